What follows belongs to an exercise in optimizing a design on an open flow for small area, a short achievable clock period and few clock cycles; a production flow would make more cautious choices.
At most, simulation tests tie the RTL to the original design; equivalence was not proved.
The runs stand in the order in which they began. Some may have run side by side, so a run need not build on the results above it, and the first need not be the original design.
The series may have gaps, and a smaller design here may also do less where the tests do not look.
Function not checked in runs 2 to 7, 9, 12, 16, 17, 19, 25, 26, 37, 39, 42, 49, 53, 58 and 68 to 70: the RTL went through the layout flow alone.
No driver is modelled on the clock port, so clocking that relies on it looks cheaper here than on a real chip.
Power and IR drop assume default switching activity.

--- flow/run.sh ---
#!/bin/bash
# synth_recipe.tcl (not shown) runs the flow's synth.tcl, then flattens the netlist and writes it again
# the make line also repeats each setting of config.mk as NAME=value (left out here)
make -C /OpenROAD-flow-scripts/flow DESIGN_CONFIG=/design/flow/config.mk WORK_HOME=/design/flow/orfs CLKGATE_MAP_FILE= SYNTH_SCRIPT=/design/flow/synth_recipe.tcl finish
--- flow/config.mk ---
export PLATFORM = sky130hd
export DESIGN_NAME = RISC_V
export DESIGN_NICKNAME = RISC_V
export VERILOG_FILES = /design/flow/design.v
export SDC_FILE = /design/flow/constraint.sdc
export NUM_CORES = 4
export LEC_CHECK = 0
export CAP_MARGIN = 20
export CORE_MARGIN = 2
export CORE_UTILIZATION = 40
export SLEW_MARGIN = 20
--- flow/constraint.sdc ---
create_clock -name core_clock -period 8.0 [get_ports {clk}]
set_input_delay 1.6000 -clock core_clock [delete_from_list [all_inputs] [get_ports {clk}]]
set_output_delay 1.6000 -clock core_clock [all_outputs]
set_load 0.01 [all_outputs]
--- flow/design.v ---
`timescale 1ns/1ps
module ALU(ALUControl, a, b, zero, less_greater, w);
    parameter N = 16;
    input [2:0] ALUControl;
    input signed [N-1:0] a, b;
    output zero, less_greater;
    output reg signed [N-1:0] w;
    always @(a or b or ALUControl) begin
        case (ALUControl)
            3'b000   :  w = a + b;
            3'b001   :  w = a - b;
            3'b010   :  w = a & b;
            3'b011    :  w = a | b;
            3'b101   :  w = $signed(a) < $signed(b) ? 16'd1 : 16'd0;
            3'b100   :  w = a ^ b;
            default:  w = {N{1'bx}};
        endcase
    end
    assign zero = (~|w);
    assign less_greater = |w;
endmodule
`timescale 1ns/1ps
module ALU_Controller(func3, Branch_funct, ALUOp, ALUControl);
    input [2:0] func3;
    input [1:0] Branch_funct;
    input [1:0] ALUOp;  
    output reg [2:0] ALUControl;
    always @(ALUOp or func3 or Branch_funct)begin
        case (ALUOp)
            2'b00   : ALUControl <= 3'b000;
            2'b01   : ALUControl <= 
                        (Branch_funct == 2'b00) ? 3'b001:
                        (Branch_funct == 2'b01) ? 3'b001:
                        (Branch_funct == 2'b10) ? 3'b101: 3'bxxx;
            2'b10   : ALUControl <= 
                        (func3 == 3'b000) ? 3'b000:
                        (func3 == 3'b001)  ? 3'b001:
                        (func3 == 3'b111) ? 3'b010:
                        (func3 == 3'b110) ? 3'b011:
                        (func3 == 3'b010) ? 3'b101 : 3'bxxx;
            2'b11   : ALUControl <= 3'b000;
            default: ALUControl <= 3'b000;
        endcase
    end
endmodule
module BranchController(Branch_funct, branch, less_greater, zero, w);
    input branch, zero, less_greater;
    input [1:0] Branch_funct;
    output reg w;
    always @(Branch_funct, zero, less_greater, branch) begin
        case (Branch_funct)
            2'b00   : w <= branch && zero;
            2'b01   : w <= branch && ~zero;
            2'b10   : w <= branch && less_greater;
            default: w <= 1'b0;
        endcase
    end
endmodule
`timescale 1ns/1ps
module CRegister(in, en, rst, clk, out);
    parameter N = 16;
    input [N-1:0] in;
    input en, clk, rst;
    output reg [N-1:0] out;
    always @(posedge clk or posedge rst) begin
        if (rst)
            out <= {N{1'b0}};
        else if (en)
            out <= in;
    end
endmodule
`timescale 1ns/1ps
module ImmExtension(immSrc, data, w);
    input [2:0] immSrc;
    input [12:0] data;
    parameter [2:0] L_T = 3'b000, S_T = 3'b001,
                    B_T = 3'b010, J_T = 3'b011,
                    I_T = 3'b100;
    output reg [15:0] w;
    always @(immSrc, data) begin
        case (immSrc)
            L_T   : w <= {{9{data[12]}},data[12], data[8:6] , data[2:0]};
            S_T   : w <= {{19{data[12]}},data[12], data[5:0]};
            J_T   : w <= {{3{data[12]}},data[12], data[11:0]};
            B_T   : w <= {{11{data[12]}}, data[12], data[9], data[2:0]};
            I_T   : w <= {{9{data[12]}},data[12], data[8:6], data[2:0]};
            default: w <= 16'dx;
        endcase
    end
endmodule
`timescale 1ns/1ps
module Mux2to1(slc, a, b, w);
    parameter N = 16;
    input slc;
    input [N-1:0] a, b;
    output [N-1:0] w;
    assign w = ~slc ? a : b;
endmodule
`timescale 1ns/1ps
module Mux4to1(slc, a, b, c, d, w);
    parameter N = 16;
    input [1:0] slc;
    input [N-1:0] a, b, c, d;
    output reg [N-1:0] w;
    always @(a or b or c or d or slc) begin
        case (slc)
            2'b00  : w <= a;
            2'b01  : w <= b;
            2'b10  : w <= c;
            2'b11  : w <= d;
            default: w <= {N{1'bx}};
        endcase
    end
endmodule
`timescale 1ns/1ps
module RegisterFile(clk, regWrite,
                    readRegister1, readRegister2,
                    writeRegister, writeData,
                    readData1, readData2);
    parameter WordLen = 16;
    parameter WordCount = 16;
    input regWrite, clk;
    input [2:0] readRegister1, readRegister2, writeRegister;
    input [WordLen-1:0] writeData;
    output [WordLen-1:0] readData1, readData2;
    reg [WordLen-1:0] registerFile [0:(WordCount /2)-1];
    always @(posedge clk) begin
        if (regWrite)
            registerFile[writeRegister] <= writeData;
    end
    assign readData1 = registerFile[readRegister1];
    assign readData2 = registerFile[readRegister2];
endmodule
`timescale 1ns/1ps
module MainController(clk, rst, op,
                      PCUpdate, adrSrc, memWrite, branch,
                      IRWrite, resultSrc, ALUOp, 
                      ALUSrcA, ALUSrcB, immSrc, regWrite, jump);
    input [2:0] op;
    input clk, rst;
    output reg [1:0]  resultSrc, ALUSrcA, ALUSrcB, ALUOp;
    output reg [2:0] immSrc;
    output reg adrSrc, regWrite, memWrite, PCUpdate, branch, IRWrite, jump;
    parameter [2:0] R_T = 3'b000, L_T = 3'b001,
                    S_T = 3'b010, B_T = 3'b011,
                    J_T = 3'b100, I_T = 3'b101;
    reg [11:0] pstate;
    reg [11:0] nstate;
    always @(*) begin
        case (pstate)
            12'b000000000001   : nstate = 12'b000000000010;
            12'b000000000010  : nstate =  (op == L_T)    ? 12'b000000000100     :
                                 (op == R_T)    ? 12'b000000010000     :
                                 (op == B_T)    ? 12'b000001000000     :                                   
                                 (op == J_T)    ? 12'b000000001000     :
                                 (op == S_T)    ? 12'b000010000000     : 
                                 (op == I_T)    ? 12'b100000000001     :12'b000000000001;   
            12'b100000000001 : nstate = 12'b000000100000;
            12'b000000000100 : nstate = 12'b001000000001;
            12'b000000010000 : nstate = 12'b000000100000;
            12'b000000100000: nstate = 12'b000000000001;
            12'b000001000000 : nstate = 12'b000000000001;
            12'b000000001000 : nstate = 12'b000000000001;
            12'b000010000000 : nstate = 12'b000100000000;
            12'b000100000000: nstate = 12'b000000000001;
            12'b001000000001: nstate = 12'b010000000001;
            12'b010000000001 : nstate = 12'b000000000001;
            default: nstate = 12'b000000000001;
        endcase
    end
    always @(pstate) begin
        {resultSrc, memWrite, ALUOp, ALUSrcA, ALUSrcB, immSrc, 
                regWrite, PCUpdate, branch, IRWrite, jump, adrSrc} = 18'b0;
        case (pstate)
            12'b000000000001 : begin
                IRWrite   = 1'b1;
                adrSrc    = 1'b0;
                ALUSrcA   = 2'b00;
                ALUSrcB   = 2'b10;
                ALUOp     = 2'b00;
                resultSrc = 2'b10;
                PCUpdate  = 1'b1;
            end
            12'b000000000010: begin
                ALUSrcA   = 2'b01;
                ALUSrcB   = 2'b01;
                ALUOp     = 2'b00;
                immSrc    = 3'b010;
            end
            12'b100000000001: begin 
                ALUSrcA   = 2'b10;
                ALUSrcB   = 2'b01;
                immSrc    = 3'b100;
                ALUOp     = 2'b11;
            end
            12'b000000000100: begin 
                ALUSrcA   = 2'b10;
                ALUSrcB   = 2'b01;
                immSrc    = 3'b000;
                ALUOp     = 2'b11;
            end
            12'b001000000001: begin
                resultSrc = 2'b00;
                adrSrc    = 1'b1;
            end
            12'b010000000001: begin
                resultSrc = 2'b01;
                regWrite  = 1'b1;
            end
            12'b000000010000: begin
                ALUSrcA   = 2'b10;
                ALUSrcB   = 2'b00;
                ALUOp     = 2'b10;
            end
            12'b000001000000: begin
                ALUSrcA   = 2'b10;
                ALUSrcB   = 2'b00;
                ALUOp     = 2'b01;
                resultSrc = 2'b00;
                branch    = 1'b1;
            end
            12'b000000001000: begin
                ALUSrcA   = 2'b01;
                ALUSrcB   = 2'b01;
                ALUOp     = 2'b00;
                resultSrc = 2'b10;
                immSrc    = 3'b011;
                jump      = 1'b1;
            end
            12'b000010000000: begin
                ALUSrcA   = 2'b10;
                ALUSrcB   = 2'b01;
                ALUOp     = 2'b00;
                immSrc    = 3'b001;
            end
            12'b000100000000: begin
                resultSrc = 2'b00;
                adrSrc    = 1'b1;
                memWrite  = 1'b1;
            end
            12'b000000100000: begin
                resultSrc = 2'b00;
                regWrite  = 1'b1;
            end
        endcase
    end
    always @(posedge clk or posedge rst) begin
        if (rst)
            pstate <= 12'b000000000001;
        else
            pstate <= nstate;
    end
endmodule
`timescale 1ns/1ps
module RISC_V_Controller(clk, rst, op, func3, Branch_funct, zero,less_greater,
                    PCWrite, adrSrc, memWrite,
                    IRWrite, resultSrc, ALUControl,
                    ALUSrcA, ALUSrcB, immSrc, regWrite);
    input [2:0] op;
    input [2:0] func3;
    input [1:0] Branch_funct;
    input clk, rst, zero, less_greater;
    output PCWrite, adrSrc, memWrite, IRWrite, regWrite;
    output [1:0] resultSrc, ALUSrcA, ALUSrcB;
    output [2:0] ALUControl;
    output [2:0] immSrc;
    wire PCUpdate, branch, Branch_out, jump;
    wire[1:0] ALUOp;
    MainController mainController(
        .clk(clk), .rst(rst), .op(op),
        .PCUpdate(PCUpdate),
        .adrSrc(adrSrc), .memWrite(memWrite),
        .branch(branch), .resultSrc(resultSrc),
        .ALUSrcA(ALUSrcA), .ALUSrcB(ALUSrcB),
        .immSrc(immSrc), .regWrite(regWrite),
        .IRWrite(IRWrite), .ALUOp(ALUOp), .jump(jump)
    );
    ALU_Controller ALUController(
        .func3(func3),  .ALUOp(ALUOp), .ALUControl(ALUControl), .Branch_funct(Branch_funct)
    );    
    BranchController Branch_Control(
                                    .Branch_funct(Branch_funct), .branch(branch), .less_greater(less_greater), .zero(zero), .w(Branch_out)
                                    );
    assign PCWrite = (PCUpdate | Branch_out | jump); 
endmodule
`timescale 1ns/1ps
module RISC_V_Datapath(clk, rst, PCWrite, adrSrc, memWrite,
                    IRWrite, resultSrc, ALUControl,
                    ALUSrcA, ALUSrcB, immSrc, regWrite,
                    op, func3, Branch_funct, zero, less_greater, funct7,
                    mem_addr, mem_wdata, mem_we, mem_rdata);
    input clk, rst, PCWrite, adrSrc, memWrite, IRWrite, regWrite;
    input [1:0] resultSrc, ALUSrcA, ALUSrcB;
    input [2:0] ALUControl;
    input [2:0] immSrc;
    input  [15:0] mem_rdata;
    output [15:0] mem_addr, mem_wdata;
    output        mem_we;
    output [2:0] op;
    output [2:0] func3;
    output [1:0] Branch_funct;
    output  zero, less_greater, funct7;
    wire [15:0] Adr, PC, ReadData, OldPC;
    wire [15:0] ImmExt, instr, Data;
    wire [15:0] RD1, RD2, A, B, SrcA, SrcB;
    wire [15:0] ALUResult, ALUOut, Result;
    CRegister  PCR  (.in(Result),    .en(PCWrite), .rst(rst), .clk(clk), .out(PC));
    CRegister OldPCR(.in(PC),        .en(IRWrite), .rst(rst), .clk(clk), .out(OldPC));
    CRegister  IR   (.in(ReadData),  .en(IRWrite), .rst(rst), .clk(clk), .out(instr));
    CRegister MDR   (.in(ReadData),  .en(1'b1),    .rst(rst), .clk(clk), .out(Data));
    CRegister AR    (.in(RD1),       .en(1'b1),    .rst(rst), .clk(clk), .out(A));
    CRegister BR    (.in(RD2),       .en(1'b1),    .rst(rst), .clk(clk), .out(B));
    CRegister ALUR  (.in(ALUResult), .en(1'b1),    .rst(rst), .clk(clk), .out(ALUOut));
    Mux2to1 AdrMux(.slc(adrSrc),    .a(PC),     .b(Result), .w(Adr));
    Mux4to1 AMux     (.slc(ALUSrcA),   .a(PC),     .b(OldPC),  .c(A),         .d(16'd0),  .w(SrcA));
    Mux4to1 BMux     (.slc(ALUSrcB),   .a(B),      .b(ImmExt), .c(16'd2),     .d(16'd0),  .w(SrcB));
    Mux4to1 ResultMux(.slc(resultSrc), .a(ALUOut), .b(Data),   .c(ALUResult), .d(ImmExt), .w(Result));
    ImmExtension Extend(
        .immSrc(immSrc), .data({instr[15], instr[11:0]}), .w(ImmExt)
    );
    ALU ALU_Instance(
        .ALUControl(ALUControl), .a(SrcA), .b(SrcB), 
        .zero(zero), .less_greater(less_greater), .w(ALUResult)
    );
    assign mem_addr  = Adr;
    assign mem_wdata = B;
    assign mem_we    = memWrite;
    assign ReadData  = mem_rdata;
    RegisterFile RF(
        .clk(clk), 
        .regWrite(regWrite),
        .writeData(Result), 
        .readData1(RD1), .readData2(RD2),
        .readRegister1(instr[5:3]), 
        .readRegister2(instr[8:6]),
        .writeRegister(instr[11:9])
    );
    assign funct7 = instr[15]; 
    assign op = instr[14:12];
    assign func3 = instr[2:0];
    assign Branch_funct = instr[11:10];
endmodule
`timescale 1ns/1ps
module RISC_V(clk, rst, mem_addr, mem_wdata, mem_we, mem_rdata);
    input clk, rst;
    input  [15:0] mem_rdata;  
    output [15:0] mem_addr;   
    output [15:0] mem_wdata;  
    output        mem_we;     
    wire [2:0] func3, ALUControl;
    wire[2:0] immSrc;
    wire zero, less_greater, PCSrc, memWrite, 
         regWrite, ALUSrc, PCWrite, adrSrc, IRWrite, funct7;
    wire [1:0] resultSrc, ALUSrcA, ALUSrcB, Branch_funct;
    wire [2:0] op; 
    RISC_V_Controller CU(
        .clk(clk), .rst(rst), .op(op), 
        .func3(func3), .immSrc(immSrc), .zero(zero), 
        .less_greater(less_greater), .PCWrite(PCWrite),
        .adrSrc(adrSrc), .memWrite(memWrite), 
        .IRWrite(IRWrite), .resultSrc(resultSrc), 
        .ALUControl(ALUControl), .ALUSrcA(ALUSrcA),
        .ALUSrcB(ALUSrcB), .regWrite(regWrite),
        .Branch_funct(Branch_funct)
    );
    RISC_V_Datapath DP(
        .clk(clk), .rst(rst), .less_greater(less_greater),
        .PCWrite(PCWrite), .adrSrc(adrSrc),
        .memWrite(memWrite), .IRWrite(IRWrite), 
        .resultSrc(resultSrc), .immSrc(immSrc), 
        .ALUControl(ALUControl), .op(op),
        .ALUSrcA(ALUSrcA), .func3(func3),
        .ALUSrcB(ALUSrcB), .zero(zero),
        .regWrite(regWrite), .Branch_funct(Branch_funct), .funct7(funct7),
        .mem_addr(mem_addr), .mem_wdata(mem_wdata), .mem_we(mem_we), .mem_rdata(mem_rdata)
    );
endmodule
==> results.sh, run 1 <==
export IMPL_die_x_um=191.8
export IMPL_setup_viol=0
export IMPL_antenna_found_initial=1
export IMPL_worst_path_max_fanout=6
export IMPL_htree_levels=1
export IMPL_hold_viol=0
export IMPL_die_h_um=191.8
export IMPL_totalWireLength_um=40670
export IMPL_path_class="reg -> out"
export IMPL_whs_path_depth=2
export IMPL_first_global_vias=10031
export IMPL_gp_congestion=0.9466
export IMPL_dp_slack_ps=-112.5
export IMPL_crit_top_cell="buf_4"
export IMPL_finClkSkew_ps=20.05
export IMPL_grt_max_degree=68
export IMPL_tightest_slew_ps=1216
export IMPL_num_antenna_cells=0
export IMPL_end_kind="primary output"
export IMPL_syn_avg_cell_area_um2=11.86
export IMPL_crit_buf_inv=6
export IMPL_vias_per_cell=5.801
export IMPL_area_growth_pct=16.98
export IMPL_cts_tree="done"
export IMPL_grt_first_pass_wirelength_um=61530
export IMPL_final_nets=1337
export IMPL_grt_overflow=0
export IMPL_ys_ff_latch=252
export IMPL_grt_usage_pct=22.29
export IMPL_start_util_pct=40.73
export IMPL_period_share_pct=97.97
export IMPL_slew_headroom_pct=18.17
export IMPL_min_delay_path_class="reg -> reg"
export IMPL_setup_ws_ps=162.5
export IMPL_hold_path_endpoint="DP.OldPCR.out[11]"
export IMPL_yosys_most_used_dff="edfxtp_1"
export IMPL_num_rows=68
export IMPL_regToRegSetupSlack_ps=880
export IMPL_io_buffers=50
export IMPL_fin_hold_ws_ps=468.1
export IMPL_slew_violations=0
export IMPL_vias=10077
export IMPL_layout_drive_gt1_share_pct=23.63
export IMPL_worst_ep_arrival_time_ps=6240
export IMPL_outcome="timing/DRC/antenna clean"
export IMPL_cts_root_buf="clkbuf_16"
export IMPL_worstSetupStartpointType="register"
export IMPL_holdCritStartpoint="DP.OldPCR.out[11]"
export IMPL_cts_inserted_buffers=25
export IMPL_hpwlAfterDp_um=28430
export IMPL_antenna_left=0
export IMPL_netlist_area_um2=14100
export IMPL_dr_pass1_iters=8
export IMPL_drt_iter0_drc=878
export IMPL_cts_sinks=252
export IMPL_fp_coreArea_um2=34630
export IMPL_crit_required_ps=6400
export IMPL_ios=51
export IMPL_cts_max_path_buffers=3
export IMPL_fmax_mhz=127.6
export IMPL_rr_startpoint="CU.mainController.pstate[7]"
export IMPL_clk_pin_slew_worst_paths_ps=70
export IMPL_rsz0062_at_grt="yes"
export IMPL_worstSkewPairLatency_ps=530
export IMPL_max_cap_violations=0
export IMPL_min_period_ps=7838
export IMPL_r2r_cells=27
export IMPL_cpPeakStageDelay_ps=560
export IMPL_cts_hold_buf=0
export IMPL_synth_seq_area_share_pct=49.26
export IMPL_yosysTopAreaCell="edfxtp_1"
export IMPL_r2r_end="DP.PCR.out[10]"
export IMPL_async_reset_ff_share_pct=49.21
export IMPL_syn_inst=1189
export IMPL_final_util_pct=47.65
export IMPL_synth_edff_count=128
export IMPL_cpLargestDelayFamily="simple AND/OR/NAND/NOR gates"
export IMPL_yosys_top_cells_area="edfxtp_1 27%, dfrtp_1 22%, mux4_2 10%"
export IMPL_synth_fp_nets=1262
export IMPL_crit_slowest_cell="or4_4"
export IMPL_drc=0
export IMPL_die_area_um2=36780
export IMPL_ys_warnings_count=8
export IMPL_synth_top_area_share_pct=27.25
export IMPL_routedWlPerCell_um=23.41
export IMPL_synth_distinct_cells=78
-- placed cells by master (no fill, tap or decap), drive strengths merged, types with 9 or more instances in the layout --
master         count
mux4              64
mux2              67
clkbuf            36
nand2            166
a211oi            14
nor3              29
buf               66
nor2              65
and2              11
clkdlybuf4s50     46
inv               55
a21oi             49
nand3             24
ha                53
o21a              19
mux2i             32
o21ai             39
nor2b              9
edfxtp           128
o22ai              9
dfrtp            123
a21o              12
or4                9
-- Yosys cell counts (10+ instances only) --
library cell / n
mux2_2: 51
a21o_1: 12
a211oi_1: 14
dfrtp_1: 123
nand2_1: 166
nor2_1: 61
a21oi_1: 48
ha_1: 53
mux4_2: 64
mux2_4: 10
o21a_1: 19
buf_1: 13
nand3_1: 24
o21ai_0: 37
clkbuf_1: 45
and2_1: 11
nor3_1: 29
mux2i_1: 32
edfxtp_1: 128
inv_1: 55
-- area by class of cell --
class / count / area, um^2
sequential: 252 / 6950
inverter: 55 / 211.5
clock inverter: 9 / 41.29
multi-input combinational: 814 / 7009
clock buffer: 36 / 696.9
timing repair buffer: 116 / 1021
fill: 3089 / 18130
tap: 455 / 569.3
-- tightest hold or removal path, delay by kind of cell, from the launching register on --
family | cells | cell delay (ps)
DFF | 1 | 340
and+or+nand+nor | 2 | 100
-- worst max path at each step --
stage | startpoint | endpoint | slack (ps) | depth (start not counted)
final | CU.mainController.pstate[7] | mem_addr[14] | 160 | 27
after global routing | CU.mainController.pstate[7] | mem_addr[14] | -110 | 27
after CTS | CU.mainController.pstate[7] | mem_addr[13] | 20 | 23
after detailed placement | CU.mainController.pstate[7] | mem_addr[14] | -110 | 25
after global placement | CU.mainController.pstate[7] | mem_addr[14] | -130 | 25
after floorplan | CU.mainController.pstate[7] | mem_addr[13] | 250 | 23
-- per-stage QoR --
step / instance area (um^2) / setup TNS [ps] / instances
after detailed placement: 15320 / -118.4 / 1680
after floorplan: 14100 / 0 / 1189
after global placement: 15320 / -133.1 / 1680
final: 16500 / 0 / 1737
after global routing: 16500 / -139.9 / 1737
after CTS: 16230 / 0 / 1730
-- kinds of logic (layout without fill, tap and decap cells) --
group / after synthesis / count (layout) / synth area share, %
mux: 163 / 163 / 18.11
xor+xnor: 7 / 7 / 0.4347
flops: 252 / 252 / 49.26
fa+ha+maj: 55 / 55 / 4.985
simple gates: 362 / 362 / 12.61
buf+inv: 123 / 216 / 3.566
compound gates: 227 / 227 / 11.04
-- metal layers --
metal | GRT usage (%) | vias up | part of all wire (%)
met2 | 36.93 | 284 | 48
met1 | 31.10 | 5122 | 44
li1 | - | 4602 | -
met3 | 2.485 | 69 | 5.1
met5 | 0 | - | 0
met4 | 6.213 | 0 | 2.9
-- state kept, by name (all words and copies together) (netlist names) --
register                  flops
DP.BR.out                    16
DP.MDR.out                   16
DP.OldPCR.out                16
DP.PCR.out                   16
DP.RF.registerFile          128
CU.mainController.pstate     12
DP.IR.out                    16
DP.AR.out                    16
DP.ALUR.out                  16
-- repair_timing --
action                                  4_1_cts  5_1_grt
pin swaps                                     6       10
resized for setup                            39       44
buffers inserted                              5        7
endpoints found under the setup margin       14       15
Testbench counts, summed over its fixed seeds: cycles 115,935.
Power of run 1 is not shown: default switching activity piles up to over one toggle a cycle in this logic, so the estimate is an artifact.
==> run 2: changes to the inputs <==
==> flow/design.v (replaced) <==
`timescale 1ns/1ps
module RISC_V(clk, rst, mem_addr, mem_wdata, mem_we, mem_rdata);
    input clk, rst;
    input  [15:0] mem_rdata;
    output [15:0] mem_addr;
    output [15:0] mem_wdata;
    output        mem_we;
    reg  [15:0] fa;         
    reg  [15:0] ir;         
    reg         iv;         
    reg  [15:0] alt;        
    reg         mem;        
    reg  [15:0] ea;         
    reg  [2:0]  midx;       
    reg         mst;        
    reg  [15:0] rf [0:7];
    wire [15:0] w      = mem_rdata;
    wire        w_jump = (w[14:12] == 3'b100);
    wire        w_br   = (w[14:12] == 3'b011);
    wire        w_pt   = w_br & w[15];                  
    wire [15:0] w_imm  = w_jump ? {{4{w[15]}}, w[11:0]}
                                : {{12{w[15]}}, w[9], w[2:0]};
    wire [15:0] tcomb  = fa + w_imm;
    wire [15:0] fa2    = fa + 16'd2;
    wire [2:0] op  = ir[14:12];
    wire [2:0] f3  = ir[2:0];
    wire       exv = iv & ~mem;
    wire is_r  = (op == 3'b000);
    wire is_l  = (op == 3'b001);
    wire is_s  = (op == 3'b010);
    wire is_b  = (op == 3'b011);
    wire is_i  = (op == 3'b101);
    wire [2:0]  ra2 = mem ? midx : ir[8:6];
    wire [15:0] a   = rf[ir[5:3]];
    wire [15:0] b   = rf[ra2];
    wire [15:0] immI = {{10{ir[15]}}, ir[8:6], ir[2:0]};
    wire [15:0] immS = {{10{ir[15]}}, ir[5:0]};
    wire        sub  = is_b | (is_r & ~f3[2] & (f3[1] | f3[0]));
    wire [15:0] op2  = (is_r | is_b) ? (sub ? ~b : b) : (is_s ? immS : immI);
    wire [15:0] sum  = a + op2 + {15'd0, sub};
    wire        lt   = (a[15] ^ b[15]) ? a[15] : sum[15];
    wire        eq   = (a == b);
    reg [15:0] res;
    always @(*) begin
        if (is_r & (f3 == 3'b111))      res = a & b;
        else if (is_r & (f3 == 3'b110)) res = a | b;
        else if (is_r & (f3 == 3'b010)) res = {15'd0, lt};
        else                            res = sum;
    end
    wire taken    = ir[11] ? lt : (eq ^ ir[10]);
    wire redirect = exv & is_b & (taken ^ ir[15]);
    wire        ex_we = exv & (is_r | is_i);
    wire        wen   = mem ? ~mst : ex_we;
    wire [2:0]  wa    = mem ? midx : ir[11:9];
    wire [15:0] wd    = mem ? mem_rdata : res;
    always @(posedge clk)
        if (wen) rf[wa] <= wd;
    always @(posedge clk or posedge rst) begin
        if (rst) begin
            fa  <= 16'd0;
            iv  <= 1'b0;
            mem <= 1'b0;
        end else begin
            mem <= exv & (is_l | is_s);
            if (~mem) begin
                if (redirect) begin
                    fa <= alt;
                    iv <= 1'b0;
                end else begin
                    fa <= (w_jump | w_pt) ? tcomb : fa2;
                    iv <= 1'b1;
                end
            end
        end
    end
    always @(posedge clk) begin
        if (~mem) begin
            ir  <= w;
            alt <= w_pt ? fa2 : tcomb;
        end
        ea   <= sum;
        midx <= is_s ? ir[8:6] : ir[11:9];
        mst  <= is_s;
    end
    assign mem_addr  = mem ? ea : fa;
    assign mem_wdata = b;
    assign mem_we    = mem & mst;
endmodule
==> run 2 against run 1 <==
Compared with the run above: critical path depth is 7 lower; cell count is 16% lower; maximum frequency grew 25%; still clean.
==> results.sh, run 2 <==
export IMPL_final_util_pct=46.65
export IMPL_synth_seq_area_share_pct=47.14
export IMPL_whs_path_depth=2
export IMPL_slew_violations=0
export IMPL_worst_path_max_fanout=61
export IMPL_min_period_ps=6279
export IMPL_start_util_pct=40.80
export IMPL_crit_slowest_cell="buf_4"
export IMPL_cts_sinks=201
export IMPL_final_common_cell="edfxtp_1"
export IMPL_totalWireLength_um=32330
export IMPL_ys_warnings_count=1
export IMPL_async_reset_ff_share_pct=8.955
export IMPL_worstSetupStartpointType="register"
export IMPL_syn_avg_cell_area_um2=12.08
export IMPL_num_rows=63
export IMPL_cts_root_buf="clkbuf_16"
export IMPL_slew_headroom_pct=37.36
export IMPL_fp_coreArea_um2=29720
export IMPL_synth_edff_count=160
export IMPL_top_usage_layer="met2"
export IMPL_routedWlPerCell_um=22.16
export IMPL_hold_viol=0
export IMPL_setup_viol=0
export IMPL_period_share_pct=78.49
export IMPL_first_global_vias=8253
export IMPL_htree_levels=1
export IMPL_outcome="timing/DRC/antenna clean"
export IMPL_yosys_most_used_dff="edfxtp_1"
export IMPL_fmax_mhz=159.3
export IMPL_grt_max_degree=62
export IMPL_gp_congestion=0.8710
export IMPL_vias_per_cell=5.683
export IMPL_grt_first_pass_wirelength_um=49780
export IMPL_worst_ep_arrival_time_ps=6520
export IMPL_tightest_slew_ps=938.3
export IMPL_cts_max_path_buffers=3
export IMPL_crit_required_ps=8240
export IMPL_antenna_left=0
export IMPL_worstSkewPairLatency_ps=530
export IMPL_die_area_um2=31720
export IMPL_antenna_found_initial=0
export IMPL_largest_reg_flops=128
export IMPL_dp_slack_ps=1825
export IMPL_dp_cells=1415
export IMPL_vias=8292
export IMPL_crit_top_cell="a21oi_1"
export IMPL_highest_layer="met4"
export IMPL_setup_ws_ps=1721
-- run 2: changes by cell type after synthesis, sizes merged, moves of 20 or more --
cell	change
edfxtp	+32
xnor2	+24
nor3	-20
dfxtp	+23
o21ai	+35
xor2	+24
dfrtp	-105
mux2	-35
nand2	-93
-- run 2: layout make-up --
cell class              instances  area, um^2
multi-input cells             686        5948
repair buffers                 74       680.7
clock buffers                  30       623.1
clock inverters                14       163.9
fillers                      2705       15850
well taps                     390       488.0
flip-flops and latches        201        5720
inverters                      64       240.2
-- run 2: logic make-up after synthesis --
kind of cell	synth area share, %
AND/OR/NAND/NOR	8.823
XOR/XNOR	3.973
flip-flops	47.14
buffers and inverters	4.045
adder cells (fa/ha/maj)	6.831
multiplexers	17.41
AO/OA/AOI/OAI	11.78
-- run 2: path summary, 6_finish.rpt --
path                        start        end
max                           mem  rf[6][10]
min                        alt[3]      fa[3]
max in group asynchronous     rst        mem
min reg2reg                alt[3]      fa[3]
max reg2reg                   mem  rf[6][10]
min in group asynchronous     rst      fa[0]
-- run 2: critical path, delay by kind of cell (launching register included) --
kind,cells,cell delay [ps]
mux,2,740
flops,1,620
buf+inv,2,1030
simple gates,1,230
compound gates,11,2150
xor+xnor,2,330
fa+ha+maj,2,820
Power of run 2 is not shown: the default activity estimate is doubtful for this run.
==> run 3: changes to the inputs <==
--- a/flow/design.v
+++ b/flow/design.v
@@ -7,13 +7,16 @@
     output        mem_we;
     reg  [15:0] fa;         
     reg  [15:0] ir;         
+    reg  [7:0]  sa, sb;     
     reg         iv;         
     reg  [15:0] alt;        
     reg         mem;        
     reg  [15:0] ea;         
-    reg  [2:0]  midx;       
+    reg  [15:0] wdata;      
+    reg  [2:0]  mrd;        
     reg         mst;        
     reg  [15:0] rf [0:7];
+    integer k;
     wire [15:0] w      = mem_rdata;
     wire        w_jump = (w[14:12] == 3'b100);
     wire        w_br   = (w[14:12] == 3'b011);
@@ -30,9 +33,15 @@
     wire is_s  = (op == 3'b010);
     wire is_b  = (op == 3'b011);
     wire is_i  = (op == 3'b101);
-    wire [2:0]  ra2 = mem ? midx : ir[8:6];
-    wire [15:0] a   = rf[ir[5:3]];
-    wire [15:0] b   = rf[ra2];
+    reg [15:0] a, b;
+    always @(*) begin
+        a = 16'd0;
+        b = 16'd0;
+        for (k = 0; k < 8; k = k + 1) begin
+            a = a | ({16{sa[k]}} & rf[k]);
+            b = b | ({16{sb[k]}} & rf[k]);
+        end
+    end
     wire [15:0] immI = {{10{ir[15]}}, ir[8:6], ir[2:0]};
     wire [15:0] immS = {{10{ir[15]}}, ir[5:0]};
     wire        sub  = is_b | (is_r & ~f3[2] & (f3[1] | f3[0]));
@@ -51,7 +60,7 @@
     wire redirect = exv & is_b & (taken ^ ir[15]);
     wire        ex_we = exv & (is_r | is_i);
     wire        wen   = mem ? ~mst : ex_we;
-    wire [2:0]  wa    = mem ? midx : ir[11:9];
+    wire [2:0]  wa    = mem ? mrd : ir[11:9];
     wire [15:0] wd    = mem ? mem_rdata : res;
     always @(posedge clk)
         if (wen) rf[wa] <= wd;
@@ -77,12 +86,17 @@
         if (~mem) begin
             ir  <= w;
             alt <= w_pt ? fa2 : tcomb;
+            for (k = 0; k < 8; k = k + 1) begin
+                sa[k] <= (w[5:3] == k);
+                sb[k] <= (w[8:6] == k);
+            end
         end
-        ea   <= sum;
-        midx <= is_s ? ir[8:6] : ir[11:9];
-        mst  <= is_s;
+        ea    <= sum;
+        wdata <= b;
+        mrd   <= ir[11:9];
+        mst   <= is_s;
     end
     assign mem_addr  = mem ? ea : fa;
-    assign mem_wdata = b;
+    assign mem_wdata = wdata;
     assign mem_we    = mem & mst;
 endmodule
==> run 3 against run 2 <==
Compared with the run above: area after synthesis down 0.36%; die area is 0.35% lower; non-clock buffer count down 1; critical path type is now in -> reg; largest cell class is now registers.
==> results.sh, run 3 <==
export IMPL_outcome="timing/DRC/antenna clean"
export IMPL_yosysTopAreaCell="edfxtp_1"
export IMPL_dp_slack_ps=2020
export IMPL_min_period_ps=5577
export IMPL_wl_met1_um=15290
export IMPL_largestClassByArea="registers"
export IMPL_wl_met2_um=16750
export IMPL_num_antenna_cells=0
export IMPL_final_common_cell="edfxtp_1"
export IMPL_ys_ff_latch=230
export IMPL_end_kind="register"
export IMPL_synthSimpleGateAreaFrac_pct=9.600
export IMPL_finalSetupTns_ps=0
export IMPL_dp_cells=1467
export IMPL_synth_edff_count=176
export IMPL_gp_congestion=0.8560
export IMPL_worst_ep_arrival_time_ps=6000
export IMPL_first_global_vias=8856
export IMPL_area_growth_pct=15.84
export IMPL_routedWlPerCell_um=23.82
export IMPL_syn_inst=1071
export IMPL_synth_top_family_by_area="compound AO/OA/AOI/OAI gates"
export IMPL_top_usage_layer="met2"
export IMPL_yosys_most_used_dff="edfxtp_1"
export IMPL_setup_viol=0
export IMPL_yosys_top_cells_area="edfxtp_1 44%, a22oi_1 8.2%, ha_1 6.4%"
export IMPL_wl_met3_um=3005
export IMPL_largest_reg_flops=128
export IMPL_setup_ws_ps=2423
export IMPL_sh_seq_area_pct=46.14
export IMPL_synthAdderAreaFrac_pct=6.918
export IMPL_ys_warnings_count=1
export IMPL_multi_input_area_share_pct=36.64
export IMPL_top_register="rf"
export IMPL_start_util_pct=40.66
export IMPL_yosys_area_share_xor_xnor_pct=4.277
export IMPL_vias_per_cell=6.012
export IMPL_clk_pin_slew_worst_paths_ps=60
export IMPL_num_rows=63
export IMPL_hold_viol=0
export IMPL_final_util_pct=47.10
export IMPL_path_class="in -> reg"
export IMPL_finClkSkew_ps=11.97
export IMPL_final_clk_cell_share_pct=7.232
export IMPL_final_nets=1190
export IMPL_cts_setup_buffers=0
export IMPL_synthMostInstantiatedCell="edfxtp_1"
export IMPL_synth_seq_area_share_pct=53.44
export IMPL_grt_max_degree=77
-- run 3: cell count changes after synthesis, moves of 17 or more --
cell	before	now
mux2_2	31	14
nor3_1	5	22
clkbuf_1	31	58
mux2i_1	34	8
a22oi_1	1	132
mux4_2	62	0
nand4_1	5	30
-- run 3: critical path: stages --
cell	delay (ps)
clkdlybuf4s50_1	540
and3_1	530
nor2b_1	280
a21o_1	220
ha_1	340
a21o_1	180
a21oi_1	190
nor2b_1	80
a2111oi_0	870
o21ai_0	300
a31oi_1	260
xnor2_1	170
mux2i_1	110
a221o_1	310
-- run 3: final timing paths --
check	start	end	slack, ps	depth (start not counted)
setup / recovery	mem_rdata[14]	fa[15]	2420	14
setup reg to reg	sb[7]	rf[0][12]	2550	15
hold / removal	ir[9]	mrd[0]	380	0
min in group asynchronous	rst	fa[11]	1520	2
hold reg to reg	ir[9]	mrd[0]	380	0
max in group asynchronous	rst	mem	5920	2
-- run 3: logic make-up after synthesis --
logic type,after synthesis
DFF,230
muxes,23
xor gates and xnor gates,59
AOI/OAI and AO/OA,339
buffers and inverters,130
and+or+nand+nor,225
adders and majority gates,65
Power of run 3 is not shown: the default activity estimate is doubtful for this run.
==> run 4: changes to the inputs <==
--- a/flow/config.mk
+++ b/flow/config.mk
@@ -8,4 +8,5 @@
 export CAP_MARGIN = 20
 export CORE_MARGIN = 2
 export CORE_UTILIZATION = 40
+export SETUP_SLACK_MARGIN = 4
 export SLEW_MARGIN = 20
==> run 4 against run 3 <==
Compared with the run above: worst setup slack better by 1500 ps; die area unchanged; flip-flop and latch count unchanged; critical path type is now reg -> reg; highest routed layer is now met5.
==> results.sh, run 4 <==
export IMPL_outcome="timing/DRC/antenna clean"
export IMPL_largest_reg_flops=128
export IMPL_multi_input_cells=714
export IMPL_antenna_left=0
export IMPL_cts_hold_buf=0
export IMPL_synthMostInstantiatedCell="edfxtp_1"
export IMPL_top_register="rf"
export IMPL_grt_first_pass_wirelength_um=57730
export IMPL_inv_count=63
export IMPL_slew_headroom_pct=19.08
export IMPL_grt_usage_pct=24.72
export IMPL_slew_violations=0
export IMPL_final_cell_mix="176 x edfxtp_1, 131 x a22oi_1, 88 x buf_4, 59 x inv_1, 56 x nand2_1"
export IMPL_grt_max_degree=77
export IMPL_final_nets=1283
export IMPL_placed_area_um2=13080
export IMPL_synth_distinct_cells=68
export IMPL_largestClassByArea="registers"
export IMPL_fin_hold_ws_ps=368.7
export IMPL_first_global_vias=9397
export IMPL_max_cap_violations=0
export IMPL_die_x_um=177.8
export IMPL_finClkSkew_ps=27.65
export IMPL_signal_buffers=165
export IMPL_ys_warnings_count=1
export IMPL_routedWlPerCell_um=25.12
export IMPL_dr_pass1_iters=6
export IMPL_io_buffers=50
export IMPL_cts_max_path_buffers=3
export IMPL_worstSetupStartpointType="register"
export IMPL_final_util_pct=52.22
export IMPL_nFillCells=2523
export IMPL_totalWireLength_um=40440
export IMPL_cts_tree="done"
export IMPL_yosysTopAreaCell="edfxtp_1"
export IMPL_worstSkewPairLatency_ps=550
export IMPL_path_class="reg -> reg"
export IMPL_setup_viol=0
export IMPL_instances_no_fill=1610
export IMPL_cts_sinks=230
export IMPL_multi_input_area_share_pct=37.99
export IMPL_worst_path_max_fanout=8
export IMPL_tap_cells=390
export IMPL_final_area_um2=15520
export IMPL_regArea_um2=6457
export IMPL_synthTopCellsByCount="176 x edfxtp_1, 132 x a22oi_1, 64 x o21ai_0, 62 x ha_1, 62 x inv_1"
export IMPL_crit_required_ps=8270
export IMPL_end_kind="register"
export IMPL_hold_viol=0
==> run 4: cell counts after synthesis <==
No cell type changed its count.
==> run 4: critical path: cells and delay by family (launching register included) <==
kind            cells  cell delay, ps
simple gates        1             410
xor+xnor            2             290
flops               1             400
compound gates     10            1830
buf+inv             1             160
fa+ha+maj           2             730
==> run 4: worst paths after layout <==
path,startpoint,endpoint,slack [ps],depth (start not counted)
max,ir[13],rf[1][12],3880,16
min reg2reg,ir[9],mrd[0],370,0
max in group asynchronous,rst,mem,5910,2
min in group asynchronous,rst,fa[2],1530,2
min,ir[9],mrd[0],370,0
max reg2reg,ir[13],rf[1][12],3880,16
==> run 4: logic make-up after synthesis <==
| group | share of synthesized area (%) |
|---|---|
| compound gates | 19.48 |
| flops | 53.44 |
| simple gates | 9.600 |
| buf+inv | 4.194 |
| fa+ha+maj | 6.918 |
| xor+xnor | 4.277 |
| mux | 2.092 |
==> run 4: routing by layer <==
metal / part of all wire, % / global-route usage (%) / vias to the layer above / routed length (um)
li1: - / - / 4366 / -
met1: 41 / 32.89 / 4937 / 16530
met2: 46 / 40.20 / 486 / 18650
met3: 8.6 / 4.006 / 112 / 3474
met4: 4.4 / 10.04 / 2 / 1778
met5: 0.032 / 0 / - / 13
Power of run 4 is not shown: the default activity estimate is doubtful for this run.
==> run 5: changes to the inputs <==
--- a/flow/config.mk
+++ b/flow/config.mk
@@ -8,5 +8,5 @@
 export CAP_MARGIN = 20
 export CORE_MARGIN = 2
 export CORE_UTILIZATION = 40
-export SETUP_SLACK_MARGIN = 4
+export SETUP_SLACK_MARGIN = 3
 export SLEW_MARGIN = 20
==> run 5 against run 4 <==
Compared with the run above: synthesized cell count stayed put; critical path depth stayed put; clock skew is 11 ps lower; via count is 6.1% lower; worst setup slack worse by 650 ps; flip-flop and latch count stayed put; worst hold slack better by 18 ps.
==> results.sh, run 5 <==
export IMPL_cts_sinks=230
export IMPL_grt_first_pass_wirelength_um=55170
export IMPL_use_met2_pct=37.76
export IMPL_largest_reg_flops=128
export IMPL_yosysTopAreaCell="edfxtp_1"
export IMPL_vias=9303
export IMPL_synthTopCellsByCount="176 x edfxtp_1, 132 x a22oi_1, 64 x o21ai_0, 62 x ha_1, 62 x inv_1"
export IMPL_holdCritStartpoint="ir[9]"
export IMPL_gp_congestion=0.8560
export IMPL_setup_ws_ps=3226
export IMPL_cts_inserted_buffers=28
export IMPL_period_share_pct=59.67
export IMPL_grt_overflow=0
export IMPL_ys_warnings_count=1
export IMPL_synth_mux_area_share_pct=2.092
export IMPL_io_buffers=50
export IMPL_outcome="timing/DRC/antenna clean"
export IMPL_final_nets=1208
export IMPL_highest_layer="met4"
export IMPL_worst_ep_arrival_time_ps=5000
export IMPL_final_util_pct=47.77
export IMPL_rsz0062_at_grt="no"
export IMPL_async_reset_ff_share_pct=7.826
export IMPL_min_delay_path_class="reg -> reg"
export IMPL_yosys_top_cells_area="edfxtp_1 44%, a22oi_1 8.2%, ha_1 6.4%"
export IMPL_cpLargestDelayFamily="compound AO/OA/AOI/OAI gates"
export IMPL_antenna_left=0
export IMPL_layout_drive_gt1_share_pct=12.12
export IMPL_cts_tree="done"
export IMPL_use_met1_pct=32.16
export IMPL_grt_usage_pct=23.33
export IMPL_antenna_found_initial=0
export IMPL_netlist_area_um2=12080
export IMPL_synth_distinct_cells=68
export IMPL_first_global_vias=8961
export IMPL_critPathLaunch="ir[12]"
export IMPL_vias_per_cell=6.053
export IMPL_grt_max_degree=77
export IMPL_final_cell_mix="176 x edfxtp_1, 132 x a22oi_1, 64 x o21ai_0, 62 x inv_1, 62 x ha_1"
export IMPL_worst_path_max_fanout=17
export IMPL_crit_buf_inv=1
export IMPL_nFillCells=2600
export IMPL_min_period_ps=4774
export IMPL_synth_compound_area_share_pct=19.48
export IMPL_fin_hold_ws_ps=386.9
export IMPL_cpPeakStageDelay_ps=470
export IMPL_clk_pin_slew_worst_paths_ps=60
export IMPL_crit_slowest_cell="fa_2"
export IMPL_cts_max_path_buffers=3
run 5: cell counts after synthesis:
No cell type changed its count.
run 5: what timing repair did:
item | in CTS | in global routing
cloned | 0 | 0
endpoints found under the hold margin | 0 | 0
endpoints found under the setup margin | 60 | 52
resized for setup | 9 | 10
setup buffers | 14 | 4
run 5: final cells by class:
cell class                 count  area, um^2  area share (%)
sequential                   230        6457           45.49
clock inverter                15       196.4           1.384
inverter                      63       236.5           1.666
multi-input combinational    711        5180           36.49
tap                          390       488.0           3.438
clock buffer                  37       815.8           5.747
timing repair buffer          91       820.8           5.782
run 5: worst paths after layout:
| kind | endpoint | slack [ps] | depth (start not counted) |
|---|---|---|---|
| worst min-delay path | mrd[0] | 390 | 0 |
| worst max register to register | rf[0][12] | 3230 | 16 |
| worst max-delay path | rf[0][12] | 3230 | 16 |
| min in group asynchronous | fa[8] | 1520 | 2 |
| worst min register to register | mrd[0] | 390 | 0 |
| max in group asynchronous | mem | 5910 | 2 |
Power of run 5 is not shown: the default activity estimate is doubtful for this run.
==> run 6: changes to the inputs <==
--- a/flow/design.v
+++ b/flow/design.v
@@ -5,26 +5,22 @@
     output [15:0] mem_addr;
     output [15:0] mem_wdata;
     output        mem_we;
-    reg  [15:0] fa;         
+    reg  [15:1] fa;         
     reg  [15:0] ir;         
     reg  [7:0]  sa, sb;     
     reg         iv;         
-    reg  [15:0] alt;        
     reg         mem;        
     reg  [15:0] ea;         
-    reg  [15:0] wdata;      
     reg  [2:0]  mrd;        
     reg         mst;        
     reg  [15:0] rf [0:7];
     integer k;
     wire [15:0] w      = mem_rdata;
     wire        w_jump = (w[14:12] == 3'b100);
-    wire        w_br   = (w[14:12] == 3'b011);
-    wire        w_pt   = w_br & w[15];                  
-    wire [15:0] w_imm  = w_jump ? {{4{w[15]}}, w[11:0]}
-                                : {{12{w[15]}}, w[9], w[2:0]};
-    wire [15:0] tcomb  = fa + w_imm;
-    wire [15:0] fa2    = fa + 16'd2;
+    wire        w_pt   = (w[14:12] == 3'b011) & w[15];   
+    wire [15:1] inc    = w_jump ? {{4{w[15]}}, w[11:1]} :
+                         w_pt   ? {{12{w[15]}}, w[9], w[2:1]} : 15'd1;
+    wire [15:1] fnext  = fa + inc;
     wire [2:0] op  = ir[14:12];
     wire [2:0] f3  = ir[2:0];
     wire       exv = iv & ~mem;
@@ -56,6 +52,9 @@
         else if (is_r & (f3 == 3'b010)) res = {15'd0, lt};
         else                            res = sum;
     end
+    wire [4:0]  bimm  = {ir[15], ir[15], ir[9], ir[2:1]};         
+    wire [4:0]  boff  = ir[15] ? (5'd1 - bimm) : (bimm - 5'd1);
+    wire [15:1] alt   = fa + {{10{boff[4]}}, boff};
     wire taken    = ir[11] ? lt : (eq ^ ir[10]);
     wire redirect = exv & is_b & (taken ^ ir[15]);
     wire        ex_we = exv & (is_r | is_i);
@@ -66,37 +65,30 @@
         if (wen) rf[wa] <= wd;
     always @(posedge clk or posedge rst) begin
         if (rst) begin
-            fa  <= 16'd0;
+            fa  <= 15'd0;
             iv  <= 1'b0;
             mem <= 1'b0;
         end else begin
             mem <= exv & (is_l | is_s);
             if (~mem) begin
-                if (redirect) begin
-                    fa <= alt;
-                    iv <= 1'b0;
-                end else begin
-                    fa <= (w_jump | w_pt) ? tcomb : fa2;
-                    iv <= 1'b1;
-                end
+                fa <= redirect ? alt : fnext;
+                iv <= ~redirect;
             end
         end
     end
+    wire keep_b = mem | (exv & is_s);
     always @(posedge clk) begin
-        if (~mem) begin
-            ir  <= w;
-            alt <= w_pt ? fa2 : tcomb;
-            for (k = 0; k < 8; k = k + 1) begin
-                sa[k] <= (w[5:3] == k);
-                sb[k] <= (w[8:6] == k);
-            end
+        if (~mem)
+            ir <= w;
+        for (k = 0; k < 8; k = k + 1) begin
+            sa[k] <= mem ? (ir[5:3] == k) : (w[5:3] == k);
+            sb[k] <= keep_b ? (ir[8:6] == k) : (w[8:6] == k);
         end
-        ea    <= sum;
-        wdata <= b;
-        mrd   <= ir[11:9];
-        mst   <= is_s;
+        ea  <= sum;
+        mrd <= ir[11:9];
+        mst <= is_s;
     end
-    assign mem_addr  = mem ? ea : fa;
-    assign mem_wdata = wdata;
+    assign mem_addr  = mem ? ea : {fa, 1'b0};
+    assign mem_wdata = b;
     assign mem_we    = mem & mst;
 endmodule
--- a/flow/config.mk
+++ b/flow/config.mk
@@ -8,5 +8,5 @@
 export CAP_MARGIN = 20
 export CORE_MARGIN = 2
 export CORE_UTILIZATION = 40
-export SETUP_SLACK_MARGIN = 3
+export SETUP_SLACK_MARGIN = 5
 export SLEW_MARGIN = 20
==> run 6 against run 5 <==
Compared with the run above: still clean; register-to-register slack worse by 1300 ps; worst hold slack gained 110 ps; non-clock buffer count up 136; routed wire length up 0.35%; critical path depth rose by 18; die area fell by 12%; utilization up 7.9 points.
==> results.sh, run 6 <==
export IMPL_min_period_ps=6068
export IMPL_finalSetupTns_ps=0
export IMPL_outcome="timing/DRC/antenna clean"
export IMPL_area_growth_pct=36.72
export IMPL_min_delay_path_class="reg -> reg"
export IMPL_final_util_pct=55.67
export IMPL_die_area_um2=27840
export IMPL_gp_congestion=0.8497
export IMPL_use_met1_pct=32.14
export IMPL_synth_seq_area_share_pct=51.56
export IMPL_cts_max_path_buffers=2
export IMPL_yosys_top_cells_area="edfxtp_1 41%, a22oi_1 9.1%, ha_1 7.3%"
export IMPL_die_h_um=166.9
export IMPL_htree_levels=4
export IMPL_worstSetupStartpointType="register"
export IMPL_largest_reg_flops=128
export IMPL_synth_compound_area_share_pct=19.30
export IMPL_synthAdderAreaFrac_pct=7.877
export IMPL_cts_hold_buf=0
export IMPL_syn_inst=981
export IMPL_clk_pin_slew_worst_paths_ps=80
export IMPL_wl_met1_um=14280
export IMPL_synth_top_area_share_pct=40.75
export IMPL_period_share_pct=75.86
export IMPL_drt_iter0_drc=1297
export IMPL_highest_layer="met4"
export IMPL_final_nets=1250
export IMPL_use_met2_pct=42.08
export IMPL_synthMostInstantiatedCell="edfxtp_1"
export IMPL_hpwlAfterDp_um=21960
export IMPL_cts_sinks=197
export IMPL_ys_warnings_count=1
export IMPL_end_kind="register"
export IMPL_synth_mux_area_share_pct=2.889
export IMPL_fp_coreArea_um2=26060
export IMPL_dp_slack_ps=1483
export IMPL_cpPeakStageDelay_ps=440
export IMPL_grt_overflow=0
export IMPL_crit_top_cell="o21ai_2"
export IMPL_placed_area_um2=11560
export IMPL_drc=0
export IMPL_instances_no_fill=1515
export IMPL_worst_ep_arrival_time_ps=6390
export IMPL_final_common_cell="edfxtp_1"
export IMPL_antenna_found_initial=0
export IMPL_worst_path_max_fanout=7
export IMPL_top_regs="rf: 128 flops, ea: 16 flops, ir: 16 flops"
export IMPL_ios=51
export IMPL_netlist_area_um2=10610
-- run 6: layout make-up --
type                            count  area (um^2)
Fill cell                        2085        11550
Sequential cell                   197         5502
Multi-Input combinational cell    652         5386
Timing Repair Buffer              227         2322
Clock buffer                       17        425.4
Tap cell                          335        419.2
Inverter                           72        272.8
Clock inverter                     15        178.9
-- run 6: critical path, delay by kind of cell (launching register included) --
kind | cells | cell delay, ps
AOI/OAI and AO/OA | 16 | 2530
and+or+nand+nor | 7 | 950
adders and majority gates | 3 | 850
xor gates and xnor gates | 4 | 710
buffers and inverters | 4 | 460
DFF | 1 | 440
-- run 6: final timing paths --
check	slack [ps]	from	end	cells after the start
worst max-delay path	1930	ir[2]	fa[15]	34
worst min-delay path	490	ir[9]	mrd[0]	0
worst max register to register	1930	ir[2]	fa[15]	34
worst min register to register	490	ir[9]	mrd[0]	0
max in group asynchronous	5880	rst	mem	2
min in group asynchronous	1570	rst	fa[6]	2
-- run 6: repair_timing --
item	in CTS	in global routing
pin swaps	76	46
endpoints found under the setup margin	190	191
cloned	3	0
hold endpoints to repair	0	0
buffers inserted	128	32
gates resized for setup	281	117
Power of run 6 is not shown: default switching activity piles up to over one toggle a cycle in this logic, so the estimate is an artifact.
==> run 7: changes to the inputs <==
--- a/flow/config.mk
+++ b/flow/config.mk
@@ -8,5 +8,5 @@
 export CAP_MARGIN = 20
 export CORE_MARGIN = 2
 export CORE_UTILIZATION = 40
-export SETUP_SLACK_MARGIN = 5
+export SETUP_SLACK_MARGIN = 4
 export SLEW_MARGIN = 20
==> run 7 against run 6 <==
Compared with the run above: design area decreased by 12%; synthesized cell count unchanged; utilization decreased by 6.8 points; critical path depth decreased by 3; global-route usage decreased by 2.3 points; register-to-register slack improved by 130 ps; flip-flop and latch count unchanged; routed wire length decreased by 11%; worst setup slack improved by 130 ps; cell count decreased by 8.1%.
==> results.sh, run 7 <==
export IMPL_end_kind="register"
export IMPL_crit_required_ps=8320
export IMPL_rsz0062_at_grt="yes"
export IMPL_slew_headroom_pct=31.23
export IMPL_ios=51
export IMPL_grt_first_pass_wirelength_um=49040
export IMPL_synth_top_area_share_pct=40.75
export IMPL_die_x_um=166.9
export IMPL_finalSetupTns_ps=0
export IMPL_cpPeakStageDelay_ps=450
export IMPL_dp_slack_ps=1498
export IMPL_synthTopCellsByCount="144 x edfxtp_1, 128 x a22oi_1, 73 x o21ai_0, 72 x inv_1, 62 x ha_1"
export IMPL_io_buffers=50
export IMPL_die_h_um=166.9
export IMPL_hold_viol=0
export IMPL_first_global_vias=8069
export IMPL_max_cap_violations=0
export IMPL_synth_edff_count=144
export IMPL_dr_pass1_iters=5
export IMPL_critPathLaunch="ir[13]"
export IMPL_area_growth_pct=20.08
export IMPL_routedWlPerCell_um=23.51
export IMPL_final_area_um2=12740
export IMPL_slew_violations=0
export IMPL_synthSimpleGateAreaFrac_pct=9.634
export IMPL_final_util_pct=48.89
export IMPL_outcome="timing/DRC/antenna clean"
export IMPL_fin_hold_ws_ps=462.5
export IMPL_yosys_top_cells_area="edfxtp_1 41%, a22oi_1 9.1%, ha_1 7.3%"
export IMPL_crit_top_cell="o21ai_2"
export IMPL_vias_per_cell=6.012
export IMPL_netlist_area_um2=10610
export IMPL_finClkSkew_ps=18.85
export IMPL_largest_reg_flops=128
export IMPL_whs_path_depth=0
export IMPL_antenna_left=0
export IMPL_synth_distinct_cells=62
export IMPL_tightest_slew_ps=1021
export IMPL_fp_coreArea_um2=26060
export IMPL_synth_compound_area_share_pct=19.30
export IMPL_cpLargestDelayFamily="compound AO/OA/AOI/OAI gates"
export IMPL_top_register="rf"
export IMPL_synth_mux_area_share_pct=2.889
export IMPL_rr_startpoint="ir[13]"
export IMPL_final_common_cell="edfxtp_1"
export IMPL_grt_usage_pct=23.29
export IMPL_die_area_um2=27840
export IMPL_synthAdderAreaFrac_pct=7.877
export IMPL_dp_cells=1319
run 7: cell counts after synthesis:
No cell type changed its count.
run 7: worst register-to-register path: cells and delay by family, from the launching register on:
| family | cells | cell delay [ps] |
|---|---|---|
| adders and majority gates | 3 | 770 |
| buffers and inverters | 2 | 200 |
| DFF | 1 | 450 |
| AOI/OAI and AO/OA | 14 | 2440 |
| and+or+nand+nor | 7 | 1020 |
| muxes | 1 | 300 |
| xor gates and xnor gates | 4 | 640 |
run 7: final cells by class:
class                   count  area, um^2
clock inverters            14       191.4
well taps                 335       419.2
repair buffers            105       972.2
multi-input cells         652        4977
clock buffers              18       429.2
fillers                  2332       13320
inverters                  72       270.3
flip-flops and latches    197        5482
run 7: per-layer routing:
| layer | GRT usage, % | up-vias | share of wire (%) |
|---|---|---|---|
| met5 | 0 | - | 0 |
| met4 | 9.408 | 0 | 3.7 |
| met3 | 4.563 | 85 | 7.8 |
| met2 | 37.20 | 438 | 46 |
| met1 | 31.18 | 4039 | 42 |
| li1 | - | 3813 | - |
run 7: timing repair:
item / CTS / global route
buffers inserted: 33 / 8
endpoints found under the hold margin: 0 / 0
setup endpoints to repair: 150 / 136
gates resized for setup: 45 / 28
pin swaps: 31 / 30
cloned: 1 / 0
Power of run 7 is not shown: the default activity estimate is doubtful for this run.
==> run 8: changes to the inputs <==
--- a/flow/design.v
+++ b/flow/design.v
@@ -71,7 +71,7 @@
         end else begin
             mem <= exv & (is_l | is_s);
             if (~mem) begin
-                fa <= redirect ? alt : fnext;
+                fa <= ({15{redirect}} & alt) | ({15{~redirect}} & fnext);
                 iv <= ~redirect;
             end
         end
==> run 8 against run 7 <==
Compared with the run above: worst setup slack gained 1600 ps; routed wire length grew 8.8%; flip-flop and latch count is the same; clock skew is essentially flat.
==> results.sh, run 8 <==
export IMPL_num_rows=61
export IMPL_whs_path_depth=0
export IMPL_netlist_area_um2=11410
export IMPL_vias_per_cell=6.078
export IMPL_hold_path_endpoint="mrd[1]"
export IMPL_worstSetupStartpointType="register"
export IMPL_signal_buffers=107
export IMPL_area_growth_pct=19.75
export IMPL_largestClassByArea="multi-input combinational cells"
export IMPL_min_period_ps=4296
export IMPL_critPathLaunch="ir[12]"
export IMPL_dp_slack_ps=2850
export IMPL_period_share_pct=53.70
export IMPL_worst_ep_arrival_time_ps=4470
export IMPL_io_buffers=50
export IMPL_dp_cells=1448
export IMPL_antenna_found_initial=0
export IMPL_multiInputGateArea_um2=5849
export IMPL_final_area_um2=13670
export IMPL_synth_seq_area_share_pct=47.92
export IMPL_die_x_um=172.9
export IMPL_final_clk_cell_share_pct=4.522
export IMPL_placed_area_um2=12320
export IMPL_final_common_cell="edfxtp_1"
export IMPL_largest_reg_flops=128
export IMPL_rsz0062_at_grt="yes"
export IMPL_endpoint="rf[6][14]"
export IMPL_antenna_left=0
export IMPL_num_antenna_cells=0
export IMPL_ios=51
export IMPL_instances_no_fill=1530
export IMPL_r2r_cells=17
export IMPL_setup_viol=0
export IMPL_gp_congestion=0.8528
export IMPL_crit_buf_inv=2
export IMPL_fmax_mhz=232.8
export IMPL_clk_pin_slew_worst_paths_ps=80
export IMPL_slew_headroom_pct=50.19
export IMPL_drt_iter0_drc=1044
export IMPL_outcome="timing/DRC/antenna clean"
export IMPL_synth_edff_count=144
export IMPL_top_register="rf"
export IMPL_cpLargestDelayFamily="compound AO/OA/AOI/OAI gates"
export IMPL_ys_ff_latch=197
export IMPL_first_global_vias=9034
export IMPL_cp_num_cells=17
export IMPL_vias=9300
export IMPL_worstSkewPairLatency_ps=450
export IMPL_worst_path_max_fanout=12
## run 8: cell count changes after synthesis, sizes merged, moves of 7 or more
cell,previous run,this run
a21oi,33,46
a31oi,10,17
ha,62,76
nand2,53,42
nor3,9,22
o21a,2,14
o21ai,75,53
xor2,16,26
## run 8: cells by family (layout without fill, tap and decap cells)
| logic type | Yosys count | in the layout | synth area share, % |
|---|---|---|---|
| flip-flops | 197 | 197 | 47.92 |
| adder cells (fa/ha/maj) | 80 | 80 | 9.032 |
| AO/OA/AOI/OAI | 342 | 343 | 21.05 |
| buffers and inverters | 136 | 209 | 4.516 |
| AND/OR/NAND/NOR | 235 | 240 | 10.62 |
| XOR/XNOR | 59 | 59 | 4.593 |
| multiplexers | 24 | 24 | 2.269 |
## run 8: repair_timing
| action | CTS | global route |
|---|---|---|
| hold buffers | 0 | 0 |
| gates resized for setup | 74 | 42 |
| pin swaps | 10 | 19 |
| setup endpoints to repair | 167 | 131 |
| buffers inserted | 26 | 18 |
| gates cloned | 4 | 2 |
## run 8: metal layers
layer | vias up | global-route usage (%) | wire length (um)
li1 | 4245 | - | -
met1 | 4519 | 29.84 | 14880
met2 | 432 | 37.95 | 17180
met3 | 104 | 4.046 | 2308
met4 | 0 | 11.05 | 1257
met5 | - | 0 | 0
Testbench counts for the RTL of run 8, summed over its fixed seeds: cycles 40,390.
Power of run 8 is not shown: the default activity estimate is doubtful for this run.
==> run 9: changes to the inputs <==
==> flow/design.v (replaced) <==
`timescale 1ns/1ps
module RISC_V(clk, rst, mem_addr, mem_wdata, mem_we, mem_rdata);
    input clk, rst;
    input  [15:0] mem_rdata;
    output [15:0] mem_addr;
    output [15:0] mem_wdata;
    output        mem_we;
    reg  [15:1] fa;         
    reg  [15:0] ir;         
    reg         iv;         
    reg         mem;        
    reg  [15:0] ea;         
    reg  [2:0]  mrd;        
    reg         mst;        
    reg  [15:0] rf [0:7];
    reg  [7:0]  sa;         
    reg  [8:0]  sb;         
    reg         c_sub;      
    reg         c_sum, c_and, c_or, c_slt;    
    reg         c_we;       
    reg         c_mem;      
    reg         c_st;       
    reg         c_br;       
    integer k;
    wire [15:0] d    = mem ? ir : mem_rdata;
    wire [2:0]  dop  = d[14:12];
    wire        d_r  = (dop == 3'b000);
    wire        d_l  = (dop == 3'b001);
    wire        d_s  = (dop == 3'b010);
    wire        d_b  = (dop == 3'b011);
    wire        d_i  = (dop == 3'b101);
    wire        d_imm = d_l | d_s | d_i;
    wire [15:0] w      = mem_rdata;
    wire        w_jump = (w[14:12] == 3'b100);
    wire        w_pt   = (w[14:12] == 3'b011) & w[15];   
    wire [15:1] fp1    = fa + 15'd1;
    wire [15:1] tj     = fa + {{4{w[15]}}, w[11:1]};
    wire [4:0]  blo    = {1'b0, fa[4:1]} + {1'b0, 1'b1, w[9], w[2:1]};
    wire [15:5] fm1    = fa[15:5] - 11'd1;
    wire [15:1] tb     = {blo[4] ? fa[15:5] : fm1, blo[3:0]};
    wire [15:1] fnext  = ({15{w_jump}} & tj) | ({15{w_pt}} & tb) |
                         ({15{~w_jump & ~w_pt}} & fp1);
    wire       exv = iv & ~mem;
    reg [15:0] a, b;
    wire [15:0] imm = c_st ? {{10{ir[15]}}, ir[5:0]}
                           : {{10{ir[15]}}, ir[8:6], ir[2:0]};
    always @(*) begin
        a = 16'd0;
        b = {16{sb[8]}} & imm;
        for (k = 0; k < 8; k = k + 1) begin
            a = a | ({16{sa[k]}} & rf[k]);
            b = b | ({16{sb[k]}} & rf[k]);
        end
    end
    wire [15:0] sum  = a + (b ^ {16{c_sub}}) + {15'd0, c_sub};
    wire        lt   = (a[15] ^ b[15]) ? a[15] : sum[15];
    wire        eq   = (a == b);
    wire [15:0] wd = ({16{c_sum & ~mem}} & sum) |
                     ({16{c_and & ~mem}} & (a & b)) |
                     ({16{c_or  & ~mem}} & (a | b)) |
                     {15'd0, c_slt & ~mem & lt} |
                     ({16{mem}} & mem_rdata);
    wire [4:0]  bimm  = {ir[15], ir[15], ir[9], ir[2:1]};   
    wire [4:0]  boff  = ir[15] ? (5'd1 - bimm) : (bimm - 5'd1);
    wire [15:1] alt   = fa + {{10{boff[4]}}, boff};
    wire taken    = ir[11] ? lt : (eq ^ ir[10]);
    wire redirect = exv & c_br & (taken ^ ir[15]);
    wire        wen   = mem ? ~mst : (exv & c_we);
    wire [2:0]  wa    = mem ? mrd : ir[11:9];
    always @(posedge clk)
        if (wen) rf[wa] <= wd;
    always @(posedge clk or posedge rst) begin
        if (rst) begin
            fa  <= 15'd0;
            iv  <= 1'b0;
            mem <= 1'b0;
        end else begin
            mem <= exv & c_mem;
            if (~mem) begin
                fa <= ({15{redirect}} & alt) | ({15{~redirect}} & fnext);
                iv <= ~redirect;
            end
        end
    end
    wire keep_b = ~mem & exv & c_st;
    always @(posedge clk) begin
        if (~mem)
            ir <= mem_rdata;
        for (k = 0; k < 8; k = k + 1) begin
            sa[k] <= (d[5:3] == k);
            sb[k] <= keep_b ? (ir[8:6] == k) : (~d_imm & (d[8:6] == k));
        end
        sb[8] <= ~keep_b & d_imm;
        c_sub <= d_b | (d_r & ~d[2] & (d[1] | d[0]));
        c_sum <= ~(d_r & (d[2:0] == 3'b111 || d[2:0] == 3'b110 || d[2:0] == 3'b010));
        c_and <= d_r & (d[2:0] == 3'b111);
        c_or  <= d_r & (d[2:0] == 3'b110);
        c_slt <= d_r & (d[2:0] == 3'b010);
        c_we  <= d_r | d_i;
        c_mem <= d_l | d_s;
        c_st  <= d_s;
        c_br  <= d_b;
        ea  <= sum;
        mrd <= ir[11:9];
        mst <= c_st;
    end
    assign mem_addr  = mem ? ea : {fa, 1'b0};
    assign mem_wdata = b;
    assign mem_we    = mem & mst;
endmodule
==> run 9 against run 8 <==
Compared with the run above: area after synthesis is 2.9% higher; worst setup slack better by 100 ps; critical path depth up 7; worst hold slack lost 19 ps; count of clock-buffer cells in the layout up 13.
==> results.sh, run 9 <==
export IMPL_rsz0062_at_grt="yes"
export IMPL_setup_ws_ps=3804
export IMPL_drt_iter0_drc=1178
export IMPL_final_nets=1327
export IMPL_final_common_cell="edfxtp_1"
export IMPL_crit_path_cell_trace="buf_8, ha_4, fa_2, a211oi_4, nand2_1, buf_4, buf_6, buf_6, buf_6, buf_6, buf_6, buf_6, buf_6, buf_6, buf_6, buf_6, buf_6, buf_6, buf_6, buf_6, buf_6, a21oi_4, a221oi_2, o21ai_1"
export IMPL_cts_setup_buffers=50
export IMPL_die_area_um2=30760
export IMPL_outcome="timing/DRC/antenna clean"
export IMPL_worstSkewPairLatency_ps=540
export IMPL_ys_warnings_count=1
export IMPL_syn_inst=1130
export IMPL_netlist_area_um2=11750
export IMPL_yosysTopAreaCell="edfxtp_1"
export IMPL_synth_mux_area_share_pct=2.183
export IMPL_cts_tree="done"
export IMPL_grt_first_pass_wirelength_um=57910
export IMPL_synthSimpleGateAreaFrac_pct=10.72
export IMPL_worstSetupStartpointType="input port"
export IMPL_finClkSkew_ps=19.73
export IMPL_nFillCells=2539
export IMPL_die_h_um=175.4
export IMPL_cts_inserted_buffers=24
export IMPL_yosys_top_cells_area="edfxtp_1 34%, dfxtp_1 9.9%, ha_1 8.5%"
export IMPL_cts_hold_buf=0
export IMPL_drc=0
export IMPL_clk_pin_slew_worst_paths_ps=60
export IMPL_yosys_most_used_dff="edfxtp_1"
export IMPL_min_period_ps=4196
export IMPL_crit_required_ps=8450
export IMPL_cts_root_buf="clkbuf_16"
export IMPL_vias=10125
export IMPL_final_area_um2=14650
export IMPL_slew_headroom_pct=32.45
export IMPL_synthTopCellsByCount="132 x edfxtp_1, 106 x a22oi_1, 80 x ha_1, 78 x inv_1, 71 x nor2_1"
export IMPL_synth_fp_nets=1231
export IMPL_vias_per_cell=6.219
export IMPL_instances_no_fill=1628
export IMPL_grt_max_degree=58
export IMPL_syn_avg_cell_area_um2=10.40
export IMPL_dp_slack_ps=2657
export IMPL_synth_seq_area_share_pct=47.24
export IMPL_cpPeakStageDelay_ps=420
export IMPL_min_delay_path_class="reg -> reg"
export IMPL_hpwlAfterDp_um=25550
export IMPL_start_util_pct=40.83
export IMPL_crit_top_cell="buf_6"
export IMPL_period_share_pct=52.45
export IMPL_antenna_found_initial=1
==> run 9: cell types whose count changed after synthesis, moves of 15 or more <==
| cell | change |
|---|---|
| xnor2_1 | +18 |
| o21ai_0 | -16 |
| and3_1 | +15 |
| dfxtp_1 | +22 |
| a22oi_1 | -22 |
| a221oi_1 | +24 |
| a21oi_1 | +21 |
| nand2_1 | +19 |
| xor2_1 | -16 |
==> run 9: area by class of cell <==
cell class                 count  area, um^2  area share (%)
clock inverter                14       145.1          0.9909
inverter                      79       296.5           2.025
timing repair buffer         131        1255           8.568
multi-input combinational    783        6166           42.10
clock buffer                  30       686.9           4.690
tap                          384       480.5           3.280
sequential                   207        5617           38.35
==> run 9: metal layers <==
metal / track usage [%] / up-vias / wire length, um
met3: 4.589 / 106 / 3849
met5: 0 / - / 0
met1: 32.98 / 4935 / 16050
li1: - / 4520 / -
met4: 8.750 / 0 / 1465
met2: 40.73 / 564 / 18240
==> run 9: final timing paths <==
path,slack [ps],start,to,cells after the start
setup / recovery,3800,mem_rdata[1],fa[5],24
hold / removal,430,c_st,mst,0
setup reg to reg,3980,rf[0][2],fa[5],16
hold reg to reg,430,c_st,mst,0
max in group asynchronous,5920,rst,mem,2
min in group asynchronous,1520,rst,mem,2
Power of run 9 is not shown: default switching activity piles up to over one toggle a cycle in this logic, so the estimate is an artifact.
==> run 10: changes to the inputs <==
==> flow/design.v: back to that of run 8 <==
==> flow/flow/run.sh (new file) <==
#!/bin/bash
# Standard layout, unchanged.
bash standard.sh > standard.log 2>&1
==> flow/standard.sh (new file) <==
#!/bin/bash
# synth_recipe.tcl (not shown) runs the flow's synth.tcl, then flattens the netlist and writes it again
# the make line also repeats each setting of config.mk as NAME=value (left out here)
make -C /OpenROAD-flow-scripts/flow DESIGN_CONFIG=/design/flow/config.mk WORK_HOME=/design/flow/orfs CLKGATE_MAP_FILE= SYNTH_SCRIPT=/design/flow/synth_recipe.tcl "${@:-finish}"
removed: flow/run.sh
==> run 10 against run 9 <==
Compared with the run above: design area down 6.7%; count of clock-buffer cells in the layout down 13; still clean on timing, DRC and antenna; die area down 2.8%; maximum frequency down 2.3%; critical path type is now reg -> reg.
==> results.sh, run 10 <==
export IMPL_tightest_slew_ps=747.1
export IMPL_start_util_pct=40.86
export IMPL_use_met1_pct=29.84
export IMPL_num_rows=61
export IMPL_setup_ws_ps=3704
export IMPL_vias=9300
export IMPL_multiInputGateArea_um2=5849
export IMPL_fmax_mhz=232.8
export IMPL_cts_sinks=197
export IMPL_end_kind="register"
export IMPL_synthSimpleGateAreaFrac_pct=10.62
export IMPL_largestClassByArea="multi-input combinational cells"
export IMPL_cts_root_buf="clkbuf_16"
export IMPL_die_x_um=172.9
export IMPL_min_period_ps=4296
export IMPL_area_growth_pct=19.75
export IMPL_synth_fp_nets=1171
export IMPL_setup_viol=0
export IMPL_first_global_vias=9034
export IMPL_sh_seq_area_pct=40.34
export IMPL_cts_inserted_buffers=17
export IMPL_vias_per_cell=6.078
export IMPL_nFillCells=2495
export IMPL_final_nets=1237
export IMPL_worst_ep_arrival_time_ps=4470
export IMPL_top_register="rf"
export IMPL_synth_distinct_cells=72
export IMPL_finalSetupTns_ps=0
export IMPL_nClkBuffers=17
export IMPL_multi_input_area_share_pct=42.79
export IMPL_synth_mux_area_share_pct=2.269
export IMPL_yosys_top_cells_area="edfxtp_1 38%, a22oi_1 8.4%, ha_1 8.3%"
export IMPL_io_buffers=50
export IMPL_wl_met2_um=17180
export IMPL_dp_slack_ps=2850
export IMPL_cts_setup_buffers=26
export IMPL_yosysTopAreaCell="edfxtp_1"
export IMPL_gp_congestion=0.8528
export IMPL_drc=0
export IMPL_final_common_cell="edfxtp_1"
export IMPL_worstSkewPairLatency_ps=450
export IMPL_cpPeakStageDelay_ps=520
export IMPL_outcome="timing/DRC/antenna clean"
export IMPL_wl_met3_um=2308
export IMPL_top_usage_layer="met2"
export IMPL_synth_top_family_by_area="compound AO/OA/AOI/OAI gates"
export IMPL_hold_viol=0
export IMPL_yosys_area_share_xor_xnor_pct=4.593
export IMPL_instances_no_fill=1530
==> run 10: changes by cell type in the layout (fill, tap and decap cells not counted), sizes merged, moves of 16 or more <==
cell    change
a21oi      -19
a221oi     -26
a22oi      +22
buf        -24
dfxtp      -22
nand2      -19
xnor2      -17
xor2       +16
==> run 10: cells by family (layout without fill, tap and decap cells) <==
group,after synthesis,count (layout)
AO/OA/AOI/OAI,342,343
flip-flops,197,197
multiplexers,24,24
adder cells (fa/ha/maj),80,80
XOR/XNOR,59,59
buffers and inverters,136,209
AND/OR/NAND/NOR,235,240
==> run 10: path summary, 6_finish.rpt <==
path                            startpoint   endpoint  slack [ps]  depth (start not counted)
worst max register to register      ir[12]  rf[6][14]        3700                         17
worst min-delay path                ir[10]     mrd[1]         450                          0
max in group asynchronous              rst        mem        5910                          2
worst max-delay path                ir[12]  rf[6][14]        3700                         17
min in group asynchronous              rst      fa[2]        1570                          2
worst min register to register      ir[10]     mrd[1]         450                          0
==> run 10: worst max-delay path, delay by kind of cell (launching register included) <==
kind / cells / cell delay, ps
AOI/OAI and AO/OA: 9 / 2090
DFF: 1 / 520
and+or+nand+nor: 2 / 270
muxes: 1 / 100
adders and majority gates: 2 / 550
buffers and inverters: 2 / 250
xor gates and xnor gates: 1 / 250
Testbench counts for the RTL of run 10, summed over its fixed seeds: cycles 40,390.
Power of run 10 is not shown: the default activity estimate is doubtful for this run.
==> run 11: changes to the inputs <==
==> flow/run.sh (new file) <==
#!/bin/bash
# synth_recipe.tcl (not shown) runs the flow's synth.tcl, then flattens the netlist and writes it again
# the make line also repeats each setting of config.mk as NAME=value (left out here)
make -C /OpenROAD-flow-scripts/flow DESIGN_CONFIG=/design/flow/config.mk WORK_HOME=/design/flow/orfs CLKGATE_MAP_FILE= SYNTH_SCRIPT=/design/flow/synth_recipe.tcl finish
--- a/flow/config.mk
+++ b/flow/config.mk
@@ -7,6 +7,6 @@
 export LEC_CHECK = 0
 export CAP_MARGIN = 20
 export CORE_MARGIN = 2
-export CORE_UTILIZATION = 40
+export CORE_UTILIZATION = 60
 export SETUP_SLACK_MARGIN = 4
 export SLEW_MARGIN = 20
removed: flow/flow/run.sh
removed: flow/standard.sh
==> run 11 against run 10 <==
Compared with the run above: first-iteration DRC count is 0.48% higher; via count is 2.6% higher; clock skew is 6.9 ps lower.
==> results.sh, run 11 <==
export IMPL_period_share_pct=54.82
export IMPL_routedWlPerCell_um=25.36
export IMPL_cp_num_cells=19
export IMPL_vias=9540
export IMPL_final_nets=1251
export IMPL_slew_headroom_pct=31.31
export IMPL_cts_root_buf="clkbuf_16"
export IMPL_crit_path_cell_trace="buf_4, nor2_4, a31oi_4, buf_6, buf_12, xnor2_2, nor2_1, a21oi_1, ha_2, or3_1, o211ai_1, a21oi_2, o211ai_1, a21oi_2, buf_4, o311ai_1, o21ai_0, a21oi_1, o21ai_1"
export IMPL_top_usage_layer="met2"
export IMPL_cts_inserted_buffers=17
export IMPL_clk_pin_slew_worst_paths_ps=80
export IMPL_fin_hold_ws_ps=451.4
export IMPL_cts_sinks=197
export IMPL_totalWireLength_um=35510
export IMPL_die_x_um=141.9
export IMPL_die_h_um=141.9
export IMPL_top_regs="rf: 128 flops, ea: 16 flops, ir: 16 flops"
export IMPL_ys_warnings_count=1
export IMPL_syn_inst=1073
export IMPL_use_met2_pct=56.52
export IMPL_worst_path_max_fanout=8
export IMPL_setup_viol=0
export IMPL_cts_tree="done"
export IMPL_end_kind="register"
export IMPL_antenna_left=0
export IMPL_grt_usage_pct=34.90
export IMPL_fp_coreArea_um2=18710
export IMPL_slew_violations=0
export IMPL_wl_met1_um=13800
export IMPL_dp_cells=1304
export IMPL_crit_slowest_cell="edfxtp_1"
export IMPL_ios=51
export IMPL_first_global_vias=9041
export IMPL_finClkSkew_ps=11.57
export IMPL_regToRegSetupSlack_ps=3610
export IMPL_netlist_area_um2=11410
export IMPL_wl_met3_um=3180
export IMPL_hpwlAfterDp_um=22040
export IMPL_crit_buf_inv=4
export IMPL_worst_ep_arrival_time_ps=4480
export IMPL_vias_per_cell=6.814
export IMPL_final_common_cell="edfxtp_1"
export IMPL_yosys_most_used_dff="edfxtp_1"
export IMPL_crit_required_ps=8100
export IMPL_max_cap_violations=0
export IMPL_outcome="timing/DRC/antenna clean"
export IMPL_min_period_ps=4386
export IMPL_cts_hold_buf=0
export IMPL_gp_congestion=0.9221
run 11: area by class of cell:
cell class	count	area, um^2	area share [%]
clock buffer	18	429.2	3.129
sequential	197	5508	40.15
inverter	70	264.0	1.925
multi-input combinational	746	6008	43.80
clock inverter	14	150.1	1.095
timing repair buffer	121	1065	7.762
tap	234	292.8	2.134
run 11: logic make-up (layout without fill, tap and decap cells):
group                    count (synthesis)  after routing  synth area share (%)
AND/OR/NAND/NOR                        235            240                 10.62
adder cells (fa/ha/maj)                 80             80                 9.032
AO/OA/AOI/OAI                          342            343                 21.05
buffers and inverters                  136            223                 4.516
flip-flops                             197            197                 47.92
XOR/XNOR                                59             59                 4.593
multiplexers                            24             24                 2.269
run 11: final timing paths:
path                        start       end
max                        ir[14]  rf[1][0]
min                        ir[10]    mrd[1]
max reg2reg                ir[14]  rf[1][0]
min reg2reg                ir[10]    mrd[1]
max in group asynchronous     rst       mem
min in group asynchronous     rst     fa[4]
run 11: repair_timing:
item / CTS / global route
gates cloned: 5 / 1
endpoints found under the setup margin: 169 / 121
setup buffers: 37 / 21
pin swaps: 28 / 23
resized for setup: 85 / 59
Power of run 11 is not shown: the default activity estimate is doubtful for this run.
==> run 12: changes to the inputs <==
==> flow/design.v: back to that of run 9 <==
--- a/flow/config.mk
+++ b/flow/config.mk
@@ -5,8 +5,9 @@
 export SDC_FILE = /design/flow/constraint.sdc
 export NUM_CORES = 4
 export LEC_CHECK = 0
+export ABC_AREA = 1
 export CAP_MARGIN = 20
 export CORE_MARGIN = 2
-export CORE_UTILIZATION = 60
+export CORE_UTILIZATION = 40
 export SETUP_SLACK_MARGIN = 4
 export SLEW_MARGIN = 20
==> run 12 against run 11 <==
Compared with the run above: critical path depth shrank 12; cell count grew 41%; still clean; via count grew 13%; worst hold slack lost 56 ps; clock skew grew 0.74 ps.
==> results.sh, run 12 <==
export IMPL_final_util_pct=48.15
export IMPL_grt_first_pass_wirelength_um=58590
export IMPL_grt_overflow=0
export IMPL_worst_path_max_fanout=5
export IMPL_crit_buf_inv=2
export IMPL_setup_ws_ps=4025
export IMPL_rr_startpoint="sa[6]"
export IMPL_slew_violations=0
export IMPL_outcome="timing/DRC/antenna clean"
export IMPL_clk_pin_slew_worst_paths_ps=60
export IMPL_cpPeakStageDelay_ps=530
export IMPL_synth_top_area_share_pct=31.47
export IMPL_die_area_um2=32920
export IMPL_drc=0
export IMPL_grt_max_degree=46
export IMPL_top_regs="rf: 128 flops, ea: 16 flops, ir: 16 flops"
export IMPL_cts_root_buf="clkbuf_16"
export IMPL_worst_ep_arrival_time_ps=2370
export IMPL_ios=51
export IMPL_wl_met1_um=16290
export IMPL_placed_area_um2=13480
export IMPL_yosysTopAreaCell="edfxtp_1"
export IMPL_top_usage_layer="met2"
export IMPL_cts_setup_buffers=15
export IMPL_setup_viol=0
export IMPL_totalWireLength_um=38620
export IMPL_use_met2_pct=38.24
export IMPL_cts_sinks=207
export IMPL_io_buffers=50
export IMPL_use_met1_pct=30.74
export IMPL_routedWlPerCell_um=19.63
export IMPL_min_period_ps=3975
export IMPL_synth_edff_count=132
export IMPL_netlist_area_um2=12590
export IMPL_wl_met3_um=2534
export IMPL_crit_required_ps=6400
export IMPL_async_reset_ff_share_pct=8.213
export IMPL_antenna_found_initial=0
export IMPL_area_growth_pct=17.85
export IMPL_ys_warnings_count=1
export IMPL_highest_layer="met4"
export IMPL_drt_iter0_drc=865
export IMPL_min_delay_path_class="reg -> reg"
export IMPL_gp_congestion=0.9229
export IMPL_num_antenna_cells=0
export IMPL_die_h_um=181.4
export IMPL_num_rows=64
export IMPL_crit_path_cell_trace="nand2_4, o21ai_0, a21oi_1, nand4_1, nor4_4, inv_2, buf_6"
export IMPL_die_x_um=181.4
[run 12: changes by cell type after synthesis, moves of 29 or more]
cell,delta
nand2_1,+318
nand3_1,+38
inv_1,+135
a22oi_1,-128
clkbuf_1,-29
o21ai_0,+51
[run 12: worst max-delay path by stage]
stage,endpoint,depth (start not counted),from
detailed placement,fa[15],17,mem_rdata[1]
CTS,mem_wdata[6],7,ir[15]
finish,mem_wdata[6],7,ir[15]
global route,fa[4],22,ir[15]
floorplan,fa[15],16,mem_rdata[1]
global placement,fa[15],17,mem_rdata[1]
[run 12: final cells by class]
cell class	instances	area, um^2	area share (%)
flip-flops and latches	207	5568	37.51
clock inverters	11	102.6	0.6912
multi-input cells	1014	6337	42.70
repair buffers	95	882.1	5.943
well taps	396	495.5	3.338
inverters	211	799.5	5.386
clock buffers	33	658.1	4.434
[run 12: kinds of logic after synthesis]
kind of cell             count (synthesis)  share of synthesized area, %
AND/OR/NAND/NOR                        614                         22.68
AO/OA/AOI/OAI                          267                         12.91
buffers and inverters                  259                         8.494
flip-flops                             207                         44.07
adder cells (fa/ha/maj)                 83                         8.424
XOR/XNOR                                48                         3.338
multiplexers                             1                       0.07948
Power of run 12 is not shown: default switching activity piles up to over one toggle a cycle in this logic, so the estimate is an artifact.
==> run 13: changes to the inputs <==
==> flow/design.v: back to that of run 8 <==
--- a/flow/config.mk
+++ b/flow/config.mk
@@ -9,5 +9,6 @@
 export CAP_MARGIN = 20
 export CORE_MARGIN = 2
 export CORE_UTILIZATION = 40
+export CTS_BUF_LIST = sky130_fd_sc_hd__clkbuf_8
 export SETUP_SLACK_MARGIN = 4
 export SLEW_MARGIN = 20
==> run 13 against run 12 <==
Compared with the run above: still clean on timing, DRC and antenna; area after synthesis down 5.5%; global-route usage is 1.1 points higher; via count fell by 4.1%; routed wire length decreased by 1.4%; utilization down 0.96 points; flip-flop and latch count is 10 lower; die area fell by 5.4%; highest routed layer unchanged.
==> results.sh, run 13 <==
export IMPL_worstSkewPairLatency_ps=490
export IMPL_drt_iter0_drc=1156
export IMPL_grt_first_pass_wirelength_um=56610
export IMPL_fp_coreArea_um2=29480
export IMPL_cts_sinks=197
export IMPL_max_cap_violations=0
export IMPL_synth_seq_area_share_pct=45.95
export IMPL_multi_input_area_share_pct=41.94
export IMPL_end_kind="primary output"
export IMPL_first_global_vias=9890
export IMPL_min_delay_path_class="reg -> reg"
export IMPL_multiInputGateArea_um2=5834
export IMPL_cts_root_buf="clkbuf_8"
export IMPL_worst_path_max_fanout=6
export IMPL_synthAdderAreaFrac_pct=8.661
export IMPL_largest_reg_flops=128
export IMPL_synth_top_area_share_pct=36.33
export IMPL_final_clk_cell_share_pct=2.573
export IMPL_hold_path_endpoint="mrd[1]"
export IMPL_cts_setup_buffers=19
export IMPL_outcome="timing/DRC/antenna clean"
export IMPL_buf_share_pct=6.135
export IMPL_synthMostInstantiatedCell="nand2_1"
export IMPL_worst_ep_arrival_time_ps=2320
export IMPL_top_regs="rf: 128 flops, ea: 16 flops, ir: 16 flops"
export IMPL_signal_buffers=96
export IMPL_regArea_um2=5493
export IMPL_crit_buf_inv=4
export IMPL_num_antenna_cells=0
export IMPL_final_cell_mix="401 x nand2_1, 217 x inv_1, 144 x edfxtp_1, 74 x ha_1, 65 x o21ai_0"
export IMPL_wl_met2_um=18120
export IMPL_final_nets=1589
export IMPL_num_rows=63
export IMPL_r2r_cells=14
export IMPL_nFillCells=2862
export IMPL_holdCritStartpoint="ir[10]"
export IMPL_whs_path_depth=0
export IMPL_synthTopCellsByCount="403 x nand2_1, 228 x inv_1, 144 x edfxtp_1, 83 x o21ai_0, 76 x ha_1"
export IMPL_grt_overflow=0
export IMPL_path_class="reg -> out"
export IMPL_top_register="rf"
export IMPL_grtUsageMet3_pct=3.015
export IMPL_ys_warnings_count=1
export IMPL_wl_met3_um=2391
export IMPL_crit_slowest_cell="clkdlybuf4s50_1"
export IMPL_antenna_found_initial=0
export IMPL_use_met2_pct=41.18
export IMPL_n_sequential_cell=197
export IMPL_die_x_um=176.5
==> run 13: kinds of logic (layout without fill, tap and decap cells) <==
group / after synthesis / in the layout
AOI/OAI and AO/OA: 219 / 219
xor gates and xnor gates: 45 / 45
adders and majority gates: 80 / 80
buffers and inverters: 280 / 359
DFF: 197 / 197
and+or+nand+nor: 602 / 604
==> run 13: how the worst max path moves through the flow <==
stage,endpoint,from
after detailed placement,rf[5][10],sb[6]
after global routing,fa[11],ir[0]
final,mem_wdata[12],sb[1]
after global placement,rf[2][10],sb[6]
after floorplan,fa[15],mem_rdata[15]
after CTS,mem_wdata[12],sb[1]
==> run 13: metrics by stage <==
| stage | instance area, um^2 | cells | setup slack [ps] | hold slack, ps | utilization, % |
|---|---|---|---|---|---|
| 2_1_floorplan | 11900 | 1423 | 4006 | 364.6 | - |
| 3_3_place_gp | 12780 | 1828 | 3035 | 425.5 | 43.35 |
| 3_5_place_dp | 12780 | 1828 | 2745 | 423.8 | 43.35 |
| 4_1_cts | 13570 | 1879 | 4001 | 449.2 | 46.03 |
| 5_1_grt | 13910 | 1894 | 3934 | 463.5 | 47.18 |
| 6_report | 13910 | 1894 | 4077 | 456.9 | 47.18 |
Testbench counts for the RTL of run 13, summed over its fixed seeds: cycles 40,390.
Power of run 13 is not shown: the default activity estimate is doubtful for this run.
==> run 14: changes to the inputs <==
--- a/flow/config.mk
+++ b/flow/config.mk
@@ -9,6 +9,5 @@
 export CAP_MARGIN = 20
 export CORE_MARGIN = 2
 export CORE_UTILIZATION = 40
-export CTS_BUF_LIST = sky130_fd_sc_hd__clkbuf_8
-export SETUP_SLACK_MARGIN = 4
+export SETUP_SLACK_MARGIN = 4.5
 export SLEW_MARGIN = 20
==> run 14 against run 13 <==
Compared with the run above: via count up 6.2%; sequential share of layout area down 4.4 points; first-iteration DRC count up 1.8%; worst hold slack worse by 25 ps; flip-flop and latch count unchanged; routed wire length up 9.6%; cell count up 4.7%; register-to-register slack better by 270 ps; still clean; count of clock-buffer cells in the layout up 1; synthesized cell count unchanged.
==> results.sh, run 14 <==
export IMPL_whs_path_depth=0
export IMPL_gp_congestion=0.8823
export IMPL_regToRegSetupSlack_ps=4370
export IMPL_cts_sinks=197
export IMPL_tightest_slew_ps=1046
export IMPL_cpLargestDelayFamily="compound AO/OA/AOI/OAI gates"
export IMPL_slew_violations=0
export IMPL_antenna_found_initial=0
export IMPL_synthMostInstantiatedCell="nand2_1"
export IMPL_final_common_cell="nand2_1"
export IMPL_crit_required_ps=8320
export IMPL_fp_coreArea_um2=29480
export IMPL_synth_top_family_by_area="simple AND/OR/NAND/NOR gates"
export IMPL_synth_seq_area_share_pct=45.95
export IMPL_use_met1_pct=32.89
export IMPL_yosys_most_used_dff="edfxtp_1"
export IMPL_grt_max_degree=31
export IMPL_ys_ff_latch=197
export IMPL_hold_viol=0
export IMPL_netlist_area_um2=11900
export IMPL_rsz0062_at_grt="yes"
export IMPL_first_global_vias=10712
export IMPL_worstSetupStartpointType="register"
export IMPL_num_rows=63
export IMPL_cts_inserted_buffers=17
export IMPL_r2r_cells=18
export IMPL_period_share_pct=45.41
export IMPL_cpPeakStageDelay_ps=460
export IMPL_top_regs="rf: 128 flops, ea: 16 flops, ir: 16 flops"
export IMPL_finalSetupTns_ps=0
export IMPL_die_area_um2=31160
export IMPL_synthSimpleGateAreaFrac_pct=21.48
export IMPL_final_nets=1678
export IMPL_critPathLaunch="sa[0]"
export IMPL_synth_fp_nets=1521
export IMPL_num_antenna_cells=0
export IMPL_outcome="timing/DRC/antenna clean"
export IMPL_synth_top_area_share_pct=36.33
export IMPL_synth_compound_area_share_pct=11.48
export IMPL_nFillCells=2600
export IMPL_drt_iter0_drc=1177
export IMPL_final_area_um2=15700
export IMPL_die_x_um=176.5
export IMPL_syn_inst=1423
export IMPL_routedWlPerCell_um=21.03
export IMPL_r2r_end="rf[6][13]"
export IMPL_wl_met1_um=16080
export IMPL_synth_distinct_cells=46
export IMPL_area_growth_pct=31.92
[run 14: cell counts after synthesis]
No cell type changed its count.
[run 14: what timing repair did]
action                                  4_1_cts  5_1_grt
pin swaps                                    49       43
endpoints found under the setup margin      185      159
hold buffers                                  0        0
setup buffers                                86       33
cloned                                        6        0
gates resized for setup                     276      118
[run 14: stage by stage]
step                util (%)  hold WS [ps]  worst slack (ps)
detailed placement     43.61         403.9              3259
global route           53.27         443.7              4194
global placement       43.61         403.8              3331
floorplan                  -         364.6              4184
finish                 53.27         432.1              4367
CTS                    50.92         430.9              4387
[run 14: layout make-up]
type	count	area (um^2)	area share (%)
sequential	197	5505	35.06
tap	390	488.0	3.107
timing repair buffer	184	1702	10.84
multi-input combinational	948	6482	41.28
timing repair inverter	1	6.256	0.03984
clock inverter	14	156.4	0.9959
clock buffer	18	429.2	2.733
inverter	231	934.6	5.952
[run 14: logic make-up (layout without fill, tap and decap cells)]
kind of cell,count (synthesis),after routing
XOR/XNOR,45,45
buffers and inverters,280,448
adder cells (fa/ha/maj),80,80
AND/OR/NAND/NOR,602,604
flip-flops,197,197
AO/OA/AOI/OAI,219,219
Power of run 14 is not shown: the default activity estimate is doubtful for this run.
==> run 15: changes to the inputs <==
--- a/flow/config.mk
+++ b/flow/config.mk
@@ -9,5 +9,5 @@
 export CAP_MARGIN = 20
 export CORE_MARGIN = 2
 export CORE_UTILIZATION = 40
-export SETUP_SLACK_MARGIN = 4.5
+export SETUP_SLACK_MARGIN = 4
 export SLEW_MARGIN = 20
==> run 15 against run 14 <==
Compared with the run above: sequential share of layout area up 3.9 points; area after synthesis did not move; count of clock-buffer cells in the layout is the same; register-to-register slack worse by 200 ps.
==> results.sh, run 15 <==
export IMPL_outcome="timing/DRC/antenna clean"
export IMPL_io_buffers=50
export IMPL_slew_headroom_pct=26.39
export IMPL_tightest_slew_ps=1093
export IMPL_regArea_um2=5494
export IMPL_crit_path_cell_trace="clkinvlp_4, buf_4, o21ai_0, nor4_4, inv_1, clkdlybuf4s50_1"
export IMPL_worst_path_max_fanout=5
export IMPL_first_global_vias=9890
export IMPL_cp_num_cells=6
export IMPL_nFillCells=2824
export IMPL_grt_usage_pct=24.38
export IMPL_num_rows=63
export IMPL_end_kind="primary output"
export IMPL_yosysTopAreaCell="edfxtp_1"
export IMPL_cts_resized_gates=73
export IMPL_instances_no_fill=1885
export IMPL_ios=51
export IMPL_fmax_mhz=255.1
export IMPL_hpwlAfterDp_um=26100
export IMPL_slew_violations=0
export IMPL_min_period_ps=3920
export IMPL_ys_warnings_count=1
export IMPL_cpLargestDelayFamily="buffers and inverters"
export IMPL_cts_hold_buf=0
export IMPL_final_common_cell="nand2_1"
export IMPL_synth_edff_count=144
export IMPL_drt_iter0_drc=1165
export IMPL_synth_seq_area_share_pct=45.95
export IMPL_htree_levels=4
export IMPL_final_nets=1579
export IMPL_max_cap_violations=0
export IMPL_ys_ff_latch=197
export IMPL_dp_cells=1828
export IMPL_crit_buf_inv=4
export IMPL_fp_coreArea_um2=29480
export IMPL_hold_viol=0
export IMPL_setup_ws_ps=4080
export IMPL_holdCritStartpoint="ir[10]"
export IMPL_vias=10308
export IMPL_min_delay_path_class="reg -> reg"
export IMPL_period_share_pct=49.00
export IMPL_cts_inserted_buffers=17
export IMPL_worstSetupStartpointType="register"
export IMPL_synth_top_area_share_pct=36.33
export IMPL_r2r_end="fa[11]"
export IMPL_cts_max_path_buffers=2
export IMPL_start_util_pct=40.38
export IMPL_synthMostInstantiatedCell="nand2_1"
export IMPL_dr_pass1_iters=6
[run 15: cell counts after synthesis]
Identical to the previous run, type by type.
[run 15: final cells by class]
| type | count | area share, % |
|---|---|---|
| flip-flops and latches | 197 | 38.98 |
| multi-input cells | 948 | 41.69 |
| clock inverters | 14 | 0.8521 |
| repair buffers | 86 | 5.690 |
| clock buffers | 18 | 3.045 |
| well taps | 390 | 3.462 |
| diodes | 1 | 0.01775 |
| inverters | 231 | 6.267 |
[run 15: per-layer routing]
metal | GRT usage [%] | routed length, um
met3 | 3.252 | 2412
met4 | 9.952 | 1487
met2 | 41.60 | 18280
met1 | 31.17 | 15790
met5 | 0 | 0
[run 15: cells by family (layout without fill, tap and decap cells)]
family,count (synthesis),in the layout,share of synthesized area (%)
simple gates,602,604,21.48
buf+inv,280,349,9.113
compound gates,219,219,11.48
flops,197,197,45.95
fa+ha+maj,80,80,8.661
xor+xnor,45,45,3.311
other cells,0,1,0
[run 15: through the flow]
step / utilization [%] / hold WS (ps) / instance area (um^2)
floorplan: - / 364.6 / 11900
global placement: 43.35 / 425.5 / 12780
detailed placement: 43.35 / 423.8 / 12780
CTS: 46.34 / 441.4 / 13660
global route: 47.81 / 454.6 / 14090
finish: 47.81 / 442.9 / 14100
Power of run 15 is not shown: the default activity estimate is doubtful for this run.
==> run 16: changes to the inputs <==
--- a/flow/design.v
+++ b/flow/design.v
@@ -18,9 +18,14 @@
     wire [15:0] w      = mem_rdata;
     wire        w_jump = (w[14:12] == 3'b100);
     wire        w_pt   = (w[14:12] == 3'b011) & w[15];   
-    wire [15:1] inc    = w_jump ? {{4{w[15]}}, w[11:1]} :
-                         w_pt   ? {{12{w[15]}}, w[9], w[2:1]} : 15'd1;
-    wire [15:1] fnext  = fa + inc;
+    wire [15:5] hp1    = fa[15:5] + 11'd1;
+    wire [15:5] hm1    = fa[15:5] - 11'd1;
+    wire [4:0]  lp1    = {1'b0, fa[4:1]} + 5'd1;
+    wire [15:1] fp1    = {lp1[4] ? hp1 : fa[15:5], lp1[3:0]};
+    wire [15:1] tj     = fa + {{4{w[15]}}, w[11:1]};
+    wire [4:0]  blo    = {1'b0, fa[4:1]} + {2'b01, w[9], w[2:1]};
+    wire [15:1] tb     = {blo[4] ? fa[15:5] : hm1, blo[3:0]};
+    wire [15:1] fnext  = w_jump ? tj : w_pt ? tb : fp1;
     wire [2:0] op  = ir[14:12];
     wire [2:0] f3  = ir[2:0];
     wire       exv = iv & ~mem;
@@ -41,8 +46,9 @@
     wire [15:0] immI = {{10{ir[15]}}, ir[8:6], ir[2:0]};
     wire [15:0] immS = {{10{ir[15]}}, ir[5:0]};
     wire        sub  = is_b | (is_r & ~f3[2] & (f3[1] | f3[0]));
-    wire [15:0] op2  = (is_r | is_b) ? (sub ? ~b : b) : (is_s ? immS : immI);
-    wire [15:0] sum  = a + op2 + {15'd0, sub};
+    wire [15:0] op2  = (is_r | is_b) ? b : (is_s ? immS : immI);
+    wire [15:0] sx   = {16{sub}};
+    wire [15:0] sum  = sx ^ ((a ^ sx) + op2);
     wire        lt   = (a[15] ^ b[15]) ? a[15] : sum[15];
     wire        eq   = (a == b);
     reg [15:0] res;
@@ -54,7 +60,8 @@
     end
     wire [4:0]  bimm  = {ir[15], ir[15], ir[9], ir[2:1]};         
     wire [4:0]  boff  = ir[15] ? (5'd1 - bimm) : (bimm - 5'd1);
-    wire [15:1] alt   = fa + {{10{boff[4]}}, boff};
+    wire [5:0]  alo   = {2'b00, fa[4:1]} + {boff[4], boff};
+    wire [15:1] alt   = {alo[5] ? hm1 : alo[4] ? hp1 : fa[15:5], alo[3:0]};
     wire taken    = ir[11] ? lt : (eq ^ ir[10]);
     wire redirect = exv & is_b & (taken ^ ir[15]);
     wire        ex_we = exv & (is_r | is_i);
==> run 16 against run 15 <==
Compared with the run above: via count increased by 7.7%; non-clock buffer count increased by 2; area after synthesis increased by 4.0%; die area increased by 3.9%; clock skew about the same; critical path type unchanged; critical endpoint is now mem_wdata[7]; highest routed layer unchanged.
==> results.sh, run 16 <==
export IMPL_yosys_most_used_dff="edfxtp_1"
export IMPL_area_growth_pct=16.72
export IMPL_worstSetupStartpointType="register"
export IMPL_slew_headroom_pct=28.42
export IMPL_min_period_ps=3945
export IMPL_synth_top_area_share_pct=34.93
export IMPL_die_x_um=179.9
export IMPL_crit_path_cell_trace="inv_6, o22ai_1, a21oi_1, o21ai_0, nor4_2, buf_4, inv_1, clkdlybuf4s50_1"
export IMPL_worst_path_max_fanout=10
export IMPL_holdCritStartpoint="ir[9]"
export IMPL_syn_inst=1503
export IMPL_period_share_pct=49.32
export IMPL_hpwlAfterDp_um=29390
export IMPL_final_nets=1656
export IMPL_outcome="timing/DRC/antenna clean"
export IMPL_largestClassByArea="multi-input combinational cells"
export IMPL_final_common_cell="nand2_1"
export IMPL_antenna_found_initial=0
export IMPL_final_cell_mix="417 x nand2_1, 215 x inv_1, 144 x edfxtp_1, 87 x o21ai_0, 70 x ha_1"
export IMPL_ys_ff_latch=197
export IMPL_final_util_pct=47.36
export IMPL_signal_buffers=88
export IMPL_grt_first_pass_wirelength_um=62680
export IMPL_cts_hold_buf=0
export IMPL_io_buffers=50
export IMPL_layout_drive_gt1_share_pct=11.29
export IMPL_path_class="reg -> out"
export IMPL_cts_setup_buffers=9
export IMPL_finalSetupTns_ps=0
export IMPL_regArea_um2=5498
export IMPL_synth_edff_count=144
export IMPL_whs_path_depth=0
export IMPL_cts_tree="done"
export IMPL_dr_pass1_iters=5
export IMPL_fin_hold_ws_ps=431.2
export IMPL_rr_startpoint="ir[12]"
export IMPL_regToRegSetupSlack_ps=4160
export IMPL_sh_seq_area_pct=38.05
export IMPL_placed_area_um2=13260
export IMPL_top_register="rf"
export IMPL_hold_viol=0
export IMPL_netlist_area_um2=12380
export IMPL_grt_max_degree=68
export IMPL_cts_sinks=197
export IMPL_multiInputGateArea_um2=6223
export IMPL_yosys_top_cells_area="edfxtp_1 35%, nand2_1 13%, ha_1 7.2%"
export IMPL_crit_buf_inv=4
export IMPL_start_util_pct=40.58
export IMPL_htree_levels=4
[run 16: changes by cell type in the layout (fill, tap and decap cells not counted), moves of 10 or more]
cell and delta:
xor2_1 +23, nand3_1 -18, o21ai_0 +18, nand2_1 +17
o211ai_1 -17, o21ai_1 +17, o22ai_1 +17, nand4_1 +12
o311ai_0 +10
[run 16: how the worst max path moves through the flow]
stage	startpoint	end	slack (ps)
CTS	sb[0]	mem_wdata[12]	4000
floorplan	ir[12]	rf[0][12]	4450
global route	ir[12]	rf[3][10]	3960
detailed placement	ir[2]	rf[1][6]	2880
finish	sb[0]	mem_wdata[7]	4050
global placement	ir[2]	rf[1][6]	2910
[run 16: per-layer routing]
metal | up-vias | GRT usage [%] | routed length [um]
met3 | 108 | 4.558 | 3831
met1 | 5200 | 33.39 | 16870
met2 | 634 | 40.48 | 18690
li1 | 5163 | - | -
met4 | 0 | 10.05 | 1636
met5 | - | 0 | 0
[run 16: cells by family (layout without fill, tap and decap cells)]
family | count (synthesis) | count (layout) | synth area share, %
compound gates | 260 | 261 | 12.61
fa+ha+maj | 74 | 74 | 7.661
simple gates | 627 | 628 | 21.97
buf+inv | 276 | 347 | 8.682
flops | 197 | 197 | 44.19
xor+xnor | 69 | 69 | 4.882
Power of run 16 is not shown: the default activity estimate is doubtful for this run.
==> run 17: changes to the inputs <==
--- a/flow/config.mk
+++ b/flow/config.mk
@@ -9,5 +9,5 @@
 export CAP_MARGIN = 20
 export CORE_MARGIN = 2
 export CORE_UTILIZATION = 40
-export SETUP_SLACK_MARGIN = 4
+export SETUP_SLACK_MARGIN = 4.5
 export SLEW_MARGIN = 20
==> run 17 against run 16 <==
Compared with the run above: clock skew about the same; non-clock buffer count increased by 117; synthesized cell count unchanged; cell count increased by 6.1%; routed wire length increased by 12%; die area unchanged; highest routed layer unchanged.
==> results.sh, run 17 <==
export IMPL_outcome="timing/DRC/antenna clean"
export IMPL_clk_pin_slew_worst_paths_ps=80
export IMPL_worstSetupStartpointType="register"
export IMPL_yosysTopAreaCell="edfxtp_1"
export IMPL_cpPeakStageDelay_ps=510
export IMPL_final_util_pct=53.71
export IMPL_cts_hold_buf=0
export IMPL_dr_pass1_iters=6
export IMPL_num_antenna_cells=0
export IMPL_antenna_found_initial=0
export IMPL_layout_drive_gt1_share_pct=25.22
export IMPL_dp_slack_ps=2994
export IMPL_vias_per_cell=5.734
export IMPL_hpwlAfterDp_um=29030
export IMPL_cts_root_buf="clkbuf_16"
export IMPL_cts_tree="done"
export IMPL_top_regs="rf: 128 flops, ea: 16 flops, ir: 16 flops"
export IMPL_min_delay_path_class="reg -> reg"
export IMPL_hold_path_endpoint="mrd[0]"
export IMPL_worst_path_max_fanout=13
export IMPL_synth_distinct_cells=51
export IMPL_setup_ws_ps=4326
export IMPL_htree_levels=4
export IMPL_yosys_most_used_dff="edfxtp_1"
export IMPL_grt_first_pass_wirelength_um=65690
export IMPL_top_register="rf"
export IMPL_synth_top_area_share_pct=34.93
export IMPL_async_reset_ff_share_pct=8.629
export IMPL_drt_iter0_drc=1251
export IMPL_finalSetupTns_ps=0
export IMPL_syn_inst=1503
export IMPL_cpLargestDelayFamily="simple AND/OR/NAND/NOR gates"
export IMPL_fmax_mhz=272.2
export IMPL_cts_setup_buffers=68
export IMPL_ios=51
export IMPL_cts_max_path_buffers=2
export IMPL_r2r_cells=23
export IMPL_ys_ff_latch=197
export IMPL_die_x_um=179.9
export IMPL_placed_area_um2=13290
export IMPL_grt_usage_pct=26.49
export IMPL_period_share_pct=45.93
export IMPL_routedWlPerCell_um=21.89
export IMPL_netlist_area_um2=12380
export IMPL_synthTopCellsByCount="418 x nand2_1, 221 x inv_1, 144 x edfxtp_1, 108 x o21ai_0, 71 x ha_1"
export IMPL_synth_seq_area_share_pct=44.19
export IMPL_antenna_left=0
export IMPL_num_rows=64
export IMPL_crit_buf_inv=5
-- run 17: changes by cell type in the layout (fill, tap and decap cells not counted), moves of 13 or more --
cell	change
buf_6	+21
o21ai_0	-20
nand2_2	+26
clkdlybuf4s50_1	-32
buf_12	+13
buf_4	+89
inv_1	-15
nand2_1	-34
-- run 17: cell type report --
cell class	instances	area, um^2	share of cell area [%]
clock buffers	17	425.4	2.596
clock inverters	15	193.9	1.183
inverters	228	925.9	5.650
multi-input cells	1033	6842	41.75
flip-flops and latches	197	5527	33.73
well taps	396	495.5	3.024
repair buffers	205	1961	11.96
repair inverters	2	17.52	0.1069
-- run 17: routing by layer --
| metal | share of wire [%] | global-route usage, % | up-vias |
|---|---|---|---|
| li1 | - | - | 5411 |
| met1 | 39 | 33.98 | 5705 |
| met2 | 46 | 42.07 | 709 |
| met3 | 8.9 | 4.923 | 176 |
| met4 | 5.8 | 15.06 | 0 |
| met5 | 0 | 0 | - |
-- run 17: cell families after synthesis --
kind of cell | synth area share (%)
fa+ha+maj | 7.661
buf+inv | 8.682
xor+xnor | 4.882
compound gates | 12.61
flops | 44.19
simple gates | 21.97
Power of run 17 is not shown: the default activity estimate is doubtful for this run.
==> run 18: changes to the inputs <==
--- a/flow/design.v
+++ b/flow/design.v
@@ -18,14 +18,9 @@
     wire [15:0] w      = mem_rdata;
     wire        w_jump = (w[14:12] == 3'b100);
     wire        w_pt   = (w[14:12] == 3'b011) & w[15];   
-    wire [15:5] hp1    = fa[15:5] + 11'd1;
-    wire [15:5] hm1    = fa[15:5] - 11'd1;
-    wire [4:0]  lp1    = {1'b0, fa[4:1]} + 5'd1;
-    wire [15:1] fp1    = {lp1[4] ? hp1 : fa[15:5], lp1[3:0]};
-    wire [15:1] tj     = fa + {{4{w[15]}}, w[11:1]};
-    wire [4:0]  blo    = {1'b0, fa[4:1]} + {2'b01, w[9], w[2:1]};
-    wire [15:1] tb     = {blo[4] ? fa[15:5] : hm1, blo[3:0]};
-    wire [15:1] fnext  = w_jump ? tj : w_pt ? tb : fp1;
+    wire [15:1] inc    = w_jump ? {{4{w[15]}}, w[11:1]} :
+                         w_pt   ? {{12{w[15]}}, w[9], w[2:1]} : 15'd1;
+    wire [15:1] fnext  = fa + inc;
     wire [2:0] op  = ir[14:12];
     wire [2:0] f3  = ir[2:0];
     wire       exv = iv & ~mem;
@@ -46,9 +41,8 @@
     wire [15:0] immI = {{10{ir[15]}}, ir[8:6], ir[2:0]};
     wire [15:0] immS = {{10{ir[15]}}, ir[5:0]};
     wire        sub  = is_b | (is_r & ~f3[2] & (f3[1] | f3[0]));
-    wire [15:0] op2  = (is_r | is_b) ? b : (is_s ? immS : immI);
-    wire [15:0] sx   = {16{sub}};
-    wire [15:0] sum  = sx ^ ((a ^ sx) + op2);
+    wire [15:0] op2  = (is_r | is_b) ? (sub ? ~b : b) : (is_s ? immS : immI);
+    wire [15:0] sum  = a + op2 + {15'd0, sub};
     wire        lt   = (a[15] ^ b[15]) ? a[15] : sum[15];
     wire        eq   = (a == b);
     reg [15:0] res;
@@ -60,8 +54,7 @@
     end
     wire [4:0]  bimm  = {ir[15], ir[15], ir[9], ir[2:1]};         
     wire [4:0]  boff  = ir[15] ? (5'd1 - bimm) : (bimm - 5'd1);
-    wire [5:0]  alo   = {2'b00, fa[4:1]} + {boff[4], boff};
-    wire [15:1] alt   = {alo[5] ? hm1 : alo[4] ? hp1 : fa[15:5], alo[3:0]};
+    wire [15:1] alt   = fa + {{10{boff[4]}}, boff};
     wire taken    = ir[11] ? lt : (eq ^ ir[10]);
     wire redirect = exv & is_b & (taken ^ ir[15]);
     wire        ex_we = exv & (is_r | is_i);
--- a/flow/config.mk
+++ b/flow/config.mk
@@ -9,5 +9,5 @@
 export CAP_MARGIN = 20
 export CORE_MARGIN = 2
 export CORE_UTILIZATION = 40
-export SETUP_SLACK_MARGIN = 4.5
+export SETUP_SLACK_MARGIN = 3.5
 export SLEW_MARGIN = 20
==> run 18 against run 17 <==
Compared with the run above: global-route usage shrank 2.6 points; utilization shrank 7.5 points; worst hold slack gained 31 ps; count of clock-buffer cells in the layout grew 1; synthesized cell count shrank 5.3%; largest cell class unchanged; highest routed layer unchanged.
==> results.sh, run 18 <==
export IMPL_outcome="timing/DRC/antenna clean"
export IMPL_die_h_um=176.5
export IMPL_cts_max_path_buffers=2
export IMPL_cts_sinks=197
export IMPL_synth_fp_nets=1521
export IMPL_rr_startpoint="sa[6]"
export IMPL_multi_input_cells=946
export IMPL_final_util_pct=46.23
export IMPL_critPathLaunch="sa[6]"
export IMPL_top_regs="rf: 128 flops, ea: 16 flops, ir: 16 flops"
export IMPL_yosys_top_cells_area="edfxtp_1 36%, nand2_1 13%, ha_1 8.0%"
export IMPL_drc=0
export IMPL_crit_required_ps=8200
export IMPL_crit_path_cell_trace="inv_1, o21ai_0, nor4_1, inv_1, ha_1, nand2_1, inv_1, nand3_1, o21ai_1, inv_1, nor3_1, nor2_1, o21ai_0, xor2_1, a21o_1, nand2_1, o21ai_2"
export IMPL_area_growth_pct=14.48
export IMPL_cts_root_buf="clkbuf_16"
export IMPL_fp_coreArea_um2=29480
export IMPL_holdCritStartpoint="ir[10]"
export IMPL_path_class="reg -> reg"
export IMPL_min_period_ps=4260
export IMPL_dp_cells=1827
export IMPL_syn_avg_cell_area_um2=8.365
export IMPL_io_buffers=50
export IMPL_die_area_um2=31160
export IMPL_grt_usage_pct=23.88
export IMPL_max_cap_violations=0
export IMPL_hpwlAfterDp_um=25950
export IMPL_yosys_most_used_dff="edfxtp_1"
export IMPL_synth_seq_area_share_pct=45.95
export IMPL_min_delay_path_class="reg -> reg"
export IMPL_routedWlPerCell_um=19.63
export IMPL_top_register="rf"
export IMPL_synth_mux_area_share_pct=0
export IMPL_first_global_vias=9509
export IMPL_nFillCells=2860
export IMPL_htree_levels=4
export IMPL_totalWireLength_um=36670
export IMPL_multiInputGateArea_um2=5519
export IMPL_vias_per_cell=5.353
export IMPL_netlist_area_um2=11900
export IMPL_antenna_left=0
export IMPL_final_common_cell="nand2_1"
export IMPL_tightest_slew_ps=1087
export IMPL_antenna_found_initial=0
export IMPL_regArea_um2=5478
export IMPL_ys_warnings_count=1
export IMPL_rsz0062_at_grt="no"
export IMPL_async_reset_ff_share_pct=8.629
export IMPL_layout_drive_gt1_share_pct=7.645
[run 18: stage by stage]
step                hold WS (ps)  cell area, um^2  setup slack (ps)
floorplan                  364.6            11900              3881
global placement           422.3            12770              2869
detailed placement         429.8            12770              2832
CTS                        451.7            13430              3480
global route               468.8            13630              3502
finish                     451.6            13630              3740
[run 18: path summary, 6_finish.rpt]
path / slack, ps / end / cells after the start
max reg2reg: 3740 / rf[6][13] / 17
min in group asynchronous: 1580 / fa[10] / 2
max: 3740 / rf[6][13] / 17
min: 450 / mrd[1] / 0
min reg2reg: 450 / mrd[1] / 0
max in group asynchronous: 5920 / fa[12] / 2
[run 18: layer usage]
| metal | up-vias | wire [um] | GRT usage (%) | share of wire, % |
|---|---|---|---|---|
| met5 | - | 0 | 0 | 0 |
| met4 | 0 | 1557 | 11.43 | 4.2 |
| met3 | 84 | 2371 | 4.242 | 6.5 |
| met2 | 384 | 17470 | 39.79 | 48 |
| met1 | 4707 | 15270 | 30.00 | 42 |
| li1 | 4825 | - | - | - |
[run 18: timing repair]
action	4_1_cts	5_1_grt
endpoints found under the setup margin	98	117
resized for setup	18	37
setup buffers	0	7
pin swaps	0	5
Testbench counts for the RTL of run 18, summed over its fixed seeds: cycles 40,390.
Power of run 18 is not shown: the default activity estimate is doubtful for this run.
==> run 19: changes to the inputs <==
--- a/flow/design.v
+++ b/flow/design.v
@@ -18,9 +18,14 @@
     wire [15:0] w      = mem_rdata;
     wire        w_jump = (w[14:12] == 3'b100);
     wire        w_pt   = (w[14:12] == 3'b011) & w[15];   
-    wire [15:1] inc    = w_jump ? {{4{w[15]}}, w[11:1]} :
-                         w_pt   ? {{12{w[15]}}, w[9], w[2:1]} : 15'd1;
-    wire [15:1] fnext  = fa + inc;
+    wire [15:5] hp1    = fa[15:5] + 11'd1;
+    wire [15:5] hm1    = fa[15:5] - 11'd1;
+    wire [4:0]  lp1    = {1'b0, fa[4:1]} + 5'd1;
+    wire [15:1] fp1    = {lp1[4] ? hp1 : fa[15:5], lp1[3:0]};
+    wire [15:1] tj     = fa + {{4{w[15]}}, w[11:1]};
+    wire [4:0]  blo    = {1'b0, fa[4:1]} + {2'b01, w[9], w[2:1]};
+    wire [15:1] tb     = {blo[4] ? fa[15:5] : hm1, blo[3:0]};
+    wire [15:1] fnext  = w_jump ? tj : w_pt ? tb : fp1;
     wire [2:0] op  = ir[14:12];
     wire [2:0] f3  = ir[2:0];
     wire       exv = iv & ~mem;
@@ -41,8 +46,9 @@
     wire [15:0] immI = {{10{ir[15]}}, ir[8:6], ir[2:0]};
     wire [15:0] immS = {{10{ir[15]}}, ir[5:0]};
     wire        sub  = is_b | (is_r & ~f3[2] & (f3[1] | f3[0]));
-    wire [15:0] op2  = (is_r | is_b) ? (sub ? ~b : b) : (is_s ? immS : immI);
-    wire [15:0] sum  = a + op2 + {15'd0, sub};
+    wire [15:0] op2  = (is_r | is_b) ? b : (is_s ? immS : immI);
+    wire [15:0] sx   = {16{sub}};
+    wire [15:0] sum  = sx ^ ((a ^ sx) + op2);
     wire        lt   = (a[15] ^ b[15]) ? a[15] : sum[15];
     wire        eq   = (a == b);
     reg [15:0] res;
@@ -54,7 +60,8 @@
     end
     wire [4:0]  bimm  = {ir[15], ir[15], ir[9], ir[2:1]};         
     wire [4:0]  boff  = ir[15] ? (5'd1 - bimm) : (bimm - 5'd1);
-    wire [15:1] alt   = fa + {{10{boff[4]}}, boff};
+    wire [5:0]  alo   = {2'b00, fa[4:1]} + {boff[4], boff};
+    wire [15:1] alt   = {alo[5] ? hm1 : alo[4] ? hp1 : fa[15:5], alo[3:0]};
     wire taken    = ir[11] ? lt : (eq ^ ir[10]);
     wire redirect = exv & is_b & (taken ^ ir[15]);
     wire        ex_we = exv & (is_r | is_i);
==> run 19 against run 18 <==
Compared with the run above: area after synthesis increased by 4.0%; utilization decreased by 0.32 points; cell count increased by 4.4%; critical endpoint is now mem_wdata[7]; flip-flop and latch count unchanged; via count increased by 8.9%; global-route usage increased by 0.86 points; routed wire length increased by 11%; critical path type is now reg -> out; synthesized cell count increased by 5.6%.
==> results.sh, run 19 <==
export IMPL_antenna_found_initial=0
export IMPL_syn_inst=1503
export IMPL_synth_seq_area_share_pct=44.19
export IMPL_synth_fp_nets=1595
export IMPL_holdCritStartpoint="ir[9]"
export IMPL_vias_per_cell=5.579
export IMPL_yosys_area_share_xor_xnor_pct=4.882
export IMPL_setup_ws_ps=3637
export IMPL_grt_max_degree=68
export IMPL_cpPeakStageDelay_ps=550
export IMPL_drc=0
export IMPL_ios=51
export IMPL_gp_congestion=0.9864
export IMPL_setup_viol=0
export IMPL_final_nets=1635
export IMPL_final_common_cell="nand2_1"
export IMPL_finClkSkew_ps=15.64
export IMPL_dp_slack_ps=2881
export IMPL_synth_distinct_cells=51
export IMPL_dr_pass1_iters=5
export IMPL_crit_path_cell_trace="inv_1, o22ai_1, a21oi_1, o21ai_0, nor4_2, inv_1, clkdlybuf4s50_1"
export IMPL_vias=10885
export IMPL_start_util_pct=40.58
export IMPL_end_kind="primary output"
export IMPL_hpwlAfterDp_um=29390
export IMPL_syn_avg_cell_area_um2=8.236
export IMPL_synthAdderAreaFrac_pct=7.661
export IMPL_min_period_ps=4363
export IMPL_die_area_um2=32370
export IMPL_num_rows=64
export IMPL_hold_viol=0
export IMPL_placed_area_um2=13260
export IMPL_yosys_most_used_dff="edfxtp_1"
export IMPL_crit_top_cell="inv_1"
export IMPL_yosys_top_cells_area="edfxtp_1 35%, nand2_1 13%, ha_1 7.2%"
export IMPL_synthTopCellsByCount="418 x nand2_1, 221 x inv_1, 144 x edfxtp_1, 108 x o21ai_0, 71 x ha_1"
export IMPL_use_met1_pct=33.39
export IMPL_cts_inserted_buffers=17
export IMPL_critPathLaunch="sb[1]"
export IMPL_cts_root_buf="clkbuf_16"
export IMPL_wl_met2_um=18660
export IMPL_crit_slowest_cell="dfxtp_1"
export IMPL_die_x_um=179.9
export IMPL_htree_levels=4
export IMPL_antenna_left=0
export IMPL_outcome="timing/DRC/antenna clean"
export IMPL_wl_met3_um=3448
export IMPL_final_cell_mix="418 x nand2_1, 220 x inv_1, 144 x edfxtp_1, 95 x o21ai_0, 71 x ha_1"
export IMPL_clk_pin_slew_worst_paths_ps=80
[run 19: layout make-up]
cell class              instances  area (um^2)
clock inverters                13        115.1
clock buffers                  18        429.2
well taps                     396        495.5
fillers                      2939        16500
multi-input cells            1031         5991
inverters                     228        865.8
repair buffers                 68        635.6
flip-flops and latches        197         5474
[run 19: kinds of logic after synthesis]
kind of cell	count (synthesis)
adder cells (fa/ha/maj)	74
AO/OA/AOI/OAI	260
flip-flops	197
buffers and inverters	276
AND/OR/NAND/NOR	627
XOR/XNOR	69
[run 19: what timing repair did]
action | in CTS | in global routing
setup buffers | 1 | 4
gates cloned | 0 | 1
gates resized for setup | 19 | 21
endpoints found under the setup margin | 108 | 132
pin swaps | 1 | 2
[run 19: worst paths after layout]
check | to | slack (ps) | cells past startpoint
setup / recovery | mem_wdata[7] | 3640 | 7
hold / removal | mrd[0] | 430 | 0
setup reg to reg | rf[4][6] | 3680 | 15
hold reg to reg | mrd[0] | 430 | 0
max in group asynchronous | mem | 5910 | 2
min in group asynchronous | asynchronous set/reset pin | 1580 | 2
Power of run 19 is not shown: the default activity estimate is doubtful for this run.
==> run 20: changes to the inputs <==
--- a/flow/design.v
+++ b/flow/design.v
@@ -18,14 +18,9 @@
     wire [15:0] w      = mem_rdata;
     wire        w_jump = (w[14:12] == 3'b100);
     wire        w_pt   = (w[14:12] == 3'b011) & w[15];   
-    wire [15:5] hp1    = fa[15:5] + 11'd1;
-    wire [15:5] hm1    = fa[15:5] - 11'd1;
-    wire [4:0]  lp1    = {1'b0, fa[4:1]} + 5'd1;
-    wire [15:1] fp1    = {lp1[4] ? hp1 : fa[15:5], lp1[3:0]};
-    wire [15:1] tj     = fa + {{4{w[15]}}, w[11:1]};
-    wire [4:0]  blo    = {1'b0, fa[4:1]} + {2'b01, w[9], w[2:1]};
-    wire [15:1] tb     = {blo[4] ? fa[15:5] : hm1, blo[3:0]};
-    wire [15:1] fnext  = w_jump ? tj : w_pt ? tb : fp1;
+    wire [15:1] inc    = w_jump ? {{4{w[15]}}, w[11:1]} :
+                         w_pt   ? {{12{w[15]}}, w[9], w[2:1]} : 15'd1;
+    wire [15:1] fnext  = fa + inc;
     wire [2:0] op  = ir[14:12];
     wire [2:0] f3  = ir[2:0];
     wire       exv = iv & ~mem;
@@ -46,9 +41,8 @@
     wire [15:0] immI = {{10{ir[15]}}, ir[8:6], ir[2:0]};
     wire [15:0] immS = {{10{ir[15]}}, ir[5:0]};
     wire        sub  = is_b | (is_r & ~f3[2] & (f3[1] | f3[0]));
-    wire [15:0] op2  = (is_r | is_b) ? b : (is_s ? immS : immI);
-    wire [15:0] sx   = {16{sub}};
-    wire [15:0] sum  = sx ^ ((a ^ sx) + op2);
+    wire [15:0] op2  = (is_r | is_b) ? (sub ? ~b : b) : (is_s ? immS : immI);
+    wire [15:0] sum  = a + op2 + {15'd0, sub};
     wire        lt   = (a[15] ^ b[15]) ? a[15] : sum[15];
     wire        eq   = (a == b);
     reg [15:0] res;
@@ -60,8 +54,7 @@
     end
     wire [4:0]  bimm  = {ir[15], ir[15], ir[9], ir[2:1]};         
     wire [4:0]  boff  = ir[15] ? (5'd1 - bimm) : (bimm - 5'd1);
-    wire [5:0]  alo   = {2'b00, fa[4:1]} + {boff[4], boff};
-    wire [15:1] alt   = {alo[5] ? hm1 : alo[4] ? hp1 : fa[15:5], alo[3:0]};
+    wire [15:1] alt   = fa + {{10{boff[4]}}, boff};
     wire taken    = ir[11] ? lt : (eq ^ ir[10]);
     wire redirect = exv & is_b & (taken ^ ir[15]);
     wire        ex_we = exv & (is_r | is_i);
--- a/flow/config.mk
+++ b/flow/config.mk
@@ -9,5 +9,7 @@
 export CAP_MARGIN = 20
 export CORE_MARGIN = 2
 export CORE_UTILIZATION = 40
-export SETUP_SLACK_MARGIN = 3.5
+export CTS_CLUSTER_DIAMETER = 150
+export CTS_CLUSTER_SIZE = 30
+export SETUP_SLACK_MARGIN = 4
 export SLEW_MARGIN = 20
==> run 20 against run 19 <==
Compared with the run above: clock skew is 2.1 ps higher; highest routed layer unchanged; routed wire length is 6.3% lower; worst setup slack gained 440 ps; utilization increased by 1.9 points; die area shrank 3.8%; non-clock buffer count is 18 higher; area after synthesis decreased by 3.8%; synthesized cell count decreased by 5.3%; sequential share of layout area down 0.11 points.
==> results.sh, run 20 <==
export IMPL_top_register="rf"
export IMPL_yosysTopAreaCell="edfxtp_1"
export IMPL_vias=10308
export IMPL_crit_buf_inv=4
export IMPL_synth_top_area_share_pct=36.33
export IMPL_slew_violations=0
export IMPL_cpLargestDelayFamily="buffers and inverters"
export IMPL_final_nets=1579
export IMPL_syn_avg_cell_area_um2=8.365
export IMPL_drt_iter0_drc=1165
export IMPL_ios=51
export IMPL_synth_distinct_cells=46
export IMPL_cts_hold_buf=0
export IMPL_die_area_um2=31160
export IMPL_outcome="timing/DRC/antenna clean"
export IMPL_die_h_um=176.5
export IMPL_setup_viol=0
export IMPL_first_global_vias=9890
export IMPL_crit_path_cell_trace="clkinvlp_4, buf_4, o21ai_0, nor4_4, inv_1, clkdlybuf4s50_1"
export IMPL_path_class="reg -> out"
export IMPL_max_cap_violations=0
export IMPL_antenna_found_initial=0
export IMPL_cts_inserted_buffers=17
export IMPL_min_period_ps=3920
export IMPL_synthMostInstantiatedCell="nand2_1"
export IMPL_layout_drive_gt1_share_pct=12.45
export IMPL_dp_slack_ps=2745
export IMPL_largest_reg_flops=128
export IMPL_async_reset_ff_share_pct=8.629
export IMPL_worst_ep_arrival_time_ps=2320
export IMPL_finalSetupTns_ps=0
export IMPL_cpPeakStageDelay_ps=610
export IMPL_instances_no_fill=1885
export IMPL_grt_max_degree=56
export IMPL_io_buffers=50
export IMPL_dr_pass1_iters=6
export IMPL_min_delay_path_class="reg -> reg"
export IMPL_clk_pin_slew_worst_paths_ps=80
export IMPL_synth_edff_count=144
export IMPL_cts_sinks=197
export IMPL_ys_ff_latch=197
export IMPL_drc=0
export IMPL_final_cell_mix="400 x nand2_1, 215 x inv_1, 144 x edfxtp_1, 74 x ha_1, 69 x o21ai_0"
export IMPL_vias_per_cell=5.468
export IMPL_rsz0062_at_grt="yes"
export IMPL_cts_max_path_buffers=2
export IMPL_grt_usage_pct=24.38
export IMPL_tightest_slew_ps=1093
export IMPL_netlist_area_um2=11900
-- run 20: repair_timing --
action / in CTS / in global routing
gates resized for setup: 73 / 79
cloned: 0 / 2
buffers inserted: 10 / 12
setup endpoints to repair: 161 / 117
pin swaps: 9 / 22
-- run 20: logic make-up after synthesis --
family | count (synthesis) | share of synthesized area, %
adder cells (fa/ha/maj) | 80 | 8.661
XOR/XNOR | 45 | 3.311
buffers and inverters | 280 | 9.113
AND/OR/NAND/NOR | 602 | 21.48
AO/OA/AOI/OAI | 219 | 11.48
flip-flops | 197 | 45.95
-- run 20: path summary, 6_finish.rpt --
path,startpoint,endpoint,slack [ps],cells past startpoint
max reg2reg,sa[6],fa[11],4170,14
min reg2reg,ir[10],mrd[1],440,0
max,sb[1],mem_wdata[3],4080,6
min,ir[10],mrd[1],440,0
min in group asynchronous,rst,fa[10],1600,2
max in group asynchronous,rst,fa[6],5890,2
-- run 20: cell type report --
type	instances	area, um^2
clock inverters	14	120.1
multi-input cells	948	5877
fillers	2824	15380
repair buffers	86	802.0
clock buffers	18	429.2
diodes	1	2.502
inverters	231	883.3
flip-flops and latches	197	5494
well taps	390	488.0
Testbench counts for the RTL of run 20, summed over its fixed seeds: cycles 40,390.
Power of run 20 is not shown: the default activity estimate is doubtful for this run.
==> run 21: changes to the inputs <==
==> flow/flow/run.sh (new file) <==
#!/bin/bash
# The standard layout, with plain buffers (sky130_fd_sc_hd__buf_2) on the
# ports instead of the delay-cell buffers buffer_ports picks by default, so
# that timing repair can size them. Full tool output goes to standard.log.
set -e
export BUFFER_PORTS_ARGS="-buffer_cell sky130_fd_sc_hd__buf_2"
bash standard.sh > standard.log 2>&1
==> flow/standard.sh (new file) <==
#!/bin/bash
# synth_recipe.tcl (not shown) runs the flow's synth.tcl, then flattens the netlist and writes it again
# the make line also repeats each setting of config.mk as NAME=value (left out here)
make -C /OpenROAD-flow-scripts/flow DESIGN_CONFIG=/design/flow/config.mk WORK_HOME=/design/flow/orfs CLKGATE_MAP_FILE= SYNTH_SCRIPT=/design/flow/synth_recipe.tcl "${@:-finish}"
--- a/flow/config.mk
+++ b/flow/config.mk
@@ -9,7 +9,5 @@
 export CAP_MARGIN = 20
 export CORE_MARGIN = 2
 export CORE_UTILIZATION = 40
-export CTS_CLUSTER_DIAMETER = 150
-export CTS_CLUSTER_SIZE = 30
 export SETUP_SLACK_MARGIN = 4
 export SLEW_MARGIN = 20
removed: flow/run.sh
==> run 21 against run 20 <==
Compared with the run above: utilization decreased by 0.77 points; synthesized cell count unchanged; register-to-register slack worse by 90 ps; count of clock-buffer cells in the layout is the same; sequential share of layout area rose by 0.67 points; flip-flop and latch count did not move; via count increased by 0.54%; routed wire length is essentially flat; cell count did not move.
==> results.sh, run 21 <==
export IMPL_synthMostInstantiatedCell="nand2_1"
export IMPL_netlist_area_um2=11900
export IMPL_antenna_left=0
export IMPL_fp_coreArea_um2=29480
export IMPL_top_regs="rf: 128 flops, ea: 16 flops, ir: 16 flops"
export IMPL_crit_top_cell="nand2_1"
export IMPL_crit_buf_inv=6
export IMPL_synth_compound_area_share_pct=11.48
export IMPL_synth_fp_nets=1521
export IMPL_outcome="timing/DRC/antenna clean"
export IMPL_ys_warnings_count=1
export IMPL_first_global_vias=9837
export IMPL_crit_slowest_cell="nor4_2"
export IMPL_cts_tree="done"
export IMPL_final_nets=1580
export IMPL_placed_area_um2=12490
export IMPL_synth_seq_area_share_pct=45.95
export IMPL_synth_top_family_by_area="simple AND/OR/NAND/NOR gates"
export IMPL_dp_cells=1823
export IMPL_layout_drive_gt1_share_pct=15.52
export IMPL_worst_ep_arrival_time_ps=4030
export IMPL_totalWireLength_um=37930
export IMPL_die_x_um=176.5
export IMPL_grt_max_degree=84
export IMPL_async_reset_ff_share_pct=8.629
export IMPL_rsz0062_at_grt="yes"
export IMPL_period_share_pct=48.94
export IMPL_hpwlAfterDp_um=26320
export IMPL_syn_avg_cell_area_um2=8.365
export IMPL_routedWlPerCell_um=20.12
export IMPL_crit_path_cell_trace="buf_4, inv_2, o21ai_0, nor4_2, inv_1, nand2_1, nand3_1, nand2_1, inv_1, ha_1, nand2_1, nor2_1, inv_1, o21bai_1, inv_1, nand2_1, nand3_1, nand3_1, nand4_1, o211ai_1, a21o_1, nand2_1"
export IMPL_dr_pass1_iters=5
export IMPL_grt_first_pass_wirelength_um=56990
export IMPL_final_area_um2=13870
run 21: path summary, 6_finish.rpt:
kind / start / endpoint / depth (start not counted)
min: ir[10] / mrd[1] / 0
min reg2reg: ir[10] / mrd[1] / 0
max in group asynchronous: rst / fa[1] / 2
min in group asynchronous: rst / fa[15] / 2
max reg2reg: sb[0] / rf[7][0] / 22
max: sb[0] / rf[7][0] / 22
run 21: cell type report:
cell class                      instances  area, um^2
Inverter                              231       875.8
Tap cell                              390       488.0
Timing Repair Buffer                   88       560.5
Clock buffer                           18       429.2
Sequential cell                       197        5499
Fill cell                            2853       15610
Clock inverter                         14       156.4
Multi-Input combinational cell        947        5861
run 21: what timing repair did:
item,4_1_cts,5_1_grt
cloned,0,1
endpoints found under the setup margin,147,104
setup buffers,8,21
resized for setup,56,83
pin swaps,9,24
run 21: logic make-up after synthesis:
kind of cell	Yosys count
compound gates	219
xor+xnor	45
fa+ha+maj	80
buf+inv	280
flops	197
simple gates	602
run 21: layer usage:
metal | up-vias | track usage [%] | wire [um]
met1 | 4939 | 31.52 | 15880
li1 | 4857 | - | -
met3 | 104 | 4.005 | 2676
met5 | - | 0 | 0
met4 | 0 | 10.78 | 1655
met2 | 464 | 39.91 | 17720
Power of run 21 is not shown: the default activity estimate is doubtful for this run.
==> run 22: changes to the inputs <==
==> flow/run.sh (new file) <==
#!/bin/bash
# synth_recipe.tcl (not shown) runs the flow's synth.tcl, then flattens the netlist and writes it again
# the make line also repeats each setting of config.mk as NAME=value (left out here)
make -C /OpenROAD-flow-scripts/flow DESIGN_CONFIG=/design/flow/config.mk WORK_HOME=/design/flow/orfs CLKGATE_MAP_FILE= SYNTH_SCRIPT=/design/flow/synth_recipe.tcl finish
--- a/flow/config.mk
+++ b/flow/config.mk
@@ -11,3 +11,4 @@
 export CORE_UTILIZATION = 40
 export SETUP_SLACK_MARGIN = 4
 export SLEW_MARGIN = 20
+export TNS_END_PERCENT = 50
removed: flow/flow/run.sh
removed: flow/standard.sh
==> run 22 against run 21 <==
Compared with the run above: global-route usage about the same; non-clock buffer count shrank 4; critical path type is now reg -> out; routed wire length increased by 0.54%; design area is 1.5% higher; flip-flop and latch count stayed put; first-iteration DRC count increased by 22%; cell count is 0.16% lower; worst hold slack got worse by 4.4 ps; area after synthesis stayed put.
==> results.sh, run 22 <==
export IMPL_outcome="timing/DRC/antenna clean"
export IMPL_final_area_um2=14080
export IMPL_fin_hold_ws_ps=454.0
export IMPL_grt_max_degree=56
export IMPL_cts_resized_gates=71
export IMPL_hold_viol=0
export IMPL_worstSkewPairLatency_ps=440
export IMPL_final_util_pct=47.76
export IMPL_ys_warnings_count=1
export IMPL_yosys_most_used_dff="edfxtp_1"
export IMPL_antenna_left=0
export IMPL_cts_root_buf="clkbuf_16"
export IMPL_top_regs="rf: 128 flops, ea: 16 flops, ir: 16 flops"
export IMPL_routedWlPerCell_um=20.26
export IMPL_cts_sinks=197
export IMPL_start_util_pct=40.38
export IMPL_worst_ep_arrival_time_ps=2410
export IMPL_synth_top_area_share_pct=36.33
export IMPL_grt_overflow=0
export IMPL_dp_slack_ps=2745
export IMPL_io_buffers=50
export IMPL_netlist_area_um2=11900
export IMPL_vias=10391
export IMPL_synthTopCellsByCount="403 x nand2_1, 228 x inv_1, 144 x edfxtp_1, 83 x o21ai_0, 76 x ha_1"
export IMPL_hold_path_endpoint="mrd[1]"
export IMPL_regToRegSetupSlack_ps=4150
export IMPL_layout_drive_gt1_share_pct=11.93
export IMPL_fmax_mhz=249.5
export IMPL_yosysTopAreaCell="edfxtp_1"
export IMPL_whs_path_depth=0
export IMPL_num_rows=63
export IMPL_critPathLaunch="sb[1]"
export IMPL_yosys_top_cells_area="edfxtp_1 36%, nand2_1 13%, ha_1 8.0%"
export IMPL_worst_path_max_fanout=5
export IMPL_ys_ff_latch=197
export IMPL_totalWireLength_um=38140
export IMPL_top_usage_layer="met2"
export IMPL_grt_first_pass_wirelength_um=57080
export IMPL_wl_met3_um=2391
export IMPL_ios=51
export IMPL_gp_congestion=0.9037
export IMPL_final_common_cell="nand2_1"
export IMPL_crit_required_ps=6400
export IMPL_setup_ws_ps=3993
export IMPL_setup_viol=0
export IMPL_syn_inst=1423
export IMPL_min_period_ps=4007
export IMPL_hpwlAfterDp_um=26100
export IMPL_die_h_um=176.5
==> run 22: cell counts after synthesis <==
No cell type changed its count.
==> run 22: worst max-delay path, cell delays in order, from the launching register on <==
cell,delay [ps]
dfxtp_4,380
clkinvlp_4,140
buf_4,140
o21ai_0,100
nor4_2,480
inv_1,160
clkdlybuf4s50_1,580
==> run 22: cell families (layout without fill, tap and decap cells) <==
| group | Yosys count | count (layout) | share of synthesized area [%] |
|---|---|---|---|
| and+or+nand+nor | 602 | 604 | 21.48 |
| buffers and inverters | 280 | 347 | 9.113 |
| AOI/OAI and AO/OA | 219 | 219 | 11.48 |
| DFF | 197 | 197 | 45.95 |
| adders and majority gates | 80 | 80 | 8.661 |
| xor gates and xnor gates | 45 | 45 | 3.311 |
==> run 22: final cells by class <==
cell class | count | area (um^2) | share of cell area (%)
clock inverters | 14 | 120.1 | 0.8531
repair buffers | 84 | 784.5 | 5.572
well taps | 390 | 488.0 | 3.466
inverters | 231 | 883.3 | 6.274
multi-input cells | 948 | 5881 | 41.77
flip-flops and latches | 197 | 5494 | 39.02
clock buffers | 18 | 429.2 | 3.048
Power of run 22 is not shown: the default activity estimate is doubtful for this run.
==> run 23: changes to the inputs <==
--- a/flow/config.mk
+++ b/flow/config.mk
@@ -8,7 +8,6 @@
 export ABC_AREA = 1
 export CAP_MARGIN = 20
 export CORE_MARGIN = 2
-export CORE_UTILIZATION = 40
+export CORE_UTILIZATION = 55
 export SETUP_SLACK_MARGIN = 4
 export SLEW_MARGIN = 20
-export TNS_END_PERCENT = 50
==> run 23 against run 22 <==
Compared with the run above: first-iteration DRC count decreased by 16%; utilization increased by 18 points; routed wire length decreased by 1.4%.
==> results.sh, run 23 <==
export IMPL_outcome="timing/DRC/antenna clean"
export IMPL_final_util_pct=66.10
export IMPL_antenna_left=0
export IMPL_num_rows=53
export IMPL_fmax_mhz=254.4
export IMPL_io_buffers=50
export IMPL_synthAdderAreaFrac_pct=8.661
export IMPL_die_x_um=151.1
export IMPL_ys_warnings_count=1
export IMPL_tightest_slew_ps=1173
export IMPL_clk_pin_slew_worst_paths_ps=90
export IMPL_largest_reg_flops=128
export IMPL_worst_ep_arrival_time_ps=2330
export IMPL_synth_fp_nets=1521
export IMPL_fp_coreArea_um2=21150
export IMPL_syn_inst=1423
export IMPL_synthSimpleGateAreaFrac_pct=21.48
export IMPL_synth_top_area_share_pct=36.33
export IMPL_slew_headroom_pct=20.98
export IMPL_finalSetupTns_ps=0
export IMPL_yosysTopAreaCell="edfxtp_1"
export IMPL_vias=10298
export IMPL_setup_ws_ps=4069
export IMPL_dr_pass1_iters=5
export IMPL_wl_met1_um=14510
export IMPL_instances_no_fill=1769
export IMPL_routedWlPerCell_um=21.26
export IMPL_htree_levels=4
export IMPL_crit_required_ps=6400
export IMPL_grt_usage_pct=33.52
export IMPL_drt_iter0_drc=1016
export IMPL_totalWireLength_um=37610
export IMPL_slew_violations=0
export IMPL_top_register="rf"
export IMPL_r2r_cells=21
export IMPL_async_reset_ff_share_pct=8.629
export IMPL_synthTopCellsByCount="403 x nand2_1, 228 x inv_1, 144 x edfxtp_1, 83 x o21ai_0, 76 x ha_1"
export IMPL_grt_first_pass_wirelength_um=56010
export IMPL_grt_overflow=0
export IMPL_yosys_most_used_dff="edfxtp_1"
export IMPL_drc=0
export IMPL_final_cell_mix="401 x nand2_1, 218 x inv_1, 144 x edfxtp_1, 71 x ha_1, 70 x o21ai_0"
export IMPL_final_common_cell="nand2_1"
export IMPL_r2r_end="rf[7][14]"
export IMPL_synth_edff_count=144
export IMPL_worstSetupStartpointType="register"
export IMPL_cts_hold_buf=0
export IMPL_yosys_area_share_xor_xnor_pct=3.311
export IMPL_placed_area_um2=12600
run 23: worst max path at each step:
stage / cells past startpoint / end
floorplan: 19 / fa[15]
global placement: 20 / fa[15]
detailed placement: 19 / rf[6][10]
CTS: 15 / rf[1][9]
global route: 20 / rf[0][11]
finish: 5 / mem_wdata[13]
run 23: kinds of logic after synthesis:
kind of cell / after synthesis
buffers and inverters: 280
DFF: 197
adders and majority gates: 80
and+or+nand+nor: 602
AOI/OAI and AO/OA: 219
xor gates and xnor gates: 45
run 23: layout make-up:
cell class / instances / area share [%]
multi-input cells: 946 / 41.64
clock buffers: 17 / 3.042
inverters: 231 / 6.281
well taps: 275 / 2.461
clock inverters: 15 / 1.360
flip-flops and latches: 197 / 39.39
repair buffers: 88 / 5.825
run 23: timing repair:
action / in CTS / in global routing
pin swaps: 12 / 17
setup buffers: 10 / 19
setup endpoints to repair: 156 / 120
gates resized for setup: 78 / 65
run 23: critical path: stages, from the launching register on:
cell and delay (ps):
dfxtp_4 430, inv_1 150, o21ai_0 180, nor4_4 440
inv_1 170, clkdlybuf4s50_1 510
run 23: layer usage:
layer  vias up  global-route usage (%)
met1      4859                   40.89
met2       481                   56.34
met3       112                   6.627
li1       4846                       -
met5         -                       0
met4         0                   17.66
Power of run 23 is not shown: the default activity estimate is doubtful for this run.
==> run 24: changes to the inputs <==
--- a/flow/config.mk
+++ b/flow/config.mk
@@ -8,6 +8,7 @@
 export ABC_AREA = 1
 export CAP_MARGIN = 20
 export CORE_MARGIN = 2
-export CORE_UTILIZATION = 55
+export CORE_UTILIZATION = 40
+export PLACE_DENSITY = 0.5
 export SETUP_SLACK_MARGIN = 4
 export SLEW_MARGIN = 20
==> run 24 against run 23 <==
Compared with the run above: still clean on timing, DRC and antenna; global-route usage fell by 7.6 points; cell count up 7.0%; count of clock-buffer cells in the layout unchanged; register-to-register slack gained 40 ps; critical path depth up 2; critical path type unchanged; largest cell class unchanged.
==> results.sh, run 24 <==
export IMPL_finClkSkew_ps=11.76
export IMPL_placed_area_um2=12790
export IMPL_area_growth_pct=19.13
export IMPL_worst_path_max_fanout=6
export IMPL_cts_sinks=197
export IMPL_slew_violations=0
export IMPL_clk_pin_slew_worst_paths_ps=80
export IMPL_hold_path_endpoint="mrd[1]"
export IMPL_synthAdderAreaFrac_pct=8.661
export IMPL_rr_startpoint="sb[3]"
export IMPL_slew_headroom_pct=19.76
export IMPL_synth_top_family_by_area="simple AND/OR/NAND/NOR gates"
export IMPL_worstSetupStartpointType="register"
export IMPL_synth_distinct_cells=46
export IMPL_synthSimpleGateAreaFrac_pct=21.48
export IMPL_cts_hold_buf=0
export IMPL_synth_fp_nets=1521
export IMPL_antenna_found_initial=0
export IMPL_start_util_pct=40.38
export IMPL_use_met1_pct=33.55
export IMPL_die_h_um=176.5
export IMPL_fin_hold_ws_ps=422.9
export IMPL_period_share_pct=49.04
export IMPL_gp_congestion=0.8830
export IMPL_netlist_area_um2=11900
export IMPL_outcome="timing/DRC/antenna clean"
export IMPL_cts_tree="done"
export IMPL_whs_path_depth=0
export IMPL_totalWireLength_um=40310
export IMPL_grt_overflow=0
export IMPL_max_cap_violations=0
export IMPL_cts_root_buf="clkbuf_16"
export IMPL_vias_per_cell=5.442
export IMPL_use_met2_pct=44.30
export IMPL_drc=0
export IMPL_final_area_um2=14180
export IMPL_r2r_cells=20
export IMPL_grt_first_pass_wirelength_um=59950
export IMPL_die_x_um=176.5
export IMPL_top_register="rf"
export IMPL_syn_inst=1423
export IMPL_io_buffers=50
export IMPL_wl_met1_um=17430
export IMPL_tightest_slew_ps=1191
export IMPL_hold_viol=0
export IMPL_largest_reg_flops=128
export IMPL_grt_usage_pct=25.96
export IMPL_wl_met3_um=1919
export IMPL_highest_layer="met4"
## run 24: cell counts after synthesis
Identical to the previous run, type by type.
## run 24: critical path, delay by kind of cell (launching register included)
| kind | cells | cell delay (ps) |
|---|---|---|
| buffers and inverters | 5 | 1110 |
| DFF | 1 | 390 |
| and+or+nand+nor | 1 | 90 |
| AOI/OAI and AO/OA | 1 | 310 |
## run 24: kinds of logic after synthesis
logic type | after synthesis
compound gates | 219
simple gates | 602
xor+xnor | 45
buf+inv | 280
flops | 197
fa+ha+maj | 80
## run 24: worst max-delay path by stage
stage	start	end	slack [ps]
finish	sb[6]	mem_wdata[9]	4080
global route	sb[3]	rf[0][14]	3990
CTS	sa[0]	rf[2][14]	3970
detailed placement	sb[6]	rf[5][10]	2900
global placement	sb[6]	rf[7][10]	3080
floorplan	mem_rdata[15]	fa[15]	4010
## run 24: final cells by class
cell class,instances,area [um^2]
Clock buffer,17,425.4
Clock inverter,15,166.4
Fill cell,2895,15300
Inverter,231,882.1
Multi-Input combinational cell,947,5852
Sequential cell,197,5500
Tap cell,390,488.0
Timing Repair Buffer,95,867.1
## run 24: repair_timing
action,in CTS,in global routing
setup endpoints to repair,173,124
pin swaps,12,20
gates resized for setup,85,67
cloned,0,1
buffers inserted,13,17
Power of run 24 is not shown: the default activity estimate is doubtful for this run.
==> run 25: changes to the inputs <==
--- a/flow/design.v
+++ b/flow/design.v
@@ -41,8 +41,9 @@
     wire [15:0] immI = {{10{ir[15]}}, ir[8:6], ir[2:0]};
     wire [15:0] immS = {{10{ir[15]}}, ir[5:0]};
     wire        sub  = is_b | (is_r & ~f3[2] & (f3[1] | f3[0]));
-    wire [15:0] op2  = (is_r | is_b) ? (sub ? ~b : b) : (is_s ? immS : immI);
-    wire [15:0] sum  = a + op2 + {15'd0, sub};
+    wire [15:0] op2  = (is_r | is_b) ? b : (is_s ? immS : immI);
+    wire [15:0] sx   = {16{sub}};
+    wire [15:0] sum  = sx ^ ((a ^ sx) + op2);
     wire        lt   = (a[15] ^ b[15]) ? a[15] : sum[15];
     wire        eq   = (a == b);
     reg [15:0] res;
--- a/flow/config.mk
+++ b/flow/config.mk
@@ -9,6 +9,5 @@
 export CAP_MARGIN = 20
 export CORE_MARGIN = 2
 export CORE_UTILIZATION = 40
-export PLACE_DENSITY = 0.5
 export SETUP_SLACK_MARGIN = 4
 export SLEW_MARGIN = 20
==> run 25 against run 24 <==
Compared with the run above: still clean on timing, DRC and antenna; global-route usage down 1.7 points; worst setup slack worse by 55 ps; die area grew 0.47%; design area down 0.58%; sequential share of layout area up 0.21 points.
==> results.sh, run 25 <==
export IMPL_outcome="timing/DRC/antenna clean"
export IMPL_instances_no_fill=1863
export IMPL_crit_slowest_cell="clkdlybuf4s50_1"
export IMPL_fin_hold_ws_ps=420.1
export IMPL_whs_path_depth=0
export IMPL_multi_input_cells=949
export IMPL_antenna_found_initial=0
export IMPL_rr_startpoint="sa[0]"
export IMPL_use_met1_pct=30.64
export IMPL_layout_drive_gt1_share_pct=11.27
export IMPL_hpwlAfterDp_um=26350
export IMPL_buf_share_pct=5.201
export IMPL_yosys_most_used_dff="edfxtp_1"
export IMPL_cts_hold_buf=0
export IMPL_syn_avg_cell_area_um2=8.520
export IMPL_largest_reg_flops=128
export IMPL_fp_coreArea_um2=29560
export IMPL_synthMostInstantiatedCell="nand2_1"
export IMPL_slew_headroom_pct=29.62
export IMPL_cpLargestDelayFamily="buffers and inverters"
export IMPL_totalWireLength_um=37360
export IMPL_setup_viol=0
export IMPL_synth_top_area_share_pct=36.15
export IMPL_hold_path_endpoint="mrd[0]"
export IMPL_cts_sinks=197
export IMPL_cts_max_path_buffers=2
export IMPL_highest_layer="met4"
export IMPL_tightest_slew_ps=1045
export IMPL_ys_ff_latch=197
export IMPL_use_met2_pct=39.91
export IMPL_routedWlPerCell_um=20.05
export IMPL_final_common_cell="nand2_1"
export IMPL_synth_seq_area_share_pct=45.73
export IMPL_dr_pass1_iters=5
export IMPL_wl_met1_um=15610
export IMPL_syn_inst=1404
export IMPL_synth_fp_nets=1502
export IMPL_signal_buffers=75
export IMPL_num_rows=63
export IMPL_cp_num_cells=6
export IMPL_cts_tree="done"
export IMPL_worst_ep_arrival_time_ps=2380
export IMPL_dp_cells=1811
export IMPL_r2r_end="iv"
export IMPL_final_util_pct=47.70
export IMPL_slew_violations=0
export IMPL_placed_area_um2=12830
export IMPL_grt_overflow=0
export IMPL_cts_root_buf="clkbuf_16"
-- run 25: changes by cell type after synthesis, moves of 8 or more --
cell       before  now
nand2_1       403  381
o22ai_1        10   26
inv_1         228  213
nand4_1        19   30
o211ai_1       23   14
o2111ai_1      12    4
nand3_1        65   38
o21ai_0        83   94
xnor2_1        16   40
-- run 25: cell families after synthesis --
family | Yosys count | synth area share [%]
AND/OR/NAND/NOR | 560 | 20.21
buffers and inverters | 260 | 8.462
AO/OA/AOI/OAI | 237 | 11.91
flip-flops | 197 | 45.73
adder cells (fa/ha/maj) | 80 | 8.556
XOR/XNOR | 70 | 5.126
-- run 25: worst max-delay path by stage --
stage / start / end / slack (ps)
after global routing: sb[0] / mem_wdata[1] / 3950
after detailed placement: mem_rdata[14] / fa[15] / 3350
after CTS: sb[6] / fa[12] / 4010
after global placement: mem_rdata[14] / fa[15] / 3390
after floorplan: mem_rdata[12] / fa[15] / 4180
final: sb[0] / mem_wdata[1] / 4020
-- run 25: timing repair --
item / CTS / global route
pin swaps: 6 / 9
setup endpoints to repair: 141 / 128
buffers inserted: 6 / 11
cloned: 1 / 2
gates resized for setup: 64 / 59
Power of run 25 is not shown: the default activity estimate is doubtful for this run.
==> run 26: changes to the inputs <==
--- a/flow/design.v
+++ b/flow/design.v
@@ -13,6 +13,7 @@
     reg  [15:0] ea;         
     reg  [2:0]  mrd;        
     reg         mst;        
+    reg  [15:0] wdata;      
     reg  [15:0] rf [0:7];
     integer k;
     wire [15:0] w      = mem_rdata;
@@ -41,9 +42,8 @@
     wire [15:0] immI = {{10{ir[15]}}, ir[8:6], ir[2:0]};
     wire [15:0] immS = {{10{ir[15]}}, ir[5:0]};
     wire        sub  = is_b | (is_r & ~f3[2] & (f3[1] | f3[0]));
-    wire [15:0] op2  = (is_r | is_b) ? b : (is_s ? immS : immI);
-    wire [15:0] sx   = {16{sub}};
-    wire [15:0] sum  = sx ^ ((a ^ sx) + op2);
+    wire [15:0] op2  = (is_r | is_b) ? (sub ? ~b : b) : (is_s ? immS : immI);
+    wire [15:0] sum  = a + op2 + {15'd0, sub};
     wire        lt   = (a[15] ^ b[15]) ? a[15] : sum[15];
     wire        eq   = (a == b);
     reg [15:0] res;
@@ -77,7 +77,7 @@
             end
         end
     end
-    wire keep_b = mem | (exv & is_s);
+    wire keep_b = mem;
     always @(posedge clk) begin
         if (~mem)
             ir <= w;
@@ -86,10 +86,11 @@
             sb[k] <= keep_b ? (ir[8:6] == k) : (w[8:6] == k);
         end
         ea  <= sum;
+        wdata <= b;
         mrd <= ir[11:9];
         mst <= is_s;
     end
     assign mem_addr  = mem ? ea : {fa, 1'b0};
-    assign mem_wdata = b;
+    assign mem_wdata = wdata;
     assign mem_we    = mem & mst;
 endmodule
==> run 26 against run 25 <==
Compared with the run above: worst hold slack improved by 25 ps; global-route usage fell by 0.079 points; utilization rose by 1.7 points; flip-flop and latch count rose by 16; clock skew fell by 2.5 ps; non-clock buffer count rose by 19; first-iteration DRC count rose by 13%; sequential share of layout area rose by 0.57 points; routed wire length rose by 3.9%; via count rose by 2.5%; critical path depth rose by 9; area after synthesis rose by 1.6%.
==> results.sh, run 26 <==
export IMPL_outcome="timing/DRC/antenna clean"
export IMPL_die_area_um2=31790
export IMPL_max_cap_violations=0
export IMPL_slew_headroom_pct=24.65
export IMPL_vias=10292
export IMPL_num_rows=63
export IMPL_buf_share_pct=5.905
export IMPL_slew_violations=0
export IMPL_cts_max_path_buffers=3
export IMPL_worst_path_max_fanout=10
export IMPL_worstSetupStartpointType="register"
export IMPL_nFillCells=2742
export IMPL_ys_ff_latch=213
export IMPL_end_kind="register"
export IMPL_die_x_um=178.3
export IMPL_yosys_area_share_xor_xnor_pct=3.244
export IMPL_synthTopCellsByCount="370 x nand2_1, 226 x inv_1, 144 x edfxtp_1, 83 x o21ai_0, 76 x ha_1"
export IMPL_fp_coreArea_um2=29800
export IMPL_final_common_cell="nand2_1"
export IMPL_synthMostInstantiatedCell="nand2_1"
export IMPL_gp_congestion=0.9613
export IMPL_synthSimpleGateAreaFrac_pct=20.31
export IMPL_synthAdderAreaFrac_pct=8.485
export IMPL_io_buffers=50
export IMPL_top_register="rf"
export IMPL_grt_max_degree=68
export IMPL_num_antenna_cells=0
export IMPL_totalWireLength_um=38800
export IMPL_dr_pass1_iters=6
export IMPL_wl_met2_um=17730
export IMPL_area_growth_pct=21.02
export IMPL_fmax_mhz=257.1
export IMPL_clk_pin_slew_worst_paths_ps=60
export IMPL_worst_ep_arrival_time_ps=4080
export IMPL_cts_hold_buf=0
export IMPL_synth_top_family_by_area="simple AND/OR/NAND/NOR gates"
export IMPL_crit_required_ps=8190
export IMPL_cts_root_buf="clkbuf_16"
export IMPL_finClkSkew_ps=14.75
export IMPL_nClkBuffers=26
export IMPL_multi_input_area_share_pct=39.60
export IMPL_synth_compound_area_share_pct=11.67
export IMPL_n_sequential_cell=213
export IMPL_cts_inserted_buffers=24
export IMPL_cpLargestDelayFamily="compound AO/OA/AOI/OAI gates"
export IMPL_synth_seq_area_share_pct=47.66
export IMPL_yosysTopAreaCell="edfxtp_1"
export IMPL_path_class="reg -> reg"
export IMPL_hold_viol=0
run 26: cell count changes after synthesis, moves of 5 or more:
cell | previous run | this run
a21oi_1 | 48 | 43
a221oi_1 | 6 | 0
a22o_1 | 22 | 17
dfxtp_1 | 36 | 52
inv_1 | 213 | 226
nand2_1 | 381 | 370
nor4_1 | 29 | 37
o211ai_1 | 14 | 24
o21ai_0 | 94 | 83
xnor2_1 | 40 | 14
run 26: stage by stage:
step                      util, %  setup WS, ps  area [um^2]  hold slack (ps)  instances
after floorplan                 -          4104        12150            385.5       1407
after detailed placement    43.70          3056        13020            429.4       1812
after global routing        49.35          3889        14700            469.0       1892
after CTS                   47.58          4009        14180            443.0       1861
final                       49.35          4111        14700            445.5       1892
after global placement      43.70          3182        13020            421.8       1812
run 26: kinds of logic after synthesis:
kind of cell	Yosys count
AO/OA/AOI/OAI	230
XOR/XNOR	45
adder cells (fa/ha/maj)	80
buffers and inverters	275
flip-flops	213
AND/OR/NAND/NOR	564
run 26: metal layers:
metal,GRT usage (%),vias up
met5,0,-
met4,10.74,0
met3,3.176,132
met2,40.26,463
met1,31.49,4798
li1,-,4899
Power of run 26 is not shown: the default activity estimate is doubtful for this run.
==> run 27: changes to the inputs <==
--- a/flow/design.v
+++ b/flow/design.v
@@ -13,7 +13,6 @@
     reg  [15:0] ea;         
     reg  [2:0]  mrd;        
     reg         mst;        
-    reg  [15:0] wdata;      
     reg  [15:0] rf [0:7];
     integer k;
     wire [15:0] w      = mem_rdata;
@@ -77,7 +76,7 @@
             end
         end
     end
-    wire keep_b = mem;
+    wire keep_b = mem | (exv & is_s);
     always @(posedge clk) begin
         if (~mem)
             ir <= w;
@@ -86,11 +85,10 @@
             sb[k] <= keep_b ? (ir[8:6] == k) : (w[8:6] == k);
         end
         ea  <= sum;
-        wdata <= b;
         mrd <= ir[11:9];
         mst <= is_s;
     end
     assign mem_addr  = mem ? ea : {fa, 1'b0};
-    assign mem_wdata = wdata;
+    assign mem_wdata = b;
     assign mem_we    = mem & mst;
 endmodule
--- a/flow/config.mk
+++ b/flow/config.mk
@@ -9,5 +9,5 @@
 export CAP_MARGIN = 20
 export CORE_MARGIN = 2
 export CORE_UTILIZATION = 40
-export SETUP_SLACK_MARGIN = 4
+export SETUP_SLACK_MARGIN = 4.2
 export SLEW_MARGIN = 20
==> run 27 against run 26 <==
Compared with the run above: largest cell class unchanged; clock skew shrank 3.8 ps; area after synthesis shrank 2.0%; design area is 1.1% lower; utilization barely moved; still clean; critical path type is now reg -> out; synthesized cell count rose by 1.1%; maximum frequency is 3.4% higher; die area shrank 2.0%; sequential share of layout area shrank 1.8 points; routed wire length fell by 0.18%.
==> results.sh, run 27 <==
export IMPL_n_sequential_cell=197
export IMPL_tightest_slew_ps=1110
export IMPL_ys_ff_latch=197
export IMPL_syn_inst=1423
export IMPL_multi_input_cells=948
export IMPL_grtUsageMet3_pct=4.027
export IMPL_dr_pass1_iters=7
export IMPL_cts_max_path_buffers=2
export IMPL_final_common_cell="nand2_1"
export IMPL_worstSetupStartpointType="register"
export IMPL_rr_startpoint="sa[1]"
export IMPL_holdCritStartpoint="ir[10]"
export IMPL_multiInputGateArea_um2=6025
export IMPL_grt_first_pass_wirelength_um=57030
export IMPL_vias_per_cell=5.480
export IMPL_top_usage_layer="met2"
export IMPL_inv_count=231
export IMPL_top_regs="rf: 128 flops, ea: 16 flops, ir: 16 flops"
export IMPL_hpwlAfterDp_um=26370
export IMPL_synth_edff_count=144
export IMPL_multi_input_area_share_pct=41.41
export IMPL_cts_inserted_buffers=17
export IMPL_sh_seq_area_pct=37.78
export IMPL_endpoint="mem_wdata[9]"
export IMPL_synthTopCellsByCount="403 x nand2_1, 228 x inv_1, 144 x edfxtp_1, 83 x o21ai_0, 76 x ha_1"
export IMPL_wl_met1_um=15500
export IMPL_rsz0062_at_grt="yes"
export IMPL_async_reset_ff_share_pct=8.629
export IMPL_slew_violations=0
export IMPL_critPathLaunch="sb[1]"
export IMPL_final_clk_cell_share_pct=3.904
export IMPL_final_nets=1608
export IMPL_start_util_pct=40.38
export IMPL_worst_ep_arrival_time_ps=2160
export IMPL_routedWlPerCell_um=20.26
export IMPL_buf_share_pct=7.413
export IMPL_yosys_most_used_dff="edfxtp_1"
export IMPL_grt_overflow=0
export IMPL_cts_sinks=197
export IMPL_final_cell_mix="396 x nand2_1, 209 x inv_1, 144 x edfxtp_1, 67 x ha_1, 59 x o21ai_0"
export IMPL_netlist_area_um2=11900
export IMPL_antenna_found_initial=0
export IMPL_highest_layer="met4"
export IMPL_syn_avg_cell_area_um2=8.365
export IMPL_synthMostInstantiatedCell="nand2_1"
export IMPL_synth_compound_area_share_pct=11.48
export IMPL_outcome="timing/DRC/antenna clean"
export IMPL_whs_path_depth=0
export IMPL_end_kind="primary output"
run 27: cell count changes after synthesis, moves of 15 or more:
cell / delta
nand2_1: +33
nand3_1: +25
dfxtp_1: -16
o22ai_1: -16
nand4_1: -15
run 27: worst min-delay path by stage:
stage / end / slack [ps]
after global placement: mrd[1] / 400
after detailed placement: mrd[1] / 410
after CTS: mrd[1] / 420
after global routing: mrd[1] / 440
after floorplan: mrd[0] / 360
final: mrd[1] / 420
run 27: what timing repair did:
item / 4_1_cts / 5_1_grt
hold buffers: 0 / 0
gates resized for setup: 112 / 95
endpoints found under the setup margin: 177 / 122
setup buffers: 26 / 21
cloned: 2 / 2
pin swaps: 20 / 34
run 27: per-stage QoR:
stage	std cells	cell area, um^2	util, %	setup slack, ps
after floorplan	1423	11950	-	4180
after global placement	1829	12830	43.52	3207
after detailed placement	1829	12830	43.52	3112
after CTS	1888	14030	47.60	4201
after global routing	1912	14550	49.35	4148
final	1912	14550	49.35	4240
run 27: worst max-delay path: stages, from the launching register on:
cell and delay (ps):
dfxtp_1 310, buf_6 150, clkinvlp_4 100, buf_4 120, o21ai_0 130, nor4_2 440, inv_1 140, dlygate4sd2_1 320
Testbench counts for the RTL of run 27, summed over its fixed seeds: cycles 40,390.
Power of run 27 is not shown: the default activity estimate is doubtful for this run.
==> run 28: changes to the inputs <==
--- a/flow/config.mk
+++ b/flow/config.mk
@@ -9,5 +9,5 @@
 export CAP_MARGIN = 20
 export CORE_MARGIN = 2
 export CORE_UTILIZATION = 40
-export SETUP_SLACK_MARGIN = 4.2
+export SETUP_SLACK_MARGIN = 3.8
 export SLEW_MARGIN = 20
==> run 28 against run 27 <==
Compared with the run above: design area fell by 4.4%; routed wire length fell by 3.7%; die area did not move; worst setup slack got worse by 450 ps; largest cell class unchanged; still clean on timing, DRC and antenna; global-route usage fell by 0.49 points; critical endpoint unchanged; register-to-register slack got worse by 410 ps; critical path depth did not move; clock skew rose by 2.7 ps.
==> results.sh, run 28 <==
export IMPL_routedWlPerCell_um=19.83
export IMPL_cts_tree="done"
export IMPL_die_area_um2=31160
export IMPL_wl_met1_um=15400
export IMPL_ios=51
export IMPL_totalWireLength_um=37300
export IMPL_grt_first_pass_wirelength_um=55530
export IMPL_ys_ff_latch=197
export IMPL_yosys_top_cells_area="edfxtp_1 36%, nand2_1 13%, ha_1 8.0%"
export IMPL_cts_sinks=197
export IMPL_yosys_most_used_dff="edfxtp_1"
export IMPL_cts_hold_buf=0
export IMPL_top_usage_layer="met2"
export IMPL_finalSetupTns_ps=0
export IMPL_signal_buffers=85
export IMPL_synth_edff_count=144
export IMPL_final_common_cell="nand2_1"
export IMPL_final_util_pct=47.16
export IMPL_num_rows=63
export IMPL_min_period_ps=4214
export IMPL_regArea_um2=5482
export IMPL_cts_inserted_buffers=17
export IMPL_critPathLaunch="sb[1]"
export IMPL_hold_path_endpoint="mrd[1]"
export IMPL_final_cell_mix="402 x nand2_1, 221 x inv_1, 144 x edfxtp_1, 74 x ha_1, 70 x o21ai_0"
export IMPL_wl_met2_um=17820
export IMPL_nFillCells=2832
export IMPL_r2r_cells=18
export IMPL_buf_share_pct=5.661
export IMPL_hpwlAfterDp_um=25950
export IMPL_path_class="reg -> out"
export IMPL_yosysTopAreaCell="edfxtp_1"
export IMPL_outcome="timing/DRC/antenna clean"
export IMPL_use_met2_pct=40.22
export IMPL_drt_iter0_drc=1074
export IMPL_grtUsageMet3_pct=4.220
export IMPL_cts_max_path_buffers=2
export IMPL_multi_input_cells=946
export IMPL_worst_path_max_fanout=11
export IMPL_inv_count=231
export IMPL_first_global_vias=9599
export IMPL_final_clk_cell_share_pct=4.320
export IMPL_worst_ep_arrival_time_ps=2610
export IMPL_regToRegSetupSlack_ps=3900
export IMPL_syn_inst=1423
export IMPL_nClkBuffers=18
export IMPL_largest_reg_flops=128
export IMPL_cts_root_buf="clkbuf_16"
export IMPL_layout_drive_gt1_share_pct=9.926
## run 28: worst max-delay path, cell delays in order (launching register included)
cell and delay (ps):
dfxtp_4 490, clkinvlp_4 200, buf_4 180, o21ai_0 350, nor4_2 100, buf_4 160
inv_1 110, clkdlybuf4s50_1 560
## run 28: logic make-up (layout without fill, tap and decap cells)
family,after synthesis,count (layout),synth area share [%]
simple gates,602,602,21.48
buf+inv,280,348,9.113
compound gates,219,219,11.48
flops,197,197,45.95
fa+ha+maj,80,80,8.661
xor+xnor,45,45,3.311
## run 28: how the worst max path moves through the flow
stage / end / depth (start not counted)
global placement: fa[15] / 20
floorplan: fa[15] / 19
CTS: fa[12] / 19
finish: mem_wdata[9] / 7
detailed placement: fa[15] / 20
global route: rf[2][14] / 22
## run 28: stage by stage
stage / hold slack, ps / instance area, um^2 / setup slack [ps]
after detailed placement: 429.8 / 12770 / 2832
final: 452.1 / 13900 / 3786
after global placement: 422.3 / 12770 / 2869
after global routing: 468.8 / 13900 / 3703
after floorplan: 364.6 / 11900 / 3881
after CTS: 451.7 / 13590 / 3806
## run 28: what timing repair did
action                     in CTS  in global routing
buffers inserted                6                 14
setup endpoints to repair     128                116
gates resized for setup        50                 44
hold endpoints to repair        0                  0
pin swaps                       6                 11
Power of run 28 is not shown: the default activity estimate is doubtful for this run.
==> run 29: changes to the inputs <==
==> flow/flow/run.sh (new file) <==
#!/bin/bash
# The standard layout with two changes: plain buffers on the ports
# (buffer_ports otherwise picks delay cells), and an area recovery pass after
# the post-CTS timing repair. Full tool output goes to standard.log.
set -e
export BUFFER_PORTS_ARGS="-buffer_cell sky130_fd_sc_hd__buf_1"
export POST_CTS_TCL=$PWD/flow/post_cts.tcl
bash standard.sh > standard.log 2>&1
==> flow/flow/post_cts.tcl (new file) <==
# Downsize cells on paths that keep their setup slack above the margin.
puts "post-CTS area recovery"
report_design_area
report_worst_slack -max
repair_timing -recover_power 100 -setup_margin $::env(SETUP_SLACK_MARGIN) -match_cell_footprint -verbose
report_design_area
report_worst_slack -max
detailed_placement
check_placement -verbose
==> flow/standard.sh (new file) <==
#!/bin/bash
# synth_recipe.tcl (not shown) runs the flow's synth.tcl, then flattens the netlist and writes it again
# the make line also repeats each setting of config.mk as NAME=value (left out here)
make -C /OpenROAD-flow-scripts/flow DESIGN_CONFIG=/design/flow/config.mk WORK_HOME=/design/flow/orfs CLKGATE_MAP_FILE= SYNTH_SCRIPT=/design/flow/synth_recipe.tcl "${@:-finish}"
--- a/flow/config.mk
+++ b/flow/config.mk
@@ -9,5 +9,5 @@
 export CAP_MARGIN = 20
 export CORE_MARGIN = 2
 export CORE_UTILIZATION = 40
-export SETUP_SLACK_MARGIN = 3.8
+export SETUP_SLACK_MARGIN = 4
 export SLEW_MARGIN = 20
removed: flow/run.sh
==> run 29 against run 28 <==
Compared with the run above: worst setup slack better by 360 ps; first-iteration DRC count is 8.4% higher; count of clock-buffer cells in the layout is 1 lower; worst hold slack better by 35 ps.
==> results.sh, run 29 <==
export IMPL_outcome="timing/DRC/antenna clean"
export IMPL_synth_fp_nets=1521
export IMPL_synth_compound_area_share_pct=11.48
export IMPL_grt_overflow=0
export IMPL_clk_pin_slew_worst_paths_ps=90
export IMPL_ys_ff_latch=197
export IMPL_regArea_um2=5494
export IMPL_ios=51
export IMPL_crit_buf_inv=4
export IMPL_routedWlPerCell_um=20.20
export IMPL_max_cap_violations=0
export IMPL_setup_ws_ps=4142
export IMPL_final_cell_mix="401 x nand2_1, 217 x inv_1, 144 x edfxtp_1, 74 x ha_1, 67 x o21ai_0"
export IMPL_cts_sinks=197
export IMPL_die_x_um=176.5
export IMPL_worst_ep_arrival_time_ps=4060
export IMPL_grt_usage_pct=24.35
export IMPL_vias_per_cell=5.468
export IMPL_start_util_pct=40.38
export IMPL_final_area_um2=13810
export IMPL_crit_path_cell_trace="clkinvlp_2, buf_4, o22ai_1, nor4_1, inv_1, ha_1, a21oi_1, o21ai_0, nand2_1, o2111ai_2, xor2_1, nand2_1, o211ai_1, o211ai_1, o21ai_1, buf_6"
export IMPL_worstSkewPairLatency_ps=450
export IMPL_syn_inst=1423
export IMPL_antenna_left=0
export IMPL_netlist_area_um2=11900
export IMPL_die_area_um2=31160
export IMPL_yosys_top_cells_area="edfxtp_1 36%, nand2_1 13%, ha_1 8.0%"
export IMPL_final_nets=1585
export IMPL_num_rows=63
export IMPL_antenna_found_initial=0
export IMPL_dp_slack_ps=2994
export IMPL_slew_violations=0
export IMPL_hold_viol=0
export IMPL_setup_viol=0
export IMPL_synthTopCellsByCount="403 x nand2_1, 228 x inv_1, 144 x edfxtp_1, 83 x o21ai_0, 76 x ha_1"
export IMPL_cpPeakStageDelay_ps=590
export IMPL_crit_slowest_cell="nor4_1"
export IMPL_period_share_pct=48.23
export IMPL_dr_pass1_iters=6
export IMPL_io_buffers=50
export IMPL_cts_tree="done"
export IMPL_wl_met3_um=2762
export IMPL_highest_layer="met4"
export IMPL_instances_no_fill=1890
export IMPL_yosys_area_share_xor_xnor_pct=3.311
export IMPL_synth_seq_area_share_pct=45.95
export IMPL_use_met1_pct=31.43
export IMPL_top_regs="rf: 128 flops, ea: 16 flops, ir: 16 flops"
export IMPL_drt_iter0_drc=1164
run 29: final timing paths:
check | from | to | slack [ps] | cells after the start
min in group asynchronous | rst | fa[14] | 1270 | 2
max | sa[6] | rf[6][14] | 4140 | 16
min reg2reg | ir[9] | mrd[0] | 490 | 0
min | ir[9] | mrd[0] | 490 | 0
max in group asynchronous | rst | fa[10] | 6240 | 2
max reg2reg | sa[6] | rf[6][14] | 4140 | 16
run 29: layout make-up:
cell class,count,share of cell area (%)
Multi-Input combinational cell,947,42.07
Clock buffer,17,3.080
Sequential cell,197,39.77
Timing Repair Buffer,92,3.850
Timing Repair inverter,1,0.03623
Inverter,231,6.377
Tap cell,390,3.533
Clock inverter,15,1.286
run 29: stage by stage:
step	hold WS (ps)	util, %
floorplan	364.6	-
global placement	461.3	42.21
detailed placement	451.9	42.21
global route	488.0	46.86
finish	487.4	46.86
run 29: cell families (layout without fill, tap and decap cells):
| kind of cell | after synthesis | in the layout |
|---|---|---|
| and+or+nand+nor | 602 | 603 |
| buffers and inverters | 280 | 356 |
| AOI/OAI and AO/OA | 219 | 219 |
| DFF | 197 | 197 |
| adders and majority gates | 80 | 80 |
| xor gates and xnor gates | 45 | 45 |
Power of run 29 is not shown: the default activity estimate is doubtful for this run.
==> run 30: changes to the inputs <==
==> flow/run.sh (new file) <==
#!/bin/bash
# synth_recipe.tcl (not shown) runs the flow's synth.tcl, then flattens the netlist and writes it again
# the make line also repeats each setting of config.mk as NAME=value (left out here)
make -C /OpenROAD-flow-scripts/flow DESIGN_CONFIG=/design/flow/config.mk WORK_HOME=/design/flow/orfs CLKGATE_MAP_FILE= SYNTH_SCRIPT=/design/flow/synth_recipe.tcl finish
--- a/flow/config.mk
+++ b/flow/config.mk
@@ -9,5 +9,6 @@
 export CAP_MARGIN = 20
 export CORE_MARGIN = 2
 export CORE_UTILIZATION = 40
+export CTS_BUF_LIST = sky130_fd_sc_hd__clkbuf_8 sky130_fd_sc_hd__clkbuf_16
 export SETUP_SLACK_MARGIN = 4
 export SLEW_MARGIN = 20
removed: flow/flow/run.sh
removed: flow/flow/post_cts.tcl
removed: flow/standard.sh
==> run 30 against run 29 <==
Compared with the run above: still clean on timing, DRC and antenna; die area did not move; sequential share of layout area fell by 0.79 points; register-to-register slack improved by 20 ps; design area rose by 2.0%; via count fell by 0.20%; count of clock-buffer cells in the layout did not move; non-clock buffer count fell by 6; routed wire length fell by 0.23%; critical path depth fell by 10; critical path type is now reg -> out; critical endpoint is now mem_wdata[14].
==> results.sh, run 30 <==
export IMPL_hpwlAfterDp_um=26100
export IMPL_ys_warnings_count=1
export IMPL_yosys_area_share_xor_xnor_pct=3.311
export IMPL_end_kind="primary output"
export IMPL_clk_pin_slew_worst_paths_ps=80
export IMPL_finalSetupTns_ps=0
export IMPL_cts_sinks=197
export IMPL_synth_top_area_share_pct=36.33
export IMPL_num_antenna_cells=0
export IMPL_die_area_um2=31160
export IMPL_cpLargestDelayFamily="buffers and inverters"
export IMPL_hold_viol=0
export IMPL_grt_first_pass_wirelength_um=57120
export IMPL_max_cap_violations=0
export IMPL_cts_hold_buf=0
export IMPL_wl_met3_um=2308
export IMPL_synth_compound_area_share_pct=11.48
export IMPL_final_nets=1579
export IMPL_final_area_um2=14090
export IMPL_worstSetupStartpointType="register"
export IMPL_wl_met1_um=15960
export IMPL_htree_levels=4
export IMPL_tightest_slew_ps=1124
export IMPL_use_met1_pct=31.17
export IMPL_crit_buf_inv=4
export IMPL_highest_layer="met4"
export IMPL_dp_cells=1828
export IMPL_worstSkewPairLatency_ps=440
export IMPL_synth_top_family_by_area="simple AND/OR/NAND/NOR gates"
export IMPL_first_global_vias=9890
export IMPL_yosysTopAreaCell="edfxtp_1"
export IMPL_min_delay_path_class="reg -> reg"
export IMPL_instances_no_fill=1884
export IMPL_fmax_mhz=255.3
export IMPL_setup_viol=0
export IMPL_grtUsageMet3_pct=3.252
export IMPL_grt_overflow=0
export IMPL_gp_congestion=0.9037
export IMPL_cts_inserted_buffers=17
export IMPL_outcome="timing/DRC/antenna clean"
export IMPL_rsz0062_at_grt="yes"
export IMPL_synth_fp_nets=1521
export IMPL_start_util_pct=40.38
export IMPL_num_rows=63
export IMPL_nFillCells=2825
export IMPL_syn_inst=1423
export IMPL_routedWlPerCell_um=20.22
export IMPL_use_met2_pct=41.60
export IMPL_slew_violations=0
## run 30: cell counts after synthesis
Identical to the previous run, type by type.
## run 30: path summary, 6_finish.rpt
| check | from | to | cells past startpoint |
|---|---|---|---|
| max | sb[0] | mem_wdata[14] | 6 |
| min | ir[10] | mrd[1] | 0 |
| max reg2reg | sa[6] | fa[11] | 14 |
| min reg2reg | ir[10] | mrd[1] | 0 |
| max in group asynchronous | rst | fa[6] | 2 |
| min in group asynchronous | rst | fa[10] | 2 |
## run 30: logic make-up after synthesis
family                   Yosys count
buffers and inverters            280
AND/OR/NAND/NOR                  602
flip-flops                       197
XOR/XNOR                          45
AO/OA/AOI/OAI                    219
adder cells (fa/ha/maj)           80
## run 30: stage by stage
stage	setup slack, ps	util [%]
3_5_place_dp	2745	43.35
5_1_grt	3947	47.81
3_3_place_gp	3035	43.35
6_report	4083	47.81
2_1_floorplan	4006	-
4_1_cts	3976	46.34
## run 30: cell type report
type / instances / share of cell area [%]
sequential: 197 / 38.98
clock inverter: 15 / 0.8789
multi-input combinational: 948 / 41.70
inverter: 231 / 6.268
tap: 390 / 3.462
clock buffer: 17 / 3.018
timing repair buffer: 86 / 5.691
Power of run 30 is not shown: the default activity estimate is doubtful for this run.
==> run 31: changes to the inputs <==
==> flow/flow/run.sh (new file) <==
#!/bin/bash
# The standard layout, with plain buffers (sky130_fd_sc_hd__buf_1) on the
# ports instead of the delay-cell buffers buffer_ports picks by default, so
# that timing repair can size them. Full tool output goes to standard.log.
set -e
export BUFFER_PORTS_ARGS="-buffer_cell sky130_fd_sc_hd__buf_1"
bash standard.sh > standard.log 2>&1
==> flow/standard.sh (new file) <==
#!/bin/bash
# synth_recipe.tcl (not shown) runs the flow's synth.tcl, then flattens the netlist and writes it again
# the make line also repeats each setting of config.mk as NAME=value (left out here)
make -C /OpenROAD-flow-scripts/flow DESIGN_CONFIG=/design/flow/config.mk WORK_HOME=/design/flow/orfs CLKGATE_MAP_FILE= SYNTH_SCRIPT=/design/flow/synth_recipe.tcl "${@:-finish}"
--- a/flow/config.mk
+++ b/flow/config.mk
@@ -9,6 +9,5 @@
 export CAP_MARGIN = 20
 export CORE_MARGIN = 2
 export CORE_UTILIZATION = 40
-export CTS_BUF_LIST = sky130_fd_sc_hd__clkbuf_8 sky130_fd_sc_hd__clkbuf_16
 export SETUP_SLACK_MARGIN = 4
 export SLEW_MARGIN = 20
removed: flow/run.sh
==> run 31 against run 30 <==
Compared with the run above: still clean; worst hold slack gained 27 ps; register-to-register slack lost 40 ps; design area shrank 2.0%; worst setup slack gained 40 ps; first-iteration DRC count shrank 10%; flip-flop and latch count is the same; global-route usage is essentially flat; clock skew grew 0.91 ps; maximum frequency grew 1.0%; critical path type is now reg -> reg.
==> results.sh, run 31 <==
export IMPL_outcome="timing/DRC/antenna clean"
export IMPL_first_global_vias=9784
export IMPL_syn_avg_cell_area_um2=8.365
export IMPL_wl_met3_um=2642
export IMPL_slew_violations=0
export IMPL_fmax_mhz=258.0
export IMPL_gp_congestion=0.9324
export IMPL_multi_input_cells=946
export IMPL_grt_usage_pct=24.33
export IMPL_min_period_ps=3877
export IMPL_yosysTopAreaCell="edfxtp_1"
export IMPL_r2r_end="rf[4][12]"
export IMPL_highest_layer="met4"
export IMPL_n_sequential_cell=197
export IMPL_wl_met1_um=15610
export IMPL_synth_seq_area_share_pct=45.95
export IMPL_final_util_pct=46.87
export IMPL_nClkBuffers=17
export IMPL_placed_area_um2=12440
export IMPL_rsz0062_at_grt="yes"
export IMPL_worstSkewPairLatency_ps=450
export IMPL_signal_buffers=91
export IMPL_multi_input_area_share_pct=42.14
export IMPL_final_clk_cell_share_pct=4.364
export IMPL_worst_ep_arrival_time_ps=4090
export IMPL_finClkSkew_ps=16.53
export IMPL_whs_path_depth=0
export IMPL_top_usage_layer="met2"
export IMPL_grt_max_degree=53
export IMPL_wl_met2_um=17890
export IMPL_largest_reg_flops=128
export IMPL_synthTopCellsByCount="403 x nand2_1, 228 x inv_1, 144 x edfxtp_1, 83 x o21ai_0, 76 x ha_1"
export IMPL_clk_pin_slew_worst_paths_ps=80
export IMPL_setup_ws_ps=4123
export IMPL_worst_path_max_fanout=13
export IMPL_period_share_pct=48.46
export IMPL_inv_count=231
export IMPL_fp_coreArea_um2=29480
export IMPL_endpoint="rf[4][12]"
export IMPL_io_buffers=50
export IMPL_cpPeakStageDelay_ps=860
export IMPL_cts_tree="done"
export IMPL_num_rows=63
export IMPL_die_x_um=176.5
export IMPL_die_area_um2=31160
export IMPL_hpwlAfterDp_um=26620
export IMPL_setup_viol=0
export IMPL_use_met1_pct=31.25
export IMPL_final_nets=1582
==> run 31: cell types whose count changed in the layout (fill, tap and decap cells not counted), sizes merged <==
cell	before	now
buf	36	88
clkdlybuf4s50	45	0
clkinvlp	5	2
clkdlybuf4s15	2	0
clkinv	6	8
clkbuf	19	20
dlymetal6s2s	1	0
inv	235	236
nand2	407	406
nand3	70	69
==> run 31: worst max-delay path, delay by kind of cell (launching register included) <==
family,cells,cell delay [ps]
fa+ha+maj,2,560
compound gates,7,1230
flops,1,860
simple gates,6,520
buf+inv,2,250
xor+xnor,1,220
==> run 31: repair_timing <==
action	CTS	global route
buffers inserted	8	22
resized for setup	53	71
pin swaps	5	17
setup endpoints to repair	145	124
==> run 31: cell families (layout without fill, tap and decap cells) <==
| logic type | count (synthesis) | count (layout) | share of synthesized area, % |
|---|---|---|---|
| xor+xnor | 45 | 45 | 3.311 |
| buf+inv | 280 | 354 | 9.113 |
| compound gates | 219 | 219 | 11.48 |
| fa+ha+maj | 80 | 80 | 8.661 |
| simple gates | 602 | 602 | 21.48 |
| flops | 197 | 197 | 45.95 |
Power of run 31 is not shown: the default activity estimate is doubtful for this run.
==> run 32: changes to the inputs <==
==> flow/run.sh (new file) <==
#!/bin/bash
# synth_recipe.tcl (not shown) runs the flow's synth.tcl, then flattens the netlist and writes it again
# the make line also repeats each setting of config.mk as NAME=value (left out here)
make -C /OpenROAD-flow-scripts/flow DESIGN_CONFIG=/design/flow/config.mk WORK_HOME=/design/flow/orfs CLKGATE_MAP_FILE= SYNTH_SCRIPT=/design/flow/synth_recipe.tcl finish
--- a/flow/config.mk
+++ b/flow/config.mk
@@ -9,5 +9,8 @@
 export CAP_MARGIN = 20
 export CORE_MARGIN = 2
 export CORE_UTILIZATION = 40
+export CTS_BUF_LIST = sky130_fd_sc_hd__clkbuf_8
+export CTS_CLUSTER_DIAMETER = 60
+export CTS_CLUSTER_SIZE = 10
 export SETUP_SLACK_MARGIN = 4
 export SLEW_MARGIN = 20
removed: flow/flow/run.sh
removed: flow/standard.sh
==> run 32 against run 31 <==
Compared with the run above: critical endpoint is now mem_wdata[12]; largest cell class unchanged; routed wire length increased by 0.46%; worst hold slack got worse by 25 ps; clock skew increased by 8.9 ps; still clean on timing, DRC and antenna.
==> results.sh, run 32 <==
export IMPL_num_rows=63
export IMPL_num_antenna_cells=0
export IMPL_hold_viol=0
export IMPL_synth_top_family_by_area="simple AND/OR/NAND/NOR gates"
export IMPL_fin_hold_ws_ps=456.9
export IMPL_slew_headroom_pct=26.71
export IMPL_multi_input_cells=948
export IMPL_highest_layer="met4"
export IMPL_ys_warnings_count=1
export IMPL_end_kind="primary output"
export IMPL_grt_overflow=0
export IMPL_largest_reg_flops=128
export IMPL_htree_levels=4
export IMPL_finClkSkew_ps=25.39
export IMPL_largestClassByArea="multi-input combinational cells"
export IMPL_syn_inst=1423
export IMPL_final_cell_mix="401 x nand2_1, 217 x inv_1, 144 x edfxtp_1, 74 x ha_1, 65 x o21ai_0"
export IMPL_synthTopCellsByCount="403 x nand2_1, 228 x inv_1, 144 x edfxtp_1, 83 x o21ai_0, 76 x ha_1"
export IMPL_critPathLaunch="sb[1]"
export IMPL_netlist_area_um2=11900
export IMPL_dr_pass1_iters=5
export IMPL_multiInputGateArea_um2=5834
export IMPL_yosys_area_share_xor_xnor_pct=3.311
export IMPL_start_util_pct=40.38
export IMPL_area_growth_pct=16.85
export IMPL_gp_congestion=0.9037
export IMPL_top_register="rf"
export IMPL_outcome="timing/DRC/antenna clean"
export IMPL_nFillCells=2862
export IMPL_multi_input_area_share_pct=41.94
export IMPL_async_reset_ff_share_pct=8.629
export IMPL_use_met1_pct=31.05
export IMPL_layout_drive_gt1_share_pct=12.63
export IMPL_yosysTopAreaCell="edfxtp_1"
export IMPL_io_buffers=50
export IMPL_routedWlPerCell_um=20.09
export IMPL_nClkBuffers=17
export IMPL_finalSetupTns_ps=0
export IMPL_cts_hold_buf=0
export IMPL_vias_per_cell=5.456
export IMPL_tightest_slew_ps=1088
export IMPL_regArea_um2=5493
export IMPL_yosys_most_used_dff="edfxtp_1"
export IMPL_cpPeakStageDelay_ps=570
export IMPL_cts_max_path_buffers=2
export IMPL_syn_avg_cell_area_um2=8.365
export IMPL_r2r_cells=14
export IMPL_max_cap_violations=0
export IMPL_period_share_pct=49.04
==> run 32: cell types whose count changed in the layout (fill, tap and decap cells not counted), sizes merged <==
| cell | delta |
|---|---|
| dlygate4sd2 | +2 |
| dlymetal6s2s | +3 |
| nand3 | +1 |
| clkbuf | -1 |
| nor2 | +1 |
| buf | -42 |
| clkinv | -3 |
| clkinvlp | +3 |
| clkdlybuf4s50 | +43 |
==> run 32: worst max path at each step <==
stage                     to  slack (ps)  cells after the start
2_1_floorplan         fa[15]        4010                     19
3_3_place_gp       rf[2][10]        3040                     19
3_5_place_dp       rf[5][10]        2740                     19
4_1_cts        mem_wdata[12]        4000                      6
5_1_grt               fa[11]        3930                     23
6_report       mem_wdata[12]        4080                      6
==> run 32: metrics by stage <==
step	setup slack [ps]	utilization [%]	cells	instance area, um^2
final	4077	47.18	1894	13910
after global routing	3934	47.18	1894	13910
after CTS	4001	46.03	1879	13570
after detailed placement	2745	43.35	1828	12780
after global placement	3035	43.35	1828	12780
after floorplan	4006	-	1423	11900
==> run 32: kinds of logic (layout without fill, tap and decap cells) <==
logic type      count (synthesis)  in the layout
simple gates                  602            604
xor+xnor                       45             45
buf+inv                       280            359
fa+ha+maj                      80             80
compound gates                219            219
flops                         197            197
Power of run 32 is not shown: the default activity estimate is doubtful for this run.
==> run 33: changes to the inputs <==
==> flow/flow/run.sh (new file) <==
#!/bin/bash
# The standard layout (standard.sh, unchanged synthesis) with two
# changes: plain buffers on the ports (buffer_ports otherwise picks delay
# cells), and an area recovery pass after each timing repair (after CTS and
# after global route) that downsizes cells while the setup slack stays at
# or above SETUP_SLACK_MARGIN. Full tool output goes to standard.log.
set -e
export FLOW_FLOW_DIR=$PWD/flow
export BUFFER_PORTS_ARGS="-buffer_cell sky130_fd_sc_hd__buf_1"
export POST_CTS_TCL=$FLOW_FLOW_DIR/post_cts.tcl
export PRE_GLOBAL_ROUTE_TCL=$FLOW_FLOW_DIR/pre_grt.tcl
bash standard.sh > standard.log 2>&1
==> flow/flow/area_recover.tcl (new file) <==
# Greedy area recovery: try each sized-up cell at smaller drive strengths of
# the same cell (same footprint) and keep the smallest one that leaves the
# worst setup slack at or above the margin. Clock cells are left alone.
proc area_recover { margin } {
  set dont_use {}
  if { [info exists ::env(DONT_USE_CELLS)] } { set dont_use $::env(DONT_USE_CELLS) }
  set wns0 [sta::worst_slack_cmd max]
  set slew0 [sta::max_slew_violation_count]
  set cap0 [sta::max_capacitance_violation_count]
  set limit [expr { min($margin * 1e-9, $wns0) }]
  puts "area_recover: worst slack $wns0, keeping it at or above $limit"
  set n 0
  set insts {}
  foreach inst [get_cells *] {
    set cell [get_property $inst ref_name]
    if { ![regexp {^(sky130_fd_sc_hd__[a-z0-9]+)_([0-9]+)$} $cell -> base drive] } { continue }
    if { [regexp {clk|dly|tap|fill|decap|diode} $base] } { continue }
    if { $drive == 0 } { continue }
    lappend insts [list $inst $base $drive $cell]
  }
  foreach rec $insts {
    lassign $rec inst base drive cell
    set cands {}
    foreach lc [get_lib_cells ${base}_*] {
      set name [get_name $lc]
      if { ![regexp "^${base}_(\[0-9\]+)\$" $name -> d] } { continue }
      if { $d >= $drive } { continue }
      set skip 0
      foreach p $dont_use { if { [string match $p $name] } { set skip 1 } }
      if { $skip } { continue }
      lappend cands [list $d $name]
    }
    set cands [lsort -integer -index 0 $cands]
    foreach c $cands {
      set name [lindex $c 1]
      replace_cell $inst $name
      if { [sta::worst_slack_cmd max] >= $limit
           && [sta::max_slew_violation_count] <= $slew0
           && [sta::max_capacitance_violation_count] <= $cap0 } {
        incr n
        break
      }
      replace_cell $inst $cell
    }
  }
  puts "area_recover: resized $n cells, worst slack [sta::worst_slack_cmd max]"
}
==> flow/flow/post_cts.tcl (new file) <==
# After CTS and its timing repair: give back the drive strength that repair
# added where the setup slack stays at or above the repair margin, then
# legalize the placement again.
source $::env(FLOW_FLOW_DIR)/area_recover.tcl
area_recover $::env(SETUP_SLACK_MARGIN)
detailed_placement
check_placement -verbose
==> flow/flow/pre_grt.tcl (new file) <==
# The global route step calls recover_power_helper between an incremental
# global route's start and end, after its own timing repair; do the same
# area recovery there, on global-route parasitics.
proc recover_power_helper { } {
  source $::env(FLOW_FLOW_DIR)/area_recover.tcl
  estimate_parasitics -global_routing
  area_recover $::env(SETUP_SLACK_MARGIN)
  detailed_placement
}
==> flow/standard.sh (new file) <==
#!/bin/bash
# synth_recipe.tcl (not shown) runs the flow's synth.tcl, then flattens the netlist and writes it again
# the make line also repeats each setting of config.mk as NAME=value (left out here)
make -C /OpenROAD-flow-scripts/flow DESIGN_CONFIG=/design/flow/config.mk WORK_HOME=/design/flow/orfs CLKGATE_MAP_FILE= SYNTH_SCRIPT=/design/flow/synth_recipe.tcl "${@:-finish}"
--- a/flow/config.mk
+++ b/flow/config.mk
@@ -9,8 +9,5 @@
 export CAP_MARGIN = 20
 export CORE_MARGIN = 2
 export CORE_UTILIZATION = 40
-export CTS_BUF_LIST = sky130_fd_sc_hd__clkbuf_8
-export CTS_CLUSTER_DIAMETER = 60
-export CTS_CLUSTER_SIZE = 10
 export SETUP_SLACK_MARGIN = 4
 export SLEW_MARGIN = 20
removed: flow/run.sh
==> run 33 against run 32 <==
Compared with the run above: the layout now fails its checks (max-capacitance violations, max-slew violations); routed wire length rose by 0.82%; flip-flop and latch count is the same; worst hold slack better by 13 ps; clock skew up 1.1 ps; non-clock buffer count shrank 10; maximum frequency decreased by 13%; critical endpoint is now mem_addr[10]; largest cell class unchanged.
==> results.sh, run 33 <==
export IMPL_final_nets=1579
export IMPL_drt_iter0_drc=1085
export IMPL_outcome="failed layout checks"
export IMPL_fin_hold_ws_ps=470.1
export IMPL_rsz0062_at_grt="yes"
export IMPL_die_area_um2=31160
export IMPL_worst_ep_arrival_time_ps=2900
export IMPL_yosys_top_cells_area="edfxtp_1 36%, nand2_1 13%, ha_1 8.0%"
export IMPL_syn_avg_cell_area_um2=8.365
export IMPL_worst_path_max_fanout=35
export IMPL_drc=0
export IMPL_num_rows=63
export IMPL_synth_top_area_share_pct=36.33
export IMPL_max_cap_violations=1
export IMPL_synthMostInstantiatedCell="nand2_1"
export IMPL_multiInputGateArea_um2=5582
export IMPL_slew_violations=36
export IMPL_layout_drive_gt1_share_pct=6.693
export IMPL_final_common_cell="nand2_1"
export IMPL_grt_first_pass_wirelength_um=57110
export IMPL_yosys_most_used_dff="edfxtp_1"
export IMPL_num_antenna_cells=0
export IMPL_min_delay_path_class="reg -> reg"
export IMPL_min_period_ps=4496
export IMPL_syn_inst=1423
export IMPL_failed_checks="max-capacitance violations, max-slew violations"
export IMPL_routedWlPerCell_um=20.37
export IMPL_grt_max_degree=53
export IMPL_io_buffers=50
export IMPL_final_util_pct=45.23
export IMPL_nFillCells=2961
export IMPL_period_share_pct=56.21
export IMPL_finalSetupTns_ps=0
export IMPL_die_x_um=176.5
export IMPL_netlist_area_um2=11900
export IMPL_hpwlAfterDp_um=26620
export IMPL_cts_sinks=197
export IMPL_vias=10434
export IMPL_ys_warnings_count=1
export IMPL_antenna_left=0
export IMPL_worstSetupStartpointType="register"
export IMPL_dr_pass1_iters=9
export IMPL_top_register="rf"
export IMPL_regArea_um2=5483
export IMPL_dp_slack_ps=2994
export IMPL_worstSkewPairLatency_ps=450
export IMPL_vias_per_cell=5.538
export IMPL_wl_met3_um=2959
export IMPL_grt_usage_pct=24.34
run 33: cell counts after synthesis:
Identical to the previous run, type by type.
run 33: cells by family after synthesis:
kind of cell    synth area share, %
buf+inv                       9.113
simple gates                  21.48
fa+ha+maj                     8.661
xor+xnor                      3.311
compound gates                11.48
flops                         45.95
run 33: final cells by class:
type	instances	share of cell area, %
multi-input combinational	948	41.86
sequential	197	41.12
inverter	231	6.559
tap	390	3.660
clock buffer	17	3.190
timing repair buffer	86	2.618
clock inverter	15	0.9947
run 33: path summary, 6_finish.rpt:
check                           startpoint            to  slack [ps]  depth (start not counted)
worst max-delay path                   mem  mem_addr[10]        3500                          5
worst min-delay path                ir[10]        mrd[1]         470                          0
worst max register to register       sa[0]     rf[4][15]        3710                         14
worst min register to register      ir[10]        mrd[1]         470                          0
max in group asynchronous              rst        fa[10]        6250                          2
min in group asynchronous              rst        fa[14]        1260                          2
run 33: critical path: stages (launching register included):
cell and delay [ps]:
dfrtp_1 360, clkbuf_2 260, buf_1 1260, nand2_1 190
nand2_1 190, buf_1 170
run 33: per-layer routing:
layer / GRT usage, % / up-vias
met5: 0 / -
met4: 10.98 / 0
met3: 3.854 / 112
met2: 40.38 / 515
met1: 31.29 / 4959
li1: - / 4848
Power of run 33 is not shown: the default activity estimate is doubtful for this run.
==> run 34: changes to the inputs <==
==> flow/flow/run.sh (replaced) <==
#!/bin/bash
# The standard layout (standard.sh, unchanged synthesis) with two
# changes: plain buffers on the ports (buffer_ports otherwise picks delay
# cells), and an area recovery pass after the post-CTS timing repair that
# downsizes cells while the setup slack stays at or above
# SETUP_SLACK_MARGIN; the global-route repair then runs as usual. Full tool
# output goes to standard.log.
set -e
export FLOW_FLOW_DIR=$PWD/flow
export BUFFER_PORTS_ARGS="-buffer_cell sky130_fd_sc_hd__buf_1"
export POST_CTS_TCL=$FLOW_FLOW_DIR/post_cts.tcl
bash standard.sh > standard.log 2>&1
removed: flow/flow/pre_grt.tcl
==> run 34 against run 33 <==
Compared with the run above: now clean on timing, DRC and antenna; die area is the same; synthesized cell count is the same; utilization grew 1.3 points; maximum frequency grew 15%; area after synthesis is the same; first-iteration DRC count grew 8.3%; critical endpoint is now fa[11]; highest routed layer unchanged.
==> results.sh, run 34 <==
export IMPL_outcome="timing/DRC/antenna clean"
export IMPL_dp_slack_ps=2994
export IMPL_yosys_most_used_dff="edfxtp_1"
export IMPL_first_global_vias=9779
export IMPL_num_rows=63
export IMPL_grtUsageMet3_pct=3.854
export IMPL_end_kind="register"
export IMPL_grt_usage_pct=24.34
export IMPL_totalWireLength_um=38330
export IMPL_worst_path_max_fanout=9
export IMPL_synthMostInstantiatedCell="nand2_1"
export IMPL_fp_coreArea_um2=29480
export IMPL_final_nets=1579
export IMPL_die_x_um=176.5
export IMPL_regArea_um2=5502
export IMPL_ios=51
export IMPL_crit_slowest_cell="nor4_2"
export IMPL_synth_distinct_cells=46
export IMPL_rsz0062_at_grt="yes"
export IMPL_cpPeakStageDelay_ps=490
export IMPL_io_buffers=50
export IMPL_synthAdderAreaFrac_pct=8.661
export IMPL_synth_fp_nets=1521
export IMPL_wl_met1_um=15900
export IMPL_dp_cells=1825
export IMPL_finalSetupTns_ps=0
export IMPL_area_growth_pct=15.26
export IMPL_synthSimpleGateAreaFrac_pct=21.48
export IMPL_netlist_area_um2=11900
export IMPL_dr_pass1_iters=6
export IMPL_crit_path_cell_trace="clkinvlp_4, buf_2, o21ai_0, nor4_2, inv_1, ha_1, nor4_1, nand4_1, xnor2_1, or2_0, nand3_1, nand2_2, nand3_1, nand3_1, nand2_1"
export IMPL_synthTopCellsByCount="403 x nand2_1, 228 x inv_1, 144 x edfxtp_1, 83 x o21ai_0, 76 x ha_1"
export IMPL_tightest_slew_ps=1028
export IMPL_cts_sinks=197
export IMPL_antenna_found_initial=0
export IMPL_async_reset_ff_share_pct=8.629
export IMPL_worstSkewPairLatency_ps=450
export IMPL_synth_edff_count=144
export IMPL_crit_buf_inv=3
export IMPL_grt_overflow=0
export IMPL_synth_mux_area_share_pct=0
export IMPL_fmax_mhz=255.4
export IMPL_crit_required_ps=8330
export IMPL_top_regs="rf: 128 flops, ea: 16 flops, ir: 16 flops"
export IMPL_grt_max_degree=53
export IMPL_wl_met2_um=18050
export IMPL_ys_ff_latch=197
export IMPL_grt_first_pass_wirelength_um=57110
export IMPL_layout_drive_gt1_share_pct=10.58
==> run 34: stage by stage <==
stage	utilization, %	area, um^2
floorplan	-	11900
global placement	42.21	12440
detailed placement	42.21	12440
global route	46.54	13720
finish	46.54	13720
==> run 34: layout make-up <==
cell class              count  share of cell area, %
clock buffers              17                  3.100
clock inverters            15                 0.9666
inverters                 231                  6.392
multi-input cells         948                  42.68
flip-flops and latches    197                  40.10
well taps                 390                  3.556
repair buffers             86                  3.210
==> run 34: logic make-up after synthesis <==
family / Yosys count
xor+xnor: 45
compound gates: 219
fa+ha+maj: 80
simple gates: 602
buf+inv: 280
flops: 197
==> run 34: final timing paths <==
| path | endpoint | slack [ps] | startpoint |
|---|---|---|---|
| setup reg to reg | fa[11] | 4080 | sa[6] |
| max in group asynchronous | fa[10] | 6240 | rst |
| hold / removal | mrd[1] | 470 | ir[10] |
| setup / recovery | fa[11] | 4080 | sa[6] |
| min in group asynchronous | fa[14] | 1270 | rst |
| hold reg to reg | mrd[1] | 470 | ir[10] |
Power of run 34 is not shown: the default activity estimate is doubtful for this run.
==> run 35: changes to the inputs <==
--- a/flow/config.mk
+++ b/flow/config.mk
@@ -9,5 +9,5 @@
 export CAP_MARGIN = 20
 export CORE_MARGIN = 2
 export CORE_UTILIZATION = 40
-export SETUP_SLACK_MARGIN = 4
+export SETUP_SLACK_MARGIN = 4.2
 export SLEW_MARGIN = 20
==> run 35 against run 34 <==
Compared with the run above: clock skew shrank 11 ps; cell count increased by 1.1%; synthesized cell count is the same; routed wire length shrank 1.5%; design area increased by 2.6%; worst setup slack improved by 200 ps; maximum frequency up 5.3%; largest cell class unchanged; non-clock buffer count grew 19; critical endpoint is now rf[5][14]; sequential share of layout area is 0.95 points lower; still clean; critical path type unchanged.
==> results.sh, run 35 <==
export IMPL_cts_tree="done"
export IMPL_use_met2_pct=39.08
export IMPL_hpwlAfterDp_um=25850
export IMPL_fin_hold_ws_ps=427.4
export IMPL_synth_seq_area_share_pct=45.95
export IMPL_clk_pin_slew_worst_paths_ps=70
export IMPL_tap_cells=390
export IMPL_largest_reg_flops=128
export IMPL_wl_met1_um=15280
export IMPL_area_growth_pct=18.21
export IMPL_r2r_end="rf[5][14]"
export IMPL_finClkSkew_ps=17.42
export IMPL_die_x_um=176.5
export IMPL_synthTopCellsByCount="403 x nand2_1, 228 x inv_1, 144 x edfxtp_1, 83 x o21ai_0, 76 x ha_1"
export IMPL_synth_mux_area_share_pct=0
export IMPL_outcome="timing/DRC/antenna clean"
export IMPL_final_nets=1601
export IMPL_antenna_found_initial=0
export IMPL_regArea_um2=5509
export IMPL_inv_count=233
export IMPL_rr_startpoint="ir[14]"
export IMPL_buf_share_pct=4.730
export IMPL_dp_slack_ps=3235
export IMPL_highest_layer="met4"
export IMPL_synth_fp_nets=1521
export IMPL_min_period_ps=3717
export IMPL_ios=51
export IMPL_die_h_um=176.5
export IMPL_yosys_most_used_dff="edfxtp_1"
export IMPL_yosys_top_cells_area="edfxtp_1 36%, nand2_1 13%, ha_1 8.0%"
export IMPL_drc=0
export IMPL_dp_cells=1821
export IMPL_worstSkewPairLatency_ps=450
export IMPL_grt_usage_pct=23.45
export IMPL_rsz0062_at_grt="yes"
export IMPL_period_share_pct=46.46
export IMPL_final_util_pct=47.73
export IMPL_n_sequential_cell=197
export IMPL_syn_inst=1423
export IMPL_nFillCells=2801
export IMPL_whs_path_depth=0
export IMPL_top_register="rf"
export IMPL_finalSetupTns_ps=0
export IMPL_top_usage_layer="met2"
export IMPL_final_common_cell="nand2_1"
export IMPL_first_global_vias=9563
export IMPL_synth_top_family_by_area="simple AND/OR/NAND/NOR gates"
export IMPL_setup_viol=0
export IMPL_cts_sinks=197
-- run 35: cell types whose count changed in the layout (fill, tap and decap cells not counted), moves of 5 or more --
cell     previous run  this run
buf_2               7         2
buf_4              16        45
inv_1             224       216
nand2_2             3         8
o21ai_0            68        63
-- run 35: worst max-delay path by stage --
| stage | startpoint | endpoint | slack [ps] | depth (start not counted) |
|---|---|---|---|---|
| floorplan | mem_rdata[15] | fa[15] | 4180 | 19 |
| global placement | sa[1] | rf[2][12] | 3290 | 17 |
| detailed placement | sb[6] | rf[7][12] | 3240 | 20 |
| global route | rf[0][6] | rf[2][13] | 4070 | 21 |
| finish | ir[14] | rf[5][14] | 4280 | 20 |
-- run 35: critical path, cell delays in order (launching register included) --
cell       delay (ps)
edfxtp_1          440
nor2_2            200
nand2_2           160
o21ai_4           230
xor2_1            160
nand2_1            80
o21ai_2            80
fa_2              220
inv_1              70
fa_2              400
nand3_1            90
nand2_2            90
a21oi_4           200
inv_1              60
nand3_1            70
o2111ai_1         120
xor2_1            240
nand2_1            80
o211ai_1          100
o211ai_1          120
o21ai_2           260
Power of run 35 is not shown: the default activity estimate is doubtful for this run.
==> run 36: changes to the inputs <==
--- a/flow/config.mk
+++ b/flow/config.mk
@@ -9,5 +9,5 @@
 export CAP_MARGIN = 20
 export CORE_MARGIN = 2
 export CORE_UTILIZATION = 40
-export SETUP_SLACK_MARGIN = 4.2
+export SETUP_SLACK_MARGIN = 4.4
 export SLEW_MARGIN = 20
==> run 36 against run 35 <==
Compared with the run above: global-route usage is 0.63 points higher; largest cell class unchanged; count of clock-buffer cells in the layout is 1 lower; register-to-register slack better by 70 ps; critical path type unchanged.
==> results.sh, run 36 <==
export IMPL_outcome="timing/DRC/antenna clean"
export IMPL_io_buffers=50
export IMPL_instances_no_fill=1931
export IMPL_syn_avg_cell_area_um2=8.365
export IMPL_finClkSkew_ps=30.04
export IMPL_hpwlAfterDp_um=26140
export IMPL_tightest_slew_ps=1097
export IMPL_die_h_um=176.5
export IMPL_signal_buffers=132
export IMPL_finalSetupTns_ps=0
export IMPL_end_kind="register"
export IMPL_vias_per_cell=5.477
export IMPL_syn_inst=1423
export IMPL_first_global_vias=9967
export IMPL_drc=0
export IMPL_drt_iter0_drc=1177
export IMPL_critPathLaunch="sa[0]"
export IMPL_cts_sinks=197
export IMPL_crit_slowest_cell="dfxtp_2"
export IMPL_final_util_pct=49.78
export IMPL_area_growth_pct=23.27
export IMPL_min_period_ps=3645
export IMPL_regArea_um2=5507
export IMPL_max_cap_violations=0
export IMPL_worst_path_max_fanout=12
export IMPL_synth_seq_area_share_pct=45.95
export IMPL_slew_headroom_pct=26.86
export IMPL_rr_startpoint="sa[0]"
export IMPL_top_regs="rf: 128 flops, ea: 16 flops, ir: 16 flops"
export IMPL_ios=51
export IMPL_crit_path_cell_trace="inv_1, o22ai_1, a221o_1, nor4_4, inv_1, ha_2, a21oi_1, nand2_2, a21oi_4, buf_6, inv_2, nand3_2, o2111ai_2, xor2_1, nand2_1, o211ai_1, o211ai_1, o21ai_4"
export IMPL_synthTopCellsByCount="403 x nand2_1, 228 x inv_1, 144 x edfxtp_1, 83 x o21ai_0, 76 x ha_1"
export IMPL_n_sequential_cell=197
export IMPL_buf_share_pct=5.491
export IMPL_final_area_um2=14670
export IMPL_ys_warnings_count=1
export IMPL_num_antenna_cells=0
export IMPL_netlist_area_um2=11900
export IMPL_die_x_um=176.5
export IMPL_rsz0062_at_grt="yes"
export IMPL_worstSetupStartpointType="register"
export IMPL_fmax_mhz=274.3
export IMPL_nFillCells=2765
export IMPL_layout_drive_gt1_share_pct=19.01
export IMPL_synth_edff_count=144
export IMPL_grt_max_degree=58
export IMPL_antenna_left=0
export IMPL_path_class="reg -> reg"
export IMPL_synthMostInstantiatedCell="nand2_1"
## run 36: cell counts after synthesis
Identical to the previous run, type by type.
## run 36: logic make-up after synthesis
logic type / count (synthesis) / share of synthesized area (%)
AND/OR/NAND/NOR: 602 / 21.48
buffers and inverters: 280 / 9.113
AO/OA/AOI/OAI: 219 / 11.48
flip-flops: 197 / 45.95
adder cells (fa/ha/maj): 80 / 8.661
XOR/XNOR: 45 / 3.311
## run 36: worst reg2reg max path: cells and delay by family, from the launching register on
family / cells / cell delay [ps]
compound gates: 8 / 1410
fa+ha+maj: 1 / 360
xor+xnor: 1 / 190
simple gates: 4 / 450
buf+inv: 4 / 530
flops: 1 / 450
## run 36: path summary, 6_finish.rpt
path,cells past startpoint,endpoint,slack [ps]
max in group asynchronous,2,fa[7],6200
worst min register to register,0,mrd[1],440
worst max register to register,18,rf[6][14],4350
min in group asynchronous,2,fa[14],1270
worst min-delay path,0,mrd[1],440
worst max-delay path,18,rf[6][14],4350
## run 36: metal layers
layer	share of wire (%)	GRT usage, %	up-vias
met5	0	0	-
met4	4.7	12.98	0
met3	6.3	3.058	120
met2	48	39.73	493
met1	41	30.79	5011
li1	-	-	4952
Power of run 36 is not shown: the default activity estimate is doubtful for this run.
==> run 37: changes to the inputs <==
--- a/flow/design.v
+++ b/flow/design.v
@@ -44,7 +44,7 @@
     wire [15:0] op2  = (is_r | is_b) ? (sub ? ~b : b) : (is_s ? immS : immI);
     wire [15:0] sum  = a + op2 + {15'd0, sub};
     wire        lt   = (a[15] ^ b[15]) ? a[15] : sum[15];
-    wire        eq   = (a == b);
+    wire        eq   = (sum == 16'd0);                    
     reg [15:0] res;
     always @(*) begin
         if (is_r & (f3 == 3'b111))      res = a & b;
--- a/flow/config.mk
+++ b/flow/config.mk
@@ -9,5 +9,5 @@
 export CAP_MARGIN = 20
 export CORE_MARGIN = 2
 export CORE_UTILIZATION = 40
-export SETUP_SLACK_MARGIN = 4.4
+export SETUP_SLACK_MARGIN = 4.2
 export SLEW_MARGIN = 20
==> run 37 against run 36 <==
Compared with the run above: still clean; utilization is 2.0 points lower; area after synthesis fell by 2.9%; clock skew down 3.5 ps; global-route usage increased by 0.99 points; non-clock buffer count decreased by 25; maximum frequency shrank 9.7%; worst hold slack got worse by 11 ps; die area shrank 2.8%; flip-flop and latch count unchanged.
==> results.sh, run 37 <==
export IMPL_outcome="timing/DRC/antenna clean"
export IMPL_synth_compound_area_share_pct=12.76
export IMPL_synth_fp_nets=1457
export IMPL_routedWlPerCell_um=20.64
export IMPL_wl_met1_um=15950
export IMPL_synthSimpleGateAreaFrac_pct=23.82
export IMPL_totalWireLength_um=38580
export IMPL_crit_required_ps=8340
export IMPL_highest_layer="met4"
export IMPL_grt_max_degree=52
export IMPL_crit_buf_inv=2
export IMPL_fmax_mhz=247.7
export IMPL_yosys_most_used_dff="edfxtp_1"
export IMPL_io_buffers=50
export IMPL_clk_pin_slew_worst_paths_ps=80
export IMPL_syn_avg_cell_area_um2=8.325
export IMPL_drc=0
export IMPL_ys_ff_latch=197
export IMPL_synth_edff_count=144
export IMPL_grt_first_pass_wirelength_um=57670
export IMPL_wl_met3_um=2471
export IMPL_yosys_top_cells_area="edfxtp_1 37%, nand2_1 13%, dfxtp_1 6.2%"
export IMPL_synth_seq_area_share_pct=47.31
export IMPL_fp_coreArea_um2=28550
export IMPL_rsz0062_at_grt="yes"
export IMPL_num_rows=62
export IMPL_use_met1_pct=32.24
export IMPL_worstSkewPairLatency_ps=450
export IMPL_largest_reg_flops=128
export IMPL_first_global_vias=9822
export IMPL_min_period_ps=4038
export IMPL_grtUsageMet3_pct=3.193
export IMPL_drt_iter0_drc=1038
export IMPL_yosysTopAreaCell="edfxtp_1"
==> run 37: cell count changes in the layout (fill, tap and decap cells not counted), moves of 14 or more <==
cell	delta
ha_1	-19
a21oi_1	+18
a221oi_1	+20
nand3_1	+16
o21ai_0	+21
nor2_1	+14
buf_4	-24
inv_1	-30
nand4_1	+17
o211ai_1	-20
==> run 37: layout make-up <==
class                      instances  area, um^2  area share, %
multi-input combinational        964        5817          42.65
tap                              384       480.5          3.523
clock inverter                    15       100.1         0.7339
sequential                       197        5502          40.34
timing repair buffer             107       599.3          4.394
clock buffer                      17       425.4          3.119
inverter                         185       715.7          5.247
==> run 37: worst paths after layout <==
check                      start      to  slack (ps)  cells past startpoint
max                        sa[6]  fa[15]        3960                     23
max in group asynchronous    rst   fa[3]        6250                      2
min                        ir[9]  mrd[0]         430                      0
min reg2reg                ir[9]  mrd[0]         430                      0
max reg2reg                sa[6]  fa[15]        3960                     23
min in group asynchronous    rst  fa[11]        1260                      2
==> run 37: per-stage QoR <==
step | utilization [%] | area, um^2
floorplan | - | 11730
global placement | 42.80 | 12220
detailed placement | 42.80 | 12220
global route | 47.78 | 13640
finish | 47.78 | 13640
Power of run 37 is not shown: the default activity estimate is doubtful for this run.
==> run 38: changes to the inputs <==
--- a/flow/design.v
+++ b/flow/design.v
@@ -44,7 +44,7 @@
     wire [15:0] op2  = (is_r | is_b) ? (sub ? ~b : b) : (is_s ? immS : immI);
     wire [15:0] sum  = a + op2 + {15'd0, sub};
     wire        lt   = (a[15] ^ b[15]) ? a[15] : sum[15];
-    wire        eq   = (sum == 16'd0);                    
+    wire        eq   = (a == b);
     reg [15:0] res;
     always @(*) begin
         if (is_r & (f3 == 3'b111))      res = a & b;
--- a/flow/config.mk
+++ b/flow/config.mk
@@ -5,7 +5,6 @@
 export SDC_FILE = /design/flow/constraint.sdc
 export NUM_CORES = 4
 export LEC_CHECK = 0
-export ABC_AREA = 1
 export CAP_MARGIN = 20
 export CORE_MARGIN = 2
 export CORE_UTILIZATION = 40
==> run 38 against run 37 <==
Compared with the run above: first-iteration DRC count up 18%; utilization up 2.5 points; maximum frequency shrank 5.0%; routed wire length decreased by 1.9%; largest cell class unchanged.
==> results.sh, run 38 <==
export IMPL_outcome="timing/DRC/antenna clean"
export IMPL_die_h_um=172.9
export IMPL_top_usage_layer="met2"
export IMPL_setup_viol=0
export IMPL_wl_met1_um=15640
export IMPL_first_global_vias=9344
export IMPL_final_cell_mix="144 x edfxtp_1, 123 x a22oi_1, 72 x buf_1, 68 x ha_1, 68 x buf_4"
export IMPL_synthMostInstantiatedCell="edfxtp_1"
export IMPL_grt_overflow=0
export IMPL_rsz0062_at_grt="yes"
export IMPL_fp_coreArea_um2=27930
export IMPL_slew_headroom_pct=49.59
export IMPL_netlist_area_um2=11410
export IMPL_antenna_left=0
export IMPL_crit_slowest_cell="a2111oi_0"
export IMPL_num_antenna_cells=0
export IMPL_yosys_top_cells_area="edfxtp_1 38%, a22oi_1 8.4%, ha_1 8.3%"
export IMPL_num_rows=61
export IMPL_crit_path_cell_trace="buf_12, buf_4, a22oi_1, nand4_1, xnor2_1, nor2_1, a21oi_2, ha_4, or3_1, o211ai_1, a21oi_2, buf_4, buf_1, a21oi_1, xnor2_1, nand2_1, o21ai_0, a2111oi_0, a21oi_2"
export IMPL_ios=51
export IMPL_start_util_pct=40.86
export IMPL_ys_warnings_count=1
export IMPL_die_area_um2=29900
export IMPL_final_area_um2=14040
export IMPL_end_kind="register"
export IMPL_largest_reg_flops=128
export IMPL_worstSetupStartpointType="register"
export IMPL_area_growth_pct=23.02
export IMPL_grtUsageMet3_pct=4.837
export IMPL_r2r_end="rf[4][9]"
export IMPL_async_reset_ff_share_pct=8.629
export IMPL_cts_tree="done"
export IMPL_holdCritStartpoint="ir[10]"
export IMPL_synth_mux_area_share_pct=2.269
export IMPL_totalWireLength_um=37850
export IMPL_ys_ff_latch=197
export IMPL_top_regs="rf: 128 flops, ea: 16 flops, ir: 16 flops"
export IMPL_use_met2_pct=39.60
export IMPL_worst_path_max_fanout=8
export IMPL_fmax_mhz=235.3
export IMPL_wl_met3_um=3318
export IMPL_clk_pin_slew_worst_paths_ps=80
export IMPL_layout_drive_gt1_share_pct=20.68
export IMPL_synthAdderAreaFrac_pct=9.032
export IMPL_drc=0
export IMPL_crit_top_cell="a21oi_2"
export IMPL_cpLargestDelayFamily="compound AO/OA/AOI/OAI gates"
export IMPL_yosysTopAreaCell="edfxtp_1"
export IMPL_grt_usage_pct=24.11
-- run 38: cell count changes in the layout (fill, tap and decap cells not counted), moves of 27 or more --
cell	before	now
a21oi_1	54	27
a22oi_1	0	123
buf_4	28	68
ha_1	41	68
inv_1	181	67
nand2_1	392	38
nand3_1	62	17
o21ai_0	76	40
-- run 38: how the worst max path moves through the flow --
stage                        startpoint   endpoint  slack, ps  cells past startpoint
after floorplan           mem_rdata[14]     fa[15]       3800                     16
after global placement            ir[2]  rf[1][14]       3040                     19
after detailed placement          ir[2]      fa[2]       2930                     17
after global routing              sb[4]   rf[4][9]       3590                     19
final                             sb[4]   rf[4][9]       3750                     19
-- run 38: area by class of cell --
class / count / area [um^2] / area share (%)
clock buffers: 17 / 425.4 / 3.029
clock inverters: 14 / 177.7 / 1.265
inverters: 70 / 267.8 / 1.907
multi-input cells: 744 / 5936 / 42.27
flip-flops and latches: 197 / 5509 / 39.23
well taps: 378 / 473.0 / 3.368
repair buffers: 191 / 1254 / 8.928
-- run 38: stage by stage --
stage,instances,utilization [%],setup slack (ps)
after floorplan,1073,-,3800
after global placement,1451,43.09,3043
after detailed placement,1451,43.09,2932
after global routing,1611,50.27,3591
final,1611,50.27,3750
Testbench counts for the RTL of run 38, summed over its fixed seeds: cycles 40,390.
Power of run 38 is not shown: the default activity estimate is doubtful for this run.
==> run 39: changes to the inputs <==
--- a/flow/design.v
+++ b/flow/design.v
@@ -18,9 +18,14 @@
     wire [15:0] w      = mem_rdata;
     wire        w_jump = (w[14:12] == 3'b100);
     wire        w_pt   = (w[14:12] == 3'b011) & w[15];   
-    wire [15:1] inc    = w_jump ? {{4{w[15]}}, w[11:1]} :
-                         w_pt   ? {{12{w[15]}}, w[9], w[2:1]} : 15'd1;
-    wire [15:1] fnext  = fa + inc;
+    wire [15:5] hp1    = fa[15:5] + 11'd1;
+    wire [15:5] hm1    = fa[15:5] - 11'd1;
+    wire [4:0]  lp1    = {1'b0, fa[4:1]} + 5'd1;
+    wire [15:1] fp1    = {lp1[4] ? hp1 : fa[15:5], lp1[3:0]};
+    wire [15:1] tj     = fa + {{4{w[15]}}, w[11:1]};
+    wire [4:0]  blo    = {1'b0, fa[4:1]} + {2'b01, w[9], w[2:1]};
+    wire [15:1] tb     = {blo[4] ? fa[15:5] : hm1, blo[3:0]};
+    wire [15:1] fnext  = w_jump ? tj : w_pt ? tb : fp1;
     wire [2:0] op  = ir[14:12];
     wire [2:0] f3  = ir[2:0];
     wire       exv = iv & ~mem;
@@ -41,8 +46,9 @@
     wire [15:0] immI = {{10{ir[15]}}, ir[8:6], ir[2:0]};
     wire [15:0] immS = {{10{ir[15]}}, ir[5:0]};
     wire        sub  = is_b | (is_r & ~f3[2] & (f3[1] | f3[0]));
-    wire [15:0] op2  = (is_r | is_b) ? (sub ? ~b : b) : (is_s ? immS : immI);
-    wire [15:0] sum  = a + op2 + {15'd0, sub};
+    wire [15:0] op2  = (is_r | is_b) ? b : (is_s ? immS : immI);
+    wire [15:0] sx   = {16{sub}};
+    wire [15:0] sum  = sx ^ ((a ^ sx) + op2);
     wire        lt   = (a[15] ^ b[15]) ? a[15] : sum[15];
     wire        eq   = (a == b);
     reg [15:0] res;
@@ -54,7 +60,8 @@
     end
     wire [4:0]  bimm  = {ir[15], ir[15], ir[9], ir[2:1]};         
     wire [4:0]  boff  = ir[15] ? (5'd1 - bimm) : (bimm - 5'd1);
-    wire [15:1] alt   = fa + {{10{boff[4]}}, boff};
+    wire [5:0]  alo   = {2'b00, fa[4:1]} + {boff[4], boff};
+    wire [15:1] alt   = {alo[5] ? hm1 : alo[4] ? hp1 : fa[15:5], alo[3:0]};
     wire taken    = ir[11] ? lt : (eq ^ ir[10]);
     wire redirect = exv & is_b & (taken ^ ir[15]);
     wire        ex_we = exv & (is_r | is_i);
--- a/flow/config.mk
+++ b/flow/config.mk
@@ -5,6 +5,7 @@
 export SDC_FILE = /design/flow/constraint.sdc
 export NUM_CORES = 4
 export LEC_CHECK = 0
+export ABC_AREA = 1
 export CAP_MARGIN = 20
 export CORE_MARGIN = 2
 export CORE_UTILIZATION = 40
==> run 39 against run 38 <==
Compared with the run above: cell count increased by 24%; utilization decreased by 2.5 points; global-route usage increased by 0.72 points; sequential share of layout area decreased by 1.4 points; still clean; worst setup slack improved by 420 ps; maximum frequency increased by 11%; non-clock buffer count decreased by 73; clock skew increased by 2.3 ps; flip-flop and latch count unchanged; via count increased by 13%; routed wire length increased by 9.4%; synthesized cell count increased by 40%.
==> results.sh, run 39 <==
export IMPL_synth_top_family_by_area="simple AND/OR/NAND/NOR gates"
export IMPL_yosys_top_cells_area="edfxtp_1 35%, nand2_1 13%, ha_1 7.2%"
export IMPL_num_antenna_cells=0
export IMPL_signal_buffers=118
export IMPL_die_h_um=179.9
export IMPL_ios=51
export IMPL_inv_count=228
export IMPL_io_buffers=50
export IMPL_hold_viol=0
export IMPL_period_share_pct=47.92
export IMPL_instances_no_fill=2003
export IMPL_syn_avg_cell_area_um2=8.236
export IMPL_top_usage_layer="met2"
export IMPL_synth_mux_area_share_pct=0
export IMPL_final_common_cell="nand2_1"
export IMPL_worstSetupStartpointType="register"
export IMPL_nClkBuffers=17
export IMPL_outcome="timing/DRC/antenna clean"
export IMPL_layout_drive_gt1_share_pct=13.25
export IMPL_cts_tree="done"
export IMPL_antenna_left=0
export IMPL_ys_warnings_count=1
export IMPL_min_period_ps=3834
export IMPL_path_class="reg -> reg"
export IMPL_top_regs="rf: 128 flops, ea: 16 flops, ir: 16 flops"
export IMPL_synthAdderAreaFrac_pct=7.661
export IMPL_largestClassByArea="multi-input combinational cells"
export IMPL_grt_usage_pct=24.83
export IMPL_fp_coreArea_um2=30510
export IMPL_min_delay_path_class="reg -> reg"
export IMPL_regArea_um2=5515
export IMPL_drc=0
export IMPL_final_cell_mix="410 x nand2_1, 212 x inv_1, 144 x edfxtp_1, 98 x o21ai_0, 68 x ha_1"
export IMPL_synth_distinct_cells=51
export IMPL_cts_sinks=197
export IMPL_dp_slack_ps=3003
export IMPL_grt_overflow=0
export IMPL_final_area_um2=14570
export IMPL_use_met1_pct=32.59
export IMPL_yosys_area_share_xor_xnor_pct=4.882
export IMPL_wl_met2_um=19070
export IMPL_yosys_most_used_dff="edfxtp_1"
export IMPL_multi_input_cells=1032
export IMPL_grtUsageMet3_pct=5.429
export IMPL_worstSkewPairLatency_ps=450
export IMPL_sh_seq_area_pct=37.87
export IMPL_setup_viol=0
export IMPL_antenna_found_initial=0
export IMPL_fmax_mhz=260.8
## run 39: cell count changes in the layout (fill, tap and decap cells not counted), moves of 24 or more
cell,delta
xor2_1,+29
nand2_1,+372
a22oi_1,-123
inv_1,+145
o21ai_0,+58
nand3_1,+24
## run 39: final timing paths
kind                       startpoint  depth (start not counted)  slack (ps)  endpoint
min in group asynchronous         rst                          2        1230     fa[4]
min                             ir[9]                          0         450    mrd[0]
min reg2reg                     ir[9]                          0         450    mrd[0]
max in group asynchronous         rst                          2        6290     fa[5]
max reg2reg                    ir[12]                         25        4170  register
max                            ir[12]                         25        4170  register
## run 39: critical path, cell delays in order (launching register included)
cell and delay [ps]:
edfxtp_1 450, nor2_2 170, nand2_2 100, inv_2 90, o211ai_1 100, nand2_2 160
clkinv_8 90, buf_12 150, xor2_1 160, ha_1 400, nand2_1 110, nand2_1 70
nand2_1 60, nand2_1 80, a21oi_2 150, nand2_2 80, nand3_1 100, nand2_2 90
nand2_2 70, nand3_2 80, nand3_4 150, nand3_4 200, buf_6 210, a21oi_4 220
nand3_1 140, nand2_1 90
Power of run 39 is not shown: the default activity estimate is doubtful for this run.
==> run 40: changes to the inputs <==
--- a/flow/design.v
+++ b/flow/design.v
@@ -18,14 +18,9 @@
     wire [15:0] w      = mem_rdata;
     wire        w_jump = (w[14:12] == 3'b100);
     wire        w_pt   = (w[14:12] == 3'b011) & w[15];   
-    wire [15:5] hp1    = fa[15:5] + 11'd1;
-    wire [15:5] hm1    = fa[15:5] - 11'd1;
-    wire [4:0]  lp1    = {1'b0, fa[4:1]} + 5'd1;
-    wire [15:1] fp1    = {lp1[4] ? hp1 : fa[15:5], lp1[3:0]};
-    wire [15:1] tj     = fa + {{4{w[15]}}, w[11:1]};
-    wire [4:0]  blo    = {1'b0, fa[4:1]} + {2'b01, w[9], w[2:1]};
-    wire [15:1] tb     = {blo[4] ? fa[15:5] : hm1, blo[3:0]};
-    wire [15:1] fnext  = w_jump ? tj : w_pt ? tb : fp1;
+    wire [15:1] inc    = w_jump ? {{4{w[15]}}, w[11:1]} :
+                         w_pt   ? {{12{w[15]}}, w[9], w[2:1]} : 15'd1;
+    wire [15:1] fnext  = fa + inc;
     wire [2:0] op  = ir[14:12];
     wire [2:0] f3  = ir[2:0];
     wire       exv = iv & ~mem;
@@ -46,9 +41,8 @@
     wire [15:0] immI = {{10{ir[15]}}, ir[8:6], ir[2:0]};
     wire [15:0] immS = {{10{ir[15]}}, ir[5:0]};
     wire        sub  = is_b | (is_r & ~f3[2] & (f3[1] | f3[0]));
-    wire [15:0] op2  = (is_r | is_b) ? b : (is_s ? immS : immI);
-    wire [15:0] sx   = {16{sub}};
-    wire [15:0] sum  = sx ^ ((a ^ sx) + op2);
+    wire [15:0] op2  = (is_r | is_b) ? (sub ? ~b : b) : (is_s ? immS : immI);
+    wire [15:0] sum  = a + op2 + {15'd0, sub};
     wire        lt   = (a[15] ^ b[15]) ? a[15] : sum[15];
     wire        eq   = (a == b);
     reg [15:0] res;
@@ -60,8 +54,7 @@
     end
     wire [4:0]  bimm  = {ir[15], ir[15], ir[9], ir[2:1]};         
     wire [4:0]  boff  = ir[15] ? (5'd1 - bimm) : (bimm - 5'd1);
-    wire [5:0]  alo   = {2'b00, fa[4:1]} + {boff[4], boff};
-    wire [15:1] alt   = {alo[5] ? hm1 : alo[4] ? hp1 : fa[15:5], alo[3:0]};
+    wire [15:1] alt   = fa + {{10{boff[4]}}, boff};
     wire taken    = ir[11] ? lt : (eq ^ ir[10]);
     wire redirect = exv & is_b & (taken ^ ir[15]);
     wire        ex_we = exv & (is_r | is_i);
==> flow/flow/run.sh (replaced) <==
#!/bin/bash
# The standard layout (standard.sh, unchanged synthesis) with two
# changes: plain buffers on the ports (buffer_ports otherwise picks delay
# cells), and an area recovery pass after each timing repair (after CTS,
# and after global route's repair) that downsizes cells while the setup
# slack stays at or above SETUP_SLACK_MARGIN and slews and loads stay well
# inside their limits. Full tool output goes to standard.log.
set -e
export FLOW_FLOW_DIR=$PWD/flow
export BUFFER_PORTS_ARGS="-buffer_cell sky130_fd_sc_hd__buf_1"
export POST_CTS_TCL=$FLOW_FLOW_DIR/post_cts.tcl
export PRE_GLOBAL_ROUTE_TCL=$FLOW_FLOW_DIR/pre_grt.tcl
bash standard.sh > standard.log 2>&1
--- a/flow/flow/area_recover.tcl
+++ b/flow/flow/area_recover.tcl
@@ -1,13 +1,15 @@
 # Greedy area recovery: try each sized-up cell at smaller drive strengths of
 # the same cell (same footprint) and keep the smallest one that leaves the
-# worst setup slack at or above the margin. Clock cells are left alone.
+# worst setup slack at or above the margin (or where it was, if lower), and
+# keeps every pin at least 20% inside its max-slew and max-capacitance
+# limits (or no worse than before). Clock-tree cells are left alone.
 proc area_recover { margin } {
   set dont_use {}
   if { [info exists ::env(DONT_USE_CELLS)] } { set dont_use $::env(DONT_USE_CELLS) }
   set wns0 [sta::worst_slack_cmd max]
-  set slew0 [sta::max_slew_violation_count]
-  set cap0 [sta::max_capacitance_violation_count]
   set limit [expr { min($margin * 1e-9, $wns0) }]
+  set slew_lim [expr { min(0.2 * [sta::max_slew_check_limit], [sta::max_slew_check_slack]) }]
+  set cap_lim [expr { min(0.2 * [sta::max_capacitance_check_limit], [sta::max_capacitance_check_slack]) }]
   puts "area_recover: worst slack $wns0, keeping it at or above $limit"
   set n 0
   set insts {}
@@ -35,8 +37,8 @@
       set name [lindex $c 1]
       replace_cell $inst $name
       if { [sta::worst_slack_cmd max] >= $limit
-           && [sta::max_slew_violation_count] <= $slew0
-           && [sta::max_capacitance_violation_count] <= $cap0 } {
+           && [sta::max_slew_check_slack] >= $slew_lim
+           && [sta::max_capacitance_check_slack] >= $cap_lim } {
         incr n
         break
       }
==> flow/flow/pre_grt.tcl (new file) <==
# The global route step calls recover_power_helper between an incremental
# global route's start and end, after its own timing repair; do the same
# area recovery there, on global-route parasitics.
proc recover_power_helper { } {
  source $::env(FLOW_FLOW_DIR)/area_recover.tcl
  estimate_parasitics -global_routing
  area_recover $::env(SETUP_SLACK_MARGIN)
}
==> run 40 against run 39 <==
Compared with the run above: now fails the layout checks on max-capacitance violations, max-slew violations; highest routed layer unchanged; area after synthesis decreased by 3.8%; flip-flop and latch count unchanged; via count fell by 7.4%; design area fell by 6.7%; routed wire length is 9.1% lower; maximum frequency decreased by 17%; worst hold slack lost 18 ps; die area decreased by 3.8%; clock skew up 3.1 ps; largest cell class unchanged; non-clock buffer count is 17 lower; synthesized cell count shrank 5.3%.
==> results.sh, run 40 <==
export IMPL_highest_layer="met4"
export IMPL_top_usage_layer="met2"
export IMPL_drt_iter0_drc=1203
export IMPL_hold_path_endpoint="mrd[0]"
export IMPL_placed_area_um2=12460
export IMPL_cts_sinks=197
export IMPL_grt_max_degree=53
export IMPL_wl_met3_um=2480
export IMPL_failed_checks="max-capacitance violations, max-slew violations"
export IMPL_signal_buffers=101
export IMPL_setup_ws_ps=3382
export IMPL_die_x_um=176.5
export IMPL_final_area_um2=13600
export IMPL_instances_no_fill=1900
export IMPL_grtUsageMet3_pct=3.252
export IMPL_crit_slowest_cell="buf_1"
export IMPL_slew_violations=46
export IMPL_die_area_um2=31160
export IMPL_max_cap_violations=1
export IMPL_min_period_ps=4619
export IMPL_area_growth_pct=14.21
export IMPL_r2r_end="rf[3][3]"
export IMPL_synth_fp_nets=1521
export IMPL_cts_tree="done"
export IMPL_min_delay_path_class="reg -> reg"
export IMPL_grt_usage_pct=23.45
export IMPL_fin_hold_ws_ps=428.1
export IMPL_worst_ep_arrival_time_ps=3020
export IMPL_rsz0062_at_grt="yes"
export IMPL_yosys_most_used_dff="edfxtp_1"
export IMPL_inv_count=232
export IMPL_async_reset_ff_share_pct=8.629
export IMPL_setup_viol=0
export IMPL_tap_cells=390
export IMPL_worstSetupStartpointType="register"
export IMPL_fp_coreArea_um2=29480
export IMPL_first_global_vias=9563
export IMPL_outcome="failed layout checks"
export IMPL_layout_drive_gt1_share_pct=9.404
export IMPL_final_nets=1596
export IMPL_slew_headroom_pct=-53.92
export IMPL_finClkSkew_ps=18.77
export IMPL_rr_startpoint="mem"
export IMPL_crit_path_cell_trace="buf_1, nand2_1, o21ai_0, buf_1"
export IMPL_n_sequential_cell=197
export IMPL_clk_pin_slew_worst_paths_ps=60
export IMPL_multi_input_cells=949
export IMPL_yosysTopAreaCell="edfxtp_1"
export IMPL_cpPeakStageDelay_ps=1650
==> run 40: changes by cell type in the layout (fill, tap and decap cells not counted), moves of 12 or more <==
| cell | change |
|---|---|
| nand4_1 | -12 |
| nand2_2 | -13 |
| o211ai_1 | +17 |
| xor2_1 | -23 |
| o22ai_1 | -19 |
| nand3_1 | +23 |
| o21ai_0 | -22 |
| inv_1 | +15 |
| o311ai_0 | -12 |
==> run 40: cells by family after synthesis <==
| family | count (synthesis) | share of synthesized area (%) |
|---|---|---|
| buf+inv | 280 | 9.113 |
| fa+ha+maj | 80 | 8.661 |
| compound gates | 219 | 11.48 |
| xor+xnor | 45 | 3.311 |
| flops | 197 | 45.95 |
| simple gates | 602 | 21.48 |
==> run 40: worst max-delay path by stage <==
stage	depth (start not counted)	slack [ps]	from	to
2_1_floorplan	19	4180	mem_rdata[15]	fa[15]
3_3_place_gp	17	3290	sa[1]	rf[2][12]
3_5_place_dp	20	3240	sb[6]	rf[7][12]
5_1_grt	4	3200	mem	mem_addr[15]
6_report	4	3380	mem	mem_addr[15]
Testbench counts for the RTL of run 40, summed over its fixed seeds: cycles 40,390.
Power of run 40 is not shown: the default activity estimate is doubtful for this run.
==> run 41: changes to the inputs <==
==> flow/flow/run.sh (replaced) <==
#!/bin/bash
# The standard layout with two changes: plain buffers on the ports
# (buffer_ports otherwise picks delay cells), and an area recovery pass after
# the post-CTS timing repair. Full tool output goes to standard.log.
set -e
export BUFFER_PORTS_ARGS="-buffer_cell sky130_fd_sc_hd__buf_1"
export POST_CTS_TCL=$PWD/flow/post_cts.tcl
bash standard.sh > standard.log 2>&1
==> flow/flow/post_cts.tcl (replaced) <==
# Downsize cells on paths that keep their setup slack above the margin.
puts "post-CTS area recovery"
report_design_area
report_worst_slack -max
repair_timing -recover_power 100 -setup_margin $::env(SETUP_SLACK_MARGIN) -match_cell_footprint -verbose
report_design_area
report_worst_slack -max
detailed_placement
check_placement -verbose
removed: flow/flow/area_recover.tcl
removed: flow/flow/pre_grt.tcl
==> run 41 against run 40 <==
Compared with the run above: now clean on timing, DRC and antenna; maximum frequency is 23% higher; utilization is 1.4 points higher; first-iteration DRC count is 2.1% higher; flip-flop and latch count stayed put; area after synthesis stayed put; non-clock buffer count is 7 lower; clock skew is 11 ps lower; sequential share of layout area is 1.0 points lower; design area is 3.0% higher; worst setup slack better by 880 ps; largest cell class unchanged; die area stayed put; cell count is 0.42% lower.
==> results.sh, run 41 <==
export IMPL_grt_usage_pct=23.46
export IMPL_num_rows=63
export IMPL_finClkSkew_ps=8.048
export IMPL_antenna_found_initial=0
export IMPL_multi_input_cells=947
export IMPL_final_clk_cell_share_pct=3.886
export IMPL_die_x_um=176.5
export IMPL_slew_headroom_pct=30.25
export IMPL_vias=10249
export IMPL_tightest_slew_ps=1035
export IMPL_multi_input_area_share_pct=42.51
export IMPL_crit_buf_inv=5
export IMPL_drc=0
export IMPL_buf_share_pct=4.315
export IMPL_outcome="timing/DRC/antenna clean"
export IMPL_async_reset_ff_share_pct=8.629
export IMPL_instances_no_fill=1892
export IMPL_period_share_pct=46.79
export IMPL_yosysTopAreaCell="edfxtp_1"
export IMPL_yosys_top_cells_area="edfxtp_1 36%, nand2_1 13%, ha_1 8.0%"
export IMPL_syn_inst=1423
export IMPL_first_global_vias=9552
export IMPL_fin_hold_ws_ps=427.9
export IMPL_grt_max_degree=53
export IMPL_regArea_um2=5507
export IMPL_min_delay_path_class="reg -> reg"
export IMPL_n_sequential_cell=197
export IMPL_end_kind="register"
export IMPL_grt_first_pass_wirelength_um=54810
export IMPL_synth_top_area_share_pct=36.33
export IMPL_io_buffers=50
export IMPL_totalWireLength_um=37100
export IMPL_gp_congestion=0.8917
export IMPL_ios=51
export IMPL_yosys_most_used_dff="edfxtp_1"
export IMPL_largest_reg_flops=128
export IMPL_start_util_pct=40.38
export IMPL_ys_ff_latch=197
export IMPL_syn_avg_cell_area_um2=8.365
export IMPL_synthMostInstantiatedCell="nand2_1"
export IMPL_rsz0062_at_grt="yes"
export IMPL_netlist_area_um2=11900
export IMPL_antenna_left=0
export IMPL_final_nets=1588
export IMPL_vias_per_cell=5.417
export IMPL_drt_iter0_drc=1228
export IMPL_grt_overflow=0
export IMPL_clk_pin_slew_worst_paths_ps=70
export IMPL_hpwlAfterDp_um=25850
## run 41: cell counts after synthesis
No cell type changed its count.
## run 41: worst paths after layout
path                            cells past startpoint   endpoint           from  slack [ps]
max in group asynchronous                           2      fa[6]            rst        6210
worst min-delay path                                0     mrd[0]          ir[9]         430
worst max-delay path                               21     fa[15]  mem_rdata[14]        4260
min in group asynchronous                           2     fa[13]            rst        1280
worst max register to register                     20  rf[5][14]         ir[14]        4310
worst min register to register                      0     mrd[0]          ir[9]         430
## run 41: per-stage QoR
step | worst slack [ps] | util, % | cell area (um^2)
global route | 4081 | 47.51 | 14010
detailed placement | 3235 | 42.25 | 12460
global placement | 3287 | 42.25 | 12460
floorplan | 4180 | - | 11950
finish | 4257 | 47.51 | 14010
## run 41: logic make-up after synthesis
kind of cell / share of synthesized area [%]
AND/OR/NAND/NOR: 21.48
buffers and inverters: 9.113
AO/OA/AOI/OAI: 11.48
flip-flops: 45.95
adder cells (fa/ha/maj): 8.661
XOR/XNOR: 3.311
## run 41: layer usage
metal	track usage [%]	up-vias	share of wire, %
met4	12.16	0	4.8
met2	39.10	464	48
met1	29.71	4810	40
li1	-	4867	-
met3	3.208	108	7.2
met5	0	-	0
Power of run 41 is not shown: the default activity estimate is doubtful for this run.
==> run 42: changes to the inputs <==
--- a/flow/design.v
+++ b/flow/design.v
@@ -13,6 +13,7 @@
     reg  [15:0] ea;         
     reg  [2:0]  mrd;        
     reg         mst;        
+    reg  [15:0] wdata;      
     reg  [15:0] rf [0:7];
     integer k;
     wire [15:0] w      = mem_rdata;
@@ -76,7 +77,7 @@
             end
         end
     end
-    wire keep_b = mem | (exv & is_s);
+    wire keep_b = mem;
     always @(posedge clk) begin
         if (~mem)
             ir <= w;
@@ -85,10 +86,11 @@
             sb[k] <= keep_b ? (ir[8:6] == k) : (w[8:6] == k);
         end
         ea  <= sum;
+        wdata <= b;
         mrd <= ir[11:9];
         mst <= is_s;
     end
     assign mem_addr  = mem ? ea : {fa, 1'b0};
-    assign mem_wdata = b;
+    assign mem_wdata = wdata;
     assign mem_we    = mem & mst;
 endmodule
==> flow/flow/run.sh (replaced) <==
#!/bin/bash
# The standard layout (standard.sh, unchanged synthesis) with two
# changes: plain buffers on the ports (buffer_ports otherwise picks delay
# cells), and an area recovery pass after the post-CTS timing repair that
# downsizes cells while the setup slack stays at or above
# SETUP_SLACK_MARGIN; the global-route repair then runs as usual. Full tool
# output goes to standard.log.
set -e
export FLOW_FLOW_DIR=$PWD/flow
export BUFFER_PORTS_ARGS="-buffer_cell sky130_fd_sc_hd__buf_1"
export POST_CTS_TCL=$FLOW_FLOW_DIR/post_cts.tcl
bash standard.sh > standard.log 2>&1
==> flow/flow/area_recover.tcl (new file) <==
# Greedy area recovery: try each sized-up cell at smaller drive strengths of
# the same cell (same footprint) and keep the smallest one that leaves the
# worst setup slack at or above the margin (or where it was, if lower), and
# keeps every pin at least 20% inside its max-slew and max-capacitance
# limits (or no worse than before). Clock-tree cells are left alone.
proc area_recover { margin } {
  set dont_use {}
  if { [info exists ::env(DONT_USE_CELLS)] } { set dont_use $::env(DONT_USE_CELLS) }
  set wns0 [sta::worst_slack_cmd max]
  set limit [expr { min($margin * 1e-9, $wns0) }]
  set slew_lim [expr { min(0.2 * [sta::max_slew_check_limit], [sta::max_slew_check_slack]) }]
  set cap_lim [expr { min(0.2 * [sta::max_capacitance_check_limit], [sta::max_capacitance_check_slack]) }]
  puts "area_recover: worst slack $wns0, keeping it at or above $limit"
  set n 0
  set insts {}
  foreach inst [get_cells *] {
    set cell [get_property $inst ref_name]
    if { ![regexp {^(sky130_fd_sc_hd__[a-z0-9]+)_([0-9]+)$} $cell -> base drive] } { continue }
    if { [regexp {clk|dly|tap|fill|decap|diode} $base] } { continue }
    if { $drive == 0 } { continue }
    lappend insts [list $inst $base $drive $cell]
  }
  foreach rec $insts {
    lassign $rec inst base drive cell
    set cands {}
    foreach lc [get_lib_cells ${base}_*] {
      set name [get_name $lc]
      if { ![regexp "^${base}_(\[0-9\]+)\$" $name -> d] } { continue }
      if { $d >= $drive } { continue }
      set skip 0
      foreach p $dont_use { if { [string match $p $name] } { set skip 1 } }
      if { $skip } { continue }
      lappend cands [list $d $name]
    }
    set cands [lsort -integer -index 0 $cands]
    foreach c $cands {
      set name [lindex $c 1]
      replace_cell $inst $name
      if { [sta::worst_slack_cmd max] >= $limit
           && [sta::max_slew_check_slack] >= $slew_lim
           && [sta::max_capacitance_check_slack] >= $cap_lim } {
        incr n
        break
      }
      replace_cell $inst $cell
    }
  }
  puts "area_recover: resized $n cells, worst slack [sta::worst_slack_cmd max]"
}
==> flow/flow/post_cts.tcl (replaced) <==
# After CTS and its timing repair: give back the drive strength that repair
# added where the setup slack stays at or above the repair margin, then
# legalize the placement again.
source $::env(FLOW_FLOW_DIR)/area_recover.tcl
area_recover $::env(SETUP_SLACK_MARGIN)
detailed_placement
check_placement -verbose
==> run 42 against run 41 <==
Compared with the run above: worst setup slack better by 74 ps; via count is 3.6% higher; global-route usage rose by 1.0 points; register-to-register slack improved by 40 ps; worst hold slack gained 11 ps; routed wire length rose by 7.5%; synthesized cell count shrank 1.1%; sequential share of layout area is 0.54 points higher; critical path type is now reg -> out; critical endpoint is now mem_addr[3]; largest cell class unchanged; highest routed layer unchanged.
==> results.sh, run 42 <==
export IMPL_outcome="timing/DRC/antenna clean"
export IMPL_nClkBuffers=32
export IMPL_nFillCells=2783
export IMPL_inv_count=232
export IMPL_r2r_cells=15
export IMPL_end_kind="primary output"
export IMPL_tap_cells=390
export IMPL_clk_pin_slew_worst_paths_ps=60
export IMPL_min_period_ps=3669
export IMPL_final_common_cell="nand2_1"
export IMPL_buf_share_pct=4.612
export IMPL_setup_ws_ps=4331
export IMPL_synth_top_area_share_pct=35.59
export IMPL_synthTopCellsByCount="370 x nand2_1, 226 x inv_1, 144 x edfxtp_1, 83 x o21ai_0, 76 x ha_1"
export IMPL_antenna_left=0
export IMPL_dp_slack_ps=3277
export IMPL_multi_input_cells=922
export IMPL_final_cell_mix="361 x nand2_1, 211 x inv_1, 144 x edfxtp_1, 70 x ha_1, 65 x o21ai_0"
export IMPL_min_delay_path_class="reg -> reg"
export IMPL_worst_path_max_fanout=48
export IMPL_r2r_end="rf[6][7]"
export IMPL_num_rows=63
export IMPL_cts_sinks=213
export IMPL_area_growth_pct=20.12
export IMPL_final_util_pct=48.98
export IMPL_antenna_found_initial=0
export IMPL_final_area_um2=14600
export IMPL_die_area_um2=31790
export IMPL_setup_viol=0
export IMPL_vias_per_cell=5.554
export IMPL_yosysTopAreaCell="edfxtp_1"
export IMPL_fin_hold_ws_ps=439.4
export IMPL_n_sequential_cell=213
export IMPL_multiInputGateArea_um2=5989
export IMPL_yosys_top_cells_area="edfxtp_1 36%, nand2_1 11%, dfxtp_1 8.6%"
export IMPL_crit_required_ps=6400
export IMPL_finalSetupTns_ps=0
export IMPL_ys_warnings_count=1
export IMPL_first_global_vias=9925
export IMPL_slew_headroom_pct=27.50
export IMPL_hold_path_endpoint="mrd[1]"
export IMPL_synth_edff_count=144
export IMPL_final_nets=1602
export IMPL_holdCritStartpoint="ir[10]"
export IMPL_rsz0062_at_grt="no"
export IMPL_period_share_pct=45.86
export IMPL_dp_cells=1814
export IMPL_async_reset_ff_share_pct=7.981
export IMPL_drt_iter0_drc=1233
[run 42: logic make-up (layout without fill, tap and decap cells)]
logic type / after synthesis / count (layout) / synth area share, %
and+or+nand+nor: 564 / 567 / 20.31
AOI/OAI and AO/OA: 230 / 230 / 11.67
buffers and inverters: 275 / 387 / 8.640
DFF: 213 / 213 / 47.66
adders and majority gates: 80 / 80 / 8.485
xor gates and xnor gates: 45 / 45 / 3.244
[run 42: how the worst max path moves through the flow]
stage	startpoint	end	cells past startpoint
after floorplan	mem_rdata[15]	fa[13]	17
after global placement	ir[2]	rf[2][12]	20
after detailed placement	sb[0]	rf[6][10]	19
after global routing	sb[0]	fa[3]	25
final	mem	mem_addr[3]	6
[run 42: metal layers]
| metal | up-vias | wire length (um) | GRT usage [%] |
|---|---|---|---|
| met5 | - | 0 | 0 |
| met4 | 0 | 1608 | 9.654 |
| met3 | 128 | 3930 | 5.882 |
| met2 | 604 | 17970 | 38.79 |
| met1 | 4941 | 16380 | 32.35 |
| li1 | 4947 | - | - |
[run 42: worst max-delay path, stage by stage (launching register included)]
cell and delay (ps):
dfrtp_1 330, clkbuf_8 340, clkinv_8 270, buf_12 270
nand2_1 80, nand2_1 60, buf_1 130
Power of run 42 is not shown: the default activity estimate is doubtful for this run.
==> run 43: changes to the inputs <==
--- a/flow/design.v
+++ b/flow/design.v
@@ -13,7 +13,6 @@
     reg  [15:0] ea;         
     reg  [2:0]  mrd;        
     reg         mst;        
-    reg  [15:0] wdata;      
     reg  [15:0] rf [0:7];
     integer k;
     wire [15:0] w      = mem_rdata;
@@ -77,7 +76,7 @@
             end
         end
     end
-    wire keep_b = mem;
+    wire keep_b = mem | (exv & is_s);
     always @(posedge clk) begin
         if (~mem)
             ir <= w;
@@ -86,11 +85,10 @@
             sb[k] <= keep_b ? (ir[8:6] == k) : (w[8:6] == k);
         end
         ea  <= sum;
-        wdata <= b;
         mrd <= ir[11:9];
         mst <= is_s;
     end
     assign mem_addr  = mem ? ea : {fa, 1'b0};
-    assign mem_wdata = wdata;
+    assign mem_wdata = b;
     assign mem_we    = mem & mst;
 endmodule
--- a/flow/config.mk
+++ b/flow/config.mk
@@ -9,5 +9,6 @@
 export CAP_MARGIN = 20
 export CORE_MARGIN = 2
 export CORE_UTILIZATION = 40
+export GPL_TIMING_DRIVEN = 0
 export SETUP_SLACK_MARGIN = 4.2
 export SLEW_MARGIN = 20
==> run 43 against run 42 <==
Compared with the run above: critical path type is now in -> reg; critical endpoint is now fa[13]; sequential share of layout area down 3.8 points; still clean on timing, DRC and antenna; cell count up 4.0%; routed wire length about the same; area after synthesis down 2.0%; highest routed layer unchanged; maximum frequency down 1.8%.
==> results.sh, run 43 <==
export IMPL_clk_pin_slew_worst_paths_ps=70
export IMPL_die_area_um2=31160
export IMPL_hold_viol=0
export IMPL_outcome="timing/DRC/antenna clean"
export IMPL_synthAdderAreaFrac_pct=8.661
export IMPL_finalSetupTns_ps=0
export IMPL_final_cell_mix="389 x nand2_1, 206 x inv_1, 144 x edfxtp_1, 65 x ha_1, 62 x buf_4"
export IMPL_worstSetupStartpointType="input port"
export IMPL_die_h_um=176.5
export IMPL_largest_reg_flops=128
export IMPL_syn_avg_cell_area_um2=8.365
export IMPL_end_kind="register"
export IMPL_final_area_um2=15210
export IMPL_synth_fp_nets=1521
export IMPL_use_met2_pct=41.16
export IMPL_vias=10813
export IMPL_path_class="in -> reg"
export IMPL_worstSkewPairLatency_ps=440
export IMPL_synth_distinct_cells=46
export IMPL_dp_slack_ps=2651
export IMPL_slew_headroom_pct=25.46
export IMPL_synthSimpleGateAreaFrac_pct=21.48
export IMPL_start_util_pct=40.38
export IMPL_cpPeakStageDelay_ps=370
export IMPL_regArea_um2=5480
export IMPL_hpwlAfterDp_um=28210
export IMPL_highest_layer="met4"
export IMPL_wl_met3_um=2838
export IMPL_tightest_slew_ps=1106
export IMPL_gp_congestion=0.9528
export IMPL_wl_met2_um=18700
export IMPL_syn_inst=1423
export IMPL_cts_tree="done"
export IMPL_period_share_pct=46.70
export IMPL_crit_slowest_cell="fa_2"
export IMPL_top_register="rf"
export IMPL_nFillCells=2669
export IMPL_synth_mux_area_share_pct=0
export IMPL_dr_pass1_iters=6
export IMPL_final_nets=1683
export IMPL_num_antenna_cells=0
export IMPL_grt_max_degree=26
export IMPL_ys_ff_latch=197
export IMPL_drt_iter0_drc=1021
export IMPL_antenna_found_initial=0
export IMPL_synth_compound_area_share_pct=11.48
export IMPL_yosys_top_cells_area="edfxtp_1 36%, nand2_1 13%, ha_1 8.0%"
export IMPL_setup_ws_ps=4264
export IMPL_grt_overflow=0
run 43: metrics by stage:
stage | instances | hold slack [ps]
after floorplan | 1423 | 364.6
after global placement | 1863 | 434.8
after detailed placement | 1863 | 437.5
after global routing | 1988 | 471.1
final | 1988 | 452.2
run 43: logic make-up (layout without fill, tap and decap cells):
family	count (synthesis)	after routing
AND/OR/NAND/NOR	602	602
XOR/XNOR	45	45
flip-flops	197	197
adder cells (fa/ha/maj)	80	80
buffers and inverters	280	455
AO/OA/AOI/OAI	219	219
run 43: layout make-up:
| class | instances | share of cell area [%] |
|---|---|---|
| clock buffer | 19 | 2.846 |
| timing repair buffer | 143 | 6.226 |
| multi-input combinational | 946 | 41.80 |
| clock inverter | 13 | 0.9129 |
| sequential | 197 | 36.02 |
| buffer | 49 | 3.010 |
| tap | 390 | 3.208 |
| inverter | 231 | 5.971 |
run 43: worst paths after layout:
kind	cells after the start	slack, ps	from	end
setup / recovery	20	4260	mem_rdata[13]	fa[13]
hold / removal	0	450	ir[9]	mrd[0]
setup reg to reg	21	4290	sb[1]	rf[0][15]
hold reg to reg	0	450	ir[9]	mrd[0]
max in group asynchronous	2	6270	rst	fa[4]
min in group asynchronous	2	1260	rst	fa[1]
Testbench counts for the RTL of run 43, summed over its fixed seeds: cycles 40,390.
Power of run 43 is not shown: the default activity estimate is doubtful for this run.
==> run 44: changes to the inputs <==
==> flow/flow/run.sh (replaced) <==
#!/bin/bash
# The standard layout (standard.sh, unchanged synthesis) with plain
# buffers on the ports (buffer_ports otherwise picks delay cells) and area
# recovery passes between the timing repairs. Full tool output goes to
# standard.log.
set -e
export FLOW_FLOW_DIR=$PWD/flow
export BUFFER_PORTS_ARGS="-buffer_cell sky130_fd_sc_hd__buf_1"
export POST_CTS_TCL=$FLOW_FLOW_DIR/post_cts.tcl
export SKIP_CTS_REPAIR_TIMING=1
bash standard.sh > standard.log 2>&1
==> flow/flow/post_cts.tcl (replaced) <==
# After CTS and its timing repair: downsize cells for area (OpenROAD's
# power recovery), then legalize the placement again. The global-route
# timing repair that follows restores the setup margin.
puts "post-CTS area recovery"
report_design_area
report_worst_slack -max
repair_timing -recover_power 100 -match_cell_footprint -verbose
report_design_area
report_worst_slack -max
detailed_placement
check_placement -verbose
==> flow/flow/post_fp.tcl (new file) <==
# After the floorplan-stage timing repair: downsize cells for area again
# (OpenROAD's power recovery); placement and the later repairs follow.
puts "post-floorplan area recovery"
report_design_area
repair_timing -recover_power 100 -match_cell_footprint -verbose
report_design_area
--- a/flow/config.mk
+++ b/flow/config.mk
@@ -9,6 +9,5 @@
 export CAP_MARGIN = 20
 export CORE_MARGIN = 2
 export CORE_UTILIZATION = 40
-export GPL_TIMING_DRIVEN = 0
 export SETUP_SLACK_MARGIN = 4.2
 export SLEW_MARGIN = 20
removed: flow/flow/area_recover.tcl
==> run 44 against run 43 <==
Compared with the run above: still clean on timing, DRC and antenna; non-clock buffer count decreased by 99; register-to-register slack got worse by 40 ps; first-iteration DRC count increased by 22%; count of clock-buffer cells in the layout decreased by 1; maximum frequency decreased by 1.7%; cell count decreased by 4.9%; global-route usage decreased by 2.0 points; area after synthesis unchanged.
==> results.sh, run 44 <==
export IMPL_crit_buf_inv=4
export IMPL_end_kind="register"
export IMPL_critPathLaunch="mem_rdata[15]"
export IMPL_dr_pass1_iters=6
export IMPL_netlist_area_um2=11900
export IMPL_layout_drive_gt1_share_pct=13.59
export IMPL_path_class="in -> reg"
export IMPL_antenna_found_initial=0
export IMPL_hold_viol=0
export IMPL_finalSetupTns_ps=0
export IMPL_ios=51
export IMPL_vias_per_cell=5.415
export IMPL_grt_max_degree=53
export IMPL_min_period_ps=3802
export IMPL_use_met2_pct=38.09
export IMPL_placed_area_um2=12460
export IMPL_die_x_um=176.5
export IMPL_outcome="timing/DRC/antenna clean"
export IMPL_setup_viol=0
export IMPL_hpwlAfterDp_um=25850
export IMPL_rr_startpoint="sa[0]"
export IMPL_synth_fp_nets=1521
export IMPL_final_cell_mix="399 x nand2_1, 214 x inv_1, 144 x edfxtp_1, 69 x ha_1"
export IMPL_area_growth_pct=17.31
export IMPL_slew_violations=0
export IMPL_largest_reg_flops=128
export IMPL_grt_first_pass_wirelength_um=54050
export IMPL_num_rows=63
export IMPL_slew_headroom_pct=27.56
export IMPL_synthMostInstantiatedCell="nand2_1"
export IMPL_ys_ff_latch=197
export IMPL_worst_path_max_fanout=5
export IMPL_min_delay_path_class="reg -> reg"
export IMPL_cpLargestDelayFamily="simple AND/OR/NAND/NOR gates"
==> run 44: worst max-delay path by stage <==
stage,to,slack (ps)
floorplan,fa[15],4180
global placement,rf[2][12],3290
detailed placement,rf[7][12],3240
global route,rf[2][13],4020
finish,fa[15],4200
==> run 44: routing by layer <==
metal  wire, um  share of wire [%]
met5          0                  0
met4       2022                5.4
met3       2651                7.1
met2      17450                 47
met1      14980                 40
==> run 44: cell families after synthesis <==
kind of cell / share of synthesized area [%]
flops: 45.95
buf+inv: 9.113
xor+xnor: 3.311
compound gates: 11.48
fa+ha+maj: 8.661
simple gates: 21.48
==> run 44: final cells by class <==
cell class | count | area share, %
Sequential cell | 197 | 39.45
Multi-Input combinational cell | 948 | 42.52
Clock inverter | 13 | 0.8243
Inverter | 231 | 6.442
Timing Repair inverter | 1 | 0.05376
Tap cell | 390 | 3.494
Clock buffer | 18 | 3.073
Timing Repair Buffer | 93 | 4.139
==> run 44: stage by stage <==
step	utilization (%)	setup WS (ps)	hold slack, ps	instances
finish	47.37	4198	424.4	1891
global placement	42.25	3287	404.7	1821
global route	47.37	4017	448.4	1891
detailed placement	42.25	3235	410.0	1821
floorplan	-	4180	364.6	1423
Power of run 44 is not shown: the default activity estimate is doubtful for this run.
==> run 45: changes to the inputs <==
--- a/flow/flow/run.sh
+++ b/flow/flow/run.sh
@@ -7,5 +7,5 @@
 export FLOW_FLOW_DIR=$PWD/flow
 export BUFFER_PORTS_ARGS="-buffer_cell sky130_fd_sc_hd__buf_1"
 export POST_CTS_TCL=$FLOW_FLOW_DIR/post_cts.tcl
-export SKIP_CTS_REPAIR_TIMING=1
+export POST_FLOORPLAN_TCL=$FLOW_FLOW_DIR/post_fp.tcl
 bash standard.sh > standard.log 2>&1
==> run 45 against run 44 <==
Compared with the run above: still clean; clock skew rose by 9.2 ps; maximum frequency increased by 1.8%; area after synthesis unchanged; worst hold slack improved by 26 ps; utilization grew 1.0 points; worst setup slack improved by 68 ps; non-clock buffer count grew 16; flip-flop and latch count unchanged; sequential share of layout area decreased by 0.85 points; via count is 2.2% higher; design area increased by 2.2%; cell count is 0.95% higher.
==> results.sh, run 45 <==
export IMPL_synthSimpleGateAreaFrac_pct=21.48
export IMPL_yosys_top_cells_area="edfxtp_1 36%, nand2_1 13%, ha_1 8.0%"
export IMPL_final_cell_mix="395 x nand2_1, 214 x inv_1, 144 x edfxtp_1, 69 x ha_1, 60 x o21ai_0"
export IMPL_worstSetupStartpointType="input port"
export IMPL_yosysTopAreaCell="edfxtp_1"
export IMPL_synth_compound_area_share_pct=11.48
export IMPL_regToRegSetupSlack_ps=4290
export IMPL_outcome="timing/DRC/antenna clean"
export IMPL_cts_tree="done"
export IMPL_grt_overflow=0
export IMPL_nFillCells=2812
export IMPL_vias_per_cell=5.482
export IMPL_tightest_slew_ps=1146
export IMPL_io_buffers=50
export IMPL_routedWlPerCell_um=20.31
export IMPL_placed_area_um2=12450
export IMPL_largest_reg_flops=128
export IMPL_setup_ws_ps=4267
export IMPL_async_reset_ff_share_pct=8.629
export IMPL_rsz0062_at_grt="yes"
export IMPL_worst_ep_arrival_time_ps=4140
export IMPL_drc=0
export IMPL_final_nets=1604
export IMPL_end_kind="register"
export IMPL_slew_headroom_pct=23.15
export IMPL_final_area_um2=14270
export IMPL_crit_required_ps=8400
export IMPL_hold_path_endpoint="mrd[0]"
export IMPL_num_antenna_cells=0
export IMPL_fp_coreArea_um2=29480
export IMPL_antenna_found_initial=0
export IMPL_antenna_left=0
export IMPL_start_util_pct=40.38
export IMPL_cpLargestDelayFamily="simple AND/OR/NAND/NOR gates"
==> run 45: cell count changes in the layout (fill, tap and decap cells not counted), moves of 3 or more <==
cell        change
o21ai_1         -3
nand3_1         -6
buf_4          +15
nand2_1         -4
clkinv_8        +3
clkinvlp_4      -3
nand2_2         +3
nand3_4         +5
==> run 45: per-stage QoR <==
stage / utilization (%) / hold WS, ps
2_1_floorplan: - / 364.6
3_3_place_gp: 42.23 / 414.5
3_5_place_dp: 42.23 / 428.5
5_1_grt: 48.40 / 476.5
6_report: 48.40 / 450.1
==> run 45: layout make-up <==
class | count | share of cell area [%]
clock buffer | 17 | 2.982
clock inverter | 15 | 1.315
inverter | 231 | 6.253
multi-input combinational | 948 | 42.77
sequential | 197 | 38.60
tap | 390 | 3.420
timing repair buffer | 109 | 4.569
timing repair inverter | 2 | 0.08770
==> run 45: routing by layer <==
metal / up-vias / part of all wire (%) / GRT usage (%)
met5: - / 0 / 0
met4: 0 / 4.1 / 10.50
met3: 117 / 6.8 / 3.467
met2: 486 / 48 / 41.24
met1: 4949 / 41 / 31.37
li1: 4913 / - / -
Power of run 45 is not shown: the default activity estimate is doubtful for this run.
==> run 46: changes to the inputs <==
--- a/flow/flow/run.sh
+++ b/flow/flow/run.sh
@@ -7,5 +7,5 @@
 export FLOW_FLOW_DIR=$PWD/flow
 export BUFFER_PORTS_ARGS="-buffer_cell sky130_fd_sc_hd__buf_1"
 export POST_CTS_TCL=$FLOW_FLOW_DIR/post_cts.tcl
-export POST_FLOORPLAN_TCL=$FLOW_FLOW_DIR/post_fp.tcl
+
 bash standard.sh > standard.log 2>&1
--- a/flow/config.mk
+++ b/flow/config.mk
@@ -9,5 +9,5 @@
 export CAP_MARGIN = 20
 export CORE_MARGIN = 2
 export CORE_UTILIZATION = 40
-export SETUP_SLACK_MARGIN = 4.2
+export SETUP_SLACK_MARGIN = 4.4
 export SLEW_MARGIN = 20
==> run 46 against run 45 <==
Compared with the run above: still clean; worst setup slack gained 79 ps; register-to-register slack gained 60 ps; global-route usage shrank 0.34 points; utilization grew 1.5 points.
==> results.sh, run 46 <==
export IMPL_dr_pass1_iters=6
export IMPL_setup_viol=0
export IMPL_die_x_um=176.5
export IMPL_finClkSkew_ps=15.70
export IMPL_num_rows=63
export IMPL_end_kind="register"
export IMPL_sh_seq_area_pct=37.43
export IMPL_holdCritStartpoint="ir[10]"
export IMPL_wl_met2_um=18610
export IMPL_top_regs="rf: 128 flops, ea: 16 flops, ir: 16 flops"
export IMPL_crit_slowest_cell="dfxtp_4"
export IMPL_first_global_vias=9945
export IMPL_async_reset_ff_share_pct=8.629
export IMPL_cpLargestDelayFamily="compound AO/OA/AOI/OAI gates"
export IMPL_netlist_area_um2=11900
export IMPL_multi_input_area_share_pct=42.56
export IMPL_fmax_mhz=273.6
export IMPL_worst_path_max_fanout=8
export IMPL_wl_met1_um=15610
export IMPL_cts_tree="done"
export IMPL_grt_overflow=0
export IMPL_ys_ff_latch=197
export IMPL_vias_per_cell=5.439
export IMPL_synth_distinct_cells=46
export IMPL_crit_top_cell="nand2_1"
export IMPL_cts_sinks=197
export IMPL_synthTopCellsByCount="403 x nand2_1, 228 x inv_1, 144 x edfxtp_1, 83 x o21ai_0, 76 x ha_1"
export IMPL_final_util_pct=49.90
export IMPL_wl_met3_um=2658
export IMPL_outcome="timing/DRC/antenna clean"
export IMPL_totalWireLength_um=38810
export IMPL_final_nets=1630
export IMPL_dp_slack_ps=3423
export IMPL_buf_share_pct=6.464
export IMPL_tap_cells=390
export IMPL_drt_iter0_drc=1139
export IMPL_synth_seq_area_share_pct=45.95
export IMPL_fp_coreArea_um2=29480
export IMPL_routedWlPerCell_um=20.06
export IMPL_finalSetupTns_ps=0
export IMPL_ios=51
export IMPL_synth_top_area_share_pct=36.33
export IMPL_highest_layer="met4"
export IMPL_nClkBuffers=17
export IMPL_max_cap_violations=0
export IMPL_vias=10524
export IMPL_syn_avg_cell_area_um2=8.365
export IMPL_crit_buf_inv=1
export IMPL_fin_hold_ws_ps=442.4
## run 46: changes by cell type in the layout (fill, tap and decap cells not counted), sizes merged
| cell | delta |
|---|---|
| buf | +28 |
| clkbuf | -1 |
| clkinv | +1 |
| inv | -2 |
## run 46: final timing paths
path | slack, ps | to | cells past startpoint
worst max-delay path | 4350 | rf[0][12] | 17
worst min-delay path | 440 | mrd[1] | 0
worst max register to register | 4350 | rf[0][12] | 17
worst min register to register | 440 | mrd[1] | 0
max in group asynchronous | 6200 | fa[7] | 2
min in group asynchronous | 1280 | fa[6] | 2
## run 46: metal layers
metal / global-route usage, % / vias to the layer above
met3: 3.230 / 101
li1: - / 4955
met2: 40.07 / 492
met4: 12.53 / 0
met1: 30.72 / 4976
met5: 0 / -
## run 46: cells by family after synthesis
| family | share of synthesized area, % |
|---|---|
| and+or+nand+nor | 21.48 |
| adders and majority gates | 8.661 |
| AOI/OAI and AO/OA | 11.48 |
| xor gates and xnor gates | 3.311 |
| buffers and inverters | 9.113 |
| DFF | 45.95 |
Power of run 46 is not shown: the default activity estimate is doubtful for this run.
==> run 47: changes to the inputs <==
==> flow/flow/run.sh (replaced) <==
#!/bin/bash
# The standard layout (standard.sh) with three changes:
# - synthesis leaves adders to ABC instead of mapping them onto the
#   library's full/half-adder cells (ADDER_MAP_FILE empty); the registers
#   are the standard synthesis's;
# - plain buffers on the ports (buffer_ports otherwise picks delay cells);
# - after the post-CTS timing repair, a downsizing pass that keeps the setup slack at or above SETUP_SLACK_MARGIN.
# Full tool output goes to standard.log.
set -e
export FLOW_FLOW_DIR=$PWD/flow
export ADDER_MAP_FILE=
export BUFFER_PORTS_ARGS="-buffer_cell sky130_fd_sc_hd__buf_1"
export POST_CTS_TCL=$FLOW_FLOW_DIR/post_cts.tcl
bash standard.sh > standard.log 2>&1
==> flow/flow/area_recover.tcl (new file) <==
# Greedy area recovery: try each sized-up cell at smaller drive strengths of
# the same cell (same footprint) and keep the smallest one that leaves the
# worst setup slack at or above the margin (or where it was, if lower), and
# keeps every pin at least 20% inside its max-slew and max-capacitance
# limits (or no worse than before). Clock-tree cells are left alone.
proc area_recover { margin } {
  set dont_use {}
  if { [info exists ::env(DONT_USE_CELLS)] } { set dont_use $::env(DONT_USE_CELLS) }
  set wns0 [sta::worst_slack_cmd max]
  set limit [expr { min($margin * 1e-9, $wns0) }]
  set slew_lim [expr { min(0.2 * [sta::max_slew_check_limit], [sta::max_slew_check_slack]) }]
  set cap_lim [expr { min(0.2 * [sta::max_capacitance_check_limit], [sta::max_capacitance_check_slack]) }]
  puts "area_recover: worst slack $wns0, keeping it at or above $limit"
  set n 0
  set insts {}
  foreach inst [get_cells *] {
    set cell [get_property $inst ref_name]
    if { ![regexp {^(sky130_fd_sc_hd__[a-z0-9]+)_([0-9]+)$} $cell -> base drive] } { continue }
    if { [regexp {clk|dly|tap|fill|decap|diode} $base] } { continue }
    if { $drive == 0 } { continue }
    lappend insts [list $inst $base $drive $cell]
  }
  foreach rec $insts {
    lassign $rec inst base drive cell
    set cands {}
    foreach lc [get_lib_cells ${base}_*] {
      set name [get_name $lc]
      if { ![regexp "^${base}_(\[0-9\]+)\$" $name -> d] } { continue }
      if { $d >= $drive } { continue }
      set skip 0
      foreach p $dont_use { if { [string match $p $name] } { set skip 1 } }
      if { $skip } { continue }
      lappend cands [list $d $name]
    }
    set cands [lsort -integer -index 0 $cands]
    foreach c $cands {
      set name [lindex $c 1]
      replace_cell $inst $name
      if { [sta::worst_slack_cmd max] >= $limit
           && [sta::max_slew_check_slack] >= $slew_lim
           && [sta::max_capacitance_check_slack] >= $cap_lim } {
        incr n
        break
      }
      replace_cell $inst $cell
    }
  }
  puts "area_recover: resized $n cells, worst slack [sta::worst_slack_cmd max]"
}
==> flow/flow/post_cts.tcl (replaced) <==
# After CTS and its timing repair: give back the drive strength that repair
# added where the setup slack stays at or above the repair margin, then
# legalize the placement again.
source $::env(FLOW_FLOW_DIR)/area_recover.tcl
area_recover $::env(SETUP_SLACK_MARGIN)
detailed_placement
check_placement -verbose
--- a/flow/config.mk
+++ b/flow/config.mk
@@ -9,5 +9,5 @@
 export CAP_MARGIN = 20
 export CORE_MARGIN = 2
 export CORE_UTILIZATION = 40
-export SETUP_SLACK_MARGIN = 4.4
+export SETUP_SLACK_MARGIN = 4.5
 export SLEW_MARGIN = 20
removed: flow/flow/post_fp.tcl
==> run 47 against run 46 <==
Compared with the run above: still clean; flip-flop and latch count is the same; first-iteration DRC count up 3.1%; register-to-register slack improved by 290 ps; synthesized cell count is 15% higher; maximum frequency increased by 3.5%; largest cell class unchanged.
==> results.sh, run 47 <==
export IMPL_outcome="timing/DRC/antenna clean"
export IMPL_io_buffers=50
export IMPL_synthTopCellsByCount="693 x nand2_1, 156 x inv_1, 144 x edfxtp_1, 132 x nor2_1, 72 x nand3_1"
export IMPL_hold_viol=0
export IMPL_vias_per_cell=5.364
export IMPL_gp_congestion=0.9316
export IMPL_max_cap_violations=0
export IMPL_antenna_found_initial=0
export IMPL_clk_pin_slew_worst_paths_ps=80
export IMPL_yosysTopAreaCell="edfxtp_1"
export IMPL_ios=51
export IMPL_synth_distinct_cells=50
export IMPL_die_x_um=176.9
export IMPL_synth_compound_area_share_pct=8.011
export IMPL_largest_reg_flops=128
export IMPL_critPathLaunch="mem_rdata[12]"
export IMPL_dp_cells=2025
export IMPL_synthSimpleGateAreaFrac_pct=34.61
export IMPL_period_share_pct=44.12
export IMPL_nFillCells=2964
export IMPL_r2r_end="rf[3][6]"
export IMPL_yosys_most_used_dff="edfxtp_1"
export IMPL_synthMostInstantiatedCell="nand2_1"
export IMPL_cts_tree="done"
export IMPL_slew_violations=0
export IMPL_async_reset_ff_share_pct=8.629
export IMPL_vias=11356
export IMPL_worstSkewPairLatency_ps=450
export IMPL_top_regs="rf: 128 flops, ea: 16 flops, ir: 16 flops"
export IMPL_hold_path_endpoint="mrd[1]"
export IMPL_worstSetupStartpointType="input port"
export IMPL_path_class="in -> reg"
export IMPL_synth_top_area_share_pct=36.14
export IMPL_hpwlAfterDp_um=27020
export IMPL_synth_seq_area_share_pct=45.72
export IMPL_final_nets=1732
export IMPL_num_antenna_cells=0
export IMPL_drt_iter0_drc=1174
export IMPL_end_kind="register"
export IMPL_die_area_um2=31310
export IMPL_routedWlPerCell_um=19.04
export IMPL_yosys_area_share_xor_xnor_pct=3.587
export IMPL_dp_slack_ps=3707
export IMPL_r2r_cells=19
export IMPL_finClkSkew_ps=30.98
export IMPL_synthAdderAreaFrac_pct=0
export IMPL_yosys_top_cells_area="edfxtp_1 36%, nand2_1 22%, dfxtp_1 6.0%"
export IMPL_setup_viol=0
export IMPL_syn_inst=1636
[run 47: through the flow]
step                      instance area, um^2  hold slack [ps]
after floorplan                         12050            385.5
after global placement                  12440            400.7
after detailed placement                12440            408.0
after global routing                    13900            433.5
final                                   13900            424.7
[run 47: critical path, stage by stage]
cell and delay, ps:
buf_8 100, nor3_4 280, buf_6 160, inv_6 50, nand2_8 90, o211ai_1 120, or2_4 290, o21ai_4 190
a21oi_2 80, o211ai_1 260, nand3b_1 160, o21ai_2 140, xor2_1 150, nand2_1 60, nand3_1 70, nand2_1 60
[run 47: final cells by class]
class / count / area [um^2] / share of cell area, %
Sequential cell: 197 / 5514 / 39.67
Clock buffer: 17 / 425.4 / 3.060
Clock inverter: 15 / 107.6 / 0.7741
Timing Repair inverter: 1 / 7.507 / 0.05401
Multi-Input combinational cell: 1219 / 5993 / 43.11
Tap cell: 390 / 488.0 / 3.510
Inverter: 166 / 653.1 / 4.698
Timing Repair Buffer: 112 / 711.9 / 5.122
[run 47: cell families after synthesis]
kind of cell / after synthesis
compound gates: 164
xor+xnor: 49
simple gates: 1001
buf+inv: 225
flops: 197
[run 47: routing by layer]
metal,track usage [%],part of all wire [%]
met1,32.23,42
met2,42.09,47
met3,2.985,6.6
met4,11.16,4.2
met5,0,0
Power of run 47 is not shown: the default activity estimate is doubtful for this run.
==> run 48: changes to the inputs <==
--- a/flow/config.mk
+++ b/flow/config.mk
@@ -5,9 +5,8 @@
 export SDC_FILE = /design/flow/constraint.sdc
 export NUM_CORES = 4
 export LEC_CHECK = 0
-export ABC_AREA = 1
 export CAP_MARGIN = 20
 export CORE_MARGIN = 2
 export CORE_UTILIZATION = 40
-export SETUP_SLACK_MARGIN = 4.5
+export SETUP_SLACK_MARGIN = 4.2
 export SLEW_MARGIN = 20
==> run 48 against run 47 <==
Compared with the run above: worst setup slack lost 790 ps; non-clock buffer count grew 35; worst hold slack gained 32 ps; synthesized cell count shrank 39%; utilization grew 1.1 points; global-route usage shrank 0.27 points; maximum frequency shrank 18%; register-to-register slack lost 840 ps; count of clock-buffer cells in the layout is the same; critical path depth shrank 2; routed wire length shrank 11%; critical path type unchanged; highest routed layer is now met5.
==> results.sh, run 48 <==
export IMPL_cpLargestDelayFamily="compound AO/OA/AOI/OAI gates"
export IMPL_vias_per_cell=6.327
export IMPL_outcome="timing/DRC/antenna clean"
export IMPL_fin_hold_ws_ps=456.8
export IMPL_ios=51
export IMPL_final_common_cell="edfxtp_1"
export IMPL_end_kind="register"
export IMPL_io_buffers=50
export IMPL_ys_warnings_count=1
export IMPL_min_period_ps=4323
export IMPL_async_reset_ff_share_pct=8.629
export IMPL_final_nets=1114
export IMPL_grt_max_degree=64
export IMPL_dp_slack_ps=2983
export IMPL_holdCritStartpoint="ir[9]"
export IMPL_largest_reg_flops=128
export IMPL_drt_iter0_drc=1152
export IMPL_highest_layer="met5"
export IMPL_rr_startpoint="sa[7]"
export IMPL_clk_pin_slew_worst_paths_ps=80
export IMPL_antenna_found_initial=1
export IMPL_syn_inst=996
export IMPL_r2r_end="fa[2]"
export IMPL_path_class="in -> reg"
export IMPL_finalSetupTns_ps=0
export IMPL_worst_ep_arrival_time_ps=4640
export IMPL_crit_slowest_cell="or3b_4"
export IMPL_crit_buf_inv=1
export IMPL_fp_coreArea_um2=26800
export IMPL_top_regs="rf: 128 flops, ea: 16 flops, ir: 16 flops"
export IMPL_antenna_left=0
export IMPL_synth_edff_count=144
export IMPL_cts_sinks=197
export IMPL_rsz0062_at_grt="yes"
run 48: cell count changes after synthesis, sizes merged, moves of 19 or more:
cell    previous run  this run
clkbuf            18        42
xnor2              9        50
a211oi             3        22
a22oi              1       133
o21ai             80        33
inv              164        34
nor2             134        63
nand3             76        15
maj3               0        27
nand2            705        54
run 48: worst max path at each step:
stage | start | end | cells after the start
after global routing | mem_rdata[15] | fa[13] | 15
after global placement | mem_rdata[14] | fa[14] | 15
after detailed placement | mem_rdata[14] | fa[14] | 15
final | mem_rdata[12] | fa[13] | 14
after floorplan | mem_rdata[12] | fa[15] | 15
run 48: logic make-up (layout without fill, tap and decap cells):
group,count (synthesis),count (layout),share of synthesized area (%)
compound gates,313,313,21.49
fa+ha+maj,27,27,2.497
simple gates,247,248,11.93
mux,33,34,3.349
flops,197,197,50.32
buf+inv,103,214,4.224
xor+xnor,76,76,6.192
run 48: area by class of cell:
class | instances | area (um^2) | area share [%]
Tap cell | 341 | 426.7 | 3.306
Inverter | 35 | 135.1 | 1.047
Multi-Input combinational cell | 698 | 5464 | 42.34
Clock buffer | 17 | 425.4 | 3.296
Timing Repair Buffer | 147 | 822.0 | 6.369
Sequential cell | 197 | 5509 | 42.69
Clock inverter | 15 | 123.9 | 0.9598
Power of run 48 is not shown: the default activity estimate is doubtful for this run.
==> run 49: changes to the inputs <==
--- a/flow/design.v
+++ b/flow/design.v
@@ -18,9 +18,14 @@
     wire [15:0] w      = mem_rdata;
     wire        w_jump = (w[14:12] == 3'b100);
     wire        w_pt   = (w[14:12] == 3'b011) & w[15];   
-    wire [15:1] inc    = w_jump ? {{4{w[15]}}, w[11:1]} :
-                         w_pt   ? {{12{w[15]}}, w[9], w[2:1]} : 15'd1;
-    wire [15:1] fnext  = fa + inc;
+    wire [15:5] hp1    = fa[15:5] + 11'd1;
+    wire [15:5] hm1    = fa[15:5] - 11'd1;
+    wire [4:0]  lp1    = {1'b0, fa[4:1]} + 5'd1;
+    wire [15:1] fp1    = {lp1[4] ? hp1 : fa[15:5], lp1[3:0]};
+    wire [15:1] tj     = fa + {{4{w[15]}}, w[11:1]};
+    wire [4:0]  blo    = {1'b0, fa[4:1]} + {2'b01, w[9], w[2:1]};
+    wire [15:1] tb     = {blo[4] ? fa[15:5] : hm1, blo[3:0]};
+    wire [15:1] fnext  = w_jump ? tj : w_pt ? tb : fp1;
     wire [2:0] op  = ir[14:12];
     wire [2:0] f3  = ir[2:0];
     wire       exv = iv & ~mem;
@@ -41,8 +46,9 @@
     wire [15:0] immI = {{10{ir[15]}}, ir[8:6], ir[2:0]};
     wire [15:0] immS = {{10{ir[15]}}, ir[5:0]};
     wire        sub  = is_b | (is_r & ~f3[2] & (f3[1] | f3[0]));
-    wire [15:0] op2  = (is_r | is_b) ? (sub ? ~b : b) : (is_s ? immS : immI);
-    wire [15:0] sum  = a + op2 + {15'd0, sub};
+    wire [15:0] op2  = (is_r | is_b) ? b : (is_s ? immS : immI);
+    wire [15:0] sx   = {16{sub}};
+    wire [15:0] sum  = sx ^ ((a ^ sx) + op2);
     wire        lt   = (a[15] ^ b[15]) ? a[15] : sum[15];
     wire        eq   = (a == b);
     reg [15:0] res;
@@ -54,7 +60,8 @@
     end
     wire [4:0]  bimm  = {ir[15], ir[15], ir[9], ir[2:1]};         
     wire [4:0]  boff  = ir[15] ? (5'd1 - bimm) : (bimm - 5'd1);
-    wire [15:1] alt   = fa + {{10{boff[4]}}, boff};
+    wire [5:0]  alo   = {2'b00, fa[4:1]} + {boff[4], boff};
+    wire [15:1] alt   = {alo[5] ? hm1 : alo[4] ? hp1 : fa[15:5], alo[3:0]};
     wire taken    = ir[11] ? lt : (eq ^ ir[10]);
     wire redirect = exv & is_b & (taken ^ ir[15]);
     wire        ex_we = exv & (is_r | is_i);
--- a/flow/config.mk
+++ b/flow/config.mk
@@ -5,8 +5,9 @@
 export SDC_FILE = /design/flow/constraint.sdc
 export NUM_CORES = 4
 export LEC_CHECK = 0
+export ABC_AREA = 1
 export CAP_MARGIN = 20
 export CORE_MARGIN = 2
 export CORE_UTILIZATION = 40
-export SETUP_SLACK_MARGIN = 4.2
+export SETUP_SLACK_MARGIN = 4.5
 export SLEW_MARGIN = 20
==> run 49 against run 48 <==
Compared with the run above: still clean on timing, DRC and antenna; synthesized cell count is 79% higher; global-route usage rose by 1.5 points; sequential share of layout area fell by 3.8 points; routed wire length increased by 23%; count of clock-buffer cells in the layout rose by 1; clock skew down 20 ps; non-clock buffer count down 47; first-iteration DRC count increased by 6.3%; critical path depth is 9 lower; largest cell class is now multi-input combinational cells; highest routed layer unchanged.
==> results.sh, run 49 <==
export IMPL_yosys_area_share_xor_xnor_pct=4.078
export IMPL_num_rows=64
export IMPL_grt_overflow=0
export IMPL_outcome="timing/DRC/antenna clean"
export IMPL_crit_required_ps=6400
export IMPL_antenna_left=0
export IMPL_regArea_um2=5503
export IMPL_cts_sinks=197
export IMPL_worstSetupStartpointType="register"
export IMPL_min_delay_path_class="reg -> reg"
export IMPL_die_area_um2=32570
export IMPL_die_h_um=180.5
export IMPL_syn_avg_cell_area_um2=7.006
export IMPL_fin_hold_ws_ps=438.7
export IMPL_yosys_most_used_dff="edfxtp_1"
export IMPL_start_util_pct=40.72
export IMPL_tightest_slew_ps=1002
export IMPL_min_period_ps=3487
export IMPL_synthMostInstantiatedCell="nand2_1"
export IMPL_top_regs="rf: 128 flops, ea: 16 flops, ir: 16 flops"
export IMPL_crit_top_cell="nand2_1"
export IMPL_fmax_mhz=286.8
export IMPL_end_kind="primary output"
export IMPL_layout_drive_gt1_share_pct=10.02
export IMPL_fp_coreArea_um2=30590
export IMPL_setup_viol=0
export IMPL_synth_distinct_cells=47
export IMPL_final_area_um2=14150
export IMPL_yosysTopAreaCell="edfxtp_1"
export IMPL_finClkSkew_ps=24.22
export IMPL_routedWlPerCell_um=19.80
export IMPL_path_class="reg -> out"
export IMPL_grt_first_pass_wirelength_um=65240
export IMPL_largest_reg_flops=128
export IMPL_use_met1_pct=34.25
export IMPL_async_reset_ff_share_pct=8.629
export IMPL_antenna_found_initial=2
export IMPL_grtUsageMet3_pct=5.113
export IMPL_finalSetupTns_ps=0
export IMPL_totalWireLength_um=44410
export IMPL_nFillCells=3145
export IMPL_slew_headroom_pct=32.47
export IMPL_yosys_top_cells_area="edfxtp_1 35%, nand2_1 23%, dfxtp_1 5.8%"
export IMPL_ys_warnings_count=1
export IMPL_synth_edff_count=144
export IMPL_use_met2_pct=42.50
export IMPL_instances_no_fill=2243
export IMPL_setup_ws_ps=4513
export IMPL_placed_area_um2=12870
==> run 49: final timing paths <==
kind / startpoint / end / slack, ps
min reg2reg: ir[10] / mrd[1] / 440
min: ir[10] / mrd[1] / 440
max reg2reg: ir[14] / rf[4][14] / 4590
max in group asynchronous: rst / fa[5] / 6210
max: sb[7] / mem_wdata[14] / 4510
min in group asynchronous: rst / asynchronous set/reset pin / 1260
==> run 49: power by group through the flow <==
stage / clock network [mW] / logic (mW) / registers (mW)
final: 0.772 / 3.39 / 1.99
after global routing: 0.826 / 3.73 / 2.00
after detailed placement: 0 / 2.98 / 1.99
after global placement: 0 / 2.96 / 1.99
after floorplan: 0 / 2.21 / 1.77
==> run 49: cell type report <==
class                      count  share of cell area (%)
antenna                        1                 0.01768
clock buffer                  18                   3.032
clock inverter                14                  0.5658
inverter                     157                   4.385
multi-input combinational   1360                   45.42
sequential                   197                   38.88
tap                          396                   3.501
timing repair buffer         100                   4.191
==> run 49: logic make-up after synthesis <==
kind of cell | count (synthesis)
flops | 197
compound gates | 187
xor+xnor | 58
buf+inv | 226
simple gates | 1110
==> run 50: changes to the inputs <==
--- a/flow/design.v
+++ b/flow/design.v
@@ -18,14 +18,9 @@
     wire [15:0] w      = mem_rdata;
     wire        w_jump = (w[14:12] == 3'b100);
     wire        w_pt   = (w[14:12] == 3'b011) & w[15];   
-    wire [15:5] hp1    = fa[15:5] + 11'd1;
-    wire [15:5] hm1    = fa[15:5] - 11'd1;
-    wire [4:0]  lp1    = {1'b0, fa[4:1]} + 5'd1;
-    wire [15:1] fp1    = {lp1[4] ? hp1 : fa[15:5], lp1[3:0]};
-    wire [15:1] tj     = fa + {{4{w[15]}}, w[11:1]};
-    wire [4:0]  blo    = {1'b0, fa[4:1]} + {2'b01, w[9], w[2:1]};
-    wire [15:1] tb     = {blo[4] ? fa[15:5] : hm1, blo[3:0]};
-    wire [15:1] fnext  = w_jump ? tj : w_pt ? tb : fp1;
+    wire [15:1] inc    = w_jump ? {{4{w[15]}}, w[11:1]} :
+                         w_pt   ? {{12{w[15]}}, w[9], w[2:1]} : 15'd1;
+    wire [15:1] fnext  = fa + inc;
     wire [2:0] op  = ir[14:12];
     wire [2:0] f3  = ir[2:0];
     wire       exv = iv & ~mem;
@@ -46,9 +41,8 @@
     wire [15:0] immI = {{10{ir[15]}}, ir[8:6], ir[2:0]};
     wire [15:0] immS = {{10{ir[15]}}, ir[5:0]};
     wire        sub  = is_b | (is_r & ~f3[2] & (f3[1] | f3[0]));
-    wire [15:0] op2  = (is_r | is_b) ? b : (is_s ? immS : immI);
-    wire [15:0] sx   = {16{sub}};
-    wire [15:0] sum  = sx ^ ((a ^ sx) + op2);
+    wire [15:0] op2  = (is_r | is_b) ? (sub ? ~b : b) : (is_s ? immS : immI);
+    wire [15:0] sum  = a + op2 + {15'd0, sub};
     wire        lt   = (a[15] ^ b[15]) ? a[15] : sum[15];
     wire        eq   = (a == b);
     reg [15:0] res;
@@ -60,8 +54,7 @@
     end
     wire [4:0]  bimm  = {ir[15], ir[15], ir[9], ir[2:1]};         
     wire [4:0]  boff  = ir[15] ? (5'd1 - bimm) : (bimm - 5'd1);
-    wire [5:0]  alo   = {2'b00, fa[4:1]} + {boff[4], boff};
-    wire [15:1] alt   = {alo[5] ? hm1 : alo[4] ? hp1 : fa[15:5], alo[3:0]};
+    wire [15:1] alt   = fa + {{10{boff[4]}}, boff};
     wire taken    = ir[11] ? lt : (eq ^ ir[10]);
     wire redirect = exv & is_b & (taken ^ ir[15]);
     wire        ex_we = exv & (is_r | is_i);
--- a/flow/config.mk
+++ b/flow/config.mk
@@ -9,5 +9,5 @@
 export CAP_MARGIN = 20
 export CORE_MARGIN = 2
 export CORE_UTILIZATION = 40
-export SETUP_SLACK_MARGIN = 4.5
+export SETUP_SLACK_MARGIN = 4.2
 export SLEW_MARGIN = 20
==> run 50 against run 49 <==
Compared with the run above: highest routed layer is now met4; worst setup slack got worse by 240 ps; first-iteration DRC count fell by 25%; register-to-register slack got worse by 180 ps; design area fell by 5.7%; via count fell by 10%.
==> results.sh, run 50 <==
export IMPL_end_kind="register"
export IMPL_synth_fp_nets=1654
export IMPL_top_register="rf"
export IMPL_synth_compound_area_share_pct=8.011
export IMPL_area_growth_pct=11.58
export IMPL_cpLargestDelayFamily="simple AND/OR/NAND/NOR gates"
export IMPL_vias=11028
export IMPL_first_global_vias=10091
export IMPL_finClkSkew_ps=28.11
export IMPL_crit_top_cell="nand2_1"
export IMPL_num_rows=63
export IMPL_synth_seq_area_share_pct=45.72
export IMPL_multi_input_cells=1218
export IMPL_setup_viol=0
export IMPL_synth_distinct_cells=50
export IMPL_yosys_most_used_dff="edfxtp_1"
export IMPL_final_cell_mix="693 x nand2_1, 164 x inv_1, 144 x edfxtp_1, 129 x nor2_1, 72 x nand3_1"
export IMPL_hpwlAfterDp_um=27090
export IMPL_yosysTopAreaCell="edfxtp_1"
export IMPL_rsz0062_at_grt="yes"
export IMPL_multiInputGateArea_um2=5722
export IMPL_cpPeakStageDelay_ps=380
export IMPL_buf_share_pct=3.402
export IMPL_antenna_left=0
export IMPL_signal_buffers=84
export IMPL_tap_cells=390
export IMPL_io_buffers=50
export IMPL_die_area_um2=31310
export IMPL_final_nets=1703
export IMPL_period_share_pct=46.61
export IMPL_grt_first_pass_wirelength_um=58310
export IMPL_netlist_area_um2=11960
export IMPL_worstSkewPairLatency_ps=460
export IMPL_layout_drive_gt1_share_pct=7.597
export IMPL_ys_ff_latch=197
export IMPL_synth_mux_area_share_pct=0
export IMPL_synthAdderAreaFrac_pct=0
export IMPL_num_antenna_cells=0
export IMPL_grt_usage_pct=25.00
export IMPL_syn_inst=1636
export IMPL_worstSetupStartpointType="input port"
export IMPL_outcome="timing/DRC/antenna clean"
export IMPL_synth_top_family_by_area="simple AND/OR/NAND/NOR gates"
export IMPL_synthMostInstantiatedCell="nand2_1"
export IMPL_syn_avg_cell_area_um2=7.313
export IMPL_grt_overflow=0
export IMPL_sh_seq_area_pct=41.13
export IMPL_crit_required_ps=8340
export IMPL_cts_tree="done"
-- run 50: cell types whose count changed after synthesis, moves of 7 or more --
cell / before / now
clkbuf_2: 13 / 0
nand3_1: 81 / 72
nand2_1: 777 / 693
xnor2_1: 16 / 9
nand4_1: 23 / 43
clkbuf_1: 25 / 18
nor2_1: 182 / 132
a21oi_1: 43 / 36
o21ai_0: 80 / 70
-- run 50: final timing paths --
kind	from	to	slack [ps]	cells after the start
setup / recovery	mem_rdata[15]	fa[8]	4270	14
min in group asynchronous	rst	fa[13]	1240	2
hold reg to reg	ir[10]	mrd[1]	430	0
setup reg to reg	ir[13]	rf[7][14]	4410	18
max in group asynchronous	rst	mem	6240	2
hold / removal	ir[10]	mrd[1]	430	0
-- run 50: per-stage QoR --
step           utilization [%]  cell area [um^2]  hold WS (ps)  setup WS (ps)
3_5_place_dp             41.82             12360         402.5           3438
6_report                 45.16             13350         430.9           4271
3_3_place_gp             41.82             12360         400.4           3597
2_1_floorplan                -             11960         385.5           4259
5_1_grt                  45.16             13350         448.8           4057
-- run 50: layer usage --
layer / track usage [%] / wire, um
met2: 42.23 / 18760
met3: 3.694 / 2886
met5: 0 / 0
met1: 32.11 / 16350
met4: 10.06 / 1446
Testbench counts for the RTL of run 50, summed over its fixed seeds: cycles 40,390.
Power of run 50 is not shown: the default activity estimate is doubtful for this run.
==> run 51: changes to the inputs <==
--- a/flow/flow/run.sh
+++ b/flow/flow/run.sh
@@ -4,7 +4,7 @@
 #   library's full/half-adder cells (ADDER_MAP_FILE empty); the registers
 #   are the standard synthesis's;
 # - plain buffers on the ports (buffer_ports otherwise picks delay cells);
-# - after the post-CTS timing repair, a downsizing pass that keeps the setup slack at or above SETUP_SLACK_MARGIN.
+# - after the post-CTS timing repair, OpenROAD's power recovery (downsizing), after which the global-route repair restores the setup margin.
 # Full tool output goes to standard.log.
 set -e
 export FLOW_FLOW_DIR=$PWD/flow
==> flow/flow/post_cts.tcl (replaced) <==
# After CTS and its timing repair: downsize cells for area (OpenROAD's
# power recovery), then legalize the placement again. The global-route
# timing repair that follows restores the setup margin.
puts "post-CTS area recovery"
report_design_area
report_worst_slack -max
repair_timing -recover_power 100 -match_cell_footprint -verbose
report_design_area
report_worst_slack -max
detailed_placement
check_placement -verbose
--- a/flow/config.mk
+++ b/flow/config.mk
@@ -9,5 +9,5 @@
 export CAP_MARGIN = 20
 export CORE_MARGIN = 2
 export CORE_UTILIZATION = 40
-export SETUP_SLACK_MARGIN = 4.2
+export SETUP_SLACK_MARGIN = 4.5
 export SLEW_MARGIN = 20
removed: flow/flow/area_recover.tcl
==> run 51 against run 50 <==
Compared with the run above: via count rose by 3.4%; critical path depth rose by 2; first-iteration DRC count rose by 25%; largest cell class unchanged; critical endpoint is now fa[15]; routed wire length rose by 2.1%; synthesized cell count did not move.
==> results.sh, run 51 <==
export IMPL_setup_ws_ps=4464
export IMPL_netlist_area_um2=11960
export IMPL_die_h_um=176.9
export IMPL_path_class="in -> reg"
export IMPL_largest_reg_flops=128
export IMPL_cts_sinks=197
export IMPL_finalSetupTns_ps=0
export IMPL_ios=51
export IMPL_drt_iter0_drc=1153
export IMPL_final_nets=1739
export IMPL_antenna_left=0
export IMPL_final_area_um2=14100
export IMPL_synth_compound_area_share_pct=8.011
export IMPL_min_delay_path_class="reg -> reg"
export IMPL_gp_congestion=0.9316
export IMPL_dp_cells=2025
export IMPL_slew_violations=0
export IMPL_clk_pin_slew_worst_paths_ps=80
export IMPL_yosys_area_share_xor_xnor_pct=3.587
export IMPL_synth_edff_count=144
export IMPL_synth_top_family_by_area="simple AND/OR/NAND/NOR gates"
export IMPL_yosys_most_used_dff="edfxtp_1"
export IMPL_tightest_slew_ps=1102
export IMPL_dr_pass1_iters=5
export IMPL_outcome="timing/DRC/antenna clean"
export IMPL_antenna_found_initial=0
export IMPL_grt_overflow=0
export IMPL_vias=11399
export IMPL_drc=0
export IMPL_cts_tree="done"
export IMPL_setup_viol=0
export IMPL_rsz0062_at_grt="yes"
export IMPL_fin_hold_ws_ps=425.8
export IMPL_worstSkewPairLatency_ps=460
export IMPL_synthSimpleGateAreaFrac_pct=34.61
export IMPL_top_regs="rf: 128 flops, ea: 16 flops, ir: 16 flops"
export IMPL_vias_per_cell=5.367
export IMPL_syn_inst=1636
export IMPL_area_growth_pct=17.83
export IMPL_synthTopCellsByCount="693 x nand2_1, 156 x inv_1, 144 x edfxtp_1, 132 x nor2_1, 72 x nand3_1"
export IMPL_ys_warnings_count=1
export IMPL_num_antenna_cells=0
export IMPL_hold_viol=0
export IMPL_regArea_um2=5514
export IMPL_crit_slowest_cell="or2_4"
export IMPL_layout_drive_gt1_share_pct=14.36
export IMPL_finClkSkew_ps=19.01
export IMPL_start_util_pct=40.47
export IMPL_grt_first_pass_wirelength_um=58430
## run 51: cell counts after synthesis
No cell type changed its count.
## run 51: final timing paths
check                               from   endpoint  slack (ps)  depth (start not counted)
max                        mem_rdata[14]     fa[15]        4460                         16
min                               ir[10]     mrd[1]         430                          0
max reg2reg                       ir[14]  rf[3][14]        4620                         20
min reg2reg                       ir[10]     mrd[1]         430                          0
max in group asynchronous            rst        mem        6230                          2
min in group asynchronous            rst      fa[6]        1230                          2
## run 51: layout make-up
cell class / count / area share (%)
clock inverters: 15 / 1.438
flip-flops and latches: 197 / 39.11
inverters: 166 / 4.642
multi-input cells: 1218 / 42.57
repair inverters: 2 / 0.08875
clock buffers: 17 / 3.018
repair buffers: 119 / 5.671
well taps: 390 / 3.461
## run 51: kinds of logic after synthesis
family | count (synthesis)
AO/OA/AOI/OAI | 164
AND/OR/NAND/NOR | 1001
buffers and inverters | 225
XOR/XNOR | 49
flip-flops | 197
## run 51: routing by layer
layer  GRT usage (%)  up-vias  wire (um)
met3           3.028       92       2674
met2           41.76      480      19030
met5               0        -          0
met1           32.14     5340      16860
li1                -     5487          -
met4           11.88        0       1717
Power of run 51 is not shown: the default activity estimate is doubtful for this run.
==> run 52: changes to the inputs <==
--- a/flow/flow/run.sh
+++ b/flow/flow/run.sh
@@ -4,7 +4,7 @@
 #   library's full/half-adder cells (ADDER_MAP_FILE empty); the registers
 #   are the standard synthesis's;
 # - plain buffers on the ports (buffer_ports otherwise picks delay cells);
-# - after the post-CTS timing repair, OpenROAD's power recovery (downsizing), after which the global-route repair restores the setup margin.
+# - after the post-CTS timing repair, a downsizing pass that keeps the setup slack at or above SETUP_SLACK_MARGIN.
 # Full tool output goes to standard.log.
 set -e
 export FLOW_FLOW_DIR=$PWD/flow
==> flow/flow/area_recover.tcl (new file) <==
# Greedy area recovery: try each sized-up cell at smaller drive strengths of
# the same cell (same footprint) and keep the smallest one that leaves the
# worst setup slack at or above the margin (or where it was, if lower), and
# keeps every pin at least 20% inside its max-slew and max-capacitance
# limits (or no worse than before). Clock-tree cells are left alone.
proc area_recover { margin } {
  set dont_use {}
  if { [info exists ::env(DONT_USE_CELLS)] } { set dont_use $::env(DONT_USE_CELLS) }
  set wns0 [sta::worst_slack_cmd max]
  set limit [expr { min($margin * 1e-9, $wns0) }]
  set slew_lim [expr { min(0.2 * [sta::max_slew_check_limit], [sta::max_slew_check_slack]) }]
  set cap_lim [expr { min(0.2 * [sta::max_capacitance_check_limit], [sta::max_capacitance_check_slack]) }]
  puts "area_recover: worst slack $wns0, keeping it at or above $limit"
  set n 0
  set insts {}
  foreach inst [get_cells *] {
    set cell [get_property $inst ref_name]
    if { ![regexp {^(sky130_fd_sc_hd__[a-z0-9]+)_([0-9]+)$} $cell -> base drive] } { continue }
    if { [regexp {clk|dly|tap|fill|decap|diode} $base] } { continue }
    if { $drive == 0 } { continue }
    lappend insts [list $inst $base $drive $cell]
  }
  foreach rec $insts {
    lassign $rec inst base drive cell
    set cands {}
    foreach lc [get_lib_cells ${base}_*] {
      set name [get_name $lc]
      if { ![regexp "^${base}_(\[0-9\]+)\$" $name -> d] } { continue }
      if { $d >= $drive } { continue }
      set skip 0
      foreach p $dont_use { if { [string match $p $name] } { set skip 1 } }
      if { $skip } { continue }
      lappend cands [list $d $name]
    }
    set cands [lsort -integer -index 0 $cands]
    foreach c $cands {
      set name [lindex $c 1]
      replace_cell $inst $name
      if { [sta::worst_slack_cmd max] >= $limit
           && [sta::max_slew_check_slack] >= $slew_lim
           && [sta::max_capacitance_check_slack] >= $cap_lim } {
        incr n
        break
      }
      replace_cell $inst $cell
    }
  }
  puts "area_recover: resized $n cells, worst slack [sta::worst_slack_cmd max]"
}
==> flow/flow/post_cts.tcl (replaced) <==
# After CTS and its timing repair: give back the drive strength that repair
# added where the setup slack stays at or above the repair margin, then
# legalize the placement again.
source $::env(FLOW_FLOW_DIR)/area_recover.tcl
area_recover $::env(SETUP_SLACK_MARGIN)
detailed_placement
check_placement -verbose
--- a/flow/config.mk
+++ b/flow/config.mk
@@ -9,5 +9,5 @@
 export CAP_MARGIN = 20
 export CORE_MARGIN = 2
 export CORE_UTILIZATION = 40
-export SETUP_SLACK_MARGIN = 4.5
+export SETUP_SLACK_MARGIN = 4.8
 export SLEW_MARGIN = 20
==> run 52 against run 51 <==
Compared with the run above: flip-flop and latch count did not move; synthesized cell count did not move; critical path depth rose by 2; critical endpoint unchanged.
==> results.sh, run 52 <==
export IMPL_outcome="timing/DRC/antenna clean"
export IMPL_routedWlPerCell_um=20.46
export IMPL_use_met2_pct=45.14
export IMPL_crit_slowest_cell="o211ai_1"
export IMPL_num_antenna_cells=0
export IMPL_period_share_pct=44.16
export IMPL_die_area_um2=31310
export IMPL_placed_area_um2=12470
export IMPL_worstSetupStartpointType="input port"
export IMPL_synth_fp_nets=1654
export IMPL_die_x_um=176.9
export IMPL_final_area_um2=15470
export IMPL_antenna_left=0
export IMPL_netlist_area_um2=11960
export IMPL_tightest_slew_ps=1054
export IMPL_wl_met3_um=3348
export IMPL_synth_edff_count=144
export IMPL_instances_no_fill=2186
export IMPL_final_util_pct=52.34
export IMPL_crit_path_cell_trace="buf_8, nor3_4, buf_6, clkinvlp_4, o21ai_2, or2_1, nand2_2, inv_2, nand2_2, nor3_2, inv_1, o211ai_1, nand3b_1, o21ai_1, xor2_1, nand2_2, nand3_2, nand2_1"
export IMPL_die_h_um=176.9
export IMPL_final_common_cell="nand2_1"
export IMPL_antenna_found_initial=0
export IMPL_top_regs="rf: 128 flops, ea: 16 flops, ir: 16 flops"
export IMPL_end_kind="register"
export IMPL_clk_pin_slew_worst_paths_ps=80
export IMPL_top_register="rf"
export IMPL_dp_slack_ps=3765
export IMPL_rsz0062_at_grt="yes"
export IMPL_crit_required_ps=8340
export IMPL_finClkSkew_ps=18.32
export IMPL_fin_hold_ws_ps=429.4
export IMPL_synth_distinct_cells=50
export IMPL_fp_coreArea_um2=29560
export IMPL_hpwlAfterDp_um=26890
export IMPL_final_nets=1801
export IMPL_max_cap_violations=0
export IMPL_fmax_mhz=283.0
export IMPL_highest_layer="met4"
export IMPL_setup_ws_ps=4467
export IMPL_largest_reg_flops=128
export IMPL_slew_headroom_pct=29.72
export IMPL_ys_warnings_count=1
export IMPL_yosysTopAreaCell="edfxtp_1"
export IMPL_totalWireLength_um=44720
export IMPL_drt_iter0_drc=1345
export IMPL_min_delay_path_class="reg -> reg"
export IMPL_drc=0
export IMPL_dr_pass1_iters=5
-- run 52: final cells by class --
| cell class | count | area [um^2] |
|---|---|---|
| Clock buffer | 17 | 425.4 |
| Clock inverter | 15 | 193.9 |
| Fill cell | 2744 | 14090 |
| Inverter | 166 | 669.4 |
| Multi-Input combinational cell | 1220 | 6610 |
| Sequential cell | 197 | 5507 |
| Tap cell | 390 | 488.0 |
| Timing Repair Buffer | 178 | 1556 |
| Timing Repair inverter | 3 | 21.27 |
-- run 52: path summary, 6_finish.rpt --
check	start	to	slack [ps]	depth (start not counted)
worst max register to register	ir[12]	rf[5][14]	4620	22
min in group asynchronous	rst	fa[7]	1240	2
worst min register to register	ir[10]	mrd[1]	430	0
max in group asynchronous	rst	mem	6250	2
worst max-delay path	mem_rdata[13]	fa[15]	4470	18
worst min-delay path	ir[10]	mrd[1]	430	0
-- run 52: cell families after synthesis --
kind of cell / count (synthesis) / share of synthesized area [%]
AO/OA/AOI/OAI: 164 / 8.011
XOR/XNOR: 49 / 3.587
buffers and inverters: 225 / 8.074
flip-flops: 197 / 45.72
AND/OR/NAND/NOR: 1001 / 34.61
Power of run 52 is not shown: the default activity estimate is doubtful for this run.
==> run 53: changes to the inputs <==
--- a/flow/design.v
+++ b/flow/design.v
@@ -18,9 +18,14 @@
     wire [15:0] w      = mem_rdata;
     wire        w_jump = (w[14:12] == 3'b100);
     wire        w_pt   = (w[14:12] == 3'b011) & w[15];   
-    wire [15:1] inc    = w_jump ? {{4{w[15]}}, w[11:1]} :
-                         w_pt   ? {{12{w[15]}}, w[9], w[2:1]} : 15'd1;
-    wire [15:1] fnext  = fa + inc;
+    wire [15:5] hp1    = fa[15:5] + 11'd1;
+    wire [15:5] hm1    = fa[15:5] - 11'd1;
+    wire [4:0]  lp1    = {1'b0, fa[4:1]} + 5'd1;
+    wire [15:1] fp1    = {lp1[4] ? hp1 : fa[15:5], lp1[3:0]};
+    wire [15:1] tj     = fa + {{4{w[15]}}, w[11:1]};
+    wire [4:0]  blo    = {1'b0, fa[4:1]} + {2'b01, w[9], w[2:1]};
+    wire [15:1] tb     = {blo[4] ? fa[15:5] : hm1, blo[3:0]};
+    wire [15:1] fnext  = w_jump ? tj : w_pt ? tb : fp1;
     wire [2:0] op  = ir[14:12];
     wire [2:0] f3  = ir[2:0];
     wire       exv = iv & ~mem;
@@ -41,8 +46,9 @@
     wire [15:0] immI = {{10{ir[15]}}, ir[8:6], ir[2:0]};
     wire [15:0] immS = {{10{ir[15]}}, ir[5:0]};
     wire        sub  = is_b | (is_r & ~f3[2] & (f3[1] | f3[0]));
-    wire [15:0] op2  = (is_r | is_b) ? (sub ? ~b : b) : (is_s ? immS : immI);
-    wire [15:0] sum  = a + op2 + {15'd0, sub};
+    wire [15:0] op2  = (is_r | is_b) ? b : (is_s ? immS : immI);
+    wire [15:0] sx   = {16{sub}};
+    wire [15:0] sum  = sx ^ ((a ^ sx) + op2);
     wire        lt   = (a[15] ^ b[15]) ? a[15] : sum[15];
     wire        eq   = (a == b);
     reg [15:0] res;
@@ -54,7 +60,8 @@
     end
     wire [4:0]  bimm  = {ir[15], ir[15], ir[9], ir[2:1]};         
     wire [4:0]  boff  = ir[15] ? (5'd1 - bimm) : (bimm - 5'd1);
-    wire [15:1] alt   = fa + {{10{boff[4]}}, boff};
+    wire [5:0]  alo   = {2'b00, fa[4:1]} + {boff[4], boff};
+    wire [15:1] alt   = {alo[5] ? hm1 : alo[4] ? hp1 : fa[15:5], alo[3:0]};
     wire taken    = ir[11] ? lt : (eq ^ ir[10]);
     wire redirect = exv & is_b & (taken ^ ir[15]);
     wire        ex_we = exv & (is_r | is_i);
==> run 53 against run 52 <==
Compared with the run above: highest routed layer unchanged; critical path type is now reg -> out; flip-flop and latch count unchanged; count of clock-buffer cells in the layout did not move; worst setup slack better by 180 ps; via count grew 5.1%; utilization is 2.9 points lower.
==> results.sh, run 53 <==
export IMPL_tightest_slew_ps=1047
export IMPL_min_period_ps=3354
export IMPL_yosys_most_used_dff="edfxtp_1"
export IMPL_buf_share_pct=7.312
export IMPL_finClkSkew_ps=26.79
export IMPL_cpPeakStageDelay_ps=440
export IMPL_worst_path_max_fanout=7
export IMPL_top_register="rf"
export IMPL_die_h_um=180.5
export IMPL_syn_avg_cell_area_um2=7.006
export IMPL_setup_viol=0
export IMPL_yosysTopAreaCell="edfxtp_1"
export IMPL_final_cell_mix="698 x nand2_1, 156 x nor2_1, 152 x inv_1, 144 x edfxtp_1, 69 x nand3_1"
export IMPL_n_sequential_cell=197
export IMPL_multi_input_cells=1360
export IMPL_r2r_cells=24
export IMPL_use_met1_pct=35.20
export IMPL_holdCritStartpoint="ir[9]"
export IMPL_regArea_um2=5533
export IMPL_ios=51
export IMPL_instances_no_fill=2296
export IMPL_antenna_left=0
export IMPL_area_growth_pct=21.29
export IMPL_num_antenna_cells=0
export IMPL_tap_cells=396
export IMPL_final_clk_cell_share_pct=3.387
export IMPL_rsz0062_at_grt="yes"
export IMPL_fp_coreArea_um2=30590
export IMPL_multi_input_area_share_pct=45.30
export IMPL_routedWlPerCell_um=20.24
export IMPL_synth_fp_nets=1796
export IMPL_slew_headroom_pct=30.18
export IMPL_wl_met2_um=21170
export IMPL_seq_power_mw=1.96
export IMPL_crit_path_cell_trace="buf_4, buf_4, nand2_1, nand2_1, nor2_1, nand2_1, clkbuf_2"
export IMPL_outcome="timing/DRC/antenna clean"
export IMPL_crit_top_cell="nand2_1"
export IMPL_final_common_cell="nand2_1"
export IMPL_ys_warnings_count=1
export IMPL_grt_usage_pct=26.96
export IMPL_synth_top_area_share_pct=34.71
export IMPL_worstSkewPairLatency_ps=460
export IMPL_whs_path_depth=0
export IMPL_cts_tree="done"
export IMPL_max_cap_violations=0
export IMPL_final_nets=1905
export IMPL_signal_buffers=154
export IMPL_largestClassByArea="multi-input combinational cells"
export IMPL_clk_pin_slew_worst_paths_ps=60
## run 53: changes by cell type in the layout (fill, tap and decap cells not counted), sizes merged, moves of 6 or more
cell,before,now
nand2,710,789
nor2,134,183
buf,167,132
nand4,44,23
o21ai,80,96
clkbuf,28,38
nand3,77,87
a21oi,36,45
inv,165,158
xnor2,9,16
o22ai,3,9
## run 53: worst max-delay path by stage
| stage | from | endpoint | slack, ps | cells past startpoint |
|---|---|---|---|---|
| floorplan | mem_rdata[2] | register | 4610 | 23 |
| global placement | mem_rdata[15] | register | 3860 | 12 |
| detailed placement | mem_rdata[15] | register | 3830 | 12 |
| global route | ir[14] | register | 4510 | 26 |
| finish | sb[4] | mem_wdata[13] | 4650 | 7 |
## run 53: stage by stage
stage	worst slack [ps]	area [um^2]	utilization, %
2_1_floorplan	4605	12510	-
3_3_place_gp	3863	12940	42.30
3_5_place_dp	3826	12950	42.35
5_1_grt	4510	15110	49.39
6_report	4646	15110	49.39
## run 53: logic make-up after synthesis
family	count (synthesis)	share of synthesized area [%]
buffers and inverters	226	7.523
AOI/OAI and AO/OA	187	8.568
and+or+nand+nor	1110	35.92
xor gates and xnor gates	58	4.078
DFF	197	43.91
==> run 54: changes to the inputs <==
--- a/flow/design.v
+++ b/flow/design.v
@@ -18,14 +18,9 @@
     wire [15:0] w      = mem_rdata;
     wire        w_jump = (w[14:12] == 3'b100);
     wire        w_pt   = (w[14:12] == 3'b011) & w[15];   
-    wire [15:5] hp1    = fa[15:5] + 11'd1;
-    wire [15:5] hm1    = fa[15:5] - 11'd1;
-    wire [4:0]  lp1    = {1'b0, fa[4:1]} + 5'd1;
-    wire [15:1] fp1    = {lp1[4] ? hp1 : fa[15:5], lp1[3:0]};
-    wire [15:1] tj     = fa + {{4{w[15]}}, w[11:1]};
-    wire [4:0]  blo    = {1'b0, fa[4:1]} + {2'b01, w[9], w[2:1]};
-    wire [15:1] tb     = {blo[4] ? fa[15:5] : hm1, blo[3:0]};
-    wire [15:1] fnext  = w_jump ? tj : w_pt ? tb : fp1;
+    wire [15:1] inc    = w_jump ? {{4{w[15]}}, w[11:1]} :
+                         w_pt   ? {{12{w[15]}}, w[9], w[2:1]} : 15'd1;
+    wire [15:1] fnext  = fa + inc;
     wire [2:0] op  = ir[14:12];
     wire [2:0] f3  = ir[2:0];
     wire       exv = iv & ~mem;
@@ -46,9 +41,8 @@
     wire [15:0] immI = {{10{ir[15]}}, ir[8:6], ir[2:0]};
     wire [15:0] immS = {{10{ir[15]}}, ir[5:0]};
     wire        sub  = is_b | (is_r & ~f3[2] & (f3[1] | f3[0]));
-    wire [15:0] op2  = (is_r | is_b) ? b : (is_s ? immS : immI);
-    wire [15:0] sx   = {16{sub}};
-    wire [15:0] sum  = sx ^ ((a ^ sx) + op2);
+    wire [15:0] op2  = (is_r | is_b) ? (sub ? ~b : b) : (is_s ? immS : immI);
+    wire [15:0] sum  = a + op2 + {15'd0, sub};
     wire        lt   = (a[15] ^ b[15]) ? a[15] : sum[15];
     wire        eq   = (a == b);
     reg [15:0] res;
@@ -60,8 +54,7 @@
     end
     wire [4:0]  bimm  = {ir[15], ir[15], ir[9], ir[2:1]};         
     wire [4:0]  boff  = ir[15] ? (5'd1 - bimm) : (bimm - 5'd1);
-    wire [5:0]  alo   = {2'b00, fa[4:1]} + {boff[4], boff};
-    wire [15:1] alt   = {alo[5] ? hm1 : alo[4] ? hp1 : fa[15:5], alo[3:0]};
+    wire [15:1] alt   = fa + {{10{boff[4]}}, boff};
     wire taken    = ir[11] ? lt : (eq ^ ir[10]);
     wire redirect = exv & is_b & (taken ^ ir[15]);
     wire        ex_we = exv & (is_r | is_i);
--- a/flow/config.mk
+++ b/flow/config.mk
@@ -5,9 +5,8 @@
 export SDC_FILE = /design/flow/constraint.sdc
 export NUM_CORES = 4
 export LEC_CHECK = 0
-export ABC_AREA = 1
 export CAP_MARGIN = 20
 export CORE_MARGIN = 2
 export CORE_UTILIZATION = 40
-export SETUP_SLACK_MARGIN = 4.8
+export SETUP_SLACK_MARGIN = 4.5
 export SLEW_MARGIN = 20
==> run 54 against run 53 <==
Compared with the run above: design area shrank 8.8%; sequential share of layout area grew 3.3 points; utilization grew 2.0 points; non-clock buffer count grew 51; synthesized cell count shrank 44%; first-iteration DRC count grew 0.92%; clock skew grew 2.1 ps; routed wire length shrank 16%; flip-flop and latch count is the same; worst setup slack lost 1000 ps; highest routed layer unchanged.
==> results.sh, run 54 <==
export IMPL_outcome="timing/DRC/antenna clean"
export IMPL_synth_edff_count=144
export IMPL_worstSkewPairLatency_ps=440
export IMPL_end_kind="register"
export IMPL_totalWireLength_um=39190
export IMPL_setup_viol=0
export IMPL_vias=9815
export IMPL_yosys_top_cells_area="edfxtp_1 40%, a22oi_1 9.2%, dfxtp_1 6.6%"
export IMPL_die_h_um=168.9
export IMPL_wl_met3_um=3559
export IMPL_min_delay_path_class="reg -> reg"
export IMPL_num_rows=60
export IMPL_synthTopCellsByCount="144 x edfxtp_1, 133 x a22oi_1, 62 x nor2_1, 54 x nand2_1, 49 x xnor2_1"
export IMPL_regToRegSetupSlack_ps=3710
export IMPL_hold_viol=0
export IMPL_cpPeakStageDelay_ps=370
export IMPL_hold_path_endpoint="mrd[0]"
export IMPL_ys_ff_latch=197
export IMPL_grt_overflow=0
export IMPL_grt_first_pass_wirelength_um=55410
export IMPL_placed_area_um2=11390
export IMPL_gp_congestion=0.8970
export IMPL_die_area_um2=28510
export IMPL_antenna_found_initial=0
export IMPL_synth_distinct_cells=92
export IMPL_grt_usage_pct=26.13
export IMPL_ios=51
export IMPL_fp_coreArea_um2=26800
export IMPL_grt_max_degree=50
export IMPL_dp_slack_ps=3000
export IMPL_antenna_left=0
export IMPL_cts_sinks=197
export IMPL_critPathLaunch="mem_rdata[15]"
export IMPL_final_nets=1173
export IMPL_start_util_pct=40.56
export IMPL_async_reset_ff_share_pct=8.629
export IMPL_instances_no_fill=1509
export IMPL_final_area_um2=13780
export IMPL_rr_startpoint="ir[2]"
export IMPL_final_cell_mix="144 x edfxtp_1, 128 x a22oi_1, 83 x buf_1, 69 x buf_4, 55 x nor2_1"
export IMPL_crit_slowest_cell="maj3_2"
export IMPL_top_register="rf"
export IMPL_drt_iter0_drc=1425
export IMPL_cts_tree="done"
export IMPL_fin_hold_ws_ps=473.7
export IMPL_io_buffers=50
export IMPL_period_share_pct=54.42
export IMPL_setup_ws_ps=3646
export IMPL_rsz0062_at_grt="yes"
run 54: cell types whose count changed after synthesis, sizes merged, moves of 16 or more:
| cell | before | now |
|---|---|---|
| nand2 | 787 | 54 |
| a22oi | 1 | 133 |
| inv | 156 | 34 |
| nor2 | 183 | 63 |
| nand3 | 85 | 15 |
| o21ai | 96 | 33 |
| xnor2 | 16 | 50 |
| maj3 | 0 | 27 |
| a211oi | 2 | 22 |
| mux2i | 0 | 18 |
| xor2 | 42 | 26 |
run 54: layer usage:
layer  up-vias  global-route usage (%)
met1      4863                   34.93
met3       142                   4.115
met2       614                   42.50
met4         0                   10.79
met5         -                       0
li1       4196                       -
run 54: kinds of logic after synthesis:
group | after synthesis | share of synthesized area, %
AO/OA/AOI/OAI | 313 | 21.49
XOR/XNOR | 76 | 6.192
adder cells (fa/ha/maj) | 27 | 2.497
buffers and inverters | 103 | 4.224
flip-flops | 197 | 50.32
multiplexers | 33 | 3.349
AND/OR/NAND/NOR | 247 | 11.93
run 54: layout make-up:
type | instances | area [um^2]
fill | 2302 | 13020
multi-input combinational | 699 | 5863
sequential | 197 | 5504
timing repair buffer | 205 | 1282
tap | 341 | 426.7
clock buffer | 17 | 425.4
clock inverter | 15 | 148.9
inverter | 35 | 131.4
Testbench counts for the RTL of run 54, summed over its fixed seeds: cycles 40,390.
Power of run 54 is not shown: the default activity estimate is doubtful for this run.
==> run 55: changes to the inputs <==
--- a/flow/config.mk
+++ b/flow/config.mk
@@ -5,8 +5,9 @@
 export SDC_FILE = /design/flow/constraint.sdc
 export NUM_CORES = 4
 export LEC_CHECK = 0
+export ABC_AREA = 1
 export CAP_MARGIN = 20
 export CORE_MARGIN = 2
 export CORE_UTILIZATION = 40
-export SETUP_SLACK_MARGIN = 4.5
+export SETUP_SLACK_MARGIN = 4.6
 export SLEW_MARGIN = 20
==> run 55 against run 54 <==
Compared with the run above: count of clock-buffer cells in the layout did not move; maximum frequency up 21%; sequential share of layout area down 0.61 points; via count grew 16%; synthesized cell count grew 64%; design area rose by 1.7%; critical path depth grew 3; flip-flop and latch count did not move; still clean on timing, DRC and antenna; worst setup slack better by 770 ps; utilization fell by 4.0 points; highest routed layer unchanged; worst hold slack got worse by 74 ps; clock skew shrank 1.3 ps.
==> results.sh, run 55 <==
export IMPL_outcome="timing/DRC/antenna clean"
export IMPL_regArea_um2=5510
export IMPL_start_util_pct=40.47
export IMPL_final_cell_mix="663 x nand2_1, 151 x inv_1, 144 x edfxtp_1, 118 x nor2_1, 67 x nand3_1"
export IMPL_hpwlAfterDp_um=27170
export IMPL_final_common_cell="nand2_1"
export IMPL_io_buffers=50
export IMPL_nFillCells=2918
export IMPL_area_growth_pct=17.13
export IMPL_synth_seq_area_share_pct=45.72
export IMPL_fin_hold_ws_ps=399.8
export IMPL_crit_slowest_cell="o211ai_1"
export IMPL_cpLargestDelayFamily="simple AND/OR/NAND/NOR gates"
export IMPL_fp_coreArea_um2=29560
export IMPL_final_nets=1743
export IMPL_n_sequential_cell=197
export IMPL_wl_met3_um=2662
export IMPL_top_regs="rf: 128 flops, ea: 16 flops, ir: 16 flops"
export IMPL_largest_reg_flops=128
export IMPL_final_util_pct=47.41
export IMPL_final_clk_cell_share_pct=3.893
export IMPL_synth_fp_nets=1654
export IMPL_buf_share_pct=5.384
export IMPL_yosys_area_share_xor_xnor_pct=3.587
export IMPL_grt_usage_pct=25.50
export IMPL_use_met2_pct=43.30
export IMPL_syn_inst=1636
export IMPL_largestClassByArea="multi-input combinational cells"
export IMPL_netlist_area_um2=11960
export IMPL_signal_buffers=124
export IMPL_ys_warnings_count=1
export IMPL_final_area_um2=14010
export IMPL_antenna_found_initial=1
export IMPL_tap_cells=390
[run 55: cell count changes after synthesis, moves of 18 or more]
cell / before / now
a22oi_1: 133 / 1
clkbuf_1: 36 / 18
inv_1: 33 / 156
maj3_1: 26 / 0
nand2_1: 54 / 693
nand3_1: 15 / 72
nor2_1: 62 / 132
o21ai_0: 30 / 70
xnor2_1: 49 / 9
[run 55: worst reg2reg max path: stages (launching register included)]
cell	delay (ps)
edfxtp_1	440
nor2_1	150
nand2_1	110
nand2_4	130
clkinvlp_4	130
buf_4	160
o211ai_1	140
buf_4	160
nand4_1	150
nand2_2	150
nor2_2	40
and2_0	120
nand2_1	70
nand2_2	70
nand2_1	80
nand2_1	60
nand2_2	70
and2_0	140
nand2_1	70
a22oi_1	160
nand2_1	70
o21ai_1	400
[run 55: path summary, 6_finish.rpt]
| path | cells past startpoint | start | to |
|---|---|---|---|
| max | 18 | mem_rdata[12] | fa[15] |
| min in group asynchronous | 2 | rst | fa[15] |
| max reg2reg | 21 | ir[12] | rf[2][15] |
| min | 0 | ir[10] | mrd[1] |
| max in group asynchronous | 2 | rst | fa[2] |
| min reg2reg | 0 | ir[10] | mrd[1] |
Power of run 55 is not shown: the default activity estimate is doubtful for this run.
==> run 56: changes to the inputs <==
--- a/flow/config.mk
+++ b/flow/config.mk
@@ -8,6 +8,6 @@
 export ABC_AREA = 1
 export CAP_MARGIN = 20
 export CORE_MARGIN = 2
-export CORE_UTILIZATION = 40
-export SETUP_SLACK_MARGIN = 4.6
+export CORE_UTILIZATION = 55
+export SETUP_SLACK_MARGIN = 4.5
 export SLEW_MARGIN = 20
==> run 56 against run 55 <==
Compared with the run above: worst hold slack gained 22 ps; worst setup slack gained 22 ps; register-to-register slack lost 90 ps; utilization grew 17 points; critical path type unchanged; highest routed layer is now met5.
==> results.sh, run 56 <==
export IMPL_synth_seq_area_share_pct=45.72
export IMPL_worstSetupStartpointType="input port"
export IMPL_synth_fp_nets=1654
export IMPL_hold_viol=0
export IMPL_io_buffers=50
export IMPL_inv_count=167
export IMPL_finalSetupTns_ps=0
export IMPL_grt_overflow=0
export IMPL_dp_slack_ps=3678
export IMPL_synth_distinct_cells=50
export IMPL_yosysTopAreaCell="edfxtp_1"
export IMPL_tap_cells=275
export IMPL_cp_num_cells=15
export IMPL_crit_slowest_cell="nor3_4"
export IMPL_final_common_cell="nand2_1"
export IMPL_path_class="in -> reg"
export IMPL_antenna_left=0
export IMPL_setup_viol=0
export IMPL_hpwlAfterDp_um=27660
export IMPL_crit_required_ps=8330
export IMPL_drc=0
export IMPL_die_x_um=151.5
export IMPL_max_cap_violations=0
export IMPL_outcome="timing/DRC/antenna clean"
export IMPL_period_share_pct=44.53
export IMPL_min_delay_path_class="reg -> reg"
export IMPL_first_global_vias=10252
export IMPL_final_clk_cell_share_pct=4.027
export IMPL_layout_drive_gt1_share_pct=10.98
export IMPL_worst_ep_arrival_time_ps=3890
export IMPL_grtUsageMet3_pct=6.916
export IMPL_nClkBuffers=19
export IMPL_crit_buf_inv=3
export IMPL_num_rows=53
export IMPL_min_period_ps=3562
export IMPL_use_met1_pct=48.40
export IMPL_final_nets=1717
export IMPL_critPathLaunch="mem_rdata[12]"
export IMPL_syn_avg_cell_area_um2=7.313
export IMPL_finClkSkew_ps=25.69
export IMPL_ys_warnings_count=1
export IMPL_top_usage_layer="met2"
export IMPL_die_area_um2=22950
export IMPL_regArea_um2=5504
export IMPL_top_register="rf"
export IMPL_slew_headroom_pct=26.91
export IMPL_use_met2_pct=55.54
export IMPL_die_h_um=151.5
export IMPL_cts_sinks=197
run 56: cell counts after synthesis:
Identical to the previous run, type by type.
run 56: logic make-up (layout without fill, tap and decap cells):
| kind of cell | count (synthesis) | count (layout) | share of synthesized area (%) |
|---|---|---|---|
| AO/OA/AOI/OAI | 164 | 164 | 8.011 |
| XOR/XNOR | 49 | 49 | 3.587 |
| buffers and inverters | 225 | 298 | 8.074 |
| flip-flops | 197 | 197 | 45.72 |
| other | 0 | 1 | 0 |
| AND/OR/NAND/NOR | 1001 | 1004 | 34.61 |
run 56: per-layer routing:
layer | routed length (um) | share of wire, % | vias to the layer above
li1 | - | - | 5436
met1 | 16200 | 40 | 5277
met2 | 18370 | 45 | 695
met3 | 4491 | 11 | 120
met4 | 1380 | 3.4 | 2
met5 | 10 | 0.025 | -
run 56: through the flow:
step                      hold WS (ps)  std cells
after floorplan                  385.5       1636
after global placement           399.6       1912
after detailed placement         395.6       1913
after global routing             443.0       1987
final                            422.2       1988
run 56: worst reg2reg max path, delay by kind of cell (launching register included):
| kind | cells | cell delay, ps |
|---|---|---|
| and+or+nand+nor | 20 | 2240 |
| AOI/OAI and AO/OA | 1 | 280 |
| buffers and inverters | 3 | 370 |
| DFF | 1 | 490 |
Power of run 56 is not shown: the default activity estimate is doubtful for this run.
==> run 57: changes to the inputs <==
--- a/flow/config.mk
+++ b/flow/config.mk
@@ -8,6 +8,6 @@
 export ABC_AREA = 1
 export CAP_MARGIN = 20
 export CORE_MARGIN = 2
-export CORE_UTILIZATION = 55
-export SETUP_SLACK_MARGIN = 4.5
+export CORE_UTILIZATION = 40
+export SETUP_SLACK_MARGIN = 4.4
 export SLEW_MARGIN = 20
==> run 57 against run 56 <==
Compared with the run above: largest cell class unchanged; first-iteration DRC count fell by 17%; sequential share of layout area rose by 0.21 points; utilization fell by 19 points; area after synthesis did not move; cell count rose by 5.3%; count of clock-buffer cells in the layout fell by 2; critical path depth rose by 1; routed wire length fell by 2.9%; global-route usage fell by 10 points; worst hold slack barely moved.
==> results.sh, run 57 <==
export IMPL_outcome="timing/DRC/antenna clean"
export IMPL_cpLargestDelayFamily="simple AND/OR/NAND/NOR gates"
export IMPL_final_cell_mix="681 x nand2_1, 163 x inv_1, 144 x edfxtp_1, 124 x nor2_1, 70 x nand3_1"
export IMPL_crit_buf_inv=3
export IMPL_syn_inst=1636
export IMPL_clk_pin_slew_worst_paths_ps=70
export IMPL_highest_layer="met4"
export IMPL_die_h_um=176.9
export IMPL_ys_ff_latch=197
export IMPL_rsz0062_at_grt="yes"
export IMPL_crit_required_ps=8340
export IMPL_min_period_ps=3618
export IMPL_r2r_end="rf[5][9]"
export IMPL_yosys_most_used_dff="edfxtp_1"
export IMPL_final_nets=1708
export IMPL_fmax_mhz=276.4
export IMPL_finalSetupTns_ps=0
export IMPL_top_register="rf"
export IMPL_tightest_slew_ps=1098
export IMPL_dr_pass1_iters=6
export IMPL_grt_first_pass_wirelength_um=58440
export IMPL_min_delay_path_class="reg -> reg"
export IMPL_netlist_area_um2=11960
export IMPL_die_x_um=176.9
export IMPL_synth_distinct_cells=50
export IMPL_worst_ep_arrival_time_ps=3960
export IMPL_totalWireLength_um=39300
export IMPL_antenna_found_initial=0
export IMPL_io_buffers=50
export IMPL_worstSetupStartpointType="input port"
export IMPL_top_usage_layer="met2"
export IMPL_synthTopCellsByCount="693 x nand2_1, 156 x inv_1, 144 x edfxtp_1, 132 x nor2_1, 72 x nand3_1"
export IMPL_slew_violations=0
export IMPL_slew_headroom_pct=26.03
export IMPL_path_class="in -> reg"
export IMPL_rr_startpoint="ir[0]"
export IMPL_regToRegSetupSlack_ps=4630
export IMPL_layout_drive_gt1_share_pct=9.278
export IMPL_synth_fp_nets=1654
export IMPL_vias_per_cell=5.280
export IMPL_syn_avg_cell_area_um2=7.313
export IMPL_ios=51
export IMPL_end_kind="register"
export IMPL_holdCritStartpoint="ir[10]"
export IMPL_worstSkewPairLatency_ps=450
export IMPL_grt_usage_pct=24.97
export IMPL_finClkSkew_ps=20.19
export IMPL_die_area_um2=31310
export IMPL_num_antenna_cells=0
## run 57: worst max path at each step
stage	startpoint	endpoint	slack (ps)	cells after the start
floorplan	mem_rdata[14]	fa[8]	4380	16
global placement	mem_rdata[12]	fa[8]	3460	16
detailed placement	mem_rdata[14]	fa[8]	3460	17
global route	mem_rdata[12]	fa[15]	4180	16
finish	mem_rdata[12]	fa[15]	4380	16
## run 57: stage by stage
step	setup slack, ps	hold WS, ps	instance area, um^2
3_5_place_dp	3462	412.0	12380
3_3_place_gp	3463	397.9	12380
6_report	4382	422.7	13500
5_1_grt	4182	435.6	13500
2_1_floorplan	4379	385.5	11980
## run 57: kinds of logic (layout without fill, tap and decap cells)
kind of cell / after synthesis / in the layout / share of synthesized area [%]
DFF: 197 / 197 / 45.72
and+or+nand+nor: 1001 / 1003 / 34.61
xor gates and xnor gates: 49 / 49 / 3.587
AOI/OAI and AO/OA: 164 / 164 / 8.011
buffers and inverters: 225 / 290 / 8.074
## run 57: area by class of cell
type                    count  area (um^2)
well taps                 390        488.0
flip-flops and latches    197         5502
clock buffers              17        425.4
clock inverters            15        113.9
repair buffers             90        523.0
repair inverters            2        22.52
multi-input cells        1216         5784
inverters                 166        645.6
fillers                  3001        16060
Power of run 57 is not shown: the default activity estimate is doubtful for this run.
==> run 58: changes to the inputs <==
--- a/flow/design.v
+++ b/flow/design.v
@@ -41,8 +41,9 @@
     wire [15:0] immI = {{10{ir[15]}}, ir[8:6], ir[2:0]};
     wire [15:0] immS = {{10{ir[15]}}, ir[5:0]};
     wire        sub  = is_b | (is_r & ~f3[2] & (f3[1] | f3[0]));
-    wire [15:0] op2  = (is_r | is_b) ? (sub ? ~b : b) : (is_s ? immS : immI);
-    wire [15:0] sum  = a + op2 + {15'd0, sub};
+    wire [15:0] op2  = (is_r | is_b) ? b : (is_s ? immS : immI);
+    wire [15:0] sx   = {16{sub}};
+    wire [15:0] sum  = sx ^ ((a ^ sx) + op2);
     wire        lt   = (a[15] ^ b[15]) ? a[15] : sum[15];
     wire        eq   = (a == b);
     reg [15:0] res;
==> run 58 against run 57 <==
Compared with the run above: worst hold slack improved by 7.9 ps; count of clock-buffer cells in the layout unchanged; global-route usage increased by 0.96 points; cell count increased by 5.1%; register-to-register slack got worse by 140 ps; via count increased by 7.6%; die area increased by 3.9%; worst setup slack improved by 110 ps; critical path depth increased by 3.
==> results.sh, run 58 <==
export IMPL_placed_area_um2=12870
export IMPL_tightest_slew_ps=1128
export IMPL_use_met1_pct=34.39
export IMPL_die_x_um=180.3
export IMPL_grt_overflow=0
export IMPL_synth_seq_area_share_pct=43.98
export IMPL_synth_mux_area_share_pct=0
export IMPL_first_global_vias=10972
export IMPL_synth_compound_area_share_pct=8.099
export IMPL_synth_fp_nets=1755
export IMPL_ys_warnings_count=1
export IMPL_yosys_area_share_xor_xnor_pct=4.507
export IMPL_path_class="reg -> reg"
export IMPL_hold_path_endpoint="mrd[0]"
export IMPL_hold_viol=0
export IMPL_synth_top_family_by_area="simple AND/OR/NAND/NOR gates"
export IMPL_final_area_um2=13900
export IMPL_end_kind="register"
export IMPL_ys_ff_latch=197
export IMPL_worst_path_max_fanout=8
export IMPL_layout_drive_gt1_share_pct=8.204
export IMPL_worstSkewPairLatency_ps=460
export IMPL_finClkSkew_ps=34.38
export IMPL_antenna_found_initial=0
export IMPL_synthMostInstantiatedCell="nand2_1"
export IMPL_rsz0062_at_grt="yes"
export IMPL_outcome="timing/DRC/antenna clean"
export IMPL_worstSetupStartpointType="register"
export IMPL_grtUsageMet3_pct=3.557
export IMPL_vias=11890
export IMPL_synthAdderAreaFrac_pct=0
export IMPL_synth_top_area_share_pct=34.77
export IMPL_fmax_mhz=285.2
export IMPL_gp_congestion=0.9861
export IMPL_drt_iter0_drc=1186
export IMPL_grt_first_pass_wirelength_um=64550
export IMPL_vias_per_cell=5.405
export IMPL_hpwlAfterDp_um=29890
export IMPL_yosys_top_cells_area="edfxtp_1 35%, nand2_1 23%, dfxtp_1 5.8%"
export IMPL_netlist_area_um2=12440
export IMPL_antenna_left=0
export IMPL_start_util_pct=40.66
export IMPL_synthSimpleGateAreaFrac_pct=35.98
export IMPL_drc=0
export IMPL_whs_path_depth=0
export IMPL_max_cap_violations=0
export IMPL_die_area_um2=32520
export IMPL_cpPeakStageDelay_ps=480
export IMPL_finalSetupTns_ps=0
## run 58: final cells by class
class / instances / area, um^2 / share of cell area, %
inverter: 162 / 630.6 / 4.538
tap: 396 / 495.5 / 3.565
multi-input combinational: 1322 / 6197 / 44.59
clock inverter: 15 / 115.1 / 0.8283
timing repair buffer: 91 / 533.0 / 3.835
clock buffer: 17 / 425.4 / 3.061
sequential: 197 / 5500 / 39.58
## run 58: worst max path at each step
stage | start | to | slack, ps | depth (start not counted)
6_report | ir[12] | rf[6][7] | 4490 | 19
3_3_place_gp | mem_rdata[12] | fa[15] | 3960 | 20
3_5_place_dp | mem_rdata[13] | fa[15] | 3850 | 20
5_1_grt | ir[12] | rf[6][7] | 4330 | 19
2_1_floorplan | mem_rdata[12] | fa[8] | 4400 | 16
## run 58: power breakdown
part | switching (mW) | internal [mW] | total, mW
Combinational | 2.38 | 0.966 | 3.35
Sequential | 0.283 | 1.67 | 1.95
Clock | 0.423 | 0.412 | 0.836
## run 58: through the flow
stage	utilization [%]	setup slack [ps]	std cells
6_report	45.43	4494	2200
3_3_place_gp	42.07	3959	2130
5_1_grt	45.43	4329	2200
2_1_floorplan	-	4401	1737
3_5_place_dp	42.07	3854	2130
==> run 59: changes to the inputs <==
--- a/flow/design.v
+++ b/flow/design.v
@@ -41,9 +41,8 @@
     wire [15:0] immI = {{10{ir[15]}}, ir[8:6], ir[2:0]};
     wire [15:0] immS = {{10{ir[15]}}, ir[5:0]};
     wire        sub  = is_b | (is_r & ~f3[2] & (f3[1] | f3[0]));
-    wire [15:0] op2  = (is_r | is_b) ? b : (is_s ? immS : immI);
-    wire [15:0] sx   = {16{sub}};
-    wire [15:0] sum  = sx ^ ((a ^ sx) + op2);
+    wire [15:0] op2  = (is_r | is_b) ? (sub ? ~b : b) : (is_s ? immS : immI);
+    wire [15:0] sum  = a + op2 + {15'd0, sub};
     wire        lt   = (a[15] ^ b[15]) ? a[15] : sum[15];
     wire        eq   = (a == b);
     reg [15:0] res;
--- a/flow/config.mk
+++ b/flow/config.mk
@@ -9,5 +9,5 @@
 export CAP_MARGIN = 20
 export CORE_MARGIN = 2
 export CORE_UTILIZATION = 40
-export SETUP_SLACK_MARGIN = 4.4
+export SETUP_SLACK_MARGIN = 4.3
 export SLEW_MARGIN = 20
==> run 59 against run 58 <==
Compared with the run above: global-route usage fell by 0.57 points; register-to-register slack got worse by 80 ps; worst setup slack got worse by 91 ps; count of clock-buffer cells in the layout did not move; flip-flop and latch count did not move; highest routed layer unchanged; via count fell by 8.1%; utilization fell by 0.63 points; clock skew fell by 12 ps; area after synthesis fell by 3.8%.
==> results.sh, run 59 <==
export IMPL_synthMostInstantiatedCell="nand2_1"
export IMPL_end_kind="primary output"
export IMPL_synth_top_area_share_pct=36.14
export IMPL_ys_ff_latch=197
export IMPL_layout_drive_gt1_share_pct=6.576
export IMPL_netlist_area_um2=11960
export IMPL_final_area_um2=13240
export IMPL_worst_path_max_fanout=73
export IMPL_placed_area_um2=12370
export IMPL_antenna_left=0
export IMPL_outcome="timing/DRC/antenna clean"
export IMPL_dp_slack_ps=3692
export IMPL_antenna_found_initial=0
export IMPL_syn_inst=1636
export IMPL_start_util_pct=40.47
export IMPL_top_register="rf"
export IMPL_cts_tree="done"
export IMPL_grt_overflow=0
export IMPL_clk_pin_slew_worst_paths_ps=80
export IMPL_crit_path_cell_trace="buf_4, o21ai_0, buf_1"
export IMPL_die_x_um=176.9
export IMPL_whs_path_depth=0
export IMPL_ys_warnings_count=1
export IMPL_largest_reg_flops=128
export IMPL_slew_headroom_pct=29.20
export IMPL_rsz0062_at_grt="yes"
export IMPL_instances_no_fill=2078
export IMPL_setup_ws_ps=4402
export IMPL_min_delay_path_class="reg -> reg"
export IMPL_hpwlAfterDp_um=27230
export IMPL_area_growth_pct=10.69
export IMPL_synth_distinct_cells=50
export IMPL_routedWlPerCell_um=18.77
export IMPL_vias_per_cell=5.259
export IMPL_crit_buf_inv=2
export IMPL_gp_congestion=0.9438
export IMPL_setup_viol=0
export IMPL_crit_slowest_cell="buf_4"
export IMPL_cpPeakStageDelay_ps=610
export IMPL_r2r_cells=23
export IMPL_highest_layer="met4"
export IMPL_finClkSkew_ps=22.72
export IMPL_grt_usage_pct=25.35
export IMPL_worstSetupStartpointType="register"
export IMPL_first_global_vias=10144
export IMPL_cp_num_cells=3
export IMPL_fmax_mhz=278.0
export IMPL_final_nets=1693
export IMPL_die_area_um2=31310
run 59: cell count changes in the layout (fill, tap and decap cells not counted), moves of 11 or more:
cell | previous run | this run
buf_4 | 29 | 18
nand2_1 | 741 | 691
nand3_1 | 84 | 73
nand4_1 | 27 | 44
nor2_1 | 155 | 128
o211ai_1 | 4 | 16
xor2_1 | 53 | 39
run 59: kinds of logic after synthesis:
family          synth area share, %
xor+xnor                      3.587
buf+inv                       8.074
simple gates                  34.61
compound gates                8.011
flops                         45.72
run 59: routing by layer:
layer  GRT usage (%)  vias to the layer above
met1           32.05                     5048
met5               0                        -
li1                -                     5369
met3           4.102                       86
met2           43.34                      425
met4           9.848                        0
run 59: final timing paths:
kind	startpoint	end	slack [ps]
min	ir[10]	mrd[1]	410
max in group asynchronous	rst	iv	6240
max	mem	mem_addr[2]	4400
max reg2reg	ir[12]	rf[1][14]	4410
min reg2reg	ir[10]	mrd[1]	410
min in group asynchronous	rst	fa[15]	1250
run 59: cell type report:
cell class,instances,area [um^2],area share (%)
clock buffers,17,425.4,3.212
multi-input cells,1215,5650,42.67
flip-flops and latches,197,5507,41.58
clock inverters,15,116.4,0.8787
well taps,390,488.0,3.685
repair buffers,78,420.4,3.175
inverters,166,635.6,4.800
Testbench counts for the RTL of run 59, summed over its fixed seeds: cycles 40,390.
Power of run 59 is not shown: the default activity estimate is doubtful for this run.
==> run 60: changes to the inputs <==
--- a/flow/design.v
+++ b/flow/design.v
@@ -16,10 +16,10 @@
     reg  [15:0] rf [0:7];
     integer k;
     wire [15:0] w      = mem_rdata;
-    wire        w_jump = (w[14:12] == 3'b100);
-    wire        w_pt   = (w[14:12] == 3'b011) & w[15];   
+    wire        w_jump = ~mem & (w[14:12] == 3'b100);
+    wire        w_pt   = ~mem & (w[14:12] == 3'b011) & w[15];   
     wire [15:1] inc    = w_jump ? {{4{w[15]}}, w[11:1]} :
-                         w_pt   ? {{12{w[15]}}, w[9], w[2:1]} : 15'd1;
+                         w_pt   ? {{12{w[15]}}, w[9], w[2:1]} : {14'd0, ~mem};
     wire [15:1] fnext  = fa + inc;
     wire [2:0] op  = ir[14:12];
     wire [2:0] f3  = ir[2:0];
@@ -70,10 +70,9 @@
             mem <= 1'b0;
         end else begin
             mem <= exv & (is_l | is_s);
-            if (~mem) begin
-                fa <= ({15{redirect}} & alt) | ({15{~redirect}} & fnext);
+            fa <= ({15{redirect}} & alt) | ({15{~redirect}} & fnext);
+            if (~mem)
                 iv <= ~redirect;
-            end
         end
     end
     wire keep_b = mem | (exv & is_s);
==> run 60 against run 59 <==
Compared with the run above: count of clock-buffer cells in the layout grew 1; still clean on timing, DRC and antenna; largest cell class unchanged; critical endpoint is now mem_wdata[15]; routed wire length is 3.6% lower; first-iteration DRC count up 0.64%; die area is 0.84% lower; maximum frequency increased by 2.6%; worst setup slack improved by 91 ps; critical path type unchanged.
==> results.sh, run 60 <==
export IMPL_nFillCells=3008
export IMPL_clk_pin_slew_worst_paths_ps=60
export IMPL_rr_startpoint="ir[13]"
export IMPL_cts_tree="done"
export IMPL_final_util_pct=44.04
export IMPL_period_share_pct=43.84
export IMPL_slew_headroom_pct=43.73
export IMPL_outcome="timing/DRC/antenna clean"
export IMPL_r2r_cells=9
export IMPL_async_reset_ff_share_pct=8.629
export IMPL_critPathLaunch="sb[0]"
export IMPL_grt_overflow=0
export IMPL_syn_avg_cell_area_um2=7.432
export IMPL_cp_num_cells=4
export IMPL_instances_no_fill=2039
export IMPL_largest_reg_flops=128
export IMPL_worst_ep_arrival_time_ps=1910
export IMPL_synth_fp_nets=1614
export IMPL_crit_buf_inv=1
export IMPL_synthMostInstantiatedCell="nand2_1"
export IMPL_yosysTopAreaCell="edfxtp_1"
export IMPL_rsz0062_at_grt="yes"
export IMPL_synth_seq_area_share_pct=46.12
export IMPL_area_growth_pct=9.177
export IMPL_max_cap_violations=0
export IMPL_final_area_um2=12950
export IMPL_antenna_found_initial=0
export IMPL_netlist_area_um2=11860
export IMPL_setup_ws_ps=4493
export IMPL_ys_warnings_count=1
export IMPL_worstSkewPairLatency_ps=450
export IMPL_tightest_slew_ps=843.2
export IMPL_top_usage_layer="met2"
export IMPL_final_cell_mix="676 x nand2_1, 147 x nor2_1, 145 x inv_1, 144 x edfxtp_1, 67 x nand3_1"
export IMPL_cpLargestDelayFamily="flip-flops"
export IMPL_r2r_end="rf[4][3]"
export IMPL_dp_slack_ps=3777
export IMPL_die_x_um=176.2
export IMPL_first_global_vias=9845
export IMPL_gp_congestion=0.9312
export IMPL_num_antenna_cells=0
export IMPL_hold_path_endpoint="mrd[1]"
export IMPL_drc=0
export IMPL_regArea_um2=5490
export IMPL_fmax_mhz=285.1
export IMPL_cts_sinks=197
export IMPL_die_area_um2=31050
export IMPL_synth_distinct_cells=56
export IMPL_layout_drive_gt1_share_pct=6.307
## run 60: cell count changes in the layout (fill, tap and decap cells not counted), sizes merged, moves of 4 or more
cell / previous run / this run
inv: 170 / 148
nor3: 16 / 11
nand2: 705 / 687
xnor2: 9 / 15
nor2: 134 / 156
a21oi: 36 / 40
or2: 13 / 7
nand3: 77 / 73
o211ai: 16 / 11
xor2: 40 / 34
## run 60: per-layer routing
metal	part of all wire (%)	routed length (um)
met3	6.4	2416
met1	43	16340
met2	46	17400
met4	3.8	1438
met5	0	0
## run 60: cell families after synthesis
| group | count (synthesis) | synth area share (%) |
|---|---|---|
| AO/OA/AOI/OAI | 164 | 8.186 |
| XOR/XNOR | 49 | 3.618 |
| flip-flops | 197 | 46.12 |
| AND/OR/NAND/NOR | 986 | 34.45 |
| buffers and inverters | 199 | 7.542 |
| multiplexers | 1 | 0.08439 |
## run 60: final cells by class
class                   instances  area share, %
multi-input cells            1201          42.84
well taps                     390          3.768
repair buffers                 74          2.744
clock buffers                  18          3.314
inverters                     145          4.300
flip-flops and latches        197          42.40
clock inverters                14         0.6377
Testbench counts for the RTL of run 60, summed over its fixed seeds: cycles 40,390.
Power of run 60 is not shown: the default activity estimate is doubtful for this run.
==> run 61: changes to the inputs <==
--- a/flow/config.mk
+++ b/flow/config.mk
@@ -8,6 +8,6 @@
 export ABC_AREA = 1
 export CAP_MARGIN = 20
 export CORE_MARGIN = 2
-export CORE_UTILIZATION = 40
-export SETUP_SLACK_MARGIN = 4.3
+export CORE_UTILIZATION = 55
+export SETUP_SLACK_MARGIN = 4.4
 export SLEW_MARGIN = 20
==> run 61 against run 60 <==
Compared with the run above: still clean on timing, DRC and antenna; area after synthesis did not move; worst setup slack improved by 27 ps; maximum frequency rose by 0.77%; highest routed layer unchanged.
==> results.sh, run 61 <==
export IMPL_outcome="timing/DRC/antenna clean"
export IMPL_synthTopCellsByCount="670 x nand2_1, 151 x nor2_1, 144 x edfxtp_1, 132 x inv_1, 71 x o21ai_0"
export IMPL_wl_met3_um=3537
export IMPL_ys_warnings_count=1
export IMPL_cts_tree="done"
export IMPL_num_rows=53
export IMPL_dr_pass1_iters=6
export IMPL_r2r_cells=23
export IMPL_whs_path_depth=0
export IMPL_antenna_found_initial=0
export IMPL_top_regs="rf: 128 flops, ea: 16 flops, ir: 16 flops"
export IMPL_totalWireLength_um=37650
export IMPL_grt_usage_pct=33.44
export IMPL_netlist_area_um2=11860
export IMPL_synth_top_area_share_pct=36.46
export IMPL_gp_congestion=0.9572
export IMPL_worstSetupStartpointType="register"
export IMPL_cpLargestDelayFamily="buffers and inverters"
export IMPL_drc=0
export IMPL_cpPeakStageDelay_ps=300
export IMPL_finalSetupTns_ps=0
export IMPL_die_x_um=150.9
export IMPL_min_period_ps=3480
export IMPL_largest_reg_flops=128
export IMPL_holdCritStartpoint="ir[10]"
export IMPL_final_common_cell="nand2_1"
export IMPL_fp_coreArea_um2=21090
export IMPL_worst_path_max_fanout=16
export IMPL_yosysTopAreaCell="edfxtp_1"
export IMPL_regToRegSetupSlack_ps=4580
export IMPL_area_growth_pct=9.072
export IMPL_final_nets=1657
export IMPL_final_area_um2=12940
export IMPL_synth_distinct_cells=56
export IMPL_critPathLaunch="sb[4]"
export IMPL_vias_per_cell=5.604
export IMPL_fmax_mhz=287.3
export IMPL_vias=10799
export IMPL_wl_met1_um=16120
export IMPL_die_h_um=150.9
export IMPL_r2r_end="fa[5]"
export IMPL_yosys_top_cells_area="edfxtp_1 36%, nand2_1 21%, dfxtp_1 6.1%"
export IMPL_crit_required_ps=6400
export IMPL_antenna_left=0
export IMPL_ios=51
export IMPL_slew_violations=0
export IMPL_tightest_slew_ps=1067
export IMPL_worst_ep_arrival_time_ps=1880
export IMPL_clk_pin_slew_worst_paths_ps=70
## run 61: cell counts after synthesis
No cell type changed its count.
## run 61: how the worst max path moves through the flow
stage	to	slack (ps)	cells after the start
after floorplan	fa[15]	4420	19
after global routing	rf[2][6]	4330	20
after global placement	fa[11]	3770	20
after detailed placement	fa[15]	3740	19
final	mem_wdata[15]	4520	6
## run 61: kinds of logic after synthesis
kind of cell           synth area share (%)
buffers and inverters                 7.542
flip-flops                            46.12
multiplexers                        0.08439
AO/OA/AOI/OAI                         8.186
AND/OR/NAND/NOR                       34.45
XOR/XNOR                              3.618
## run 61: layout make-up
class / count / area (um^2) / area share, %
clock buffer: 17 / 425.4 / 3.288
tap: 275 / 344.1 / 2.660
inverter: 145 / 559.3 / 4.323
timing repair buffer: 75 / 371.6 / 2.872
multi-input combinational: 1202 / 5599 / 43.28
clock inverter: 15 / 145.1 / 1.122
timing repair inverter: 1 / 5.005 / 0.03868
sequential: 197 / 5488 / 42.42
## run 61: per-stage QoR
| stage | setup WS, ps | instances |
|---|---|---|
| after global routing | 4334 | 1927 |
| final | 4520 | 1927 |
| after detailed placement | 3740 | 1881 |
| after global placement | 3766 | 1881 |
| after floorplan | 4425 | 1596 |
Power of run 61 is not shown: the default activity estimate is doubtful for this run.
==> run 62: changes to the inputs <==
--- a/flow/config.mk
+++ b/flow/config.mk
@@ -8,6 +8,6 @@
 export ABC_AREA = 1
 export CAP_MARGIN = 20
 export CORE_MARGIN = 2
-export CORE_UTILIZATION = 55
+export CORE_UTILIZATION = 40
 export SETUP_SLACK_MARGIN = 4.4
 export SLEW_MARGIN = 20
==> run 62 against run 61 <==
Compared with the run above: area after synthesis unchanged; worst hold slack gained 15 ps; worst setup slack worse by 30 ps; utilization shrank 17 points; routed wire length up 0.99%; register-to-register slack better by 20 ps; global-route usage is 9.2 points lower; design area up 1.4%; critical endpoint unchanged.
==> results.sh, run 62 <==
export IMPL_hpwlAfterDp_um=26410
export IMPL_setup_ws_ps=4490
export IMPL_layout_drive_gt1_share_pct=7.766
export IMPL_rsz0062_at_grt="yes"
export IMPL_synth_edff_count=144
export IMPL_die_h_um=176.2
export IMPL_drt_iter0_drc=976
export IMPL_slew_violations=0
export IMPL_synthMostInstantiatedCell="nand2_1"
export IMPL_synth_distinct_cells=56
export IMPL_max_cap_violations=0
export IMPL_antenna_left=0
export IMPL_area_growth_pct=10.62
export IMPL_syn_avg_cell_area_um2=7.432
export IMPL_hold_path_endpoint="mrd[1]"
export IMPL_vias_per_cell=5.260
export IMPL_whs_path_depth=0
export IMPL_worstSetupStartpointType="register"
export IMPL_gp_congestion=0.9312
export IMPL_antenna_found_initial=0
export IMPL_multiInputGateArea_um2=5615
export IMPL_regArea_um2=5490
export IMPL_cts_sinks=197
export IMPL_period_share_pct=43.88
export IMPL_clk_pin_slew_worst_paths_ps=60
export IMPL_worstSkewPairLatency_ps=450
export IMPL_finClkSkew_ps=25.58
export IMPL_tightest_slew_ps=836.0
export IMPL_holdCritStartpoint="ir[10]"
export IMPL_first_global_vias=9845
export IMPL_grt_overflow=0
export IMPL_outcome="timing/DRC/antenna clean"
export IMPL_slew_headroom_pct=44.21
export IMPL_dp_slack_ps=3777
export IMPL_min_delay_path_class="reg -> reg"
export IMPL_yosys_top_cells_area="edfxtp_1 36%, nand2_1 21%, dfxtp_1 6.1%"
export IMPL_path_class="reg -> out"
export IMPL_grt_first_pass_wirelength_um=56750
export IMPL_routedWlPerCell_um=18.54
export IMPL_io_buffers=50
export IMPL_nFillCells=2999
export IMPL_vias=10789
export IMPL_synth_fp_nets=1614
export IMPL_setup_viol=0
export IMPL_r2r_cells=18
export IMPL_fin_hold_ws_ps=424.4
export IMPL_crit_slowest_cell="dfxtp_2"
export IMPL_final_nets=1666
export IMPL_drc=0
## run 62: layout make-up
cell class	instances	area share, %
inverters	145	4.320
clock inverters	14	0.6294
repair buffers	84	3.423
flip-flops and latches	197	41.84
multi-input cells	1203	42.80
well taps	390	3.719
clock buffers	18	3.271
## run 62: layer usage
metal | vias to the layer above | global-route usage (%) | share of wire [%]
li1 | 5288 | - | -
met1 | 5026 | 32.06 | 43
met2 | 391 | 39.85 | 47
met3 | 84 | 3.553 | 6.3
met4 | 0 | 10.30 | 3.6
met5 | - | 0 | 0
## run 62: worst max path at each step
stage	end
floorplan	fa[15]
global placement	fa[12]
detailed placement	fa[15]
global route	fa[14]
finish	mem_wdata[15]
## run 62: stage by stage
step	std cells	instance area, um^2
global route	2051	13120
global placement	1992	12280
finish	2051	13120
floorplan	1596	11860
detailed placement	1992	12280
## run 62: worst max-delay path: cells and delay by family, from the launching register on
family / cells / cell delay, ps
AOI/OAI and AO/OA: 2 / 250
buffers and inverters: 1 / 290
DFF: 1 / 690
and+or+nand+nor: 1 / 260
## run 62: kinds of logic after synthesis
group                  synth area share (%)
flip-flops                            46.12
AO/OA/AOI/OAI                         8.186
AND/OR/NAND/NOR                       34.45
buffers and inverters                 7.542
XOR/XNOR                              3.618
multiplexers                        0.08439
Power of run 62 is not shown: the default activity estimate is doubtful for this run.
==> run 63: changes to the inputs <==
--- a/flow/config.mk
+++ b/flow/config.mk
@@ -9,5 +9,5 @@
 export CAP_MARGIN = 20
 export CORE_MARGIN = 2
 export CORE_UTILIZATION = 40
-export SETUP_SLACK_MARGIN = 4.4
+export SETUP_SLACK_MARGIN = 4.5
 export SLEW_MARGIN = 20
==> run 63 against run 62 <==
Compared with the run above: still clean on timing, DRC and antenna; worst hold slack improved by 6.7 ps; worst setup slack better by 110 ps; area after synthesis did not move.
==> results.sh, run 63 <==
export IMPL_synthMostInstantiatedCell="nand2_1"
export IMPL_rr_startpoint="mem"
export IMPL_routedWlPerCell_um=18.84
export IMPL_synth_distinct_cells=56
export IMPL_fin_hold_ws_ps=431.1
export IMPL_dp_slack_ps=3868
export IMPL_num_antenna_cells=0
export IMPL_hold_viol=0
export IMPL_clk_pin_slew_worst_paths_ps=80
export IMPL_ys_warnings_count=1
export IMPL_largest_reg_flops=128
export IMPL_r2r_end="rf[7][3]"
export IMPL_vias_per_cell=5.332
export IMPL_regToRegSetupSlack_ps=4620
export IMPL_fp_coreArea_um2=29400
export IMPL_wl_met3_um=2547
export IMPL_top_regs="rf: 128 flops, ea: 16 flops, ir: 16 flops"
export IMPL_dp_cells=1990
export IMPL_cts_sinks=197
export IMPL_gp_congestion=0.9357
export IMPL_min_period_ps=3402
export IMPL_cpPeakStageDelay_ps=470
export IMPL_grtUsageMet3_pct=3.531
export IMPL_cpLargestDelayFamily="flip-flops"
export IMPL_crit_required_ps=6400
export IMPL_synth_edff_count=144
export IMPL_drc=0
export IMPL_yosysTopAreaCell="edfxtp_1"
export IMPL_slew_violations=0
export IMPL_die_area_um2=31050
export IMPL_yosys_most_used_dff="edfxtp_1"
export IMPL_ys_ff_latch=197
export IMPL_regArea_um2=5495
export IMPL_end_kind="primary output"
export IMPL_crit_buf_inv=1
export IMPL_min_delay_path_class="reg -> reg"
export IMPL_nFillCells=2935
export IMPL_antenna_found_initial=0
export IMPL_period_share_pct=42.52
export IMPL_cts_tree="done"
export IMPL_rsz0062_at_grt="yes"
export IMPL_start_util_pct=40.34
export IMPL_outcome="timing/DRC/antenna clean"
export IMPL_crit_slowest_cell="dfxtp_2"
export IMPL_synth_fp_nets=1614
export IMPL_endpoint="mem_wdata[15]"
export IMPL_worstSkewPairLatency_ps=450
export IMPL_netlist_area_um2=11860
export IMPL_final_nets=1679
[run 63: cell counts after synthesis]
No cell type changed its count.
[run 63: kinds of logic (layout without fill, tap and decap cells)]
| kind of cell | after synthesis | after routing | synth area share, % |
|---|---|---|---|
| muxes | 1 | 1 | 0.08439 |
| xor gates and xnor gates | 49 | 49 | 3.618 |
| buffers and inverters | 199 | 273 | 7.542 |
| AOI/OAI and AO/OA | 164 | 164 | 8.186 |
| DFF | 197 | 197 | 46.12 |
| and+or+nand+nor | 986 | 990 | 34.45 |
[run 63: worst reg2reg max path, stage by stage, from the launching register on]
cell        delay, ps
dfrtp_1           370
buf_8             390
clkinvlp_4        280
clkbuf_2          380
o21ai_1           450
nand2_1           150
nor2_1            480
buf_2             510
[run 63: worst min-delay path by stage]
stage	depth (start not counted)	endpoint	slack, ps
6_report	0	mrd[1]	430
5_1_grt	0	mrd[1]	460
2_1_floorplan	0	mrd[1]	380
3_5_place_dp	0	mrd[1]	420
3_3_place_gp	0	mrd[1]	400
[run 63: layout make-up]
cell class              instances  area share, %
well taps                     390          3.621
multi-input cells            1204          42.90
inverters                     145          4.233
clock buffers                  17          3.156
flip-flops and latches        197          40.77
clock inverters                15          1.188
repair buffers                 94          4.029
repair inverters                2         0.1021
Power of run 63 is not shown: the default activity estimate is doubtful for this run.
==> run 64: changes to the inputs <==
--- a/flow/config.mk
+++ b/flow/config.mk
@@ -9,5 +9,5 @@
 export CAP_MARGIN = 20
 export CORE_MARGIN = 2
 export CORE_UTILIZATION = 40
-export SETUP_SLACK_MARGIN = 4.5
+export SETUP_SLACK_MARGIN = 4.6
 export SLEW_MARGIN = 20
==> run 64 against run 63 <==
Compared with the run above: largest cell class unchanged; global-route usage about the same; area after synthesis unchanged; via count up 0.49%; critical path depth is 15 higher; design area is 1.3% higher; critical endpoint is now fa[12].
==> results.sh, run 64 <==
export IMPL_outcome="timing/DRC/antenna clean"
export IMPL_finClkSkew_ps=21.02
export IMPL_vias_per_cell=5.312
export IMPL_antenna_left=0
export IMPL_slew_violations=0
export IMPL_synth_distinct_cells=56
export IMPL_placed_area_um2=12370
export IMPL_cpPeakStageDelay_ps=190
export IMPL_crit_required_ps=8390
export IMPL_dp_cells=1995
export IMPL_vias=11060
export IMPL_cts_sinks=197
export IMPL_setup_ws_ps=4614
export IMPL_final_cell_mix="642 x nand2_1, 144 x edfxtp_1, 142 x nor2_1, 133 x inv_1, 64 x nand3_1"
export IMPL_drc=0
export IMPL_die_x_um=176.2
export IMPL_synthTopCellsByCount="670 x nand2_1, 151 x nor2_1, 144 x edfxtp_1, 132 x inv_1, 71 x o21ai_0"
export IMPL_dp_slack_ps=3956
export IMPL_slew_headroom_pct=34.57
export IMPL_grt_overflow=0
export IMPL_rsz0062_at_grt="yes"
export IMPL_wl_met3_um=2400
export IMPL_highest_layer="met4"
export IMPL_io_buffers=50
export IMPL_ios=51
export IMPL_fin_hold_ws_ps=419.3
export IMPL_crit_path_cell_trace="buf_6, nor2_4, nand2_2, nor2_4, clkinv_4, buf_6, o21ai_4, or2_4, nand2_4, nor2_4, inv_2, nor3_2, a21oi_2, o21ai_2, nand2_1, nand2_1, xnor2_1, nand2_1, nand2_1"
export IMPL_yosys_top_cells_area="edfxtp_1 36%, nand2_1 21%, dfxtp_1 6.1%"
export IMPL_min_delay_path_class="reg -> reg"
export IMPL_gp_congestion=0.9512
export IMPL_die_h_um=176.2
export IMPL_area_growth_pct=15.16
export IMPL_start_util_pct=40.34
export IMPL_synth_seq_area_share_pct=46.12
export IMPL_clk_pin_slew_worst_paths_ps=70
export IMPL_synth_fp_nets=1614
export IMPL_wl_met2_um=18690
export IMPL_synth_edff_count=144
export IMPL_dr_pass1_iters=5
export IMPL_final_nets=1700
export IMPL_ys_warnings_count=1
export IMPL_top_register="rf"
export IMPL_num_antenna_cells=0
export IMPL_fp_coreArea_um2=29400
export IMPL_max_cap_violations=0
export IMPL_grt_max_degree=75
export IMPL_worst_ep_arrival_time_ps=3770
export IMPL_final_util_pct=46.46
export IMPL_tightest_slew_ps=981.4
## run 64: layout make-up
cell class	count	area, um^2
Inverter	145	563.0
Timing Repair inverter	1	7.507
Sequential cell	197	5510
Clock buffer	18	429.2
Fill cell	2895	15740
Tap cell	390	488.0
Timing Repair Buffer	118	723.2
Clock inverter	11	58.81
Multi-Input combinational cell	1202	5879
## run 64: worst paths after layout
check | start | to | slack, ps | cells after the start
worst max register to register | ir[2] | fa[4] | 4690 | 25
max in group asynchronous | rst | fa[15] | 6330 | 2
worst min register to register | ir[10] | mrd[1] | 420 | 0
worst min-delay path | ir[10] | mrd[1] | 420 | 0
worst max-delay path | mem_rdata[13] | fa[12] | 4610 | 19
min in group asynchronous | rst | fa[6] | 1220 | 2
## run 64: cell families (layout without fill, tap and decap cells)
kind of cell | count (synthesis) | count (layout) | share of synthesized area (%)
buffers and inverters | 199 | 293 | 7.542
DFF | 197 | 197 | 46.12
xor gates and xnor gates | 49 | 49 | 3.618
and+or+nand+nor | 986 | 988 | 34.45
AOI/OAI and AO/OA | 164 | 164 | 8.186
muxes | 1 | 1 | 0.08439
## run 64: metal layers
metal  vias up  global-route usage (%)
met5         -                       0
met1      5162                   31.90
met2       454                   41.72
li1       5342                       -
met3       102                   2.778
met4         0                   11.60
Power of run 64 is not shown: the default activity estimate is doubtful for this run.
==> run 65: changes to the inputs <==
==> flow/flow/run.sh (replaced) <==
#!/bin/bash
# The standard layout (standard.sh) with four changes:
# - synthesis leaves adders to ABC instead of mapping them onto the
#   library's full/half-adder cells (ADDER_MAP_FILE empty);
# - ABC maps with flow/abc_area.script (ABC_AREA is 1): the ORFS scripts are
#   copied into scripts/ here with only that file replaced. The registers
#   are the standard synthesis's;
# - plain buffers on the ports (buffer_ports otherwise picks delay cells);
# - after the post-CTS timing repair, a downsizing pass that keeps the
#   setup slack at or above SETUP_SLACK_MARGIN (flow/area_recover.tcl).
# Full tool output goes to standard.log.
set -e
export FLOW_FLOW_DIR=$PWD/flow
rm -rf scripts
cp -r "$FLOW_HOME/scripts" scripts
cp flow/abc_area.script scripts/abc_area.script
export SCRIPTS_DIR=$PWD/scripts
export ADDER_MAP_FILE=
export BUFFER_PORTS_ARGS="-buffer_cell sky130_fd_sc_hd__buf_1"
export POST_CTS_TCL=$FLOW_FLOW_DIR/post_cts.tcl
bash standard.sh > standard.log 2>&1
==> flow/flow/abc_area.script (new file) <==
strash
dch
amap
topo
stime -c
buffer -c
upsize -c
dnsize -c
--- a/flow/config.mk
+++ b/flow/config.mk
@@ -9,5 +9,5 @@
 export CAP_MARGIN = 20
 export CORE_MARGIN = 2
 export CORE_UTILIZATION = 40
-export SETUP_SLACK_MARGIN = 4.6
+export SETUP_SLACK_MARGIN = 4.4
 export SLEW_MARGIN = 20
==> run 65 against run 64 <==
Compared with the run above: cell count decreased by 26%; design area decreased by 7.9%; clock skew increased by 11 ps; global-route usage increased by 1.5 points; critical endpoint is now fa[3].
==> results.sh, run 65 <==
export IMPL_crit_required_ps=8330
export IMPL_first_global_vias=8940
export IMPL_end_kind="register"
export IMPL_hold_viol=0
export IMPL_clk_pin_slew_worst_paths_ps=80
export IMPL_cpLargestDelayFamily="compound AO/OA/AOI/OAI gates"
export IMPL_slew_violations=0
export IMPL_die_x_um=163.5
export IMPL_layout_drive_gt1_share_pct=20.10
export IMPL_grt_first_pass_wirelength_um=52440
export IMPL_worstSetupStartpointType="register"
export IMPL_path_class="reg -> reg"
export IMPL_rsz0062_at_grt="yes"
export IMPL_synthTopCellsByCount="152 x nor2_1, 144 x edfxtp_1, 111 x inv_1, 99 x nand2_1, 78 x o21ai_0"
export IMPL_grt_usage_pct=26.30
export IMPL_min_delay_path_class="reg -> reg"
export IMPL_antenna_left=0
export IMPL_largest_reg_flops=128
export IMPL_crit_top_cell="inv_1"
export IMPL_totalWireLength_um=35630
export IMPL_dr_pass1_iters=9
export IMPL_final_util_pct=50.08
export IMPL_ys_warnings_count=1
export IMPL_yosys_most_used_dff="edfxtp_1"
export IMPL_ios=51
export IMPL_tightest_slew_ps=1133
export IMPL_top_register="rf"
export IMPL_dp_slack_ps=2687
export IMPL_setup_viol=0
export IMPL_yosysTopAreaCell="edfxtp_1"
export IMPL_regToRegSetupSlack_ps=3510
export IMPL_outcome="timing/DRC/antenna clean"
export IMPL_top_regs="rf: 128 flops, ea: 16 flops, ir: 16 flops"
export IMPL_finalSetupTns_ps=0
export IMPL_cts_tree="done"
export IMPL_dp_cells=1424
export IMPL_synth_edff_count=144
export IMPL_cpPeakStageDelay_ps=1070
export IMPL_max_cap_violations=0
export IMPL_die_area_um2=26730
export IMPL_fp_coreArea_um2=25110
export IMPL_finClkSkew_ps=31.83
export IMPL_io_buffers=50
export IMPL_area_growth_pct=23.61
export IMPL_final_cell_mix="144 x nor2_1, 144 x edfxtp_1, 114 x inv_1, 94 x nand2_1, 88 x buf_1"
export IMPL_critPathLaunch="sa[6]"
export IMPL_syn_inst=1059
export IMPL_rr_startpoint="sa[6]"
export IMPL_final_nets=1224
[run 65: changes by cell type in the layout (fill, tap and decap cells not counted), sizes merged, moves of 16 or more]
cell / change
nand4: -36
buf: +36
a222oi: +44
o22ai: +38
xor2: -34
a22oi: +16
o221ai: +20
nand3: -60
nand2: -586
inv: -22
a21oi: +34
[run 65: per-layer routing]
layer  wire length [um]  GRT usage (%)  vias up
li1                   -              -     4323
met1              14500          36.49     4626
met2              16540          41.62      601
met3               3615          5.104       80
met4                980          8.333        0
met5                  0              0        -
[run 65: kinds of logic (layout without fill, tap and decap cells)]
family	count (synthesis)	count (layout)	synth area share, %
xor gates and xnor gates	1	1	0.08611
buffers and inverters	157	317	5.891
and+or+nand+nor	325	325	13.54
AOI/OAI and AO/OA	379	379	26.71
DFF	197	197	53.77
[run 65: cell type report]
class,instances,area (um^2),area share [%]
repair buffers,164,879.6,6.994
clock buffers,17,425.4,3.383
inverters,120,464.2,3.691
well taps,330,412.9,3.283
clock inverters,15,117.6,0.9352
multi-input cells,705,4768,37.92
repair inverters,1,11.26,0.08954
flip-flops and latches,197,5497,43.71
Power of run 65 is not shown: the default activity estimate is doubtful for this run.
==> run 66: changes to the inputs <==
==> flow/flow/abc_area.script (replaced) <==
strash
dch
map -a
topo
stime -c
buffer -c
upsize -c
dnsize -c
==> run 66 against run 65 <==
Compared with the run above: first-iteration DRC count up 5.6%; synthesized cell count up 21%; routed wire length up 9.3%; worst setup slack better by 290 ps; die area up 6.7%; non-clock buffer count up 58; critical endpoint is now iv; critical path depth down 3; utilization down 0.63 points; area after synthesis up 6.8%; still clean; register-to-register slack better by 290 ps.
==> results.sh, run 66 <==
export IMPL_cpPeakStageDelay_ps=720
export IMPL_final_cell_mix="200 x nand2_1, 199 x nor2_1, 162 x inv_1, 144 x edfxtp_1, 142 x buf_1"
export IMPL_synth_edff_count=144
export IMPL_num_rows=60
export IMPL_layout_drive_gt1_share_pct=14.73
export IMPL_regToRegSetupSlack_ps=3800
export IMPL_crit_buf_inv=4
export IMPL_max_cap_violations=0
export IMPL_async_reset_ff_share_pct=8.629
export IMPL_ios=51
export IMPL_clk_pin_slew_worst_paths_ps=70
export IMPL_worstSkewPairLatency_ps=450
export IMPL_first_global_vias=9965
export IMPL_vias=10684
export IMPL_die_area_um2=28500
export IMPL_synthMostInstantiatedCell="nor2_1"
export IMPL_worst_path_max_fanout=15
export IMPL_outcome="timing/DRC/antenna clean"
export IMPL_whs_path_depth=0
export IMPL_vias_per_cell=5.845
export IMPL_synthAdderAreaFrac_pct=0.09210
export IMPL_finClkSkew_ps=29.78
export IMPL_min_period_ps=4203
export IMPL_drc=0
export IMPL_tightest_slew_ps=975.8
export IMPL_worstSetupStartpointType="register"
export IMPL_finalSetupTns_ps=0
export IMPL_routedWlPerCell_um=21.30
export IMPL_critPathLaunch="sa[3]"
export IMPL_r2r_cells=17
export IMPL_cts_tree="done"
export IMPL_final_nets=1492
export IMPL_fp_coreArea_um2=26800
export IMPL_crit_required_ps=8290
-- run 66: cell types whose count changed after synthesis, moves of 15 or more --
cell,delta
a222oi_1,-44
a22o_1,-15
a22oi_1,+53
inv_1,+51
nand2_1,+109
nor2_1,+65
o21ai_0,-19
o221ai_1,-19
xor2_1,+35
-- run 66: area by class of cell --
class | instances | area share (%)
well taps | 341 | 3.219
repair buffers | 222 | 8.684
clock inverters | 13 | 0.7835
inverters | 175 | 5.126
multi-input cells | 860 | 37.44
repair inverters | 1 | 0.03776
clock buffers | 19 | 3.266
flip-flops and latches | 197 | 41.45
-- run 66: layer usage --
| layer | global-route usage, % | part of all wire [%] | up-vias |
|---|---|---|---|
| met3 | 4.770 | 9.4 | 105 |
| met4 | 9.445 | 3.4 | 0 |
| met2 | 43.03 | 46 | 656 |
| met1 | 36.16 | 41 | 5145 |
| met5 | 0 | 0 | - |
| li1 | - | - | 4778 |
-- run 66: logic make-up after synthesis --
family,after synthesis
flops,197
fa+ha+maj,1
simple gates,495
compound gates,312
buf+inv,222
xor+xnor,50
-- run 66: metrics by stage --
step,hold WS (ps),setup slack [ps]
floorplan,348.0,3688
global placement,354.5,2985
detailed placement,365.7,2924
global route,381.7,3604
finish,380.3,3797
Power of run 66 is not shown: the default activity estimate is doubtful for this run.
==> run 67: changes to the inputs <==
==> flow/flow/abc_area.script (replaced) <==
strash
dch
amap
topo
stime -c
buffer -c
upsize -c
dnsize -c
--- a/flow/config.mk
+++ b/flow/config.mk
@@ -9,5 +9,5 @@
 export CAP_MARGIN = 20
 export CORE_MARGIN = 2
 export CORE_UTILIZATION = 40
-export SETUP_SLACK_MARGIN = 4.4
+export SETUP_SLACK_MARGIN = 4.2
 export SLEW_MARGIN = 20
==> run 67 against run 66 <==
Compared with the run above: global-route usage down 0.80 points; utilization down 0.30 points; flip-flop and latch count unchanged; sequential share of layout area up 3.0 points; register-to-register slack worse by 280 ps; worst hold slack better by 89 ps; critical path depth up 4; count of clock-buffer cells in the layout down 1; largest cell class unchanged; routed wire length down 11%; via count down 12%; non-clock buffer count down 84; area after synthesis down 6.4%.
==> results.sh, run 67 <==
export IMPL_antenna_left=0
export IMPL_fin_hold_ws_ps=469.0
export IMPL_async_reset_ff_share_pct=8.629
export IMPL_clk_pin_slew_worst_paths_ps=80
export IMPL_rr_startpoint="rf[0][4]"
export IMPL_final_area_um2=12340
export IMPL_end_kind="register"
export IMPL_crit_required_ps=8330
export IMPL_dp_slack_ps=2495
export IMPL_signal_buffers=138
export IMPL_final_clk_cell_share_pct=4.358
export IMPL_layout_drive_gt1_share_pct=18.46
export IMPL_cts_sinks=197
export IMPL_slew_headroom_pct=30.74
export IMPL_syn_inst=1059
export IMPL_r2r_cells=21
export IMPL_largest_reg_flops=128
export IMPL_num_rows=58
export IMPL_synth_edff_count=144
export IMPL_synth_seq_area_share_pct=53.77
export IMPL_hold_viol=0
export IMPL_cpLargestDelayFamily="compound AO/OA/AOI/OAI gates"
export IMPL_whs_path_depth=0
export IMPL_crit_buf_inv=5
export IMPL_yosys_top_cells_area="edfxtp_1 43%, dfxtp_1 7.1%, nor2_1 5.6%"
export IMPL_yosys_most_used_dff="edfxtp_1"
export IMPL_vias_per_cell=6.184
export IMPL_path_class="reg -> reg"
export IMPL_outcome="timing/DRC/antenna clean"
export IMPL_final_nets=1197
export IMPL_gp_congestion=0.8956
export IMPL_ys_ff_latch=197
export IMPL_cp_num_cells=21
export IMPL_area_growth_pct=21.34
export IMPL_top_regs="rf: 128 flops, ea: 16 flops, ir: 16 flops"
export IMPL_min_delay_path_class="reg -> reg"
export IMPL_synthTopCellsByCount="152 x nor2_1, 144 x edfxtp_1, 111 x inv_1, 99 x nand2_1, 78 x o21ai_0"
export IMPL_cpPeakStageDelay_ps=410
export IMPL_worst_path_max_fanout=7
export IMPL_regArea_um2=5493
export IMPL_largestClassByArea="registers"
export IMPL_min_period_ps=4482
export IMPL_buf_share_pct=6.193
export IMPL_endpoint="fa[3]"
export IMPL_inv_count=120
export IMPL_synthMostInstantiatedCell="nor2_1"
export IMPL_grt_max_degree=60
export IMPL_max_cap_violations=0
export IMPL_rsz0062_at_grt="yes"
-- run 67: cell count changes after synthesis, sizes merged, moves of 15 or more --
cell    before  now
nand2      211  102
nor2       221  154
xor2        36    0
a222oi       0   44
a22oi       70   17
nor2b        0   15
a22o         1   16
inv        174  116
o221ai       1   23
-- run 67: kinds of logic (layout without fill, tap and decap cells) --
group	count (synthesis)	after routing	share of synthesized area, %
xor gates and xnor gates	1	1	0.08611
DFF	197	197	53.77
AOI/OAI and AO/OA	379	379	26.71
and+or+nand+nor	325	325	13.54
buffers and inverters	157	290	5.891
-- run 67: layer usage --
layer	vias up	track usage (%)	wire length [um]
met5	-	0	0
met4	0	11.04	1257
met3	90	4.825	3103
met2	561	40.76	15750
met1	4491	34.98	14520
li1	4270	-	-
-- run 67: through the flow --
step / util (%) / instances
global route: 49.16 / 1522
detailed placement: 43.45 / 1424
floorplan: - / 1059
global placement: 43.45 / 1424
finish: 49.16 / 1522
Power of run 67 is not shown: the default activity estimate is doubtful for this run.
==> run 68: changes to the inputs <==
--- a/flow/design.v
+++ b/flow/design.v
@@ -18,9 +18,11 @@
     wire [15:0] w      = mem_rdata;
     wire        w_jump = ~mem & (w[14:12] == 3'b100);
     wire        w_pt   = ~mem & (w[14:12] == 3'b011) & w[15];   
-    wire [15:1] inc    = w_jump ? {{4{w[15]}}, w[11:1]} :
-                         w_pt   ? {{12{w[15]}}, w[9], w[2:1]} : {14'd0, ~mem};
-    wire [15:1] fnext  = fa + inc;
+    wire [15:1] joff   = w[14] ? {{4{w[15]}}, w[11:1]}
+                               : {{12{w[15]}}, w[9], w[2:1]};
+    wire [15:1] tgt    = fa + joff;
+    wire [15:1] fp1    = fa + {14'd0, ~mem};
+    wire [15:1] fnext  = (w_jump | w_pt) ? tgt : fp1;
     wire [2:0] op  = ir[14:12];
     wire [2:0] f3  = ir[2:0];
     wire       exv = iv & ~mem;
==> flow/flow/run.sh (replaced) <==
#!/bin/bash
# The standard layout (standard.sh) with three changes:
# - synthesis leaves adders to ABC instead of mapping them onto the
#   library's full/half-adder cells (ADDER_MAP_FILE empty); the registers
#   are the standard synthesis's;
# - plain buffers on the ports (buffer_ports otherwise picks delay cells);
# - after the post-CTS timing repair, a downsizing pass that keeps the setup slack at or above SETUP_SLACK_MARGIN.
# Full tool output goes to standard.log.
set -e
export FLOW_FLOW_DIR=$PWD/flow
export ADDER_MAP_FILE=
export BUFFER_PORTS_ARGS="-buffer_cell sky130_fd_sc_hd__buf_1"
export POST_CTS_TCL=$FLOW_FLOW_DIR/post_cts.tcl
bash standard.sh > standard.log 2>&1
--- a/flow/config.mk
+++ b/flow/config.mk
@@ -9,5 +9,5 @@
 export CAP_MARGIN = 20
 export CORE_MARGIN = 2
 export CORE_UTILIZATION = 40
-export SETUP_SLACK_MARGIN = 4.2
+export SETUP_SLACK_MARGIN = 4.6
 export SLEW_MARGIN = 20
removed: flow/flow/abc_area.script
==> run 68 against run 67 <==
Compared with the run above: global-route usage shrank 0.36 points; area after synthesis grew 17%; die area grew 17%.
==> results.sh, run 68 <==
export IMPL_outcome="timing/DRC/antenna clean"
export IMPL_grt_max_degree=67
export IMPL_syn_inst=1583
export IMPL_nClkBuffers=20
export IMPL_drt_iter0_drc=998
export IMPL_worstSkewPairLatency_ps=450
export IMPL_r2r_end="rf[4][5]"
export IMPL_worstSetupStartpointType="input port"
export IMPL_ys_warnings_count=1
export IMPL_gp_congestion=0.9049
export IMPL_syn_avg_cell_area_um2=7.519
export IMPL_tightest_slew_ps=940.3
export IMPL_finalSetupTns_ps=0
export IMPL_finClkSkew_ps=18.48
export IMPL_slew_violations=0
export IMPL_regArea_um2=5510
export IMPL_top_regs="rf: 128 flops, ea: 16 flops, ir: 16 flops"
export IMPL_synth_top_area_share_pct=36.33
export IMPL_synthTopCellsByCount="657 x nand2_1, 144 x edfxtp_1, 137 x nor2_1, 128 x inv_1, 69 x o21ai_0"
export IMPL_placed_area_um2=12410
export IMPL_synth_distinct_cells=55
export IMPL_hpwlAfterDp_um=26800
export IMPL_ys_ff_latch=197
export IMPL_setup_ws_ps=4582
export IMPL_grt_overflow=0
export IMPL_cts_tree="done"
export IMPL_final_nets=1686
export IMPL_final_cell_mix="658 x nand2_1, 144 x edfxtp_1, 134 x nor2_1, 128 x inv_1, 58 x nand3_1"
export IMPL_grt_first_pass_wirelength_um=59210
export IMPL_synth_edff_count=144
export IMPL_dp_slack_ps=3938
export IMPL_multi_input_area_share_pct=42.62
export IMPL_synthMostInstantiatedCell="nand2_1"
export IMPL_setup_viol=0
export IMPL_buf_share_pct=5.117
export IMPL_hold_path_endpoint="mrd[1]"
export IMPL_layout_drive_gt1_share_pct=12.91
export IMPL_antenna_found_initial=0
export IMPL_dp_cells=1983
export IMPL_num_rows=63
export IMPL_hold_viol=0
export IMPL_vias_per_cell=5.310
export IMPL_r2r_cells=9
export IMPL_nFillCells=2974
export IMPL_yosys_top_cells_area="edfxtp_1 36%, nand2_1 21%, dfxtp_1 6.1%"
export IMPL_clk_pin_slew_worst_paths_ps=70
export IMPL_end_kind="register"
export IMPL_worst_ep_arrival_time_ps=3760
export IMPL_period_share_pct=42.73
## run 68: cell count changes in the layout (fill, tap and decap cells not counted), sizes merged, moves of 15 or more
cell	change
o22ai	-37
a22oi	-16
nor2b	-15
o221ai	-22
nand3	+57
nand2	+589
a222oi	-44
nand4	+39
xor2	+34
inv	+23
a21oi	-33
xnor2	+16
## run 68: worst max-delay path, cell delays in order
cell	delay [ps]
buf_6	130
inv_4	60
nand2_2	70
o21ai_2	180
nand2_4	140
nor2_4	190
a21oi_1	80
or2_4	290
nand2_4	120
buf_4	120
nor2_1	40
a21oi_2	140
nand3_2	120
nand4_1	110
nand3_2	100
xnor2_2	150
nand2_2	70
nand2_1	50
## run 68: routing by layer
layer | up-vias | part of all wire [%] | global-route usage, %
met5 | - | 0 | 0
met4 | 0 | 3.5 | 9.676
met3 | 91 | 8.4 | 3.984
met2 | 501 | 45 | 39.63
met1 | 5101 | 43 | 35.81
li1 | 5305 | - | -
## run 68: kinds of logic after synthesis
| family | count (synthesis) | share of synthesized area [%] |
|---|---|---|
| XOR/XNOR | 51 | 3.753 |
| AO/OA/AOI/OAI | 161 | 7.979 |
| buffers and inverters | 195 | 7.222 |
| flip-flops | 197 | 45.96 |
| AND/OR/NAND/NOR | 979 | 35.09 |
Power of run 68 is not shown: the default activity estimate is doubtful for this run.
==> run 69: changes to the inputs <==
--- a/flow/config.mk
+++ b/flow/config.mk
@@ -9,5 +9,5 @@
 export CAP_MARGIN = 20
 export CORE_MARGIN = 2
 export CORE_UTILIZATION = 40
-export SETUP_SLACK_MARGIN = 4.6
+export SETUP_SLACK_MARGIN = 4.4
 export SLEW_MARGIN = 20
==> run 69 against run 68 <==
Compared with the run above: synthesized cell count did not move; worst setup slack lost 67 ps; non-clock buffer count down 20; clock skew is 13 ps higher; worst hold slack gained 33 ps; sequential share of layout area up 1.0 points; critical path depth is 1 higher; critical path type is now reg -> reg; critical endpoint is now rf[6][9].
==> results.sh, run 69 <==
export IMPL_outcome="timing/DRC/antenna clean"
export IMPL_worstSetupStartpointType="register"
export IMPL_largest_reg_flops=128
export IMPL_synth_top_family_by_area="simple AND/OR/NAND/NOR gates"
export IMPL_tightest_slew_ps=1023
export IMPL_crit_slowest_cell="edfxtp_1"
export IMPL_fin_hold_ws_ps=474.8
export IMPL_syn_inst=1583
export IMPL_die_x_um=176.5
export IMPL_crit_path_cell_trace="inv_2, buf_4, nand3_1, inv_1, nand2_1, nand3_1, nand4_1, nand2_1, nor2_1, a21oi_1, nand2_2, buf_4, a21oi_1, xor2_1, nand2_1, o211ai_1, nand2_1, o21ai_0, clkbuf_2"
export IMPL_num_antenna_cells=0
export IMPL_top_usage_layer="met2"
export IMPL_grt_first_pass_wirelength_um=58600
export IMPL_gp_congestion=0.9302
export IMPL_rr_startpoint="ir[14]"
export IMPL_synth_top_area_share_pct=36.33
export IMPL_vias_per_cell=5.282
export IMPL_grt_max_degree=67
export IMPL_worst_path_max_fanout=8
export IMPL_synthMostInstantiatedCell="nand2_1"
export IMPL_max_cap_violations=0
export IMPL_hpwlAfterDp_um=27230
export IMPL_async_reset_ff_share_pct=8.629
export IMPL_r2r_end="rf[6][9]"
export IMPL_drt_iter0_drc=1082
export IMPL_synthAdderAreaFrac_pct=0
export IMPL_r2r_cells=19
export IMPL_multiInputGateArea_um2=5612
export IMPL_wl_met3_um=3177
export IMPL_end_kind="register"
export IMPL_ios=51
export IMPL_antenna_left=0
export IMPL_path_class="reg -> reg"
export IMPL_yosys_top_cells_area="edfxtp_1 36%, nand2_1 21%, dfxtp_1 6.1%"
export IMPL_rsz0062_at_grt="yes"
export IMPL_worst_ep_arrival_time_ps=3740
export IMPL_yosysTopAreaCell="edfxtp_1"
export IMPL_crit_buf_inv=5
export IMPL_grt_overflow=0
export IMPL_slew_violations=0
export IMPL_synthTopCellsByCount="657 x nand2_1, 144 x edfxtp_1, 137 x nor2_1, 128 x inv_1, 69 x o21ai_0"
export IMPL_grtUsageMet3_pct=3.252
export IMPL_wl_met2_um=17810
export IMPL_area_growth_pct=10.95
export IMPL_start_util_pct=40.37
export IMPL_cts_tree="done"
export IMPL_antenna_found_initial=0
export IMPL_synth_edff_count=144
export IMPL_hold_path_endpoint="mrd[1]"
[run 69: cell counts after synthesis]
No cell type changed its count.
[run 69: layout make-up]
class,count,area share (%)
Clock inverter,15,0.7864
Inverter,143,4.254
Timing Repair Buffer,96,4.008
Multi-Input combinational cell,1192,42.49
Tap cell,390,3.695
Clock buffer,17,3.221
Sequential cell,197,41.54
[run 69: worst max-delay path by stage]
stage,from,to,cells after the start
2_1_floorplan,mem_rdata[14],fa[13],15
5_1_grt,sb[1],fa[13],25
3_3_place_gp,mem_rdata[14],fa[13],18
3_5_place_dp,mem_rdata[14],fa[9],20
6_report,ir[14],rf[6][9],19
[run 69: through the flow]
| step | instances | instance area, um^2 | utilization (%) | worst slack (ps) |
|---|---|---|---|---|
| 3_3_place_gp | 1989 | 12400 | 42.05 | 3763 |
| 5_1_grt | 2050 | 13210 | 44.80 | 4352 |
| 2_1_floorplan | 1583 | 11900 | - | 4488 |
| 6_report | 2050 | 13210 | 44.80 | 4514 |
| 3_5_place_dp | 1990 | 12400 | 42.08 | 3705 |
Power of run 69 is not shown: the default activity estimate is doubtful for this run.
==> run 70: changes to the inputs <==
--- a/flow/design.v
+++ b/flow/design.v
@@ -13,16 +13,15 @@
     reg  [15:0] ea;         
     reg  [2:0]  mrd;        
     reg         mst;        
+    reg  [15:0] wdata;      
     reg  [15:0] rf [0:7];
     integer k;
     wire [15:0] w      = mem_rdata;
     wire        w_jump = ~mem & (w[14:12] == 3'b100);
     wire        w_pt   = ~mem & (w[14:12] == 3'b011) & w[15];   
-    wire [15:1] joff   = w[14] ? {{4{w[15]}}, w[11:1]}
-                               : {{12{w[15]}}, w[9], w[2:1]};
-    wire [15:1] tgt    = fa + joff;
-    wire [15:1] fp1    = fa + {14'd0, ~mem};
-    wire [15:1] fnext  = (w_jump | w_pt) ? tgt : fp1;
+    wire [15:1] inc    = w_jump ? {{4{w[15]}}, w[11:1]} :
+                         w_pt   ? {{12{w[15]}}, w[9], w[2:1]} : {14'd0, ~mem};
+    wire [15:1] fnext  = fa + inc;
     wire [2:0] op  = ir[14:12];
     wire [2:0] f3  = ir[2:0];
     wire       exv = iv & ~mem;
@@ -77,7 +76,7 @@
                 iv <= ~redirect;
         end
     end
-    wire keep_b = mem | (exv & is_s);
+    wire keep_b = mem;
     always @(posedge clk) begin
         if (~mem)
             ir <= w;
@@ -86,10 +85,11 @@
             sb[k] <= keep_b ? (ir[8:6] == k) : (w[8:6] == k);
         end
         ea  <= sum;
+        wdata <= b;
         mrd <= ir[11:9];
         mst <= is_s;
     end
     assign mem_addr  = mem ? ea : {fa, 1'b0};
-    assign mem_wdata = b;
+    assign mem_wdata = wdata;
     assign mem_we    = mem & mst;
 endmodule
==> run 70 against run 69 <==
Compared with the run above: critical endpoint is now fa[12]; clock skew decreased by 9.1 ps; flip-flop and latch count increased by 16; maximum frequency grew 0.64%; worst setup slack better by 22 ps; critical path depth fell by 1; highest routed layer unchanged; non-clock buffer count is 15 lower; die area increased by 2.4%; synthesized cell count is 1.4% higher; still clean.
==> results.sh, run 70 <==
export IMPL_cpPeakStageDelay_ps=360
export IMPL_ios=51
export IMPL_regArea_um2=5831
export IMPL_final_clk_cell_share_pct=5.500
export IMPL_antenna_found_initial=0
export IMPL_outcome="timing/DRC/antenna clean"
export IMPL_clk_pin_slew_worst_paths_ps=60
export IMPL_largest_reg_flops=128
export IMPL_async_reset_ff_share_pct=7.981
export IMPL_synth_seq_area_share_pct=47.49
export IMPL_final_common_cell="nand2_1"
export IMPL_final_cell_mix="676 x nand2_1, 148 x nor2_1, 144 x inv_1, 144 x edfxtp_1, 70 x o21ai_0"
export IMPL_instances_no_fill=2073
export IMPL_rsz0062_at_grt="yes"
export IMPL_crit_path_cell_trace="buf_1, nor2_1, nand2_1, nor2_1, inv_2, o21ai_0, nor2_1, inv_1, nand2_1, nor2_1, inv_1, nor3_1, a21oi_1, o21ai_1, a21oi_1, xor2_1, nand2_1, nand2_1"
export IMPL_dp_slack_ps=3861
export IMPL_setup_viol=0
export IMPL_tightest_slew_ps=1016
export IMPL_top_register="rf"
export IMPL_max_cap_violations=0
export IMPL_worstSetupStartpointType="input port"
export IMPL_die_area_um2=31900
export IMPL_crit_slowest_cell="o21ai_0"
export IMPL_period_share_pct=43.29
export IMPL_die_h_um=178.6
export IMPL_layout_drive_gt1_share_pct=6.774
export IMPL_synth_fp_nets=1623
export IMPL_worstSkewPairLatency_ps=520
export IMPL_num_rows=63
export IMPL_setup_ws_ps=4537
export IMPL_first_global_vias=10097
export IMPL_vias_per_cell=5.280
export IMPL_routedWlPerCell_um=18.92
export IMPL_placed_area_um2=12670
export IMPL_fin_hold_ws_ps=423.8
export IMPL_worst_ep_arrival_time_ps=3880
export IMPL_final_nets=1683
export IMPL_dp_cells=2008
export IMPL_multi_input_cells=1195
export IMPL_yosys_most_used_dff="edfxtp_1"
export IMPL_regToRegSetupSlack_ps=4600
export IMPL_grt_usage_pct=24.37
export IMPL_fmax_mhz=288.7
export IMPL_yosysTopAreaCell="edfxtp_1"
export IMPL_finalSetupTns_ps=0
export IMPL_ys_warnings_count=1
export IMPL_dr_pass1_iters=5
export IMPL_multiInputGateArea_um2=5482
export IMPL_buf_share_pct=3.069
==> run 70: cell types whose count changed after synthesis, sizes merged, moves of 4 or more <==
cell | before | now
dfxtp | 36 | 52
inv | 141 | 148
nand2 | 690 | 686
nand3 | 69 | 58
nand4 | 44 | 39
nor2 | 144 | 152
o21ai | 74 | 81
==> run 70: worst paths after layout <==
path | depth (start not counted) | from | end
max in group asynchronous | 2 | rst | fa[13]
setup / recovery | 18 | mem_rdata[12] | fa[12]
hold / removal | 0 | ir[11] | mrd[2]
setup reg to reg | 9 | ir[12] | rf[4][2]
min in group asynchronous | 2 | rst | mem
hold reg to reg | 0 | ir[11] | mrd[2]
==> run 70: per-layer routing <==
| metal | part of all wire [%] | vias up | routed length (um) |
|---|---|---|---|
| met4 | 4.3 | 0 | 1690 |
| met3 | 7.1 | 92 | 2772 |
| li1 | - | 5335 | - |
| met1 | 42 | 5081 | 16650 |
| met2 | 46 | 438 | 18110 |
| met5 | 0 | - | 0 |
==> run 70: cells by family after synthesis <==
logic type,synth area share (%)
flops,47.49
xor+xnor,3.376
simple gates,33.53
mux,0.08209
buf+inv,7.080
compound gates,8.444
Power of run 70 is not shown: the default activity estimate is doubtful for this run.
==> run 71: changes to the inputs <==
--- a/flow/design.v
+++ b/flow/design.v
@@ -13,7 +13,6 @@
     reg  [15:0] ea;         
     reg  [2:0]  mrd;        
     reg         mst;        
-    reg  [15:0] wdata;      
     reg  [15:0] rf [0:7];
     integer k;
     wire [15:0] w      = mem_rdata;
@@ -76,7 +75,7 @@
                 iv <= ~redirect;
         end
     end
-    wire keep_b = mem;
+    wire keep_b = mem | (exv & is_s);
     always @(posedge clk) begin
         if (~mem)
             ir <= w;
@@ -85,11 +84,10 @@
             sb[k] <= keep_b ? (ir[8:6] == k) : (w[8:6] == k);
         end
         ea  <= sum;
-        wdata <= b;
         mrd <= ir[11:9];
         mst <= is_s;
     end
     assign mem_addr  = mem ? ea : {fa, 1'b0};
-    assign mem_wdata = wdata;
+    assign mem_wdata = b;
     assign mem_we    = mem & mst;
 endmodule
--- a/flow/config.mk
+++ b/flow/config.mk
@@ -9,5 +9,5 @@
 export CAP_MARGIN = 20
 export CORE_MARGIN = 2
 export CORE_UTILIZATION = 40
-export SETUP_SLACK_MARGIN = 4.4
+export SETUP_SLACK_MARGIN = 4.35
 export SLEW_MARGIN = 20
==> run 71 against run 70 <==
Compared with the run above: clock skew is 1.3 ps higher; worst setup slack worse by 12 ps; maximum frequency is 0.33% lower; routed wire length is 3.2% lower; sequential share of layout area is 0.94 points lower; non-clock buffer count is 2 lower; utilization is 1.1 points lower; area after synthesis is 2.7% lower; critical path type is now reg -> out.
==> results.sh, run 71 <==
export IMPL_outcome="timing/DRC/antenna clean"
export IMPL_gp_congestion=0.9312
export IMPL_top_regs="rf: 128 flops, ea: 16 flops, ir: 16 flops"
export IMPL_finClkSkew_ps=24.10
export IMPL_end_kind="primary output"
export IMPL_setup_ws_ps=4525
export IMPL_die_x_um=176.2
export IMPL_crit_required_ps=6400
export IMPL_fp_coreArea_um2=29400
export IMPL_path_class="reg -> out"
export IMPL_fin_hold_ws_ps=423.5
export IMPL_crit_slowest_cell="dfxtp_2"
export IMPL_ys_ff_latch=197
export IMPL_dp_cells=1992
export IMPL_num_rows=63
export IMPL_die_h_um=176.2
export IMPL_min_period_ps=3475
export IMPL_cpLargestDelayFamily="flip-flops"
export IMPL_slew_violations=0
export IMPL_synth_top_area_share_pct=36.46
export IMPL_grt_overflow=0
export IMPL_cts_sinks=197
export IMPL_worst_ep_arrival_time_ps=1880
export IMPL_async_reset_ff_share_pct=8.629
export IMPL_largest_reg_flops=128
export IMPL_max_cap_violations=0
export IMPL_fmax_mhz=287.8
export IMPL_syn_avg_cell_area_um2=7.432
export IMPL_netlist_area_um2=11860
export IMPL_synth_edff_count=144
export IMPL_ys_warnings_count=1
export IMPL_hold_viol=0
export IMPL_die_area_um2=31050
export IMPL_period_share_pct=43.44
export IMPL_layout_drive_gt1_share_pct=7.009
export IMPL_totalWireLength_um=37980
export IMPL_antenna_left=0
export IMPL_syn_inst=1596
export IMPL_vias=10764
export IMPL_cts_tree="done"
export IMPL_drt_iter0_drc=905
export IMPL_worstSkewPairLatency_ps=450
export IMPL_worst_path_max_fanout=16
export IMPL_finalSetupTns_ps=0
export IMPL_final_area_um2=13030
export IMPL_grt_usage_pct=24.27
export IMPL_synthMostInstantiatedCell="nand2_1"
export IMPL_placed_area_um2=12280
export IMPL_hpwlAfterDp_um=26410
==> run 71: cell type report <==
class / count / area (um^2) / share of cell area, %
Multi-Input combinational cell: 1202 / 5590 / 42.90
Sequential cell: 197 / 5490 / 42.13
Inverter: 145 / 560.5 / 4.301
Tap cell: 390 / 488.0 / 3.744
Clock buffer: 18 / 429.2 / 3.293
Timing Repair Buffer: 79 / 391.6 / 3.005
Clock inverter: 14 / 82.58 / 0.6336
==> run 71: layer usage <==
layer	GRT usage (%)	vias to the layer above	routed length, um
li1	-	5263	-
met1	32.06	4957	16280
met2	39.85	458	17780
met3	3.553	86	2593
met4	10.30	0	1317
met5	0	-	0
==> run 71: logic make-up after synthesis <==
kind of cell           share of synthesized area [%]
AND/OR/NAND/NOR                                34.45
buffers and inverters                          7.542
XOR/XNOR                                       3.618
AO/OA/AOI/OAI                                  8.186
flip-flops                                     46.12
multiplexers                                 0.08439
==> run 71: path summary, 6_finish.rpt <==
kind	depth (start not counted)	to	start	slack (ps)
hold reg to reg	0	mrd[1]	ir[10]	420
setup reg to reg	22	fa[14]	ir[13]	4570
min in group asynchronous	2	mem	rst	1220
max in group asynchronous	2	fa[6]	rst	6340
hold / removal	0	mrd[1]	ir[10]	420
setup / recovery	4	mem_wdata[15]	sb[1]	4520
Testbench counts for the RTL of run 71, summed over its fixed seeds: cycles 40,390.
Power of run 71 is not shown: the default activity estimate is doubtful for this run.
==> run 72: changes to the inputs <==
--- a/flow/config.mk
+++ b/flow/config.mk
@@ -8,6 +8,6 @@
 export ABC_AREA = 1
 export CAP_MARGIN = 20
 export CORE_MARGIN = 2
-export CORE_UTILIZATION = 40
-export SETUP_SLACK_MARGIN = 4.35
+export CORE_UTILIZATION = 50
+export SETUP_SLACK_MARGIN = 4.4
 export SLEW_MARGIN = 20
==> run 72 against run 71 <==
Compared with the run above: global-route usage up 6.5 points; still clean on timing, DRC and antenna; via count up 0.87%; maximum frequency is 1.4% lower; flip-flop and latch count unchanged; design area increased by 1.4%; largest cell class unchanged; worst setup slack got worse by 50 ps; synthesized cell count is the same; clock skew up 19 ps; utilization is 12 points higher.
==> results.sh, run 72 <==
export IMPL_r2r_end="rf[4][6]"
export IMPL_finClkSkew_ps=43.50
export IMPL_use_met1_pct=42.23
export IMPL_die_h_um=158.0
export IMPL_synth_edff_count=144
export IMPL_outcome="timing/DRC/antenna clean"
export IMPL_final_nets=1674
export IMPL_hold_viol=0
export IMPL_grt_usage_pct=30.80
export IMPL_async_reset_ff_share_pct=8.629
export IMPL_dr_pass1_iters=6
export IMPL_grt_first_pass_wirelength_um=56540
export IMPL_top_register="rf"
export IMPL_ios=51
export IMPL_antenna_found_initial=0
export IMPL_cts_sinks=197
export IMPL_synthTopCellsByCount="670 x nand2_1, 151 x nor2_1, 144 x edfxtp_1, 132 x inv_1, 71 x o21ai_0"
export IMPL_regToRegSetupSlack_ps=4470
export IMPL_synth_top_area_share_pct=36.46
export IMPL_grtUsageMet3_pct=4.298
export IMPL_syn_inst=1596
export IMPL_fmax_mhz=283.7
export IMPL_totalWireLength_um=38800
export IMPL_area_growth_pct=11.43
export IMPL_netlist_area_um2=11860
export IMPL_drt_iter0_drc=1072
export IMPL_largest_reg_flops=128
export IMPL_hold_path_endpoint="mrd[1]"
export IMPL_clk_pin_slew_worst_paths_ps=80
export IMPL_synth_distinct_cells=56
export IMPL_setup_ws_ps=4475
export IMPL_final_cell_mix="670 x nand2_1, 147 x nor2_1, 144 x edfxtp_1, 140 x inv_1, 67 x nand3_1"
export IMPL_die_x_um=158.0
export IMPL_highest_layer="met4"
export IMPL_yosys_most_used_dff="edfxtp_1"
export IMPL_drc=0
export IMPL_hpwlAfterDp_um=27170
export IMPL_wl_met2_um=18060
export IMPL_r2r_cells=20
export IMPL_finalSetupTns_ps=0
export IMPL_min_delay_path_class="reg -> reg"
export IMPL_setup_viol=0
export IMPL_ys_ff_latch=197
export IMPL_worst_ep_arrival_time_ps=3670
export IMPL_wl_met3_um=3207
export IMPL_final_common_cell="nand2_1"
export IMPL_crit_required_ps=8150
export IMPL_worst_path_max_fanout=8
export IMPL_cts_tree="done"
[run 72: logic make-up after synthesis]
family,share of synthesized area (%)
AO/OA/AOI/OAI,8.186
multiplexers,0.08439
flip-flops,46.12
AND/OR/NAND/NOR,34.45
buffers and inverters,7.542
XOR/XNOR,3.618
[run 72: metrics by stage]
stage / hold WS (ps) / area [um^2] / instances / util, %
2_1_floorplan: 380.8 / 11860 / 1596 / -
3_3_place_gp: 416.1 / 12230 / 1925 / 52.25
3_5_place_dp: 422.9 / 12230 / 1925 / 52.25
5_1_grt: 474.2 / 13220 / 1988 / 56.48
6_report: 454.5 / 13220 / 1988 / 56.48
[run 72: layout make-up]
cell class | count | area (um^2)
Clock buffer | 18 | 429.2
Timing Repair Buffer | 91 | 516.7
Multi-Input combinational cell | 1204 | 5658
Fill cell | 2310 | 10180
Inverter | 145 | 566.8
Clock inverter | 14 | 145.1
Tap cell | 319 | 399.1
Sequential cell | 197 | 5503
[run 72: critical path, delay by kind of cell, from the launching register on]
kind            cells  cell delay, ps
compound gates      3             710
xor+xnor            1             240
buf+inv             3             420
simple gates       13            1430
flops               1             450
Power of run 72 is not shown: the default activity estimate is doubtful for this run.
==> run 73: changes to the inputs <==
--- a/flow/config.mk
+++ b/flow/config.mk
@@ -8,6 +8,7 @@
 export ABC_AREA = 1
 export CAP_MARGIN = 20
 export CORE_MARGIN = 2
-export CORE_UTILIZATION = 50
+export CORE_UTILIZATION = 40
+export PLACE_DENSITY = 0.7
 export SETUP_SLACK_MARGIN = 4.4
 export SLEW_MARGIN = 20
==> run 73 against run 72 <==
Compared with the run above: still clean on timing, DRC and antenna; clock skew fell by 14 ps; sequential share of layout area rose by 0.78 points; count of clock-buffer cells in the layout fell by 1; register-to-register slack barely moved; first-iteration DRC count rose by 4.2%; synthesized cell count did not move; worst hold slack got worse by 35 ps; routed wire length fell by 5.4%; cell count rose by 2.5%; area after synthesis did not move; worst setup slack improved by 11 ps; highest routed layer unchanged.
==> results.sh, run 73 <==
export IMPL_path_class="reg -> reg"
export IMPL_cts_tree="done"
export IMPL_grt_overflow=0
export IMPL_vias_per_cell=5.347
export IMPL_hpwlAfterDp_um=25530
export IMPL_synthMostInstantiatedCell="nand2_1"
export IMPL_dp_cells=1992
export IMPL_synth_edff_count=144
export IMPL_crit_path_cell_trace="inv_1, clkbuf_2, o21ai_0, nand3_1, nor2_1, buf_1"
export IMPL_dr_pass1_iters=5
export IMPL_crit_slowest_cell="buf_1"
export IMPL_regArea_um2=5510
export IMPL_outcome="timing/DRC/antenna clean"
export IMPL_final_area_um2=12990
export IMPL_crit_buf_inv=3
export IMPL_nFillCells=2948
export IMPL_synth_fp_nets=1614
export IMPL_use_met1_pct=29.77
export IMPL_fmax_mhz=284.6
export IMPL_rsz0062_at_grt="yes"
export IMPL_final_util_pct=44.19
export IMPL_finalSetupTns_ps=0
export IMPL_r2r_cells=6
export IMPL_ios=51
export IMPL_top_usage_layer="met2"
export IMPL_worst_path_max_fanout=26
export IMPL_max_cap_violations=0
export IMPL_start_util_pct=40.34
export IMPL_grt_usage_pct=23.45
export IMPL_final_cell_mix="673 x nand2_1, 150 x nor2_1, 144 x edfxtp_1, 142 x inv_1, 66 x nand3_1"
export IMPL_yosysTopAreaCell="edfxtp_1"
export IMPL_synth_top_area_share_pct=36.46
export IMPL_period_share_pct=43.92
export IMPL_worstSkewPairLatency_ps=450
export IMPL_syn_avg_cell_area_um2=7.432
export IMPL_syn_inst=1596
export IMPL_antenna_left=0
export IMPL_slew_violations=0
export IMPL_grt_max_degree=74
export IMPL_min_period_ps=3514
export IMPL_die_area_um2=31050
export IMPL_worstSetupStartpointType="register"
export IMPL_antenna_found_initial=0
export IMPL_finClkSkew_ps=29.62
export IMPL_drt_iter0_drc=1117
export IMPL_slew_headroom_pct=12.28
export IMPL_setup_ws_ps=4486
export IMPL_cpPeakStageDelay_ps=760
export IMPL_final_common_cell="nand2_1"
[run 73: cell counts after synthesis]
Identical to the previous run, type by type.
[run 73: layer usage]
metal | share of wire, % | vias to the layer above
met5 | 0 | -
met4 | 5.3 | 0
met3 | 6.7 | 119
met2 | 47 | 467
met1 | 41 | 5057
li1 | - | 5248
[run 73: cell type report]
class / instances / share of cell area, %
inverter: 145 / 4.334
clock buffer: 17 / 3.274
multi-input combinational: 1202 / 42.71
clock inverter: 15 / 0.8089
timing repair buffer: 71 / 2.706
tap: 390 / 3.756
sequential: 197 / 42.41
[run 73: worst paths after layout]
path / start / to
min in group asynchronous: rst / iv
max: mem / rf[0][2]
min reg2reg: ir[10] / mrd[1]
max in group asynchronous: rst / fa[12]
min: ir[10] / mrd[1]
max reg2reg: mem / rf[0][2]
[run 73: cells by family after synthesis]
| family | after synthesis | share of synthesized area, % |
|---|---|---|
| simple gates | 986 | 34.45 |
| buf+inv | 199 | 7.542 |
| flops | 197 | 46.12 |
| compound gates | 164 | 8.186 |
| xor+xnor | 49 | 3.618 |
| mux | 1 | 0.08439 |
[run 73: worst register-to-register path: cells and delay by family, from the launching register on]
kind            cells  cell delay (ps)
buf+inv             3             1220
simple gates        2              810
compound gates      1              730
flops               1              360
Power of run 73 is not shown: the default activity estimate is doubtful for this run.
==> run 74: changes to the inputs <==
==> flow/flow/run.sh (replaced) <==
#!/bin/bash
# The standard layout (standard.sh) with three changes:
# - synthesis leaves adders to ABC instead of mapping them onto the
#   library's full/half-adder cells (ADDER_MAP_FILE empty); the registers
#   are the standard synthesis's;
# - plain buffers on the ports (buffer_ports otherwise picks delay cells);
# - after the floorplan-stage and the post-CTS timing repairs, a downsizing pass that keeps the setup slack at or above SETUP_SLACK_MARGIN.
# Full tool output goes to standard.log.
set -e
export FLOW_FLOW_DIR=$PWD/flow
export ADDER_MAP_FILE=
export BUFFER_PORTS_ARGS="-buffer_cell sky130_fd_sc_hd__buf_1"
export POST_CTS_TCL=$FLOW_FLOW_DIR/post_cts.tcl
export POST_FLOORPLAN_TCL=$FLOW_FLOW_DIR/post_fp.tcl
bash standard.sh > standard.log 2>&1
==> flow/flow/post_fp.tcl (new file) <==
# After the floorplan-stage timing repair (no wires yet): give back drive
# strength that is not needed to keep the setup slack at the margin.
source $::env(FLOW_FLOW_DIR)/area_recover.tcl
area_recover $::env(SETUP_SLACK_MARGIN)
--- a/flow/config.mk
+++ b/flow/config.mk
@@ -9,6 +9,5 @@
 export CAP_MARGIN = 20
 export CORE_MARGIN = 2
 export CORE_UTILIZATION = 40
-export PLACE_DENSITY = 0.7
 export SETUP_SLACK_MARGIN = 4.4
 export SLEW_MARGIN = 20
==> run 74 against run 73 <==
Compared with the run above: design area increased by 1.7%; critical endpoint is now mem_wdata[15]; clock skew fell by 13 ps; critical path depth shrank 1; maximum frequency up 1.5%; area after synthesis is the same.
==> results.sh, run 74 <==
export IMPL_min_period_ps=3461
export IMPL_fmax_mhz=288.9
export IMPL_synthMostInstantiatedCell="nand2_1"
export IMPL_final_util_pct=44.96
export IMPL_min_delay_path_class="reg -> reg"
export IMPL_clk_pin_slew_worst_paths_ps=80
export IMPL_first_global_vias=10193
export IMPL_num_rows=63
export IMPL_area_growth_pct=11.43
export IMPL_path_class="reg -> out"
export IMPL_max_cap_violations=0
export IMPL_outcome="timing/DRC/antenna clean"
export IMPL_grt_first_pass_wirelength_um=57230
export IMPL_tightest_slew_ps=1264
export IMPL_grt_max_degree=75
export IMPL_finalSetupTns_ps=0
export IMPL_instances_no_fill=2048
export IMPL_crit_required_ps=6400
export IMPL_synth_distinct_cells=56
export IMPL_antenna_left=0
export IMPL_final_cell_mix="667 x nand2_1, 149 x nor2_1, 144 x edfxtp_1, 135 x inv_1, 67 x nand3_1"
export IMPL_worstSkewPairLatency_ps=450
export IMPL_start_util_pct=40.34
export IMPL_ys_warnings_count=1
export IMPL_finClkSkew_ps=16.29
export IMPL_synth_seq_area_share_pct=46.12
export IMPL_io_buffers=50
export IMPL_fp_coreArea_um2=29400
export IMPL_synth_fp_nets=1614
export IMPL_cpLargestDelayFamily="flip-flops"
export IMPL_crit_path_cell_trace="nand2_1, nand2_1, a221oi_1, nand3_1, buf_1"
export IMPL_fin_hold_ws_ps=448.0
export IMPL_highest_layer="met4"
export IMPL_top_register="rf"
export IMPL_synthTopCellsByCount="670 x nand2_1, 151 x nor2_1, 144 x edfxtp_1, 132 x inv_1, 71 x o21ai_0"
export IMPL_dp_cells=1994
export IMPL_worstSetupStartpointType="register"
export IMPL_vias=10976
export IMPL_yosysTopAreaCell="edfxtp_1"
export IMPL_drc=0
export IMPL_die_x_um=176.2
export IMPL_netlist_area_um2=11860
export IMPL_dp_slack_ps=3487
export IMPL_period_share_pct=43.26
export IMPL_cts_sinks=197
export IMPL_yosys_most_used_dff="edfxtp_1"
export IMPL_cts_tree="done"
export IMPL_synth_compound_area_share_pct=8.186
export IMPL_synth_mux_area_share_pct=0.08439
-- run 74: changes by cell type in the layout (fill, tap and decap cells not counted), moves of 3 or more --
cell | previous run | this run
nand2_1 | 673 | 667
o21ai_1 | 14 | 10
inv_1 | 142 | 135
buf_4 | 8 | 23
dfxtp_2 | 8 | 13
inv_8 | 1 | 5
nand2_2 | 11 | 17
dfxtp_4 | 8 | 2
buf_1 | 50 | 47
-- run 74: worst paths after layout --
kind / from / to / slack [ps] / depth (start not counted)
hold / removal: ir[11] / mrd[2] / 450 / 0
max in group asynchronous: rst / fa[14] / 6330 / 2
setup / recovery: sb[4] / mem_wdata[15] / 4540 / 5
min in group asynchronous: rst / fa[1] / 1220 / 2
hold reg to reg: ir[11] / mrd[2] / 450 / 0
setup reg to reg: sb[4] / rf[6][8] / 4620 / 20
-- run 74: final cells by class --
type / count / area (um^2)
sequential: 197 / 5494
clock buffer: 17 / 425.4
clock inverter: 15 / 195.2
timing repair inverter: 1 / 7.507
timing repair buffer: 80 / 435.4
fill: 2948 / 16180
tap: 390 / 488.0
inverter: 145 / 554.3
multi-input combinational: 1203 / 5618
Power of run 74 is not shown: the default activity estimate is doubtful for this run.
==> run 75: changes to the inputs <==
==> flow/flow/run.sh (replaced) <==
#!/bin/bash
# The standard layout (standard.sh) with three changes:
# - synthesis leaves adders to ABC instead of mapping them onto the
#   library's full/half-adder cells (ADDER_MAP_FILE empty); the registers
#   are the standard synthesis's;
# - plain buffers on the ports (buffer_ports otherwise picks delay cells);
# - after the post-CTS timing repair, a downsizing pass that keeps the setup slack at or above SETUP_SLACK_MARGIN.
# Full tool output goes to standard.log.
set -e
export FLOW_FLOW_DIR=$PWD/flow
export ADDER_MAP_FILE=
export BUFFER_PORTS_ARGS="-buffer_cell sky130_fd_sc_hd__buf_1"
export POST_CTS_TCL=$FLOW_FLOW_DIR/post_cts.tcl
bash standard.sh > standard.log 2>&1
==> flow/flow/post_cts.tcl (replaced) <==
# After CTS and its timing repair: give back the drive strength that repair
# added where the setup slack stays at or above the repair margin (two
# passes, as one downsizing can make room for another), then legalize the
# placement again.
source $::env(FLOW_FLOW_DIR)/area_recover.tcl
area_recover $::env(SETUP_SLACK_MARGIN)
area_recover $::env(SETUP_SLACK_MARGIN)
detailed_placement
check_placement -verbose
removed: flow/flow/post_fp.tcl
==> run 75 against run 74 <==
Compared with the run above: area after synthesis unchanged; still clean on timing, DRC and antenna; flip-flop and latch count stayed put; worst hold slack worse by 24 ps; design area is 0.98% lower; utilization decreased by 0.44 points; sequential share of layout area is 0.38 points higher; first-iteration DRC count is 2.4% lower; non-clock buffer count is 1 lower; critical path depth down 1; count of clock-buffer cells in the layout increased by 1; clock skew rose by 10 ps.
==> results.sh, run 75 <==
export IMPL_outcome="timing/DRC/antenna clean"
export IMPL_cpLargestDelayFamily="flip-flops"
export IMPL_buf_share_pct=3.174
export IMPL_antenna_found_initial=0
export IMPL_grt_first_pass_wirelength_um=56730
export IMPL_signal_buffers=79
export IMPL_multi_input_cells=1202
export IMPL_synthMostInstantiatedCell="nand2_1"
export IMPL_cpPeakStageDelay_ps=670
export IMPL_final_cell_mix="669 x nand2_1, 147 x nor2_1, 144 x edfxtp_1, 142 x inv_1, 68 x nand3_1"
export IMPL_final_clk_cell_share_pct=3.910
export IMPL_gp_congestion=0.9312
export IMPL_min_period_ps=3503
export IMPL_hold_path_endpoint="mrd[1]"
export IMPL_ys_ff_latch=197
export IMPL_synth_fp_nets=1614
export IMPL_cts_tree="done"
export IMPL_vias=10763
export IMPL_synth_mux_area_share_pct=0.08439
export IMPL_r2r_end="fa[14]"
export IMPL_io_buffers=50
export IMPL_holdCritStartpoint="ir[10]"
export IMPL_rr_startpoint="sa[0]"
export IMPL_totalWireLength_um=37770
export IMPL_slew_headroom_pct=43.93
export IMPL_die_area_um2=31050
export IMPL_hpwlAfterDp_um=26410
export IMPL_use_met1_pct=32.05
export IMPL_die_h_um=176.2
export IMPL_synth_edff_count=144
export IMPL_multiInputGateArea_um2=5618
export IMPL_worstSetupStartpointType="register"
export IMPL_multi_input_area_share_pct=42.93
export IMPL_final_common_cell="nand2_1"
export IMPL_tap_cells=390
export IMPL_synthSimpleGateAreaFrac_pct=34.45
export IMPL_fmax_mhz=285.5
export IMPL_min_delay_path_class="reg -> reg"
export IMPL_syn_inst=1596
export IMPL_period_share_pct=43.78
export IMPL_n_sequential_cell=197
export IMPL_worst_ep_arrival_time_ps=1900
export IMPL_yosys_area_share_xor_xnor_pct=3.618
export IMPL_grt_overflow=0
export IMPL_synth_compound_area_share_pct=8.186
export IMPL_grt_usage_pct=24.26
export IMPL_finalSetupTns_ps=0
export IMPL_nClkBuffers=18
export IMPL_async_reset_ff_share_pct=8.629
## run 75: cell counts after synthesis
No cell type changed its count.
## run 75: routing by layer
layer / routed length, um / vias to the layer above
met5: 0 / -
met4: 1383 / 0
li1: - / 5275
met3: 2479 / 86
met1: 16280 / 5002
met2: 17630 / 400
## run 75: worst max path at each step
| stage | to | slack [ps] | depth (start not counted) |
|---|---|---|---|
| floorplan | fa[15] | 4420 | 19 |
| global placement | fa[12] | 3840 | 19 |
| detailed placement | fa[15] | 3780 | 22 |
| global route | rf[7][12] | 4390 | 23 |
| finish | mem_wdata[15] | 4500 | 4 |
## run 75: metrics by stage
| step | utilization [%] | cells | setup slack (ps) | instance area, um^2 | hold WS [ps] |
|---|---|---|---|---|---|
| 2_1_floorplan | - | 1596 | 4425 | 11860 | 380.8 |
| 3_3_place_gp | 41.78 | 1992 | 3838 | 12280 | 404.2 |
| 3_5_place_dp | 41.78 | 1992 | 3777 | 12280 | 401.4 |
| 5_1_grt | 44.51 | 2046 | 4388 | 13090 | 430.5 |
| 6_report | 44.51 | 2046 | 4497 | 13090 | 424.4 |
Power of run 75 is not shown: the default activity estimate is doubtful for this run.
==> run 76: changes to the inputs <==
==> flow/flow/run.sh (replaced) <==
#!/bin/bash
# The standard layout (standard.sh) with these changes:
# - synthesis leaves adders to ABC instead of mapping them onto the
#   library's full/half-adder cells (ADDER_MAP_FILE empty); the registers
#   are the standard synthesis's;
# - adders' carry logic is yosys's own (SYNTH_OPERATIONS_ARGS replaces the
#   Kogge-Stone extra map that ORFS adds by default);
# - plain buffers on the ports (buffer_ports otherwise picks delay cells);
# - after the post-CTS timing repair, a downsizing pass (flow/area_recover.tcl)
#   that keeps the setup slack at or above SETUP_SLACK_MARGIN.
# Full tool output goes to standard.log.
set -e
export FLOW_FLOW_DIR=$PWD/flow
export ADDER_MAP_FILE=
export SYNTH_OPERATIONS_ARGS=-noshare
export BUFFER_PORTS_ARGS="-buffer_cell sky130_fd_sc_hd__buf_1"
export POST_CTS_TCL=$FLOW_FLOW_DIR/post_cts.tcl
bash standard.sh > standard.log 2>&1
==> run 76 against run 75 <==
Compared with the run above: still clean; utilization up 2.8 points; worst hold slack better by 2.6 ps; register-to-register slack worse by 170 ps; non-clock buffer count rose by 43; die area shrank 6.0%; cell count decreased by 9.0%; critical path type is now in -> reg; critical endpoint is now fa[15]; highest routed layer unchanged.
==> results.sh, run 76 <==
export IMPL_endpoint="fa[15]"
export IMPL_placed_area_um2=11750
export IMPL_max_cap_violations=0
export IMPL_hold_path_endpoint="mrd[1]"
export IMPL_vias_per_cell=5.424
export IMPL_yosys_most_used_dff="edfxtp_1"
export IMPL_end_kind="register"
export IMPL_setup_viol=0
export IMPL_finalSetupTns_ps=0
export IMPL_rsz0062_at_grt="yes"
export IMPL_antenna_found_initial=0
export IMPL_crit_slowest_cell="nand2_2"
export IMPL_num_antenna_cells=0
export IMPL_ios=51
export IMPL_async_reset_ff_share_pct=8.629
export IMPL_worstSetupStartpointType="input port"
export IMPL_synth_distinct_cells=52
export IMPL_dp_cells=1774
export IMPL_instances_no_fill=1862
export IMPL_die_x_um=170.9
export IMPL_path_class="in -> reg"
export IMPL_synth_seq_area_share_pct=49.12
export IMPL_outcome="timing/DRC/antenna clean"
export IMPL_cts_sinks=197
export IMPL_num_rows=61
export IMPL_die_area_um2=29190
export IMPL_slew_violations=0
export IMPL_yosys_top_cells_area="edfxtp_1 39%, nand2_1 15%, dfxtp_1 6.5%"
export IMPL_ys_warnings_count=1
export IMPL_die_h_um=170.9
export IMPL_syn_inst=1367
export IMPL_grt_max_degree=60
export IMPL_whs_path_depth=0
export IMPL_grt_overflow=0
export IMPL_slew_headroom_pct=26.66
export IMPL_io_buffers=50
export IMPL_totalWireLength_um=36960
export IMPL_finClkSkew_ps=25.73
export IMPL_tightest_slew_ps=1089
export IMPL_worst_path_max_fanout=6
export IMPL_ys_ff_latch=197
export IMPL_cpPeakStageDelay_ps=200
export IMPL_grt_usage_pct=25.01
export IMPL_yosysTopAreaCell="edfxtp_1"
export IMPL_holdCritStartpoint="ir[10]"
export IMPL_synth_top_area_share_pct=38.83
export IMPL_worstSkewPairLatency_ps=450
export IMPL_area_growth_pct=17.31
export IMPL_hold_viol=0
## run 76: final cells by class
type | instances | area (um^2)
multi-input combinational | 941 | 5027
clock inverter | 14 | 92.59
tap | 378 | 473.0
inverter | 191 | 742.0
clock buffer | 18 | 429.2
sequential | 197 | 5497
timing repair inverter | 1 | 7.507
timing repair buffer | 122 | 795.8
fill | 2707 | 14570
## run 76: cells by family after synthesis
logic type             synth area share (%)
AND/OR/NAND/NOR                       25.79
flip-flops                            49.12
buffers and inverters                 8.393
AO/OA/AOI/OAI                         12.61
XOR/XNOR                              4.090
## run 76: worst max-delay path, delay by kind of cell
| kind | cells | cell delay (ps) |
|---|---|---|
| AO/OA/AOI/OAI | 3 | 390 |
| XOR/XNOR | 1 | 160 |
| buffers and inverters | 2 | 140 |
| AND/OR/NAND/NOR | 20 | 1650 |
## run 76: through the flow
step	setup slack, ps	utilization [%]
after floorplan	4222	-
after global placement	3702	42.51
final	4355	47.28
after detailed placement	3625	42.51
after global routing	4104	47.28
## run 76: routing by layer
metal,up-vias,GRT usage (%),wire length (um)
met5,-,0,0
met4,0,12.01,1894
met3,134,4.279,2951
met2,511,41.72,17240
met1,4706,31.59,14880
li1,4749,-,-
Power of run 76 is not shown: the default activity estimate is doubtful for this run.
==> run 77: changes to the inputs <==
--- a/flow/config.mk
+++ b/flow/config.mk
@@ -9,5 +9,5 @@
 export CAP_MARGIN = 20
 export CORE_MARGIN = 2
 export CORE_UTILIZATION = 40
-export SETUP_SLACK_MARGIN = 4.4
+export SETUP_SLACK_MARGIN = 4.2
 export SLEW_MARGIN = 20
==> run 77 against run 76 <==
Compared with the run above: register-to-register slack lost 80 ps; first-iteration DRC count shrank 8.6%; design area shrank 3.9%; cell count shrank 2.0%; synthesized cell count is the same; worst setup slack lost 72 ps; maximum frequency shrank 1.9%; sequential share of layout area grew 1.7 points; via count shrank 3.1%; critical path type is now reg -> out; critical endpoint is now mem_wdata[13].
==> results.sh, run 77 <==
export IMPL_async_reset_ff_share_pct=8.629
export IMPL_end_kind="primary output"
export IMPL_rsz0062_at_grt="yes"
export IMPL_clk_pin_slew_worst_paths_ps=70
export IMPL_period_share_pct=46.46
export IMPL_min_delay_path_class="reg -> reg"
export IMPL_holdCritStartpoint="ir[10]"
export IMPL_r2r_cells=21
export IMPL_grt_overflow=0
export IMPL_first_global_vias=8996
export IMPL_synth_fp_nets=1385
export IMPL_grt_usage_pct=24.39
export IMPL_yosys_most_used_dff="edfxtp_1"
export IMPL_syn_inst=1367
export IMPL_layout_drive_gt1_share_pct=10.30
export IMPL_slew_headroom_pct=30.10
export IMPL_grt_max_degree=60
export IMPL_cts_tree="done"
export IMPL_synthMostInstantiatedCell="nand2_1"
export IMPL_io_buffers=50
export IMPL_worst_path_max_fanout=11
export IMPL_gp_congestion=0.9401
export IMPL_worstSetupStartpointType="register"
export IMPL_final_nets=1451
export IMPL_largest_reg_flops=128
export IMPL_vias=9790
export IMPL_top_usage_layer="met2"
export IMPL_regToRegSetupSlack_ps=4360
export IMPL_ys_ff_latch=197
export IMPL_hpwlAfterDp_um=24930
export IMPL_syn_avg_cell_area_um2=8.146
export IMPL_die_x_um=170.9
export IMPL_worstSkewPairLatency_ps=440
export IMPL_synth_edff_count=144
export IMPL_area_growth_pct=12.74
export IMPL_synth_seq_area_share_pct=49.12
export IMPL_rr_startpoint="ir[13]"
export IMPL_drc=0
export IMPL_worst_ep_arrival_time_ps=2120
export IMPL_synthTopCellsByCount="433 x nand2_1, 177 x inv_1, 144 x edfxtp_1, 100 x nor2_1, 87 x o21ai_0"
export IMPL_drt_iter0_drc=1013
export IMPL_min_period_ps=3717
export IMPL_crit_path_cell_trace="inv_1, o22ai_1, nor3_1, inv_1, buf_1"
export IMPL_crit_buf_inv=3
export IMPL_cp_num_cells=5
export IMPL_outcome="timing/DRC/antenna clean"
export IMPL_top_regs="rf: 128 flops, ea: 16 flops, ir: 16 flops"
export IMPL_use_met1_pct=31.20
export IMPL_crit_top_cell="inv_1"
[run 77: final cells by class]
type | count | area [um^2] | share of cell area, %
flip-flops and latches | 197 | 5495 | 43.77
multi-input cells | 941 | 4906 | 39.08
inverters | 191 | 732.0 | 5.830
well taps | 378 | 473.0 | 3.767
clock buffers | 17 | 425.4 | 3.388
repair buffers | 85 | 435.4 | 3.468
clock inverters | 15 | 87.58 | 0.6976
[run 77: logic make-up (layout without fill, tap and decap cells)]
kind of cell           count (synthesis)  in the layout  synth area share (%)
AND/OR/NAND/NOR                      666            667                 25.79
flip-flops                           197            197                 49.12
buffers and inverters                230            308                 8.393
XOR/XNOR                              52             52                 4.090
AO/OA/AOI/OAI                        222            222                 12.61
[run 77: layer usage]
metal / vias up / routed length [um] / share of wire (%)
met1: 4578 / 14790 / 42
li1: 4683 / - / -
met5: - / 0 / 0
met3: 82 / 2551 / 7.2
met4: 0 / 1372 / 3.9
met2: 447 / 16870 / 47
[run 77: stage by stage]
stage	setup WS, ps	utilization (%)	instances
floorplan	4196	-	1367
global placement	3604	42.39	1771
detailed placement	3558	42.39	1771
global route	4087	45.44	1824
finish	4283	45.44	1824
Power of run 77 is not shown: the default activity estimate is doubtful for this run.
==> run 78: changes to the inputs <==
--- a/flow/config.mk
+++ b/flow/config.mk
@@ -9,5 +9,5 @@
 export CAP_MARGIN = 20
 export CORE_MARGIN = 2
 export CORE_UTILIZATION = 40
-export SETUP_SLACK_MARGIN = 4.2
+export SETUP_SLACK_MARGIN = 4.6
 export SLEW_MARGIN = 20
==> run 78 against run 77 <==
Compared with the run above: worst setup slack improved by 65 ps; cell count increased by 4.9%; area after synthesis unchanged; sequential share of layout area decreased by 3.0 points; clock skew increased by 7.0 ps; global-route usage increased by 1.4 points; critical path depth increased by 18; via count increased by 6.0%.
==> results.sh, run 78 <==
export IMPL_wl_met2_um=18320
export IMPL_crit_top_cell="nand2_1"
export IMPL_drc=0
export IMPL_yosys_area_share_xor_xnor_pct=4.090
export IMPL_finClkSkew_ps=37.99
export IMPL_drt_iter0_drc=1226
export IMPL_yosys_top_cells_area="edfxtp_1 39%, nand2_1 15%, dfxtp_1 6.5%"
export IMPL_antenna_found_initial=0
export IMPL_syn_inst=1367
export IMPL_regToRegSetupSlack_ps=4540
export IMPL_crit_slowest_cell="nand4_1"
export IMPL_slew_headroom_pct=30.17
export IMPL_finalSetupTns_ps=0
export IMPL_hold_path_endpoint="mrd[1]"
export IMPL_highest_layer="met4"
export IMPL_grtUsageMet3_pct=4.164
export IMPL_inv_count=192
export IMPL_die_area_um2=29190
export IMPL_hold_viol=0
export IMPL_setup_viol=0
export IMPL_vias=10378
export IMPL_multi_input_area_share_pct=38.35
export IMPL_grt_max_degree=60
export IMPL_multiInputGateArea_um2=5171
export IMPL_endpoint="fa[13]"
export IMPL_syn_avg_cell_area_um2=8.146
export IMPL_largestClassByArea="registers"
export IMPL_area_growth_pct=21.09
export IMPL_synthAdderAreaFrac_pct=0
export IMPL_synth_distinct_cells=52
export IMPL_rsz0062_at_grt="yes"
export IMPL_synthMostInstantiatedCell="nand2_1"
export IMPL_crit_required_ps=8340
export IMPL_critPathLaunch="mem_rdata[13]"
export IMPL_slew_violations=0
export IMPL_num_rows=61
export IMPL_final_common_cell="nand2_1"
export IMPL_tap_cells=378
export IMPL_outcome="timing/DRC/antenna clean"
export IMPL_hpwlAfterDp_um=24910
export IMPL_final_cell_mix="404 x nand2_1, 176 x inv_1, 144 x edfxtp_1, 100 x nor2_1, 72 x buf_1"
export IMPL_routedWlPerCell_um=19.82
export IMPL_io_buffers=50
export IMPL_ys_ff_latch=197
export IMPL_ys_warnings_count=1
export IMPL_multi_input_cells=942
export IMPL_netlist_area_um2=11140
export IMPL_whs_path_depth=0
export IMPL_crit_buf_inv=7
run 78: cell count changes in the layout (fill, tap and decap cells not counted), moves of 5 or more:
cell and change:
buf_4 +36, nand2_1 -24, buf_1 +21, nand2_2 +21, o21ai_0 -16, clkbuf_2 +11, o21ai_1 +10, inv_1 -8
buf_2 +7, nand3_1 -7, buf_6 +6, nand3_2 +5, o21ai_2 +5
run 78: through the flow:
| step | instance area (um^2) | cells | setup slack [ps] | hold slack, ps | utilization [%] |
|---|---|---|---|---|---|
| 6_report | 13480 | 1913 | 4348 | 464.2 | 48.80 |
| 2_1_floorplan | 11170 | 1367 | 4223 | 385.5 | - |
| 3_5_place_dp | 11750 | 1775 | 3628 | 406.9 | 42.54 |
| 3_3_place_gp | 11750 | 1775 | 3676 | 415.6 | 42.54 |
| 5_1_grt | 13480 | 1913 | 4007 | 486.7 | 48.80 |
run 78: cells by family (layout without fill, tap and decap cells):
group / after synthesis / after routing
and+or+nand+nor: 666 / 668
buffers and inverters: 230 / 396
AOI/OAI and AO/OA: 222 / 222
DFF: 197 / 197
xor gates and xnor gates: 52 / 52
Power of run 78 is not shown: the default activity estimate is doubtful for this run.
==> run 79: changes to the inputs <==
==> flow/flow/run.sh (replaced) <==
#!/bin/bash
# The standard layout (standard.sh) with these changes:
# - synthesis leaves adders to ABC instead of mapping them onto the
#   library's full/half-adder cells (ADDER_MAP_FILE empty); the registers
#   are the standard synthesis's;

# - plain buffers on the ports (buffer_ports otherwise picks delay cells);
# - after the post-CTS timing repair, a downsizing pass (flow/area_recover.tcl)
#   that keeps the setup slack at or above SETUP_SLACK_MARGIN.
# Full tool output goes to standard.log.
set -e
export FLOW_FLOW_DIR=$PWD/flow
export ADDER_MAP_FILE=

export BUFFER_PORTS_ARGS="-buffer_cell sky130_fd_sc_hd__buf_1"
export POST_CTS_TCL=$FLOW_FLOW_DIR/post_cts.tcl
bash standard.sh > standard.log 2>&1
--- a/flow/config.mk
+++ b/flow/config.mk
@@ -9,5 +9,5 @@
 export CAP_MARGIN = 20
 export CORE_MARGIN = 2
 export CORE_UTILIZATION = 40
-export SETUP_SLACK_MARGIN = 4.6
+export SETUP_SLACK_MARGIN = 4.3
 export SLEW_MARGIN = 20
==> run 79 against run 78 <==
Compared with the run above: die area rose by 6.4%; worst hold slack got worse by 40 ps; synthesized cell count increased by 17%; clock skew down 14 ps; utilization fell by 4.7 points; critical endpoint is now mem_wdata[15]; worst setup slack improved by 150 ps; global-route usage down 1.5 points; flip-flop and latch count stayed put; area after synthesis up 6.5%; critical path type is now reg -> out; routed wire length shrank 0.99%.
==> results.sh, run 79 <==
export IMPL_start_util_pct=40.34
export IMPL_whs_path_depth=0
export IMPL_wl_met3_um=2457
export IMPL_path_class="reg -> out"
export IMPL_final_common_cell="nand2_1"
export IMPL_synth_seq_area_share_pct=46.12
export IMPL_synth_top_area_share_pct=36.46
export IMPL_r2r_end="fa[14]"
export IMPL_clk_pin_slew_worst_paths_ps=60
export IMPL_grt_max_degree=75
export IMPL_outcome="timing/DRC/antenna clean"
export IMPL_fp_coreArea_um2=29400
export IMPL_totalWireLength_um=37540
export IMPL_multiInputGateArea_um2=5572
export IMPL_ys_warnings_count=1
export IMPL_grtUsageMet3_pct=3.553
export IMPL_placed_area_um2=12280
export IMPL_async_reset_ff_share_pct=8.629
export IMPL_synthTopCellsByCount="670 x nand2_1, 151 x nor2_1, 144 x edfxtp_1, 132 x inv_1, 71 x o21ai_0"
export IMPL_synthMostInstantiatedCell="nand2_1"
export IMPL_area_growth_pct=9.367
export IMPL_yosysTopAreaCell="edfxtp_1"
export IMPL_worstSetupStartpointType="register"
export IMPL_gp_congestion=0.9312
export IMPL_ios=51
export IMPL_endpoint="mem_wdata[15]"
export IMPL_finClkSkew_ps=24.05
export IMPL_first_global_vias=9843
export IMPL_drc=0
export IMPL_antenna_left=0
export IMPL_drt_iter0_drc=943
export IMPL_routedWlPerCell_um=18.42
export IMPL_fin_hold_ws_ps=424.7
export IMPL_die_x_um=176.2
export IMPL_largest_reg_flops=128
export IMPL_wl_met2_um=17530
export IMPL_worst_ep_arrival_time_ps=1910
export IMPL_grt_first_pass_wirelength_um=56730
export IMPL_use_met1_pct=32.05
export IMPL_dp_slack_ps=3777
export IMPL_dr_pass1_iters=6
export IMPL_io_buffers=50
export IMPL_highest_layer="met4"
export IMPL_yosys_most_used_dff="edfxtp_1"
export IMPL_dp_cells=1992
export IMPL_regToRegSetupSlack_ps=4540
export IMPL_crit_required_ps=6400
export IMPL_min_delay_path_class="reg -> reg"
export IMPL_die_area_um2=31050
## run 79: cell count changes in the layout (fill, tap and decap cells not counted), moves of 22 or more
cell / before / now
buf_1: 72 / 50
buf_4: 52 / 12
inv_1: 176 / 144
nand2_1: 404 / 673
nand2_2: 39 / 9
nand3_1: 26 / 68
nor2_1: 100 / 147
## run 79: layout make-up
class | count | share of cell area (%)
Clock inverter | 14 | 0.6366
Sequential cell | 197 | 42.30
Timing Repair Buffer | 73 | 2.778
Inverter | 145 | 4.263
Tap cell | 390 | 3.762
Clock buffer | 18 | 3.308
Multi-Input combinational cell | 1201 | 42.95
## run 79: cells by family (layout without fill, tap and decap cells)
| group | count (synthesis) | count (layout) | share of synthesized area [%] |
|---|---|---|---|
| buf+inv | 199 | 250 | 7.542 |
| xor+xnor | 49 | 49 | 3.618 |
| mux | 1 | 1 | 0.08439 |
| flops | 197 | 197 | 46.12 |
| compound gates | 164 | 164 | 8.186 |
| simple gates | 986 | 987 | 34.45 |
## run 79: worst max-delay path, stage by stage (launching register included)
cell,delay [ps]
dfxtp_2,660
a22o_1,220
a21oi_1,40
nand3_1,250
buf_1,290
Power of run 79 is not shown: the default activity estimate is doubtful for this run.
==> run 80: changes to the inputs <==
--- a/flow/config.mk
+++ b/flow/config.mk
@@ -9,5 +9,5 @@
 export CAP_MARGIN = 20
 export CORE_MARGIN = 2
 export CORE_UTILIZATION = 40
-export SETUP_SLACK_MARGIN = 4.3
+export SETUP_SLACK_MARGIN = 4.5
 export SLEW_MARGIN = 20
==> run 80 against run 79 <==
Compared with the run above: via count is 2.1% higher; still clean on timing, DRC and antenna; maximum frequency is 4.0% higher; design area rose by 3.9%; critical path type unchanged.
==> results.sh, run 80 <==
export IMPL_regArea_um2=5500
export IMPL_fin_hold_ws_ps=432.8
export IMPL_worst_ep_arrival_time_ps=1770
export IMPL_ios=51
export IMPL_vias_per_cell=5.268
export IMPL_r2r_end="rf[3][7]"
export IMPL_n_sequential_cell=197
export IMPL_endpoint="mem_wdata[15]"
export IMPL_use_met2_pct=40.78
export IMPL_synth_seq_area_share_pct=46.12
export IMPL_top_regs="rf: 128 flops, ea: 16 flops, ir: 16 flops"
export IMPL_rsz0062_at_grt="yes"
export IMPL_die_area_um2=31050
export IMPL_grt_max_degree=75
export IMPL_top_usage_layer="met2"
export IMPL_outcome="timing/DRC/antenna clean"
export IMPL_largest_reg_flops=128
export IMPL_grtUsageMet3_pct=3.682
export IMPL_final_util_pct=45.82
export IMPL_syn_avg_cell_area_um2=7.432
export IMPL_first_global_vias=10202
export IMPL_max_cap_violations=0
export IMPL_start_util_pct=40.34
export IMPL_worstSkewPairLatency_ps=450
export IMPL_final_area_um2=13470
export IMPL_buf_share_pct=4.569
export IMPL_antenna_left=0
export IMPL_syn_inst=1596
export IMPL_async_reset_ff_share_pct=8.629
export IMPL_yosys_top_cells_area="edfxtp_1 36%, nand2_1 21%, dfxtp_1 6.1%"
export IMPL_fmax_mhz=296.5
export IMPL_worstSetupStartpointType="register"
export IMPL_gp_congestion=0.9357
export IMPL_tightest_slew_ps=1085
export IMPL_worst_path_max_fanout=16
export IMPL_drt_iter0_drc=1061
export IMPL_hold_viol=0
export IMPL_final_nets=1689
export IMPL_setup_viol=0
export IMPL_multiInputGateArea_um2=5729
export IMPL_end_kind="primary output"
export IMPL_synth_fp_nets=1614
export IMPL_layout_drive_gt1_share_pct=11.22
export IMPL_ys_warnings_count=1
export IMPL_multi_input_area_share_pct=42.52
export IMPL_num_antenna_cells=0
export IMPL_slew_headroom_pct=27.61
export IMPL_slew_violations=0
export IMPL_placed_area_um2=12280
run 80: changes by cell type in the layout (fill, tap and decap cells not counted), moves of 4 or more:
| cell | previous run | this run |
|---|---|---|
| buf_4 | 12 | 41 |
| clkbuf_2 | 0 | 4 |
| clkinvlp_4 | 2 | 6 |
| dfxtp_4 | 0 | 4 |
| nand2_1 | 673 | 656 |
| nand2_2 | 9 | 28 |
| nand3_1 | 68 | 62 |
| nand3_2 | 1 | 7 |
| o21ai_0 | 61 | 53 |
| o21ai_2 | 8 | 15 |
run 80: cells by family after synthesis:
group           after synthesis  share of synthesized area, %
mux                           1                       0.08439
compound gates              164                         8.186
buf+inv                     199                         7.542
simple gates                986                         34.45
flops                       197                         46.12
xor+xnor                     49                         3.618
run 80: worst max-delay path: stages, from the launching register on:
cell and delay [ps]:
dfxtp_2 470, nand2_1 130, nand2_1 60, a221oi_1 240, nand3_2 210, buf_1 230
run 80: worst min path at each step:
| stage | endpoint | slack, ps | cells past startpoint |
|---|---|---|---|
| after floorplan | mrd[1] | 380 | 0 |
| after global placement | mrd[1] | 400 | 0 |
| after detailed placement | mrd[1] | 420 | 0 |
| after global routing | mrd[1] | 460 | 0 |
| final | mrd[1] | 430 | 0 |
Power of run 80 is not shown: the default activity estimate is doubtful for this run.
==> run 81: changes to the inputs <==
--- a/flow/config.mk
+++ b/flow/config.mk
@@ -6,8 +6,8 @@
 export NUM_CORES = 4
 export LEC_CHECK = 0
 export ABC_AREA = 1
-export CAP_MARGIN = 20
+export CAP_MARGIN = 10
 export CORE_MARGIN = 2
 export CORE_UTILIZATION = 40
-export SETUP_SLACK_MARGIN = 4.5
-export SLEW_MARGIN = 20
+export SETUP_SLACK_MARGIN = 4.4
+export SLEW_MARGIN = 10
==> run 81 against run 80 <==
Compared with the run above: still clean; maximum frequency decreased by 1.2%; flip-flop and latch count is the same; cell count shrank 1.3%; design area decreased by 2.9%; worst setup slack worse by 40 ps; critical endpoint unchanged; largest cell class unchanged; highest routed layer unchanged.
==> results.sh, run 81 <==
export IMPL_cpPeakStageDelay_ps=650
export IMPL_synth_mux_area_share_pct=0.08439
export IMPL_syn_inst=1596
export IMPL_cts_sinks=197
export IMPL_cpLargestDelayFamily="flip-flops"
export IMPL_first_global_vias=9843
export IMPL_start_util_pct=40.34
export IMPL_cts_tree="done"
export IMPL_clk_pin_slew_worst_paths_ps=60
export IMPL_io_buffers=50
export IMPL_totalWireLength_um=37790
export IMPL_synth_seq_area_share_pct=46.12
export IMPL_top_regs="rf: 128 flops, ea: 16 flops, ir: 16 flops"
export IMPL_vias_per_cell=5.261
export IMPL_tightest_slew_ps=1315
export IMPL_die_h_um=176.2
export IMPL_crit_slowest_cell="dfxtp_2"
export IMPL_async_reset_ff_share_pct=8.629
export IMPL_worstSkewPairLatency_ps=450
export IMPL_outcome="timing/DRC/antenna clean"
export IMPL_syn_avg_cell_area_um2=7.432
export IMPL_synthSimpleGateAreaFrac_pct=34.45
export IMPL_max_cap_violations=0
export IMPL_worst_path_max_fanout=16
export IMPL_yosys_most_used_dff="edfxtp_1"
export IMPL_ys_warnings_count=1
export IMPL_synth_compound_area_share_pct=8.186
export IMPL_hold_viol=0
export IMPL_wl_met2_um=17580
export IMPL_synth_distinct_cells=56
export IMPL_highest_layer="met4"
export IMPL_yosys_top_cells_area="edfxtp_1 36%, nand2_1 21%, dfxtp_1 6.1%"
export IMPL_top_usage_layer="met2"
export IMPL_largest_reg_flops=128
## run 81: path summary, 6_finish.rpt
| check | slack (ps) | to | startpoint | depth (start not counted) |
|---|---|---|---|---|
| max in group asynchronous | 6340 | fa[13] | rst | 2 |
| worst min register to register | 420 | mrd[1] | ir[10] | 0 |
| worst min-delay path | 420 | mrd[1] | ir[10] | 0 |
| min in group asynchronous | 1220 | mem | rst | 2 |
| worst max register to register | 4640 | fa[6] | sa[4] | 16 |
| worst max-delay path | 4590 | mem_wdata[15] | sb[5] | 5 |
## run 81: layout make-up
class	instances	share of cell area [%]
clock inverter	14	0.6310
timing repair buffer	80	3.270
tap	390	3.729
multi-input combinational	1203	42.81
inverter	145	4.274
sequential	197	42.01
clock buffer	18	3.279
## run 81: through the flow
stage               util [%]  hold WS (ps)  setup WS [ps]  cell area (um^2)  instances
floorplan                  -         380.8           4425             11860       1596
global placement       41.78         404.2           3838             12280       1992
detailed placement     41.78         401.4           3777             12280       1992
global route           44.51         430.5           4356             13090       2047
finish                 44.51         423.6           4588             13090       2047
## run 81: kinds of logic after synthesis
group | after synthesis
AOI/OAI and AO/OA | 164
xor gates and xnor gates | 49
buffers and inverters | 199
DFF | 197
muxes | 1
and+or+nand+nor | 986
Power of run 81 is not shown: the default activity estimate is doubtful for this run.
==> run 82: changes to the inputs <==
--- a/flow/config.mk
+++ b/flow/config.mk
@@ -6,8 +6,8 @@
 export NUM_CORES = 4
 export LEC_CHECK = 0
 export ABC_AREA = 1
-export CAP_MARGIN = 10
+export CAP_MARGIN = 0
 export CORE_MARGIN = 2
 export CORE_UTILIZATION = 40
 export SETUP_SLACK_MARGIN = 4.4
-export SLEW_MARGIN = 10
+export SLEW_MARGIN = 0
==> run 82 against run 81 <==
Compared with the run above: via count shrank 0.15%; non-clock buffer count rose by 1; synthesized cell count unchanged; die area did not move; register-to-register slack lost 40 ps; design area is 0.12% higher.
==> results.sh, run 82 <==
export IMPL_outcome="timing/DRC/antenna clean"
export IMPL_crit_buf_inv=1
export IMPL_yosys_top_cells_area="edfxtp_1 36%, nand2_1 21%, dfxtp_1 6.1%"
export IMPL_synth_top_area_share_pct=36.46
export IMPL_area_growth_pct=10.46
export IMPL_rsz0062_at_grt="no"
export IMPL_finalSetupTns_ps=0
export IMPL_top_regs="rf: 128 flops, ea: 16 flops, ir: 16 flops"
export IMPL_final_common_cell="nand2_1"
export IMPL_tap_cells=390
export IMPL_num_antenna_cells=0
export IMPL_worst_ep_arrival_time_ps=1810
export IMPL_fp_coreArea_um2=29400
export IMPL_period_share_pct=42.63
export IMPL_grt_usage_pct=24.26
export IMPL_ios=51
export IMPL_synth_edff_count=144
export IMPL_die_h_um=176.2
export IMPL_syn_avg_cell_area_um2=7.432
export IMPL_crit_path_cell_trace="nand2_1, nand2_1, nor2_1, nand2_1, buf_1"
export IMPL_layout_drive_gt1_share_pct=7.780
export IMPL_crit_top_cell="nand2_1"
export IMPL_totalWireLength_um=37730
export IMPL_nClkBuffers=18
export IMPL_multiInputGateArea_um2=5610
export IMPL_cpPeakStageDelay_ps=640
export IMPL_worstSetupStartpointType="register"
export IMPL_antenna_left=0
export IMPL_fmax_mhz=293.2
export IMPL_synthTopCellsByCount="670 x nand2_1, 151 x nor2_1, 144 x edfxtp_1, 132 x inv_1, 71 x o21ai_0"
export IMPL_clk_pin_slew_worst_paths_ps=60
export IMPL_hold_viol=0
export IMPL_routedWlPerCell_um=18.42
export IMPL_grt_first_pass_wirelength_um=56730
export IMPL_largest_reg_flops=128
export IMPL_final_nets=1663
export IMPL_cts_sinks=197
export IMPL_setup_viol=0
export IMPL_worst_path_max_fanout=16
export IMPL_die_x_um=176.2
export IMPL_antenna_found_initial=0
export IMPL_regArea_um2=5498
export IMPL_end_kind="primary output"
export IMPL_yosys_most_used_dff="edfxtp_1"
export IMPL_largestClassByArea="multi-input combinational cells"
export IMPL_min_period_ps=3410
export IMPL_ys_warnings_count=1
export IMPL_start_util_pct=40.34
export IMPL_buf_share_pct=3.323
run 82: cell counts after synthesis:
No cell type changed its count.
run 82: path summary, 6_finish.rpt:
check | from | to | slack, ps | depth (start not counted)
max in group asynchronous | rst | fa[6] | 6340 | 2
min in group asynchronous | rst | mem | 1220 | 2
min reg2reg | ir[10] | mrd[1] | 420 | 0
max reg2reg | sa[1] | fa[6] | 4600 | 16
max | sb[3] | mem_wdata[3] | 4590 | 5
min | ir[10] | mrd[1] | 420 | 0
run 82: cell families after synthesis:
family	count (synthesis)	synth area share (%)
AO/OA/AOI/OAI	164	8.186
flip-flops	197	46.12
AND/OR/NAND/NOR	986	34.45
buffers and inverters	199	7.542
multiplexers	1	0.08439
XOR/XNOR	49	3.618
run 82: metrics by stage:
step	cell area [um^2]	hold WS (ps)	worst slack (ps)	cells	utilization (%)
6_report	13100	424.0	4590	2048	44.56
5_1_grt	13100	430.5	4379	2048	44.56
3_5_place_dp	12280	401.4	3777	1992	41.78
3_3_place_gp	12280	404.2	3838	1992	41.78
2_1_floorplan	11860	380.8	4425	1596	-
run 82: layer usage:
metal	part of all wire [%]	vias up	global-route usage, %
met5	0	-	0
met4	3.6	0	10.30
met3	6.6	86	3.553
met2	47	406	39.85
met1	43	4979	32.05
li1	-	5283	-
Power of run 82 is not shown: the default activity estimate is doubtful for this run.
==> run 83: changes to the inputs <==
--- a/flow/config.mk
+++ b/flow/config.mk
@@ -6,8 +6,8 @@
 export NUM_CORES = 4
 export LEC_CHECK = 0
 export ABC_AREA = 1
-export CAP_MARGIN = 0
+export CAP_MARGIN = 10
 export CORE_MARGIN = 2
 export CORE_UTILIZATION = 40
-export SETUP_SLACK_MARGIN = 4.4
-export SLEW_MARGIN = 0
+export SETUP_SLACK_MARGIN = 4.3
+export SLEW_MARGIN = 10
==> run 83 against run 82 <==
Compared with the run above: sequential share of layout area grew 0.31 points; count of clock-buffer cells in the layout is the same; critical endpoint is now mem_wdata[15]; still clean; via count shrank 0.43%; first-iteration DRC count shrank 2.4%; design area shrank 0.92%; worst hold slack lost 0.62 ps; global-route usage is the same; die area is the same; maximum frequency shrank 2.9%; worst setup slack lost 100 ps.
==> results.sh, run 83 <==
export IMPL_synthTopCellsByCount="670 x nand2_1, 151 x nor2_1, 144 x edfxtp_1, 132 x inv_1, 71 x o21ai_0"
export IMPL_fp_coreArea_um2=29400
export IMPL_hold_path_endpoint="mrd[1]"
export IMPL_grt_overflow=0
export IMPL_layout_drive_gt1_share_pct=6.602
export IMPL_yosysTopAreaCell="edfxtp_1"
export IMPL_holdCritStartpoint="ir[10]"
export IMPL_final_nets=1656
export IMPL_highest_layer="met4"
export IMPL_nFillCells=3004
export IMPL_worst_path_max_fanout=16
export IMPL_setup_viol=0
export IMPL_synth_fp_nets=1614
export IMPL_endpoint="mem_wdata[15]"
export IMPL_yosys_top_cells_area="edfxtp_1 36%, nand2_1 21%, dfxtp_1 6.1%"
export IMPL_first_global_vias=9843
export IMPL_synthAdderAreaFrac_pct=0
export IMPL_synth_top_area_share_pct=36.46
export IMPL_use_met1_pct=32.05
export IMPL_outcome="timing/DRC/antenna clean"
export IMPL_hpwlAfterDp_um=26410
export IMPL_num_rows=63
export IMPL_ys_warnings_count=1
export IMPL_top_regs="rf: 128 flops, ea: 16 flops, ir: 16 flops"
export IMPL_cts_sinks=197
export IMPL_synthSimpleGateAreaFrac_pct=34.45
export IMPL_clk_pin_slew_worst_paths_ps=60
export IMPL_die_area_um2=31050
export IMPL_regToRegSetupSlack_ps=4550
export IMPL_grt_max_degree=75
export IMPL_top_usage_layer="met2"
export IMPL_use_met2_pct=39.85
export IMPL_cts_tree="done"
export IMPL_worst_ep_arrival_time_ps=1910
export IMPL_largest_reg_flops=128
export IMPL_rr_startpoint="ir[1]"
export IMPL_grtUsageMet3_pct=3.553
export IMPL_grt_usage_pct=24.26
export IMPL_whs_path_depth=0
export IMPL_io_buffers=50
export IMPL_min_period_ps=3511
export IMPL_drc=0
export IMPL_area_growth_pct=9.452
export IMPL_vias_per_cell=5.246
export IMPL_wl_met3_um=2584
export IMPL_drt_iter0_drc=1017
export IMPL_antenna_found_initial=0
export IMPL_max_cap_violations=0
export IMPL_top_register="rf"
==> run 83: cell count changes in the layout (fill, tap and decap cells not counted), moves of 4 or more <==
cell,before,now
buf_4,19,13
dfxtp_2,10,14
dfxtp_4,4,0
nand2_2,15,10
nand2_1,669,673
==> run 83: logic make-up after synthesis <==
family | count (synthesis)
mux | 1
compound gates | 164
flops | 197
xor+xnor | 49
simple gates | 986
buf+inv | 199
==> run 83: metrics by stage <==
stage	setup slack [ps]	area, um^2	cells	hold slack, ps	utilization [%]
global placement	3838	12280	1992	404.2	41.78
detailed placement	3777	12280	1992	401.4	41.78
floorplan	4425	11860	1596	380.8	-
finish	4489	12980	2041	423.4	44.16
global route	4279	12980	2041	430.5	44.16
==> run 83: layout make-up <==
class,instances,area (um^2),area share [%]
clock buffer,18,429.2,3.306
tap,390,488.0,3.759
multi-input combinational,1202,5558,42.81
clock inverter,14,82.58,0.6361
timing repair buffer,75,384.1,2.959
sequential,197,5488,42.27
inverter,145,553.0,4.260
==> run 83: critical path: stages, from the launching register on <==
cell and delay [ps]:
dfxtp_2 690, a22o_1 210, a21oi_1 40, nand3_1 250
buf_1 290
Power of run 83 is not shown: the default activity estimate is doubtful for this run.
==> run 84: changes to the inputs <==
==> flow/flow/run.sh (replaced) <==
#!/bin/bash
# The standard layout (standard.sh) with these changes:
# - synthesis leaves adders to ABC instead of mapping them onto the
#   library's full/half-adder cells (ADDER_MAP_FILE empty), and ABC maps
#   with flow/abc_area.script (the ORFS scripts are copied into scripts/
#   here with only that file replaced); the registers are the standard
#   synthesis's;
# - plain buffers on the ports (buffer_ports otherwise picks delay cells);
# - after the post-CTS timing repair, a downsizing pass (flow/area_recover.tcl)
#   that keeps the setup slack at or above SETUP_SLACK_MARGIN.
# Full tool output goes to standard.log.
set -e
export FLOW_FLOW_DIR=$PWD/flow
rm -rf scripts
cp -r "$FLOW_HOME/scripts" scripts
cp flow/abc_area.script scripts/abc_area.script
export SCRIPTS_DIR=$PWD/scripts
export ADDER_MAP_FILE=
export BUFFER_PORTS_ARGS="-buffer_cell sky130_fd_sc_hd__buf_1"
export POST_CTS_TCL=$FLOW_FLOW_DIR/post_cts.tcl
bash standard.sh > standard.log 2>&1
==> flow/flow/abc_area.script (new file) <==
strash
dch
map -B 0.9
strash
dch
map -B 0.9
topo
stime -c
buffer -c
upsize -c
dnsize -c
--- a/flow/config.mk
+++ b/flow/config.mk
@@ -9,5 +9,5 @@
 export CAP_MARGIN = 10
 export CORE_MARGIN = 2
 export CORE_UTILIZATION = 40
-export SETUP_SLACK_MARGIN = 4.3
+export SETUP_SLACK_MARGIN = 4.4
 export SLEW_MARGIN = 10
==> run 84 against run 83 <==
Compared with the run above: routed wire length increased by 2.5%; cell count increased by 0.29%; sequential share of layout area decreased by 0.40 points; largest cell class unchanged.
==> results.sh, run 84 <==
export IMPL_dp_cells=1978
export IMPL_hpwlAfterDp_um=26200
export IMPL_routedWlPerCell_um=18.86
export IMPL_grt_first_pass_wirelength_um=57440
export IMPL_cts_sinks=197
export IMPL_top_usage_layer="met2"
export IMPL_fmax_mhz=284.3
export IMPL_crit_required_ps=8060
export IMPL_die_h_um=175.1
export IMPL_synth_edff_count=144
export IMPL_ys_warnings_count=1
export IMPL_vias_per_cell=5.364
export IMPL_num_antenna_cells=0
export IMPL_placed_area_um2=12200
export IMPL_final_area_um2=13150
export IMPL_fp_coreArea_um2=28780
export IMPL_die_x_um=175.1
export IMPL_gp_congestion=0.9368
export IMPL_outcome="timing/DRC/antenna clean"
export IMPL_path_class="reg -> reg"
export IMPL_yosysTopAreaCell="edfxtp_1"
export IMPL_tightest_slew_ps=1299
export IMPL_synth_distinct_cells=54
export IMPL_grt_overflow=0
export IMPL_cpPeakStageDelay_ps=1020
export IMPL_drt_iter0_drc=951
export IMPL_vias=10980
export IMPL_synth_seq_area_share_pct=46.72
export IMPL_instances_no_fill=2047
export IMPL_setup_viol=0
export IMPL_min_delay_path_class="reg -> reg"
export IMPL_grtUsageMet3_pct=4.134
export IMPL_worst_ep_arrival_time_ps=3580
export IMPL_syn_inst=1583
export IMPL_syn_avg_cell_area_um2=7.397
export IMPL_use_met1_pct=33.76
export IMPL_period_share_pct=43.96
export IMPL_crit_slowest_cell="nor2_1"
export IMPL_antenna_left=0
export IMPL_top_register="rf"
export IMPL_drc=0
export IMPL_dp_slack_ps=3880
export IMPL_min_period_ps=3517
export IMPL_synth_top_area_share_pct=36.93
export IMPL_area_growth_pct=12.29
export IMPL_grt_max_degree=66
export IMPL_worst_path_max_fanout=65
export IMPL_hold_viol=0
export IMPL_crit_path_cell_trace="buf_4, o21ai_0, inv_1, nor2_1, buf_1"
## run 84: metal layers
| layer | wire length [um] | part of all wire, % |
|---|---|---|
| met1 | 16850 | 44 |
| met2 | 17450 | 45 |
| met3 | 2960 | 7.7 |
| met4 | 1344 | 3.5 |
| met5 | 0 | 0 |
## run 84: cell families after synthesis
kind of cell / synth area share (%)
simple gates: 35.64
compound gates: 7.331
flops: 46.72
mux: 0.08549
buf+inv: 7.234
xor+xnor: 2.992
## run 84: path summary, 6_finish.rpt
| kind | slack [ps] | to | startpoint |
|---|---|---|---|
| max in group asynchronous | 6250 | fa[14] | rst |
| min reg2reg | 390 | mrd[1] | ir[10] |
| max reg2reg | 4480 | rf[3][4] | mem |
| min in group asynchronous | 1250 | fa[1] | rst |
| max | 4480 | rf[3][4] | mem |
| min | 390 | mrd[1] | ir[10] |
## run 84: layout make-up
class | count | area [um^2]
well taps | 384 | 480.5
clock inverters | 15 | 138.9
clock buffers | 17 | 425.4
flip-flops and latches | 197 | 5505
repair buffers | 99 | 529.3
fillers | 2890 | 15630
multi-input cells | 1192 | 5528
inverters | 143 | 540.5
Power of run 84 is not shown: the default activity estimate is doubtful for this run.
==> run 85: changes to the inputs <==
==> flow/flow/abc_area.script (replaced) <==
strash
&get -n
&fraig -x
&put
scorr
dc2
dretime
strash
dch -f
map -B 0.9
topo
stime -c
buffer -c
upsize -c
dnsize -c
==> run 85 against run 84 <==
Compared with the run above: register-to-register slack got worse by 380 ps; critical path type is now in -> reg; worst hold slack improved by 40 ps; critical path depth increased by 24; sequential share of layout area decreased by 1.4 points; maximum frequency decreased by 13%; flip-flop and latch count unchanged; non-clock buffer count increased by 139; global-route usage increased by 1.1 points; utilization increased by 4.7 points; worst setup slack got worse by 510 ps.
==> results.sh, run 85 <==
export IMPL_fp_coreArea_um2=27030
export IMPL_path_class="in -> reg"
export IMPL_ys_warnings_count=1
export IMPL_min_delay_path_class="reg -> reg"
export IMPL_ios=51
export IMPL_nFillCells=2604
export IMPL_final_cell_mix="312 x nand2_1, 206 x inv_1, 144 x edfxtp_1, 138 x buf_1, 81 x nor2_1"
export IMPL_num_rows=60
export IMPL_async_reset_ff_share_pct=8.629
export IMPL_tightest_slew_ps=1342
export IMPL_largest_reg_flops=128
export IMPL_yosysTopAreaCell="edfxtp_1"
export IMPL_grt_max_degree=60
export IMPL_yosys_top_cells_area="edfxtp_1 39%, nand2_1 11%, inv_1 7.1%"
export IMPL_synth_distinct_cells=51
export IMPL_dp_cells=1695
export IMPL_crit_required_ps=8380
export IMPL_min_period_ps=4027
export IMPL_worst_ep_arrival_time_ps=4410
export IMPL_netlist_area_um2=11010
export IMPL_vias=10546
export IMPL_ys_ff_latch=197
export IMPL_synth_top_area_share_pct=39.27
export IMPL_grt_overflow=0
export IMPL_wl_met3_um=3205
export IMPL_outcome="timing/DRC/antenna clean"
export IMPL_wl_met2_um=18030
export IMPL_layout_drive_gt1_share_pct=18.12
export IMPL_use_met2_pct=42.91
export IMPL_clk_pin_slew_worst_paths_ps=80
export IMPL_syn_avg_cell_area_um2=8.342
export IMPL_highest_layer="met4"
export IMPL_first_global_vias=9751
export IMPL_end_kind="register"
export IMPL_start_util_pct=40.75
export IMPL_final_nets=1567
export IMPL_yosys_most_used_dff="edfxtp_1"
export IMPL_final_area_um2=13610
export IMPL_instances_no_fill=1903
export IMPL_grt_usage_pct=25.90
export IMPL_finClkSkew_ps=30.44
export IMPL_final_common_cell="nand2_1"
export IMPL_antenna_left=0
export IMPL_die_x_um=169.9
export IMPL_final_util_pct=50.36
export IMPL_die_area_um2=28870
export IMPL_top_usage_layer="met2"
export IMPL_grt_first_pass_wirelength_um=55480
export IMPL_drt_iter0_drc=1317
run 85: cell types whose count changed in the layout (fill, tap and decap cells not counted), moves of 22 or more:
cell and delta:
nand2_1 -377, buf_1 +81, inv_1 +63, nor2_1 -57, o22ai_1 +42, nand4_1 -38
buf_4 +31, o211ai_1 +27, nand3_1 -22
run 85: final timing paths:
path	from	end	slack (ps)	depth (start not counted)
max in group asynchronous	rst	fa[12]	6320	2
worst min register to register	ir[10]	mrd[1]	430	0
worst max-delay path	mem_rdata[12]	fa[15]	3970	29
worst min-delay path	ir[10]	mrd[1]	430	0
worst max register to register	ir[14]	rf[0][8]	4100	19
min in group asynchronous	rst	fa[13]	1220	2
run 85: area by class of cell:
class,count,area [um^2],share of cell area (%)
flip-flops and latches,197,5513,40.51
inverters,224,907.1,6.665
repair inverters,1,8.758,0.06436
clock buffers,17,425.4,3.126
multi-input cells,870,4917,36.13
repair buffers,238,1299,9.543
clock inverters,15,112.6,0.8274
well taps,341,426.7,3.135
run 85: kinds of logic after synthesis:
logic type | count (synthesis) | share of synthesized area [%]
and+or+nand+nor | 574 | 23.26
AOI/OAI and AO/OA | 258 | 14.83
buffers and inverters | 256 | 9.453
DFF | 197 | 49.68
xor gates and xnor gates | 35 | 2.784
Power of run 85 is not shown: the default activity estimate is doubtful for this run.

-- what the ideal ports hide --
In the flow no input, the clock included, has a driving cell. The finished layouts below were timed again as built, in two steps.
Step 1 assumes that a clkbuf_16 drives the clock port and a buf_2 every other input.
Step 2 moves the port delays by t, midway between the first and last clock arrival at a register: inputs arrive t later, outputs are due t later. That takes back most of the time a late clock gives input paths.
Slacks: no drivers / after step 1 / after step 2; pairs: no drivers / after step 1.
| run | t (ns) | slack for setup (ns) | worst setup path after step 2 | latest minus earliest clock arrival (ns) | pins driven straight from the clock port |
|---|---|---|---|---|---|
| run 1 | 0.577 | 0.162 / 0.111 / 0.687 | register to output | 0.021 / 0.021 | 1 |
| run 2 | 0.572 | 1.721 / 1.721 / 1.721 | register to register | 0.021 / 0.021 | 1 |
| run 3 | 0.588 | 2.423 / 2.446 / 1.858 | input to register | 0.012 / 0.012 | 1 |
| run 4 | 0.591 | 3.876 / 3.876 / 3.355 | input to register | 0.027 / 0.028 | 1 |
| run 5 | 0.591 | 3.226 / 3.226 / 2.687 | input to register | 0.017 / 0.017 | 1 |
| run 6 | 0.487 | 1.932 / 1.932 / 1.932 | register to register | 0.026 / 0.026 | 1 |
| run 7 | 0.482 | 2.065 / 2.065 / 2.065 | register to register | 0.018 / 0.019 | 1 |
| run 8 | 0.491 | 3.704 / 3.704 / 3.428 | input to register | 0.019 / 0.019 | 1 |
| run 9 | 0.577 | 3.804 / 3.812 / 3.236 | input to register | 0.020 / 0.019 | 1 |
| run 10 | 0.491 | 3.704 / 3.704 / 3.428 | input to register | 0.019 / 0.019 | 1 |
| run 11 | 0.489 | 3.614 / 3.614 / 3.468 | input to register | 0.012 / 0.012 | 1 |
| run 12 | 0.579 | 4.025 / 3.976 / 3.622 | input to register | 0.012 / 0.012 | 1 |
| run 13 | 0.528 | 4.077 / 4.030 / 3.630 | input to register | 0.025 / 0.026 | 1 |
| run 14 | 0.514 | 4.367 / 4.367 / 3.875 | input to register | 0.022 / 0.022 | 1 |
| run 15 | 0.488 | 4.080 / 4.029 / 3.688 | input to register | 0.018 / 0.017 | 1 |
| run 16 | 0.489 | 4.055 / 4.005 / 3.743 | input to register | 0.017 / 0.017 | 1 |
| run 17 | 0.505 | 4.326 / 4.326 / 4.013 | input to register | 0.017 / 0.018 | 1 |
| run 18 | 0.496 | 3.740 / 3.706 / 3.273 | input to register | 0.024 / 0.023 | 1 |
| run 19 | 0.492 | 3.637 / 3.588 / 3.305 | input to register | 0.016 / 0.015 | 1 |
| run 20 | 0.488 | 4.080 / 4.029 / 3.688 | input to register | 0.018 / 0.017 | 1 |
| run 21 | 0.492 | 4.085 / 4.085 / 3.660 | input to register | 0.010 / 0.010 | 1 |
| run 22 | 0.487 | 3.993 / 3.941 / 3.586 | input to register | 0.017 / 0.018 | 1 |
| run 23 | 0.488 | 4.069 / 4.022 / 3.783 | input to register | 0.017 / 0.017 | 1 |
| run 24 | 0.489 | 4.077 / 4.024 / 3.721 | input to register | 0.012 / 0.012 | 1 |
| run 25 | 0.512 | 4.022 / 3.969 / 3.789 | input to register | 0.017 / 0.017 | 1 |
| run 26 | 0.589 | 4.111 / 4.086 / 3.675 | input to register | 0.014 / 0.015 | 1 |
| run 27 | 0.492 | 4.240 / 4.191 / 3.848 | input to register | 0.010 / 0.010 | 1 |
| run 28 | 0.497 | 3.786 / 3.736 / 3.681 | input to register | 0.014 / 0.013 | 1 |
| run 29 | 0.488 | 4.142 / 4.142 / 3.759 | input to register | 0.016 / 0.016 | 1 |
| run 30 | 0.487 | 4.083 / 4.032 / 3.686 | input to register | 0.016 / 0.016 | 1 |
| run 31 | 0.489 | 4.123 / 4.123 / 3.740 | input to register | 0.017 / 0.017 | 1 |
| run 32 | 0.528 | 4.077 / 4.030 / 3.630 | input to register | 0.025 / 0.026 | 1 |
| run 33 | 0.483 | 3.504 / 3.453 / 3.313 | input to register | 0.027 / 0.026 | 1 |
| run 34 | 0.483 | 4.085 / 4.085 / 3.735 | input to register | 0.028 / 0.028 | 1 |
| run 35 | 0.488 | 4.283 / 4.283 / 3.807 | input to register | 0.017 / 0.017 | 1 |
| run 36 | 0.490 | 4.355 / 4.355 / 3.957 | input to register | 0.030 / 0.030 | 1 |
| run 37 | 0.489 | 3.962 / 3.962 / 3.560 | input to register | 0.027 / 0.027 | 1 |
| run 38 | 0.477 | 3.750 / 3.750 / 3.491 | input to register | 0.013 / 0.013 | 1 |
| run 39 | 0.495 | 4.166 / 4.166 / 3.816 | input to register | 0.016 / 0.016 | 1 |
| run 40 | 0.487 | 3.382 / 3.332 / 3.362 | input to register | 0.019 / 0.018 | 1 |
| run 41 | 0.489 | 4.257 / 4.275 / 3.786 | input to register | 0.008 / 0.008 | 1 |
| run 42 | 0.574 | 4.331 / 4.281 / 3.815 | input to register | 0.026 / 0.026 | 1 |
| run 43 | 0.482 | 4.264 / 4.251 / 3.768 | input to register | 0.020 / 0.019 | 1 |
| run 44 | 0.491 | 4.198 / 4.223 / 3.732 | input to register | 0.009 / 0.009 | 1 |
| run 45 | 0.502 | 4.267 / 4.290 / 3.788 | input to register | 0.018 / 0.018 | 1 |
| run 46 | 0.491 | 4.346 / 4.346 / 3.902 | input to register | 0.015 / 0.016 | 1 |
| run 47 | 0.483 | 4.470 / 4.472 / 3.989 | input to register | 0.031 / 0.031 | 1 |
| run 48 | 0.476 | 3.677 / 3.678 / 3.202 | input to register | 0.045 / 0.044 | 1 |
| run 49 | 0.490 | 4.513 / 4.463 / 4.166 | input to register | 0.024 / 0.024 | 1 |
| run 50 | 0.491 | 4.271 / 4.248 / 3.757 | input to register | 0.028 / 0.028 | 1 |
| run 51 | 0.495 | 4.464 / 4.441 / 3.945 | input to register | 0.019 / 0.019 | 1 |
| run 52 | 0.494 | 4.467 / 4.469 / 3.975 | input to register | 0.019 / 0.019 | 1 |
| run 53 | 0.496 | 4.646 / 4.598 / 4.197 | input to register | 0.027 / 0.027 | 1 |
| run 54 | 0.478 | 3.646 / 3.665 / 3.188 | input to register | 0.029 / 0.029 | 1 |
| run 55 | 0.491 | 4.415 / 4.401 / 3.910 | input to register | 0.028 / 0.028 | 1 |
| run 56 | 0.481 | 4.438 / 4.436 / 3.956 | input to register | 0.025 / 0.025 | 1 |
| run 57 | 0.486 | 4.382 / 4.390 / 3.904 | input to register | 0.021 / 0.020 | 1 |
| run 58 | 0.490 | 4.494 / 4.494 / 4.096 | input to register | 0.034 / 0.035 | 1 |
| run 59 | 0.492 | 4.402 / 4.354 / 3.987 | input to register | 0.023 / 0.023 | 1 |
| run 60 | 0.483 | 4.493 / 4.445 / 4.074 | input to register | 0.025 / 0.025 | 1 |
| run 61 | 0.478 | 4.520 / 4.470 / 4.151 | input to register | 0.031 / 0.031 | 1 |
| run 62 | 0.481 | 4.490 / 4.441 / 4.146 | input to register | 0.026 / 0.025 | 1 |
| run 63 | 0.488 | 4.598 / 4.547 / 4.147 | input to register | 0.028 / 0.028 | 1 |
| run 64 | 0.483 | 4.614 / 4.629 / 4.145 | input to register | 0.021 / 0.021 | 1 |
| run 65 | 0.474 | 3.506 / 3.506 / 3.192 | input to register | 0.032 / 0.032 | 1 |
| run 66 | 0.481 | 3.797 / 3.797 / 3.350 | input to register | 0.030 / 0.030 | 1 |
| run 67 | 0.485 | 3.518 / 3.518 / 3.167 | input to register | 0.026 / 0.026 | 1 |
| run 68 | 0.490 | 4.582 / 4.596 / 4.105 | input to register | 0.019 / 0.019 | 1 |
| run 69 | 0.484 | 4.514 / 4.483 / 4.126 | input to register | 0.032 / 0.032 | 1 |
| run 70 | 0.564 | 4.537 / 4.538 / 3.998 | input to register | 0.023 / 0.023 | 1 |
| run 71 | 0.482 | 4.525 / 4.477 / 4.095 | input to register | 0.024 / 0.024 | 1 |
| run 72 | 0.472 | 4.475 / 4.475 / 4.136 | input to register | 0.044 / 0.043 | 1 |
| run 73 | 0.483 | 4.486 / 4.486 / 4.099 | input to register | 0.029 / 0.029 | 1 |
| run 74 | 0.494 | 4.539 / 4.490 / 4.074 | input to register | 0.016 / 0.016 | 1 |
| run 75 | 0.481 | 4.497 / 4.449 / 4.145 | input to register | 0.027 / 0.027 | 1 |
| run 76 | 0.486 | 4.355 / 4.364 / 3.878 | input to register | 0.026 / 0.026 | 1 |
| run 77 | 0.481 | 4.283 / 4.231 / 3.870 | input to register | 0.031 / 0.031 | 1 |
| run 78 | 0.483 | 4.348 / 4.365 / 3.882 | input to register | 0.038 / 0.038 | 1 |
| run 79 | 0.483 | 4.493 / 4.445 / 4.097 | input to register | 0.024 / 0.024 | 1 |
| run 80 | 0.485 | 4.628 / 4.578 / 4.210 | input to register | 0.028 / 0.028 | 1 |
| run 81 | 0.481 | 4.588 / 4.540 / 4.157 | input to register | 0.025 / 0.025 | 1 |
| run 82 | 0.482 | 4.590 / 4.542 / 4.151 | input to register | 0.025 / 0.026 | 1 |
| run 83 | 0.482 | 4.489 / 4.442 / 4.079 | input to register | 0.026 / 0.027 | 1 |
| run 84 | 0.474 | 4.483 / 4.483 / 4.090 | input to register | 0.030 / 0.030 | 1 |
| run 85 | 0.487 | 3.973 / 3.972 / 3.485 | input to register | 0.030 / 0.031 | 1 |
For run 9, which loses most, drivers alone change the setup slack by +0.008 ns; drivers and shift together by -0.568 ns.
